Background: an optimization exercise with open tools, aiming at small area. Do not read the settings as production practice. RTL that was checked went through simulation tests only; none was proved equivalent to the original. Order is by start time. A run may have started before the one above it ended, and the first run may already hold edits. Not every run is shown, and edits may drop behaviour that the tests do not exercise. Function not checked in runs 10, 16, 17, 19, 24 and 25: the RTL went through the layout flow alone.

==> flow/design.v <==
module rgb_to_ycrcb(input clk,
	input [7:0] r,   
	input [7:0] g,   
	input [7:0] b,   
	output reg [7:0] y,   
	output reg [7:0] cr,   
	output reg [7:0] cb);   
	wire [7:0] const_y_r = 8'h4c;   
	wire [7:0] const_y_g = 8'h96;   
	wire [7:0] const_y_b = 8'h24;   
	wire signed [8:0] const_cr_scale = 9'h0b6;   
	wire signed [8:0] const_cb_scale = 8'h090;   
	reg [15:0] y_product_r, y_product_g, y_product_b;
	always @(posedge clk) begin
		y_product_r <= r * const_y_r;
		y_product_g <= g * const_y_g;
		y_product_b <= b * const_y_b;
	end
	wire signed [16:0] y_signed = y_product_r + y_product_g + y_product_b;
	reg signed [16:0] r_sub_y, b_sub_y;
	reg [8:0] y_buffer;
	reg [7:0] r_delay, b_delay;
	always @(posedge clk) begin
		r_delay <= r;
		b_delay <= b;
	end
	always @(posedge clk) begin
		y_buffer <= y_signed[16:8];
		r_sub_y <= {1'b0, r_delay, {8{1'b0}}} - y_signed;
		b_sub_y <= {1'b0, b_delay, {8{1'b0}}} - y_signed;
	end
	wire signed [24:0] cr_product =  r_sub_y * const_cr_scale + (128 << 16);
	wire signed [24:0] cb_product =  b_sub_y * const_cb_scale + (128 << 16);
	always @(posedge clk) begin
		cr <= cr_product[23:16];
		cb <= cb_product[23:16];
		if(y_buffer > 255) begin
			y <= 255;
		end else begin
			y <= y_buffer[7:0];
		end
	end
endmodule
==> flow/run.sh <==
#!/bin/bash
# synth_recipe.tcl (not shown) runs the flow's synth.tcl, then flattens the netlist and writes it again
# the make line also repeats each setting of config.mk as NAME=value (left out here)
make -C /OpenROAD-flow-scripts/flow DESIGN_CONFIG=/design/flow/config.mk WORK_HOME=/design/flow/orfs CLKGATE_MAP_FILE= SYNTH_SCRIPT=/design/flow/synth_recipe.tcl finish
==> flow/config.mk <==
export PLATFORM = sky130hd
export DESIGN_NAME = rgb_to_ycrcb
export DESIGN_NICKNAME = rgb_to_ycrcb
export VERILOG_FILES = /design/flow/design.v
export SDC_FILE = /design/flow/constraint.sdc
export NUM_CORES = 4
export LEC_CHECK = 0
export CAP_MARGIN = 20
export CORE_MARGIN = 2
export CORE_UTILIZATION = 40
export SLEW_MARGIN = 20
==> flow/constraint.sdc <==
create_clock -name core_clock -period 5.0 [get_ports {clk}]
set_input_delay 1.0000 -clock core_clock [delete_from_list [all_inputs] [get_ports {clk}]]
set_output_delay 1.0000 -clock core_clock [all_outputs]
set_load 0.01 [all_outputs]
==> results by group, run 1 <==
Synth
  – Synthesized area: around 8600 µm²
  – Count leader, synth: ha_1
  – Post-synthesis cell type count: 65
  – Post-synth net total: 1115
  – Synthesized instance count: roughly 850
  – Synth Area per Inst: 10.1 µm²
  – Largest cells by area after synthesis: dfxtp_1, ha_1, fa_1
  – Yosys top cell by area: dfxtp_1
  – Register area share after synthesis: 0.255
  – Yosys warns: 1
  – Post-synth EDFFs: 0
  – Synth cell count leaders: ha_1, inv_1, dfxtp_1, fa_1, xnor2_1
  – Number of synthesized register bits: 110
  – Async SR Flop Fraction: 0
  – Prevailing post-synth register cell: dfxtp_1
  – Synth top area share: 0.255

Clock tree
  – CTS max path bufs: 2
  – Clock tree root driver cell: clkbuf_16
  – Post-CTS setup buffers: 0
  – CTS tree: built
  – Hold buffers post-CTS: 0
  – CTS H-tree lvls: 3
  – CTS Buf Count: 9
  – Post-cts sizing count: 0
  – Clock latency on the worst-skew pair: 0.35 ns
  – Sink Count: 110
  – Clock transition at the registers of the reported paths: roughly 0.070 ns

Global routing
  – Global route total overflow: 0
  – Initial antenna violation count: 0
  – Largest net degree at the start of global routing: 17
  – GR Util All Layers: 0.149
  – First-pass GRT wire length: roughly 27000 µm
  – Vias in the first global route: 5879

Routing
  – Vias: 5653
  – DRT iter0 DRCs: 194
  – DR DRC count: 0
  – Routed len/inst: around 13 µm
  – Via-per-instance ratio: around 4.8
  – Drt first pass iters: 4
  – Routed Antenna Nets: 0
  – Post-Route WL: 15600 µm

Timing
  – Crit share post-route: 0.892
  – TNS Setup: 0 ns
  – Hold Fails Final Rpt: 0
  – Clock skew: roughly 0.0067 ns
  – Worst-Margin Slew: just over 0.6 ns
  – Final Slew Violations: 0
  – F_max: roughly 220 MHz
  – Unrepaired setup endpoints after global routing: no
  – Final min period: ~4.5 ns
  – Slew HR: 0.586
  – Final Setup Violations: 0

Floorplan
  – FP Rows: 53
  – Die ar.: roughly 23000 µm²
  – Effective utilization at floorplan: 0.409
  – CORE AREA: between 20000 and 25000 µm²
  – Io pins: 49
  – Die H: roughly 150 µm
  – Die Wd: around 150 µm

Critical path
  – Reg2Reg Depth: 16
  – Reg2Reg Launch Point: b_sub_y[7]
  – R2r setup slk: roughly 0.54 ns
  – CP Capture Type: flip-flop
  – Crit path DAT: 4.70 ns
  – Critical Path Source Type: flip-flop
  – Worst path required time: between 5 and 6 ns
  – R2r endpoint: cr[7]
  – WS Path Type: flip-flop to flip-flop
  – CP Max Fanout: 7

Min path
  – Hold depth: 0
  – HP Start: y_product_g[1]
  – Hold Path Class: flip-flop to flip-flop
  – Hold Path End: b_sub_y[1]

Placed design
  – Port Buffers: 48
  – Dpl hpwl: around 14000 µm
  – GPL Wtd Cong: roughly 0.8

Finish
  – Layout cells sized above 1: 0.0559
  – Area delta synth->final: 12.8%
  – Nets: around 1200
  – Ant diodes: 0

Status
  – Status: complete, no violations

Flow run
  – Maxcap violations: 0
==> metrics by stage <==
step | hold WS (ns) | instance area [µm²] | util | worst slack, ns | cells
3_5_place_dp | 0.393 | 9440 | 0.448 | 0.371 | 1174
2_1_floorplan | 0.351 | 8630 | - | 0.926 | 852
4_1_cts | 0.408 | 9730 | 0.462 | 0.473 | 1188
6_report | 0.403 | 9730 | 0.462 | 0.540 | 1188
3_3_place_gp | 0.392 | 9440 | 0.448 | 0.446 | 1174
5_1_grt | 0.417 | 9730 | 0.462 | 0.128 | 1188
==> layout make-up <==
class	count	area, µm²
Inverter	162	613
Clock inverter	3	43.8
Multi-Input combinational cell	576	5780
Clock buffer	11	253
Timing Repair Buffer	51	503
Sequential cell	110	2200
Tap cell	275	344
Fill cell	2023	11400
==> flip-flops by register name, indices dropped and copies added, names as in the netlist <==
name and flops:
b_sub_y 16, y_product_g 15, y_product_r 12, r_sub_y 9
y_buffer 9, y_product_b 9, b_delay 8, cb 8
cr 8, r_delay 8, y 8
==> cells in the final DEF (no fill, tap or decap), types with 3 or more instances in the layout <==
| cell | n |
|---|---|
| nand4_1 | 3 |
| xor2_1 | 20 |
| nor3_1 | 13 |
| and3_1 | 9 |
| a31oi_1 | 5 |
| clkbuf_16 | 9 |
| a21o_1 | 12 |
| ha_1 | 173 |
| o21ai_0 | 16 |
| nand3_1 | 6 |
| o22ai_1 | 3 |
| and2_1 | 5 |
| fa_1 | 65 |
| buf_4 | 3 |
| clkdlybuf4s50_1 | 48 |
| o21bai_1 | 11 |
| xnor2_1 | 55 |
| a41o_1 | 3 |
| inv_1 | 161 |
| a21oi_1 | 40 |
| o21a_1 | 6 |
| nand2b_1 | 6 |
| nor4_1 | 4 |
| dfxtp_1 | 110 |
| nor2b_1 | 4 |
| a211o_1 | 3 |
| or2_2 | 12 |
| o31ai_1 | 4 |
| nor2_1 | 35 |
| nand2_1 | 17 |
==> worst max-delay path, stage by stage, from the launching register on <==
cell	delay (ns)
dfxtp_1	0.53
ha_1	0.24
fa_1	0.43
fa_1	0.49
inv_1	0.05
fa_1	0.53
inv_1	0.04
ha_1	0.20
nor4_1	0.29
o21ai_0	0.14
a41oi_1	0.17
o21ai_0	0.18
a41oi_1	0.40
o21ai_0	0.22
nor4_1	0.21
nor3_1	0.11
xnor2_1	0.12
==> metal layers <==
metal	track usage	up-vias	part of all wire
met3	0.0322	10	0.029
li1	-	2938	-
met4	0.0327	0	0.012
met1	0.173	2638	0.45
met2	0.280	67	0.51
met5	0	-	0
==> cell families after synthesis <==
family,after synthesis,share of synthesized area
xor gates and xnor gates,76,0.0780
AOI/OAI and AO/OA,129,0.105
adders and majority gates,241,0.405
DFF,110,0.255
and+or+nand+nor,130,0.0805
buffers and inverters,166,0.0754
==> worst max path at each step <==
stage	startpoint	to	depth (start not counted)
after floorplan	b_sub_y[6]	cr[7]	18
after global placement	g[4]	y_product_g[15]	14
after detailed placement	g[4]	y_product_g[15]	14
after CTS	b_sub_y[7]	cr[7]	16
after global routing	b_sub_y[7]	cr[7]	16
final	b_sub_y[7]	cr[7]	16
Power of run 1 is left out: the tool's default activity adds up to more than one toggle a clock period on the data nets, which glitch-free logic cannot reach.
==> run 2: changes to the inputs <==
==> flow/design.v (replaced) <==
module rgb_to_ycrcb(input clk,
	input [7:0] r,
	input [7:0] g,
	input [7:0] b,
	output [7:0] y,
	output [7:0] cr,
	output [7:0] cb);
reg r1_1;
reg r1_2;
reg r1_3;
reg r1_4;
reg r1_5;
reg r1_6;
reg r1_7;
reg r1_8;
reg g1_9;
reg g1_10;
reg g1_11;
reg g1_12;
reg g1_13;
reg g1_14;
reg g1_15;
reg g1_16;
reg b1_17;
reg b1_18;
reg b1_19;
reg b1_20;
reg b1_21;
reg b1_22;
reg b1_23;
reg b1_24;
reg w2_220;
reg w2_221;
reg w2_222;
reg w2_223;
reg w2_224;
reg w2_225;
reg w2_226;
reg w2_227;
reg w2_228;
reg w2_229;
reg w2_230;
reg w2_231;
reg w2_232;
reg w2_233;
reg w2_234;
reg w2_235;
reg r2_236;
reg r2_237;
reg r2_238;
reg r2_239;
reg r2_240;
reg r2_241;
reg r2_242;
reg r2_243;
reg b2_244;
reg b2_245;
reg b2_246;
reg b2_247;
reg b2_248;
reg b2_249;
reg b2_250;
reg b2_251;
reg cr3_686;
reg cr3_687;
reg cr3_688;
reg cr3_689;
reg cr3_690;
reg cr3_691;
reg cr3_692;
reg cr3_693;
reg cb3_694;
reg cb3_695;
reg cb3_696;
reg cb3_697;
reg cb3_698;
reg cb3_699;
reg cb3_700;
reg cb3_701;
reg y3_702;
reg y3_703;
reg y3_704;
reg y3_705;
reg y3_706;
reg y3_707;
reg y3_708;
reg y3_709;
wire s25;
wire c26;
wire s27;
wire c28;
wire s29;
wire c30;
wire s31;
wire c32;
wire s33;
wire c34;
wire s35;
wire c36;
wire s37;
wire c38;
wire s39;
wire c40;
wire s41;
wire c42;
wire s43;
wire c44;
wire s45;
wire c46;
wire s47;
wire c48;
wire s49;
wire c50;
wire s51;
wire c52;
wire s53;
wire c54;
wire s55;
wire c56;
wire s57;
wire c58;
wire s59;
wire c60;
wire s61;
wire c62;
wire s63;
wire c64;
wire s65;
wire c66;
wire s67;
wire c68;
wire s69;
wire c70;
wire s71;
wire c72;
wire s73;
wire c74;
wire s75;
wire c76;
wire s77;
wire c78;
wire s79;
wire c80;
wire s81;
wire c82;
wire s83;
wire c84;
wire s85;
wire c86;
wire s87;
wire c88;
wire s89;
wire c90;
wire s91;
wire c92;
wire s93;
wire c94;
wire s95;
wire c96;
wire s97;
wire c98;
wire s99;
wire c100;
wire s101;
wire c102;
wire s103;
wire c104;
wire s105;
wire c106;
wire s107;
wire c108;
wire s109;
wire c110;
wire s111;
wire c112;
wire s113;
wire c114;
wire s115;
wire c116;
wire s117;
wire c118;
wire s119;
wire c120;
wire s121;
wire c122;
wire s123;
wire c124;
wire s125;
wire c126;
wire s127;
wire c128;
wire s129;
wire c130;
wire s131;
wire c132;
wire s133;
wire c134;
wire s135;
wire c136;
wire p137;
wire p138;
wire p139;
wire p140;
wire p141;
wire p142;
wire p143;
wire p144;
wire p145;
wire p146;
wire p147;
wire p148;
wire p149;
wire p150;
wire p151;
wire p152;
wire p153;
wire p154;
wire p155;
wire p156;
wire p157;
wire p158;
wire p159;
wire p160;
wire p161;
wire p162;
wire q163;
wire g164;
wire q165;
wire g166;
wire q167;
wire g168;
wire q169;
wire g170;
wire q171;
wire g172;
wire q173;
wire g174;
wire q175;
wire g176;
wire q177;
wire g178;
wire q179;
wire g180;
wire q181;
wire g182;
wire q183;
wire g184;
wire q185;
wire g186;
wire q187;
wire g188;
wire q189;
wire g190;
wire q191;
wire g192;
wire q193;
wire g194;
wire q195;
wire g196;
wire q197;
wire g198;
wire q199;
wire g200;
wire q201;
wire g202;
wire q203;
wire g204;
wire q205;
wire o206;
wire o207;
wire o208;
wire o209;
wire o210;
wire o211;
wire o212;
wire o213;
wire o214;
wire o215;
wire o216;
wire o217;
wire o218;
wire o219;
wire i252;
wire i253;
wire i254;
wire i255;
wire i256;
wire i257;
wire i258;
wire i259;
wire i260;
wire p261;
wire p262;
wire p263;
wire p264;
wire p265;
wire p266;
wire p267;
wire p268;
wire p269;
wire p270;
wire p271;
wire p272;
wire p273;
wire p274;
wire p275;
wire p276;
wire g277;
wire q278;
wire g279;
wire q280;
wire g281;
wire q282;
wire g283;
wire q284;
wire g285;
wire q286;
wire g287;
wire q288;
wire g289;
wire q290;
wire g291;
wire q292;
wire g293;
wire q294;
wire g295;
wire q296;
wire g297;
wire q298;
wire o299;
wire o300;
wire o301;
wire o302;
wire o303;
wire o304;
wire o305;
wire o306;
wire p307;
wire p308;
wire p309;
wire p310;
wire p311;
wire p312;
wire p313;
wire p314;
wire p315;
wire p316;
wire p317;
wire p318;
wire p319;
wire p320;
wire p321;
wire p322;
wire g323;
wire q324;
wire g325;
wire q326;
wire g327;
wire q328;
wire g329;
wire q330;
wire g331;
wire q332;
wire g333;
wire q334;
wire g335;
wire q336;
wire g337;
wire q338;
wire g339;
wire q340;
wire g341;
wire q342;
wire g343;
wire q344;
wire o345;
wire o346;
wire o347;
wire o348;
wire o349;
wire o350;
wire o351;
wire o352;
wire y353;
wire y354;
wire y355;
wire y356;
wire y357;
wire y358;
wire y359;
wire y360;
wire i361;
wire i362;
wire i363;
wire i364;
wire i365;
wire i366;
wire i367;
wire i368;
wire i369;
wire i370;
wire i371;
wire i372;
wire i373;
wire i374;
wire i375;
wire i376;
wire s377;
wire c378;
wire s379;
wire c380;
wire s381;
wire c382;
wire s383;
wire c384;
wire s385;
wire c386;
wire s387;
wire c388;
wire s389;
wire c390;
wire s391;
wire c392;
wire s393;
wire c394;
wire s395;
wire c396;
wire s397;
wire c398;
wire s399;
wire c400;
wire s401;
wire c402;
wire s403;
wire c404;
wire s405;
wire c406;
wire s407;
wire c408;
wire s409;
wire c410;
wire s411;
wire c412;
wire s413;
wire c414;
wire s415;
wire c416;
wire s417;
wire c418;
wire s419;
wire c420;
wire s421;
wire c422;
wire s423;
wire c424;
wire s425;
wire c426;
wire s427;
wire c428;
wire s429;
wire c430;
wire s431;
wire c432;
wire s433;
wire c434;
wire s435;
wire c436;
wire s437;
wire c438;
wire s439;
wire c440;
wire s441;
wire c442;
wire s443;
wire c444;
wire s445;
wire c446;
wire p447;
wire p448;
wire p449;
wire p450;
wire p451;
wire p452;
wire p453;
wire p454;
wire p455;
wire p456;
wire p457;
wire p458;
wire p459;
wire p460;
wire p461;
wire p462;
wire p463;
wire p464;
wire p465;
wire p466;
wire p467;
wire p468;
wire p469;
wire p470;
wire p471;
wire p472;
wire p473;
wire p474;
wire p475;
wire p476;
wire p477;
wire p478;
wire p479;
wire p480;
wire p481;
wire p482;
wire p483;
wire p484;
wire p485;
wire p486;
wire q487;
wire g488;
wire q489;
wire g490;
wire q491;
wire g492;
wire q493;
wire g494;
wire q495;
wire g496;
wire q497;
wire g498;
wire q499;
wire g500;
wire q501;
wire g502;
wire q503;
wire g504;
wire q505;
wire q506;
wire g507;
wire q508;
wire g509;
wire q510;
wire g511;
wire q512;
wire g513;
wire q514;
wire g515;
wire q516;
wire g517;
wire q518;
wire g519;
wire q520;
wire g521;
wire q522;
wire g523;
wire q524;
wire g525;
wire q526;
wire g527;
wire q528;
wire g529;
wire q530;
wire g531;
wire q532;
wire q533;
wire g534;
wire q535;
wire g536;
wire q537;
wire g538;
wire q539;
wire g540;
wire q541;
wire g542;
wire q543;
wire g544;
wire q545;
wire g546;
wire q547;
wire g548;
wire q549;
wire g550;
wire q551;
wire o552;
wire o553;
wire o554;
wire o555;
wire o556;
wire o557;
wire o558;
wire o559;
wire i560;
wire s561;
wire c562;
wire s563;
wire c564;
wire s565;
wire c566;
wire s567;
wire c568;
wire s569;
wire c570;
wire s571;
wire c572;
wire s573;
wire c574;
wire s575;
wire c576;
wire s577;
wire c578;
wire s579;
wire c580;
wire s581;
wire c582;
wire s583;
wire c584;
wire i585;
wire i586;
wire p587;
wire p588;
wire p589;
wire p590;
wire p591;
wire p592;
wire p593;
wire p594;
wire p595;
wire p596;
wire p597;
wire p598;
wire p599;
wire p600;
wire p601;
wire p602;
wire p603;
wire p604;
wire p605;
wire p606;
wire p607;
wire p608;
wire p609;
wire p610;
wire p611;
wire p612;
wire p613;
wire p614;
wire p615;
wire p616;
wire p617;
wire p618;
wire p619;
wire p620;
wire g621;
wire q622;
wire q623;
wire g624;
wire q625;
wire g626;
wire q627;
wire g628;
wire q629;
wire g630;
wire q631;
wire g632;
wire q633;
wire g634;
wire q635;
wire g636;
wire q637;
wire g638;
wire q639;
wire g640;
wire q641;
wire g642;
wire q643;
wire g644;
wire q645;
wire g646;
wire q647;
wire g648;
wire q649;
wire g650;
wire q651;
wire g652;
wire q653;
wire g654;
wire q655;
wire g656;
wire q657;
wire g658;
wire q659;
wire g660;
wire q661;
wire g662;
wire q663;
wire g664;
wire q665;
wire g666;
wire q667;
wire g668;
wire q669;
wire g670;
wire q671;
wire g672;
wire q673;
wire g674;
wire q675;
wire g676;
wire q677;
wire o678;
wire o679;
wire o680;
wire o681;
wire o682;
wire o683;
wire o684;
wire o685;
always @(posedge clk) r1_1 <= r[0];
always @(posedge clk) r1_2 <= r[1];
always @(posedge clk) r1_3 <= r[2];
always @(posedge clk) r1_4 <= r[3];
always @(posedge clk) r1_5 <= r[4];
always @(posedge clk) r1_6 <= r[5];
always @(posedge clk) r1_7 <= r[6];
always @(posedge clk) r1_8 <= r[7];
always @(posedge clk) g1_9 <= g[0];
always @(posedge clk) g1_10 <= g[1];
always @(posedge clk) g1_11 <= g[2];
always @(posedge clk) g1_12 <= g[3];
always @(posedge clk) g1_13 <= g[4];
always @(posedge clk) g1_14 <= g[5];
always @(posedge clk) g1_15 <= g[6];
always @(posedge clk) g1_16 <= g[7];
always @(posedge clk) b1_17 <= b[0];
always @(posedge clk) b1_18 <= b[1];
always @(posedge clk) b1_19 <= b[2];
always @(posedge clk) b1_20 <= b[3];
always @(posedge clk) b1_21 <= b[4];
always @(posedge clk) b1_22 <= b[5];
always @(posedge clk) b1_23 <= b[6];
always @(posedge clk) b1_24 <= b[7];
add2 u_s25 (.a(r1_4), .b(r1_3), .s(s25), .co(c26));
add3 u_s27 (.a(r1_5), .b(r1_4), .c(r1_1), .s(s27), .co(c28));
add2 u_s29 (.a(g1_14), .b(g1_13), .s(s29), .co(c30));
add3 u_s31 (.a(r1_6), .b(r1_5), .c(r1_2), .s(s31), .co(c32));
add3 u_s33 (.a(g1_15), .b(g1_14), .c(g1_12), .s(s33), .co(c34));
add2 u_s35 (.a(g1_9), .b(b1_22), .s(s35), .co(c36));
add3 u_s37 (.a(r1_7), .b(r1_6), .c(r1_3), .s(s37), .co(c38));
add3 u_s39 (.a(g1_16), .b(g1_15), .c(g1_13), .s(s39), .co(c40));
add3 u_s41 (.a(g1_10), .b(b1_23), .c(b1_20), .s(s41), .co(c42));
add3 u_s43 (.a(r1_8), .b(r1_7), .c(r1_4), .s(s43), .co(c44));
add3 u_s45 (.a(g1_16), .b(g1_14), .c(g1_11), .s(s45), .co(c46));
add2 u_s47 (.a(b1_24), .b(b1_21), .s(s47), .co(c48));
add3 u_s49 (.a(r1_8), .b(r1_5), .c(g1_15), .s(s49), .co(c50));
add2 u_s51 (.a(r1_2), .b(r1_1), .s(s51), .co(c52));
add3 u_s53 (.a(r1_3), .b(r1_2), .c(g1_12), .s(s53), .co(c54));
add2 u_s55 (.a(g1_11), .b(g1_9), .s(s55), .co(c56));
add3 u_s57 (.a(g1_13), .b(g1_12), .c(g1_10), .s(s57), .co(c58));
add3 u_s59 (.a(b1_20), .b(b1_17), .c(s25), .s(s59), .co(c60));
add3 u_s61 (.a(g1_11), .b(b1_21), .c(b1_18), .s(s61), .co(c62));
add3 u_s63 (.a(c26), .b(s29), .c(s27), .s(s63), .co(c64));
add3 u_s65 (.a(b1_19), .b(c30), .c(s35), .s(s65), .co(c66));
add3 u_s67 (.a(c28), .b(s31), .c(s33), .s(s67), .co(c68));
add3 u_s69 (.a(c36), .b(c32), .c(c34), .s(s69), .co(c70));
add3 u_s71 (.a(s37), .b(s39), .c(s41), .s(s71), .co(c72));
add3 u_s73 (.a(s47), .b(c38), .c(c40), .s(s73), .co(c74));
add3 u_s75 (.a(c42), .b(s43), .c(s45), .s(s75), .co(c76));
add3 u_s77 (.a(g1_12), .b(b1_22), .c(c48), .s(s77), .co(c78));
add3 u_s79 (.a(c44), .b(c46), .c(s49), .s(s79), .co(c80));
add3 u_s81 (.a(r1_6), .b(g1_16), .c(g1_13), .s(s81), .co(c82));
add2 u_s83 (.a(b1_23), .b(c50), .s(s83), .co(c84));
add2 u_s85 (.a(r1_7), .b(g1_14), .s(s85), .co(c86));
add2 u_s87 (.a(r1_1), .b(g1_10), .s(s87), .co(c88));
add3 u_s89 (.a(g1_11), .b(g1_10), .c(b1_18), .s(s89), .co(c90));
add3 u_s91 (.a(b1_19), .b(c52), .c(s55), .s(s91), .co(c92));
add3 u_s93 (.a(c56), .b(c54), .c(s57), .s(s93), .co(c94));
add3 u_s95 (.a(c58), .b(s61), .c(c60), .s(s95), .co(c96));
add3 u_s97 (.a(c62), .b(s65), .c(c64), .s(s97), .co(c98));
add3 u_s99 (.a(c66), .b(s69), .c(c68), .s(s99), .co(c100));
add3 u_s101 (.a(c70), .b(s73), .c(c72), .s(s101), .co(c102));
add3 u_s103 (.a(s77), .b(c74), .c(c76), .s(s103), .co(c104));
add3 u_s105 (.a(s81), .b(c78), .c(s83), .s(s105), .co(c106));
add3 u_s107 (.a(b1_24), .b(s85), .c(c82), .s(s107), .co(c108));
add2 u_s109 (.a(r1_8), .b(g1_15), .s(s109), .co(c110));
add2 u_s111 (.a(g1_9), .b(b1_17), .s(s111), .co(c112));
add3 u_s113 (.a(c88), .b(s51), .c(s89), .s(s113), .co(c114));
add3 u_s115 (.a(c90), .b(s53), .c(s91), .s(s115), .co(c116));
add3 u_s117 (.a(c92), .b(s59), .c(s93), .s(s117), .co(c118));
add3 u_s119 (.a(c94), .b(s63), .c(s95), .s(s119), .co(c120));
add3 u_s121 (.a(s67), .b(c96), .c(s97), .s(s121), .co(c122));
add3 u_s123 (.a(s71), .b(c98), .c(s99), .s(s123), .co(c124));
add3 u_s125 (.a(s75), .b(c100), .c(s101), .s(s125), .co(c126));
add3 u_s127 (.a(s79), .b(c102), .c(s103), .s(s127), .co(c128));
add3 u_s129 (.a(c80), .b(s105), .c(c104), .s(s129), .co(c130));
add3 u_s131 (.a(c84), .b(s107), .c(c106), .s(s131), .co(c132));
add3 u_s133 (.a(c86), .b(s109), .c(c108), .s(s133), .co(c134));
add2 u_s135 (.a(g1_16), .b(c110), .s(s135), .co(c136));
assign p137 = s87 ^ s111;
assign p138 = s87 & s111;
assign p139 = s113 ^ c112;
assign p140 = s113 & c112;
assign p141 = s115 ^ c114;
assign p142 = s115 & c114;
assign p143 = s117 ^ c116;
assign p144 = s117 & c116;
assign p145 = s119 ^ c118;
assign p146 = s119 & c118;
assign p147 = s121 ^ c120;
assign p148 = s121 & c120;
assign p149 = s123 ^ c122;
assign p150 = s123 & c122;
assign p151 = s125 ^ c124;
assign p152 = s125 & c124;
assign p153 = s127 ^ c126;
assign p154 = s127 & c126;
assign p155 = s129 ^ c128;
assign p156 = s129 & c128;
assign p157 = s131 ^ c130;
assign p158 = s131 & c130;
assign p159 = s133 ^ c132;
assign p160 = s133 & c132;
assign p161 = s135 ^ c134;
assign p162 = s135 & c134;
assign q163 = p137 & g1_9;
assign g164 = p142 | (p141 & p140);
assign q165 = p141 & p139;
assign g166 = p146 | (p145 & p144);
assign q167 = p145 & p143;
assign g168 = p150 | (p149 & p148);
assign q169 = p149 & p147;
assign g170 = p154 | (p153 & p152);
assign q171 = p153 & p151;
assign g172 = p158 | (p157 & p156);
assign q173 = p157 & p155;
assign g174 = p162 | (p161 & p160);
assign q175 = p161 & p159;
assign g176 = g164 | (q165 & p138);
assign q177 = q165 & q163;
assign g178 = g168 | (q169 & g166);
assign q179 = q169 & q167;
assign g180 = g172 | (q173 & g170);
assign q181 = q173 & q171;
assign g182 = g178 | (q179 & g176);
assign q183 = q179 & q177;
assign g184 = g180 | (q181 & g182);
assign q185 = q181 & q183;
assign g186 = g166 | (q167 & g176);
assign q187 = q167 & q177;
assign g188 = g170 | (q171 & g182);
assign q189 = q171 & q183;
assign g190 = g174 | (q175 & g184);
assign q191 = q175 & q185;
assign g192 = p140 | (p139 & p138);
assign q193 = p139 & q163;
assign g194 = p144 | (p143 & g176);
assign q195 = p143 & q177;
assign g196 = p148 | (p147 & g186);
assign q197 = p147 & q187;
assign g198 = p152 | (p151 & g182);
assign q199 = p151 & q183;
assign g200 = p156 | (p155 & g188);
assign q201 = p155 & q189;
assign g202 = p160 | (p159 & g184);
assign q203 = p159 & q185;
assign g204 = 1'b0 | (c136 & g190);
assign q205 = c136 & q191;
assign o206 = p139 ^ p138;
assign o207 = p141 ^ g192;
assign o208 = p143 ^ g176;
assign o209 = p145 ^ g194;
assign o210 = p147 ^ g186;
assign o211 = p149 ^ g196;
assign o212 = p151 ^ g182;
assign o213 = p153 ^ g198;
assign o214 = p155 ^ g188;
assign o215 = p157 ^ g200;
assign o216 = p159 ^ g184;
assign o217 = p161 ^ g202;
assign o218 = c136 ^ g190;
assign o219 = 1'b0 ^ g204;
always @(posedge clk) w2_220 <= g1_9;
always @(posedge clk) w2_221 <= p137;
always @(posedge clk) w2_222 <= o206;
always @(posedge clk) w2_223 <= o207;
always @(posedge clk) w2_224 <= o208;
always @(posedge clk) w2_225 <= o209;
always @(posedge clk) w2_226 <= o210;
always @(posedge clk) w2_227 <= o211;
always @(posedge clk) w2_228 <= o212;
always @(posedge clk) w2_229 <= o213;
always @(posedge clk) w2_230 <= o214;
always @(posedge clk) w2_231 <= o215;
always @(posedge clk) w2_232 <= o216;
always @(posedge clk) w2_233 <= o217;
always @(posedge clk) w2_234 <= o218;
always @(posedge clk) w2_235 <= o219;
always @(posedge clk) r2_236 <= r1_1;
always @(posedge clk) r2_237 <= r1_2;
always @(posedge clk) r2_238 <= r1_3;
always @(posedge clk) r2_239 <= r1_4;
always @(posedge clk) r2_240 <= r1_5;
always @(posedge clk) r2_241 <= r1_6;
always @(posedge clk) r2_242 <= r1_7;
always @(posedge clk) r2_243 <= r1_8;
always @(posedge clk) b2_244 <= b1_17;
always @(posedge clk) b2_245 <= b1_18;
always @(posedge clk) b2_246 <= b1_19;
always @(posedge clk) b2_247 <= b1_20;
always @(posedge clk) b2_248 <= b1_21;
always @(posedge clk) b2_249 <= b1_22;
always @(posedge clk) b2_250 <= b1_23;
always @(posedge clk) b2_251 <= b1_24;
assign i252 = ~w2_227;
assign i253 = ~w2_228;
assign i254 = ~w2_229;
assign i255 = ~w2_230;
assign i256 = ~w2_231;
assign i257 = ~w2_232;
assign i258 = ~w2_233;
assign i259 = ~w2_234;
assign i260 = ~w2_235;
assign p261 = r2_236 ^ i252;
assign p262 = r2_236 & i252;
assign p263 = r2_237 ^ i253;
assign p264 = r2_237 & i253;
assign p265 = r2_238 ^ i254;
assign p266 = r2_238 & i254;
assign p267 = r2_239 ^ i255;
assign p268 = r2_239 & i255;
assign p269 = r2_240 ^ i256;
assign p270 = r2_240 & i256;
assign p271 = r2_241 ^ i257;
assign p272 = r2_241 & i257;
assign p273 = r2_242 ^ i258;
assign p274 = r2_242 & i258;
assign p275 = r2_243 ^ i259;
assign p276 = r2_243 & i259;
assign g277 = p264 | (p263 & p262);
assign q278 = p263 & p261;
assign g279 = p268 | (p267 & p266);
assign q280 = p267 & p265;
assign g281 = p272 | (p271 & p270);
assign q282 = p271 & p269;
assign g283 = p276 | (p275 & p274);
assign q284 = p275 & p273;
assign g285 = g279 | (q280 & g277);
assign q286 = q280 & q278;
assign g287 = g283 | (q284 & g281);
assign q288 = q284 & q282;
assign g289 = g287 | (q288 & g285);
assign q290 = q288 & q286;
assign g291 = g281 | (q282 & g285);
assign q292 = q282 & q286;
assign g293 = p266 | (p265 & g277);
assign q294 = p265 & q278;
assign g295 = p270 | (p269 & g285);
assign q296 = p269 & q286;
assign g297 = p274 | (p273 & g291);
assign q298 = p273 & q292;
assign o299 = p263 ^ p262;
assign o300 = p265 ^ g277;
assign o301 = p267 ^ g293;
assign o302 = p269 ^ g285;
assign o303 = p271 ^ g295;
assign o304 = p273 ^ g291;
assign o305 = p275 ^ g297;
assign o306 = i260 ^ g289;
assign p307 = b2_244 ^ i252;
assign p308 = b2_244 & i252;
assign p309 = b2_245 ^ i253;
assign p310 = b2_245 & i253;
assign p311 = b2_246 ^ i254;
assign p312 = b2_246 & i254;
assign p313 = b2_247 ^ i255;
assign p314 = b2_247 & i255;
assign p315 = b2_248 ^ i256;
assign p316 = b2_248 & i256;
assign p317 = b2_249 ^ i257;
assign p318 = b2_249 & i257;
assign p319 = b2_250 ^ i258;
assign p320 = b2_250 & i258;
assign p321 = b2_251 ^ i259;
assign p322 = b2_251 & i259;
assign g323 = p310 | (p309 & p308);
assign q324 = p309 & p307;
assign g325 = p314 | (p313 & p312);
assign q326 = p313 & p311;
assign g327 = p318 | (p317 & p316);
assign q328 = p317 & p315;
assign g329 = p322 | (p321 & p320);
assign q330 = p321 & p319;
assign g331 = g325 | (q326 & g323);
assign q332 = q326 & q324;
assign g333 = g329 | (q330 & g327);
assign q334 = q330 & q328;
assign g335 = g333 | (q334 & g331);
assign q336 = q334 & q332;
assign g337 = g327 | (q328 & g331);
assign q338 = q328 & q332;
assign g339 = p312 | (p311 & g323);
assign q340 = p311 & q324;
assign g341 = p316 | (p315 & g331);
assign q342 = p315 & q332;
assign g343 = p320 | (p319 & g337);
assign q344 = p319 & q338;
assign o345 = p309 ^ p308;
assign o346 = p311 ^ g323;
assign o347 = p313 ^ g339;
assign o348 = p315 ^ g331;
assign o349 = p317 ^ g341;
assign o350 = p319 ^ g337;
assign o351 = p321 ^ g343;
assign o352 = i260 ^ g335;
assign y353 = w2_227 | w2_235;
assign y354 = w2_228 | w2_235;
assign y355 = w2_229 | w2_235;
assign y356 = w2_230 | w2_235;
assign y357 = w2_231 | w2_235;
assign y358 = w2_232 | w2_235;
assign y359 = w2_233 | w2_235;
assign y360 = w2_234 | w2_235;
assign i361 = ~w2_220;
assign i362 = ~w2_221;
assign i363 = ~w2_222;
assign i364 = ~w2_223;
assign i365 = ~w2_224;
assign i366 = ~w2_225;
assign i367 = ~w2_226;
assign i368 = ~o306;
assign i369 = ~p261;
assign i370 = ~o299;
assign i371 = ~o300;
assign i372 = ~o301;
assign i373 = ~o302;
assign i374 = ~o303;
assign i375 = ~o304;
assign i376 = ~o305;
add2 u_s377 (.a(w2_223), .b(w2_226), .s(s377), .co(c378));
add2 u_s379 (.a(w2_224), .b(i363), .s(s379), .co(c380));
add2 u_s381 (.a(w2_225), .b(i364), .s(s381), .co(c382));
add2 u_s383 (.a(w2_226), .b(i365), .s(s383), .co(c384));
add2 u_s385 (.a(i366), .b(i369), .s(s385), .co(c386));
add2 u_s387 (.a(i367), .b(i370), .s(s387), .co(c388));
add2 u_s389 (.a(p261), .b(i371), .s(s389), .co(c390));
assign s391 = ~(o299 ^ i372);
assign c392 = o299 | i372;
add2 u_s393 (.a(w2_225), .b(i361), .s(s393), .co(c394));
add3 u_s395 (.a(w2_222), .b(i362), .c(s377), .s(s395), .co(c396));
add3 u_s397 (.a(c378), .b(s379), .c(i369), .s(s397), .co(c398));
add3 u_s399 (.a(c380), .b(s381), .c(i370), .s(s399), .co(c400));
add3 u_s401 (.a(c382), .b(s383), .c(i371), .s(s401), .co(c402));
add3 u_s403 (.a(c384), .b(s385), .c(i372), .s(s403), .co(c404));
add3 u_s405 (.a(c386), .b(s387), .c(i373), .s(s405), .co(c406));
add3 u_s407 (.a(c388), .b(s389), .c(i374), .s(s407), .co(c408));
add3 u_s409 (.a(c390), .b(o306), .c(i375), .s(s409), .co(c410));
add3 u_s411 (.a(i371), .b(i373), .c(c392), .s(s411), .co(c412));
add3 u_s413 (.a(o300), .b(o301), .c(o306), .s(s413), .co(c414));
add2 u_s415 (.a(w2_220), .b(w2_223), .s(s415), .co(c416));
add3 u_s417 (.a(w2_221), .b(w2_224), .c(w2_226), .s(s417), .co(c418));
add3 u_s419 (.a(i363), .b(s393), .c(i369), .s(s419), .co(c420));
add3 u_s421 (.a(c394), .b(i370), .c(s395), .s(s421), .co(c422));
add3 u_s423 (.a(c396), .b(i371), .c(s397), .s(s423), .co(c424));
add3 u_s425 (.a(c398), .b(i372), .c(s399), .s(s425), .co(c426));
add3 u_s427 (.a(i373), .b(c400), .c(s401), .s(s427), .co(c428));
add3 u_s429 (.a(i374), .b(c402), .c(s403), .s(s429), .co(c430));
add3 u_s431 (.a(i375), .b(c404), .c(s405), .s(s431), .co(c432));
add3 u_s433 (.a(i376), .b(c406), .c(s407), .s(s433), .co(c434));
add3 u_s435 (.a(s391), .b(c408), .c(s409), .s(s435), .co(c436));
add3 u_s437 (.a(i376), .b(c410), .c(s411), .s(s437), .co(c438));
add3 u_s439 (.a(i374), .b(s413), .c(c412), .s(s439), .co(c440));
add3 u_s441 (.a(i373), .b(i375), .c(c414), .s(s441), .co(c442));
add3 u_s443 (.a(o302), .b(i374), .c(i376), .s(s443), .co(c444));
add3 u_s445 (.a(o304), .b(o306), .c(o303), .s(s445), .co(c446));
assign p447 = w2_220 & w2_222;
assign p448 = w2_220 | w2_222;
assign p449 = w2_221 & w2_223;
assign p450 = w2_221 | w2_223;
assign p451 = w2_222 & w2_224;
assign p452 = w2_222 | w2_224;
assign p453 = w2_225 & s415;
assign p454 = w2_225 | s415;
assign p455 = s417 & c416;
assign p456 = s417 | c416;
assign p457 = s419 & c418;
assign p458 = s419 | c418;
assign p459 = s421 & c420;
assign p460 = s421 | c420;
assign p461 = s423 & c422;
assign p462 = s423 | c422;
assign p463 = s425 & c424;
assign p464 = s425 | c424;
assign p465 = s427 & c426;
assign p466 = s427 | c426;
assign p467 = s429 & c428;
assign p468 = s429 | c428;
assign p469 = s431 & c430;
assign p470 = s431 | c430;
assign p471 = s433 ^ c432;
assign p472 = s433 & c432;
assign p473 = s435 ^ c434;
assign p474 = s435 & c434;
assign p475 = s437 ^ c436;
assign p476 = s437 & c436;
assign p477 = s439 ^ c438;
assign p478 = s439 & c438;
assign p479 = s441 ^ c440;
assign p480 = s441 & c440;
assign p481 = s443 ^ c442;
assign p482 = s443 & c442;
assign p483 = s445 ^ c444;
assign p484 = s445 & c444;
assign p485 = o305 ^ c446;
assign p486 = o305 & c446;
assign q487 = w2_221 & w2_220;
assign g488 = p449 | (p450 & p447);
assign q489 = p450 & p448;
assign g490 = p453 | (p454 & p451);
assign q491 = p454 & p452;
assign g492 = p457 | (p458 & p455);
assign q493 = p458 & p456;
assign g494 = p461 | (p462 & p459);
assign q495 = p462 & p460;
assign g496 = p465 | (p466 & p463);
assign q497 = p466 & p464;
assign g498 = p469 | (p470 & p467);
assign q499 = p470 & p468;
assign g500 = p474 | (p473 & p472);
assign q501 = p473 & p471;
assign g502 = p478 | (p477 & p476);
assign q503 = p477 & p475;
assign g504 = p482 | (p481 & p480);
assign q505 = p481 & p479;
assign q506 = q489 & q487;
assign g507 = g492 | (q493 & g490);
assign q508 = q493 & q491;
assign g509 = g496 | (q497 & g494);
assign q510 = q497 & q495;
assign g511 = g500 | (q501 & g498);
assign q512 = q501 & q499;
assign g513 = g504 | (q505 & g502);
assign q514 = q505 & q503;
assign g515 = g507 | (q508 & g488);
assign q516 = q508 & q506;
assign g517 = g511 | (q512 & g509);
assign q518 = q512 & q510;
assign g519 = g517 | (q518 & g515);
assign q520 = q518 & q516;
assign g521 = g509 | (q510 & g515);
assign q522 = q510 & q516;
assign g523 = g513 | (q514 & g519);
assign q524 = q514 & q520;
assign g525 = g490 | (q491 & g488);
assign q526 = q491 & q506;
assign g527 = g494 | (q495 & g515);
assign q528 = q495 & q516;
assign g529 = g498 | (q499 & g521);
assign q530 = q499 & q522;
assign g531 = g502 | (q503 & g519);
assign q532 = q503 & q520;
assign q533 = p448 & q487;
assign g534 = p451 | (p452 & g488);
assign q535 = p452 & q506;
assign g536 = p455 | (p456 & g525);
assign q537 = p456 & q526;
assign g538 = p459 | (p460 & g515);
assign q539 = p460 & q516;
assign g540 = p463 | (p464 & g527);
assign q541 = p464 & q528;
assign g542 = p467 | (p468 & g521);
assign q543 = p468 & q522;
assign g544 = p472 | (p471 & g529);
assign q545 = p471 & q530;
assign g546 = p476 | (p475 & g519);
assign q547 = p475 & q520;
assign g548 = p480 | (p479 & g531);
assign q549 = p479 & q532;
assign g550 = p484 | (p483 & g523);
assign q551 = p483 & q524;
assign o552 = p471 ^ g529;
assign o553 = p473 ^ g544;
assign o554 = p475 ^ g519;
assign o555 = p477 ^ g546;
assign o556 = p479 ^ g531;
assign o557 = p481 ^ g548;
assign o558 = p483 ^ g523;
assign o559 = p485 ^ g550;
assign i560 = ~o352;
add2 u_s561 (.a(i362), .b(i365), .s(s561), .co(c562));
add2 u_s563 (.a(i363), .b(i366), .s(s563), .co(c564));
add2 u_s565 (.a(i364), .b(i367), .s(s565), .co(c566));
add2 u_s567 (.a(i365), .b(p307), .s(s567), .co(c568));
add2 u_s569 (.a(i366), .b(o345), .s(s569), .co(c570));
add2 u_s571 (.a(i367), .b(o346), .s(s571), .co(c572));
add2 u_s573 (.a(p307), .b(o347), .s(s573), .co(c574));
add2 u_s575 (.a(o345), .b(o348), .s(s575), .co(c576));
add2 u_s577 (.a(o346), .b(o349), .s(s577), .co(c578));
add2 u_s579 (.a(o347), .b(o350), .s(s579), .co(c580));
add2 u_s581 (.a(o348), .b(o351), .s(s581), .co(c582));
assign s583 = ~(o349 ^ i560);
assign c584 = o349 | i560;
assign i585 = ~o350;
assign i586 = ~o351;
assign p587 = 1'b1 & i361;
assign p588 = 1'b1 | i361;
assign p589 = i364 & w2_220;
assign p590 = i364 | w2_220;
assign p591 = s561 & i361;
assign p592 = s561 | i361;
assign p593 = s563 & c562;
assign p594 = s563 | c562;
assign p595 = s565 & c564;
assign p596 = s565 | c564;
assign p597 = s567 & c566;
assign p598 = s567 | c566;
assign p599 = s569 & c568;
assign p600 = s569 | c568;
assign p601 = s571 & c570;
assign p602 = s571 | c570;
assign p603 = s573 & c572;
assign p604 = s573 | c572;
assign p605 = s575 ^ c574;
assign p606 = s575 & c574;
assign p607 = s577 ^ c576;
assign p608 = s577 & c576;
assign p609 = s579 ^ c578;
assign p610 = s579 & c578;
assign p611 = s581 ^ c580;
assign p612 = s581 & c580;
assign p613 = s583 ^ c582;
assign p614 = s583 & c582;
assign p615 = i585 ^ c584;
assign p616 = i585 & c584;
assign p617 = i586 ^ o350;
assign p618 = i586 & o350;
assign p619 = o352 ^ o351;
assign p620 = o352 & o351;
assign g621 = 1'b0 | (i362 & p587);
assign q622 = i362 & p588;
assign q623 = p590 & i363;
assign g624 = p593 | (p594 & p591);
assign q625 = p594 & p592;
assign g626 = p597 | (p598 & p595);
assign q627 = p598 & p596;
assign g628 = p601 | (p602 & p599);
assign q629 = p602 & p600;
assign g630 = p606 | (p605 & p603);
assign q631 = p605 & p604;
assign g632 = p610 | (p609 & p608);
assign q633 = p609 & p607;
assign g634 = p614 | (p613 & p612);
assign q635 = p613 & p611;
assign g636 = p618 | (p617 & p616);
assign q637 = p617 & p615;
assign g638 = p589 | (q623 & g621);
assign q639 = q623 & q622;
assign g640 = g626 | (q627 & g624);
assign q641 = q627 & q625;
assign g642 = g630 | (q631 & g628);
assign q643 = q631 & q629;
assign g644 = g634 | (q635 & g632);
assign q645 = q635 & q633;
assign g646 = g640 | (q641 & g638);
assign q647 = q641 & q639;
assign g648 = g644 | (q645 & g642);
assign q649 = q645 & q643;
assign g650 = g648 | (q649 & g646);
assign q651 = q649 & q647;
assign g652 = g642 | (q643 & g646);
assign q653 = q643 & q647;
assign g654 = g624 | (q625 & g638);
assign q655 = q625 & q639;
assign g656 = g628 | (q629 & g646);
assign q657 = q629 & q647;
assign g658 = g632 | (q633 & g652);
assign q659 = q633 & q653;
assign g660 = g636 | (q637 & g650);
assign q661 = q637 & q651;
assign g662 = 1'b0 | (i363 & g621);
assign q663 = i363 & q622;
assign g664 = p591 | (p592 & g638);
assign q665 = p592 & q639;
assign g666 = p595 | (p596 & g654);
assign q667 = p596 & q655;
assign g668 = p599 | (p600 & g646);
assign q669 = p600 & q647;
assign g670 = p603 | (p604 & g656);
assign q671 = p604 & q657;
assign g672 = p608 | (p607 & g652);
assign q673 = p607 & q653;
assign g674 = p612 | (p611 & g658);
assign q675 = p611 & q659;
assign g676 = p616 | (p615 & g650);
assign q677 = p615 & q651;
assign o678 = p605 ^ g670;
assign o679 = p607 ^ g652;
assign o680 = p609 ^ g672;
assign o681 = p611 ^ g658;
assign o682 = p613 ^ g674;
assign o683 = p615 ^ g650;
assign o684 = p617 ^ g676;
assign o685 = p619 ^ g660;
always @(posedge clk) cr3_686 <= o552;
always @(posedge clk) cr3_687 <= o553;
always @(posedge clk) cr3_688 <= o554;
always @(posedge clk) cr3_689 <= o555;
always @(posedge clk) cr3_690 <= o556;
always @(posedge clk) cr3_691 <= o557;
always @(posedge clk) cr3_692 <= o558;
always @(posedge clk) cr3_693 <= o559;
always @(posedge clk) cb3_694 <= o678;
always @(posedge clk) cb3_695 <= o679;
always @(posedge clk) cb3_696 <= o680;
always @(posedge clk) cb3_697 <= o681;
always @(posedge clk) cb3_698 <= o682;
always @(posedge clk) cb3_699 <= o683;
always @(posedge clk) cb3_700 <= o684;
always @(posedge clk) cb3_701 <= o685;
always @(posedge clk) y3_702 <= y353;
always @(posedge clk) y3_703 <= y354;
always @(posedge clk) y3_704 <= y355;
always @(posedge clk) y3_705 <= y356;
always @(posedge clk) y3_706 <= y357;
always @(posedge clk) y3_707 <= y358;
always @(posedge clk) y3_708 <= y359;
always @(posedge clk) y3_709 <= y360;
assign y = {y3_709, y3_708, y3_707, y3_706, y3_705, y3_704, y3_703, y3_702};
assign cr = {cr3_693, cr3_692, cr3_691, cr3_690, cr3_689, cr3_688, cr3_687, cr3_686};
assign cb = {cb3_701, cb3_700, cb3_699, cb3_698, cb3_697, cb3_696, cb3_695, cb3_694};
endmodule
module add3(input a, input b, input c, output s, output co);
assign s = a ^ b ^ c;
assign co = (a & b) | (a & c) | (b & c);
endmodule
module add2(input a, input b, output s, output co);
assign s = a ^ b;
assign co = a & b;
endmodule
--- a/flow/config.mk
+++ b/flow/config.mk
@@ -10,2 +10,4 @@
 export CORE_UTILIZATION = 40
 export SLEW_MARGIN = 20
+export SYNTH_HIERARCHICAL = 1
+export SYNTH_MINIMUM_KEEP_SIZE = 0
==> run 2 against run 1 <==
  * Still clean
  * Register-to-register slack got worse by 0.36 ns
  * Global-route usage increased by 0.33 points
  * Area after synthesis decreased by 35%
==> results by group, run 2 <==
Routing
  – DR DRC count: 0 (unchanged)
  – Routed Antenna Nets: 0 (unchanged)
  – Routed len/inst: 15.1 µm (+15%)
  – Drt first pass iters: 4 (unchanged)
  – Post-Route WL: 10200 µm (-35%)
  – Vias: 3256 (-42%)
  – DRT iter0 DRCs: 105 (-46%)
  – Via-per-instance ratio: 4.80 (+0.92%)

Clock tree
  – Clock latency on the worst-skew pair: 0.34 ns (about the same)
  – CTS Buf Count: 9 (unchanged)
  – CTS max path bufs: 2 (unchanged)
  – Sink Count: 80 (-27%)
  – Clock tree root driver cell: clkbuf_16
  – Clock transition at the registers of the reported paths: 0.06 ns (about the same)
  – CTS H-tree lvls: 3 (unchanged)
  – CTS tree: built
  – Hold buffers post-CTS: 0 (unchanged)

Timing
  – TNS Setup: 0 ns (unchanged)
  – Crit share post-route: 0.963 (+0.0712)
  – Worst-Margin Slew: 0.424 ns (-0.192 ns)
  – Clock skew: 0.00848 ns (+0.00181 ns)
  – Setup ws final: 0.184 ns (-0.356 ns)
  – Final Setup Violations: 0 (unchanged)
  – Hold Fails Final Rpt: 0 (unchanged)
  – Final Slew Violations: 0 (unchanged)
  – Slew HR: 0.717 (+0.131)
  – F_max: 208 MHz (-7.4%)
  – Final min period: 4.82 ns (+0.356 ns)

Placed design
  – Port Buffers: 48 (unchanged)
  – Dpl hpwl: 8520 µm (-38%)
  – Pre-CTS WS: 0.00712 ns (-0.363 ns)
  – Placed insts: 654 (-44%)
  – Cell Area, Placed: 6130 µm² (-35%)
  – GPL Wtd Cong: 0.797 (+2.6%)

Synth
  – Synth top area share: 0.322 (+0.0671)
  – Post-synth net total: 638 (-43%)
  – Adder-Cell Fraction of Synth Area: 0.496 (+0.0903)
  – Post-synthesis xor/xnor area fraction: 0.0392 (-0.0388)
  – Synth Area per Inst: 12.5 µm² (+23%)
  – Prevailing post-synth register cell: dfxtp_1
  – Compound-Gate Fraction of Synth Area: 0.0718 (-0.0336)
  – Post-synthesis simple-gate area fraction: 0.0443 (-0.0362)
  – Post-synthesis mux area share: 0 (unchanged)
  – Largest cells by area after synthesis: fa_1, dfxtp_1, ha_1
  – Yosys warns: 7 (+6)
  – Largest family of logic cells by synthesized area: adder cells
  – Post-synthesis cell type count: 41 (-37%)
  – Yosys top cell by area: fa_1
  – Register area share after synthesis: 0.286 (+0.0313)
  – Number of synthesized register bits: 80 (-27%)
  – Synthesized area: 5590 µm² (-35%)
  – Synthesized instance count: 448 (-47%)
  – Async SR Flop Fraction: 0 (unchanged)
  – Count leader, synth: fa_1
  – Synth cell count leaders: fa_1, dfxtp_1, ha_1, inv_1, buf_4
  – Post-synth EDFFs: 0 (unchanged)

Floorplan
  – FP Rows: 43 (-19%)
  – Die Wd: 122 µm (-19%)
  – Io pins: 49 (unchanged)
  – Die H: 122 µm (-19%)
  – Die ar.: 14900 µm² (-34%)
  – Effective utilization at floorplan: 0.406 (-0.00327)
  – CORE AREA: 13800 µm² (-35%)

Critical path
  – CP Capture Type: flip-flop
  – Crit path DAT: 5.04 ns (+0.34 ns)
  – Worst path depth: 20 (+4)
  – CP Max Fanout: 4 (-3)
  – Crit-path cells: inv_2 > ha_2 > inv_2 > fa_2 > inv_2 > a21o_1 > a21o_1 > a21o_1 > a21oi_2 > fa_1 > fa_1 > fa_1 > ha_4 > nor2b_1 > o211ai_1 > nand3_1 > a31o_2 > fa_2 > xor2_1 > xnor2_1
  – Critical Path Source Type: flip-flop
  – Worst path required time: 5.23 ns (about the same)
  – WS Path Type: flip-flop to flip-flop
  – Slowest CP cell: fa_1
  – Buf+Inv Stages, Crit Path: 3 (+1)
  – Reg2Reg Depth: 20 (+4)
  – CP top delay family: adder cells
  – Delay of the slowest critical-path stage: 0.60 ns (+0.07 ns)

Finish
  – Nets: 683 (-42%)
  – Commonest cells after routing, fill and taps aside: fa_1, dfxtp_1, ha_1
  – Most common cell after layout, fill and taps aside: fa_1
  – Ant diodes: 0 (unchanged)
  – Finished Layout Cells: 678 (-43%)
  – Design area: 6570 µm² (-32%)
  – Fill cells: 1273 (-37%)
  – Layout cells sized above 1: 0.114 (+0.0586)
  – Area delta synth->final: 17.5%

Global routing
  – Vias in the first global route: 3625 (-38%)
  – Largest net degree at the start of global routing: 15 (-2)
  – Global route total overflow: 0 (unchanged)
  – First-pass GRT wire length: 17200 µm (-36%)
  – Initial antenna violation count: 0 (unchanged)
  – GR Util All Layers: 0.152 (+0.00330)

Flow run
  – Maxcap violations: 0 (unchanged)

Status
  – Status: complete, no violations

Min path
  – Hold depth: 0 (unchanged)
  – Hold Path Class: flip-flop to flip-flop
==> run 2: kinds of logic after synthesis <==
group	after synthesis
AOI/OAI and AO/OA	59
DFF	80
xor gates and xnor gates	25
buffers and inverters	69
adders and majority gates	168
and+or+nand+nor	47
==> run 2: final timing paths <==
kind | slack, ns | startpoint | to
setup / recovery | 0.18 | w2_227 | cr3_693
hold / removal | 0.42 | b1_24 | b2_251
setup reg to reg | 0.18 | w2_227 | cr3_693
hold reg to reg | 0.42 | b1_24 | b2_251
==> run 2: repair_timing <==
item / in CTS / in global routing
buffers inserted: 0 / 8
gates resized for setup: 1 / 17
setup endpoints to repair: 1 / 2
pin swaps: 0 / 16
==> run 2: area by class of cell <==
cell class	instances	area (µm²)	share of cell area
clock buffers	11	253	0.0385
clock inverters	5	62.6	0.00952
inverters	44	165	0.0251
multi-input cells	299	3700	0.563
flip-flops and latches	80	1600	0.244
well taps	180	225	0.0343
repair buffers	59	563	0.0857
==> run 2: modules after synthesis, one instance, submodules excluded <==
module,times used,flops+latches,cells inside
add2,32,0,1
add3,69,0,1
rgb_to_ycrcb,1,80,347
==> run 2: stage by stage <==
stage          hold WS, ns  utilization
2_1_floorplan        0.375            -
3_3_place_gp         0.418        0.445
3_5_place_dp         0.421        0.445
4_1_cts              0.430        0.469
5_1_grt              0.444        0.477
6_report             0.418        0.477
==> run 2: routing by layer <==
| metal | up-vias | GRT usage | share of wire |
|---|---|---|---|
| met5 | - | 0 | 0 |
| met4 | 0 | 0.0611 | 0.023 |
| met3 | 22 | 0.0367 | 0.036 |
| met2 | 66 | 0.261 | 0.50 |
| met1 | 1607 | 0.185 | 0.44 |
| li1 | 1561 | - | - |
Power of run 2 is left out for the same reason.
==> run 3: changes to the inputs <==
==> flow/flow/run.sh (new file) <==
#!/bin/bash
bash standard.sh > standard.log 2>&1
==> flow/standard.sh (new file) <==
#!/bin/bash
# synth_recipe.tcl (not shown) runs the flow's synth.tcl, then flattens the netlist and writes it again
# the make line also repeats each setting of config.mk as NAME=value (left out here)
make -C /OpenROAD-flow-scripts/flow DESIGN_CONFIG=/design/flow/config.mk WORK_HOME=/design/flow/orfs CLKGATE_MAP_FILE= SYNTH_SCRIPT=/design/flow/synth_recipe.tcl "${@:-finish}"
removed: flow/run.sh
==> run 3 against run 2 <==
  * Via count stayed put
  * Wire length stayed put
  * Design area stayed put
  * Hold slack stayed put
  * Non-clock buffer count stayed put
  * Sequential share of layout area stayed put
  * First-iteration DRC count stayed put
  * Setup slack stayed put
  * Maximum frequency stayed put
  * Critical path depth stayed put
  * Critical path type unchanged
  * Largest cell class unchanged
==> results by group, run 3 <==
Status
  – Status: complete, no violations

Timing
  – Worst hold margin: 0.418 ns (unchanged)
  – Final Slew Violations: 0 (unchanged)
  – Hold Fails Final Rpt: 0 (unchanged)
  – Final min period: 4.82 ns (unchanged)
  – Clock skew: 0.00848 ns (unchanged)
  – Setup ws final: 0.184 ns (unchanged)
  – Slew HR: 0.717 (unchanged)
  – F_max: 208 MHz (unchanged)
  – Final Setup Violations: 0 (unchanged)
  – Worst-Margin Slew: 0.424 ns (unchanged)
  – Crit share post-route: 0.963 (unchanged)

Routing
  – DR DRC count: 0 (unchanged)
  – DRT iter0 DRCs: 105 (unchanged)
  – Routed Antenna Nets: 0 (unchanged)
  – Via-per-instance ratio: 4.80 (unchanged)
  – Routed len/inst: 15.1 µm (unchanged)
  – Vias: 3256 (unchanged)
  – Drt first pass iters: 4 (unchanged)
  – Post-Route WL: 10200 µm (unchanged)

Critical path
  – Worst path required time: 5.23 ns (about the same)
  – WS Path Type: flip-flop to flip-flop
  – Reg2Reg Launch Point: w2_227
  – CP Launch Point: w2_227
  – CP endpoint: cr3_693
  – CP Max Fanout: 4 (unchanged)
  – R2r endpoint: cr3_693
  – Critical Path Source Type: flip-flop
  – CP Capture Type: flip-flop
  – Reg2Reg Depth: 20 (unchanged)
  – Crit path DAT: 5.04 ns (about the same)
  – R2r setup slk: 0.18 ns (about the same)

Min path
  – Hold depth: 0 (unchanged)
  – Hold Path Class: flip-flop to flip-flop

Synth
  – Prevailing post-synth register cell: dfxtp_1
  – Synth cell count leaders: fa_1, dfxtp_1, ha_1, inv_1, buf_4
  – Count leader, synth: fa_1
  – Number of synthesized register bits: 80 (unchanged)
  – Yosys top cell by area: fa_1
  – Largest cells by area after synthesis: fa_1, dfxtp_1, ha_1
  – Synthesized area: 5590 µm² (unchanged)
  – Post-synth net total: 638 (unchanged)
  – Post-synth EDFFs: 0 (unchanged)
  – Post-synthesis cell type count: 41 (unchanged)
  – Yosys warns: 7 (unchanged)
  – Synthesized instance count: 448 (unchanged)
  – Synth top area share: 0.322 (unchanged)
  – Synth Area per Inst: 12.5 µm² (unchanged)
  – Register area share after synthesis: 0.286 (unchanged)
  – Async SR Flop Fraction: 0 (unchanged)

Floorplan
  – Die ar.: 14900 µm² (unchanged)
  – CORE AREA: 13800 µm² (unchanged)
  – FP Rows: 43 (unchanged)
  – Die H: 122 µm (unchanged)
  – Die Wd: 122 µm (unchanged)
  – Effective utilization at floorplan: 0.406 (unchanged)
  – Io pins: 49 (unchanged)

Finish
  – Most common cell after layout, fill and taps aside: fa_1
  – Nets: 683 (unchanged)
  – Layout cells sized above 1: 0.114 (unchanged)
  – Ant diodes: 0 (unchanged)
  – Commonest cells after routing, fill and taps aside: fa_1, dfxtp_1, ha_1
  – Area delta synth->final: 17.5% (unchanged)
  – Finished Layout Cells: 678 (unchanged)

Flow run
  – Maxcap violations: 0 (unchanged)

Clock tree
  – Clock latency on the worst-skew pair: 0.34 ns (about the same)
  – CTS Buf Count: 9 (unchanged)
  – Clock tree root driver cell: clkbuf_16
  – CTS max path bufs: 2 (unchanged)
  – CTS tree: built
  – Hold buffers post-CTS: 0 (unchanged)
  – Sink Count: 80 (unchanged)
  – CTS H-tree lvls: 3 (unchanged)
  – Clock transition at the registers of the reported paths: 0.06 ns (about the same)

Global routing
  – GR Util All Layers: 0.152 (unchanged)
  – First-pass GRT wire length: 17200 µm (unchanged)
  – Largest net degree at the start of global routing: 15 (unchanged)
  – Global route total overflow: 0 (unchanged)
  – Initial antenna violation count: 0 (unchanged)
  – Vias in the first global route: 3625 (unchanged)

Placed design
  – Port Buffers: 48 (unchanged)
  – Pre-CTS WS: 0.00712 ns (unchanged)
  – Dpl hpwl: 8520 µm (unchanged)
  – Placed insts: 654 (unchanged)
  – GPL Wtd Cong: 0.797 (unchanged)
run 3: cell counts in the layout (fill, tap and decap cells not counted):
Identical to the previous run, type by type.
run 3: final cells by class:
class / instances / area [µm²]
clock inverters: 5 / 62.6
fillers: 1273 / 7200
inverters: 44 / 165
well taps: 180 / 225
repair buffers: 59 / 563
multi-input cells: 299 / 3700
clock buffers: 11 / 253
flip-flops and latches: 80 / 1600
run 3: logic make-up (layout without fill, tap and decap cells):
group                    Yosys count  count (layout)  share of synthesized area
XOR/XNOR                          25              25                     0.0392
adder cells (fa/ha/maj)          168             168                      0.496
flip-flops                        80              80                      0.286
AND/OR/NAND/NOR                   47              47                     0.0443
AO/OA/AOI/OAI                     59              59                     0.0718
buffers and inverters             69             119                     0.0624
run 3: repair_timing:
action	4_1_cts	5_1_grt
resized for setup	1	17
buffers inserted	0	8
setup endpoints to repair	1	2
pin swaps	0	16
run 3: critical path: stages, from the launching register on:
cell      delay (ns)
dfxtp_2         0.33
inv_2           0.04
ha_2            0.16
inv_2           0.05
fa_2            0.19
inv_2           0.04
a21o_1          0.15
a21o_1          0.18
a21o_1          0.17
a21oi_2         0.17
fa_1            0.50
fa_1            0.53
fa_1            0.60
ha_4            0.23
nor2b_1         0.13
o211ai_1        0.21
nand3_1         0.14
a31o_2          0.27
fa_2            0.36
xor2_1          0.15
xnor2_1         0.12
run 3: stage by stage:
| stage | TNS [ns] | cell area, µm² | util |
|---|---|---|---|
| after floorplan | 0 | 5590 | - |
| after global placement | 0 | 6130 | 0.445 |
| after detailed placement | 0 | 6130 | 0.445 |
| after CTS | 0 | 6460 | 0.469 |
| after global routing | -0.0340 | 6570 | 0.477 |
| final | 0 | 6570 | 0.477 |
run 3: worst min path at each step:
stage,start,endpoint,slack (ns)
finish,b1_24,b2_251,0.42
global route,b1_18,b2_245,0.44
CTS,b1_24,b2_251,0.43
detailed placement,b1_24,b2_251,0.42
global placement,b1_18,b2_245,0.42
floorplan,b1_17,b2_244,0.37
run 3: layer usage:
metal,share of wire,global-route usage,up-vias
met2,0.50,0.261,66
met4,0.023,0.0611,0
met3,0.036,0.0367,22
met1,0.44,0.185,1607
met5,0,0,-
li1,-,-,1561
run 3: per-module statistics from Yosys (local to each module, per instance):
module        cells inside  flops+latches
add2                     1              0
rgb_to_ycrcb           347             80
add3                     1              0
Power of run 3 is left out for the same reason.
==> run 4: changes to the inputs <==
==> flow/flow/run.sh (replaced) <==
#!/bin/bash
bash standard.sh "BUFFER_PORTS_ARGS=-buffer_cell sky130_fd_sc_hd__buf_1" finish > standard.log 2>&1
==> run 4 against run 3 <==
  * Core utilization is 2.6 points lower
  * Critical path depth stayed put
  * Cell count is 0.15% lower
  * Synthesized cell count stayed put
  * Register-to-register slack better by 0.03 ns
  * Global-route usage is 0.34 points lower
  * Setup slack better by 0.031 ns
  * Via count is 1.3% lower
  * Design area is 5.4% lower
  * Largest cell class unchanged
==> results by group, run 4 <==
Status
  – Status: complete, no violations

Global routing
  – Largest net degree at the start of global routing: 13 (-2)
  – Vias in the first global route: 3559 (-1.8%)
  – GR Util All Layers: 0.149 (-0.00344)
  – Initial antenna violation count: 0 (unchanged)
  – Global route total overflow: 0 (unchanged)
  – First-pass GRT wire length: 16900 µm (-1.9%)

Synth
  – Largest cells by area after synthesis: fa_1, dfxtp_1, ha_1
  – Synthesized instance count: 448 (unchanged)
  – Synthesized area: 5590 µm² (unchanged)
  – Post-synth EDFFs: 0 (unchanged)
  – Async SR Flop Fraction: 0 (unchanged)
  – Post-synthesis cell type count: 41 (unchanged)
  – Count leader, synth: fa_1
  – Synth Area per Inst: 12.5 µm² (unchanged)
  – Synth top area share: 0.322 (unchanged)
  – Synth cell count leaders: fa_1, dfxtp_1, ha_1, inv_1, buf_4
  – Post-synth net total: 638 (unchanged)
  – Yosys warns: 7 (unchanged)
  – Register area share after synthesis: 0.286 (unchanged)
  – Number of synthesized register bits: 80 (unchanged)
  – Yosys top cell by area: fa_1
  – Prevailing post-synth register cell: dfxtp_1

Routing
  – Vias: 3215 (-1.3%)
  – Via-per-instance ratio: 4.75 (-1.1%)
  – DR DRC count: 0 (unchanged)
  – Post-Route WL: 9830 µm (-3.8%)
  – Drt first pass iters: 5 (+1)
  – DRT iter0 DRCs: 171 (+63%)
  – Routed len/inst: 14.5 µm (-3.6%)
  – Routed Antenna Nets: 0 (unchanged)

Finish
  – Fill cells: 1309 (+2.8%)
  – Commonest cells after routing, fill and taps aside: fa_1, dfxtp_1, ha_1
  – Ant diodes: 0 (unchanged)
  – Design area: 6220 µm² (-5.4%)
  – Layout cells sized above 1: 0.103 (-0.0118)
  – Area delta synth->final: 11.2%
  – Most common cell after layout, fill and taps aside: fa_1
  – Nets: 684 (+0.15%)

Critical path
  – Worst path required time: 5.23 ns (about the same)
  – Worst path depth: 20 (unchanged)
  – CP endpoint: cr3_693
  – Critical Path Source Type: flip-flop
  – Delay of the slowest critical-path stage: 0.60 ns (about the same)
  – R2r endpoint: cr3_693
  – Reg2Reg Launch Point: w2_227
  – CP top delay family: adder cells
  – Most frequent cell on the critical path: fa_1
  – Crit-path cells: inv_1 > ha_1 > inv_1 > fa_1 > inv_1 > a21o_1 > a21o_1 > a21o_1 > a21oi_2 > fa_1 > fa_1 > fa_1 > ha_4 > nor2b_1 > o211ai_1 > nand3_1 > a31o_2 > fa_2 > xor2_1 > xnor2_1
  – R2r setup slk: 0.21 ns (+0.03 ns)
  – Crit path DAT: 5.01 ns (-0.03 ns)
  – CP Capture Type: flip-flop
  – Reg2Reg Depth: 20 (unchanged)
  – CP Launch Point: w2_227
  – WS Path Type: flip-flop to flip-flop
  – Slowest CP cell: fa_1
  – Buf+Inv Stages, Crit Path: 3 (unchanged)
  – CP Max Fanout: 5 (+1)

Timing
  – Unrepaired setup endpoints after global routing: no
  – Crit share post-route: 0.957 (-0.00618)
  – F_max: 209 MHz (+0.65%)
  – Worst-Margin Slew: 0.429 ns (+0.00549 ns)
  – Hold Fails Final Rpt: 0 (unchanged)
  – Final Slew Violations: 0 (unchanged)
  – Slew HR: 0.714 (-0.00328)
  – Clock skew: 0.00688 ns (-0.00160 ns)
  – Final Setup Violations: 0 (unchanged)
  – Final min period: 4.79 ns (-0.0309 ns)

Placed design
  – Port Buffers: 48 (unchanged)
  – Cell Area, Placed: 5840 µm² (-4.8%)
  – GPL Wtd Cong: 0.843 (+5.7%)
  – Dpl hpwl: 8360 µm (-1.9%)

Floorplan
  – CORE AREA: 13800 µm² (unchanged)
  – Die ar.: 14900 µm² (unchanged)
  – Effective utilization at floorplan: 0.406 (unchanged)
  – FP Rows: 43 (unchanged)
  – Die Wd: 122 µm (unchanged)
  – Io pins: 49 (unchanged)
  – Die H: 122 µm (unchanged)

Clock tree
  – Clock transition at the registers of the reported paths: 0.06 ns (about the same)
  – CTS tree: built
  – CTS H-tree lvls: 3 (unchanged)
  – CTS Buf Count: 9 (unchanged)
  – Clock latency on the worst-skew pair: 0.34 ns (about the same)
  – Sink Count: 80 (unchanged)
  – Hold buffers post-CTS: 0 (unchanged)
  – Clock tree root driver cell: clkbuf_16
  – CTS max path bufs: 2 (unchanged)

Min path
  – Hold depth: 0 (unchanged)
  – Hold Path Class: flip-flop to flip-flop

Flow run
  – Maxcap violations: 0 (unchanged)
-- run 4: cell counts after synthesis --
No cell type changed its count.
-- run 4: cells by family (layout without fill, tap and decap cells) --
| logic type | Yosys count | in the layout | synth area share |
|---|---|---|---|
| compound gates | 59 | 59 | 0.0718 |
| flops | 80 | 80 | 0.286 |
| buf+inv | 69 | 118 | 0.0624 |
| simple gates | 47 | 47 | 0.0443 |
| xor+xnor | 25 | 25 | 0.0392 |
| fa+ha+maj | 168 | 168 | 0.496 |
-- run 4: worst min-delay path by stage --
| stage | to | slack, ns | start |
|---|---|---|---|
| after global placement | b2_245 | 0.42 | b1_18 |
| after detailed placement | b2_244 | 0.42 | b1_17 |
| after global routing | b2_245 | 0.45 | b1_18 |
| final | b2_244 | 0.42 | b1_17 |
| after floorplan | b2_244 | 0.37 | b1_17 |
| after CTS | b2_244 | 0.43 | b1_17 |
-- run 4: cell type report --
class                           instances  area [µm²]  area share
Multi-Input combinational cell        299        3690       0.594
Sequential cell                        80        1600       0.258
Timing Repair Buffer                   60         270      0.0435
Clock buffer                           10         239      0.0384
Tap cell                              180         225      0.0362
Inverter                               44         165      0.0266
Clock inverter                          4        22.5     0.00362
-- run 4: metrics by stage --
stage	std cells	TNS [ns]	setup WS [ns]	util	hold slack, ns
6_report	677	0	0.215	0.451	0.420
2_1_floorplan	448	0	0.292	-	0.375
4_1_cts	669	0	0.0631	0.444	0.433
3_3_place_gp	655	0	0.157	0.424	0.418
3_5_place_dp	655	-0.00365	-0.00365	0.424	0.422
5_1_grt	677	0	0.0203	0.451	0.446
-- run 4: routing by layer --
layer / vias to the layer above / GRT usage / wire (µm)
met4: 0 / 0.0603 / 182
met2: 53 / 0.250 / 4860
li1: 1563 / - / -
met5: - / 0 / 0
met1: 1587 / 0.185 / 4470
met3: 12 / 0.0353 / 326
-- run 4: modules after synthesis (local to each module, per instance) --
module	cells inside	cell area, µm²	flops+latches
add2	1	12.5	0
add3	1	20.0	0
rgb_to_ycrcb	347	3810	80
-- run 4: repair_timing --
| action | in CTS | in global routing |
|---|---|---|
| setup buffers | 0 | 8 |
| gates cloned | 0 | 0 |
| endpoints found under the setup margin | 1 | 2 |
| pin swaps | 0 | 9 |
| hold endpoints to repair | 0 | 0 |
| gates resized for setup | 1 | 12 |
-- run 4: worst reg2reg max path, cell delays in order, from the launching register on --
cell and delay [ns]:
dfxtp_2 0.32, inv_1 0.05, ha_1 0.19, inv_1 0.06, fa_1 0.15, inv_1 0.06, a21o_1 0.15, a21o_1 0.18
a21o_1 0.20, a21oi_2 0.17, fa_1 0.48, fa_1 0.53, fa_1 0.60, ha_4 0.23, nor2b_1 0.13, o211ai_1 0.16
nand3_1 0.13, a31o_2 0.26, fa_2 0.33, xor2_1 0.17, xnor2_1 0.12
Power of run 4 is left out for the same reason.
==> run 5: changes to the inputs <==
--- a/flow/config.mk
+++ b/flow/config.mk
@@ -8,5 +8,7 @@
 export CAP_MARGIN = 20
 export CORE_MARGIN = 2
-export CORE_UTILIZATION = 40
+export CORE_UTILIZATION = 60
+export CTS_BUF_LIST = sky130_fd_sc_hd__clkbuf_8
+export CTS_CLUSTER_SIZE = 20
 export SLEW_MARGIN = 20
 export SYNTH_HIERARCHICAL = 1
==> run 5 against run 4 <==
  * Sequential share of layout area is 0.75 points higher
  * Critical endpoint unchanged
  * Cell count is 10% lower
  * Die area down 32%
  * Sequential cell count stayed put
  * Critical path depth shrank 1
  * Non-clock buffer count down 4
  * Global-route usage is 6.4 points higher
  * First-iteration DRC count shrank 75%
==> results by group, run 5 <==
Critical path
  – Worst path required time: 5.26 ns (+0.03 ns)
  – WS Path Type: flip-flop to flip-flop
  – CP Launch Point: w2_227
  – Reg2Reg Launch Point: w2_227
  – CP Max Fanout: 3 (-2)
  – Crit path DAT: 4.99 ns (-0.02 ns)
  – R2r setup slk: 0.26 ns (+0.05 ns)
  – CP endpoint: cr3_693
  – Critical Path Source Type: flip-flop
  – Reg2Reg Depth: 19 (-5.0%)
  – R2r endpoint: cr3_693
  – CP Capture Type: flip-flop

Placed design
  – GPL Wtd Cong: 0.853 (+1.1%)
  – Dpl hpwl: 8100 µm (-3.1%)
  – Port Buffers: 48 (unchanged)

Routing
  – Routed Antenna Nets: 0 (unchanged)
  – Vias: 3179 (-1.1%)
  – Drt first pass iters: 6 (+1)
  – Via-per-instance ratio: 5.25 (+10%)
  – Routed len/inst: 15.4 µm (+6.2%)
  – DR DRC count: 0 (unchanged)
  – Post-Route WL: 9350 µm (-4.9%)
  – DRT iter0 DRCs: 43 (-75%)

Timing
  – Hold Fails Final Rpt: 0 (unchanged)
  – Final Setup Violations: 0 (unchanged)
  – Crit share post-route: 0.948 (-0.00937)
  – Slew HR: 0.739 (+0.0248)
  – F_max: 211 MHz (+0.99%)
  – Unrepaired setup endpoints after global routing: no
  – Worst-Margin Slew: 0.388 ns (-0.0413 ns)
  – Final min period: 4.74 ns (-0.0468 ns)
  – Final Slew Violations: 0 (unchanged)
  – TNS Setup: 0 ns (unchanged)
  – Clock skew: 0.0125 ns (+0.00564 ns)

Finish
  – Area delta synth->final: 7.95%
  – Commonest cells after routing, fill and taps aside: fa_1, dfxtp_1, ha_1
  – Layout cells sized above 1: 0.0889 (-0.0137)
  – Final Util: 0.659 (+0.208)
  – Ant diodes: 0 (unchanged)
  – Most common cell after layout, fill and taps aside: fa_1
  – Nets: 680 (-0.58%)

Floorplan
  – Io pins: 49 (unchanged)
  – Effective utilization at floorplan: 0.611 (+0.205)
  – Die ar.: 10100 µm² (-32%)
  – Die Wd: 101 µm (-18%)
  – Die H: 101 µm (-18%)
  – CORE AREA: 9150 µm² (-34%)
  – FP Rows: 35 (-19%)

Synth
  – Prevailing post-synth register cell: dfxtp_1
  – Synth Area per Inst: 12.5 µm² (unchanged)
  – Number of synthesized register bits: 80 (unchanged)
  – Post-synth net total: 638 (unchanged)
  – Synthesized area: 5590 µm² (unchanged)
  – Yosys top cell by area: fa_1
  – Synth cell count leaders: fa_1, dfxtp_1, ha_1, inv_1, buf_4
  – Synthesized instance count: 448 (unchanged)
  – Register area share after synthesis: 0.286 (unchanged)
  – Async SR Flop Fraction: 0 (unchanged)
  – Largest cells by area after synthesis: fa_1, dfxtp_1, ha_1
  – Synth top area share: 0.322 (unchanged)
  – Yosys warns: 7 (unchanged)
  – Post-synthesis cell type count: 41 (unchanged)
  – Post-synth EDFFs: 0 (unchanged)
  – Count leader, synth: fa_1

Clock tree
  – Clock latency on the worst-skew pair: 0.36 ns (+0.02 ns)
  – CTS max path bufs: 2 (unchanged)
  – CTS Buf Count: 9 (unchanged)
  – Sink Count: 80 (unchanged)
  – Hold buffers post-CTS: 0 (unchanged)
  – Clock tree root driver cell: clkbuf_8
  – Clock transition at the registers of the reported paths: 0.09 ns (+0.03 ns)
  – CTS tree: built
  – CTS H-tree lvls: 3 (unchanged)

Flow run
  – Maxcap violations: 0 (unchanged)

Global routing
  – Largest net degree at the start of global routing: 16 (+3)
  – Vias in the first global route: 3525 (-0.96%)
  – GR Util All Layers: 0.213 (+0.0641)
  – First-pass GRT wire length: 16200 µm (-4.0%)
  – Global route total overflow: 0 (unchanged)
  – Initial antenna violation count: 0 (unchanged)

Status
  – Status: complete, no violations

Min path
  – Hold Path Class: flip-flop to flip-flop
## run 5: how the worst min path moves through the flow
| stage | from | to | cells after the start |
|---|---|---|---|
| after floorplan | b1_17 | b2_244 | 0 |
| after global placement | b1_17 | b2_244 | 0 |
| after detailed placement | b1_17 | b2_244 | 0 |
| after CTS | b1_24 | b2_251 | 0 |
| after global routing | b1_24 | b2_251 | 0 |
| final | b1_24 | b2_251 | 0 |
## run 5: what timing repair did
action / CTS / global route
setup endpoints to repair: 0 / 3
gates resized for setup: 0 / 7
setup buffers: 0 / 2
## run 5: metal layers
metal / up-vias / global-route usage / wire length (µm)
li1: 1564 / - / -
met1: 1531 / 0.262 / 4240
met2: 68 / 0.373 / 4630
met3: 16 / 0.0409 / 300
met4: 0 / 0.0811 / 180
met5: - / 0 / 0
## run 5: critical path, cell delays in order (launching register included)
cell and delay, ns:
dfxtp_1 0.31, inv_1 0.07, ha_1 0.14, inv_1 0.05, fa_1 0.35, inv_1 0.09
fa_1 0.47, inv_1 0.15, ha_1 0.26, fa_1 0.53, fa_1 0.46, ha_1 0.34
a21oi_1 0.15, nor2b_1 0.06, o211ai_1 0.15, nand3_1 0.12, a31o_2 0.27, fa_1 0.37
xor2_1 0.16, xnor2_1 0.13
## run 5: cell type report
type	instances	area [µm²]
tap	111	139
clock inverter	6	73.8
inverter	44	165
multi-input combinational	299	3680
sequential	80	1600
clock buffer	10	138
timing repair buffer	56	240
fill	703	3120
## run 5: cell families (layout without fill, tap and decap cells)
kind of cell	Yosys count	in the layout	share of synthesized area
fa+ha+maj	168	168	0.496
flops	80	80	0.286
buf+inv	69	116	0.0624
compound gates	59	59	0.0718
simple gates	47	47	0.0443
xor+xnor	25	25	0.0392
## run 5: metrics by stage
stage | cells | hold slack (ns) | area (µm²) | worst slack (ns)
6_report | 606 | 0.423 | 6030 | 0.261
5_1_grt | 606 | 0.436 | 6030 | 0.00898
4_1_cts | 604 | 0.429 | 5980 | 0.0127
3_5_place_dp | 588 | 0.414 | 5770 | 0.0342
3_3_place_gp | 588 | 0.418 | 5770 | 0.155
2_1_floorplan | 448 | 0.375 | 5590 | 0.292
## run 5: modules after synthesis (local to each module, per instance)
module | copies in the design | cells inside | cell area [µm²]
add2 | 32 | 1 | 12.5
rgb_to_ycrcb | 1 | 347 | 3810
add3 | 69 | 1 | 20.0
Power of run 5 is left out for the same reason.
--- run 6: outline of the changes from run 5 ---
flow/design.v: 1336 -> 1199 lines; modules unchanged: 2
  rgb_to_ycrcb: edited, 1328 -> 1191 lines, not shown
==> run 6 against run 5 <==
  * Still clean on timing, DRC and antenna
  * Sequential cell count up 9
  * Highest routed layer unchanged
  * Design area is 1.3% lower
  * Global-route usage shrank 0.94 points
  * Critical endpoint is now eh2_326
  * Synthesized cell count down 6.3%
  * Core utilization increased by 1.7 points
  * Critical path type unchanged
  * Die area shrank 1.8%
  * First-iteration DRC count rose by 26%
==> results by group, run 6 <==
Status
  – Status: complete, no violations

Placed design
  – Port Buffers: 48 (unchanged)
  – GPL Wtd Cong: 0.845 (-0.88%)
  – Cell Area, Placed: 5730 µm² (-0.74%)
  – Dpl hpwl: 7800 µm (-3.7%)
  – Placed insts: 566 (-3.7%)

Finish
  – Nets: 644 (-5.3%)
  – Area delta synth->final: 8.57%
  – Fill cells: 669 (-4.8%)
  – Design area: 5960 µm² (-1.3%)
  – Final Util: 0.677 (+0.0173)
  – Most common cell after layout, fill and taps aside: fa_1
  – Layout cells sized above 1: 0.0949 (+0.00605)
  – Ant diodes: 0 (unchanged)
  – Commonest cells after routing, fill and taps aside: fa_1, dfxtp_1, ha_1
  – Finished Layout Cells: 582 (-4.0%)

Clock tree
  – Sink Count: 89 (+11%)
  – CTS max path bufs: 2 (unchanged)
  – Clock tree root driver cell: clkbuf_8
  – Post-CTS setup buffers: 0 (unchanged)
  – Clock transition at the registers of the reported paths: 0.10 ns (about the same)
  – Clock latency on the worst-skew pair: 0.37 ns (about the same)
  – Hold buffers post-CTS: 0 (unchanged)
  – CTS H-tree lvls: 3 (unchanged)
  – CTS Buf Count: 9 (unchanged)
  – CTS tree: built

Synth
  – Synthesized instance count: 420 (-6.3%)
  – Yosys warns: 7 (unchanged)
  – Synth top area share: 0.365 (+0.0425)
  – Count leader, synth: fa_1
  – Number of synthesized register bits: 89 (+11%)
  – Post-synthesis mux area share: 0 (unchanged)
  – Compound-Gate Fraction of Synth Area: 0.0741 (+0.00226)
  – Synth cell count leaders: fa_1, dfxtp_1, ha_1, inv_1, buf_4
  – Prevailing post-synth register cell: dfxtp_1
  – Largest cells by area after synthesis: fa_1, dfxtp_1, ha_1
  – Post-synth net total: 595 (-6.7%)
  – Yosys top cell by area: fa_1
  – Post-synthesis xor/xnor area fraction: 0.0255 (-0.0136)
  – Async SR Flop Fraction: 0 (unchanged)
  – Register area share after synthesis: 0.325 (+0.0382)
  – Post-synthesis cell type count: 40 (-2.4%)
  – Post-synth EDFFs: 0 (unchanged)
  – Post-synthesis simple-gate area fraction: 0.0312 (-0.0131)
  – Synthesized area: 5490 µm² (-1.8%)
  – Adder-Cell Fraction of Synth Area: 0.479 (-0.0170)
  – Synth Area per Inst: 13.1 µm² (+4.7%)
  – Largest family of logic cells by synthesized area: adder cells

Routing
  – Via-per-instance ratio: 5.24 (about the same)
  – Routed Antenna Nets: 0 (unchanged)
  – Vias: 3051 (-4.0%)
  – DRT iter0 DRCs: 54 (+26%)
  – Routed len/inst: 15.4 µm (-0.42%)
  – Post-Route WL: 8940 µm (-4.4%)
  – DR DRC count: 0 (unchanged)
  – Drt first pass iters: 4 (-2)

Floorplan
  – Io pins: 49 (unchanged)
  – Die Wd: 99.6 µm (-0.89%)
  – Die ar.: 9930 µm² (-1.8%)
  – Die H: 99.6 µm (-0.89%)
  – Effective utilization at floorplan: 0.623 (+0.0124)
  – FP Rows: 34 (-2.9%)
  – CORE AREA: 8810 µm² (-3.8%)

Timing
  – Unrepaired setup endpoints after global routing: no
  – F_max: 208 MHz (-1.7%)
  – Final Setup Violations: 0 (unchanged)
  – Clock skew: 0.00977 ns (-0.00274 ns)
  – Worst-Margin Slew: 0.504 ns (+0.116 ns)
  – Slew HR: 0.663 (-0.0762)
  – Crit share post-route: 0.964 (+0.0161)
  – Hold Fails Final Rpt: 0 (unchanged)
  – Final min period: 4.82 ns (+0.0807 ns)
  – Final Slew Violations: 0 (unchanged)

Critical path
  – CP top delay family: adder cells
  – Crit path DAT: 5.08 ns (+0.09 ns)
  – Slowest CP cell: fa_1
  – Worst path required time: 5.26 ns (about the same)
  – Critical Path Source Type: flip-flop
  – Delay of the slowest critical-path stage: 0.40 ns (-0.13 ns)
  – Most frequent cell on the critical path: ha_1
  – CP Max Fanout: 2 (-1)
  – Buf+Inv Stages, Crit Path: 1 (-3)
  – CP Capture Type: flip-flop
  – Crit-path cells: inv_1 > ha_1 > ha_1 > ha_1 > ha_1 > ha_1 > ha_1 > fa_2 > fa_1 > fa_2 > fa_2 > fa_2 > fa_1 > fa_2 > fa_1 > ha_1
  – WS Path Type: flip-flop to flip-flop

Global routing
  – Global route total overflow: 0 (unchanged)
  – Vias in the first global route: 3332 (-5.5%)
  – First-pass GRT wire length: 15600 µm (-3.9%)
  – Initial antenna violation count: 0 (unchanged)
  – GR Util All Layers: 0.204 (-0.00945)
  – Largest net degree at the start of global routing: 20 (+4)

Min path
  – Hold Path Class: flip-flop to flip-flop

Flow run
  – Maxcap violations: 0 (unchanged)
==> run 6: cell count changes after synthesis, sizes merged, moves of 4 or more <==
cell,previous run,this run
a21oi,15,8
dfxtp,80,89
fa,90,100
ha,75,50
nand2,7,17
nor2b,4,0
nor3,6,1
or2,9,2
xor2,18,9
==> run 6: area by class of cell <==
class | count | area, µm² | area share
flip-flops and latches | 89 | 1780 | 0.299
repair buffers | 62 | 285 | 0.0479
clock buffers | 9 | 124 | 0.0208
clock inverters | 7 | 81.3 | 0.0136
well taps | 108 | 135 | 0.0227
multi-input cells | 259 | 3370 | 0.566
inverters | 48 | 180 | 0.0302
==> run 6: final timing paths <==
path / start / to / slack (ns) / cells after the start
setup / recovery: w1_196 / eh2_326 / 0.18 / 16
hold / removal: y2_300 / y3_641 / 0.34 / 0
setup reg to reg: w1_196 / eh2_326 / 0.18 / 16
hold reg to reg: y2_300 / y3_641 / 0.34 / 0
==> run 6: worst register-to-register path: stages, from the launching register on <==
cell	delay, ns
dfxtp_1	0.34
inv_1	0.04
ha_1	0.19
ha_1	0.19
ha_1	0.18
ha_1	0.18
ha_1	0.18
ha_1	0.22
fa_2	0.35
fa_1	0.38
fa_2	0.36
fa_2	0.35
fa_2	0.35
fa_1	0.40
fa_2	0.36
fa_1	0.37
ha_1	0.29
==> run 6: layer usage <==
layer / global-route usage / wire, µm
met1: 0.268 / 4060
met2: 0.347 / 4430
met3: 0.0274 / 299
met4: 0.0780 / 157
met5: 0 / 0
==> run 6: kinds of logic after synthesis <==
family	count (synthesis)
adders and majority gates	150
DFF	89
buffers and inverters	72
AOI/OAI and AO/OA	57
and+or+nand+nor	36
xor gates and xnor gates	16
==> run 6: per-module statistics from Yosys, one instance, submodules excluded <==
module	flops+latches	cells
add2	0	1
add3	0	1
rgb_to_ycrcb	89	316
==> run 6: through the flow <==
| stage | hold WS (ns) | setup WS (ns) | TNS (ns) |
|---|---|---|---|
| after floorplan | 0.310 | 0.192 | 0 |
| after global placement | 0.310 | 0.0460 | 0 |
| after detailed placement | 0.316 | -0.0517 | -0.0581 |
| after CTS | 0.340 | 0.0268 | 0 |
| after global routing | 0.346 | 0.0353 | 0 |
| final | 0.338 | 0.181 | 0 |
==> run 6: repair_timing <==
| action | 4_1_cts | 5_1_grt |
|---|---|---|
| gates cloned | 0 | 0 |
| setup endpoints to repair | 2 | 2 |
| resized for setup | 3 | 7 |
Power of run 6 is left out for the same reason.
==> run 7: changes to the inputs <==
--- a/flow/config.mk
+++ b/flow/config.mk
@@ -8,7 +8,8 @@
 export CAP_MARGIN = 20
 export CORE_MARGIN = 2
-export CORE_UTILIZATION = 60
-export CTS_BUF_LIST = sky130_fd_sc_hd__clkbuf_8
+export CORE_UTILIZATION = 70
+export CTS_BUF_LIST = sky130_fd_sc_hd__clkbuf_4 sky130_fd_sc_hd__clkbuf_8
 export CTS_CLUSTER_SIZE = 20
+export PLACE_DENSITY = 0.8
 export SLEW_MARGIN = 20
 export SYNTH_HIERARCHICAL = 1
==> run 7 against run 6 <==
  * Wire length increased by 5.0%
  * Critical path depth did not move
  * Non-clock buffer count shrank 9
  * Design area fell by 1.7%
  * Register-to-register slack is essentially flat
  * Global-route usage up 4.6 points
  * Via count is 1.3% higher
  * Area after synthesis unchanged
  * Sequential share of layout area is 0.50 points higher
  * Clock-buffer cell count did not move
  * Largest cell class unchanged
==> results by group, run 7 <==
Timing
  – Hold Fails Final Rpt: 0 (unchanged)
  – Clock skew: 0.0132 ns (+0.00345 ns)
  – Final min period: 4.81 ns (-0.00582 ns)
  – Crit share post-route: 0.963 (-0.00116)
  – Slew HR: 0.738 (+0.0758)
  – Worst-Margin Slew: 0.393 ns (-0.111 ns)
  – F_max: 208 MHz (+0.12%)
  – Worst hold margin: 0.332 ns (-0.00563 ns)
  – Setup ws final: 0.187 ns (+0.00582 ns)
  – Final Setup Violations: 0 (unchanged)
  – Unrepaired setup endpoints after global routing: no
  – Final Slew Violations: 0 (unchanged)

Synth
  – Count leader, synth: fa_1
  – Synth top area share: 0.365 (unchanged)
  – Post-synth net total: 595 (unchanged)
  – Yosys warns: 7 (unchanged)
  – Async SR Flop Fraction: 0 (unchanged)
  – Prevailing post-synth register cell: dfxtp_1
  – Synth Area per Inst: 13.1 µm² (unchanged)
  – Post-synthesis cell type count: 40 (unchanged)
  – Yosys top cell by area: fa_1
  – Register area share after synthesis: 0.325 (unchanged)
  – Post-synth EDFFs: 0 (unchanged)
  – Synthesized area: 5490 µm² (unchanged)
  – Number of synthesized register bits: 89 (unchanged)
  – Largest cells by area after synthesis: fa_1, dfxtp_1, ha_1
  – Synthesized instance count: 420 (unchanged)
  – Synth cell count leaders: fa_1, dfxtp_1, ha_1, inv_1, buf_4

Critical path
  – Most frequent cell on the critical path: ha_1
  – CP Capture Type: flip-flop
  – Slowest CP cell: fa_1
  – Worst path required time: 5.25 ns (about the same)
  – Delay of the slowest critical-path stage: 0.38 ns (-0.02 ns)
  – Reg2Reg Launch Point: w1_196
  – WS Path Type: flip-flop to flip-flop
  – R2r endpoint: eh2_326
  – R2r setup slk: 0.19 ns (about the same)
  – Reg2Reg Depth: 16 (unchanged)
  – Crit-path cells: inv_1 > ha_1 > ha_1 > ha_1 > ha_1 > ha_1 > ha_2 > fa_1 > fa_2 > fa_2 > fa_1 > fa_2 > fa_2 > fa_1 > fa_1 > ha_1
  – Crit path DAT: 5.07 ns (about the same)
  – CP Max Fanout: 2 (unchanged)
  – Critical Path Source Type: flip-flop

Clock tree
  – Hold buffers post-CTS: 0 (unchanged)
  – Clock tree root driver cell: clkbuf_8
  – CTS max path bufs: 2 (unchanged)
  – CTS H-tree lvls: 3 (unchanged)
  – CTS tree: built
  – Clock transition at the registers of the reported paths: 0.10 ns (about the same)
  – Clock latency on the worst-skew pair: 0.36 ns (about the same)
  – Post-CTS setup buffers: 0 (unchanged)
  – Post-cts sizing count: 3 (unchanged)
  – Sink Count: 89 (unchanged)
  – CTS Buf Count: 9 (unchanged)

Floorplan
  – Die ar.: 8560 µm² (-14%)
  – Die Wd: 92.5 µm (-7.1%)
  – CORE AREA: 7650 µm² (-13%)
  – Die H: 92.5 µm (-7.1%)
  – Effective utilization at floorplan: 0.718 (+0.0944)
  – FP Rows: 32 (-5.9%)
  – Io pins: 49 (unchanged)

Finish
  – Ant diodes: 0 (unchanged)
  – Area delta synth->final: 6.77%
  – Most common cell after layout, fill and taps aside: fa_1
  – Design area: 5860 µm² (-1.7%)
  – Nets: 635 (-1.4%)
  – Finished Layout Cells: 567 (-2.6%)
  – Commonest cells after routing, fill and taps aside: fa_1, dfxtp_1, ha_1
  – Layout cells sized above 1: 0.0753 (-0.0197)

Routing
  – Post-Route WL: 9380 µm (+5.0%)
  – Via-per-instance ratio: 5.45 (+4.0%)
  – Routed Antenna Nets: 0 (unchanged)
  – DR DRC count: 0 (unchanged)
  – Routed len/inst: 16.6 µm (+7.7%)
  – Vias: 3091 (+1.3%)
  – Drt first pass iters: 4 (unchanged)
  – DRT iter0 DRCs: 93 (+72%)

Min path
  – Hold Path Class: flip-flop to flip-flop
  – HP Start: y2_295
  – Hold depth: 0 (unchanged)
  – Hold Path End: y3_636

Global routing
  – Global route total overflow: 0 (unchanged)
  – First-pass GRT wire length: 16100 µm (+3.1%)
  – Largest net degree at the start of global routing: 18 (-10%)
  – Vias in the first global route: 3420 (+2.6%)
  – GR Util All Layers: 0.250 (+0.0462)
  – Initial antenna violation count: 0 (unchanged)

Flow run
  – Maxcap violations: 0 (unchanged)

Placed design
  – Cell Area, Placed: 5650 µm² (-1.3%)
  – Pre-CTS WS: -0.0642 ns (-0.0125 ns)
  – GPL Wtd Cong: 0.837 (-1.0%)
  – Placed insts: 551 (-2.7%)
  – Port Buffers: 48 (unchanged)
  – Dpl hpwl: 8140 µm (+4.4%)

Status
  – Status: complete, no violations
[run 7: cell counts after synthesis]
No cell type changed its count.
[run 7: logic make-up (layout without fill, tap and decap cells)]
group / count (synthesis) / after routing / synth area share
compound gates: 57 / 57 / 0.0741
xor+xnor: 16 / 16 / 0.0255
fa+ha+maj: 150 / 150 / 0.479
buf+inv: 72 / 117 / 0.0657
flops: 89 / 89 / 0.325
simple gates: 36 / 36 / 0.0312
[run 7: how the worst max path moves through the flow]
stage,from,slack (ns),endpoint,cells after the start
after floorplan,w1_196,0.19,dh2_317,16
after global placement,w1_196,0.11,eh2_326,16
after detailed placement,w1_196,-0.06,eh2_326,16
after CTS,w1_196,0.03,eh2_326,16
after global routing,w1_196,0.04,dh2_317,16
final,w1_196,0.19,eh2_326,16
[run 7: final cells by class]
cell class	instances	area, µm²
Multi-Input combinational cell	259	3370
Timing Repair Buffer	53	218
Tap cell	102	128
Clock inverter	7	60.1
Clock buffer	9	124
Inverter	48	180
Fill cell	485	1790
Sequential cell	89	1780
[run 7: worst max-delay path: cells and delay by family (launching register included)]
family,cells,cell delay (ns)
DFF,1,0.33
adders and majority gates,15,4.33
buffers and inverters,1,0.04
[run 7: metrics by stage]
stage | util | setup TNS [ns]
5_1_grt | 0.766 | 0
3_5_place_dp | 0.739 | -0.107
3_3_place_gp | 0.739 | 0
2_1_floorplan | - | 0
4_1_cts | 0.764 | 0
6_report | 0.766 | 0
[run 7: Yosys stat by module, one instance, submodules excluded]
module,copies in the design,cell area (µm²),cells
rgb_to_ycrcb,1,3530,316
add2,17,12.5,1
add3,87,20.0,1
[run 7: routing by layer]
layer | wire, µm | share of wire | GRT usage | vias up
met5 | 0 | 0 | 0 | -
met4 | 168 | 0.018 | 0.0771 | 0
met3 | 280 | 0.030 | 0.0480 | 17
met2 | 5190 | 0.55 | 0.453 | 67
met1 | 3750 | 0.40 | 0.302 | 1563
li1 | - | - | - | 1444
Power of run 7 is left out for the same reason.
## Run 8: large edit since run 7, in outline
flow/design.v: 1199 -> 1245 lines; modules unchanged: 2
  rgb_to_ycrcb: edited, 1191 -> 1237 lines, not shown
==> flow/flow/run.sh (replaced) <==
#!/bin/bash
bash standard.sh "BUFFER_PORTS_ARGS=-buffer_cell sky130_fd_sc_hd__buf_1" \
  "CTS_ARGS=-sink_clustering_enable -repair_clock_nets -dont_use_dummy_load -buf_list sky130_fd_sc_hd__clkbuf_8 -sink_clustering_size 30" \
  finish > standard.log 2>&1
--- a/flow/config.mk
+++ b/flow/config.mk
@@ -9,6 +9,4 @@
 export CORE_MARGIN = 2
 export CORE_UTILIZATION = 70
-export CTS_BUF_LIST = sky130_fd_sc_hd__clkbuf_4 sky130_fd_sc_hd__clkbuf_8
-export CTS_CLUSTER_SIZE = 20
 export PLACE_DENSITY = 0.8
 export SLEW_MARGIN = 20
==> run 8 against run 7 <==
  * Non-clock buffer count rose by 3
  * Register-to-register slack barely moved
  * Cell count rose by 0.18%
  * Critical path type unchanged
  * Still clean
  * Critical endpoint is now dh2_340
  * Setup slack got worse by 0.0070 ns
  * Highest routed layer unchanged
==> results by group, run 8 <==
Status
  – Status: complete, no violations

Finish
  – Layout cells sized above 1: 0.0579 (-0.0173)
  – Commonest cells after routing, fill and taps aside: fa_1, dfxtp_1, ha_1
  – Area delta synth->final: 5.95%
  – Ant diodes: 0 (unchanged)
  – Most common cell after layout, fill and taps aside: fa_1
  – Nets: 643 (+1.3%)
  – Finished Layout Cells: 568 (+0.18%)
  – Design area: 5840 µm² (-0.36%)

Global routing
  – First-pass GRT wire length: 16700 µm (+4.0%)
  – Initial antenna violation count: 0 (unchanged)
  – Global route total overflow: 0 (unchanged)
  – GR Util All Layers: 0.256 (+0.00611)
  – Largest net degree at the start of global routing: 18 (unchanged)
  – Vias in the first global route: 3671 (+7.3%)

Min path
  – Hold depth: 0 (unchanged)
  – HP Start: y2_323
  – Hold Path Class: flip-flop to flip-flop
  – Hold Path End: y3_664

Timing
  – Hold Fails Final Rpt: 0 (unchanged)
  – Setup ws final: 0.180 ns (-0.00702 ns)
  – Unrepaired setup endpoints after global routing: no
  – Clock skew: 0.0334 ns (+0.0202 ns)
  – F_max: 207 MHz (-0.15%)
  – Final Setup Violations: 0 (unchanged)
  – Slew HR: 0.495 (-0.243)
  – Crit share post-route: 0.964 (+0.00140)
  – Final Slew Violations: 0 (unchanged)
  – Final min period: 4.82 ns (+0.00702 ns)
  – Worst-Margin Slew: 0.749 ns (+0.357 ns)

Placed design
  – Dpl hpwl: 8220 µm (+0.97%)
  – Placed insts: 559 (+1.5%)
  – GPL Wtd Cong: 0.817 (-2.4%)
  – Pre-CTS WS: -0.0117 ns (+0.0525 ns)
  – Port Buffers: 48 (unchanged)
  – Cell Area, Placed: 5690 µm² (+0.73%)

Clock tree
  – CTS H-tree lvls: 3 (unchanged)
  – CTS tree: built
  – Clock tree root driver cell: clkbuf_8
  – CTS Buf Count: 9 (unchanged)
  – Clock transition at the registers of the reported paths: 0.09 ns (about the same)
  – Sink Count: 89 (unchanged)
  – CTS max path bufs: 2 (unchanged)
  – Clock latency on the worst-skew pair: 0.36 ns (about the same)

Synth
  – Count leader, synth: fa_1
  – Register area share after synthesis: 0.323 (-0.00133)
  – Post-synth net total: 601 (+1.0%)
  – Post-synthesis cell type count: 40 (unchanged)
  – Post-synth EDFFs: 0 (unchanged)
  – Yosys top cell by area: fa_1
  – Largest cells by area after synthesis: fa_1, dfxtp_1, ha_1
  – Yosys warns: 7 (unchanged)
  – Prevailing post-synth register cell: dfxtp_1
  – Number of synthesized register bits: 89 (unchanged)
  – Synthesized area: 5510 µm² (+0.41%)
  – Synth top area share: 0.363 (-0.00149)
  – Synthesized instance count: 426 (+1.4%)
  – Synth cell count leaders: fa_1, dfxtp_1, ha_1, inv_1, buf_4
  – Async SR Flop Fraction: 0 (unchanged)
  – Synth Area per Inst: 12.9 µm² (-1.0%)

Critical path
  – Most frequent cell on the critical path: ha_1
  – R2r setup slk: 0.18 ns (about the same)
  – Critical Path Source Type: flip-flop
  – Delay of the slowest critical-path stage: 0.40 ns (+0.02 ns)
  – Crit-path cells: ha_1 > ha_1 > ha_1 > ha_1 > ha_1 > ha_2 > fa_2 > fa_2 > fa_2 > fa_1 > fa_1 > fa_1 > fa_2 > fa_1 > ha_1
  – Reg2Reg Launch Point: w1_212
  – WS Path Type: flip-flop to flip-flop
  – R2r endpoint: dh2_340
  – Worst path required time: 5.23 ns (-0.02 ns)
  – Slowest CP cell: fa_1
  – Crit path DAT: 5.05 ns (-0.02 ns)
  – CP Capture Type: flip-flop
  – CP Max Fanout: 2 (unchanged)
  – Reg2Reg Depth: 15 (-1)

Flow run
  – Maxcap violations: 0 (unchanged)

Routing
  – Via-per-instance ratio: 5.64 (+3.5%)
  – Routed Antenna Nets: 0 (unchanged)
  – DR DRC count: 0 (unchanged)
  – Routed len/inst: 17.2 µm (+3.8%)
  – Post-Route WL: 9750 µm (+3.9%)
  – Vias: 3204 (+3.7%)
  – Drt first pass iters: 4 (unchanged)
  – DRT iter0 DRCs: 78 (-16%)

Floorplan
  – FP Rows: 32 (unchanged)
  – Die ar.: 8600 µm² (+0.40%)
  – Io pins: 49 (unchanged)
  – Die H: 92.7 µm (+0.20%)
  – Die Wd: 92.7 µm (+0.20%)
  – Effective utilization at floorplan: 0.717 (-0.000808)
  – CORE AREA: 7690 µm² (+0.52%)
## run 8: changes by cell type in the layout (fill, tap and decap cells not counted), moves of 3 or more
cell / change
a31oi_1: -4
a21o_1: -4
a21oi_1: +6
inv_6: -3
o21ai_0: +6
clkinvlp_4: -3
buf_4: +3
a211oi_1: +3
o21ai_1: -3
nor2b_1: +3
inv_1: -7
nor2_1: +7
## run 8: layer usage
| layer | vias to the layer above | wire length (µm) | global-route usage |
|---|---|---|---|
| li1 | 1467 | - | - |
| met1 | 1625 | 3930 | 0.303 |
| met2 | 90 | 5240 | 0.470 |
| met3 | 22 | 346 | 0.0350 |
| met4 | 0 | 239 | 0.105 |
| met5 | - | 0 | 0 |
## run 8: worst max path at each step
| stage | startpoint | to | slack (ns) | cells past startpoint |
|---|---|---|---|---|
| after floorplan | w1_212 | dh2_340 | 0.23 | 15 |
| after global placement | w1_212 | eh2_349 | 0.11 | 15 |
| after detailed placement | w1_212 | dh2_340 | -0.01 | 15 |
| after CTS | w1_212 | dh2_340 | 0.04 | 15 |
| after global routing | w1_212 | dh2_340 | 0.02 | 15 |
| final | w1_212 | dh2_340 | 0.18 | 15 |
## run 8: metrics by stage
step / utilization / TNS [ns] / hold WS (ns)
global route: 0.759 / 0 / 0.326
finish: 0.759 / 0 / 0.315
detailed placement: 0.741 / -0.0117 / 0.313
floorplan: - / 0 / 0.310
global placement: 0.741 / 0 / 0.310
CTS: 0.758 / 0 / 0.319
## run 8: repair_timing
action                     CTS  global route
hold buffers                 0             0
gates resized for setup      3             5
pin swaps                    0             0
setup endpoints to repair    2             2
setup buffers                0             0
## run 8: cells by family (layout without fill, tap and decap cells)
family	Yosys count	in the layout	share of synthesized area
fa+ha+maj	150	150	0.477
flops	89	89	0.323
buf+inv	64	104	0.0599
compound gates	63	63	0.0781
simple gates	44	44	0.0363
xor+xnor	16	16	0.0254
## run 8: cell type report
cell class                      instances  area, µm²
Tap cell                              102        128
Multi-Input combinational cell        273       3420
Sequential cell                        89       1780
Timing Repair Buffer                   56        240
Fill cell                             512       1850
Clock buffer                            9        124
Inverter                               39        146
## run 8: per-module statistics from Yosys (local to each module, per instance)
| module | flip-flops and latches | cell area, µm² |
|---|---|---|
| rgb_to_ycrcb | 89 | 3560 |
| add3 | 0 | 20.0 |
| add2 | 0 | 12.5 |
## run 8: critical path: cells and delay by family, from the launching register on
kind,cells,cell delay [ns]
adder cells (fa/ha/maj),15,4.39
flip-flops,1,0.32
Power of run 8 is left out for the same reason.
==> run 9: changes to the inputs <==
==> flow/flow/run.sh (replaced) <==
#!/bin/bash
bash standard.sh "BUFFER_PORTS_ARGS=-buffer_cell sky130_fd_sc_hd__buf_1" \
  "CTS_ARGS=-sink_clustering_enable -repair_clock_nets -dont_use_dummy_load -buf_list {sky130_fd_sc_hd__clkbuf_4 sky130_fd_sc_hd__clkbuf_8} -sink_clustering_size 20" \
  finish > standard.log 2>&1
==> run 9 against run 8 <==
  * Via count did not move
  * Synthesized cell count stayed put
  * Area after synthesis stayed put
  * Register-to-register slack barely moved
  * Critical path type unchanged
==> results by group, run 9 <==
Critical path
  – CP Capture Type: flip-flop
  – R2r endpoint: dh2_340
  – Crit path DAT: 5.05 ns (about the same)
  – R2r setup slk: 0.18 ns (about the same)
  – Reg2Reg Launch Point: w1_212
  – CP Max Fanout: 2 (unchanged)
  – Critical Path Source Type: flip-flop
  – Reg2Reg Depth: 15 (unchanged)
  – Worst path required time: 5.23 ns (about the same)
  – WS Path Type: flip-flop to flip-flop

Synth
  – Post-synth EDFFs: 0 (unchanged)
  – Async SR Flop Fraction: 0 (unchanged)
  – Count leader, synth: fa_1
  – Yosys top cell by area: fa_1
  – Synthesized instance count: 426 (unchanged)
  – Synth top area share: 0.363 (unchanged)
  – Synth cell count leaders: fa_1, dfxtp_1, ha_1, inv_1, buf_4
  – Post-synth net total: 601 (unchanged)
  – Synthesized area: 5510 µm² (unchanged)
  – Largest cells by area after synthesis: fa_1, dfxtp_1, ha_1
  – Register area share after synthesis: 0.323 (unchanged)
  – Synth Area per Inst: 12.9 µm² (unchanged)
  – Number of synthesized register bits: 89 (unchanged)
  – Post-synthesis cell type count: 40 (unchanged)
  – Yosys warns: 7 (unchanged)
  – Prevailing post-synth register cell: dfxtp_1

Global routing
  – Initial antenna violation count: 0 (unchanged)
  – Vias in the first global route: 3671 (unchanged)
  – Largest net degree at the start of global routing: 18 (unchanged)
  – First-pass GRT wire length: 16700 µm (unchanged)
  – GR Util All Layers: 0.256 (unchanged)
  – Global route total overflow: 0 (unchanged)

Placed design
  – Dpl hpwl: 8220 µm (unchanged)
  – Port Buffers: 48 (unchanged)
  – Placed insts: 559 (unchanged)
  – GPL Wtd Cong: 0.817 (unchanged)
  – Pre-CTS WS: -0.0117 ns (unchanged)

Finish
  – Sequential cell area: 1780 µm² (unchanged)
  – Commonest cells after routing, fill and taps aside: fa_1, dfxtp_1, ha_1
  – Nets: 643 (unchanged)
  – Finished Layout Cells: 568 (unchanged)
  – Fill cells: 512 (unchanged)
  – Area delta synth->final: 5.95% (unchanged)
  – Layout cells sized above 1: 0.0579 (unchanged)
  – Most common cell after layout, fill and taps aside: fa_1
  – Ant diodes: 0 (unchanged)
  – Multi-input logic area: 3420 µm² (unchanged)

Routing
  – DR DRC count: 0 (unchanged)
  – Metal3 WL: 346 µm (unchanged)
  – Post-Route WL: 9750 µm (unchanged)
  – DR WL met2: 5240 µm (unchanged)
  – Routed len/inst: 17.2 µm (unchanged)
  – Via-per-instance ratio: 5.64 (unchanged)
  – Routed Antenna Nets: 0 (unchanged)
  – DRT iter0 DRCs: 78 (unchanged)
  – Max Used Layer: met4
  – Vias: 3204 (unchanged)
  – Drt first pass iters: 4 (unchanged)
  – Met1 wire length: 3930 µm (unchanged)

Min path
  – Hold Path End: y3_664
  – Hold Path Class: flip-flop to flip-flop
  – HP Start: y2_323
  – Hold depth: 0 (unchanged)

Timing
  – Crit share post-route: 0.964 (unchanged)
  – Hold Fails Final Rpt: 0 (unchanged)
  – Worst hold margin: 0.315 ns (unchanged)
  – F_max: 207 MHz (unchanged)
  – Setup ws final: 0.180 ns (unchanged)
  – Final min period: 4.82 ns (unchanged)
  – Clock skew: 0.0334 ns (unchanged)
  – Unrepaired setup endpoints after global routing: no
  – Worst-Margin Slew: 0.749 ns (unchanged)
  – Final Setup Violations: 0 (unchanged)
  – Slew HR: 0.495 (unchanged)
  – Final Slew Violations: 0 (unchanged)

Clock tree
  – Sink Count: 89 (unchanged)
  – CTS Buf Count: 9 (unchanged)
  – CTS H-tree lvls: 3 (unchanged)
  – CTS max path bufs: 2 (unchanged)
  – Hold buffers post-CTS: 0 (unchanged)
  – Post-CTS setup buffers: 0 (unchanged)
  – CTS tree: built
  – Clock latency on the worst-skew pair: 0.36 ns (about the same)
  – Post-cts sizing count: 3 (unchanged)
  – Clock transition at the registers of the reported paths: 0.09 ns (about the same)
  – Clock tree root driver cell: clkbuf_8

Floorplan
  – Die Wd: 92.7 µm (unchanged)
  – FP Rows: 32 (unchanged)
  – Io pins: 49 (unchanged)
  – CORE AREA: 7690 µm² (unchanged)
  – Die ar.: 8600 µm² (unchanged)
  – Effective utilization at floorplan: 0.717 (unchanged)
  – Die H: 92.7 µm (unchanged)

Flow run
  – Maxcap violations: 0 (unchanged)

Status
  – Status: complete, no violations
run 9: cells by family (layout without fill, tap and decap cells):
kind of cell | count (synthesis) | in the layout | share of synthesized area
fa+ha+maj | 150 | 150 | 0.477
xor+xnor | 16 | 16 | 0.0254
compound gates | 63 | 63 | 0.0781
simple gates | 44 | 44 | 0.0363
buf+inv | 64 | 104 | 0.0599
flops | 89 | 89 | 0.323
run 9: area by class of cell:
type	count	area share
clock buffer	9	0.0212
multi-input combinational	273	0.586
tap	102	0.0219
inverter	39	0.0251
sequential	89	0.305
timing repair buffer	56	0.0411
run 9: per-stage QoR:
step	instance area, µm²	util	TNS (ns)
3_5_place_dp	5690	0.741	-0.0117
3_3_place_gp	5690	0.741	0
6_report	5840	0.759	0
2_1_floorplan	5510	-	0
5_1_grt	5840	0.759	0
4_1_cts	5830	0.758	0
run 9: worst max path at each step:
stage	endpoint	slack, ns	start	depth (start not counted)
CTS	dh2_340	0.04	w1_212	15
global placement	eh2_349	0.11	w1_212	15
global route	dh2_340	0.02	w1_212	15
floorplan	dh2_340	0.23	w1_212	15
detailed placement	dh2_340	-0.01	w1_212	15
finish	dh2_340	0.18	w1_212	15
run 9: modules after synthesis, one instance, submodules excluded:
module / area, µm² / cells inside / flip-flops and latches
rgb_to_ycrcb: 3560 / 322 / 89
add3: 20.0 / 1 / 0
add2: 12.5 / 1 / 0
run 9: routing by layer:
metal	vias to the layer above	global-route usage
met1	1625	0.303
met5	-	0
met2	90	0.470
met3	22	0.0350
li1	1467	-
met4	0	0.105
run 9: critical path: stages, from the launching register on:
cell and delay (ns):
dfxtp_1 0.32, ha_1 0.19, ha_1 0.18, ha_1 0.20, ha_1 0.20, ha_1 0.19
ha_2 0.20, fa_2 0.35, fa_2 0.36, fa_2 0.34, fa_1 0.38, fa_1 0.38
fa_1 0.40, fa_2 0.35, fa_1 0.38, ha_1 0.29
Power of run 9 is left out for the same reason.
==> run 10: changes to the inputs <==
--- a/flow/design.v
+++ b/flow/design.v
@@ -207,30 +207,30 @@
 wire s111;
 wire c112;
-wire p113;
-wire p114;
-wire p115;
-wire p116;
-wire p117;
-wire p118;
-wire p119;
-wire p120;
-wire p121;
-wire p122;
-wire p123;
-wire p124;
-wire p125;
-wire p126;
-wire p127;
-wire p128;
-wire p129;
-wire p130;
-wire p131;
-wire p132;
-wire p133;
-wire p134;
-wire p135;
-wire p136;
-wire p137;
-wire p138;
+wire s113;
+wire c114;
+wire s115;
+wire c116;
+wire s117;
+wire c118;
+wire s119;
+wire c120;
+wire s121;
+wire c122;
+wire s123;
+wire c124;
+wire s125;
+wire c126;
+wire s127;
+wire c128;
+wire s129;
+wire c130;
+wire s131;
+wire c132;
+wire s133;
+wire c134;
+wire s135;
+wire c136;
+wire s137;
+wire c138;
 wire q139;
 wire g140;
@@ -481,20 +481,20 @@
 wire p450;
 wire p451;
-wire p452;
-wire p453;
-wire p454;
-wire p455;
-wire p456;
-wire p457;
-wire p458;
-wire p459;
-wire p460;
-wire p461;
-wire p462;
-wire p463;
-wire p464;
-wire p465;
-wire p466;
-wire p467;
+wire s452;
+wire c453;
+wire s454;
+wire c455;
+wire s456;
+wire c457;
+wire s458;
+wire c459;
+wire s460;
+wire c461;
+wire s462;
+wire c463;
+wire s464;
+wire c465;
+wire s466;
+wire c467;
 wire g468;
 wire q469;
@@ -593,20 +593,20 @@
 wire p562;
 wire p563;
-wire p564;
-wire p565;
-wire p566;
-wire p567;
-wire p568;
-wire p569;
-wire p570;
-wire p571;
-wire p572;
-wire p573;
-wire p574;
-wire p575;
-wire p576;
-wire p577;
-wire p578;
-wire p579;
+wire s564;
+wire c565;
+wire s566;
+wire c567;
+wire s568;
+wire c569;
+wire s570;
+wire c571;
+wire s572;
+wire c573;
+wire s574;
+wire c575;
+wire s576;
+wire c577;
+wire s578;
+wire c579;
 wire q580;
 wire q581;
@@ -727,44 +727,31 @@
 add3 u_s109 (.a(c62), .b(s85), .c(c84), .s(s109), .co(c110));
 add2 u_s111 (.a(g[7]), .b(c86), .s(s111), .co(c112));
-assign p113 = s63 ^ s87;
-assign p114 = s63 & s87;
-assign p115 = s89 ^ c88;
-assign p116 = s89 & c88;
-assign p117 = s91 ^ c90;
-assign p118 = s91 & c90;
-assign p119 = s93 ^ c92;
-assign p120 = s93 & c92;
-assign p121 = s95 ^ c94;
-assign p122 = s95 & c94;
-assign p123 = s97 ^ c96;
-assign p124 = s97 & c96;
-assign p125 = s99 ^ c98;
-assign p126 = s99 & c98;
-assign p127 = s101 ^ c100;
-assign p128 = s101 & c100;
-assign p129 = s103 ^ c102;
-assign p130 = s103 & c102;
-assign p131 = s105 ^ c104;
-assign p132 = s105 & c104;
-assign p133 = s107 ^ c106;
-assign p134 = s107 & c106;
-assign p135 = s109 ^ c108;
-assign p136 = s109 & c108;
-assign p137 = s111 ^ c110;
-assign p138 = s111 & c110;
-assign q139 = p113 & g[0];
-assign g140 = p118 | (p117 & p116);
-assign q141 = p117 & p115;
-assign g142 = p122 | (p121 & p120);
-assign q143 = p121 & p119;
-assign g144 = p126 | (p125 & p124);
-assign q145 = p125 & p123;
-assign g146 = p130 | (p129 & p128);
-assign q147 = p129 & p127;
-assign g148 = p134 | (p133 & p132);
-assign q149 = p133 & p131;
-assign g150 = p138 | (p137 & p136);
-assign q151 = p137 & p135;
-assign g152 = g140 | (q141 & p114);
+add2 u_s113 (.a(s63), .b(s87), .s(s113), .co(c114));
+add2 u_s115 (.a(s89), .b(c88), .s(s115), .co(c116));
+add2 u_s117 (.a(s91), .b(c90), .s(s117), .co(c118));
+add2 u_s119 (.a(s93), .b(c92), .s(s119), .co(c120));
+add2 u_s121 (.a(s95), .b(c94), .s(s121), .co(c122));
+add2 u_s123 (.a(s97), .b(c96), .s(s123), .co(c124));
+add2 u_s125 (.a(s99), .b(c98), .s(s125), .co(c126));
+add2 u_s127 (.a(s101), .b(c100), .s(s127), .co(c128));
+add2 u_s129 (.a(s103), .b(c102), .s(s129), .co(c130));
+add2 u_s131 (.a(s105), .b(c104), .s(s131), .co(c132));
+add2 u_s133 (.a(s107), .b(c106), .s(s133), .co(c134));
+add2 u_s135 (.a(s109), .b(c108), .s(s135), .co(c136));
+add2 u_s137 (.a(s111), .b(c110), .s(s137), .co(c138));
+assign q139 = s113 & g[0];
+assign g140 = c118 | (s117 & c116);
+assign q141 = s117 & s115;
+assign g142 = c122 | (s121 & c120);
+assign q143 = s121 & s119;
+assign g144 = c126 | (s125 & c124);
+assign q145 = s125 & s123;
+assign g146 = c130 | (s129 & c128);
+assign q147 = s129 & s127;
+assign g148 = c134 | (s133 & c132);
+assign q149 = s133 & s131;
+assign g150 = c138 | (s137 & c136);
+assign q151 = s137 & s135;
+assign g152 = g140 | (q141 & c114);
 assign q153 = q141 & q139;
 assign g154 = g144 | (q145 & g142);
@@ -782,34 +769,34 @@
 assign g166 = g150 | (q151 & g160);
 assign q167 = q151 & q161;
-assign g168 = p116 | (p115 & p114);
-assign q169 = p115 & q139;
-assign g170 = p120 | (p119 & g152);
-assign q171 = p119 & q153;
-assign g172 = p124 | (p123 & g162);
-assign q173 = p123 & q163;
-assign g174 = p128 | (p127 & g158);
-assign q175 = p127 & q159;
-assign g176 = p132 | (p131 & g164);
-assign q177 = p131 & q165;
-assign g178 = p136 | (p135 & g160);
-assign q179 = p135 & q161;
+assign g168 = c116 | (s115 & c114);
+assign q169 = s115 & q139;
+assign g170 = c120 | (s119 & g152);
+assign q171 = s119 & q153;
+assign g172 = c124 | (s123 & g162);
+assign q173 = s123 & q163;
+assign g174 = c128 | (s127 & g158);
+assign q175 = s127 & q159;
+assign g176 = c132 | (s131 & g164);
+assign q177 = s131 & q165;
+assign g178 = c136 | (s135 & g160);
+assign q179 = s135 & q161;
 assign g180 = 1'b0 | (c112 & g166);
 assign q181 = c112 & q167;
-assign o182 = p115 ^ p114;
-assign o183 = p117 ^ g168;
-assign o184 = p119 ^ g152;
-assign o185 = p121 ^ g170;
-assign o186 = p123 ^ g162;
-assign o187 = p125 ^ g172;
-assign o188 = p127 ^ g158;
-assign o189 = p129 ^ g174;
-assign o190 = p131 ^ g164;
-assign o191 = p133 ^ g176;
-assign o192 = p135 ^ g160;
-assign o193 = p137 ^ g178;
+assign o182 = s115 ^ c114;
+assign o183 = s117 ^ g168;
+assign o184 = s119 ^ g152;
+assign o185 = s121 ^ g170;
+assign o186 = s123 ^ g162;
+assign o187 = s125 ^ g172;
+assign o188 = s127 ^ g158;
+assign o189 = s129 ^ g174;
+assign o190 = s131 ^ g164;
+assign o191 = s133 ^ g176;
+assign o192 = s135 ^ g160;
+assign o193 = s137 ^ g178;
 assign o194 = c112 ^ g166;
 assign o195 = 1'b0 ^ g180;
 assign i196 = ~g[0];
-assign i197 = ~p113;
+assign i197 = ~s113;
 assign i198 = ~o182;
 assign i199 = ~o183;
@@ -1018,20 +1005,12 @@
 assign p450 = s410 & c409;
 assign p451 = s410 | c409;
-assign p452 = s412 ^ c411;
-assign p453 = s412 & c411;
-assign p454 = s414 ^ c413;
-assign p455 = s414 & c413;
-assign p456 = s416 ^ c415;
-assign p457 = s416 & c415;
-assign p458 = s418 ^ c417;
-assign p459 = s418 & c417;
-assign p460 = s420 ^ c419;
-assign p461 = s420 & c419;
-assign p462 = s422 ^ c421;
-assign p463 = s422 & c421;
-assign p464 = s424 ^ c423;
-assign p465 = s424 & c423;
-assign p466 = dh2_339 ^ c425;
-assign p467 = dh2_339 & c425;
+add2 u_s452 (.a(s412), .b(c411), .s(s452), .co(c453));
+add2 u_s454 (.a(s414), .b(c413), .s(s454), .co(c455));
+add2 u_s456 (.a(s416), .b(c415), .s(s456), .co(c457));
+add2 u_s458 (.a(s418), .b(c417), .s(s458), .co(c459));
+add2 u_s460 (.a(s420), .b(c419), .s(s460), .co(c461));
+add2 u_s462 (.a(s422), .b(c421), .s(s462), .co(c463));
+add2 u_s464 (.a(s424), .b(c423), .s(s464), .co(c465));
+add2 u_s466 (.a(dh2_339), .b(c425), .s(s466), .co(c467));
 assign g468 = 1'b0 | (i352 & p426);
 assign q469 = i352 & p427;
@@ -1048,10 +1027,10 @@
 assign g480 = p450 | (p451 & p448);
 assign q481 = p451 & p449;
-assign g482 = p455 | (p454 & p453);
-assign q483 = p454 & p452;
-assign g484 = p459 | (p458 & p457);
-assign q485 = p458 & p456;
-assign g486 = p463 | (p462 & p461);
-assign q487 = p462 & p460;
+assign g482 = c455 | (s454 & c453);
+assign q483 = s454 & s452;
+assign g484 = c459 | (s458 & c457);
+assign q485 = s458 & s456;
+assign g486 = c463 | (s462 & c461);
+assign q487 = s462 & s460;
 assign g488 = g470 | (q471 & g468);
 assign q489 = q471 & q469;
@@ -1094,20 +1073,20 @@
 assign g526 = p448 | (p449 & g504);
 assign q527 = p449 & q505;
-assign g528 = p453 | (p452 & g512);
-assign q529 = p452 & q513;
-assign g530 = p457 | (p456 & g502);
-assign q531 = p456 & q503;
-assign g532 = p461 | (p460 & g514);
-assign q533 = p460 & q515;
-assign g534 = p465 | (p464 & g506);
-assign q535 = p464 & q507;
-assign o536 = p452 ^ g512;
-assign o537 = p454 ^ g528;
-assign o538 = p456 ^ g502;
-assign o539 = p458 ^ g530;
-assign o540 = p460 ^ g514;
-assign o541 = p462 ^ g532;
-assign o542 = p464 ^ g506;
-assign o543 = p466 ^ g534;
+assign g528 = c453 | (s452 & g512);
+assign q529 = s452 & q513;
+assign g530 = c457 | (s456 & g502);
+assign q531 = s456 & q503;
+assign g532 = c461 | (s460 & g514);
+assign q533 = s460 & q515;
+assign g534 = c465 | (s464 & g506);
+assign q535 = s464 & q507;
+assign o536 = s452 ^ g512;
+assign o537 = s454 ^ g528;
+assign o538 = s456 ^ g502;
+assign o539 = s458 ^ g530;
+assign o540 = s460 ^ g514;
+assign o541 = s462 ^ g532;
+assign o542 = s464 ^ g506;
+assign o543 = s466 ^ g534;
 assign i544 = ~eh2_349;
 assign i545 = ~eh2_346;
@@ -1130,20 +1109,12 @@
 assign p562 = eh2_341 & eh2_344;
 assign p563 = eh2_341 | eh2_344;
-assign p564 = eh2_342 ^ eh2_345;
-assign p565 = eh2_342 & eh2_345;
-assign p566 = eh2_343 ^ eh2_346;
-assign p567 = eh2_343 & eh2_346;
-assign p568 = eh2_344 ^ eh2_347;
-assign p569 = eh2_344 & eh2_347;
-assign p570 = eh2_345 ^ eh2_348;
-assign p571 = eh2_345 & eh2_348;
-assign p572 = i544 ^ i545;
-assign p573 = i544 & i545;
-assign p574 = i546 ^ eh2_346;
-assign p575 = i546 & eh2_346;
-assign p576 = i547 ^ eh2_347;
-assign p577 = i547 & eh2_347;
-assign p578 = eh2_349 ^ eh2_348;
-assign p579 = eh2_349 & eh2_348;
+add2 u_s564 (.a(eh2_342), .b(eh2_345), .s(s564), .co(c565));
+add2 u_s566 (.a(eh2_343), .b(eh2_346), .s(s566), .co(c567));
+add2 u_s568 (.a(eh2_344), .b(eh2_347), .s(s568), .co(c569));
+add2 u_s570 (.a(eh2_345), .b(eh2_348), .s(s570), .co(c571));
+add2 u_s572 (.a(i544), .b(i545), .s(s572), .co(c573));
+add2 u_s574 (.a(i546), .b(eh2_346), .s(s574), .co(c575));
+add2 u_s576 (.a(i547), .b(eh2_347), .s(s576), .co(c577));
+add2 u_s578 (.a(eh2_349), .b(eh2_348), .s(s578), .co(c579));
 assign q580 = wl2_326 & wl2_325;
 assign q581 = p549 & wl2_327;
@@ -1154,12 +1125,12 @@
 assign g586 = p560 | (p561 & p558);
 assign q587 = p561 & p559;
-assign g588 = p565 | (p564 & p562);
-assign q589 = p564 & p563;
-assign g590 = p569 | (p568 & p567);
-assign q591 = p568 & p566;
-assign g592 = p573 | (p572 & p571);
-assign q593 = p572 & p570;
-assign g594 = p577 | (p576 & p575);
-assign q595 = p576 & p574;
+assign g588 = c565 | (s564 & p562);
+assign q589 = s564 & p563;
+assign g590 = c569 | (s568 & c567);
+assign q591 = s568 & s566;
+assign g592 = c573 | (s572 & c571);
+assign q593 = s572 & s570;
+assign g594 = c577 | (s576 & c575);
+assign q595 = s576 & s574;
 assign q596 = q581 & q580;
 assign g597 = g584 | (q585 & g582);
@@ -1194,18 +1165,18 @@
 assign g626 = p562 | (p563 & g613);
 assign q627 = p563 & q614;
-assign g628 = p567 | (p566 & g609);
-assign q629 = p566 & q610;
-assign g630 = p571 | (p570 & g615);
-assign q631 = p570 & q616;
-assign g632 = p575 | (p574 & g607);
-assign q633 = p574 & q608;
-assign o634 = p564 ^ g626;
-assign o635 = p566 ^ g609;
-assign o636 = p568 ^ g628;
-assign o637 = p570 ^ g615;
-assign o638 = p572 ^ g630;
-assign o639 = p574 ^ g607;
-assign o640 = p576 ^ g632;
-assign o641 = p578 ^ g617;
+assign g628 = c567 | (s566 & g609);
+assign q629 = s566 & q610;
+assign g630 = c571 | (s570 & g615);
+assign q631 = s570 & q616;
+assign g632 = c575 | (s574 & g607);
+assign q633 = s574 & q608;
+assign o634 = s564 ^ g626;
+assign o635 = s566 ^ g609;
+assign o636 = s568 ^ g628;
+assign o637 = s570 ^ g615;
+assign o638 = s572 ^ g630;
+assign o639 = s574 ^ g607;
+assign o640 = s576 ^ g632;
+assign o641 = s578 ^ g617;
 always @(posedge clk) cr3_642 <= o536;
 always @(posedge clk) cr3_643 <= o537;
@@ -1240,4 +1211,8 @@
 assign co = (a & b) | (a & c) | (b & c);
 endmodule
+module add2c(input a, input b, output s, output co);
+assign s = ~(a ^ b);
+assign co = a | b;
+endmodule
 module add2(input a, input b, output s, output co);
 assign s = a ^ b;
==> run 10 against run 9 <==
  * Core utilization is 0.57 points lower
  * Via count shrank 0.84%
  * Wire length hardly changed
  * Setup slack worse by 0.020 ns
  * Highest routed layer unchanged
==> results by group, run 10 <==
Floorplan
  – Die H: 92.2 µm (-0.53%)
  – Effective utilization at floorplan: 0.713 (-0.00426)
  – Die Wd: 92.2 µm (-0.53%)
  – Die ar.: 8510 µm² (-1.1%)
  – FP Rows: 32 (unchanged)
  – CORE AREA: 7650 µm² (-0.52%)
  – Io pins: 49 (unchanged)

Finish
  – Sequential cell area: 1780 µm² (unchanged)
  – Layout cells sized above 1: 0.0629 (+0.00495)
  – Most common cell after layout, fill and taps aside: dfxtp_1
  – Nets: 657 (+2.2%)
  – Final Util: 0.754 (-0.00568)
  – Fill cells: 499 (-2.5%)
  – Commonest cells after routing, fill and taps aside: dfxtp_1, fa_1, ha_1
  – Area delta synth->final: 5.79%
  – Multi-input logic area: 3380 µm² (-1.2%)
  – Ant diodes: 0 (unchanged)

Synth
  – Count leader, synth: dfxtp_1
  – Post-synth EDFFs: 0 (unchanged)
  – Async SR Flop Fraction: 0 (unchanged)
  – Prevailing post-synth register cell: dfxtp_1
  – Register area share after synthesis: 0.327 (+0.00364)
  – Post-synth net total: 616 (+2.5%)
  – Number of synthesized register bits: 89 (unchanged)
  – Synthesized instance count: 438 (+2.8%)
  – Synthesized area: 5450 µm² (-1.1%)
  – Synth top area share: 0.327 (-0.0363)
  – Synth Area per Inst: 12.4 µm² (-3.8%)
  – Yosys warns: 7 (unchanged)
  – Post-synthesis cell type count: 42 (+5.0%)
  – Largest cells by area after synthesis: dfxtp_1, fa_1, ha_1
  – Synth cell count leaders: dfxtp_1, fa_1, ha_1, inv_1, nor2_1
  – Yosys top cell by area: dfxtp_1

Critical path
  – CP endpoint: dh2_340
  – CP Capture Type: flip-flop
  – R2r endpoint: dh2_340
  – Reg2Reg Depth: 15 (unchanged)
  – R2r setup slk: 0.16 ns (-0.02 ns)
  – CP Launch Point: w1_212
  – Critical Path Source Type: flip-flop
  – CP Max Fanout: 2 (unchanged)
  – WS Path Type: flip-flop to flip-flop
  – Crit path DAT: 5.08 ns (+0.03 ns)
  – Reg2Reg Launch Point: w1_212
  – Worst path required time: 5.24 ns (about the same)

Timing
  – Clock skew: 0.0303 ns (-0.00313 ns)
  – Worst hold margin: 0.326 ns (+0.0108 ns)
  – Final min period: 4.84 ns (+0.0201 ns)
  – Worst-Margin Slew: 0.463 ns (-0.286 ns)
  – Unrepaired setup endpoints after global routing: no
  – Final Slew Violations: 0 (unchanged)
  – F_max: 207 MHz (-0.42%)
  – Setup ws final: 0.159 ns (-0.0201 ns)
  – TNS Setup: 0 ns (unchanged)
  – Hold Fails Final Rpt: 0 (unchanged)
  – Crit share post-route: 0.968 (+0.00403)
  – Final Setup Violations: 0 (unchanged)
  – Slew HR: 0.687 (+0.192)

Routing
  – DRT iter0 DRCs: 76 (-2.6%)
  – Routed Antenna Nets: 0 (unchanged)
  – Post-Route WL: 9760 µm (about the same)
  – Vias: 3177 (-0.84%)
  – Drt first pass iters: 4 (unchanged)
  – Routed len/inst: 16.8 µm (-1.9%)
  – Via-per-instance ratio: 5.49 (-2.7%)
  – DR DRC count: 0 (unchanged)

Global routing
  – GR Util All Layers: 0.256 (about the same)
  – Largest net degree at the start of global routing: 15 (-3)
  – Global route total overflow: 0 (unchanged)
  – Initial antenna violation count: 0 (unchanged)
  – First-pass GRT wire length: 16400 µm (-1.7%)
  – Vias in the first global route: 3573 (-2.7%)

Clock tree
  – Clock tree root driver cell: clkbuf_8
  – CTS H-tree lvls: 3 (unchanged)
  – CTS Buf Count: 9 (unchanged)
  – Clock latency on the worst-skew pair: 0.34 ns (-0.02 ns)
  – CTS tree: built
  – CTS max path bufs: 2 (unchanged)
  – Post-CTS setup buffers: 0 (unchanged)
  – Clock transition at the registers of the reported paths: 0.08 ns (about the same)
  – Sink Count: 89 (unchanged)

Min path
  – Hold Path Class: flip-flop to flip-flop

Placed design
  – Port Buffers: 48 (unchanged)
  – Dpl hpwl: 8380 µm (+1.9%)
  – Pre-CTS WS: -0.000286 ns (+0.0114 ns)
  – GPL Wtd Cong: 0.851 (+4.2%)

Status
  – Status: complete, no violations

Flow run
  – Maxcap violations: 0 (unchanged)
[run 10: changes by cell type after synthesis, moves of 3 or more]
cell / before / now
xor2_1: 9 / 6
a21oi_1: 14 / 11
ha_1: 50 / 66
nor2b_1: 3 / 0
nand2_1: 16 / 26
nor2_1: 13 / 28
inv_1: 39 / 31
a211oi_1: 3 / 0
fa_1: 100 / 87
[run 10: what timing repair did]
item | in CTS | in global routing
endpoints found under the setup margin | 0 | 2
resized for setup | 0 | 6
hold buffers | 0 | 0
[run 10: area by class of cell]
type	count	area share
Clock buffer	9	0.0215
Multi-Input combinational cell	292	0.586
Tap cell	102	0.0221
Inverter	32	0.0208
Sequential cell	89	0.309
Timing Repair Buffer	55	0.0404
[run 10: worst min path at each step]
stage,start,to,slack [ns],cells after the start
after floorplan,y2_317,y3_658,0.31,0
after global placement,y2_317,y3_658,0.31,0
after detailed placement,y2_319,y3_660,0.31,0
after CTS,y2_319,y3_660,0.33,0
after global routing,y2_319,y3_660,0.33,0
final,y2_319,y3_660,0.33,0
[run 10: metal layers]
metal / global-route usage / up-vias / routed length [µm]
li1: - / 1505 / -
met1: 0.306 / 1567 / 4080
met2: 0.465 / 87 / 5140
met3: 0.0411 / 18 / 314
met4: 0.0958 / 0 / 216
met5: 0 / - / 0
[run 10: critical path, cell delays in order, from the launching register on]
cell and delay, ns:
dfxtp_1 0.32, ha_1 0.19, ha_1 0.18, ha_1 0.19, ha_1 0.19, ha_1 0.19
ha_2 0.20, fa_1 0.38, fa_1 0.39, fa_2 0.35, fa_1 0.38, fa_2 0.35
fa_1 0.39, fa_1 0.39, fa_1 0.38, ha_1 0.27
[run 10: logic make-up after synthesis]
family,share of synthesized area
adders and majority gates,0.477
DFF,0.327
muxes,0.00207
buffers and inverters,0.0558
AOI/OAI and AO/OA,0.0643
xor gates and xnor gates,0.0209
and+or+nand+nor,0.0528
[run 10: through the flow]
step                      cell area, µm²  cells
after floorplan                     5450    438
after global placement              5630    570
after detailed placement            5630    570
after CTS                           5750    579
after global routing                5760    579
final                               5760    579
[run 10: per-module statistics from Yosys, one instance, submodules excluded]
module	cells	copies in the design
rgb_to_ycrcb	305	1
add3	1	87
add2	1	46
Power of run 10 is left out for the same reason.
## Run 11: large edit since run 10, in outline
flow/design.v: 1220 -> 1197 lines; modules unchanged: 3
  rgb_to_ycrcb: edited, 1208 -> 1185 lines, not shown
==> flow/flow/run.sh (replaced) <==
#!/bin/bash
bash standard.sh "BUFFER_PORTS_ARGS=-buffer_cell sky130_fd_sc_hd__buf_1" \
  "CTS_ARGS=-sink_clustering_enable -repair_clock_nets -dont_use_dummy_load -root_buf sky130_fd_sc_hd__clkbuf_8 -buf_list sky130_fd_sc_hd__clkbuf_4 -sink_clustering_size 20" \
  finish > standard.log 2>&1
==> run 11 against run 10 <==
  * Sequential cell count did not move
  * Global-route usage increased by 1.2 points
  * Register-to-register slack got worse by 0.04 ns
  * Critical path depth did not move
  * Largest cell class unchanged
  * Via count fell by 1.0%
  * Synthesized cell count is 4.6% lower
  * Highest routed layer unchanged
  * Cell count fell by 3.5%
  * Clock skew decreased by 0.0046 ns
  * Design area is 1.1% lower
  * Hold slack got worse by 0.0043 ns
  * Setup slack got worse by 0.037 ns
  * Non-clock buffer count rose by 3
==> results by group, run 11 <==
Clock tree
  – CTS tree: built
  – Sink Count: 89 (unchanged)
  – CTS max path bufs: 2 (unchanged)
  – Clock latency on the worst-skew pair: 0.36 ns (+0.02 ns)
  – CTS H-tree lvls: 3 (unchanged)
  – CTS Buf Count: 9 (unchanged)
  – Clock tree root driver cell: clkbuf_8
  – Clock transition at the registers of the reported paths: 0.09 ns (about the same)

Timing
  – Crit share post-route: 0.976 (+0.00741)
  – Clock skew: 0.0256 ns (-0.00463 ns)
  – F_max: 205 MHz (-0.76%)
  – Slew HR: 0.635 (-0.0522)
  – Unrepaired setup endpoints after global routing: no
  – Worst-Margin Slew: 0.543 ns (+0.0800 ns)
  – Hold Fails Final Rpt: 0 (unchanged)
  – Final min period: 4.88 ns (+0.0370 ns)
  – TNS Setup: 0 ns (unchanged)
  – Setup ws final: 0.122 ns (-0.0370 ns)
  – Final Slew Violations: 0 (unchanged)
  – Final Setup Violations: 0 (unchanged)

Flow run
  – Maxcap violations: 0 (unchanged)

Global routing
  – Global route total overflow: 0 (unchanged)
  – Initial antenna violation count: 0 (unchanged)
  – Largest net degree at the start of global routing: 17 (+2)
  – First-pass GRT wire length: 16800 µm (+2.2%)
  – Vias in the first global route: 3532 (-1.1%)
  – GR Util All Layers: 0.268 (+0.0119)

Critical path
  – Crit-path cells: ha_1 > ha_1 > ha_1 > ha_1 > ha_1 > ha_2 > fa_1 > fa_2 > fa_2 > fa_2 > fa_2 > fa_1 > fa_1 > fa_1 > ha_1
  – Critical Path Source Type: flip-flop
  – Most frequent cell on the critical path: ha_1
  – Slowest CP cell: fa_1
  – Worst path required time: 5.25 ns (about the same)
  – WS Path Type: flip-flop to flip-flop
  – Crit path DAT: 5.13 ns (+0.05 ns)
  – Buf+Inv Stages, Crit Path: 0 (unchanged)
  – CP Max Fanout: 2 (unchanged)
  – R2r endpoint: eh2_334
  – CP Capture Type: flip-flop
  – CP top delay family: adder cells
  – R2r setup slk: 0.12 ns (-0.04 ns)
  – Reg2Reg Launch Point: w1_197
  – Reg2Reg Depth: 15 (unchanged)
  – Delay of the slowest critical-path stage: 0.39 ns (about the same)

Synth
  – Post-synth net total: 589 (-4.4%)
  – Register area share after synthesis: 0.332 (+0.00542)
  – Synth Area per Inst: 12.8 µm² (+3.1%)
  – Prevailing post-synth register cell: dfxtp_1
  – Synthesized area: 5360 µm² (-1.6%)
  – Largest cells by area after synthesis: dfxtp_1, fa_1, ha_1
  – Synthesized instance count: 418 (-4.6%)
  – Count leader, synth: dfxtp_1
  – Number of synthesized register bits: 89 (unchanged)
  – Synth top area share: 0.332 (+0.00542)
  – Synth cell count leaders: dfxtp_1, fa_1, ha_1, inv_1
  – Yosys warns: 7 (unchanged)
  – Yosys top cell by area: dfxtp_1
  – Post-synthesis cell type count: 42 (unchanged)
  – Async SR Flop Fraction: 0 (unchanged)
  – Post-synth EDFFs: 0 (unchanged)

Routing
  – Post-Route WL: 9930 µm (+1.8%)
  – Via-per-instance ratio: 5.62 (+2.5%)
  – DRT iter0 DRCs: 124 (+63%)
  – Routed Antenna Nets: 0 (unchanged)
  – DR DRC count: 0 (unchanged)
  – Routed len/inst: 17.8 µm (+5.4%)
  – Drt first pass iters: 4 (unchanged)
  – Vias: 3144 (-1.0%)

Floorplan
  – Die Wd: 91.5 µm (-0.79%)
  – Io pins: 49 (unchanged)
  – CORE AREA: 7330 µm² (-4.1%)
  – FP Rows: 31 (-3.1%)
  – Die H: 91.5 µm (-0.79%)
  – Die ar.: 8370 µm² (-1.6%)
  – Effective utilization at floorplan: 0.731 (+0.0187)

Status
  – Status: complete, no violations

Placed design
  – GPL Wtd Cong: 0.889 (+4.5%)
  – Cell Area, Placed: 5560 µm² (-1.2%)
  – Dpl hpwl: 8270 µm (-1.2%)
  – Port Buffers: 48 (unchanged)
  – Pre-CTS WS: -0.0610 ns (-0.0607 ns)

Finish
  – Design area: 5700 µm² (-1.1%)
  – Nets: 633 (-3.7%)
  – Commonest cells after routing, fill and taps aside: dfxtp_1, fa_1, ha_1
  – Ant diodes: 0 (unchanged)
  – Area delta synth->final: 6.37%
  – Most common cell after layout, fill and taps aside: dfxtp_1
  – Layout cells sized above 1: 0.0717 (+0.00885)

Min path
  – Hold Path End: y3_645
  – HP Start: y2_304
  – Hold Path Class: flip-flop to flip-flop
  – Hold depth: 0 (unchanged)
[run 11: changes by cell type in the layout (fill, tap and decap cells not counted), moves of 3 or more]
cell | previous run | this run
nand2_1 | 26 | 15
ha_1 | 65 | 57
nor2_1 | 28 | 24
o21ai_0 | 11 | 7
buf_4 | 7 | 10
fa_2 | 5 | 8
[run 11: modules after synthesis (local to each module, per instance)]
module,copies in the design,cell area (µm²)
add2,38,12.5
rgb_to_ycrcb,1,3120
add3,88,20.0
[run 11: worst register-to-register path, stage by stage (launching register included)]
cell and delay [ns]:
dfxtp_1 0.32, ha_1 0.20, ha_1 0.21, ha_1 0.21, ha_1 0.20, ha_1 0.21, ha_2 0.20, fa_1 0.39
fa_2 0.35, fa_2 0.35, fa_2 0.37, fa_2 0.35, fa_1 0.38, fa_1 0.39, fa_1 0.38, ha_1 0.28
[run 11: final cells by class]
class	count	area, µm²
Tap cell	99	124
Sequential cell	89	1780
Fill cell	435	1630
Multi-Input combinational cell	272	3300
Inverter	32	120
Timing Repair Buffer	58	255
Clock buffer	9	124
[run 11: timing repair]
action / 4_1_cts / 5_1_grt
endpoints found under the hold margin: 0 / 0
setup buffers: 0 / 0
hold buffers: 0 / 0
resized for setup: 4 / 5
pin swaps: 0 / 0
setup endpoints to repair: 2 / 2
[run 11: kinds of logic after synthesis]
family,Yosys count,synth area share
flops,89,0.332
xor+xnor,15,0.0245
compound gates,59,0.0796
buf+inv,57,0.0567
fa+ha+maj,147,0.466
simple gates,51,0.0406
[run 11: how the worst max path moves through the flow]
stage,cells past startpoint,startpoint,endpoint
after global placement,14,g[6],w1_211
final,15,w1_197,eh2_334
after CTS,15,w1_197,dh2_325
after global routing,15,w1_197,eh2_334
after detailed placement,14,r[5],w1_211
after floorplan,15,w1_197,dh2_325
[run 11: metal layers]
| layer | part of all wire | up-vias | wire, µm | track usage |
|---|---|---|---|---|
| met1 | 0.40 | 1572 | 3920 | 0.309 |
| met2 | 0.53 | 95 | 5300 | 0.474 |
| met4 | 0.035 | 0 | 345 | 0.146 |
| li1 | - | 1445 | - | - |
| met3 | 0.036 | 32 | 354 | 0.0432 |
| met5 | 0 | - | 0 | 0 |
[run 11: through the flow]
stage	cells	util	hold WS [ns]
floorplan	418	-	0.310
global placement	550	0.758	0.310
detailed placement	550	0.758	0.312
CTS	559	0.776	0.324
global route	559	0.778	0.327
finish	559	0.778	0.322
Power of run 11 is left out for the same reason.
==> run 12: changes to the inputs <==
==> flow/flow/run.sh (replaced) <==
#!/bin/bash
bash standard.sh "BUFFER_PORTS_ARGS=-buffer_cell sky130_fd_sc_hd__buf_1" \
  "CTS_ARGS=-sink_clustering_enable -repair_clock_nets -dont_use_dummy_load -buf_list {sky130_fd_sc_hd__clkbuf_4 sky130_fd_sc_hd__clkbuf_8} -sink_clustering_size 20" \
  finish > standard.log 2>&1
--- a/flow/config.mk
+++ b/flow/config.mk
@@ -8,6 +8,6 @@
 export CAP_MARGIN = 20
 export CORE_MARGIN = 2
-export CORE_UTILIZATION = 70
-export PLACE_DENSITY = 0.8
+export CORE_UTILIZATION = 80
+export PLACE_DENSITY = 0.9
 export SLEW_MARGIN = 20
 export SYNTH_HIERARCHICAL = 1
==> run 12 against run 11 <==
  * First-iteration DRC count up 110%
  * Highest routed layer unchanged
  * Global-route usage is 11 points higher
  * Still clean
  * Die area down 12%
  * Hold slack improved by 0.0075 ns
==> results by group, run 12 <==
Status
  – Status: complete, no violations

Clock tree
  – CTS Buf Count: 9 (unchanged)
  – Sink Count: 89 (unchanged)
  – Clock latency on the worst-skew pair: 0.35 ns (about the same)
  – Post-CTS setup buffers: 0 (unchanged)
  – CTS H-tree lvls: 3 (unchanged)
  – Clock tree root driver cell: clkbuf_8
  – CTS tree: built
  – CTS max path bufs: 2 (unchanged)
  – Clock transition at the registers of the reported paths: 0.08 ns (about the same)
  – Hold buffers post-CTS: 0 (unchanged)

Routing
  – Vias: 3484 (+11%)
  – DRT iter0 DRCs: 264 (+110%)
  – DR DRC count: 0 (unchanged)
  – Post-Route WL: 12900 µm (+30%)
  – Routed Antenna Nets: 0 (unchanged)
  – Drt first pass iters: 21 (+17)
  – Via-per-instance ratio: 6.49 (+15%)
  – Routed len/inst: 24.0 µm (+35%)

Min path
  – Hold Path Class: flip-flop to flip-flop
  – HP Start: y2_302

Placed design
  – Cell Area, Placed: 5530 µm² (-0.50%)
  – Dpl hpwl: 9460 µm (+14%)
  – Placed insts: 528 (-4.0%)
  – GPL Wtd Cong: 0.905 (+1.7%)
  – Port Buffers: 48 (unchanged)

Timing
  – Crit share post-route: 0.985 (+0.00941)
  – Hold Fails Final Rpt: 0 (unchanged)
  – Slew HR: 0.604 (-0.0312)
  – Worst-Margin Slew: 0.589 ns (+0.0465 ns)
  – Final Slew Violations: 0 (unchanged)
  – TNS Setup: 0 ns (unchanged)
  – Final Setup Violations: 0 (unchanged)
  – Unrepaired setup endpoints after global routing: no
  – Clock skew: 0.0179 ns (-0.00770 ns)
  – F_max: 203 MHz (-0.96%)
  – Final min period: 4.92 ns (+0.0470 ns)

Flow run
  – Maxcap violations: 0 (unchanged)

Synth
  – Yosys warns: 7 (unchanged)
  – Number of synthesized register bits: 89 (unchanged)
  – Synthesized instance count: 418 (unchanged)
  – Post-synth net total: 589 (unchanged)
  – Synth top area share: 0.332 (unchanged)
  – Post-synthesis cell type count: 42 (unchanged)
  – Register area share after synthesis: 0.332 (unchanged)
  – Async SR Flop Fraction: 0 (unchanged)
  – Largest cells by area after synthesis: dfxtp_1, fa_1, ha_1
  – Count leader, synth: dfxtp_1
  – Post-synth EDFFs: 0 (unchanged)
  – Synth cell count leaders: dfxtp_1, fa_1, ha_1, inv_1
  – Yosys top cell by area: dfxtp_1
  – Synthesized area: 5360 µm² (unchanged)
  – Prevailing post-synth register cell: dfxtp_1
  – Synth Area per Inst: 12.8 µm² (unchanged)

Global routing
  – Largest net degree at the start of global routing: 15 (-2)
  – First-pass GRT wire length: 20100 µm (+20%)
  – Vias in the first global route: 3965 (+12%)
  – Global route total overflow: 0 (unchanged)
  – Initial antenna violation count: 0 (unchanged)
  – GR Util All Layers: 0.378 (+0.111)

Finish
  – Most common cell after layout, fill and taps aside: dfxtp_1
  – Area delta synth->final: 6.19%
  – Layout cells sized above 1: 0.0913 (+0.0196)
  – Finished Layout Cells: 537 (-3.9%)
  – Final Util: 0.886 (+0.108)
  – Commonest cells after routing, fill and taps aside: dfxtp_1, fa_1, ha_1
  – Ant diodes: 0 (unchanged)
  – Design area: 5690 µm² (-0.18%)
  – Nets: 633 (unchanged)

Critical path
  – Buf+Inv Stages, Crit Path: 0 (unchanged)
  – Reg2Reg Launch Point: w1_197
  – WS Path Type: flip-flop to flip-flop
  – CP Launch Point: w1_197
  – Slowest CP cell: fa_1
  – Crit path DAT: 5.16 ns (+0.03 ns)
  – CP Capture Type: flip-flop
  – Crit-path cells: ha_1 > ha_1 > ha_1 > ha_1 > ha_2 > ha_2 > fa_1 > fa_2 > fa_1 > fa_2 > fa_2 > fa_2 > fa_2 > fa_2 > ha_1
  – Most frequent cell on the critical path: fa_2
  – Critical Path Source Type: flip-flop
  – CP top delay family: adder cells
  – Delay of the slowest critical-path stage: 0.40 ns (about the same)
  – CP Max Fanout: 2 (unchanged)
  – Worst path required time: 5.23 ns (-0.02 ns)

Floorplan
  – FP Rows: 29 (-6.5%)
  – CORE AREA: 6420 µm² (-12%)
  – Die ar.: 7370 µm² (-12%)
  – Effective utilization at floorplan: 0.835 (+0.103)
  – Io pins: 49 (unchanged)
  – Die H: 85.9 µm (-6.2%)
  – Die Wd: 85.9 µm (-6.2%)
## run 12: cell count changes in the layout (fill, tap and decap cells not counted), sizes merged
| cell | previous run | this run |
|---|---|---|
| clkbuf | 9 | 13 |
| buf | 58 | 54 |
## run 12: cell type report
type	count	area, µm²
Clock buffer	9	124
Fill cell	257	731
Inverter	32	120
Multi-Input combinational cell	272	3310
Sequential cell	89	1780
Tap cell	77	96.3
Timing Repair Buffer	58	260
## run 12: per-stage QoR
step / setup slack, ns / hold WS [ns]
2_1_floorplan: 0.232 / 0.310
3_3_place_gp: 0.108 / 0.310
3_5_place_dp: -0.265 / 0.313
4_1_cts: 0.00527 / 0.330
5_1_grt: 0.0233 / 0.340
6_report: 0.0754 / 0.329
## run 12: worst reg2reg max path, stage by stage, from the launching register on
cell,delay (ns)
dfxtp_1,0.33
ha_1,0.22
ha_1,0.19
ha_1,0.20
ha_1,0.22
ha_2,0.20
ha_2,0.20
fa_1,0.39
fa_2,0.36
fa_1,0.40
fa_2,0.37
fa_2,0.37
fa_2,0.36
fa_2,0.35
fa_2,0.35
ha_1,0.29
## run 12: path summary, 6_finish.rpt
check / to / slack, ns / depth (start not counted)
setup reg to reg: dh2_325 / 0.08 / 15
hold reg to reg: y3_643 / 0.33 / 0
hold / removal: y3_643 / 0.33 / 0
setup / recovery: dh2_325 / 0.08 / 15
## run 12: what timing repair did
item,CTS,global route
hold endpoints to repair,0,0
endpoints found under the setup margin,2,4
resized for setup,8,10
## run 12: cell families (layout without fill, tap and decap cells)
kind of cell,after synthesis,count (layout),share of synthesized area
and+or+nand+nor,51,51,0.0406
xor gates and xnor gates,15,15,0.0245
AOI/OAI and AO/OA,59,59,0.0796
buffers and inverters,57,99,0.0567
adders and majority gates,147,147,0.466
DFF,89,89,0.332
## run 12: modules after synthesis, one instance, submodules excluded
| module | cell area (µm²) | flip-flops and latches | copies in the design | cells |
|---|---|---|---|---|
| add2 | 12.5 | 0 | 38 | 1 |
| add3 | 20.0 | 0 | 88 | 1 |
| rgb_to_ycrcb | 3120 | 89 | 1 | 292 |
## run 12: routing by layer
layer	GRT usage	wire length, µm	vias up
li1	-	-	1447
met1	0.429	4600	1751
met2	0.683	6790	221
met3	0.0731	780	65
met4	0.189	732	0
met5	0	0	-
Power of run 12 is left out for the same reason.
==> run 13: changes to the inputs <==
--- a/flow/config.mk
+++ b/flow/config.mk
@@ -8,6 +8,6 @@
 export CAP_MARGIN = 20
 export CORE_MARGIN = 2
-export CORE_UTILIZATION = 80
-export PLACE_DENSITY = 0.9
+export CORE_UTILIZATION = 70
+export PLACE_DENSITY = 0.8
 export SLEW_MARGIN = 20
 export SYNTH_HIERARCHICAL = 1
==> run 13 against run 12 <==
  * Die area increased by 14%
  * Design area increased by 0.18%
  * Clock-buffer cell count unchanged
  * Via count decreased by 9.8%
  * First-iteration DRC count decreased by 53%
  * Core utilization decreased by 11 points
  * Still clean
  * Clock skew increased by 0.0077 ns
  * Setup slack improved by 0.047 ns
  * Non-clock buffer count unchanged
  * Critical path type unchanged
  * Sequential cell count unchanged
  * Cell count increased by 4.1%
  * Critical endpoint is now eh2_334
==> results by group, run 13 <==
Status
  – Status: complete, no violations

Floorplan
  – Io pins: 49 (unchanged)
  – FP Rows: 31 (+6.9%)
  – CORE AREA: 7330 µm² (+14%)
  – Effective utilization at floorplan: 0.731 (-0.103)
  – Die H: 91.5 µm (+6.6%)
  – Die ar.: 8370 µm² (+14%)
  – Die Wd: 91.5 µm (+6.6%)

Routing
  – DR DRC count: 0 (unchanged)
  – Routed len/inst: 17.8 µm (-26%)
  – Vias: 3144 (-9.8%)
  – Via-per-instance ratio: 5.62 (-13%)
  – Post-Route WL: 9930 µm (-23%)
  – Drt first pass iters: 4 (-81%)
  – DRT iter0 DRCs: 124 (-53%)
  – Routed Antenna Nets: 0 (unchanged)

Synth
  – Register area share after synthesis: 0.332 (unchanged)
  – Post-synthesis cell type count: 42 (unchanged)
  – Prevailing post-synth register cell: dfxtp_1
  – Yosys warns: 7 (unchanged)
  – Number of synthesized register bits: 89 (unchanged)
  – Post-synth EDFFs: 0 (unchanged)
  – Synth top area share: 0.332 (unchanged)
  – Largest cells by area after synthesis: dfxtp_1, fa_1, ha_1
  – Synthesized instance count: 418 (unchanged)
  – Post-synth net total: 589 (unchanged)
  – Count leader, synth: dfxtp_1
  – Yosys top cell by area: dfxtp_1
  – Async SR Flop Fraction: 0 (unchanged)
  – Synth cell count leaders: dfxtp_1, fa_1, ha_1, inv_1
  – Synth Area per Inst: 12.8 µm² (unchanged)
  – Synthesized area: 5360 µm² (unchanged)

Min path
  – HP Start: y2_304
  – Hold Path Class: flip-flop to flip-flop

Critical path
  – CP top delay family: adder cells
  – Slowest CP cell: fa_1
  – Crit path DAT: 5.13 ns (-0.03 ns)
  – Reg2Reg Launch Point: w1_197
  – Delay of the slowest critical-path stage: 0.39 ns (about the same)
  – Crit-path cells: ha_1 > ha_1 > ha_1 > ha_1 > ha_1 > ha_2 > fa_1 > fa_2 > fa_2 > fa_2 > fa_2 > fa_1 > fa_1 > fa_1 > ha_1
  – CP Launch Point: w1_197
  – CP Max Fanout: 2 (unchanged)
  – Most frequent cell on the critical path: ha_1
  – Buf+Inv Stages, Crit Path: 0 (unchanged)
  – Critical Path Source Type: flip-flop
  – WS Path Type: flip-flop to flip-flop
  – Worst path required time: 5.25 ns (+0.02 ns)
  – CP Capture Type: flip-flop

Timing
  – Slew HR: 0.635 (+0.0312)
  – Final Setup Violations: 0 (unchanged)
  – Final min period: 4.88 ns (-0.0470 ns)
  – TNS Setup: 0 ns (unchanged)
  – Setup ws final: 0.122 ns (+0.0470 ns)
  – Hold Fails Final Rpt: 0 (unchanged)
  – Unrepaired setup endpoints after global routing: no
  – Crit share post-route: 0.976 (-0.00941)
  – Clock skew: 0.0256 ns (+0.00770 ns)
  – Final Slew Violations: 0 (unchanged)
  – F_max: 205 MHz (+0.96%)
  – Worst-Margin Slew: 0.543 ns (-0.0465 ns)

Finish
  – Most common cell after layout, fill and taps aside: dfxtp_1
  – Finished Layout Cells: 559 (+4.1%)
  – Area delta synth->final: 6.37%
  – Fill cells: 435 (+69%)
  – Design area: 5700 µm² (+0.18%)
  – Nets: 633 (unchanged)
  – Ant diodes: 0 (unchanged)
  – Commonest cells after routing, fill and taps aside: dfxtp_1, fa_1, ha_1
  – Layout cells sized above 1: 0.0717 (-0.0196)
  – Multi-input logic area: 3300 µm² (-0.38%)
  – Sequential cell area: 1780 µm² (unchanged)

Clock tree
  – Sink Count: 89 (unchanged)
  – CTS tree: built
  – Clock tree root driver cell: clkbuf_8
  – Clock transition at the registers of the reported paths: 0.09 ns (about the same)
  – Clock latency on the worst-skew pair: 0.36 ns (about the same)
  – CTS H-tree lvls: 3 (unchanged)
  – CTS Buf Count: 9 (unchanged)
  – CTS max path bufs: 2 (unchanged)
  – Post-CTS setup buffers: 0 (unchanged)

Global routing
  – First-pass GRT wire length: 16800 µm (-16%)
  – GR Util All Layers: 0.268 (-0.111)
  – Global route total overflow: 0 (unchanged)
  – Initial antenna violation count: 0 (unchanged)
  – Vias in the first global route: 3532 (-11%)
  – Largest net degree at the start of global routing: 17 (+2)

Flow run
  – Maxcap violations: 0 (unchanged)

Placed design
  – Pre-CTS WS: -0.0610 ns (+0.204 ns)
  – Cell Area, Placed: 5560 µm² (+0.50%)
  – Placed insts: 550 (+4.2%)
  – Dpl hpwl: 8270 µm (-13%)
  – GPL Wtd Cong: 0.889 (-1.7%)
  – Port Buffers: 48 (unchanged)
[run 13: cell types whose count changed in the layout (fill, tap and decap cells not counted)]
cell      before  now
buf_1         44   48
clkbuf_2       4    0
fa_1          76   80
fa_2          12    8
ha_1          56   57
ha_2           2    1
[run 13: area by class of cell]
cell class / count / share of cell area
clock buffer: 9 / 0.0217
inverter: 32 / 0.0211
multi-input combinational: 272 / 0.578
sequential: 89 / 0.312
tap: 99 / 0.0217
timing repair buffer: 58 / 0.0448
[run 13: worst paths after layout]
path              slack (ns)  depth (start not counted)       to
setup / recovery        0.12                         15  eh2_334
hold / removal          0.32                          0   y3_645
setup reg to reg        0.12                         15  eh2_334
hold reg to reg         0.32                          0   y3_645
[run 13: repair_timing]
item	in CTS	in global routing
hold buffers	0	0
endpoints found under the setup margin	2	2
resized for setup	4	5
[run 13: per-layer routing]
| layer | routed length, µm | global-route usage |
|---|---|---|
| met1 | 3920 | 0.309 |
| met2 | 5300 | 0.474 |
| met3 | 354 | 0.0432 |
| met4 | 345 | 0.146 |
| met5 | 0 | 0 |
[run 13: cell families after synthesis]
| kind of cell | after synthesis | synth area share |
|---|---|---|
| flops | 89 | 0.332 |
| xor+xnor | 15 | 0.0245 |
| buf+inv | 57 | 0.0567 |
| simple gates | 51 | 0.0406 |
| compound gates | 59 | 0.0796 |
| fa+ha+maj | 147 | 0.466 |
[run 13: metrics by stage]
| stage | hold WS (ns) | util |
|---|---|---|
| after floorplan | 0.310 | - |
| after global placement | 0.310 | 0.758 |
| after detailed placement | 0.312 | 0.758 |
| after CTS | 0.324 | 0.776 |
| after global routing | 0.327 | 0.778 |
| final | 0.322 | 0.778 |
[run 13: Yosys stat by module, one instance, submodules excluded]
module	cells inside	area [µm²]	flops+latches
add2	1	12.5	0
add3	1	20.0	0
rgb_to_ycrcb	292	3120	89
Power of run 13 is left out for the same reason.
==> run 14: changes to the inputs <==
--- a/flow/design.v
+++ b/flow/design.v
@@ -71,28 +71,28 @@
 reg eh2_333;
 reg eh2_334;
-reg cr3_627;
-reg cr3_628;
-reg cr3_629;
-reg cr3_630;
-reg cr3_631;
-reg cr3_632;
-reg cr3_633;
-reg cr3_634;
-reg cb3_635;
-reg cb3_636;
-reg cb3_637;
-reg cb3_638;
-reg cb3_639;
-reg cb3_640;
-reg cb3_641;
-reg cb3_642;
-reg y3_643;
-reg y3_644;
-reg y3_645;
-reg y3_646;
-reg y3_647;
-reg y3_648;
-reg y3_649;
-reg y3_650;
+reg cr3_567;
+reg cr3_568;
+reg cr3_569;
+reg cr3_570;
+reg cr3_571;
+reg cr3_572;
+reg cr3_573;
+reg cr3_574;
+reg cb3_575;
+reg cb3_576;
+reg cb3_577;
+reg cb3_578;
+reg cb3_579;
+reg cb3_580;
+reg cb3_581;
+reg cb3_582;
+reg y3_583;
+reg y3_584;
+reg y3_585;
+reg y3_586;
+reg y3_587;
+reg y3_588;
+reg y3_589;
+reg y3_590;
 wire s1;
 wire c2;
@@ -559,101 +559,41 @@
 wire o528;
 wire i529;
-wire i530;
-wire i531;
-wire i532;
-wire p533;
-wire p534;
-wire p535;
-wire p536;
-wire p537;
-wire p538;
-wire p539;
-wire p540;
-wire p541;
-wire p542;
-wire p543;
-wire p544;
-wire p545;
-wire p546;
-wire p547;
-wire p548;
+wire c530;
+wire c531;
+wire c532;
+wire c533;
+wire c534;
+wire c535;
+wire c536;
+wire c537;
+wire s538;
+wire c539;
+wire s540;
+wire c541;
+wire s542;
+wire c543;
+wire s544;
+wire c545;
+wire i546;
+wire s547;
+wire c548;
 wire s549;
 wire c550;
-wire s551;
-wire c552;
-wire s553;
-wire c554;
-wire s555;
-wire c556;
-wire s557;
-wire c558;
-wire s559;
-wire c560;
-wire s561;
-wire c562;
-wire s563;
-wire c564;
-wire q565;
-wire q566;
-wire g567;
-wire q568;
-wire g569;
-wire q570;
-wire g571;
-wire q572;
-wire g573;
-wire q574;
-wire g575;
-wire q576;
-wire g577;
-wire q578;
-wire g579;
-wire q580;
-wire q581;
-wire g582;
-wire q583;
-wire g584;
-wire q585;
-wire g586;
-wire q587;
-wire g588;
-wire q589;
-wire g590;
-wire q591;
-wire g592;
-wire q593;
-wire g594;
-wire q595;
-wire g596;
-wire q597;
-wire g598;
-wire q599;
-wire g600;
-wire q601;
-wire g602;
-wire q603;
-wire q604;
-wire g605;
-wire q606;
-wire g607;
-wire q608;
-wire g609;
-wire q610;
-wire g611;
-wire q612;
-wire g613;
-wire q614;
-wire g615;
-wire q616;
-wire g617;
-wire q618;
-wire o619;
-wire o620;
-wire o621;
-wire o622;
-wire o623;
-wire o624;
-wire o625;
-wire o626;
+wire i551;
+wire s552;
+wire c553;
+wire s554;
+wire c555;
+wire s556;
+wire c557;
+wire s558;
+wire c559;
+wire g560;
+wire q561;
+wire g562;
+wire q563;
+wire o564;
+wire o565;
+wire o566;
 add3 u_s1 (.a(r[0]), .b(g[1]), .c(g[0]), .s(s1), .co(c2));
 add3 u_s3 (.a(r[1]), .b(r[0]), .c(g[2]), .s(s3), .co(c4));
@@ -1067,120 +1007,59 @@
 assign o528 = s451 ^ g519;
 assign i529 = ~eh2_334;
-assign i530 = ~eh2_331;
-assign i531 = ~eh2_332;
-assign i532 = ~eh2_333;
-assign p533 = wl2_310 & wl2_313;
-assign p534 = wl2_310 | wl2_313;
-assign p535 = wl2_311 & wl2_314;
-assign p536 = wl2_311 | wl2_314;
-assign p537 = wl2_312 & wl2_315;
-assign p538 = wl2_312 | wl2_315;
-assign p539 = wl2_313 & wl2_316;
-assign p540 = wl2_313 | wl2_316;
-assign p541 = wl2_314 & eh2_326;
-assign p542 = wl2_314 | eh2_326;
-assign p543 = wl2_315 & eh2_327;
-assign p544 = wl2_315 | eh2_327;
-assign p545 = wl2_316 & eh2_328;
-assign p546 = wl2_316 | eh2_328;
-assign p547 = eh2_326 & eh2_329;
-assign p548 = eh2_326 | eh2_329;
-add2 u_s549 (.a(eh2_327), .b(eh2_330), .s(s549), .co(c550));
-add2 u_s551 (.a(eh2_328), .b(eh2_331), .s(s551), .co(c552));
-add2 u_s553 (.a(eh2_329), .b(eh2_332), .s(s553), .co(c554));
-add2 u_s555 (.a(eh2_330), .b(eh2_333), .s(s555), .co(c556));
-add2 u_s557 (.a(i529), .b(i530), .s(s557), .co(c558));
-add2 u_s559 (.a(i531), .b(eh2_331), .s(s559), .co(c560));
-add2 u_s561 (.a(i532), .b(eh2_332), .s(s561), .co(c562));
-add2 u_s563 (.a(eh2_334), .b(eh2_333), .s(s563), .co(c564));
-assign q565 = wl2_311 & wl2_310;
-assign q566 = p534 & wl2_312;
-assign g567 = p537 | (p538 & p535);
-assign q568 = p538 & p536;
-assign g569 = p541 | (p542 & p539);
-assign q570 = p542 & p540;
-assign g571 = p545 | (p546 & p543);
-assign q572 = p546 & p544;
-assign g573 = c550 | (s549 & p547);
-assign q574 = s549 & p548;
-assign g575 = c554 | (s553 & c552);
-assign q576 = s553 & s551;
-assign g577 = c558 | (s557 & c556);
-assign q578 = s557 & s555;
-assign g579 = c562 | (s561 & c560);
-assign q580 = s561 & s559;
-assign q581 = q566 & q565;
-assign g582 = g569 | (q570 & g567);
-assign q583 = q570 & q568;
-assign g584 = g573 | (q574 & g571);
-assign q585 = q574 & q572;
-assign g586 = g577 | (q578 & g575);
-assign q587 = q578 & q576;
-assign g588 = g582 | (q583 & p533);
-assign q589 = q583 & q581;
-assign g590 = g586 | (q587 & g584);
-assign q591 = q587 & q585;
-assign g592 = g590 | (q591 & g588);
-assign q593 = q591 & q589;
-assign g594 = g584 | (q585 & g588);
-assign q595 = q585 & q589;
-assign g596 = g567 | (q568 & p533);
-assign q597 = q568 & q581;
-assign g598 = g571 | (q572 & g588);
-assign q599 = q572 & q589;
-assign g600 = g575 | (q576 & g594);
-assign q601 = q576 & q595;
-assign g602 = g579 | (q580 & g592);
-assign q603 = q580 & q593;
-assign q604 = wl2_312 & q565;
-assign g605 = p535 | (p536 & p533);
-assign q606 = p536 & q581;
-assign g607 = p539 | (p540 & g596);
-assign q608 = p540 & q597;
-assign g609 = p543 | (p544 & g588);
-assign q610 = p544 & q589;
-assign g611 = p547 | (p548 & g598);
-assign q612 = p548 & q599;
-assign g613 = c552 | (s551 & g594);
-assign q614 = s551 & q595;
-assign g615 = c556 | (s555 & g600);
-assign q616 = s555 & q601;
-assign g617 = c560 | (s559 & g592);
-assign q618 = s559 & q593;
-assign o619 = s549 ^ g611;
-assign o620 = s551 ^ g594;
-assign o621 = s553 ^ g613;
-assign o622 = s555 ^ g600;
-assign o623 = s557 ^ g615;
-assign o624 = s559 ^ g592;
-assign o625 = s561 ^ g617;
-assign o626 = s563 ^ g602;
-always @(posedge clk) cr3_627 <= o521;
-always @(posedge clk) cr3_628 <= o522;
-always @(posedge clk) cr3_629 <= o523;
-always @(posedge clk) cr3_630 <= o524;
-always @(posedge clk) cr3_631 <= o525;
-always @(posedge clk) cr3_632 <= o526;
-always @(posedge clk) cr3_633 <= o527;
-always @(posedge clk) cr3_634 <= o528;
-always @(posedge clk) cb3_635 <= o619;
-always @(posedge clk) cb3_636 <= o620;
-always @(posedge clk) cb3_637 <= o621;
-always @(posedge clk) cb3_638 <= o622;
-always @(posedge clk) cb3_639 <= o623;
-always @(posedge clk) cb3_640 <= o624;
-always @(posedge clk) cb3_641 <= o625;
-always @(posedge clk) cb3_642 <= o626;
-always @(posedge clk) y3_643 <= y2_302;
-always @(posedge clk) y3_644 <= y2_303;
-always @(posedge clk) y3_645 <= y2_304;
-always @(posedge clk) y3_646 <= y2_305;
-always @(posedge clk) y3_647 <= y2_306;
-always @(posedge clk) y3_648 <= y2_307;
-always @(posedge clk) y3_649 <= y2_308;
-always @(posedge clk) y3_650 <= y2_309;
-assign y = {y3_650, y3_649, y3_648, y3_647, y3_646, y3_645, y3_644, y3_643};
-assign cr = {cr3_634, cr3_633, cr3_632, cr3_631, cr3_630, cr3_629, cr3_628, cr3_627};
-assign cb = {cb3_642, cb3_641, cb3_640, cb3_639, cb3_638, cb3_637, cb3_636, cb3_635};
+assign c530 = wl2_310 & wl2_313;
+assign c531 = (wl2_311 & wl2_314) | (wl2_311 & c530) | (wl2_314 & c530);
+assign c532 = (wl2_312 & wl2_315) | (wl2_312 & c531) | (wl2_315 & c531);
+assign c533 = (wl2_313 & wl2_316) | (wl2_313 & c532) | (wl2_316 & c532);
+assign c534 = (wl2_314 & eh2_326) | (wl2_314 & c533) | (eh2_326 & c533);
+assign c535 = (wl2_315 & eh2_327) | (wl2_315 & c534) | (eh2_327 & c534);
+assign c536 = (wl2_316 & eh2_328) | (wl2_316 & c535) | (eh2_328 & c535);
+assign c537 = (eh2_326 & eh2_329) | (eh2_326 & c536) | (eh2_329 & c536);
+add3 u_s538 (.a(eh2_327), .b(eh2_330), .c(c537), .s(s538), .co(c539));
+add3 u_s540 (.a(eh2_328), .b(eh2_331), .c(c539), .s(s540), .co(c541));
+add3 u_s542 (.a(eh2_329), .b(eh2_332), .c(c541), .s(s542), .co(c543));
+add3 u_s544 (.a(eh2_330), .b(eh2_333), .c(c543), .s(s544), .co(c545));
+assign i546 = ~eh2_331;
+add2 u_s547 (.a(i529), .b(i546), .s(s547), .co(c548));
+xnor2m u_s549 (.a(eh2_332), .b(eh2_331), .y(s549));
+or2m u_c550 (.a(eh2_332), .b(eh2_331), .y(c550));
+assign i551 = ~eh2_333;
+add2 u_s552 (.a(c545), .b(s547), .s(s552), .co(c553));
+add2 u_s554 (.a(s549), .b(c548), .s(s554), .co(c555));
+add2 u_s556 (.a(i551), .b(c550), .s(s556), .co(c557));
+add2 u_s558 (.a(eh2_334), .b(eh2_333), .s(s558), .co(c559));
+assign g560 = c555 | (s554 & c553);
+assign q561 = s554 & s552;
+assign g562 = c557 | (s556 & g560);
+assign q563 = s556 & q561;
+assign o564 = s554 ^ c553;
+assign o565 = s556 ^ g560;
+assign o566 = s558 ^ g562;
+always @(posedge clk) cr3_567 <= o521;
+always @(posedge clk) cr3_568 <= o522;
+always @(posedge clk) cr3_569 <= o523;
+always @(posedge clk) cr3_570 <= o524;
+always @(posedge clk) cr3_571 <= o525;
+always @(posedge clk) cr3_572 <= o526;
+always @(posedge clk) cr3_573 <= o527;
+always @(posedge clk) cr3_574 <= o528;
+always @(posedge clk) cb3_575 <= s538;
+always @(posedge clk) cb3_576 <= s540;
+always @(posedge clk) cb3_577 <= s542;
+always @(posedge clk) cb3_578 <= s544;
+always @(posedge clk) cb3_579 <= s552;
+always @(posedge clk) cb3_580 <= o564;
+always @(posedge clk) cb3_581 <= o565;
+always @(posedge clk) cb3_582 <= o566;
+always @(posedge clk) y3_583 <= y2_302;
+always @(posedge clk) y3_584 <= y2_303;
+always @(posedge clk) y3_585 <= y2_304;
+always @(posedge clk) y3_586 <= y2_305;
+always @(posedge clk) y3_587 <= y2_306;
+always @(posedge clk) y3_588 <= y2_307;
+always @(posedge clk) y3_589 <= y2_308;
+always @(posedge clk) y3_590 <= y2_309;
+assign y = {y3_590, y3_589, y3_588, y3_587, y3_586, y3_585, y3_584, y3_583};
+assign cr = {cr3_574, cr3_573, cr3_572, cr3_571, cr3_570, cr3_569, cr3_568, cr3_567};
+assign cb = {cb3_582, cb3_581, cb3_580, cb3_579, cb3_578, cb3_577, cb3_576, cb3_575};
 endmodule
 module add3(input a, input b, input c, output s, output co);
@@ -1188,7 +1067,9 @@
 assign co = (a & b) | (a & c) | (b & c);
 endmodule
-module add2c(input a, input b, output s, output co);
-assign s = ~(a ^ b);
-assign co = a | b;
+module xnor2m(input a, input b, output y);
+assign y = ~(a ^ b);
+endmodule
+module or2m(input a, input b, output y);
+assign y = a | b;
 endmodule
 module add2(input a, input b, output s, output co);
==> run 14 against run 13 <==
  * Still clean on timing, DRC and antenna
  * Cell count down 4.5%
  * Hold slack better by 0.0070 ns
  * Via count down 7.3%
  * Maximum frequency down 0.91%
  * Clock skew up 0.0071 ns
  * Clock-buffer cell count unchanged
  * Register-to-register slack worse by 0.04 ns
  * First-iteration DRC count down 25%
  * Sequential cell count unchanged
  * Sequential share of layout area up 0.66 points
  * Synthesized cell count down 5.7%
  * Area after synthesis down 2.0%
  * Largest cell class unchanged
==> results by group, run 14 <==
Synth
  – Count leader, synth: fa_1
  – Post-synth net total: 565 (-4.1%)
  – Number of synthesized register bits: 89 (unchanged)
  – Prevailing post-synth register cell: dfxtp_1
  – Synth Area per Inst: 13.3 µm² (+4.0%)
  – Synthesized area: 5250 µm² (-2.0%)
  – Register area share after synthesis: 0.339 (+0.00681)
  – Async SR Flop Fraction: 0 (unchanged)
  – Yosys warns: 7 (unchanged)
  – Synthesized instance count: 394 (-5.7%)
  – Largest cells by area after synthesis: fa_1, dfxtp_1, ha_1
  – Synth cell count leaders: fa_1, dfxtp_1, ha_1, inv_1, buf_4
  – Post-synthesis cell type count: 43 (+2.4%)
  – Yosys top cell by area: fa_1
  – Post-synth EDFFs: 0 (unchanged)
  – Synth top area share: 0.351 (+0.0182)

Timing
  – Crit share post-route: 0.984 (+0.00895)
  – Worst-Margin Slew: 0.377 ns (-0.166 ns)
  – Final min period: 4.92 ns (+0.0447 ns)
  – TNS Setup: 0 ns (unchanged)
  – Hold Fails Final Rpt: 0 (unchanged)
  – Final Setup Violations: 0 (unchanged)
  – Final Slew Violations: 0 (unchanged)
  – Slew HR: 0.746 (+0.111)
  – F_max: 203 MHz (-0.91%)
  – Clock skew: 0.0327 ns (+0.00708 ns)

Critical path
  – Crit-path cells: ha_1 > ha_1 > ha_1 > ha_1 > ha_1 > ha_1 > fa_1 > fa_2 > fa_2 > fa_2 > fa_1 > fa_1 > fa_1 > fa_2 > ha_1
  – R2r setup slk: 0.08 ns (-0.04 ns)
  – Crit path DAT: 5.15 ns (+0.02 ns)
  – CP Max Fanout: 2 (unchanged)
  – CP Capture Type: flip-flop
  – Delay of the slowest critical-path stage: 0.43 ns (+0.04 ns)
  – Reg2Reg Launch Point: w1_197
  – Reg2Reg Depth: 15 (unchanged)
  – Slowest CP cell: fa_1
  – Most frequent cell on the critical path: ha_1
  – Worst path required time: 5.23 ns (-0.02 ns)
  – R2r endpoint: dh2_325
  – WS Path Type: flip-flop to flip-flop
  – Critical Path Source Type: flip-flop

Finish
  – Nets: 608 (-3.9%)
  – Layout cells sized above 1: 0.0828 (+0.0110)
  – Commonest cells after routing, fill and taps aside: dfxtp_1, fa_1, ha_1
  – Most common cell after layout, fill and taps aside: dfxtp_1
  – Area delta synth->final: 6.31% (about the same)
  – Design area: 5580 µm² (-2.1%)
  – Ant diodes: 0 (unchanged)

Min path
  – Hold Path Class: flip-flop to flip-flop
  – Hold Path End: y3_583
  – HP Start: y2_302
  – Hold depth: 0 (unchanged)

Routing
  – Via-per-instance ratio: 5.46 (-2.9%)
  – Routed len/inst: 17.4 µm (-2.2%)
  – Routed Antenna Nets: 0 (unchanged)
  – Drt first pass iters: 4 (unchanged)
  – DRT iter0 DRCs: 93 (-25%)
  – DR DRC count: 0 (unchanged)
  – Vias: 2915 (-7.3%)
  – Post-Route WL: 9270 µm (-6.6%)

Global routing
  – Largest net degree at the start of global routing: 16 (-1)
  – Vias in the first global route: 3277 (-7.2%)
  – Global route total overflow: 0 (unchanged)
  – GR Util All Layers: 0.245 (-0.0230)
  – First-pass GRT wire length: 15300 µm (-8.9%)
  – Initial antenna violation count: 0 (unchanged)

Clock tree
  – CTS tree: built
  – CTS H-tree lvls: 3 (unchanged)
  – Hold buffers post-CTS: 0 (unchanged)
  – Clock latency on the worst-skew pair: 0.35 ns (about the same)
  – Post-CTS setup buffers: 0 (unchanged)
  – Clock transition at the registers of the reported paths: 0.08 ns (about the same)
  – CTS max path bufs: 2 (unchanged)
  – Post-cts sizing count: 1 (-3)
  – CTS Buf Count: 9 (unchanged)
  – Sink Count: 89 (unchanged)
  – Clock tree root driver cell: clkbuf_8

Placed design
  – GPL Wtd Cong: 0.923 (+3.8%)
  – Port Buffers: 48 (unchanged)
  – Dpl hpwl: 7860 µm (-5.0%)
  – Cell Area, Placed: 5440 µm² (-2.1%)

Floorplan
  – FP Rows: 31 (unchanged)
  – Die Wd: 90.6 µm (-0.96%)
  – Die H: 90.6 µm (-0.96%)
  – Effective utilization at floorplan: 0.724 (-0.00702)
  – CORE AREA: 7250 µm² (-1.1%)
  – Io pins: 49 (unchanged)
  – Die ar.: 8210 µm² (-1.9%)

Flow run
  – Maxcap violations: 0 (unchanged)

Status
  – Status: complete, no violations
## run 14: cell types whose count changed in the layout (fill, tap and decap cells not counted), sizes merged, moves of 4 or more
cell	delta
nor2	-5
a21oi	-4
fa	+4
ha	-4
o211ai	-4
## run 14: layer usage
layer  up-vias  global-route usage  share of wire
li1       1351                   -              -
met1      1477               0.310           0.42
met2        75               0.438           0.53
met3        12              0.0334          0.028
met4         0              0.0756          0.014
met5         -                   0              0
## run 14: final cells by class
cell class | instances | area (µm²)
clock buffer | 9 | 124
fill | 487 | 1670
inverter | 31 | 116
multi-input combinational | 249 | 3190
sequential | 89 | 1780
tap | 99 | 124
timing repair buffer | 57 | 248
## run 14: critical path: cells and delay by family, from the launching register on
family                     cells  cell delay (ns)
DFF                            1             0.32
adders and majority gates     15             4.51
## run 14: per-module statistics from Yosys, one instance, submodules excluded
module	area (µm²)	flops+latches	cells	times used
add2	12.5	0	1	35
or2m	6.26	0	1	1
xnor2m	8.76	0	1	1
add3	20.0	0	1	92
rgb_to_ycrcb	2960	89	265	1
## run 14: per-stage QoR
step	worst slack, ns	std cells	hold WS [ns]	utilization
global placement	0.136	525	0.310	0.750
CTS	0.00712	534	0.332	0.767
detailed placement	-0.0214	525	0.312	0.750
global route	-0.0706	534	0.339	0.770
finish	0.0777	534	0.329	0.770
floorplan	0.232	394	0.310	-
## run 14: cell families (layout without fill, tap and decap cells)
kind of cell,Yosys count,in the layout,share of synthesized area
simple gates,45,45,0.0372
fa+ha+maj,149,149,0.485
buf+inv,56,97,0.0572
flops,89,89,0.339
xor+xnor,12,12,0.0200
compound gates,43,43,0.0612
## run 14: worst max-delay path by stage
stage / start / slack [ns] / to
floorplan: w1_197 / 0.23 / dh2_325
global placement: w1_197 / 0.14 / eh2_334
detailed placement: w1_197 / -0.02 / eh2_334
CTS: w1_197 / 0.007 / eh2_334
global route: w1_197 / -0.07 / dh2_325
finish: w1_197 / 0.08 / dh2_325
Power of run 14 is left out for the same reason.
==> run 15: changes to the inputs <==
--- a/flow/config.mk
+++ b/flow/config.mk
@@ -9,4 +9,5 @@
 export CORE_MARGIN = 2
 export CORE_UTILIZATION = 70
+export GPL_TIMING_DRIVEN = 0
 export PLACE_DENSITY = 0.8
 export SLEW_MARGIN = 20
==> run 15 against run 14 <==
  * Still clean on timing, DRC and antenna
  * Register-to-register slack better by 0.06 ns
  * Maximum frequency increased by 1.3%
  * Die area did not move
  * Setup slack improved by 0.064 ns
  * Clock-buffer cell count is the same
  * Sequential cell count unchanged
  * First-iteration DRC count decreased by 18%
  * Sequential share of layout area shrank 0.66 points
  * Global-route usage rose by 1.2 points
  * Hold slack worse by 0.0012 ns
  * Core utilization up 1.6 points
  * Critical path depth stayed put
==> results by group, run 15 <==
Timing
  – TNS Setup: 0 ns (unchanged)
  – Final Slew Violations: 0 (unchanged)
  – Final min period: 4.86 ns (-0.0638 ns)
  – Worst-Margin Slew: 0.397 ns (+0.0200 ns)
  – Slew HR: 0.735 (-0.0106)
  – F_max: 206 MHz (+1.3%)
  – Crit share post-route: 0.972 (-0.0128)
  – Setup ws final: 0.142 ns (+0.0638 ns)
  – Final Setup Violations: 0 (unchanged)
  – Clock skew: 0.0280 ns (-0.00477 ns)
  – Hold Fails Final Rpt: 0 (unchanged)

Synth
  – Register area share after synthesis: 0.339 (unchanged)
  – Yosys warns: 7 (unchanged)
  – Synthesized instance count: 394 (unchanged)
  – Count leader, synth: fa_1
  – Synthesized area: 5250 µm² (unchanged)
  – Synth Area per Inst: 13.3 µm² (unchanged)
  – Prevailing post-synth register cell: dfxtp_1
  – Post-synth net total: 565 (unchanged)
  – Post-synth EDFFs: 0 (unchanged)
  – Yosys top cell by area: fa_1
  – Synth cell count leaders: fa_1, dfxtp_1, ha_1, inv_1, buf_4
  – Largest cells by area after synthesis: fa_1, dfxtp_1, ha_1
  – Number of synthesized register bits: 89 (unchanged)
  – Post-synthesis cell type count: 43 (unchanged)
  – Async SR Flop Fraction: 0 (unchanged)
  – Synth top area share: 0.351 (unchanged)

Critical path
  – CP Max Fanout: 2 (unchanged)
  – Buf+Inv Stages, Crit Path: 0 (unchanged)
  – Critical Path Source Type: flip-flop
  – CP Launch Point: w1_197
  – WS Path Type: flip-flop to flip-flop
  – R2r endpoint: eh2_334
  – CP Capture Type: flip-flop
  – Most frequent cell on the critical path: ha_1
  – CP top delay family: adder cells
  – Worst path required time: 5.23 ns (about the same)
  – R2r setup slk: 0.14 ns (+0.06 ns)
  – Crit path DAT: 5.09 ns (-0.06 ns)
  – Slowest CP cell: fa_1
  – Delay of the slowest critical-path stage: 0.40 ns (-0.03 ns)
  – Reg2Reg Depth: 15 (unchanged)
  – Crit-path cells: ha_1 > ha_1 > ha_1 > ha_1 > ha_1 > ha_2 > fa_2 > fa_2 > fa_1 > fa_2 > fa_1 > fa_2 > fa_1 > fa_1 > ha_1
  – Reg2Reg Launch Point: w1_197

Clock tree
  – Hold buffers post-CTS: 0 (unchanged)
  – Clock latency on the worst-skew pair: 0.35 ns (about the same)
  – CTS max path bufs: 2 (unchanged)
  – CTS H-tree lvls: 3 (unchanged)
  – CTS tree: built
  – CTS Buf Count: 9 (unchanged)
  – Clock transition at the registers of the reported paths: 0.09 ns (about the same)
  – Sink Count: 89 (unchanged)
  – Clock tree root driver cell: clkbuf_8

Routing
  – Vias: 2974 (+2.0%)
  – Via-per-instance ratio: 5.41 (-0.94%)
  – DRT iter0 DRCs: 76 (-18%)
  – DR DRC count: 0 (unchanged)
  – Routed len/inst: 17.0 µm (-1.9%)
  – Post-Route WL: 9370 µm (+1.0%)
  – Routed Antenna Nets: 0 (unchanged)
  – Drt first pass iters: 4 (unchanged)

Floorplan
  – Die Wd: 90.6 µm (unchanged)
  – Die ar.: 8210 µm² (unchanged)
  – Io pins: 49 (unchanged)
  – Effective utilization at floorplan: 0.724 (unchanged)
  – FP Rows: 31 (unchanged)
  – CORE AREA: 7250 µm² (unchanged)
  – Die H: 90.6 µm (unchanged)

Placed design
  – Port Buffers: 48 (unchanged)
  – Dpl hpwl: 7920 µm (+0.70%)
  – Pre-CTS WS: -0.0771 ns (-0.0557 ns)
  – GPL Wtd Cong: 0.845 (-8.5%)

Min path
  – Hold depth: 0 (unchanged)
  – HP Start: y2_304
  – Hold Path End: y3_585
  – Hold Path Class: flip-flop to flip-flop

Status
  – Status: complete, no violations

Finish
  – Layout cells sized above 1: 0.115 (+0.0325)
  – Most common cell after layout, fill and taps aside: dfxtp_1
  – Nets: 624 (+2.6%)
  – Ant diodes: 0 (unchanged)
  – Fill cells: 464 (-4.7%)
  – Area delta synth->final: 8.58%
  – Commonest cells after routing, fill and taps aside: dfxtp_1, fa_1, ha_1

Flow run
  – Maxcap violations: 0 (unchanged)

Global routing
  – Initial antenna violation count: 0 (unchanged)
  – Vias in the first global route: 3428 (+4.6%)
  – GR Util All Layers: 0.257 (+0.0118)
  – Global route total overflow: 0 (unchanged)
  – First-pass GRT wire length: 16100 µm (+5.0%)
  – Largest net degree at the start of global routing: 17 (+1)
run 15: timing repair:
item,CTS,global route
setup buffers,0,0
setup endpoints to repair,2,2
gates resized for setup,3,6
run 15: layout make-up:
cell class | instances | area [µm²] | share of cell area
Sequential cell | 89 | 1780 | 0.312
Tap cell | 99 | 124 | 0.0217
Inverter | 31 | 116 | 0.0204
Timing Repair Buffer | 48 | 180 | 0.0316
Buffer | 25 | 184 | 0.0323
Clock buffer | 9 | 124 | 0.0217
Multi-Input combinational cell | 249 | 3190 | 0.560
run 15: worst max-delay path by stage:
stage | slack (ns) | cells after the start | end
3_3_place_gp | -0.04 | 14 | w1_211
6_report | 0.14 | 15 | eh2_334
5_1_grt | -0.008 | 15 | eh2_334
3_5_place_dp | -0.08 | 15 | eh2_334
4_1_cts | 0.01 | 15 | dh2_325
2_1_floorplan | 0.23 | 15 | dh2_325
run 15: cell families after synthesis:
logic type | count (synthesis) | synth area share
flops | 89 | 0.339
buf+inv | 56 | 0.0572
xor+xnor | 12 | 0.0200
fa+ha+maj | 149 | 0.485
compound gates | 43 | 0.0612
simple gates | 45 | 0.0372
run 15: Yosys stat by module (local to each module, per instance):
module / flip-flops and latches / cells / times used / area (µm²)
add3: 0 / 1 / 92 / 20.0
add2: 0 / 1 / 35 / 12.5
xnor2m: 0 / 1 / 1 / 8.76
rgb_to_ycrcb: 89 / 265 / 1 / 2960
or2m: 0 / 1 / 1 / 6.26
run 15: worst register-to-register path: stages (launching register included):
cell and delay [ns]:
dfxtp_1 0.32, ha_1 0.19, ha_1 0.18, ha_1 0.18
ha_1 0.18, ha_1 0.19, ha_2 0.21, fa_2 0.35
fa_2 0.36, fa_1 0.40, fa_2 0.36, fa_1 0.40
fa_2 0.36, fa_1 0.38, fa_1 0.38, ha_1 0.31
run 15: stage by stage:
step	instances	instance area [µm²]	hold slack, ns	util
2_1_floorplan	394	5250	0.310	-
6_report	550	5700	0.328	0.786
3_5_place_dp	541	5560	0.312	0.766
5_1_grt	550	5700	0.338	0.786
3_3_place_gp	541	5560	0.311	0.766
4_1_cts	550	5690	0.327	0.784
run 15: metal layers:
metal  vias up  share of wire  GRT usage
li1       1379              -          -
met4         0          0.026     0.0795
met3        18          0.032     0.0434
met2        77           0.55      0.484
met5         -              0          0
met1      1500           0.39      0.296
Power of run 15 is left out for the same reason.
==> run 16: changes to the inputs <==
--- a/flow/design.v
+++ b/flow/design.v
@@ -319,5 +319,5 @@
 wire l255;
 wire o256;
-wire i257;
+wire z257;
 wire s258;
 wire c259;
@@ -790,6 +790,6 @@
 assign l255 = i219 ^ o254;
 assign o256 = i219 | o254;
-assign i257 = ~o256;
-add3 u_s258 (.a(r1_229), .b(w1_204), .c(i257), .s(s258), .co(c259));
+zero7 u_z257 (.a({i219, i218, i217, i216, i215, i214, i213}), .z(z257));
+add3 u_s258 (.a(r1_229), .b(w1_204), .c(z257), .s(s258), .co(c259));
 add3 u_s260 (.a(r1_230), .b(w1_205), .c(c259), .s(s260), .co(c261));
 add3 u_s262 (.a(r1_231), .b(w1_206), .c(c261), .s(s262), .co(c263));
@@ -800,5 +800,5 @@
 add3 u_s272 (.a(r1_236), .b(w1_211), .c(c271), .s(s272), .co(c273));
 add2 u_s274 (.a(w1_212), .b(c273), .s(s274), .co(c275));
-add3 u_s276 (.a(b1_237), .b(w1_204), .c(i257), .s(s276), .co(c277));
+add3 u_s276 (.a(b1_237), .b(w1_204), .c(z257), .s(s276), .co(c277));
 add3 u_s278 (.a(b1_238), .b(w1_205), .c(c277), .s(s278), .co(c279));
 add3 u_s280 (.a(b1_239), .b(w1_206), .c(c279), .s(s280), .co(c281));
@@ -1067,4 +1067,7 @@
 assign co = (a & b) | (a & c) | (b & c);
 endmodule
+module zero7(input [6:0] a, output z);
+assign z = ~(|a);
+endmodule
 module xnor2m(input a, input b, output y);
 assign y = ~(a ^ b);
--- a/flow/config.mk
+++ b/flow/config.mk
@@ -9,5 +9,4 @@
 export CORE_MARGIN = 2
 export CORE_UTILIZATION = 70
-export GPL_TIMING_DRIVEN = 0
 export PLACE_DENSITY = 0.8
 export SLEW_MARGIN = 20
==> run 16 against run 15 <==
  * Still clean
  * Via count up 0.67%
  * Clock skew up 0.0034 ns
  * First-iteration DRC count up 9.2%
  * Sequential cell count unchanged
  * Die area up 1.0%
  * Sequential share of layout area up 0.42 points
  * Clock-buffer cell count unchanged
  * Cell count up 0.18%
  * Global-route usage down 0.25 points
  * Maximum frequency up 6.0%
  * Critical endpoint is now w1_210
  * Largest cell class unchanged
==> results by group, run 16 <==
Synth
  – Yosys top cell by area: fa_1
  – Post-synth EDFFs: 0 (unchanged)
  – Synth cell count leaders: fa_1, dfxtp_1, ha_1, inv_1, buf_4
  – Post-synthesis cell type count: 39 (-9.3%)
  – Post-synth net total: 580 (+2.7%)
  – Synth Area per Inst: 12.9 µm² (-2.9%)
  – Count leader, synth: fa_1
  – Yosys warns: 7 (unchanged)
  – Async SR Flop Fraction: 0 (unchanged)
  – Synth top area share: 0.347 (-0.00372)
  – Synthesized instance count: 410 (+4.1%)
  – Prevailing post-synth register cell: dfxtp_1
  – Register area share after synthesis: 0.336 (-0.00360)
  – Synthesized area: 5310 µm² (+1.1%)
  – Number of synthesized register bits: 89 (unchanged)
  – Largest cells by area after synthesis: fa_1, dfxtp_1, ha_1

Critical path
  – Slowest CP cell: fa_1
  – R2r endpoint: eh2_334
  – R2r setup slk: 0.87 ns (+0.73 ns)
  – CP Max Fanout: 4 (+2)
  – Buf+Inv Stages, Crit Path: 1 (+1)
  – Crit-path cells: buf_1 > fa_1 > fa_1 > fa_1 > fa_1 > fa_1 > ha_1 > o211ai_1 > nor2_1 > and3_1 > o31ai_1 > nand2_1 > ha_1 > nor2_1 > xor2_1
  – Worst path required time: 5.27 ns (+0.04 ns)
  – Reg2Reg Launch Point: w1_201
  – Delay of the slowest critical-path stage: 0.50 ns (+0.10 ns)
  – Most frequent cell on the critical path: fa_1
  – CP endpoint: w1_210
  – Worst path depth: 15 (unchanged)
  – Critical Path Source Type: input pin
  – CP Launch Point: g[4]
  – Reg2Reg Depth: 12 (-3)
  – CP top delay family: adder cells
  – WS Path Type: input pin to flip-flop
  – CP Capture Type: flip-flop
  – Crit path DAT: 4.85 ns (-0.24 ns)

Clock tree
  – CTS max path bufs: 2 (unchanged)
  – CTS Buf Count: 9 (unchanged)
  – Sink Count: 89 (unchanged)
  – Hold buffers post-CTS: 0 (unchanged)
  – Clock tree root driver cell: clkbuf_8
  – Clock transition at the registers of the reported paths: 0.09 ns (about the same)
  – CTS H-tree lvls: 3 (unchanged)
  – CTS tree: built
  – Clock latency on the worst-skew pair: 0.36 ns (about the same)
  – Post-CTS setup buffers: 0 (unchanged)
  – Post-cts sizing count: 0 (-3)

Placed design
  – Port Buffers: 48 (unchanged)
  – Dpl hpwl: 7850 µm (-0.88%)
  – GPL Wtd Cong: 0.893 (+5.8%)

Timing
  – Hold Fails Final Rpt: 0 (unchanged)
  – F_max: 218 MHz (+6.0%)
  – Unrepaired setup endpoints after global routing: no
  – Worst-Margin Slew: 0.395 ns (-0.00214 ns)
  – Worst hold margin: 0.333 ns (+0.00549 ns)
  – Final min period: 4.58 ns (-0.276 ns)
  – Final Setup Violations: 0 (unchanged)
  – Clock skew: 0.0314 ns (+0.00342 ns)
  – Slew HR: 0.735 (-0.000763)
  – Crit share post-route: 0.916 (-0.0553)
  – TNS Setup: 0 ns (unchanged)
  – Final Slew Violations: 0 (unchanged)

Floorplan
  – FP Rows: 31 (unchanged)
  – Die ar.: 8300 µm² (+1.0%)
  – CORE AREA: 7290 µm² (+0.53%)
  – Io pins: 49 (unchanged)
  – Effective utilization at floorplan: 0.728 (+0.00387)
  – Die Wd: 91.1 µm (+0.51%)
  – Die H: 91.1 µm (+0.51%)

Finish
  – Layout cells sized above 1: 0.0509 (-0.0644)
  – Commonest cells after routing, fill and taps aside: fa_1, dfxtp_1, ha_1
  – Most common cell after layout, fill and taps aside: fa_1
  – Nets: 624 (unchanged)
  – Area delta synth->final: 6.01%
  – Fill cells: 485 (+4.5%)
  – Ant diodes: 0 (unchanged)
  – Final Util: 0.772 (-0.0145)

Routing
  – Routed Antenna Nets: 0 (unchanged)
  – Post-Route WL: 9360 µm (-0.13%)
  – DR DRC count: 0 (unchanged)
  – Drt first pass iters: 4 (unchanged)
  – Vias: 2994 (+0.67%)
  – DRT iter0 DRCs: 83 (+9.2%)
  – Routed len/inst: 17.0 µm (-0.31%)
  – Via-per-instance ratio: 5.43 (+0.49%)

Global routing
  – Largest net degree at the start of global routing: 17 (unchanged)
  – GR Util All Layers: 0.254 (-0.00252)
  – Global route total overflow: 0 (unchanged)
  – First-pass GRT wire length: 16000 µm (-0.65%)
  – Vias in the first global route: 3422 (-0.18%)
  – Initial antenna violation count: 0 (unchanged)

Flow run
  – Maxcap violations: 0 (unchanged)

Status
  – Status: complete, no violations

Min path
  – Hold Path Class: flip-flop to flip-flop
run 16: worst min-delay path by stage:
stage / start / slack [ns] / end / cells past startpoint
global placement: y2_309 / 0.31 / y3_590 / 0
detailed placement: y2_309 / 0.31 / y3_590 / 0
CTS: y2_309 / 0.33 / y3_590 / 0
finish: y2_309 / 0.33 / y3_590 / 0
global route: y2_306 / 0.35 / y3_587 / 0
floorplan: y2_302 / 0.31 / y3_583 / 0
run 16: layout make-up:
| class | instances | area [µm²] | share of cell area |
|---|---|---|---|
| multi-input combinational | 261 | 3210 | 0.571 |
| clock buffer | 9 | 124 | 0.0220 |
| timing repair buffer | 58 | 255 | 0.0454 |
| tap | 99 | 124 | 0.0220 |
| sequential | 89 | 1780 | 0.317 |
| inverter | 35 | 131 | 0.0233 |
run 16: layer usage:
layer	wire length, µm	vias to the layer above	global-route usage	part of all wire
met3	280	18	0.0456	0.030
met5	0	-	0	0
li1	-	1407	-	-
met2	5000	67	0.464	0.53
met4	176	0	0.0884	0.019
met1	3900	1502	0.301	0.42
run 16: kinds of logic (layout without fill, tap and decap cells):
| group | Yosys count | after routing | share of synthesized area |
|---|---|---|---|
| buffers and inverters | 60 | 102 | 0.0594 |
| AO/OA/AOI/OAI | 51 | 51 | 0.0665 |
| adder cells (fa/ha/maj) | 145 | 145 | 0.472 |
| flip-flops | 89 | 89 | 0.336 |
| XOR/XNOR | 13 | 13 | 0.0214 |
| AND/OR/NAND/NOR | 52 | 52 | 0.0453 |
run 16: per-module statistics from Yosys (local to each module, per instance):
module	cells	cell area [µm²]	flops+latches	copies in the design
add2	1	12.5	0	35
xnor2m	1	8.76	0	1
zero7	2	20.0	0	1
or2m	1	6.26	0	1
rgb_to_ycrcb	279	2990	89	1
add3	1	20.0	0	92
run 16: metrics by stage:
| step | cell area (µm²) | setup WS, ns | cells |
|---|---|---|---|
| floorplan | 5310 | 0.520 | 410 |
| global placement | 5500 | 0.153 | 542 |
| detailed placement | 5500 | 0.0549 | 542 |
| CTS | 5630 | 0.399 | 551 |
| global route | 5630 | 0.208 | 551 |
| finish | 5630 | 0.418 | 551 |
Power of run 16 is left out for the same reason.
## Run 17: large edit since run 16, in outline
flow/design.v: 1081 -> 1033 lines; modules unchanged: 5
  rgb_to_ycrcb: edited, 1064 -> 1016 lines, not shown
==> run 17 against run 16 <==
  * Still clean
  * Register-to-register slack worse by 0.34 ns
  * Die area fell by 3.2%
  * Sequential share of layout area up 0.19 points
  * Clock skew shrank 0.0035 ns
  * Wire length down 13%
==> results by group, run 17 <==
Status
  – Status: complete, no violations

Placed design
  – Port Buffers: 48 (unchanged)
  – Dpl hpwl: 7180 µm (-8.5%)
  – GPL Wtd Cong: 0.864 (-3.2%)

Timing
  – Hold Fails Final Rpt: 0 (unchanged)
  – Worst-Margin Slew: 0.379 ns (-0.0156 ns)
  – Unrepaired setup endpoints after global routing: no
  – Clock skew: 0.0279 ns (-0.00348 ns)
  – F_max: 220 MHz (+0.61%)
  – Final Setup Violations: 0 (unchanged)
  – TNS Setup: 0 ns (unchanged)
  – Slew HR: 0.747 (+0.0126)
  – Crit share post-route: 0.911 (-0.00557)
  – Final min period: 4.55 ns (-0.0278 ns)
  – Final Slew Violations: 0 (unchanged)

Routing
  – DR DRC count: 0 (unchanged)
  – Vias: 2722 (-9.1%)
  – Routed Antenna Nets: 0 (unchanged)
  – Post-Route WL: 8100 µm (-13%)
  – Drt first pass iters: 4 (unchanged)
  – DRT iter0 DRCs: 72 (-13%)
  – Via-per-instance ratio: 5.25 (-3.3%)
  – Routed len/inst: 15.6 µm (-7.9%)

Critical path
  – WS Path Type: input pin to flip-flop
  – CP Capture Type: flip-flop
  – Crit path DAT: 4.83 ns (-0.02 ns)
  – Critical Path Source Type: input pin
  – CP Max Fanout: 4 (unchanged)
  – Worst path required time: 5.27 ns (about the same)

Synth
  – Synth top area share: 0.386 (+0.0392)
  – Number of synthesized register bits: 86 (-3.4%)
  – Yosys top cell by area: fa_1
  – Prevailing post-synth register cell: dfxtp_1
  – Synthesized instance count: 383 (-6.6%)
  – Count leader, synth: fa_1
  – Synth cell count leaders: fa_1, dfxtp_1, inv_1, ha_1, buf_4
  – Register area share after synthesis: 0.335 (about the same)
  – Async SR Flop Fraction: 0 (unchanged)
  – Synthesized area: 5130 µm² (-3.3%)
  – Post-synthesis cell type count: 44 (+13%)
  – Post-synth net total: 547 (-5.7%)
  – Synth Area per Inst: 13.4 µm² (+3.5%)
  – Largest cells by area after synthesis: fa_1, dfxtp_1, ha_1
  – Post-synth EDFFs: 0 (unchanged)
  – Yosys warns: 7 (unchanged)

Clock tree
  – Post-cts sizing count: 0 (unchanged)
  – Clock transition at the registers of the reported paths: 0.08 ns (about the same)
  – CTS H-tree lvls: 3 (unchanged)
  – Clock tree root driver cell: clkbuf_8
  – CTS max path bufs: 2 (unchanged)
  – CTS tree: built
  – Clock latency on the worst-skew pair: 0.34 ns (-0.02 ns)
  – Post-CTS setup buffers: 0 (unchanged)
  – CTS Buf Count: 9 (unchanged)
  – Hold buffers post-CTS: 0 (unchanged)
  – Sink Count: 86 (-3.4%)

Floorplan
  – CORE AREA: 7180 µm² (-1.6%)
  – Die Wd: 89.6 µm (-1.6%)
  – Die ar.: 8030 µm² (-3.2%)
  – FP Rows: 31 (unchanged)
  – Io pins: 49 (unchanged)
  – Effective utilization at floorplan: 0.715 (-0.0128)
  – Die H: 89.6 µm (-1.6%)

Finish
  – Most common cell after layout, fill and taps aside: fa_1
  – Commonest cells after routing, fill and taps aside: fa_1, dfxtp_1, buf_1
  – Ant diodes: 0 (unchanged)
  – Fill cells: 455 (-6.2%)
  – Area delta synth->final: 5.34%
  – Sequential cell area: 1720 µm² (-3.4%)
  – Layout cells sized above 1: 0.0549 (+0.00401)
  – Multi-input logic area: 3050 µm² (-4.9%)
  – Nets: 585 (-6.3%)

Global routing
  – First-pass GRT wire length: 13800 µm (-13%)
  – Largest net degree at the start of global routing: 16 (-1)
  – M3 GR Usage: 0.0430 (-0.00268)
  – Vias in the first global route: 3060 (-11%)
  – GRT busiest layer: met2
  – Met1 usage: 0.286 (-0.0150)
  – Global route total overflow: 0 (unchanged)
  – Met2 usage: 0.432 (-0.0317)
  – Initial antenna violation count: 0 (unchanged)
  – GR Util All Layers: 0.237 (-0.0170)

Min path
  – Hold Path Class: flip-flop to flip-flop

Flow run
  – Maxcap violations: 0 (unchanged)
-- run 17: changes by cell type after synthesis, moves of 3 or more --
cell      before  now
maj3_1         0    3
o21ai_1        5    1
a22oi_1        4    1
inv_1         35   45
ha_1          53   40
a21o_1         6    2
o31ai_1        3    0
fa_1          92   99
nor2_1        20    9
dfxtp_1       89   86
o211ai_1       3    0
a21oi_1        6   10
-- run 17: kinds of logic after synthesis --
| group | Yosys count | synth area share |
|---|---|---|
| fa+ha+maj | 142 | 0.490 |
| flops | 86 | 0.335 |
| buf+inv | 71 | 0.0695 |
| compound gates | 37 | 0.0505 |
| simple gates | 35 | 0.0332 |
| xor+xnor | 12 | 0.0219 |
-- run 17: layout make-up --
cell class	count	share of cell area
well taps	99	0.0229
multi-input cells	226	0.565
inverters	46	0.0319
clock buffers	9	0.0229
repair buffers	52	0.0389
flip-flops and latches	86	0.318
-- run 17: worst max-delay path: stages --
cell and delay (ns):
buf_1 0.26, fa_1 0.51, fa_1 0.56, fa_1 0.41, ha_1 0.29, ha_1 0.34, a41o_1 0.25, a21oi_1 0.11
o21ai_1 0.11, a31o_2 0.28, a21boi_1 0.19, inv_1 0.08, ha_1 0.18, nor2_1 0.12, xor2_1 0.15
-- run 17: modules after synthesis, one instance, submodules excluded --
| module | cells inside | area (µm²) |
|---|---|---|
| add2 | 1 | 12.5 |
| add3 | 1 | 20.0 |
| or2m | 1 | 6.26 |
| rgb_to_ycrcb | 252 | 2780 |
| xnor2m | 1 | 8.76 |
| zero7 | 2 | 20.0 |
-- run 17: path summary, 6_finish.rpt --
kind | slack (ns) | startpoint | endpoint | cells after the start
max | 0.45 | r[5] | w1_210 | 15
max reg2reg | 0.53 | w1_200 | d2_c452 | 16
min | 0.33 | y2_302 | y3_558 | 0
min reg2reg | 0.33 | y2_302 | y3_558 | 0
-- run 17: layer usage --
| layer | vias up | wire (µm) |
|---|---|---|
| met3 | 10 | 246 |
| met2 | 49 | 4420 |
| met5 | - | 0 |
| met1 | 1403 | 3310 |
| li1 | 1260 | - |
| met4 | 0 | 130 |
-- run 17: per-stage QoR --
step	utilization	cells	setup WS (ns)	instance area [µm²]	hold slack (ns)
after detailed placement	0.736	509	0.0686	5280	0.312
after global placement	0.736	509	0.221	5280	0.310
after global routing	0.753	518	0.212	5410	0.332
after CTS	0.753	518	0.428	5410	0.329
after floorplan	-	383	0.594	5130	0.310
final	0.753	518	0.446	5410	0.328
Power of run 17 is left out for the same reason.
==> run 18: changes to the inputs <==
--- a/flow/design.v
+++ b/flow/design.v
@@ -59,37 +59,37 @@
 reg d2_c451;
 reg d2_c452;
-reg e2_512;
-reg e2_513;
-reg e2_514;
-reg e2_515;
-reg e2_516;
-reg e2_517;
-reg e2_518;
-reg e2_519;
-reg e2_c521;
-reg cr3_542;
-reg cr3_543;
-reg cr3_544;
-reg cr3_545;
-reg cr3_546;
-reg cr3_547;
-reg cr3_548;
-reg cr3_549;
-reg cb3_550;
-reg cb3_551;
-reg cb3_552;
-reg cb3_553;
-reg cb3_554;
-reg cb3_555;
-reg cb3_556;
-reg cb3_557;
-reg y3_558;
-reg y3_559;
-reg y3_560;
-reg y3_561;
-reg y3_562;
-reg y3_563;
-reg y3_564;
-reg y3_565;
+reg e2_520;
+reg e2_521;
+reg e2_522;
+reg e2_523;
+reg e2_524;
+reg e2_525;
+reg e2_526;
+reg e2_527;
+reg e2_c529;
+reg cr3_550;
+reg cr3_551;
+reg cr3_552;
+reg cr3_553;
+reg cr3_554;
+reg cr3_555;
+reg cr3_556;
+reg cr3_557;
+reg cb3_558;
+reg cb3_559;
+reg cb3_560;
+reg cb3_561;
+reg cb3_562;
+reg cb3_563;
+reg cb3_564;
+reg cb3_565;
+reg y3_566;
+reg y3_567;
+reg y3_568;
+reg y3_569;
+reg y3_570;
+reg y3_571;
+reg y3_572;
+reg y3_573;
 wire s1;
 wire c2;
@@ -511,12 +511,12 @@
 wire s471;
 wire c472;
-wire i473;
-wire s474;
-wire c475;
-wire s476;
-wire c477;
-wire s478;
-wire c479;
-wire i480;
+wire s473;
+wire c474;
+wire s475;
+wire c476;
+wire s477;
+wire c478;
+wire s479;
+wire c480;
 wire s481;
 wire c482;
@@ -539,36 +539,44 @@
 wire s499;
 wire c500;
-wire s501;
-wire c502;
-wire q503;
+wire g501;
+wire q502;
+wire g503;
 wire q504;
-wire g505;
-wire q506;
-wire g507;
-wire q508;
-wire o509;
-wire o510;
-wire o511;
-wire i520;
-wire s522;
-wire c523;
-wire s524;
-wire c525;
-wire s526;
-wire c527;
-wire s528;
-wire c529;
+wire q505;
+wire g506;
+wire q507;
+wire g508;
+wire q509;
+wire g510;
+wire q511;
+wire g512;
+wire q513;
+wire o514;
+wire o515;
+wire o516;
+wire o517;
+wire o518;
+wire o519;
+wire i528;
 wire s530;
 wire c531;
-wire i532;
-wire s533;
-wire c534;
-wire i535;
+wire s532;
+wire c533;
+wire s534;
+wire c535;
 wire s536;
 wire c537;
-wire i538;
-wire s539;
-wire c540;
-wire i541;
+wire s538;
+wire c539;
+wire i540;
+wire s541;
+wire c542;
+wire i543;
+wire s544;
+wire c545;
+wire i546;
+wire s547;
+wire c548;
+wire i549;
 add3 u_s1 (.a(r[0]), .b(g[1]), .c(g[0]), .s(s1), .co(c2));
 add3 u_s3 (.a(r[1]), .b(r[0]), .c(g[2]), .s(s3), .co(c4));
@@ -935,83 +943,93 @@
 add3 u_s463 (.a(i450), .b(c457), .c(s461), .s(s463), .co(c464));
 add3 u_s465 (.a(c459), .b(s463), .c(c460), .s(s465), .co(c466));
-add3 u_s467 (.a(d2_431), .b(d2_438), .c(i446), .s(s467), .co(c468));
-add3 u_s469 (.a(i449), .b(c462), .c(s467), .s(s469), .co(c470));
-add3 u_s471 (.a(c464), .b(s469), .c(c466), .s(s471), .co(c472));
-assign i473 = ~s471;
-add3 u_s474 (.a(d2_432), .b(i447), .c(i450), .s(s474), .co(c475));
-add3 u_s476 (.a(c468), .b(s474), .c(c470), .s(s476), .co(c477));
-add3 u_s478 (.a(s476), .b(c472), .c(s471), .s(s478), .co(c479));
-assign i480 = ~s478;
-add3 u_s481 (.a(d2_433), .b(d2_438), .c(i448), .s(s481), .co(c482));
-add3 u_s483 (.a(c475), .b(s481), .c(c477), .s(s483), .co(c484));
-add3 u_s485 (.a(s483), .b(c479), .c(s478), .s(s485), .co(c486));
-xnor2m u_s487 (.a(d2_434), .b(i449), .y(s487));
-or2m u_c488 (.a(d2_434), .b(i449), .y(c488));
-add3 u_s489 (.a(s487), .b(c482), .c(c484), .s(s489), .co(c490));
-xnor2m u_s491 (.a(d2_435), .b(i450), .y(s491));
-or2m u_c492 (.a(d2_435), .b(i450), .y(c492));
-add3 u_s493 (.a(c488), .b(s491), .c(c490), .s(s493), .co(c494));
-add3 u_s495 (.a(d2_436), .b(d2_438), .c(c492), .s(s495), .co(c496));
-add2 u_s497 (.a(c486), .b(s489), .s(s497), .co(c498));
-add2 u_s499 (.a(c494), .b(s495), .s(s499), .co(c500));
-add2 u_s501 (.a(d2_437), .b(c496), .s(s501), .co(c502));
-assign q503 = s497 & s485;
-assign q504 = s499 & s493;
-assign g505 = c500 | (q504 & c498);
-assign q506 = q504 & q503;
-assign g507 = 1'b0 | (s493 & c498);
-assign q508 = s493 & q503;
-assign o509 = s493 ^ c498;
-assign o510 = s499 ^ g507;
-assign o511 = s501 ^ g505;
-always @(posedge clk) e2_512 <= s278;
-always @(posedge clk) e2_513 <= s280;
-always @(posedge clk) e2_514 <= s282;
-always @(posedge clk) e2_515 <= s284;
-always @(posedge clk) e2_516 <= s286;
-always @(posedge clk) e2_517 <= s288;
-always @(posedge clk) e2_518 <= s290;
-always @(posedge clk) e2_519 <= s292;
-assign i520 = ~e2_519;
-always @(posedge clk) e2_c521 <= c427;
-add3 u_s522 (.a(e2_512), .b(e2_515), .c(e2_c521), .s(s522), .co(c523));
-add3 u_s524 (.a(e2_513), .b(e2_516), .c(c523), .s(s524), .co(c525));
-add3 u_s526 (.a(e2_514), .b(e2_517), .c(c525), .s(s526), .co(c527));
-add3 u_s528 (.a(e2_515), .b(e2_518), .c(c527), .s(s528), .co(c529));
-add3 u_s530 (.a(e2_516), .b(i520), .c(c529), .s(s530), .co(c531));
-assign i532 = ~s530;
-add3 u_s533 (.a(e2_517), .b(c531), .c(s530), .s(s533), .co(c534));
-assign i535 = ~s533;
-add3 u_s536 (.a(e2_518), .b(c534), .c(s533), .s(s536), .co(c537));
-assign i538 = ~s536;
-add3 u_s539 (.a(i520), .b(c537), .c(s536), .s(s539), .co(c540));
-assign i541 = ~s539;
-always @(posedge clk) cr3_542 <= s465;
-always @(posedge clk) cr3_543 <= i473;
-always @(posedge clk) cr3_544 <= i480;
-always @(posedge clk) cr3_545 <= s485;
-always @(posedge clk) cr3_546 <= s497;
-always @(posedge clk) cr3_547 <= o509;
-always @(posedge clk) cr3_548 <= o510;
-always @(posedge clk) cr3_549 <= o511;
-always @(posedge clk) cb3_550 <= s522;
-always @(posedge clk) cb3_551 <= s524;
-always @(posedge clk) cb3_552 <= s526;
-always @(posedge clk) cb3_553 <= s528;
-always @(posedge clk) cb3_554 <= i532;
-always @(posedge clk) cb3_555 <= i535;
-always @(posedge clk) cb3_556 <= i538;
-always @(posedge clk) cb3_557 <= i541;
-always @(posedge clk) y3_558 <= y2_302;
-always @(posedge clk) y3_559 <= y2_303;
-always @(posedge clk) y3_560 <= y2_304;
-always @(posedge clk) y3_561 <= y2_305;
-always @(posedge clk) y3_562 <= y2_306;
-always @(posedge clk) y3_563 <= y2_307;
-always @(posedge clk) y3_564 <= y2_308;
-always @(posedge clk) y3_565 <= y2_309;
-assign y = {y3_565, y3_564, y3_563, y3_562, y3_561, y3_560, y3_559, y3_558};
-assign cr = {cr3_549, cr3_548, cr3_547, cr3_546, cr3_545, cr3_544, cr3_543, cr3_542};
-assign cb = {cb3_557, cb3_556, cb3_555, cb3_554, cb3_553, cb3_552, cb3_551, cb3_550};
+xnor2m u_s467 (.a(d2_431), .b(d2_438), .y(s467));
+or2m u_c468 (.a(d2_431), .b(d2_438), .y(c468));
+add3 u_s469 (.a(i446), .b(i449), .c(s467), .s(s469), .co(c470));
+add3 u_s471 (.a(c462), .b(s469), .c(c464), .s(s471), .co(c472));
+xnor2m u_s473 (.a(d2_432), .b(i447), .y(s473));
+or2m u_c474 (.a(d2_432), .b(i447), .y(c474));
+add3 u_s475 (.a(i450), .b(c468), .c(s473), .s(s475), .co(c476));
+add3 u_s477 (.a(c470), .b(s475), .c(c472), .s(s477), .co(c478));
+add3 u_s479 (.a(d2_433), .b(d2_438), .c(i448), .s(s479), .co(c480));
+add3 u_s481 (.a(c474), .b(s479), .c(c476), .s(s481), .co(c482));
+xnor2m u_s483 (.a(d2_434), .b(i449), .y(s483));
+or2m u_c484 (.a(d2_434), .b(i449), .y(c484));
+add3 u_s485 (.a(s483), .b(c480), .c(c482), .s(s485), .co(c486));
+xnor2m u_s487 (.a(d2_435), .b(i450), .y(s487));
+or2m u_c488 (.a(d2_435), .b(i450), .y(c488));
+add3 u_s489 (.a(c484), .b(s487), .c(c486), .s(s489), .co(c490));
+add3 u_s491 (.a(d2_436), .b(d2_438), .c(c488), .s(s491), .co(c492));
+add2 u_s493 (.a(c466), .b(s471), .s(s493), .co(c494));
+add2 u_s495 (.a(c478), .b(s481), .s(s495), .co(c496));
+add2 u_s497 (.a(c490), .b(s491), .s(s497), .co(c498));
+add2 u_s499 (.a(d2_437), .b(c492), .s(s499), .co(c500));
+assign g501 = 1'b0 | (s477 & c494);
+assign q502 = s477 & s493;
+assign g503 = 1'b0 | (s485 & c496);
+assign q504 = s485 & s495;
+assign q505 = s497 & s489;
+assign g506 = g503 | (q504 & g501);
+assign q507 = q504 & q502;
+assign g508 = c498 | (q505 & g506);
+assign q509 = q505 & q507;
+assign g510 = c496 | (s495 & g501);
+assign q511 = s495 & q502;
+assign g512 = 1'b0 | (s489 & g506);
+assign q513 = s489 & q507;
+assign o514 = s477 ^ c494;
+assign o515 = s495 ^ g501;
+assign o516 = s485 ^ g510;
+assign o517 = s489 ^ g506;
+assign o518 = s497 ^ g512;
+assign o519 = s499 ^ g508;
+always @(posedge clk) e2_520 <= s278;
+always @(posedge clk) e2_521 <= s280;
+always @(posedge clk) e2_522 <= s282;
+always @(posedge clk) e2_523 <= s284;
+always @(posedge clk) e2_524 <= s286;
+always @(posedge clk) e2_525 <= s288;
+always @(posedge clk) e2_526 <= s290;
+always @(posedge clk) e2_527 <= s292;
+assign i528 = ~e2_527;
+always @(posedge clk) e2_c529 <= c427;
+add3 u_s530 (.a(e2_520), .b(e2_523), .c(e2_c529), .s(s530), .co(c531));
+add3 u_s532 (.a(e2_521), .b(e2_524), .c(c531), .s(s532), .co(c533));
+add3 u_s534 (.a(e2_522), .b(e2_525), .c(c533), .s(s534), .co(c535));
+add3 u_s536 (.a(e2_523), .b(e2_526), .c(c535), .s(s536), .co(c537));
+add3 u_s538 (.a(e2_524), .b(i528), .c(c537), .s(s538), .co(c539));
+assign i540 = ~s538;
+add3 u_s541 (.a(e2_525), .b(c539), .c(s538), .s(s541), .co(c542));
+assign i543 = ~s541;
+add3 u_s544 (.a(e2_526), .b(c542), .c(s541), .s(s544), .co(c545));
+assign i546 = ~s544;
+add3 u_s547 (.a(i528), .b(c545), .c(s544), .s(s547), .co(c548));
+assign i549 = ~s547;
+always @(posedge clk) cr3_550 <= s465;
+always @(posedge clk) cr3_551 <= s493;
+always @(posedge clk) cr3_552 <= o514;
+always @(posedge clk) cr3_553 <= o515;
+always @(posedge clk) cr3_554 <= o516;
+always @(posedge clk) cr3_555 <= o517;
+always @(posedge clk) cr3_556 <= o518;
+always @(posedge clk) cr3_557 <= o519;
+always @(posedge clk) cb3_558 <= s530;
+always @(posedge clk) cb3_559 <= s532;
+always @(posedge clk) cb3_560 <= s534;
+always @(posedge clk) cb3_561 <= s536;
+always @(posedge clk) cb3_562 <= i540;
+always @(posedge clk) cb3_563 <= i543;
+always @(posedge clk) cb3_564 <= i546;
+always @(posedge clk) cb3_565 <= i549;
+always @(posedge clk) y3_566 <= y2_302;
+always @(posedge clk) y3_567 <= y2_303;
+always @(posedge clk) y3_568 <= y2_304;
+always @(posedge clk) y3_569 <= y2_305;
+always @(posedge clk) y3_570 <= y2_306;
+always @(posedge clk) y3_571 <= y2_307;
+always @(posedge clk) y3_572 <= y2_308;
+always @(posedge clk) y3_573 <= y2_309;
+assign y = {y3_573, y3_572, y3_571, y3_570, y3_569, y3_568, y3_567, y3_566};
+assign cr = {cr3_557, cr3_556, cr3_555, cr3_554, cr3_553, cr3_552, cr3_551, cr3_550};
+assign cb = {cb3_565, cb3_564, cb3_563, cb3_562, cb3_561, cb3_560, cb3_559, cb3_558};
 endmodule
 module add3(input a, input b, input c, output s, output co);
==> run 18 against run 17 <==
  * Still clean on timing, DRC and antenna
  * Register-to-register slack hardly changed
  * Synthesized cell count is 1.3% higher
  * Design area is 0.49% higher
  * First-iteration DRC count is 6.9% higher
  * Clock skew is 0.0054 ns higher
  * Via count is 3.3% higher
  * Critical path depth stayed put
  * Non-clock buffer count is 3 higher
  * Global-route usage is 1.6 points higher
  * Highest routed layer unchanged
==> results by group, run 18 <==
Synth
  – Post-synth EDFFs: 0 (unchanged)
  – Async SR Flop Fraction: 0 (unchanged)
  – Synthesized instance count: 388 (+1.3%)
  – Number of synthesized register bits: 86 (unchanged)
  – Post-synthesis simple-gate area fraction: 0.0356 (+0.00241)
  – Synthesized area: 5140 µm² (about the same)
  – Post-synth net total: 552 (+0.91%)
  – Synth top area share: 0.374 (-0.0120)
  – Post-synthesis mux area share: 0 (unchanged)
  – Yosys warns: 7 (unchanged)
  – Adder-Cell Fraction of Synth Area: 0.487 (-0.00279)
  – Yosys top cell by area: fa_1
  – Largest family of logic cells by synthesized area: adder cells
  – Compound-Gate Fraction of Synth Area: 0.0468 (-0.00369)
  – Count leader, synth: fa_1
  – Prevailing post-synth register cell: dfxtp_1
  – Post-synthesis cell type count: 39 (-11%)
  – Synth Area per Inst: 13.2 µm² (-1.2%)
  – Post-synthesis xor/xnor area fraction: 0.0270 (+0.00510)
  – Register area share after synthesis: 0.335 (about the same)
  – Largest cells by area after synthesis: fa_1, dfxtp_1, ha_1
  – Synth cell count leaders: fa_1, dfxtp_1, inv_1, ha_1, buf_4

Floorplan
  – CORE AREA: 7180 µm² (unchanged)
  – Die ar.: 8040 µm² (about the same)
  – FP Rows: 31 (unchanged)
  – Io pins: 49 (unchanged)
  – Die Wd: 89.7 µm (about the same)
  – Die H: 89.7 µm (about the same)
  – Effective utilization at floorplan: 0.716 (about the same)

Placed design
  – Pre-CTS WS: -0.111 ns (-0.179 ns)
  – GPL Wtd Cong: 0.868 (+0.44%)
  – Port Buffers: 48 (unchanged)
  – Dpl hpwl: 7650 µm (+6.6%)

Min path
  – HP Start: y2_304
  – Hold Path Class: flip-flop to flip-flop
  – Hold depth: 0 (unchanged)
  – Hold Path End: y3_568

Finish
  – Commonest cells after routing, fill and taps aside: fa_1, dfxtp_1, buf_1
  – Most common cell after layout, fill and taps aside: fa_1
  – Ant diodes: 0 (unchanged)
  – Nets: 593 (+1.4%)
  – Sequential cell area: 1720 µm² (unchanged)
  – Area delta synth->final: 5.77%
  – Fill cells: 457 (+0.44%)
  – Layout cells sized above 1: 0.0539 (-0.00103)
  – Multi-input logic area: 3060 µm² (+0.25%)

Timing
  – Worst-Margin Slew: 0.418 ns (+0.0383 ns)
  – F_max: 211 MHz (-3.9%)
  – Crit share post-route: 0.948 (+0.0374)
  – Final Setup Violations: 0 (unchanged)
  – Slew HR: 0.722 (-0.0255)
  – Final min period: 4.74 ns (+0.187 ns)
  – Hold Fails Final Rpt: 0 (unchanged)
  – Clock skew: 0.0333 ns (+0.00540 ns)
  – Final Slew Violations: 0 (unchanged)
  – Unrepaired setup endpoints after global routing: no
  – Setup ws final: 0.259 ns (-0.187 ns)

Routing
  – DR DRC count: 0 (unchanged)
  – Via-per-instance ratio: 5.35 (+1.8%)
  – Routed len/inst: 16.7 µm (+6.5%)
  – DRT iter0 DRCs: 77 (+6.9%)
  – Drt first pass iters: 4 (unchanged)
  – Vias: 2813 (+3.3%)
  – Routed Antenna Nets: 0 (unchanged)
  – Post-Route WL: 8760 µm (+8.1%)

Clock tree
  – CTS tree: built
  – Clock latency on the worst-skew pair: 0.35 ns (about the same)
  – CTS H-tree lvls: 3 (unchanged)
  – Post-cts sizing count: 0 (unchanged)
  – Sink Count: 86 (unchanged)
  – Clock transition at the registers of the reported paths: 0.07 ns (about the same)
  – Clock tree root driver cell: clkbuf_8
  – Hold buffers post-CTS: 0 (unchanged)
  – Post-CTS setup buffers: 0 (unchanged)
  – CTS max path bufs: 2 (unchanged)
  – CTS Buf Count: 9 (unchanged)

Critical path
  – CP Capture Type: flip-flop
  – Worst path required time: 5.26 ns (about the same)
  – WS Path Type: input pin to flip-flop
  – Reg2Reg Launch Point: w1_200
  – CP Max Fanout: 4 (unchanged)
  – Critical Path Source Type: input pin
  – R2r setup slk: 0.53 ns (about the same)
  – Crit path DAT: 5.01 ns (+0.18 ns)
  – Reg2Reg Depth: 16 (unchanged)
  – R2r endpoint: d2_c452

Global routing
  – Initial antenna violation count: 0 (unchanged)
  – GR Util All Layers: 0.253 (+0.0163)
  – Vias in the first global route: 3183 (+4.0%)
  – First-pass GRT wire length: 14700 µm (+6.1%)
  – Global route total overflow: 0 (unchanged)
  – Largest net degree at the start of global routing: 16 (unchanged)

Flow run
  – Maxcap violations: 0 (unchanged)

Status
  – Status: complete, no violations
run 18: changes by cell type in the layout (fill, tap and decap cells not counted), sizes merged, moves of 3 or more:
cell / delta
buf: +3
ha: +3
fa: -3
xnor2: +3
run 18: cells by family (layout without fill, tap and decap cells):
family,after synthesis,after routing
adders and majority gates,143,143
xor gates and xnor gates,15,15
DFF,86,86
buffers and inverters,70,109
and+or+nand+nor,37,37
AOI/OAI and AO/OA,37,37
run 18: per-module statistics from Yosys (local to each module, per instance):
module	copies in the design	area [µm²]
zero7	1	20.0
rgb_to_ycrcb	1	2800
add2	27	12.5
or2m	4	6.26
add3	96	20.0
xnor2m	4	8.76
run 18: metrics by stage:
step	setup TNS, ns	utilization	instance area, µm²	hold slack [ns]	std cells
finish	0	0.757	5430	0.311	526
global route	0	0.757	5430	0.330	526
CTS	0	0.757	5430	0.314	526
detailed placement	-0.212	0.740	5310	0.314	517
global placement	0	0.740	5310	0.311	517
floorplan	0	-	5140	0.310	388
run 18: how the worst max path moves through the flow:
stage / start / endpoint / slack [ns] / depth (start not counted)
3_5_place_dp: r[5] / w1_210 / -0.11 / 15
2_1_floorplan: r[6] / w1_210 / 0.53 / 14
6_report: r[5] / w1_210 / 0.26 / 15
5_1_grt: r[5] / w1_210 / 0.01 / 15
3_3_place_gp: r[5] / w1_210 / 0.12 / 15
4_1_cts: r[5] / w1_210 / 0.24 / 15
run 18: worst max-delay path: stages:
cell and delay [ns]:
buf_1 0.26, fa_1 0.52, fa_1 0.58, fa_1 0.42, ha_1 0.29, ha_1 0.35
a41o_1 0.26, a21oi_1 0.10, o21ai_0 0.13, a31o_2 0.29, a21boi_0 0.27, inv_1 0.08
ha_1 0.19, nor2_1 0.13, xor2_1 0.14
run 18: metal layers:
metal / part of all wire / up-vias / GRT usage
met2: 0.54 / 76 / 0.463
met1: 0.39 / 1426 / 0.296
met3: 0.036 / 26 / 0.0430
li1: - / 1285 / -
met4: 0.028 / 0 / 0.103
met5: 0 / - / 0
run 18: area by class of cell:
class | count | share of cell area
sequential | 86 | 0.317
inverter | 45 | 0.0311
multi-input combinational | 232 | 0.564
timing repair buffer | 55 | 0.0428
tap | 99 | 0.0228
clock buffer | 9 | 0.0228
Power of run 18 is left out for the same reason.
==> run 19: changes to the inputs <==
--- a/flow/design.v
+++ b/flow/design.v
@@ -46,50 +46,49 @@
 reg y2_308;
 reg y2_309;
-reg d2_428;
-reg d2_429;
-reg d2_430;
-reg d2_431;
-reg d2_432;
-reg d2_433;
-reg d2_434;
-reg d2_435;
-reg d2_436;
-reg d2_437;
 reg d2_438;
-reg d2_c451;
-reg d2_c452;
+reg d2_439;
+reg d2_440;
+reg d2_441;
+reg d2_442;
+reg d2_443;
+reg d2_444;
+reg d2_445;
+reg d2_446;
+reg d2_447;
+reg d2_c459;
+reg d2_c460;
+reg e2_515;
+reg e2_516;
+reg e2_517;
+reg e2_518;
+reg e2_519;
 reg e2_520;
 reg e2_521;
 reg e2_522;
-reg e2_523;
-reg e2_524;
-reg e2_525;
-reg e2_526;
-reg e2_527;
-reg e2_c529;
+reg e2_c524;
+reg cr3_545;
+reg cr3_546;
+reg cr3_547;
+reg cr3_548;
+reg cr3_549;
 reg cr3_550;
 reg cr3_551;
 reg cr3_552;
-reg cr3_553;
-reg cr3_554;
-reg cr3_555;
-reg cr3_556;
-reg cr3_557;
+reg cb3_553;
+reg cb3_554;
+reg cb3_555;
+reg cb3_556;
+reg cb3_557;
 reg cb3_558;
 reg cb3_559;
 reg cb3_560;
-reg cb3_561;
-reg cb3_562;
-reg cb3_563;
-reg cb3_564;
-reg cb3_565;
+reg y3_561;
+reg y3_562;
+reg y3_563;
+reg y3_564;
+reg y3_565;
 reg y3_566;
 reg y3_567;
 reg y3_568;
-reg y3_569;
-reg y3_570;
-reg y3_571;
-reg y3_572;
-reg y3_573;
 wire s1;
 wire c2;
@@ -407,8 +406,8 @@
 wire s354;
 wire c355;
-wire p356;
-wire p357;
-wire p358;
-wire p359;
+wire s356;
+wire c357;
+wire s358;
+wire c359;
 wire p360;
 wire p361;
@@ -429,12 +428,12 @@
 wire p376;
 wire p377;
-wire s378;
-wire c379;
-wire g380;
-wire q381;
-wire g382;
-wire q383;
-wire g384;
-wire q385;
+wire p378;
+wire p379;
+wire p380;
+wire p381;
+wire p382;
+wire p383;
+wire s384;
+wire c385;
 wire g386;
 wire q387;
@@ -469,50 +468,51 @@
 wire g416;
 wire q417;
-wire o418;
-wire o419;
-wire c420;
-wire c421;
-wire c422;
-wire c423;
-wire c424;
-wire c425;
-wire c426;
-wire c427;
-wire i439;
-wire i440;
-wire i441;
-wire i442;
-wire i443;
-wire i444;
-wire i445;
-wire i446;
-wire i447;
+wire g418;
+wire q419;
+wire g420;
+wire q421;
+wire g422;
+wire q423;
+wire g424;
+wire q425;
+wire g426;
+wire q427;
+wire o428;
+wire o429;
+wire c430;
+wire c431;
+wire c432;
+wire c433;
+wire c434;
+wire c435;
+wire c436;
+wire c437;
 wire i448;
 wire i449;
 wire i450;
-wire s453;
-wire c454;
-wire c455;
-wire s456;
-wire c457;
-wire s458;
-wire c459;
-wire c460;
+wire i451;
+wire i452;
+wire i453;
+wire i454;
+wire i455;
+wire i456;
+wire i457;
+wire i458;
 wire s461;
 wire c462;
-wire s463;
-wire c464;
-wire s465;
-wire c466;
-wire s467;
-wire c468;
-wire s469;
-wire c470;
-wire s471;
-wire c472;
-wire s473;
-wire c474;
-wire s475;
-wire c476;
+wire c463;
+wire s464;
+wire c465;
+wire s466;
+wire c467;
+wire s468;
+wire c469;
+wire s470;
+wire c471;
+wire s472;
+wire c473;
+wire s474;
+wire c475;
+wire i476;
 wire s477;
 wire c478;
@@ -521,28 +521,28 @@
 wire s481;
 wire c482;
-wire s483;
-wire c484;
-wire s485;
-wire c486;
-wire s487;
-wire c488;
-wire s489;
-wire c490;
-wire s491;
-wire c492;
-wire s493;
-wire c494;
-wire s495;
-wire c496;
-wire s497;
-wire c498;
-wire s499;
-wire c500;
-wire g501;
-wire q502;
-wire g503;
-wire q504;
-wire q505;
-wire g506;
+wire i483;
+wire s484;
+wire c485;
+wire s486;
+wire c487;
+wire s488;
+wire c489;
+wire s490;
+wire c491;
+wire s492;
+wire c493;
+wire s494;
+wire c495;
+wire s496;
+wire c497;
+wire s498;
+wire c499;
+wire s500;
+wire c501;
+wire s502;
+wire c503;
+wire s504;
+wire c505;
+wire q506;
 wire q507;
 wire g508;
@@ -550,33 +550,28 @@
 wire g510;
 wire q511;
-wire g512;
-wire q513;
+wire o512;
+wire o513;
 wire o514;
-wire o515;
-wire o516;
-wire o517;
-wire o518;
-wire o519;
-wire i528;
-wire s530;
-wire c531;
-wire s532;
-wire c533;
-wire s534;
-wire c535;
+wire i523;
+wire s525;
+wire c526;
+wire s527;
+wire c528;
+wire s529;
+wire c530;
+wire s531;
+wire c532;
+wire s533;
+wire c534;
+wire i535;
 wire s536;
 wire c537;
-wire s538;
-wire c539;
-wire i540;
-wire s541;
-wire c542;
-wire i543;
-wire s544;
-wire c545;
-wire i546;
-wire s547;
-wire c548;
-wire i549;
+wire i538;
+wire s539;
+wire c540;
+wire i541;
+wire s542;
+wire c543;
+wire i544;
 add3 u_s1 (.a(r[0]), .b(g[1]), .c(g[0]), .s(s1), .co(c2));
 add3 u_s3 (.a(r[1]), .b(r[0]), .c(g[2]), .s(s3), .co(c4));
@@ -830,206 +825,199 @@
 add3 u_s334 (.a(l249), .b(i315), .c(i318), .s(s334), .co(c335));
 add3 u_s336 (.a(l251), .b(i316), .c(i319), .s(s336), .co(c337));
-add2 u_s338 (.a(i311), .b(i313), .s(s338), .co(c339));
-add2 u_s340 (.a(i312), .b(i314), .s(s340), .co(c341));
-add3 u_s342 (.a(i213), .b(i313), .c(i315), .s(s342), .co(c343));
-add3 u_s344 (.a(w1_197), .b(s326), .c(i316), .s(s344), .co(c345));
-add3 u_s346 (.a(i317), .b(c327), .c(s328), .s(s346), .co(c347));
-add3 u_s348 (.a(i318), .b(c329), .c(s330), .s(s348), .co(c349));
-add3 u_s350 (.a(s332), .b(c331), .c(i319), .s(s350), .co(c351));
-add3 u_s352 (.a(c333), .b(s334), .c(i320), .s(s352), .co(c353));
-add3 u_s354 (.a(c335), .b(s336), .c(i321), .s(s354), .co(c355));
-assign p356 = 1'b1 & w1_197;
-assign p357 = 1'b1 | w1_197;
-assign p358 = i312 & i213;
-assign p359 = i312 | i213;
-assign p360 = s338 & w1_197;
-assign p361 = s338 | w1_197;
-assign p362 = s340 & c339;
-assign p363 = s340 | c339;
-assign p364 = s342 & c341;
-assign p365 = s342 | c341;
-assign p366 = s344 & c343;
-assign p367 = s344 | c343;
-assign p368 = s346 & c345;
-assign p369 = s346 | c345;
-assign p370 = s348 & c347;
-assign p371 = s348 | c347;
-assign p372 = s350 & c349;
-assign p373 = s350 | c349;
-assign p374 = s352 & c351;
-assign p375 = s352 | c351;
-assign p376 = s354 & c353;
-assign p377 = s354 | c353;
-add2 u_s378 (.a(c337), .b(c355), .s(s378), .co(c379));
-assign g380 = 1'b0 | (i311 & p356);
-assign q381 = i311 & p357;
-assign g382 = p360 | (p361 & p358);
-assign q383 = p361 & p359;
-assign g384 = p364 | (p365 & p362);
-assign q385 = p365 & p363;
-assign g386 = p368 | (p369 & p366);
-assign q387 = p369 & p367;
-assign g388 = p372 | (p373 & p370);
-assign q389 = p373 & p371;
-assign g390 = p376 | (p377 & p374);
-assign q391 = p377 & p375;
-assign g392 = g382 | (q383 & g380);
-assign q393 = q383 & q381;
-assign g394 = g386 | (q387 & g384);
-assign q395 = q387 & q385;
-assign g396 = g390 | (q391 & g388);
-assign q397 = q391 & q389;
-assign g398 = g394 | (q395 & g392);
-assign q399 = q395 & q393;
-assign g400 = g396 | (q397 & g398);
-assign q401 = q397 & q399;
-assign g402 = g384 | (q385 & g392);
-assign q403 = q385 & q393;
-assign g404 = g388 | (q389 & g398);
-assign q405 = q389 & q399;
-assign g406 = p358 | (p359 & g380);
-assign q407 = p359 & q381;
-assign g408 = p362 | (p363 & g392);
-assign q409 = p363 & q393;
-assign g410 = p366 | (p367 & g402);
-assign q411 = p367 & q403;
-assign g412 = p370 | (p371 & g398);
-assign q413 = p371 & q399;
-assign g414 = p374 | (p375 & g404);
-assign q415 = p375 & q405;
-assign g416 = c379 | (s378 & g400);
-assign q417 = s378 & q401;
-assign o418 = s378 ^ g400;
-assign o419 = 1'b0 ^ g416;
-assign c420 = i213 & l249;
-assign c421 = (l245 & c420) | (l245 & l251) | (c420 & l251);
-assign c422 = (l247 & l253) | (l247 & c421) | (l253 & c421);
-assign c423 = (l249 & l255) | (l249 & c422) | (l255 & c422);
-assign c424 = (l251 & s276) | (l251 & c423) | (s276 & c423);
-assign c425 = (l253 & s278) | (l253 & c424) | (s278 & c424);
-assign c426 = (l255 & s280) | (l255 & c425) | (s280 & c425);
-assign c427 = (s276 & s282) | (s276 & c426) | (s282 & c426);
-always @(posedge clk) d2_428 <= l253;
-always @(posedge clk) d2_429 <= l255;
-always @(posedge clk) d2_430 <= s258;
-always @(posedge clk) d2_431 <= s260;
-always @(posedge clk) d2_432 <= s262;
-always @(posedge clk) d2_433 <= s264;
-always @(posedge clk) d2_434 <= s266;
-always @(posedge clk) d2_435 <= s268;
-always @(posedge clk) d2_436 <= s270;
-always @(posedge clk) d2_437 <= s272;
-always @(posedge clk) d2_438 <= s274;
-assign i439 = ~d2_438;
-assign i440 = ~1'b0;
-assign i441 = ~d2_428;
-assign i442 = ~d2_429;
-assign i443 = ~d2_430;
-assign i444 = ~d2_431;
-assign i445 = ~d2_432;
-assign i446 = ~d2_433;
-assign i447 = ~d2_434;
-assign i448 = ~d2_435;
-assign i449 = ~d2_436;
-assign i450 = ~d2_437;
-always @(posedge clk) d2_c451 <= o418;
-always @(posedge clk) d2_c452 <= o419;
-add3 u_s453 (.a(d2_428), .b(d2_c451), .c(i443), .s(s453), .co(c454));
-assign c455 = (i446 & i448) | (i446 & s453) | (i448 & s453);
-add3 u_s456 (.a(d2_429), .b(d2_c452), .c(i444), .s(s456), .co(c457));
-add3 u_s458 (.a(i447), .b(i449), .c(c454), .s(s458), .co(c459));
-assign c460 = (s456 & c455) | (s456 & s458) | (c455 & s458);
-add3 u_s461 (.a(d2_430), .b(i445), .c(i448), .s(s461), .co(c462));
-add3 u_s463 (.a(i450), .b(c457), .c(s461), .s(s463), .co(c464));
-add3 u_s465 (.a(c459), .b(s463), .c(c460), .s(s465), .co(c466));
-xnor2m u_s467 (.a(d2_431), .b(d2_438), .y(s467));
-or2m u_c468 (.a(d2_431), .b(d2_438), .y(c468));
-add3 u_s469 (.a(i446), .b(i449), .c(s467), .s(s469), .co(c470));
-add3 u_s471 (.a(c462), .b(s469), .c(c464), .s(s471), .co(c472));
-xnor2m u_s473 (.a(d2_432), .b(i447), .y(s473));
-or2m u_c474 (.a(d2_432), .b(i447), .y(c474));
-add3 u_s475 (.a(i450), .b(c468), .c(s473), .s(s475), .co(c476));
-add3 u_s477 (.a(c470), .b(s475), .c(c472), .s(s477), .co(c478));
-add3 u_s479 (.a(d2_433), .b(d2_438), .c(i448), .s(s479), .co(c480));
-add3 u_s481 (.a(c474), .b(s479), .c(c476), .s(s481), .co(c482));
-xnor2m u_s483 (.a(d2_434), .b(i449), .y(s483));
-or2m u_c484 (.a(d2_434), .b(i449), .y(c484));
-add3 u_s485 (.a(s483), .b(c480), .c(c482), .s(s485), .co(c486));
-xnor2m u_s487 (.a(d2_435), .b(i450), .y(s487));
-or2m u_c488 (.a(d2_435), .b(i450), .y(c488));
-add3 u_s489 (.a(c484), .b(s487), .c(c486), .s(s489), .co(c490));
-add3 u_s491 (.a(d2_436), .b(d2_438), .c(c488), .s(s491), .co(c492));
-add2 u_s493 (.a(c466), .b(s471), .s(s493), .co(c494));
-add2 u_s495 (.a(c478), .b(s481), .s(s495), .co(c496));
-add2 u_s497 (.a(c490), .b(s491), .s(s497), .co(c498));
-add2 u_s499 (.a(d2_437), .b(c492), .s(s499), .co(c500));
-assign g501 = 1'b0 | (s477 & c494);
-assign q502 = s477 & s493;
-assign g503 = 1'b0 | (s485 & c496);
-assign q504 = s485 & s495;
-assign q505 = s497 & s489;
-assign g506 = g503 | (q504 & g501);
-assign q507 = q504 & q502;
-assign g508 = c498 | (q505 & g506);
-assign q509 = q505 & q507;
-assign g510 = c496 | (s495 & g501);
-assign q511 = s495 & q502;
-assign g512 = 1'b0 | (s489 & g506);
-assign q513 = s489 & q507;
-assign o514 = s477 ^ c494;
-assign o515 = s495 ^ g501;
-assign o516 = s485 ^ g510;
-assign o517 = s489 ^ g506;
-assign o518 = s497 ^ g512;
-assign o519 = s499 ^ g508;
-always @(posedge clk) e2_520 <= s278;
-always @(posedge clk) e2_521 <= s280;
-always @(posedge clk) e2_522 <= s282;
-always @(posedge clk) e2_523 <= s284;
-always @(posedge clk) e2_524 <= s286;
-always @(posedge clk) e2_525 <= s288;
-always @(posedge clk) e2_526 <= s290;
-always @(posedge clk) e2_527 <= s292;
-assign i528 = ~e2_527;
-always @(posedge clk) e2_c529 <= c427;
-add3 u_s530 (.a(e2_520), .b(e2_523), .c(e2_c529), .s(s530), .co(c531));
-add3 u_s532 (.a(e2_521), .b(e2_524), .c(c531), .s(s532), .co(c533));
-add3 u_s534 (.a(e2_522), .b(e2_525), .c(c533), .s(s534), .co(c535));
-add3 u_s536 (.a(e2_523), .b(e2_526), .c(c535), .s(s536), .co(c537));
-add3 u_s538 (.a(e2_524), .b(i528), .c(c537), .s(s538), .co(c539));
-assign i540 = ~s538;
-add3 u_s541 (.a(e2_525), .b(c539), .c(s538), .s(s541), .co(c542));
-assign i543 = ~s541;
-add3 u_s544 (.a(e2_526), .b(c542), .c(s541), .s(s544), .co(c545));
-assign i546 = ~s544;
-add3 u_s547 (.a(i528), .b(c545), .c(s544), .s(s547), .co(c548));
-assign i549 = ~s547;
-always @(posedge clk) cr3_550 <= s465;
-always @(posedge clk) cr3_551 <= s493;
+add3 u_s338 (.a(l253), .b(i317), .c(i320), .s(s338), .co(c339));
+add2 u_s340 (.a(i311), .b(i313), .s(s340), .co(c341));
+add2 u_s342 (.a(i312), .b(i314), .s(s342), .co(c343));
+add3 u_s344 (.a(i213), .b(i313), .c(i315), .s(s344), .co(c345));
+add3 u_s346 (.a(w1_197), .b(s326), .c(i316), .s(s346), .co(c347));
+add3 u_s348 (.a(i317), .b(c327), .c(s328), .s(s348), .co(c349));
+add3 u_s350 (.a(i318), .b(c329), .c(s330), .s(s350), .co(c351));
+add3 u_s352 (.a(s332), .b(c331), .c(i319), .s(s352), .co(c353));
+add3 u_s354 (.a(c333), .b(s334), .c(i320), .s(s354), .co(c355));
+add3 u_s356 (.a(c335), .b(s336), .c(i321), .s(s356), .co(c357));
+add3 u_s358 (.a(c337), .b(s338), .c(i322), .s(s358), .co(c359));
+assign p360 = 1'b1 & w1_197;
+assign p361 = 1'b1 | w1_197;
+assign p362 = i312 & i213;
+assign p363 = i312 | i213;
+assign p364 = s340 & w1_197;
+assign p365 = s340 | w1_197;
+assign p366 = s342 & c341;
+assign p367 = s342 | c341;
+assign p368 = s344 & c343;
+assign p369 = s344 | c343;
+assign p370 = s346 & c345;
+assign p371 = s346 | c345;
+assign p372 = s348 & c347;
+assign p373 = s348 | c347;
+assign p374 = s350 & c349;
+assign p375 = s350 | c349;
+assign p376 = s352 & c351;
+assign p377 = s352 | c351;
+assign p378 = s354 & c353;
+assign p379 = s354 | c353;
+assign p380 = s356 & c355;
+assign p381 = s356 | c355;
+assign p382 = s358 & c357;
+assign p383 = s358 | c357;
+add2 u_s384 (.a(c339), .b(c359), .s(s384), .co(c385));
+assign g386 = 1'b0 | (i311 & p360);
+assign q387 = i311 & p361;
+assign g388 = p364 | (p365 & p362);
+assign q389 = p365 & p363;
+assign g390 = p368 | (p369 & p366);
+assign q391 = p369 & p367;
+assign g392 = p372 | (p373 & p370);
+assign q393 = p373 & p371;
+assign g394 = p376 | (p377 & p374);
+assign q395 = p377 & p375;
+assign g396 = p380 | (p381 & p378);
+assign q397 = p381 & p379;
+assign g398 = c385 | (s384 & p382);
+assign q399 = s384 & p383;
+assign g400 = g388 | (q389 & g386);
+assign q401 = q389 & q387;
+assign g402 = g392 | (q393 & g390);
+assign q403 = q393 & q391;
+assign g404 = g396 | (q397 & g394);
+assign q405 = q397 & q395;
+assign g406 = g402 | (q403 & g400);
+assign q407 = q403 & q401;
+assign g408 = g404 | (q405 & g406);
+assign q409 = q405 & q407;
+assign g410 = g390 | (q391 & g400);
+assign q411 = q391 & q401;
+assign g412 = g394 | (q395 & g406);
+assign q413 = q395 & q407;
+assign g414 = g398 | (q399 & g408);
+assign q415 = q399 & q409;
+assign g416 = p362 | (p363 & g386);
+assign q417 = p363 & q387;
+assign g418 = p366 | (p367 & g400);
+assign q419 = p367 & q401;
+assign g420 = p370 | (p371 & g410);
+assign q421 = p371 & q411;
+assign g422 = p374 | (p375 & g406);
+assign q423 = p375 & q407;
+assign g424 = p378 | (p379 & g412);
+assign q425 = p379 & q413;
+assign g426 = p382 | (p383 & g408);
+assign q427 = p383 & q409;
+assign o428 = s384 ^ g426;
+assign o429 = 1'b0 ^ g414;
+assign c430 = i213 & l249;
+assign c431 = (l245 & c430) | (l245 & l251) | (c430 & l251);
+assign c432 = (l247 & l253) | (l247 & c431) | (l253 & c431);
+assign c433 = (l249 & l255) | (l249 & c432) | (l255 & c432);
+assign c434 = (l251 & s276) | (l251 & c433) | (s276 & c433);
+assign c435 = (l253 & s278) | (l253 & c434) | (s278 & c434);
+assign c436 = (l255 & s280) | (l255 & c435) | (s280 & c435);
+assign c437 = (s276 & s282) | (s276 & c436) | (s282 & c436);
+always @(posedge clk) d2_438 <= l255;
+always @(posedge clk) d2_439 <= s258;
+always @(posedge clk) d2_440 <= s260;
+always @(posedge clk) d2_441 <= s262;
+always @(posedge clk) d2_442 <= s264;
+always @(posedge clk) d2_443 <= s266;
+always @(posedge clk) d2_444 <= s268;
+always @(posedge clk) d2_445 <= s270;
+always @(posedge clk) d2_446 <= s272;
+always @(posedge clk) d2_447 <= s274;
+assign i448 = ~d2_447;
+assign i449 = ~1'b0;
+assign i450 = ~d2_438;
+assign i451 = ~d2_439;
+assign i452 = ~d2_440;
+assign i453 = ~d2_441;
+assign i454 = ~d2_442;
+assign i455 = ~d2_443;
+assign i456 = ~d2_444;
+assign i457 = ~d2_445;
+assign i458 = ~d2_446;
+always @(posedge clk) d2_c459 <= o428;
+always @(posedge clk) d2_c460 <= o429;
+add3 u_s461 (.a(d2_438), .b(d2_c459), .c(i452), .s(s461), .co(c462));
+assign c463 = (i455 & i457) | (i455 & s461) | (i457 & s461);
+add3 u_s464 (.a(d2_439), .b(d2_c460), .c(i453), .s(s464), .co(c465));
+add3 u_s466 (.a(i456), .b(i458), .c(c462), .s(s466), .co(c467));
+add3 u_s468 (.a(s464), .b(c463), .c(s466), .s(s468), .co(c469));
+add3 u_s470 (.a(d2_440), .b(d2_447), .c(i454), .s(s470), .co(c471));
+add3 u_s472 (.a(i457), .b(c465), .c(s470), .s(s472), .co(c473));
+add3 u_s474 (.a(c467), .b(s472), .c(c469), .s(s474), .co(c475));
+assign i476 = ~s474;
+add3 u_s477 (.a(d2_441), .b(i455), .c(i458), .s(s477), .co(c478));
+add3 u_s479 (.a(c471), .b(s477), .c(c473), .s(s479), .co(c480));
+add3 u_s481 (.a(s479), .b(c475), .c(s474), .s(s481), .co(c482));
+assign i483 = ~s481;
+add3 u_s484 (.a(d2_442), .b(d2_447), .c(i456), .s(s484), .co(c485));
+add3 u_s486 (.a(c478), .b(s484), .c(c480), .s(s486), .co(c487));
+add3 u_s488 (.a(s486), .b(c482), .c(s481), .s(s488), .co(c489));
+xnor2m u_s490 (.a(d2_443), .b(i457), .y(s490));
+or2m u_c491 (.a(d2_443), .b(i457), .y(c491));
+add3 u_s492 (.a(s490), .b(c485), .c(c487), .s(s492), .co(c493));
+xnor2m u_s494 (.a(d2_444), .b(i458), .y(s494));
+or2m u_c495 (.a(d2_444), .b(i458), .y(c495));
+add3 u_s496 (.a(c491), .b(s494), .c(c493), .s(s496), .co(c497));
+add3 u_s498 (.a(d2_445), .b(d2_447), .c(c495), .s(s498), .co(c499));
+add2 u_s500 (.a(c489), .b(s492), .s(s500), .co(c501));
+add2 u_s502 (.a(c497), .b(s498), .s(s502), .co(c503));
+add2 u_s504 (.a(d2_446), .b(c499), .s(s504), .co(c505));
+assign q506 = s500 & s488;
+assign q507 = s502 & s496;
+assign g508 = c503 | (q507 & c501);
+assign q509 = q507 & q506;
+assign g510 = 1'b0 | (s496 & c501);
+assign q511 = s496 & q506;
+assign o512 = s496 ^ c501;
+assign o513 = s502 ^ g510;
+assign o514 = s504 ^ g508;
+always @(posedge clk) e2_515 <= s278;
+always @(posedge clk) e2_516 <= s280;
+always @(posedge clk) e2_517 <= s282;
+always @(posedge clk) e2_518 <= s284;
+always @(posedge clk) e2_519 <= s286;
+always @(posedge clk) e2_520 <= s288;
+always @(posedge clk) e2_521 <= s290;
+always @(posedge clk) e2_522 <= s292;
+assign i523 = ~e2_522;
+always @(posedge clk) e2_c524 <= c437;
+add3 u_s525 (.a(e2_515), .b(e2_518), .c(e2_c524), .s(s525), .co(c526));
+add3 u_s527 (.a(e2_516), .b(e2_519), .c(c526), .s(s527), .co(c528));
+add3 u_s529 (.a(e2_517), .b(e2_520), .c(c528), .s(s529), .co(c530));
+add3 u_s531 (.a(e2_518), .b(e2_521), .c(c530), .s(s531), .co(c532));
+add3 u_s533 (.a(e2_519), .b(i523), .c(c532), .s(s533), .co(c534));
+assign i535 = ~s533;
+add3 u_s536 (.a(e2_520), .b(c534), .c(s533), .s(s536), .co(c537));
+assign i538 = ~s536;
+add3 u_s539 (.a(e2_521), .b(c537), .c(s536), .s(s539), .co(c540));
+assign i541 = ~s539;
+add3 u_s542 (.a(i523), .b(c540), .c(s539), .s(s542), .co(c543));
+assign i544 = ~s542;
+always @(posedge clk) cr3_545 <= s468;
+always @(posedge clk) cr3_546 <= i476;
+always @(posedge clk) cr3_547 <= i483;
+always @(posedge clk) cr3_548 <= s488;
+always @(posedge clk) cr3_549 <= s500;
+always @(posedge clk) cr3_550 <= o512;
+always @(posedge clk) cr3_551 <= o513;
 always @(posedge clk) cr3_552 <= o514;
-always @(posedge clk) cr3_553 <= o515;
-always @(posedge clk) cr3_554 <= o516;
-always @(posedge clk) cr3_555 <= o517;
-always @(posedge clk) cr3_556 <= o518;
-always @(posedge clk) cr3_557 <= o519;
-always @(posedge clk) cb3_558 <= s530;
-always @(posedge clk) cb3_559 <= s532;
-always @(posedge clk) cb3_560 <= s534;
-always @(posedge clk) cb3_561 <= s536;
-always @(posedge clk) cb3_562 <= i540;
-always @(posedge clk) cb3_563 <= i543;
-always @(posedge clk) cb3_564 <= i546;
-always @(posedge clk) cb3_565 <= i549;
-always @(posedge clk) y3_566 <= y2_302;
-always @(posedge clk) y3_567 <= y2_303;
-always @(posedge clk) y3_568 <= y2_304;
-always @(posedge clk) y3_569 <= y2_305;
-always @(posedge clk) y3_570 <= y2_306;
-always @(posedge clk) y3_571 <= y2_307;
-always @(posedge clk) y3_572 <= y2_308;
-always @(posedge clk) y3_573 <= y2_309;
-assign y = {y3_573, y3_572, y3_571, y3_570, y3_569, y3_568, y3_567, y3_566};
-assign cr = {cr3_557, cr3_556, cr3_555, cr3_554, cr3_553, cr3_552, cr3_551, cr3_550};
-assign cb = {cb3_565, cb3_564, cb3_563, cb3_562, cb3_561, cb3_560, cb3_559, cb3_558};
+always @(posedge clk) cb3_553 <= s525;
+always @(posedge clk) cb3_554 <= s527;
+always @(posedge clk) cb3_555 <= s529;
+always @(posedge clk) cb3_556 <= s531;
+always @(posedge clk) cb3_557 <= i535;
+always @(posedge clk) cb3_558 <= i538;
+always @(posedge clk) cb3_559 <= i541;
+always @(posedge clk) cb3_560 <= i544;
+always @(posedge clk) y3_561 <= y2_302;
+always @(posedge clk) y3_562 <= y2_303;
+always @(posedge clk) y3_563 <= y2_304;
+always @(posedge clk) y3_564 <= y2_305;
+always @(posedge clk) y3_565 <= y2_306;
+always @(posedge clk) y3_566 <= y2_307;
+always @(posedge clk) y3_567 <= y2_308;
+always @(posedge clk) y3_568 <= y2_309;
+assign y = {y3_568, y3_567, y3_566, y3_565, y3_564, y3_563, y3_562, y3_561};
+assign cr = {cr3_552, cr3_551, cr3_550, cr3_549, cr3_548, cr3_547, cr3_546, cr3_545};
+assign cb = {cb3_560, cb3_559, cb3_558, cb3_557, cb3_556, cb3_555, cb3_554, cb3_553};
 endmodule
 module add3(input a, input b, input c, output s, output co);
==> run 19 against run 18 <==
  * Die area about the same
  * Design area increased by 1.5%
  * Core utilization increased by 1.1 points
  * Critical path depth decreased by 2
  * Clock skew decreased by 0.0013 ns
  * Wire length increased by 1.6%
  * Area after synthesis about the same
  * Setup slack got worse by 0.064 ns
  * Global-route usage increased by 0.46 points
  * Maximum frequency decreased by 1.3%
  * Via count about the same
==> results by group, run 19 <==
Status
  – Status: complete, no violations

Synth
  – Yosys top cell by area: fa_1
  – Synth cell count leaders: fa_1, dfxtp_1, inv_1, ha_1, buf_4
  – Number of synthesized register bits: 85 (-1.2%)
  – Register area share after synthesis: 0.331 (-0.00382)
  – Post-synth net total: 550 (-0.36%)
  – Post-synthesis cell type count: 39 (unchanged)
  – Synth top area share: 0.386 (+0.0118)
  – Synthesized area: 5130 µm² (about the same)
  – Async SR Flop Fraction: 0 (unchanged)
  – Largest cells by area after synthesis: fa_1, dfxtp_1, ha_1
  – Synth Area per Inst: 13.3 µm² (+0.23%)
  – Yosys warns: 7 (unchanged)
  – Synthesized instance count: 387 (-0.26%)
  – Post-synth EDFFs: 0 (unchanged)
  – Count leader, synth: fa_1
  – Prevailing post-synth register cell: dfxtp_1

Global routing
  – Global route total overflow: 0 (unchanged)
  – Largest net degree at the start of global routing: 17 (+1)
  – GR Util All Layers: 0.258 (+0.00457)
  – Vias in the first global route: 3204 (+0.66%)
  – First-pass GRT wire length: 14900 µm (+1.5%)
  – Initial antenna violation count: 0 (unchanged)

Routing
  – Max Used Layer: met4
  – DR DRC count: 0 (unchanged)
  – Routed Antenna Nets: 0 (unchanged)
  – Routed len/inst: 16.6 µm (-0.32%)
  – Post-Route WL: 8900 µm (+1.6%)
  – DR WL met2: 4830 µm (+1.1%)
  – Met1 wire length: 3430 µm (+0.12%)
  – DRT iter0 DRCs: 95 (+23%)
  – Drt first pass iters: 7 (+3)
  – Vias: 2815 (+0.071%)
  – Metal3 WL: 426 µm (+34%)
  – Via-per-instance ratio: 5.25 (-1.8%)

Timing
  – Slew HR: 0.692 (-0.0294)
  – Hold Fails Final Rpt: 0 (unchanged)
  – Final min period: 4.81 ns (+0.0639 ns)
  – Worst-Margin Slew: 0.459 ns (+0.0418 ns)
  – Crit share post-route: 0.961 (+0.0128)
  – Final Slew Violations: 0 (unchanged)
  – F_max: 208 MHz (-1.3%)
  – Worst hold margin: 0.325 ns (+0.0145 ns)
  – Clock skew: 0.0320 ns (-0.00132 ns)
  – Final Setup Violations: 0 (unchanged)
  – Unrepaired setup endpoints after global routing: no
  – Setup ws final: 0.195 ns (-0.0639 ns)

Finish
  – Layout cells sized above 1: 0.0732 (+0.0194)
  – Final Util: 0.768 (+0.0113)
  – Finished Layout Cells: 536 (+1.9%)
  – Ant diodes: 0 (unchanged)
  – Fill cells: 450 (-1.5%)
  – Multi-input logic area: 3070 µm² (+0.37%)
  – Sequential cell area: 1700 µm² (-1.2%)
  – Area delta synth->final: 7.38%
  – Nets: 602 (+1.5%)
  – Most common cell after layout, fill and taps aside: fa_1
  – Commonest cells after routing, fill and taps aside: fa_1, dfxtp_1, buf_1

Floorplan
  – Die H: 89.7 µm (about the same)
  – Die ar.: 8040 µm² (about the same)
  – Die Wd: 89.7 µm (about the same)
  – Io pins: 49 (unchanged)
  – CORE AREA: 7180 µm² (unchanged)
  – FP Rows: 31 (unchanged)
  – Effective utilization at floorplan: 0.716 (about the same)

Min path
  – Hold Path End: y3_562
  – Hold depth: 0 (unchanged)
  – HP Start: y2_303
  – Hold Path Class: flip-flop to flip-flop

Clock tree
  – Clock tree root driver cell: clkbuf_8
  – Post-CTS setup buffers: 0 (unchanged)
  – CTS tree: built
  – Clock latency on the worst-skew pair: 0.35 ns (about the same)
  – Hold buffers post-CTS: 0 (unchanged)
  – CTS H-tree lvls: 3 (unchanged)
  – CTS max path bufs: 2 (unchanged)
  – CTS Buf Count: 9 (unchanged)
  – Post-cts sizing count: 0 (unchanged)
  – Clock transition at the registers of the reported paths: 0.07 ns (about the same)
  – Sink Count: 85 (-1.2%)

Critical path
  – Crit path DAT: 5.07 ns (+0.06 ns)
  – CP Launch Point: r[5]
  – Slowest CP cell: fa_1
  – CP top delay family: adder cells
  – CP Capture Type: flip-flop
  – Reg2Reg Launch Point: w1_197
  – Reg2Reg Depth: 15 (-1)
  – Worst path required time: 5.27 ns (about the same)
  – R2r setup slk: 0.23 ns (-0.30 ns)
  – Crit-path cells: buf_1 > fa_1 > fa_1 > fa_1 > fa_1 > fa_1 > ha_1 > or4_1 > o22ai_1 > inv_1 > ha_1 > nor2_1 > xor2_1
  – Buf+Inv Stages, Crit Path: 2 (unchanged)
  – CP Max Fanout: 3 (-1)
  – Critical Path Source Type: input pin
  – Most frequent cell on the critical path: fa_1
  – Delay of the slowest critical-path stage: 0.52 ns (-0.06 ns)
  – R2r endpoint: d2_c460
  – WS Path Type: input pin to flip-flop

Flow run
  – Maxcap violations: 0 (unchanged)

Placed design
  – Dpl hpwl: 7490 µm (-2.1%)
  – GPL Wtd Cong: 0.880 (+1.3%)
  – Pre-CTS WS: -0.0936 ns (+0.0170 ns)
  – Port Buffers: 48 (unchanged)
  – Placed insts: 527 (+1.9%)
[run 19: stage by stage]
step,cell area (µm²),TNS (ns)
CTS,5510,0
detailed placement,5390,-0.161
global placement,5390,0
floorplan,5130,0
finish,5510,0
global route,5510,0
[run 19: final cells by class]
| class | instances | share of cell area |
|---|---|---|
| Multi-Input combinational cell | 230 | 0.557 |
| Sequential cell | 85 | 0.309 |
| Timing Repair Buffer | 66 | 0.0572 |
| Inverter | 47 | 0.0320 |
| Clock buffer | 9 | 0.0225 |
| Tap cell | 99 | 0.0225 |
[run 19: Yosys stat by module (local to each module, per instance)]
module	cell area, µm²	copies in the design
rgb_to_ycrcb	2780	1
add2	12.5	26
zero7	20.0	1
xnor2m	8.76	2
or2m	6.26	2
add3	20.0	99
[run 19: how the worst max path moves through the flow]
stage	end	slack [ns]	cells after the start
floorplan	w1_210	0.40	12
global placement	w1_210	0.07	13
detailed placement	w1_210	-0.09	13
CTS	w1_208	0.21	13
global route	d2_c460	0.01	15
finish	w1_208	0.19	13
[run 19: cell families (layout without fill, tap and decap cells)]
kind of cell | after synthesis | after routing | synth area share
fa+ha+maj | 140 | 140 | 0.485
flops | 85 | 85 | 0.331
buf+inv | 72 | 122 | 0.0702
compound gates | 44 | 44 | 0.0582
simple gates | 33 | 33 | 0.0302
xor+xnor | 13 | 13 | 0.0251
[run 19: worst reg2reg max path: cells and delay by family, from the launching register on]
family,cells,cell delay (ns)
buffers and inverters,2,0.28
adder cells (fa/ha/maj),7,3.01
AO/OA/AOI/OAI,4,0.67
flip-flops,1,0.37
AND/OR/NAND/NOR,2,0.35
[run 19: metal layers]
metal  vias to the layer above  track usage
li1                       1309            -
met1                      1391        0.303
met2                        93        0.468
met3                        22       0.0585
met4                         0       0.0868
met5                         -            0
Power of run 19 is left out for the same reason.
## Run 20: large edit since run 19, in outline
flow/design.v: 1039 -> 953 lines; modules unchanged: 5
  rgb_to_ycrcb: edited, 1022 -> 936 lines, not shown
==> run 20 against run 19 <==
  * Still clean
  * Clock-buffer cell count stayed put
  * Die area is 2.3% lower
  * Register-to-register slack improved by 0.27 ns
  * Synthesized cell count shrank 8.0%
  * Cell count fell by 8.6%
  * Clock skew rose by 0.0044 ns
  * Non-clock buffer count is 13 lower
  * Global-route usage shrank 0.90 points
  * Critical path depth decreased by 1
  * Critical path type unchanged
  * Critical endpoint is now wc1_145
==> results by group, run 20 <==
Finish
  – Multi-input logic area: 2910 µm² (-5.3%)
  – Sequential cell area: 1740 µm² (+2.4%)
  – Most common cell after layout, fill and taps aside: fa_1
  – Commonest cells after routing, fill and taps aside: fa_1, dfxtp_1, buf_1
  – Fill cells: 417 (-7.3%)
  – Nets: 555 (-7.8%)
  – Layout cells sized above 1: 0.0558 (-0.0174)
  – Ant diodes: 0 (unchanged)
  – Area delta synth->final: 5.62%

Timing
  – Clock skew: 0.0364 ns (+0.00444 ns)
  – F_max: 218 MHz (+4.5%)
  – Final Slew Violations: 0 (unchanged)
  – Slew HR: 0.657 (-0.0350)
  – Final min period: 4.60 ns (-0.208 ns)
  – Setup ws final: 0.403 ns (+0.208 ns)
  – Crit share post-route: 0.919 (-0.0416)
  – Unrepaired setup endpoints after global routing: no
  – Hold Fails Final Rpt: 0 (unchanged)
  – TNS Setup: 0 ns (unchanged)
  – Worst-Margin Slew: 0.501 ns (+0.0418 ns)
  – Final Setup Violations: 0 (unchanged)

Global routing
  – Vias in the first global route: 2964 (-7.5%)
  – First-pass GRT wire length: 14000 µm (-6.0%)
  – Initial antenna violation count: 0 (unchanged)
  – GR Util All Layers: 0.249 (-0.00900)
  – Largest net degree at the start of global routing: 17 (unchanged)
  – Global route total overflow: 0 (unchanged)

Synth
  – Number of synthesized register bits: 87 (+2.4%)
  – Synthesized instance count: 356 (-8.0%)
  – Post-synthesis cell type count: 34 (-13%)
  – Synth top area share: 0.431 (+0.0454)
  – Async SR Flop Fraction: 0 (unchanged)
  – Yosys top cell by area: fa_1
  – Register area share after synthesis: 0.347 (+0.0161)
  – Post-synth EDFFs: 0 (unchanged)
  – Yosys warns: 7 (unchanged)
  – Synth cell count leaders: fa_1, dfxtp_1, inv_1, ha_1, buf_4
  – Prevailing post-synth register cell: dfxtp_1
  – Count leader, synth: fa_1
  – Synth Area per Inst: 14.1 µm² (+6.1%)
  – Largest cells by area after synthesis: fa_1, dfxtp_1, ha_1
  – Synthesized area: 5010 µm² (-2.4%)
  – Post-synth net total: 515 (-6.4%)

Clock tree
  – Clock tree root driver cell: clkbuf_8
  – Sink Count: 87 (+2.4%)
  – Post-cts sizing count: 0 (unchanged)
  – Post-CTS setup buffers: 0 (unchanged)
  – Clock latency on the worst-skew pair: 0.35 ns (about the same)
  – Hold buffers post-CTS: 0 (unchanged)
  – Clock transition at the registers of the reported paths: 0.06 ns (about the same)
  – CTS tree: built
  – CTS H-tree lvls: 3 (unchanged)
  – CTS max path bufs: 2 (unchanged)
  – CTS Buf Count: 9 (unchanged)

Critical path
  – Reg2Reg Launch Point: w1_134
  – Slowest CP cell: fa_1
  – Delay of the slowest critical-path stage: 0.45 ns (-0.07 ns)
  – CP Max Fanout: 2 (-1)
  – R2r setup slk: 0.50 ns (+0.27 ns)
  – Worst path required time: 5.20 ns (-0.07 ns)
  – Crit path DAT: 4.80 ns (-0.27 ns)
  – Critical Path Source Type: input pin
  – Reg2Reg Depth: 15 (unchanged)
  – Most frequent cell on the critical path: fa_1
  – Crit-path cells: buf_1 > fa_1 > fa_1 > fa_1 > fa_1 > fa_1 > fa_1 > fa_1 > ha_1 > a31o_2 > ha_1 > xor2_1
  – R2r endpoint: d2_c412
  – CP Capture Type: flip-flop
  – WS Path Type: input pin to flip-flop

Routing
  – Drt first pass iters: 4 (-3)
  – DRT iter0 DRCs: 90 (-5.3%)
  – Routed Antenna Nets: 0 (unchanged)
  – Post-Route WL: 8240 µm (-7.4%)
  – Vias: 2498 (-11%)
  – Via-per-instance ratio: 5.10 (-2.9%)
  – DR DRC count: 0 (unchanged)
  – Routed len/inst: 16.8 µm (+1.3%)

Floorplan
  – Die ar.: 7850 µm² (-2.3%)
  – FP Rows: 30 (-3.2%)
  – CORE AREA: 6870 µm² (-4.3%)
  – Effective utilization at floorplan: 0.730 (+0.0141)
  – Io pins: 49 (unchanged)
  – Die Wd: 88.6 µm (-1.1%)
  – Die H: 88.6 µm (-1.1%)

Placed design
  – Dpl hpwl: 7320 µm (-2.3%)
  – Port Buffers: 48 (unchanged)
  – Pre-CTS WS: 0.0781 ns (+0.172 ns)
  – GPL Wtd Cong: 0.918 (+4.4%)

Min path
  – HP Start: y2_263
  – Hold Path End: y3_519
  – Hold depth: 0 (unchanged)
  – Hold Path Class: flip-flop to flip-flop

Flow run
  – Maxcap violations: 0 (unchanged)

Status
  – Status: complete, no violations
run 20: modules after synthesis, one instance, submodules excluded:
module	cells	area (µm²)	copies in the design
rgb_to_ycrcb	225	2590	1
or2m	1	6.26	2
add2	1	12.5	17
xnor2m	1	8.76	2
zero7	2	20.0	1
add3	1	20.0	108
run 20: cells by family after synthesis:
group / count (synthesis) / synth area share
XOR/XNOR: 8 / 0.0170
flip-flops: 87 / 0.347
AO/OA/AOI/OAI: 26 / 0.0367
adder cells (fa/ha/maj): 136 / 0.500
buffers and inverters: 72 / 0.0719
AND/OR/NAND/NOR: 27 / 0.0267
run 20: through the flow:
step,hold slack [ns],util,instance area (µm²),std cells
final,0.328,0.771,5290,490
after global routing,0.338,0.771,5290,490
after CTS,0.328,0.771,5290,490
after detailed placement,0.313,0.753,5170,481
after global placement,0.311,0.753,5170,481
after floorplan,0.310,-,5010,356
run 20: worst max-delay path by stage:
stage / end / from / cells after the start
after global routing: wc1_145 / r[0] / 12
after global placement: wc1_145 / r[0] / 12
after detailed placement: wc1_145 / r[0] / 12
final: wc1_145 / r[0] / 12
after floorplan: wc1_145 / r[0] / 11
after CTS: wc1_145 / r[0] / 12
run 20: worst max-delay path, delay by kind of cell:
kind                     cells  cell delay [ns]
adder cells (fa/ha/maj)      9             3.27
AO/OA/AOI/OAI                1             0.26
buffers and inverters        1             0.12
XOR/XNOR                     1             0.14
run 20: final cells by class:
| type | instances | area share |
|---|---|---|
| clock buffer | 9 | 0.0234 |
| inverter | 48 | 0.0340 |
| multi-input combinational | 197 | 0.550 |
| sequential | 87 | 0.329 |
| tap | 96 | 0.0227 |
| timing repair buffer | 53 | 0.0411 |
run 20: routing by layer:
layer,track usage,part of all wire
met4,0.0771,0.017
met2,0.441,0.53
met3,0.0513,0.034
met5,0,0
met1,0.310,0.41
Power of run 20 is left out for the same reason.
==> run 21: changes to the inputs <==
==> flow/flow/run.sh (replaced) <==
#!/bin/bash
bash standard.sh "BUFFER_PORTS_ARGS=-buffer_cell sky130_fd_sc_hd__buf_1" \
  "CTS_ARGS=-sink_clustering_enable -repair_clock_nets -dont_use_dummy_load -buf_list {sky130_fd_sc_hd__clkbuf_8 sky130_fd_sc_hd__clkbuf_16} -sink_clustering_size 45 -sink_clustering_max_diameter 200" \
  finish > standard.log 2>&1
==> run 21 against run 20 <==
  * Setup slack unchanged
  * Area after synthesis unchanged
  * Sequential cell count unchanged
==> results by group, run 21 <==
Status
  – Status: complete, no violations

Min path
  – Hold depth: 0 (unchanged)
  – Hold Path Class: flip-flop to flip-flop
  – HP Start: y2_263
  – Hold Path End: y3_519

Placed design
  – GPL Wtd Cong: 0.918 (unchanged)
  – Port Buffers: 48 (unchanged)
  – Dpl hpwl: 7320 µm (unchanged)

Synth
  – Async SR Flop Fraction: 0 (unchanged)
  – Yosys top cell by area: fa_1
  – Post-synthesis cell type count: 34 (unchanged)
  – Synth Area per Inst: 14.1 µm² (unchanged)
  – Post-synth EDFFs: 0 (unchanged)
  – Synthesized area: 5010 µm² (unchanged)
  – Prevailing post-synth register cell: dfxtp_1
  – Yosys warns: 7 (unchanged)
  – Synthesized instance count: 356 (unchanged)
  – Register area share after synthesis: 0.347 (unchanged)
  – Count leader, synth: fa_1
  – Number of synthesized register bits: 87 (unchanged)
  – Largest cells by area after synthesis: fa_1, dfxtp_1, ha_1
  – Synth top area share: 0.431 (unchanged)
  – Synth cell count leaders: fa_1, dfxtp_1, inv_1, ha_1, buf_4
  – Post-synth net total: 515 (unchanged)

Global routing
  – M3 GR Usage: 0.0513 (unchanged)
  – Met1 usage: 0.310 (unchanged)
  – Global route total overflow: 0 (unchanged)
  – GR Util All Layers: 0.249 (unchanged)
  – Vias in the first global route: 2964 (unchanged)
  – Initial antenna violation count: 0 (unchanged)
  – Met2 usage: 0.441 (unchanged)
  – First-pass GRT wire length: 14000 µm (unchanged)
  – Largest net degree at the start of global routing: 17 (unchanged)
  – GRT busiest layer: met2

Finish
  – Multi-input logic area: 2910 µm² (unchanged)
  – Fill cells: 417 (unchanged)
  – Nets: 555 (unchanged)
  – Area delta synth->final: 5.62% (unchanged)
  – Ant diodes: 0 (unchanged)
  – Commonest cells after routing, fill and taps aside: fa_1, dfxtp_1, buf_1
  – Most common cell after layout, fill and taps aside: fa_1
  – Layout cells sized above 1: 0.0558 (unchanged)
  – Sequential cell area: 1740 µm² (unchanged)

Floorplan
  – Die Wd: 88.6 µm (unchanged)
  – CORE AREA: 6870 µm² (unchanged)
  – Die ar.: 7850 µm² (unchanged)
  – Effective utilization at floorplan: 0.730 (unchanged)
  – FP Rows: 30 (unchanged)
  – Io pins: 49 (unchanged)
  – Die H: 88.6 µm (unchanged)

Timing
  – Crit share post-route: 0.919 (unchanged)
  – Worst-Margin Slew: 0.501 ns (unchanged)
  – TNS Setup: 0 ns (unchanged)
  – Slew HR: 0.657 (unchanged)
  – Final min period: 4.60 ns (unchanged)
  – Final Slew Violations: 0 (unchanged)
  – Clock skew: 0.0364 ns (unchanged)
  – Final Setup Violations: 0 (unchanged)
  – Unrepaired setup endpoints after global routing: no
  – F_max: 218 MHz (unchanged)
  – Hold Fails Final Rpt: 0 (unchanged)

Routing
  – Via-per-instance ratio: 5.10 (unchanged)
  – DR DRC count: 0 (unchanged)
  – DRT iter0 DRCs: 90 (unchanged)
  – Post-Route WL: 8240 µm (unchanged)
  – Routed Antenna Nets: 0 (unchanged)
  – Drt first pass iters: 4 (unchanged)
  – Vias: 2498 (unchanged)
  – Routed len/inst: 16.8 µm (unchanged)

Clock tree
  – CTS max path bufs: 2 (unchanged)
  – Clock latency on the worst-skew pair: 0.35 ns (about the same)
  – Clock transition at the registers of the reported paths: 0.06 ns (about the same)
  – CTS tree: built
  – CTS H-tree lvls: 3 (unchanged)
  – Post-CTS setup buffers: 0 (unchanged)
  – Post-cts sizing count: 0 (unchanged)
  – Clock tree root driver cell: clkbuf_8
  – Sink Count: 87 (unchanged)
  – Hold buffers post-CTS: 0 (unchanged)
  – CTS Buf Count: 9 (unchanged)

Critical path
  – Worst path required time: 5.20 ns (about the same)
  – CP Capture Type: flip-flop
  – CP Max Fanout: 2 (unchanged)
  – WS Path Type: input pin to flip-flop
  – R2r endpoint: d2_c412
  – R2r setup slk: 0.50 ns (about the same)
  – Critical Path Source Type: input pin
  – Reg2Reg Depth: 15 (unchanged)
  – Crit path DAT: 4.80 ns (about the same)
  – Reg2Reg Launch Point: w1_134

Flow run
  – Maxcap violations: 0 (unchanged)
## run 21: cell counts in the layout (fill, tap and decap cells not counted)
No cell type changed its count.
## run 21: layout make-up
class | instances | area share
sequential | 87 | 0.329
clock buffer | 9 | 0.0234
inverter | 48 | 0.0340
timing repair buffer | 53 | 0.0411
multi-input combinational | 197 | 0.550
tap | 96 | 0.0227
## run 21: worst max path at each step
stage          startpoint       to  slack (ns)  cells after the start
3_5_place_dp         r[0]  wc1_145        0.08                     12
4_1_cts              r[0]  wc1_145        0.40                     12
3_3_place_gp         r[0]  wc1_145        0.16                     12
6_report             r[0]  wc1_145        0.40                     12
2_1_floorplan        r[0]  wc1_145        0.36                     11
5_1_grt              r[0]  wc1_145        0.28                     12
## run 21: modules after synthesis (local to each module, per instance)
module | cells inside | cell area, µm² | flip-flops and latches | copies in the design
or2m | 1 | 6.26 | 0 | 2
zero7 | 2 | 20.0 | 0 | 1
xnor2m | 1 | 8.76 | 0 | 2
add2 | 1 | 12.5 | 0 | 17
add3 | 1 | 20.0 | 0 | 108
rgb_to_ycrcb | 225 | 2590 | 87 | 1
## run 21: logic make-up after synthesis
logic type / synth area share
and+or+nand+nor: 0.0267
xor gates and xnor gates: 0.0170
AOI/OAI and AO/OA: 0.0367
adders and majority gates: 0.500
buffers and inverters: 0.0719
DFF: 0.347
## run 21: critical path: stages
cell and delay [ns]:
buf_1 0.12, fa_1 0.44, fa_1 0.45, fa_1 0.39
fa_1 0.41, fa_1 0.39, fa_1 0.40, fa_1 0.38
ha_1 0.22, a31o_2 0.26, ha_1 0.19, xor2_1 0.14
## run 21: per-layer routing
metal / up-vias / wire length, µm
met5: - / 0
met4: 0 / 139
met3: 16 / 277
met2: 61 / 4410
met1: 1267 / 3410
li1: 1154 / -
## run 21: metrics by stage
| step | utilization | std cells | hold slack, ns | instance area (µm²) | setup WS [ns] |
|---|---|---|---|---|---|
| final | 0.771 | 490 | 0.328 | 5290 | 0.403 |
| after global routing | 0.771 | 490 | 0.338 | 5290 | 0.280 |
| after CTS | 0.771 | 490 | 0.328 | 5290 | 0.401 |
| after detailed placement | 0.753 | 481 | 0.313 | 5170 | 0.0781 |
| after global placement | 0.753 | 481 | 0.311 | 5170 | 0.155 |
| after floorplan | - | 356 | 0.310 | 5010 | 0.360 |
Power of run 21 is left out for the same reason.
==> run 22: changes to the inputs <==
==> flow/flow/run.sh (replaced) <==
#!/bin/bash
bash standard.sh "BUFFER_PORTS_ARGS=-buffer_cell sky130_fd_sc_hd__buf_1" \
  "CTS_ARGS=-sink_clustering_enable -repair_clock_nets -dont_use_dummy_load -root_buf sky130_fd_sc_hd__clkbuf_16 -buf_list sky130_fd_sc_hd__clkbuf_4 -sink_clustering_size 10 -sink_buffer_max_cap_derate 1.0" \
  finish > standard.log 2>&1
==> run 22 against run 21 <==
  * Sequential share of layout area down 0.62 points
  * Maximum frequency shrank 3.0%
  * Design area is 1.9% higher
  * Clock-buffer cell count is the same
  * Hold slack worse by 0.0052 ns
  * Die area is the same
  * Setup slack worse by 0.14 ns
  * Non-clock buffer count unchanged
  * Sequential cell count unchanged
  * Area after synthesis did not move
  * Cell count did not move
==> results by group, run 22 <==
Finish
  – Commonest cells after routing, fill and taps aside: fa_1, dfxtp_1, buf_1
  – Sequential cell area: 1740 µm² (unchanged)
  – Fill cells: 380 (-8.9%)
  – Ant diodes: 0 (unchanged)
  – Most common cell after layout, fill and taps aside: fa_1
  – Layout cells sized above 1: 0.0558 (unchanged)
  – Multi-input logic area: 2910 µm² (unchanged)
  – Nets: 555 (unchanged)
  – Area delta synth->final: 7.64%

Critical path
  – Buf+Inv Stages, Crit Path: 1 (unchanged)
  – Most frequent cell on the critical path: fa_1
  – Reg2Reg Launch Point: w1_134
  – Critical Path Source Type: input pin
  – Crit-path cells: buf_1 > fa_1 > fa_1 > fa_1 > fa_1 > fa_1 > fa_1 > fa_1 > ha_1 > a31o_2 > ha_1 > xor2_1
  – Delay of the slowest critical-path stage: 0.46 ns (about the same)
  – CP Launch Point: r[0]
  – Crit path DAT: 4.94 ns (+0.14 ns)
  – Slowest CP cell: fa_1
  – WS Path Type: input pin to flip-flop
  – Worst path required time: 5.20 ns (about the same)
  – CP Max Fanout: 2 (unchanged)
  – CP Capture Type: flip-flop
  – CP top delay family: adder cells

Routing
  – DRT iter0 DRCs: 111 (+23%)
  – Post-Route WL: 9700 µm (+18%)
  – DR DRC count: 0 (unchanged)
  – Vias: 2648 (+6.0%)
  – Via-per-instance ratio: 5.40 (+6.0%)
  – Routed Antenna Nets: 0 (unchanged)
  – Routed len/inst: 19.8 µm (+18%)
  – Drt first pass iters: 4 (unchanged)

Floorplan
  – Effective utilization at floorplan: 0.730 (unchanged)
  – CORE AREA: 6870 µm² (unchanged)
  – Die H: 88.6 µm (unchanged)
  – Die Wd: 88.6 µm (unchanged)
  – Die ar.: 7850 µm² (unchanged)
  – FP Rows: 30 (unchanged)
  – Io pins: 49 (unchanged)

Global routing
  – GR Util All Layers: 0.286 (+0.0375)
  – Largest net degree at the start of global routing: 17 (unchanged)
  – Global route total overflow: 0 (unchanged)
  – Vias in the first global route: 3122 (+5.3%)
  – First-pass GRT wire length: 15800 µm (+12%)
  – Initial antenna violation count: 0 (unchanged)

Min path
  – HP Start: y2_263
  – Hold Path Class: flip-flop to flip-flop

Timing
  – Unrepaired setup endpoints after global routing: no
  – Final Setup Violations: 0 (unchanged)
  – Worst-Margin Slew: 0.487 ns (-0.0137 ns)
  – Hold Fails Final Rpt: 0 (unchanged)
  – Slew HR: 0.667 (+0.00937)
  – Crit share post-route: 0.948 (+0.0285)
  – Clock skew: 0.0162 ns (-0.0202 ns)
  – Final min period: 4.74 ns (+0.143 ns)
  – TNS Setup: 0 ns (unchanged)
  – F_max: 211 MHz (-3.0%)
  – Final Slew Violations: 0 (unchanged)

Synth
  – Synth top area share: 0.431 (unchanged)
  – Number of synthesized register bits: 87 (unchanged)
  – Synth cell count leaders: fa_1, dfxtp_1, inv_1, ha_1, buf_4
  – Yosys top cell by area: fa_1
  – Post-synthesis cell type count: 34 (unchanged)
  – Largest cells by area after synthesis: fa_1, dfxtp_1, ha_1
  – Async SR Flop Fraction: 0 (unchanged)
  – Yosys warns: 7 (unchanged)
  – Synthesized area: 5010 µm² (unchanged)
  – Post-synth EDFFs: 0 (unchanged)
  – Count leader, synth: fa_1
  – Synth Area per Inst: 14.1 µm² (unchanged)
  – Prevailing post-synth register cell: dfxtp_1
  – Register area share after synthesis: 0.347 (unchanged)
  – Post-synth net total: 515 (unchanged)
  – Synthesized instance count: 356 (unchanged)

Clock tree
  – Clock latency on the worst-skew pair: 0.33 ns (-0.02 ns)
  – CTS Buf Count: 9 (unchanged)
  – CTS max path bufs: 2 (unchanged)
  – Clock tree root driver cell: clkbuf_16
  – CTS tree: built
  – Post-cts sizing count: 0 (unchanged)
  – Sink Count: 87 (unchanged)
  – Hold buffers post-CTS: 0 (unchanged)
  – Clock transition at the registers of the reported paths: 0.05 ns (about the same)
  – Post-CTS setup buffers: 0 (unchanged)
  – CTS H-tree lvls: 3 (unchanged)

Status
  – Status: complete, no violations

Placed design
  – Port Buffers: 48 (unchanged)
  – Dpl hpwl: 7320 µm (unchanged)
  – GPL Wtd Cong: 0.918 (unchanged)

Flow run
  – Maxcap violations: 0 (unchanged)
run 22: cell counts after synthesis:
Identical to the previous run, type by type.
run 22: per-module statistics from Yosys (local to each module, per instance):
module / cell area (µm²) / flops+latches
zero7: 20.0 / 0
xnor2m: 8.76 / 0
rgb_to_ycrcb: 2590 / 87
add3: 20.0 / 0
or2m: 6.26 / 0
add2: 12.5 / 0
run 22: per-layer routing:
| layer | GRT usage | up-vias | part of all wire |
|---|---|---|---|
| met5 | 0 | - | 0 |
| met3 | 0.0644 | 21 | 0.042 |
| met1 | 0.339 | 1371 | 0.38 |
| met4 | 0.0882 | 0 | 0.019 |
| met2 | 0.522 | 99 | 0.56 |
| li1 | - | 1157 | - |
run 22: kinds of logic (layout without fill, tap and decap cells):
group | after synthesis | after routing | share of synthesized area
adders and majority gates | 136 | 136 | 0.500
buffers and inverters | 72 | 110 | 0.0719
and+or+nand+nor | 27 | 27 | 0.0267
xor gates and xnor gates | 8 | 8 | 0.0170
DFF | 87 | 87 | 0.347
AOI/OAI and AO/OA | 26 | 26 | 0.0367
run 22: final cells by class:
type	instances	share of cell area
multi-input cells	197	0.539
flip-flops and latches	87	0.323
clock buffers	9	0.0417
repair buffers	53	0.0404
inverters	48	0.0334
well taps	96	0.0223
run 22: final timing paths:
path	to	slack, ns	cells after the start
worst max register to register	d2_c412	0.49	15
worst min register to register	y3_519	0.32	0
worst max-delay path	wc1_145	0.26	12
worst min-delay path	y3_519	0.32	0
run 22: stage by stage:
| stage | util | cell area, µm² | instances | setup slack, ns | hold slack, ns |
|---|---|---|---|---|---|
| after floorplan | - | 5010 | 356 | 0.360 | 0.310 |
| after global placement | 0.753 | 5170 | 481 | 0.155 | 0.311 |
| after detailed placement | 0.753 | 5170 | 481 | 0.0781 | 0.313 |
| after CTS | 0.785 | 5400 | 490 | 0.304 | 0.325 |
| after global routing | 0.785 | 5400 | 490 | 0.191 | 0.334 |
| final | 0.785 | 5400 | 490 | 0.260 | 0.323 |
Power of run 22 is left out for the same reason.
==> run 23: changes to the inputs <==
==> flow/flow/run.sh (replaced) <==
#!/bin/bash
bash standard.sh "BUFFER_PORTS_ARGS=-buffer_cell sky130_fd_sc_hd__buf_1" \
  "CTS_ARGS=-sink_clustering_enable -repair_clock_nets -dont_use_dummy_load -root_buf sky130_fd_sc_hd__clkbuf_8 -buf_list {sky130_fd_sc_hd__clkbuf_4 sky130_fd_sc_hd__clkbuf_8} -sink_clustering_size 20 -sink_buffer_max_cap_derate 0.5" \
  finish > standard.log 2>&1
==> run 23 against run 22 <==
  * Maximum frequency grew 3.1%
  * Synthesized cell count is the same
  * Hold slack gained 0.0052 ns
  * Clock-buffer cell count is the same
  * Setup slack gained 0.14 ns
  * Via count shrank 5.7%
  * Wire length shrank 15%
  * Highest routed layer unchanged
  * Still clean on timing, DRC and antenna
  * Non-clock buffer count is the same
  * Clock skew grew 0.020 ns
  * Core utilization shrank 1.5 points
  * Register-to-register slack is essentially flat
  * Design area shrank 1.9%
==> results by group, run 23 <==
Timing
  – Hold Fails Final Rpt: 0 (unchanged)
  – Final min period: 4.60 ns (-0.143 ns)
  – TNS Setup: 0 ns (unchanged)
  – Slew HR: 0.657 (-0.00937)
  – Clock skew: 0.0364 ns (+0.0202 ns)
  – Crit share post-route: 0.919 (-0.0285)
  – Unrepaired setup endpoints after global routing: no
  – Final Slew Violations: 0 (unchanged)
  – Final Setup Violations: 0 (unchanged)
  – F_max: 218 MHz (+3.1%)
  – Worst-Margin Slew: 0.501 ns (+0.0137 ns)

Floorplan
  – Die Wd: 88.6 µm (unchanged)
  – Die ar.: 7850 µm² (unchanged)
  – Effective utilization at floorplan: 0.730 (unchanged)
  – FP Rows: 30 (unchanged)
  – Die H: 88.6 µm (unchanged)
  – Io pins: 49 (unchanged)
  – CORE AREA: 6870 µm² (unchanged)

Routing
  – Drt first pass iters: 4 (unchanged)
  – Routed Antenna Nets: 0 (unchanged)
  – Post-Route WL: 8240 µm (-15%)
  – DR DRC count: 0 (unchanged)
  – Routed len/inst: 16.8 µm (-15%)
  – Via-per-instance ratio: 5.10 (-5.7%)
  – Vias: 2498 (-5.7%)
  – DRT iter0 DRCs: 90 (-19%)

Synth
  – Synth top area share: 0.431 (unchanged)
  – Yosys warns: 7 (unchanged)
  – Synthesized area: 5010 µm² (unchanged)
  – Prevailing post-synth register cell: dfxtp_1
  – Number of synthesized register bits: 87 (unchanged)
  – Largest cells by area after synthesis: fa_1, dfxtp_1, ha_1
  – Post-synthesis mux area share: 0 (unchanged)
  – Adder-Cell Fraction of Synth Area: 0.500 (unchanged)
  – Register area share after synthesis: 0.347 (unchanged)
  – Yosys top cell by area: fa_1
  – Synth cell count leaders: fa_1, dfxtp_1, inv_1, ha_1, buf_4
  – Post-synthesis cell type count: 34 (unchanged)
  – Post-synthesis xor/xnor area fraction: 0.0170 (unchanged)
  – Post-synth EDFFs: 0 (unchanged)
  – Post-synthesis simple-gate area fraction: 0.0267 (unchanged)
  – Largest family of logic cells by synthesized area: adder cells
  – Async SR Flop Fraction: 0 (unchanged)
  – Count leader, synth: fa_1
  – Synthesized instance count: 356 (unchanged)
  – Compound-Gate Fraction of Synth Area: 0.0367 (unchanged)
  – Post-synth net total: 515 (unchanged)
  – Synth Area per Inst: 14.1 µm² (unchanged)

Clock tree
  – Clock latency on the worst-skew pair: 0.35 ns (+0.02 ns)
  – Post-cts sizing count: 0 (unchanged)
  – Post-CTS setup buffers: 0 (unchanged)
  – CTS tree: built
  – Hold buffers post-CTS: 0 (unchanged)
  – CTS Buf Count: 9 (unchanged)
  – CTS H-tree lvls: 3 (unchanged)
  – CTS max path bufs: 2 (unchanged)
  – Clock transition at the registers of the reported paths: 0.06 ns (about the same)
  – Clock tree root driver cell: clkbuf_8
  – Sink Count: 87 (unchanged)

Critical path
  – Most frequent cell on the critical path: fa_1
  – CP top delay family: adder cells
  – Crit-path cells: buf_1 > fa_1 > fa_1 > fa_1 > fa_1 > fa_1 > fa_1 > fa_1 > ha_1 > a31o_2 > ha_1 > xor2_1
  – Slowest CP cell: fa_1
  – Delay of the slowest critical-path stage: 0.45 ns (about the same)
  – Worst path required time: 5.20 ns (about the same)
  – CP Capture Type: flip-flop
  – WS Path Type: input pin to flip-flop
  – Crit path DAT: 4.80 ns (-0.14 ns)
  – CP Max Fanout: 2 (unchanged)
  – Critical Path Source Type: input pin
  – Buf+Inv Stages, Crit Path: 1 (unchanged)

Min path
  – Hold Path Class: flip-flop to flip-flop

Global routing
  – First-pass GRT wire length: 14000 µm (-11%)
  – Largest net degree at the start of global routing: 17 (unchanged)
  – GR Util All Layers: 0.249 (-0.0375)
  – Initial antenna violation count: 0 (unchanged)
  – Vias in the first global route: 2964 (-5.1%)
  – Global route total overflow: 0 (unchanged)

Finish
  – Sequential cell area: 1740 µm² (unchanged)
  – Multi-input logic area: 2910 µm² (unchanged)
  – Fill cells: 417 (+9.7%)
  – Area delta synth->final: 5.62%
  – Most common cell after layout, fill and taps aside: fa_1
  – Commonest cells after routing, fill and taps aside: fa_1, dfxtp_1, buf_1
  – Nets: 555 (unchanged)
  – Ant diodes: 0 (unchanged)
  – Layout cells sized above 1: 0.0558 (unchanged)

Placed design
  – Dpl hpwl: 7320 µm (unchanged)
  – GPL Wtd Cong: 0.918 (unchanged)
  – Port Buffers: 48 (unchanged)

Flow run
  – Maxcap violations: 0 (unchanged)

Status
  – Status: complete, no violations
## run 23: through the flow
step	hold slack, ns	std cells	utilization	area [µm²]	setup WS, ns
6_report	0.328	490	0.771	5290	0.403
2_1_floorplan	0.310	356	-	5010	0.360
3_3_place_gp	0.311	481	0.753	5170	0.155
3_5_place_dp	0.313	481	0.753	5170	0.0781
5_1_grt	0.338	490	0.771	5290	0.280
4_1_cts	0.328	490	0.771	5290	0.401
## run 23: metal layers
layer / GRT usage / share of wire
met5: 0 / 0
met4: 0.0771 / 0.017
met3: 0.0513 / 0.034
met2: 0.441 / 0.53
met1: 0.310 / 0.41
## run 23: per-module statistics from Yosys, one instance, submodules excluded
| module | cell area, µm² | cells | times used |
|---|---|---|---|
| xnor2m | 8.76 | 1 | 2 |
| add3 | 20.0 | 1 | 108 |
| rgb_to_ycrcb | 2590 | 225 | 1 |
| add2 | 12.5 | 1 | 17 |
| or2m | 6.26 | 1 | 2 |
| zero7 | 20.0 | 2 | 1 |
## run 23: cell families after synthesis
logic type,count (synthesis)
adders and majority gates,136
DFF,87
buffers and inverters,72
and+or+nand+nor,27
AOI/OAI and AO/OA,26
xor gates and xnor gates,8
## run 23: final timing paths
kind	startpoint	cells past startpoint	to	slack [ns]
min reg2reg	y2_263	0	y3_519	0.33
min	y2_263	0	y3_519	0.33
max reg2reg	w1_134	15	d2_c412	0.50
max	r[0]	12	wc1_145	0.40
## run 23: final cells by class
type                    count  share of cell area
clock buffers               9              0.0234
inverters                  48              0.0340
multi-input cells         197               0.550
flip-flops and latches     87               0.329
well taps                  96              0.0227
repair buffers             53              0.0411
## run 23: worst reg2reg max path, stage by stage, from the launching register on
cell and delay [ns]:
dfxtp_1 0.39, inv_1 0.19, nor4_2 0.09, fa_1 0.39
fa_1 0.42, fa_1 0.40, fa_1 0.39, fa_1 0.53
inv_1 0.07, fa_1 0.44, and2_0 0.18, or3_1 0.31
o21ai_0 0.08, nor2_1 0.06, ha_1 0.18, or2_2 0.28
Power of run 23 is left out for the same reason.
==> run 24: changes to the inputs <==
--- a/flow/design.v
+++ b/flow/design.v
@@ -47,50 +47,48 @@
 reg y2_268;
 reg y2_269;
-reg d2_388;
-reg d2_389;
-reg d2_390;
-reg d2_391;
-reg d2_392;
-reg d2_393;
-reg d2_394;
-reg d2_395;
-reg d2_396;
-reg d2_397;
-reg d2_398;
-reg d2_c411;
-reg d2_c412;
-reg e2_472;
-reg e2_473;
-reg e2_474;
-reg e2_475;
+reg d2_406;
+reg d2_407;
+reg d2_408;
+reg d2_409;
+reg d2_410;
+reg d2_411;
+reg d2_412;
+reg d2_413;
+reg d2_414;
+reg d2_c425;
+reg d2_c426;
 reg e2_476;
 reg e2_477;
 reg e2_478;
 reg e2_479;
-reg e2_c481;
-reg cr3_502;
-reg cr3_503;
-reg cr3_504;
-reg cr3_505;
+reg e2_480;
+reg e2_481;
+reg e2_482;
+reg e2_483;
+reg e2_c485;
 reg cr3_506;
 reg cr3_507;
 reg cr3_508;
 reg cr3_509;
-reg cb3_510;
-reg cb3_511;
-reg cb3_512;
-reg cb3_513;
+reg cr3_510;
+reg cr3_511;
+reg cr3_512;
+reg cr3_513;
 reg cb3_514;
 reg cb3_515;
 reg cb3_516;
 reg cb3_517;
-reg y3_518;
-reg y3_519;
-reg y3_520;
-reg y3_521;
+reg cb3_518;
+reg cb3_519;
+reg cb3_520;
+reg cb3_521;
 reg y3_522;
 reg y3_523;
 reg y3_524;
 reg y3_525;
+reg y3_526;
+reg y3_527;
+reg y3_528;
+reg y3_529;
 wire s1;
 wire c2;
@@ -367,12 +365,12 @@
 wire s314;
 wire c315;
-wire p316;
-wire p317;
-wire p318;
-wire p319;
-wire p320;
-wire p321;
-wire p322;
-wire p323;
+wire s316;
+wire c317;
+wire s318;
+wire c319;
+wire s320;
+wire c321;
+wire s322;
+wire c323;
 wire p324;
 wire p325;
@@ -389,18 +387,18 @@
 wire p336;
 wire p337;
-wire s338;
-wire c339;
-wire g340;
-wire q341;
-wire g342;
-wire q343;
-wire g344;
-wire q345;
-wire g346;
-wire q347;
-wire g348;
-wire q349;
-wire g350;
-wire q351;
+wire p338;
+wire p339;
+wire p340;
+wire p341;
+wire p342;
+wire p343;
+wire p344;
+wire p345;
+wire p346;
+wire p347;
+wire p348;
+wire p349;
+wire s350;
+wire c351;
 wire g352;
 wire q353;
@@ -429,40 +427,42 @@
 wire g376;
 wire q377;
-wire o378;
-wire o379;
-wire c380;
-wire c381;
-wire c382;
-wire c383;
-wire c384;
-wire c385;
-wire c386;
-wire c387;
-wire i399;
-wire i400;
-wire i401;
-wire i402;
-wire i403;
-wire i404;
-wire i405;
-wire i406;
-wire i407;
-wire i408;
-wire i409;
-wire i410;
-wire s413;
-wire c414;
-wire c415;
-wire s416;
-wire c417;
-wire s418;
-wire c419;
-wire c420;
-wire s421;
-wire c422;
-wire s423;
-wire c424;
-wire s425;
-wire c426;
+wire g378;
+wire q379;
+wire g380;
+wire q381;
+wire g382;
+wire q383;
+wire g384;
+wire q385;
+wire g386;
+wire q387;
+wire g388;
+wire q389;
+wire g390;
+wire q391;
+wire g392;
+wire q393;
+wire g394;
+wire q395;
+wire o396;
+wire o397;
+wire c398;
+wire c399;
+wire c400;
+wire c401;
+wire c402;
+wire c403;
+wire c404;
+wire c405;
+wire i415;
+wire i416;
+wire i417;
+wire i418;
+wire i419;
+wire i420;
+wire i421;
+wire i422;
+wire i423;
+wire i424;
 wire s427;
 wire c428;
@@ -471,16 +471,16 @@
 wire s431;
 wire c432;
-wire i433;
-wire s434;
-wire c435;
-wire s436;
-wire c437;
+wire s433;
+wire c434;
+wire s435;
+wire c436;
+wire i437;
 wire s438;
 wire c439;
-wire i440;
-wire s441;
-wire c442;
-wire s443;
-wire c444;
+wire s440;
+wire c441;
+wire s442;
+wire c443;
+wire i444;
 wire s445;
 wire c446;
@@ -501,18 +501,18 @@
 wire s461;
 wire c462;
-wire q463;
-wire q464;
-wire g465;
-wire q466;
-wire g467;
+wire s463;
+wire c464;
+wire s465;
+wire c466;
+wire q467;
 wire q468;
-wire o469;
-wire o470;
-wire o471;
-wire i480;
-wire s482;
-wire c483;
-wire s484;
-wire c485;
+wire g469;
+wire q470;
+wire g471;
+wire q472;
+wire o473;
+wire o474;
+wire o475;
+wire i484;
 wire s486;
 wire c487;
@@ -521,14 +521,18 @@
 wire s490;
 wire c491;
-wire i492;
-wire s493;
-wire c494;
-wire i495;
-wire s496;
-wire c497;
-wire i498;
-wire s499;
-wire c500;
-wire i501;
+wire s492;
+wire c493;
+wire s494;
+wire c495;
+wire i496;
+wire s497;
+wire c498;
+wire i499;
+wire s500;
+wire c501;
+wire i502;
+wire s503;
+wire c504;
+wire i505;
 add3 u_s1 (.a(r[0]), .b(g[1]), .c(g[0]), .s(s1), .co(c2));
 add2 u_s3 (.a(b[0]), .b(s1), .s(s3), .co(c4));
@@ -742,196 +746,200 @@
 add3 u_s294 (.a(l209), .b(i275), .c(i278), .s(s294), .co(c295));
 add3 u_s296 (.a(l211), .b(i276), .c(i279), .s(s296), .co(c297));
-add2 u_s298 (.a(i271), .b(i273), .s(s298), .co(c299));
-add2 u_s300 (.a(i272), .b(i274), .s(s300), .co(c301));
-add3 u_s302 (.a(i189), .b(i273), .c(i275), .s(s302), .co(c303));
-add3 u_s304 (.a(w1_134), .b(s286), .c(i276), .s(s304), .co(c305));
-add3 u_s306 (.a(i277), .b(c287), .c(s288), .s(s306), .co(c307));
-add3 u_s308 (.a(i278), .b(c289), .c(s290), .s(s308), .co(c309));
-add3 u_s310 (.a(s292), .b(c291), .c(i279), .s(s310), .co(c311));
-add3 u_s312 (.a(c293), .b(s294), .c(i280), .s(s312), .co(c313));
-add3 u_s314 (.a(c295), .b(s296), .c(i281), .s(s314), .co(c315));
-assign p316 = 1'b1 & w1_134;
-assign p317 = 1'b1 | w1_134;
-assign p318 = i272 & i189;
-assign p319 = i272 | i189;
-assign p320 = s298 & w1_134;
-assign p321 = s298 | w1_134;
-assign p322 = s300 & c299;
-assign p323 = s300 | c299;
-assign p324 = s302 & c301;
-assign p325 = s302 | c301;
-assign p326 = s304 & c303;
-assign p327 = s304 | c303;
-assign p328 = s306 & c305;
-assign p329 = s306 | c305;
-assign p330 = s308 & c307;
-assign p331 = s308 | c307;
-assign p332 = s310 & c309;
-assign p333 = s310 | c309;
-assign p334 = s312 & c311;
-assign p335 = s312 | c311;
-assign p336 = s314 & c313;
-assign p337 = s314 | c313;
-add2 u_s338 (.a(c297), .b(c315), .s(s338), .co(c339));
-assign g340 = 1'b0 | (i271 & p316);
-assign q341 = i271 & p317;
-assign g342 = p320 | (p321 & p318);
-assign q343 = p321 & p319;
-assign g344 = p324 | (p325 & p322);
-assign q345 = p325 & p323;
-assign g346 = p328 | (p329 & p326);
-assign q347 = p329 & p327;
-assign g348 = p332 | (p333 & p330);
-assign q349 = p333 & p331;
-assign g350 = p336 | (p337 & p334);
-assign q351 = p337 & p335;
-assign g352 = g342 | (q343 & g340);
-assign q353 = q343 & q341;
-assign g354 = g346 | (q347 & g344);
-assign q355 = q347 & q345;
-assign g356 = g350 | (q351 & g348);
-assign q357 = q351 & q349;
-assign g358 = g354 | (q355 & g352);
-assign q359 = q355 & q353;
-assign g360 = g356 | (q357 & g358);
-assign q361 = q357 & q359;
-assign g362 = g344 | (q345 & g352);
-assign q363 = q345 & q353;
-assign g364 = g348 | (q349 & g358);
-assign q365 = q349 & q359;
-assign g366 = p318 | (p319 & g340);
-assign q367 = p319 & q341;
-assign g368 = p322 | (p323 & g352);
-assign q369 = p323 & q353;
-assign g370 = p326 | (p327 & g362);
-assign q371 = p327 & q363;
-assign g372 = p330 | (p331 & g358);
-assign q373 = p331 & q359;
-assign g374 = p334 | (p335 & g364);
-assign q375 = p335 & q365;
-assign g376 = c339 | (s338 & g360);
-assign q377 = s338 & q361;
-assign o378 = s338 ^ g360;
-assign o379 = 1'b0 ^ g376;
-assign c380 = i189 & l209;
-assign c381 = (l205 & c380) | (l205 & l211) | (c380 & l211);
-assign c382 = (l207 & l213) | (l207 & c381) | (l213 & c381);
-assign c383 = (l209 & l215) | (l209 & c382) | (l215 & c382);
-assign c384 = (l211 & s236) | (l211 & c383) | (s236 & c383);
-assign c385 = (l213 & s238) | (l213 & c384) | (s238 & c384);
-assign c386 = (l215 & s240) | (l215 & c385) | (s240 & c385);
-assign c387 = (s236 & s242) | (s236 & c386) | (s242 & c386);
-always @(posedge clk) d2_388 <= l213;
-always @(posedge clk) d2_389 <= l215;
-always @(posedge clk) d2_390 <= s218;
-always @(posedge clk) d2_391 <= s220;
-always @(posedge clk) d2_392 <= s222;
-always @(posedge clk) d2_393 <= s224;
-always @(posedge clk) d2_394 <= s226;
-always @(posedge clk) d2_395 <= s228;
-always @(posedge clk) d2_396 <= s230;
-always @(posedge clk) d2_397 <= s232;
-always @(posedge clk) d2_398 <= s234;
-assign i399 = ~d2_398;
-assign i400 = ~1'b0;
-assign i401 = ~d2_388;
-assign i402 = ~d2_389;
-assign i403 = ~d2_390;
-assign i404 = ~d2_391;
-assign i405 = ~d2_392;
-assign i406 = ~d2_393;
-assign i407 = ~d2_394;
-assign i408 = ~d2_395;
-assign i409 = ~d2_396;
-assign i410 = ~d2_397;
-always @(posedge clk) d2_c411 <= o378;
-always @(posedge clk) d2_c412 <= o379;
-add3 u_s413 (.a(d2_388), .b(d2_c411), .c(i403), .s(s413), .co(c414));
-assign c415 = (i406 & i408) | (i406 & s413) | (i408 & s413);
-add3 u_s416 (.a(d2_389), .b(d2_c412), .c(i404), .s(s416), .co(c417));
-add3 u_s418 (.a(i407), .b(i409), .c(c414), .s(s418), .co(c419));
-assign c420 = (s416 & c415) | (s416 & s418) | (c415 & s418);
-add3 u_s421 (.a(d2_390), .b(i405), .c(i408), .s(s421), .co(c422));
-add3 u_s423 (.a(i410), .b(c417), .c(s421), .s(s423), .co(c424));
-add3 u_s425 (.a(c419), .b(s423), .c(c420), .s(s425), .co(c426));
-add3 u_s427 (.a(d2_391), .b(d2_398), .c(i406), .s(s427), .co(c428));
-add3 u_s429 (.a(i409), .b(c422), .c(s427), .s(s429), .co(c430));
-add3 u_s431 (.a(c424), .b(s429), .c(c426), .s(s431), .co(c432));
-assign i433 = ~s431;
-add3 u_s434 (.a(d2_392), .b(i407), .c(i410), .s(s434), .co(c435));
-add3 u_s436 (.a(c428), .b(s434), .c(c430), .s(s436), .co(c437));
-add3 u_s438 (.a(s436), .b(c432), .c(s431), .s(s438), .co(c439));
-assign i440 = ~s438;
-add3 u_s441 (.a(d2_393), .b(d2_398), .c(i408), .s(s441), .co(c442));
-add3 u_s443 (.a(c435), .b(s441), .c(c437), .s(s443), .co(c444));
-add3 u_s445 (.a(s443), .b(c439), .c(s438), .s(s445), .co(c446));
-xnor2m u_s447 (.a(d2_394), .b(i409), .y(s447));
-or2m u_c448 (.a(d2_394), .b(i409), .y(c448));
-add3 u_s449 (.a(s447), .b(c442), .c(c444), .s(s449), .co(c450));
-xnor2m u_s451 (.a(d2_395), .b(i410), .y(s451));
-or2m u_c452 (.a(d2_395), .b(i410), .y(c452));
-add3 u_s453 (.a(c448), .b(s451), .c(c450), .s(s453), .co(c454));
-add3 u_s455 (.a(d2_396), .b(d2_398), .c(c452), .s(s455), .co(c456));
-add2 u_s457 (.a(c446), .b(s449), .s(s457), .co(c458));
-add2 u_s459 (.a(c454), .b(s455), .s(s459), .co(c460));
-add2 u_s461 (.a(d2_397), .b(c456), .s(s461), .co(c462));
-assign q463 = s457 & s445;
-assign q464 = s459 & s453;
-assign g465 = c460 | (q464 & c458);
-assign q466 = q464 & q463;
-assign g467 = 1'b0 | (s453 & c458);
-assign q468 = s453 & q463;
-assign o469 = s453 ^ c458;
-assign o470 = s459 ^ g467;
-assign o471 = s461 ^ g465;
-always @(posedge clk) e2_472 <= s238;
-always @(posedge clk) e2_473 <= s240;
-always @(posedge clk) e2_474 <= s242;
-always @(posedge clk) e2_475 <= s244;
-always @(posedge clk) e2_476 <= s246;
-always @(posedge clk) e2_477 <= s248;
-always @(posedge clk) e2_478 <= s250;
-always @(posedge clk) e2_479 <= s252;
-assign i480 = ~e2_479;
-always @(posedge clk) e2_c481 <= c387;
-add3 u_s482 (.a(e2_472), .b(e2_475), .c(e2_c481), .s(s482), .co(c483));
-add3 u_s484 (.a(e2_473), .b(e2_476), .c(c483), .s(s484), .co(c485));
-add3 u_s486 (.a(e2_474), .b(e2_477), .c(c485), .s(s486), .co(c487));
-add3 u_s488 (.a(e2_475), .b(e2_478), .c(c487), .s(s488), .co(c489));
-add3 u_s490 (.a(e2_476), .b(i480), .c(c489), .s(s490), .co(c491));
-assign i492 = ~s490;
-add3 u_s493 (.a(e2_477), .b(c491), .c(s490), .s(s493), .co(c494));
-assign i495 = ~s493;
-add3 u_s496 (.a(e2_478), .b(c494), .c(s493), .s(s496), .co(c497));
-assign i498 = ~s496;
-add3 u_s499 (.a(i480), .b(c497), .c(s496), .s(s499), .co(c500));
-assign i501 = ~s499;
-always @(posedge clk) cr3_502 <= s425;
-always @(posedge clk) cr3_503 <= i433;
-always @(posedge clk) cr3_504 <= i440;
-always @(posedge clk) cr3_505 <= s445;
-always @(posedge clk) cr3_506 <= s457;
-always @(posedge clk) cr3_507 <= o469;
-always @(posedge clk) cr3_508 <= o470;
-always @(posedge clk) cr3_509 <= o471;
-always @(posedge clk) cb3_510 <= s482;
-always @(posedge clk) cb3_511 <= s484;
-always @(posedge clk) cb3_512 <= s486;
-always @(posedge clk) cb3_513 <= s488;
-always @(posedge clk) cb3_514 <= i492;
-always @(posedge clk) cb3_515 <= i495;
-always @(posedge clk) cb3_516 <= i498;
-always @(posedge clk) cb3_517 <= i501;
-always @(posedge clk) y3_518 <= y2_262;
-always @(posedge clk) y3_519 <= y2_263;
-always @(posedge clk) y3_520 <= y2_264;
-always @(posedge clk) y3_521 <= y2_265;
-always @(posedge clk) y3_522 <= y2_266;
-always @(posedge clk) y3_523 <= y2_267;
-always @(posedge clk) y3_524 <= y2_268;
-always @(posedge clk) y3_525 <= y2_269;
-assign y = {y3_525, y3_524, y3_523, y3_522, y3_521, y3_520, y3_519, y3_518};
-assign cr = {cr3_509, cr3_508, cr3_507, cr3_506, cr3_505, cr3_504, cr3_503, cr3_502};
-assign cb = {cb3_517, cb3_516, cb3_515, cb3_514, cb3_513, cb3_512, cb3_511, cb3_510};
+add3 u_s298 (.a(l213), .b(i277), .c(i280), .s(s298), .co(c299));
+add3 u_s300 (.a(l215), .b(i278), .c(i281), .s(s300), .co(c301));
+add2 u_s302 (.a(i271), .b(i273), .s(s302), .co(c303));
+add2 u_s304 (.a(i272), .b(i274), .s(s304), .co(c305));
+add3 u_s306 (.a(i189), .b(i273), .c(i275), .s(s306), .co(c307));
+add3 u_s308 (.a(w1_134), .b(s286), .c(i276), .s(s308), .co(c309));
+add3 u_s310 (.a(i277), .b(c287), .c(s288), .s(s310), .co(c311));
+add3 u_s312 (.a(i278), .b(c289), .c(s290), .s(s312), .co(c313));
+add3 u_s314 (.a(s292), .b(c291), .c(i279), .s(s314), .co(c315));
+add3 u_s316 (.a(c293), .b(s294), .c(i280), .s(s316), .co(c317));
+add3 u_s318 (.a(c295), .b(s296), .c(i281), .s(s318), .co(c319));
+add3 u_s320 (.a(c297), .b(s298), .c(i282), .s(s320), .co(c321));
+add3 u_s322 (.a(c299), .b(s300), .c(i283), .s(s322), .co(c323));
+assign p324 = 1'b1 & w1_134;
+assign p325 = 1'b1 | w1_134;
+assign p326 = i272 & i189;
+assign p327 = i272 | i189;
+assign p328 = s302 & w1_134;
+assign p329 = s302 | w1_134;
+assign p330 = s304 & c303;
+assign p331 = s304 | c303;
+assign p332 = s306 & c305;
+assign p333 = s306 | c305;
+assign p334 = s308 & c307;
+assign p335 = s308 | c307;
+assign p336 = s310 & c309;
+assign p337 = s310 | c309;
+assign p338 = s312 & c311;
+assign p339 = s312 | c311;
+assign p340 = s314 & c313;
+assign p341 = s314 | c313;
+assign p342 = s316 & c315;
+assign p343 = s316 | c315;
+assign p344 = s318 & c317;
+assign p345 = s318 | c317;
+assign p346 = s320 & c319;
+assign p347 = s320 | c319;
+assign p348 = s322 & c321;
+assign p349 = s322 | c321;
+add2 u_s350 (.a(c301), .b(c323), .s(s350), .co(c351));
+assign g352 = 1'b0 | (i271 & p324);
+assign q353 = i271 & p325;
+assign g354 = p328 | (p329 & p326);
+assign q355 = p329 & p327;
+assign g356 = p332 | (p333 & p330);
+assign q357 = p333 & p331;
+assign g358 = p336 | (p337 & p334);
+assign q359 = p337 & p335;
+assign g360 = p340 | (p341 & p338);
+assign q361 = p341 & p339;
+assign g362 = p344 | (p345 & p342);
+assign q363 = p345 & p343;
+assign g364 = p348 | (p349 & p346);
+assign q365 = p349 & p347;
+assign g366 = g354 | (q355 & g352);
+assign q367 = q355 & q353;
+assign g368 = g358 | (q359 & g356);
+assign q369 = q359 & q357;
+assign g370 = g362 | (q363 & g360);
+assign q371 = q363 & q361;
+assign g372 = g368 | (q369 & g366);
+assign q373 = q369 & q367;
+assign g374 = g370 | (q371 & g372);
+assign q375 = q371 & q373;
+assign g376 = g356 | (q357 & g366);
+assign q377 = q357 & q367;
+assign g378 = g360 | (q361 & g372);
+assign q379 = q361 & q373;
+assign g380 = g364 | (q365 & g374);
+assign q381 = q365 & q375;
+assign g382 = p326 | (p327 & g352);
+assign q383 = p327 & q353;
+assign g384 = p330 | (p331 & g366);
+assign q385 = p331 & q367;
+assign g386 = p334 | (p335 & g376);
+assign q387 = p335 & q377;
+assign g388 = p338 | (p339 & g372);
+assign q389 = p339 & q373;
+assign g390 = p342 | (p343 & g378);
+assign q391 = p343 & q379;
+assign g392 = p346 | (p347 & g374);
+assign q393 = p347 & q375;
+assign g394 = c351 | (s350 & g380);
+assign q395 = s350 & q381;
+assign o396 = s350 ^ g380;
+assign o397 = 1'b0 ^ g394;
+assign c398 = i189 & l209;
+assign c399 = (l205 & c398) | (l205 & l211) | (c398 & l211);
+assign c400 = (l207 & l213) | (l207 & c399) | (l213 & c399);
+assign c401 = (l209 & l215) | (l209 & c400) | (l215 & c400);
+assign c402 = (l211 & s236) | (l211 & c401) | (s236 & c401);
+assign c403 = (l213 & s238) | (l213 & c402) | (s238 & c402);
+assign c404 = (l215 & s240) | (l215 & c403) | (s240 & c403);
+assign c405 = (s236 & s242) | (s236 & c404) | (s242 & c404);
+always @(posedge clk) d2_406 <= s218;
+always @(posedge clk) d2_407 <= s220;
+always @(posedge clk) d2_408 <= s222;
+always @(posedge clk) d2_409 <= s224;
+always @(posedge clk) d2_410 <= s226;
+always @(posedge clk) d2_411 <= s228;
+always @(posedge clk) d2_412 <= s230;
+always @(posedge clk) d2_413 <= s232;
+always @(posedge clk) d2_414 <= s234;
+assign i415 = ~d2_414;
+assign i416 = ~1'b0;
+assign i417 = ~d2_406;
+assign i418 = ~d2_407;
+assign i419 = ~d2_408;
+assign i420 = ~d2_409;
+assign i421 = ~d2_410;
+assign i422 = ~d2_411;
+assign i423 = ~d2_412;
+assign i424 = ~d2_413;
+always @(posedge clk) d2_c425 <= o396;
+always @(posedge clk) d2_c426 <= o397;
+add3 u_s427 (.a(d2_406), .b(d2_c425), .c(i419), .s(s427), .co(c428));
+add3 u_s429 (.a(i422), .b(i424), .c(s427), .s(s429), .co(c430));
+add3 u_s431 (.a(d2_407), .b(d2_414), .c(d2_c426), .s(s431), .co(c432));
+add3 u_s433 (.a(i420), .b(i423), .c(c428), .s(s433), .co(c434));
+add3 u_s435 (.a(s431), .b(c430), .c(s433), .s(s435), .co(c436));
+assign i437 = ~s435;
+add3 u_s438 (.a(d2_408), .b(i421), .c(i424), .s(s438), .co(c439));
+add3 u_s440 (.a(c432), .b(s438), .c(c434), .s(s440), .co(c441));
+add3 u_s442 (.a(s440), .b(c436), .c(s435), .s(s442), .co(c443));
+assign i444 = ~s442;
+add3 u_s445 (.a(d2_409), .b(d2_414), .c(i422), .s(s445), .co(c446));
+add3 u_s447 (.a(c439), .b(s445), .c(c441), .s(s447), .co(c448));
+add3 u_s449 (.a(s447), .b(c443), .c(s442), .s(s449), .co(c450));
+xnor2m u_s451 (.a(d2_410), .b(i423), .y(s451));
+or2m u_c452 (.a(d2_410), .b(i423), .y(c452));
+add3 u_s453 (.a(s451), .b(c446), .c(c448), .s(s453), .co(c454));
+xnor2m u_s455 (.a(d2_411), .b(i424), .y(s455));
+or2m u_c456 (.a(d2_411), .b(i424), .y(c456));
+add3 u_s457 (.a(c452), .b(s455), .c(c454), .s(s457), .co(c458));
+add3 u_s459 (.a(d2_412), .b(d2_414), .c(c456), .s(s459), .co(c460));
+add2 u_s461 (.a(c450), .b(s453), .s(s461), .co(c462));
+add2 u_s463 (.a(c458), .b(s459), .s(s463), .co(c464));
+add2 u_s465 (.a(d2_413), .b(c460), .s(s465), .co(c466));
+assign q467 = s461 & s449;
+assign q468 = s463 & s457;
+assign g469 = c464 | (q468 & c462);
+assign q470 = q468 & q467;
+assign g471 = 1'b0 | (s457 & c462);
+assign q472 = s457 & q467;
+assign o473 = s457 ^ c462;
+assign o474 = s463 ^ g471;
+assign o475 = s465 ^ g469;
+always @(posedge clk) e2_476 <= s238;
+always @(posedge clk) e2_477 <= s240;
+always @(posedge clk) e2_478 <= s242;
+always @(posedge clk) e2_479 <= s244;
+always @(posedge clk) e2_480 <= s246;
+always @(posedge clk) e2_481 <= s248;
+always @(posedge clk) e2_482 <= s250;
+always @(posedge clk) e2_483 <= s252;
+assign i484 = ~e2_483;
+always @(posedge clk) e2_c485 <= c405;
+add3 u_s486 (.a(e2_476), .b(e2_479), .c(e2_c485), .s(s486), .co(c487));
+add3 u_s488 (.a(e2_477), .b(e2_480), .c(c487), .s(s488), .co(c489));
+add3 u_s490 (.a(e2_478), .b(e2_481), .c(c489), .s(s490), .co(c491));
+add3 u_s492 (.a(e2_479), .b(e2_482), .c(c491), .s(s492), .co(c493));
+add3 u_s494 (.a(e2_480), .b(i484), .c(c493), .s(s494), .co(c495));
+assign i496 = ~s494;
+add3 u_s497 (.a(e2_481), .b(c495), .c(s494), .s(s497), .co(c498));
+assign i499 = ~s497;
+add3 u_s500 (.a(e2_482), .b(c498), .c(s497), .s(s500), .co(c501));
+assign i502 = ~s500;
+add3 u_s503 (.a(i484), .b(c501), .c(s500), .s(s503), .co(c504));
+assign i505 = ~s503;
+always @(posedge clk) cr3_506 <= s429;
+always @(posedge clk) cr3_507 <= i437;
+always @(posedge clk) cr3_508 <= i444;
+always @(posedge clk) cr3_509 <= s449;
+always @(posedge clk) cr3_510 <= s461;
+always @(posedge clk) cr3_511 <= o473;
+always @(posedge clk) cr3_512 <= o474;
+always @(posedge clk) cr3_513 <= o475;
+always @(posedge clk) cb3_514 <= s486;
+always @(posedge clk) cb3_515 <= s488;
+always @(posedge clk) cb3_516 <= s490;
+always @(posedge clk) cb3_517 <= s492;
+always @(posedge clk) cb3_518 <= i496;
+always @(posedge clk) cb3_519 <= i499;
+always @(posedge clk) cb3_520 <= i502;
+always @(posedge clk) cb3_521 <= i505;
+always @(posedge clk) y3_522 <= y2_262;
+always @(posedge clk) y3_523 <= y2_263;
+always @(posedge clk) y3_524 <= y2_264;
+always @(posedge clk) y3_525 <= y2_265;
+always @(posedge clk) y3_526 <= y2_266;
+always @(posedge clk) y3_527 <= y2_267;
+always @(posedge clk) y3_528 <= y2_268;
+always @(posedge clk) y3_529 <= y2_269;
+assign y = {y3_529, y3_528, y3_527, y3_526, y3_525, y3_524, y3_523, y3_522};
+assign cr = {cr3_513, cr3_512, cr3_511, cr3_510, cr3_509, cr3_508, cr3_507, cr3_506};
+assign cb = {cb3_521, cb3_520, cb3_519, cb3_518, cb3_517, cb3_516, cb3_515, cb3_514};
 endmodule
 module add3(input a, input b, input c, output s, output co);
==> flow/flow/run.sh (replaced) <==
#!/bin/bash
bash standard.sh "BUFFER_PORTS_ARGS=-buffer_cell sky130_fd_sc_hd__buf_1" \
  "CTS_ARGS=-sink_clustering_enable -repair_clock_nets -dont_use_dummy_load -buf_list {sky130_fd_sc_hd__clkbuf_4 sky130_fd_sc_hd__clkbuf_8} -sink_clustering_size 20" \
  finish > standard.log 2>&1
==> run 24 against run 23 <==
  * Non-clock buffer count is 3 higher
  * Area after synthesis down 0.22%
  * Clock skew is 0.0056 ns lower
  * Register-to-register slack lost 0.31 ns
  * Setup slack got worse by 0.21 ns
  * Largest cell class unchanged
==> results by group, run 24 <==
Critical path
  – Worst path required time: 5.22 ns (+0.02 ns)
  – Buf+Inv Stages, Crit Path: 2 (+1)
  – Crit-path cells: inv_1 > or4_1 > nor4_2 > fa_1 > fa_1 > fa_1 > fa_2 > fa_2 > fa_1 > fa_1 > inv_1 > fa_2 > o22ai_2 > nor3_1 > a21o_1 > ha_1 > or2_2
  – Slowest CP cell: fa_1
  – Critical Path Source Type: flip-flop
  – CP top delay family: adder cells
  – Most frequent cell on the critical path: fa_1
  – Delay of the slowest critical-path stage: 0.52 ns (+0.07 ns)
  – CP Max Fanout: 3 (+1)
  – WS Path Type: flip-flop to flip-flop
  – CP Capture Type: flip-flop
  – Crit path DAT: 5.03 ns (+0.23 ns)

Finish
  – Commonest cells after routing, fill and taps aside: fa_1, dfxtp_1, buf_1
  – Layout cells sized above 1: 0.0861 (+0.0302)
  – Area delta synth->final: 6.35%
  – Fill cells: 415 (-0.48%)
  – Ant diodes: 0 (unchanged)
  – Most common cell after layout, fill and taps aside: fa_1
  – Nets: 556 (+0.18%)

Synth
  – Yosys top cell by area: fa_1
  – Largest cells by area after synthesis: fa_1, dfxtp_1, ha_1
  – Number of synthesized register bits: 85 (-2.3%)
  – Synth Area per Inst: 14.1 µm² (+0.34%)
  – Synthesized instance count: 354 (-0.56%)
  – Post-synthesis cell type count: 38 (+12%)
  – Async SR Flop Fraction: 0 (unchanged)
  – Register area share after synthesis: 0.340 (-0.00722)
  – Post-synth net total: 513 (-0.39%)
  – Prevailing post-synth register cell: dfxtp_1
  – Yosys warns: 7 (unchanged)
  – Synth top area share: 0.432 (+0.000971)
  – Synth cell count leaders: fa_1, dfxtp_1, inv_1, ha_1, buf_4
  – Post-synth EDFFs: 0 (unchanged)
  – Synthesized area: 5000 µm² (-0.22%)
  – Count leader, synth: fa_1

Timing
  – Final min period: 4.81 ns (+0.210 ns)
  – Slew HR: 0.682 (+0.0251)
  – Final Slew Violations: 0 (unchanged)
  – Unrepaired setup endpoints after global routing: no
  – Clock skew: 0.0308 ns (-0.00558 ns)
  – Hold Fails Final Rpt: 0 (unchanged)
  – Final Setup Violations: 0 (unchanged)
  – TNS Setup: 0 ns (unchanged)
  – Worst-Margin Slew: 0.464 ns (-0.0368 ns)
  – Worst hold margin: 0.323 ns (-0.00476 ns)
  – F_max: 208 MHz (-4.4%)
  – Crit share post-route: 0.961 (+0.0420)

Floorplan
  – Io pins: 49 (unchanged)
  – Die ar.: 7840 µm² (-0.21%)
  – Die H: 88.5 µm (-0.11%)
  – Effective utilization at floorplan: 0.728 (-0.00164)
  – Die Wd: 88.5 µm (-0.11%)
  – FP Rows: 30 (unchanged)
  – CORE AREA: 6870 µm² (unchanged)

Clock tree
  – CTS tree: built
  – Clock transition at the registers of the reported paths: 0.07 ns (about the same)
  – CTS max path bufs: 2 (unchanged)
  – CTS Buf Count: 9 (unchanged)
  – Clock tree root driver cell: clkbuf_8
  – Clock latency on the worst-skew pair: 0.35 ns (about the same)
  – CTS H-tree lvls: 3 (unchanged)
  – Sink Count: 85 (-2.3%)

Global routing
  – Largest net degree at the start of global routing: 16 (-1)
  – Vias in the first global route: 3016 (+1.8%)
  – Initial antenna violation count: 0 (unchanged)
  – GR Util All Layers: 0.251 (+0.00173)
  – First-pass GRT wire length: 14000 µm (about the same)
  – Global route total overflow: 0 (unchanged)

Status
  – Status: complete, no violations

Min path
  – Hold Path Class: flip-flop to flip-flop

Routing
  – DR DRC count: 0 (unchanged)
  – Routed Antenna Nets: 0 (unchanged)
  – Routed len/inst: 16.6 µm (-1.3%)
  – Drt first pass iters: 4 (unchanged)
  – DRT iter0 DRCs: 56 (-38%)
  – Post-Route WL: 8150 µm (-1.1%)
  – Via-per-instance ratio: 5.22 (+2.4%)
  – Vias: 2562 (+2.6%)

Flow run
  – Maxcap violations: 0 (unchanged)

Placed design
  – GPL Wtd Cong: 0.850 (-7.4%)
  – Port Buffers: 48 (unchanged)
  – Dpl hpwl: 7030 µm (-4.0%)
[run 24: cell count changes after synthesis, sizes merged, moves of 2 or more]
cell,previous run,this run
a211oi,1,3
dfxtp,87,85
maj3,2,0
nand2,11,9
nor2,6,8
nor3,0,2
o22ai,5,3
[run 24: path summary, 6_finish.rpt]
| path | from | endpoint | slack (ns) | cells past startpoint |
|---|---|---|---|---|
| max reg2reg | w1_140 | d2_c426 | 0.19 | 17 |
| max | w1_140 | d2_c426 | 0.19 | 17 |
| min reg2reg | y2_263 | y3_523 | 0.32 | 0 |
| min | y2_263 | y3_523 | 0.32 | 0 |
[run 24: final cells by class]
cell class,count,area [µm²],share of cell area
Multi-Input combinational cell,197,2950,0.555
Sequential cell,85,1700,0.320
Tap cell,96,120,0.0226
Timing Repair Buffer,56,240,0.0452
Inverter,48,180,0.0339
Clock buffer,9,124,0.0233
[run 24: what timing repair did]
item	4_1_cts	5_1_grt
setup endpoints to repair	0	2
hold buffers	0	0
buffers inserted	0	0
gates resized for setup	0	4
[run 24: per-layer routing]
layer,track usage,routed length [µm]
met5,0,0
met4,0.0716,136
met3,0.0504,312
met2,0.454,4530
met1,0.308,3160
[run 24: cell families (layout without fill, tap and decap cells)]
family                   after synthesis  after routing  synth area share
AND/OR/NAND/NOR                       26             26            0.0263
flip-flops                            85             85             0.340
adder cells (fa/ha/maj)              134            134             0.497
AO/OA/AOI/OAI                         29             29            0.0448
buffers and inverters                 72            113            0.0721
XOR/XNOR                               8              8            0.0193
[run 24: stage by stage]
stage	util	worst slack [ns]	instance area [µm²]	instances
2_1_floorplan	-	0.194	5000	354
3_5_place_dp	0.754	0.0722	5180	482
5_1_grt	0.774	0.0120	5320	491
4_1_cts	0.772	0.0324	5310	491
3_3_place_gp	0.754	0.162	5180	482
6_report	0.774	0.193	5320	491
[run 24: per-module statistics from Yosys (local to each module, per instance)]
module,cell area (µm²),flops+latches,times used,cells
rgb_to_ycrcb,2580,85,1,223
add3,20.0,0,108,1
xnor2m,8.76,0,2,1
zero7,20.0,0,1,2
or2m,6.26,0,2,1
add2,12.5,0,17,1
Power of run 24 is left out for the same reason.
==> run 25: changes to the inputs <==
--- a/flow/design.v
+++ b/flow/design.v
@@ -47,15 +47,19 @@
 reg y2_268;
 reg y2_269;
+reg d2_398;
+reg d2_399;
+reg d2_400;
+reg d2_401;
+reg d2_402;
+reg d2_403;
+reg d2_404;
+reg d2_405;
 reg d2_406;
 reg d2_407;
-reg d2_408;
-reg d2_409;
-reg d2_410;
-reg d2_411;
-reg d2_412;
-reg d2_413;
-reg d2_414;
-reg d2_c425;
-reg d2_c426;
+reg d2_c419;
+reg d2_c420;
+reg e2_473;
+reg e2_474;
+reg e2_475;
 reg e2_476;
 reg e2_477;
@@ -63,8 +67,8 @@
 reg e2_479;
 reg e2_480;
-reg e2_481;
-reg e2_482;
-reg e2_483;
-reg e2_c485;
+reg e2_c482;
+reg cr3_503;
+reg cr3_504;
+reg cr3_505;
 reg cr3_506;
 reg cr3_507;
@@ -72,7 +76,7 @@
 reg cr3_509;
 reg cr3_510;
-reg cr3_511;
-reg cr3_512;
-reg cr3_513;
+reg cb3_511;
+reg cb3_512;
+reg cb3_513;
 reg cb3_514;
 reg cb3_515;
@@ -80,7 +84,7 @@
 reg cb3_517;
 reg cb3_518;
-reg cb3_519;
-reg cb3_520;
-reg cb3_521;
+reg y3_519;
+reg y3_520;
+reg y3_521;
 reg y3_522;
 reg y3_523;
@@ -88,7 +92,4 @@
 reg y3_525;
 reg y3_526;
-reg y3_527;
-reg y3_528;
-reg y3_529;
 wire s1;
 wire c2;
@@ -369,8 +370,8 @@
 wire s318;
 wire c319;
-wire s320;
-wire c321;
-wire s322;
-wire c323;
+wire p320;
+wire p321;
+wire p322;
+wire p323;
 wire p324;
 wire p325;
@@ -393,12 +394,12 @@
 wire p342;
 wire p343;
-wire p344;
-wire p345;
-wire p346;
-wire p347;
-wire p348;
-wire p349;
-wire s350;
-wire c351;
+wire s344;
+wire c345;
+wire g346;
+wire q347;
+wire g348;
+wire q349;
+wire g350;
+wire q351;
 wire g352;
 wire q353;
@@ -437,90 +438,89 @@
 wire g386;
 wire q387;
-wire g388;
-wire q389;
-wire g390;
-wire q391;
-wire g392;
-wire q393;
-wire g394;
-wire q395;
-wire o396;
-wire o397;
-wire c398;
-wire c399;
-wire c400;
-wire c401;
-wire c402;
-wire c403;
-wire c404;
-wire c405;
+wire o388;
+wire o389;
+wire c390;
+wire c391;
+wire c392;
+wire c393;
+wire c394;
+wire c395;
+wire c396;
+wire c397;
+wire i408;
+wire i409;
+wire i410;
+wire i411;
+wire i412;
+wire i413;
+wire i414;
 wire i415;
 wire i416;
 wire i417;
 wire i418;
-wire i419;
-wire i420;
-wire i421;
-wire i422;
-wire i423;
-wire i424;
-wire s427;
-wire c428;
-wire s429;
-wire c430;
-wire s431;
-wire c432;
-wire s433;
-wire c434;
-wire s435;
-wire c436;
-wire i437;
-wire s438;
-wire c439;
-wire s440;
-wire c441;
-wire s442;
-wire c443;
-wire i444;
-wire s445;
-wire c446;
-wire s447;
-wire c448;
-wire s449;
-wire c450;
-wire s451;
-wire c452;
-wire s453;
-wire c454;
-wire s455;
-wire c456;
-wire s457;
-wire c458;
-wire s459;
-wire c460;
-wire s461;
-wire c462;
-wire s463;
-wire c464;
-wire s465;
-wire c466;
+wire s421;
+wire c422;
+wire c423;
+wire s424;
+wire c425;
+wire s426;
+wire c427;
+wire s428;
+wire c429;
+wire s430;
+wire c431;
+wire s432;
+wire c433;
+wire s434;
+wire c435;
+wire i436;
+wire s437;
+wire c438;
+wire s439;
+wire c440;
+wire s441;
+wire c442;
+wire i443;
+wire s444;
+wire c445;
+wire s446;
+wire c447;
+wire s448;
+wire c449;
+wire s450;
+wire c451;
+wire s452;
+wire c453;
+wire s454;
+wire c455;
+wire s456;
+wire c457;
+wire s458;
+wire c459;
+wire s460;
+wire c461;
+wire s462;
+wire c463;
+wire s464;
+wire c465;
+wire g466;
 wire q467;
-wire q468;
-wire g469;
-wire q470;
-wire g471;
-wire q472;
-wire o473;
-wire o474;
-wire o475;
-wire i484;
-wire s486;
-wire c487;
-wire s488;
-wire c489;
-wire s490;
-wire c491;
-wire s492;
-wire c493;
+wire g468;
+wire q469;
+wire o470;
+wire o471;
+wire o472;
+wire i481;
+wire s483;
+wire c484;
+wire s485;
+wire c486;
+wire s487;
+wire c488;
+wire s489;
+wire c490;
+wire s491;
+wire c492;
+wire i493;
 wire s494;
 wire c495;
@@ -532,7 +532,4 @@
 wire c501;
 wire i502;
-wire s503;
-wire c504;
-wire i505;
 add3 u_s1 (.a(r[0]), .b(g[1]), .c(g[0]), .s(s1), .co(c2));
 add2 u_s3 (.a(b[0]), .b(s1), .s(s3), .co(c4));
@@ -747,199 +744,196 @@
 add3 u_s296 (.a(l211), .b(i276), .c(i279), .s(s296), .co(c297));
 add3 u_s298 (.a(l213), .b(i277), .c(i280), .s(s298), .co(c299));
-add3 u_s300 (.a(l215), .b(i278), .c(i281), .s(s300), .co(c301));
-add2 u_s302 (.a(i271), .b(i273), .s(s302), .co(c303));
-add2 u_s304 (.a(i272), .b(i274), .s(s304), .co(c305));
-add3 u_s306 (.a(i189), .b(i273), .c(i275), .s(s306), .co(c307));
-add3 u_s308 (.a(w1_134), .b(s286), .c(i276), .s(s308), .co(c309));
-add3 u_s310 (.a(i277), .b(c287), .c(s288), .s(s310), .co(c311));
-add3 u_s312 (.a(i278), .b(c289), .c(s290), .s(s312), .co(c313));
-add3 u_s314 (.a(s292), .b(c291), .c(i279), .s(s314), .co(c315));
-add3 u_s316 (.a(c293), .b(s294), .c(i280), .s(s316), .co(c317));
-add3 u_s318 (.a(c295), .b(s296), .c(i281), .s(s318), .co(c319));
-add3 u_s320 (.a(c297), .b(s298), .c(i282), .s(s320), .co(c321));
-add3 u_s322 (.a(c299), .b(s300), .c(i283), .s(s322), .co(c323));
-assign p324 = 1'b1 & w1_134;
-assign p325 = 1'b1 | w1_134;
-assign p326 = i272 & i189;
-assign p327 = i272 | i189;
-assign p328 = s302 & w1_134;
-assign p329 = s302 | w1_134;
-assign p330 = s304 & c303;
-assign p331 = s304 | c303;
-assign p332 = s306 & c305;
-assign p333 = s306 | c305;
-assign p334 = s308 & c307;
-assign p335 = s308 | c307;
-assign p336 = s310 & c309;
-assign p337 = s310 | c309;
-assign p338 = s312 & c311;
-assign p339 = s312 | c311;
-assign p340 = s314 & c313;
-assign p341 = s314 | c313;
-assign p342 = s316 & c315;
-assign p343 = s316 | c315;
-assign p344 = s318 & c317;
-assign p345 = s318 | c317;
-assign p346 = s320 & c319;
-assign p347 = s320 | c319;
-assign p348 = s322 & c321;
-assign p349 = s322 | c321;
-add2 u_s350 (.a(c301), .b(c323), .s(s350), .co(c351));
-assign g352 = 1'b0 | (i271 & p324);
-assign q353 = i271 & p325;
-assign g354 = p328 | (p329 & p326);
-assign q355 = p329 & p327;
-assign g356 = p332 | (p333 & p330);
-assign q357 = p333 & p331;
-assign g358 = p336 | (p337 & p334);
-assign q359 = p337 & p335;
-assign g360 = p340 | (p341 & p338);
-assign q361 = p341 & p339;
-assign g362 = p344 | (p345 & p342);
-assign q363 = p345 & p343;
-assign g364 = p348 | (p349 & p346);
-assign q365 = p349 & p347;
-assign g366 = g354 | (q355 & g352);
-assign q367 = q355 & q353;
-assign g368 = g358 | (q359 & g356);
-assign q369 = q359 & q357;
-assign g370 = g362 | (q363 & g360);
-assign q371 = q363 & q361;
-assign g372 = g368 | (q369 & g366);
-assign q373 = q369 & q367;
-assign g374 = g370 | (q371 & g372);
-assign q375 = q371 & q373;
-assign g376 = g356 | (q357 & g366);
-assign q377 = q357 & q367;
-assign g378 = g360 | (q361 & g372);
-assign q379 = q361 & q373;
-assign g380 = g364 | (q365 & g374);
-assign q381 = q365 & q375;
-assign g382 = p326 | (p327 & g352);
-assign q383 = p327 & q353;
-assign g384 = p330 | (p331 & g366);
-assign q385 = p331 & q367;
-assign g386 = p334 | (p335 & g376);
-assign q387 = p335 & q377;
-assign g388 = p338 | (p339 & g372);
-assign q389 = p339 & q373;
-assign g390 = p342 | (p343 & g378);
-assign q391 = p343 & q379;
-assign g392 = p346 | (p347 & g374);
-assign q393 = p347 & q375;
-assign g394 = c351 | (s350 & g380);
-assign q395 = s350 & q381;
-assign o396 = s350 ^ g380;
-assign o397 = 1'b0 ^ g394;
-assign c398 = i189 & l209;
-assign c399 = (l205 & c398) | (l205 & l211) | (c398 & l211);
-assign c400 = (l207 & l213) | (l207 & c399) | (l213 & c399);
-assign c401 = (l209 & l215) | (l209 & c400) | (l215 & c400);
-assign c402 = (l211 & s236) | (l211 & c401) | (s236 & c401);
-assign c403 = (l213 & s238) | (l213 & c402) | (s238 & c402);
-assign c404 = (l215 & s240) | (l215 & c403) | (s240 & c403);
-assign c405 = (s236 & s242) | (s236 & c404) | (s242 & c404);
-always @(posedge clk) d2_406 <= s218;
-always @(posedge clk) d2_407 <= s220;
-always @(posedge clk) d2_408 <= s222;
-always @(posedge clk) d2_409 <= s224;
-always @(posedge clk) d2_410 <= s226;
-always @(posedge clk) d2_411 <= s228;
-always @(posedge clk) d2_412 <= s230;
-always @(posedge clk) d2_413 <= s232;
-always @(posedge clk) d2_414 <= s234;
-assign i415 = ~d2_414;
-assign i416 = ~1'b0;
-assign i417 = ~d2_406;
-assign i418 = ~d2_407;
-assign i419 = ~d2_408;
-assign i420 = ~d2_409;
-assign i421 = ~d2_410;
-assign i422 = ~d2_411;
-assign i423 = ~d2_412;
-assign i424 = ~d2_413;
-always @(posedge clk) d2_c425 <= o396;
-always @(posedge clk) d2_c426 <= o397;
-add3 u_s427 (.a(d2_406), .b(d2_c425), .c(i419), .s(s427), .co(c428));
-add3 u_s429 (.a(i422), .b(i424), .c(s427), .s(s429), .co(c430));
-add3 u_s431 (.a(d2_407), .b(d2_414), .c(d2_c426), .s(s431), .co(c432));
-add3 u_s433 (.a(i420), .b(i423), .c(c428), .s(s433), .co(c434));
-add3 u_s435 (.a(s431), .b(c430), .c(s433), .s(s435), .co(c436));
-assign i437 = ~s435;
-add3 u_s438 (.a(d2_408), .b(i421), .c(i424), .s(s438), .co(c439));
-add3 u_s440 (.a(c432), .b(s438), .c(c434), .s(s440), .co(c441));
-add3 u_s442 (.a(s440), .b(c436), .c(s435), .s(s442), .co(c443));
-assign i444 = ~s442;
-add3 u_s445 (.a(d2_409), .b(d2_414), .c(i422), .s(s445), .co(c446));
-add3 u_s447 (.a(c439), .b(s445), .c(c441), .s(s447), .co(c448));
-add3 u_s449 (.a(s447), .b(c443), .c(s442), .s(s449), .co(c450));
-xnor2m u_s451 (.a(d2_410), .b(i423), .y(s451));
-or2m u_c452 (.a(d2_410), .b(i423), .y(c452));
-add3 u_s453 (.a(s451), .b(c446), .c(c448), .s(s453), .co(c454));
-xnor2m u_s455 (.a(d2_411), .b(i424), .y(s455));
-or2m u_c456 (.a(d2_411), .b(i424), .y(c456));
-add3 u_s457 (.a(c452), .b(s455), .c(c454), .s(s457), .co(c458));
-add3 u_s459 (.a(d2_412), .b(d2_414), .c(c456), .s(s459), .co(c460));
-add2 u_s461 (.a(c450), .b(s453), .s(s461), .co(c462));
-add2 u_s463 (.a(c458), .b(s459), .s(s463), .co(c464));
-add2 u_s465 (.a(d2_413), .b(c460), .s(s465), .co(c466));
-assign q467 = s461 & s449;
-assign q468 = s463 & s457;
-assign g469 = c464 | (q468 & c462);
-assign q470 = q468 & q467;
-assign g471 = 1'b0 | (s457 & c462);
-assign q472 = s457 & q467;
-assign o473 = s457 ^ c462;
-assign o474 = s463 ^ g471;
-assign o475 = s465 ^ g469;
-always @(posedge clk) e2_476 <= s238;
-always @(posedge clk) e2_477 <= s240;
-always @(posedge clk) e2_478 <= s242;
-always @(posedge clk) e2_479 <= s244;
-always @(posedge clk) e2_480 <= s246;
-always @(posedge clk) e2_481 <= s248;
-always @(posedge clk) e2_482 <= s250;
-always @(posedge clk) e2_483 <= s252;
-assign i484 = ~e2_483;
-always @(posedge clk) e2_c485 <= c405;
-add3 u_s486 (.a(e2_476), .b(e2_479), .c(e2_c485), .s(s486), .co(c487));
-add3 u_s488 (.a(e2_477), .b(e2_480), .c(c487), .s(s488), .co(c489));
-add3 u_s490 (.a(e2_478), .b(e2_481), .c(c489), .s(s490), .co(c491));
-add3 u_s492 (.a(e2_479), .b(e2_482), .c(c491), .s(s492), .co(c493));
-add3 u_s494 (.a(e2_480), .b(i484), .c(c493), .s(s494), .co(c495));
+add2 u_s300 (.a(i271), .b(i273), .s(s300), .co(c301));
+add2 u_s302 (.a(i272), .b(i274), .s(s302), .co(c303));
+add3 u_s304 (.a(i189), .b(i273), .c(i275), .s(s304), .co(c305));
+add3 u_s306 (.a(w1_134), .b(s286), .c(i276), .s(s306), .co(c307));
+add3 u_s308 (.a(i277), .b(c287), .c(s288), .s(s308), .co(c309));
+add3 u_s310 (.a(i278), .b(c289), .c(s290), .s(s310), .co(c311));
+add3 u_s312 (.a(s292), .b(c291), .c(i279), .s(s312), .co(c313));
+add3 u_s314 (.a(c293), .b(s294), .c(i280), .s(s314), .co(c315));
+add3 u_s316 (.a(c295), .b(s296), .c(i281), .s(s316), .co(c317));
+add3 u_s318 (.a(c297), .b(s298), .c(i282), .s(s318), .co(c319));
+assign p320 = 1'b1 & w1_134;
+assign p321 = 1'b1 | w1_134;
+assign p322 = i272 & i189;
+assign p323 = i272 | i189;
+assign p324 = s300 & w1_134;
+assign p325 = s300 | w1_134;
+assign p326 = s302 & c301;
+assign p327 = s302 | c301;
+assign p328 = s304 & c303;
+assign p329 = s304 | c303;
+assign p330 = s306 & c305;
+assign p331 = s306 | c305;
+assign p332 = s308 & c307;
+assign p333 = s308 | c307;
+assign p334 = s310 & c309;
+assign p335 = s310 | c309;
+assign p336 = s312 & c311;
+assign p337 = s312 | c311;
+assign p338 = s314 & c313;
+assign p339 = s314 | c313;
+assign p340 = s316 & c315;
+assign p341 = s316 | c315;
+assign p342 = s318 & c317;
+assign p343 = s318 | c317;
+add2 u_s344 (.a(c299), .b(c319), .s(s344), .co(c345));
+assign g346 = 1'b0 | (i271 & p320);
+assign q347 = i271 & p321;
+assign g348 = p324 | (p325 & p322);
+assign q349 = p325 & p323;
+assign g350 = p328 | (p329 & p326);
+assign q351 = p329 & p327;
+assign g352 = p332 | (p333 & p330);
+assign q353 = p333 & p331;
+assign g354 = p336 | (p337 & p334);
+assign q355 = p337 & p335;
+assign g356 = p340 | (p341 & p338);
+assign q357 = p341 & p339;
+assign g358 = c345 | (s344 & p342);
+assign q359 = s344 & p343;
+assign g360 = g348 | (q349 & g346);
+assign q361 = q349 & q347;
+assign g362 = g352 | (q353 & g350);
+assign q363 = q353 & q351;
+assign g364 = g356 | (q357 & g354);
+assign q365 = q357 & q355;
+assign g366 = g362 | (q363 & g360);
+assign q367 = q363 & q361;
+assign g368 = g364 | (q365 & g366);
+assign q369 = q365 & q367;
+assign g370 = g350 | (q351 & g360);
+assign q371 = q351 & q361;
+assign g372 = g354 | (q355 & g366);
+assign q373 = q355 & q367;
+assign g374 = g358 | (q359 & g368);
+assign q375 = q359 & q369;
+assign g376 = p322 | (p323 & g346);
+assign q377 = p323 & q347;
+assign g378 = p326 | (p327 & g360);
+assign q379 = p327 & q361;
+assign g380 = p330 | (p331 & g370);
+assign q381 = p331 & q371;
+assign g382 = p334 | (p335 & g366);
+assign q383 = p335 & q367;
+assign g384 = p338 | (p339 & g372);
+assign q385 = p339 & q373;
+assign g386 = p342 | (p343 & g368);
+assign q387 = p343 & q369;
+assign o388 = s344 ^ g386;
+assign o389 = 1'b0 ^ g374;
+assign c390 = i189 & l209;
+assign c391 = (l205 & c390) | (l205 & l211) | (c390 & l211);
+assign c392 = (l207 & l213) | (l207 & c391) | (l213 & c391);
+assign c393 = (l209 & l215) | (l209 & c392) | (l215 & c392);
+assign c394 = (l211 & s236) | (l211 & c393) | (s236 & c393);
+assign c395 = (l213 & s238) | (l213 & c394) | (s238 & c394);
+assign c396 = (l215 & s240) | (l215 & c395) | (s240 & c395);
+assign c397 = (s236 & s242) | (s236 & c396) | (s242 & c396);
+always @(posedge clk) d2_398 <= l215;
+always @(posedge clk) d2_399 <= s218;
+always @(posedge clk) d2_400 <= s220;
+always @(posedge clk) d2_401 <= s222;
+always @(posedge clk) d2_402 <= s224;
+always @(posedge clk) d2_403 <= s226;
+always @(posedge clk) d2_404 <= s228;
+always @(posedge clk) d2_405 <= s230;
+always @(posedge clk) d2_406 <= s232;
+always @(posedge clk) d2_407 <= s234;
+assign i408 = ~d2_407;
+assign i409 = ~1'b0;
+assign i410 = ~d2_398;
+assign i411 = ~d2_399;
+assign i412 = ~d2_400;
+assign i413 = ~d2_401;
+assign i414 = ~d2_402;
+assign i415 = ~d2_403;
+assign i416 = ~d2_404;
+assign i417 = ~d2_405;
+assign i418 = ~d2_406;
+always @(posedge clk) d2_c419 <= o388;
+always @(posedge clk) d2_c420 <= o389;
+add3 u_s421 (.a(d2_398), .b(d2_c419), .c(i412), .s(s421), .co(c422));
+assign c423 = (i415 & i417) | (i415 & s421) | (i417 & s421);
+add3 u_s424 (.a(d2_399), .b(d2_c420), .c(i413), .s(s424), .co(c425));
+add3 u_s426 (.a(i416), .b(i418), .c(c422), .s(s426), .co(c427));
+add3 u_s428 (.a(s424), .b(c423), .c(s426), .s(s428), .co(c429));
+add3 u_s430 (.a(d2_400), .b(d2_407), .c(i414), .s(s430), .co(c431));
+add3 u_s432 (.a(i417), .b(c425), .c(s430), .s(s432), .co(c433));
+add3 u_s434 (.a(c427), .b(s432), .c(c429), .s(s434), .co(c435));
+assign i436 = ~s434;
+add3 u_s437 (.a(d2_401), .b(i415), .c(i418), .s(s437), .co(c438));
+add3 u_s439 (.a(c431), .b(s437), .c(c433), .s(s439), .co(c440));
+add3 u_s441 (.a(s439), .b(c435), .c(s434), .s(s441), .co(c442));
+assign i443 = ~s441;
+add3 u_s444 (.a(d2_402), .b(d2_407), .c(i416), .s(s444), .co(c445));
+add3 u_s446 (.a(c438), .b(s444), .c(c440), .s(s446), .co(c447));
+add3 u_s448 (.a(s446), .b(c442), .c(s441), .s(s448), .co(c449));
+xnor2m u_s450 (.a(d2_403), .b(i417), .y(s450));
+or2m u_c451 (.a(d2_403), .b(i417), .y(c451));
+add3 u_s452 (.a(s450), .b(c445), .c(c447), .s(s452), .co(c453));
+xnor2m u_s454 (.a(d2_404), .b(i418), .y(s454));
+or2m u_c455 (.a(d2_404), .b(i418), .y(c455));
+add3 u_s456 (.a(c451), .b(s454), .c(c453), .s(s456), .co(c457));
+add3 u_s458 (.a(d2_405), .b(d2_407), .c(c455), .s(s458), .co(c459));
+add2 u_s460 (.a(c449), .b(s452), .s(s460), .co(c461));
+add2 u_s462 (.a(c457), .b(s458), .s(s462), .co(c463));
+add2 u_s464 (.a(d2_406), .b(c459), .s(s464), .co(c465));
+assign g466 = 1'b0 | (s456 & c461);
+assign q467 = s456 & s460;
+assign g468 = c463 | (s462 & g466);
+assign q469 = s462 & q467;
+assign o470 = s456 ^ c461;
+assign o471 = s462 ^ g466;
+assign o472 = s464 ^ g468;
+always @(posedge clk) e2_473 <= s238;
+always @(posedge clk) e2_474 <= s240;
+always @(posedge clk) e2_475 <= s242;
+always @(posedge clk) e2_476 <= s244;
+always @(posedge clk) e2_477 <= s246;
+always @(posedge clk) e2_478 <= s248;
+always @(posedge clk) e2_479 <= s250;
+always @(posedge clk) e2_480 <= s252;
+assign i481 = ~e2_480;
+always @(posedge clk) e2_c482 <= c397;
+add3 u_s483 (.a(e2_473), .b(e2_476), .c(e2_c482), .s(s483), .co(c484));
+add3 u_s485 (.a(e2_474), .b(e2_477), .c(c484), .s(s485), .co(c486));
+add3 u_s487 (.a(e2_475), .b(e2_478), .c(c486), .s(s487), .co(c488));
+add3 u_s489 (.a(e2_476), .b(e2_479), .c(c488), .s(s489), .co(c490));
+add3 u_s491 (.a(e2_477), .b(i481), .c(c490), .s(s491), .co(c492));
+assign i493 = ~s491;
+add3 u_s494 (.a(e2_478), .b(c492), .c(s491), .s(s494), .co(c495));
 assign i496 = ~s494;
-add3 u_s497 (.a(e2_481), .b(c495), .c(s494), .s(s497), .co(c498));
+add3 u_s497 (.a(e2_479), .b(c495), .c(s494), .s(s497), .co(c498));
 assign i499 = ~s497;
-add3 u_s500 (.a(e2_482), .b(c498), .c(s497), .s(s500), .co(c501));
+add3 u_s500 (.a(i481), .b(c498), .c(s497), .s(s500), .co(c501));
 assign i502 = ~s500;
-add3 u_s503 (.a(i484), .b(c501), .c(s500), .s(s503), .co(c504));
-assign i505 = ~s503;
-always @(posedge clk) cr3_506 <= s429;
-always @(posedge clk) cr3_507 <= i437;
-always @(posedge clk) cr3_508 <= i444;
-always @(posedge clk) cr3_509 <= s449;
-always @(posedge clk) cr3_510 <= s461;
-always @(posedge clk) cr3_511 <= o473;
-always @(posedge clk) cr3_512 <= o474;
-always @(posedge clk) cr3_513 <= o475;
-always @(posedge clk) cb3_514 <= s486;
-always @(posedge clk) cb3_515 <= s488;
-always @(posedge clk) cb3_516 <= s490;
-always @(posedge clk) cb3_517 <= s492;
-always @(posedge clk) cb3_518 <= i496;
-always @(posedge clk) cb3_519 <= i499;
-always @(posedge clk) cb3_520 <= i502;
-always @(posedge clk) cb3_521 <= i505;
-always @(posedge clk) y3_522 <= y2_262;
-always @(posedge clk) y3_523 <= y2_263;
-always @(posedge clk) y3_524 <= y2_264;
-always @(posedge clk) y3_525 <= y2_265;
-always @(posedge clk) y3_526 <= y2_266;
-always @(posedge clk) y3_527 <= y2_267;
-always @(posedge clk) y3_528 <= y2_268;
-always @(posedge clk) y3_529 <= y2_269;
-assign y = {y3_529, y3_528, y3_527, y3_526, y3_525, y3_524, y3_523, y3_522};
-assign cr = {cr3_513, cr3_512, cr3_511, cr3_510, cr3_509, cr3_508, cr3_507, cr3_506};
-assign cb = {cb3_521, cb3_520, cb3_519, cb3_518, cb3_517, cb3_516, cb3_515, cb3_514};
+always @(posedge clk) cr3_503 <= s428;
+always @(posedge clk) cr3_504 <= i436;
+always @(posedge clk) cr3_505 <= i443;
+always @(posedge clk) cr3_506 <= s448;
+always @(posedge clk) cr3_507 <= s460;
+always @(posedge clk) cr3_508 <= o470;
+always @(posedge clk) cr3_509 <= o471;
+always @(posedge clk) cr3_510 <= o472;
+always @(posedge clk) cb3_511 <= s483;
+always @(posedge clk) cb3_512 <= s485;
+always @(posedge clk) cb3_513 <= s487;
+always @(posedge clk) cb3_514 <= s489;
+always @(posedge clk) cb3_515 <= i493;
+always @(posedge clk) cb3_516 <= i496;
+always @(posedge clk) cb3_517 <= i499;
+always @(posedge clk) cb3_518 <= i502;
+always @(posedge clk) y3_519 <= y2_262;
+always @(posedge clk) y3_520 <= y2_263;
+always @(posedge clk) y3_521 <= y2_264;
+always @(posedge clk) y3_522 <= y2_265;
+always @(posedge clk) y3_523 <= y2_266;
+always @(posedge clk) y3_524 <= y2_267;
+always @(posedge clk) y3_525 <= y2_268;
+always @(posedge clk) y3_526 <= y2_269;
+assign y = {y3_526, y3_525, y3_524, y3_523, y3_522, y3_521, y3_520, y3_519};
+assign cr = {cr3_510, cr3_509, cr3_508, cr3_507, cr3_506, cr3_505, cr3_504, cr3_503};
+assign cb = {cb3_518, cb3_517, cb3_516, cb3_515, cb3_514, cb3_513, cb3_512, cb3_511};
 endmodule
 module add3(input a, input b, input c, output s, output co);
==> run 25 against run 24 <==
  * Still clean on timing, DRC and antenna
  * Sequential cell count grew 1
  * Design area did not move
  * Register-to-register slack improved by 0.14 ns
  * Setup slack better by 0.14 ns
  * Wire length rose by 2.9%
  * Synthesized cell count rose by 2.8%
  * Area after synthesis up 0.73%
  * Clock-buffer cell count did not move
  * Largest cell class unchanged
==> results by group, run 25 <==
Placed design
  – Dpl hpwl: 7220 µm (+2.8%)
  – GPL Wtd Cong: 0.891 (+4.8%)
  – Pre-CTS WS: 0.0571 ns (-0.0152 ns)
  – Port Buffers: 48 (unchanged)
  – Placed insts: 489 (+1.5%)

Critical path
  – Critical Path Source Type: flip-flop
  – Reg2Reg Depth: 15 (-2)
  – CP Launch Point: w1_134
  – CP endpoint: d2_c419
  – CP Max Fanout: 6 (+3)
  – CP Capture Type: flip-flop
  – Worst path required time: 5.20 ns (-0.02 ns)
  – R2r setup slk: 0.34 ns (+0.14 ns)
  – Reg2Reg Launch Point: w1_134
  – R2r endpoint: d2_c419
  – Crit path DAT: 4.87 ns (-0.16 ns)
  – WS Path Type: flip-flop to flip-flop

Routing
  – Routed len/inst: 16.8 µm (+1.4%)
  – DR DRC count: 0 (unchanged)
  – Post-Route WL: 8380 µm (+2.9%)
  – Via-per-instance ratio: 5.28 (+1.1%)
  – Routed Antenna Nets: 0 (unchanged)
  – Drt first pass iters: 4 (unchanged)
  – DRT iter0 DRCs: 150 (+170%)
  – Vias: 2627 (+2.5%)

Finish
  – Fill cells: 393 (-5.3%)
  – Area delta synth->final: 5.59%
  – Commonest cells after routing, fill and taps aside: fa_1, dfxtp_1, buf_1
  – Finished Layout Cells: 498 (+1.4%)
  – Nets: 563 (+1.3%)
  – Most common cell after layout, fill and taps aside: fa_1
  – Ant diodes: 0 (unchanged)
  – Layout cells sized above 1: 0.0473 (-0.0388)

Timing
  – Final Slew Violations: 0 (unchanged)
  – Hold Fails Final Rpt: 0 (unchanged)
  – Clock skew: 0.0364 ns (+0.00556 ns)
  – Unrepaired setup endpoints after global routing: no
  – Crit share post-route: 0.933 (-0.0286)
  – Final Setup Violations: 0 (unchanged)
  – TNS Setup: 0 ns (unchanged)
  – Slew HR: 0.590 (-0.0927)
  – Final min period: 4.66 ns (-0.143 ns)
  – Setup ws final: 0.336 ns (+0.143 ns)
  – Worst-Margin Slew: 0.611 ns (+0.147 ns)
  – F_max: 214 MHz (+3.1%)

Global routing
  – Global route total overflow: 0 (unchanged)
  – First-pass GRT wire length: 14300 µm (+1.8%)
  – Initial antenna violation count: 0 (unchanged)
  – GR Util All Layers: 0.253 (+0.00252)
  – Vias in the first global route: 3044 (+0.93%)
  – Largest net degree at the start of global routing: 17 (+1)

Min path
  – Hold Path Class: flip-flop to flip-flop

Clock tree
  – CTS H-tree lvls: 3 (unchanged)
  – Clock transition at the registers of the reported paths: 0.07 ns (about the same)
  – CTS Buf Count: 9 (unchanged)
  – Sink Count: 86 (+1.2%)
  – Post-cts sizing count: 0 (unchanged)
  – CTS max path bufs: 2 (unchanged)
  – Hold buffers post-CTS: 0 (unchanged)
  – Post-CTS setup buffers: 0 (unchanged)
  – Clock tree root driver cell: clkbuf_8
  – CTS tree: built
  – Clock latency on the worst-skew pair: 0.35 ns (about the same)

Status
  – Status: complete, no violations

Synth
  – Post-synthesis cell type count: 34 (-11%)
  – Yosys top cell by area: fa_1
  – Yosys warns: 7 (unchanged)
  – Synth top area share: 0.429 (-0.00311)
  – Count leader, synth: fa_1
  – Synth Area per Inst: 13.8 µm² (-2.0%)
  – Number of synthesized register bits: 86 (+1.2%)
  – Synth cell count leaders: fa_1, dfxtp_1, inv_1, ha_1, buf_4
  – Prevailing post-synth register cell: dfxtp_1
  – Register area share after synthesis: 0.342 (+0.00152)
  – Post-synth EDFFs: 0 (unchanged)
  – Post-synth net total: 523 (+1.9%)
  – Synthesized instance count: 364 (+2.8%)
  – Synthesized area: 5040 µm² (+0.73%)
  – Async SR Flop Fraction: 0 (unchanged)
  – Largest cells by area after synthesis: fa_1, dfxtp_1, ha_1

Floorplan
  – Die H: 88.8 µm (+0.34%)
  – Io pins: 49 (unchanged)
  – Die ar.: 7890 µm² (+0.69%)
  – FP Rows: 30 (unchanged)
  – Die Wd: 88.8 µm (+0.34%)
  – Effective utilization at floorplan: 0.733 (+0.00528)
  – CORE AREA: 6870 µm² (unchanged)

Flow run
  – Maxcap violations: 0 (unchanged)
==> run 25: logic make-up after synthesis <==
group	count (synthesis)	synth area share
fa+ha+maj	137	0.500
flops	86	0.342
buf+inv	72	0.0715
compound gates	38	0.0497
simple gates	23	0.0219
xor+xnor	8	0.0154
==> run 25: worst min path at each step <==
| stage | start | endpoint | cells after the start |
|---|---|---|---|
| 6_report | y2_263 | y3_520 | 0 |
| 5_1_grt | y2_263 | y3_520 | 0 |
| 4_1_cts | y2_263 | y3_520 | 0 |
| 3_5_place_dp | y2_266 | y3_523 | 0 |
| 3_3_place_gp | y2_263 | y3_520 | 0 |
| 2_1_floorplan | y2_262 | y3_519 | 0 |
==> run 25: Yosys stat by module, one instance, submodules excluded <==
module / times used / flops+latches / area [µm²]
zero7: 1 / 0 / 20.0
add2: 17 / 0 / 12.5
add3: 108 / 0 / 20.0
xnor2m: 2 / 0 / 8.76
or2m: 2 / 0 / 6.26
rgb_to_ycrcb: 1 / 86 / 2610
==> run 25: metal layers <==
| metal | up-vias | track usage | routed length [µm] |
|---|---|---|---|
| li1 | 1195 | - | - |
| met1 | 1367 | 0.306 | 3410 |
| met2 | 53 | 0.464 | 4600 |
| met3 | 12 | 0.0532 | 250 |
| met4 | 0 | 0.0634 | 114 |
| met5 | - | 0 | 0 |
==> run 25: area by class of cell <==
type | count | area (µm²) | area share
repair buffers | 53 | 218 | 0.0409
flip-flops and latches | 86 | 1720 | 0.324
inverters | 48 | 180 | 0.0339
clock buffers | 9 | 124 | 0.0233
multi-input cells | 206 | 2960 | 0.556
well taps | 96 | 120 | 0.0226
==> run 25: through the flow <==
step	util	hold WS, ns	instance area [µm²]
global route	0.774	0.340	5320
detailed placement	0.756	0.313	5190
finish	0.774	0.324	5320
global placement	0.756	0.311	5190
floorplan	-	0.310	5040
CTS	0.774	0.326	5320
==> run 25: worst max-delay path: stages (launching register included) <==
cell and delay [ns]:
dfxtp_1 0.38, inv_1 0.21, nor4_2 0.10, fa_1 0.39, fa_1 0.39, fa_1 0.40, fa_1 0.39, fa_1 0.40
fa_1 0.55, inv_1 0.08, fa_1 0.45, nand2_1 0.10, o21ai_0 0.10, a211oi_1 0.30, a211oi_1 0.12, xor2_1 0.17
Power of run 25 is left out for the same reason.
==> run 26: changes to the inputs <==
==> flow/design.v (replaced) <==
module rgb_to_ycrcb(input clk,
	input [7:0] r,
	input [7:0] g,
	input [7:0] b,
	output [7:0] y,
	output [7:0] cr,
	output [7:0] cb);
reg w1_124;
reg w1_125;
reg w1_126;
reg w1_127;
reg w1_128;
reg w1_129;
reg w1_130;
reg w1_131;
reg w1_132;
reg w1_133;
reg wc1_144;
reg wc1_145;
reg wc1_146;
reg r1_147;
reg r1_148;
reg r1_149;
reg r1_150;
reg r1_151;
reg r1_152;
reg r1_153;
reg r1_154;
reg b1_155;
reg b1_156;
reg b1_157;
reg b1_158;
reg b1_159;
reg b1_160;
reg b1_161;
reg b1_162;
reg g1_163;
reg g1_164;
reg g1_165;
reg g1_166;
reg y2_252;
reg y2_253;
reg y2_254;
reg y2_255;
reg y2_256;
reg y2_257;
reg y2_258;
reg y2_259;
reg d2_378;
reg d2_379;
reg d2_380;
reg d2_381;
reg d2_382;
reg d2_383;
reg d2_384;
reg d2_385;
reg d2_386;
reg d2_387;
reg d2_388;
reg d2_c401;
reg d2_c402;
reg e2_462;
reg e2_463;
reg e2_464;
reg e2_465;
reg e2_466;
reg e2_467;
reg e2_468;
reg e2_469;
reg e2_c471;
reg cr3_492;
reg cr3_493;
reg cr3_494;
reg cr3_495;
reg cr3_496;
reg cr3_497;
reg cr3_498;
reg cr3_499;
reg cb3_500;
reg cb3_501;
reg cb3_502;
reg cb3_503;
reg cb3_504;
reg cb3_505;
reg cb3_506;
reg cb3_507;
reg y3_508;
reg y3_509;
reg y3_510;
reg y3_511;
reg y3_512;
reg y3_513;
reg y3_514;
reg y3_515;
wire s1;
wire c2;
wire s3;
wire c4;
wire s5;
wire c6;
wire s7;
wire c8;
wire s9;
wire c10;
wire s11;
wire c12;
wire s13;
wire c14;
wire s15;
wire c16;
wire s17;
wire c18;
wire s19;
wire c20;
wire s21;
wire c22;
wire s23;
wire c24;
wire s25;
wire c26;
wire s27;
wire c28;
wire s29;
wire c30;
wire s31;
wire c32;
wire s33;
wire c34;
wire s35;
wire c36;
wire s37;
wire c38;
wire s39;
wire c40;
wire s41;
wire c42;
wire s43;
wire c44;
wire s45;
wire c46;
wire s47;
wire c48;
wire s49;
wire c50;
wire s51;
wire c52;
wire s53;
wire c54;
wire s55;
wire c56;
wire s57;
wire c58;
wire s59;
wire c60;
wire s61;
wire c62;
wire s63;
wire c64;
wire s65;
wire c66;
wire s67;
wire c68;
wire s69;
wire c70;
wire s71;
wire c72;
wire s73;
wire c74;
wire s75;
wire c76;
wire s77;
wire c78;
wire s79;
wire c80;
wire s81;
wire c82;
wire s83;
wire c84;
wire s85;
wire c86;
wire s87;
wire c88;
wire s89;
wire c90;
wire s91;
wire c92;
wire s93;
wire c94;
wire s95;
wire c96;
wire s97;
wire c98;
wire s99;
wire c100;
wire s101;
wire c102;
wire q103;
wire q104;
wire q105;
wire q106;
wire q107;
wire g108;
wire q109;
wire g110;
wire q111;
wire g112;
wire q113;
wire q114;
wire g115;
wire q116;
wire g117;
wire q118;
wire o119;
wire o120;
wire o121;
wire o122;
wire o123;
wire i134;
wire i135;
wire i136;
wire i137;
wire i138;
wire i139;
wire i140;
wire i141;
wire i142;
wire i143;
wire s167;
wire c168;
wire s169;
wire c170;
wire s171;
wire c172;
wire s173;
wire c174;
wire s175;
wire c176;
wire s177;
wire c178;
wire s179;
wire c180;
wire s181;
wire c182;
wire s183;
wire c184;
wire s185;
wire c186;
wire s187;
wire c188;
wire i189;
wire i190;
wire i191;
wire i192;
wire i193;
wire i194;
wire l195;
wire o196;
wire l197;
wire o198;
wire l199;
wire o200;
wire l201;
wire o202;
wire l203;
wire o204;
wire l205;
wire o206;
wire z207;
wire s208;
wire c209;
wire s210;
wire c211;
wire s212;
wire c213;
wire s214;
wire c215;
wire s216;
wire c217;
wire s218;
wire c219;
wire s220;
wire c221;
wire s222;
wire c223;
wire s224;
wire c225;
wire s226;
wire c227;
wire s228;
wire c229;
wire s230;
wire c231;
wire s232;
wire c233;
wire s234;
wire c235;
wire s236;
wire c237;
wire s238;
wire c239;
wire s240;
wire c241;
wire s242;
wire c243;
wire y244;
wire y245;
wire y246;
wire y247;
wire y248;
wire y249;
wire y250;
wire y251;
wire i260;
wire i261;
wire i262;
wire i263;
wire i264;
wire i265;
wire i266;
wire i267;
wire i268;
wire i269;
wire i270;
wire i271;
wire i272;
wire i273;
wire i274;
wire i275;
wire s276;
wire c277;
wire s278;
wire c279;
wire s280;
wire c281;
wire s282;
wire c283;
wire s284;
wire c285;
wire s286;
wire c287;
wire s288;
wire c289;
wire s290;
wire c291;
wire s292;
wire c293;
wire s294;
wire c295;
wire s296;
wire c297;
wire s298;
wire c299;
wire s300;
wire c301;
wire s302;
wire c303;
wire s304;
wire c305;
wire p306;
wire p307;
wire p308;
wire p309;
wire p310;
wire p311;
wire p312;
wire p313;
wire p314;
wire p315;
wire p316;
wire p317;
wire p318;
wire p319;
wire p320;
wire p321;
wire p322;
wire p323;
wire p324;
wire p325;
wire p326;
wire p327;
wire s328;
wire c329;
wire g330;
wire q331;
wire g332;
wire q333;
wire g334;
wire q335;
wire g336;
wire q337;
wire g338;
wire q339;
wire g340;
wire q341;
wire g342;
wire q343;
wire g344;
wire q345;
wire g346;
wire q347;
wire g348;
wire q349;
wire g350;
wire q351;
wire g352;
wire q353;
wire g354;
wire q355;
wire g356;
wire q357;
wire g358;
wire q359;
wire g360;
wire q361;
wire g362;
wire q363;
wire g364;
wire q365;
wire g366;
wire q367;
wire o368;
wire o369;
wire c370;
wire c371;
wire c372;
wire c373;
wire c374;
wire c375;
wire c376;
wire c377;
wire i389;
wire i390;
wire i391;
wire i392;
wire i393;
wire i394;
wire i395;
wire i396;
wire i397;
wire i398;
wire i399;
wire i400;
wire s403;
wire c404;
wire c405;
wire s406;
wire c407;
wire s408;
wire c409;
wire c410;
wire s411;
wire c412;
wire s413;
wire c414;
wire s415;
wire c416;
wire s417;
wire c418;
wire s419;
wire c420;
wire s421;
wire c422;
wire i423;
wire s424;
wire c425;
wire s426;
wire c427;
wire s428;
wire c429;
wire i430;
wire s431;
wire c432;
wire s433;
wire c434;
wire s435;
wire c436;
wire s437;
wire c438;
wire s439;
wire c440;
wire s441;
wire c442;
wire s443;
wire c444;
wire s445;
wire c446;
wire s447;
wire c448;
wire s449;
wire c450;
wire s451;
wire c452;
wire q453;
wire q454;
wire g455;
wire q456;
wire g457;
wire q458;
wire o459;
wire o460;
wire o461;
wire i470;
wire s472;
wire c473;
wire s474;
wire c475;
wire s476;
wire c477;
wire s478;
wire c479;
wire s480;
wire c481;
wire i482;
wire s483;
wire c484;
wire i485;
wire s486;
wire c487;
wire i488;
wire s489;
wire c490;
wire i491;
add3 u_s1 (.a(r[0]), .b(g[1]), .c(g[0]), .s(s1), .co(c2));
add2 u_s3 (.a(b[0]), .b(s1), .s(s3), .co(c4));
add3 u_s5 (.a(r[1]), .b(r[0]), .c(g[2]), .s(s5), .co(c6));
add3 u_s7 (.a(g[1]), .b(b[1]), .c(c2), .s(s7), .co(c8));
add3 u_s9 (.a(s5), .b(c4), .c(s7), .s(s9), .co(c10));
add3 u_s11 (.a(r[2]), .b(r[1]), .c(g[3]), .s(s11), .co(c12));
add3 u_s13 (.a(g[2]), .b(g[0]), .c(b[2]), .s(s13), .co(c14));
add3 u_s15 (.a(c6), .b(s11), .c(s13), .s(s15), .co(c16));
add3 u_s17 (.a(c8), .b(s15), .c(c10), .s(s17), .co(c18));
add3 u_s19 (.a(r[3]), .b(r[2]), .c(g[4]), .s(s19), .co(c20));
add3 u_s21 (.a(g[3]), .b(g[1]), .c(b[3]), .s(s21), .co(c22));
add3 u_s23 (.a(b[0]), .b(c12), .c(c14), .s(s23), .co(c24));
add3 u_s25 (.a(s19), .b(s21), .c(c16), .s(s25), .co(c26));
add3 u_s27 (.a(s23), .b(s25), .c(c18), .s(s27), .co(c28));
add3 u_s29 (.a(r[4]), .b(r[3]), .c(r[0]), .s(s29), .co(c30));
add3 u_s31 (.a(g[5]), .b(g[4]), .c(g[2]), .s(s31), .co(c32));
add3 u_s33 (.a(b[4]), .b(b[1]), .c(c20), .s(s33), .co(c34));
add3 u_s35 (.a(c22), .b(s29), .c(s31), .s(s35), .co(c36));
add3 u_s37 (.a(c24), .b(s33), .c(s35), .s(s37), .co(c38));
add3 u_s39 (.a(c26), .b(s37), .c(c28), .s(s39), .co(c40));
add3 u_s41 (.a(r[5]), .b(r[4]), .c(r[1]), .s(s41), .co(c42));
add3 u_s43 (.a(g[6]), .b(g[5]), .c(g[3]), .s(s43), .co(c44));
add3 u_s45 (.a(g[0]), .b(b[5]), .c(b[2]), .s(s45), .co(c46));
add3 u_s47 (.a(c30), .b(c32), .c(s41), .s(s47), .co(c48));
add3 u_s49 (.a(s43), .b(s45), .c(c34), .s(s49), .co(c50));
add3 u_s51 (.a(c36), .b(s47), .c(s49), .s(s51), .co(c52));
add3 u_s53 (.a(c38), .b(s51), .c(c40), .s(s53), .co(c54));
add3 u_s55 (.a(r[6]), .b(r[5]), .c(r[2]), .s(s55), .co(c56));
add3 u_s57 (.a(g[7]), .b(g[6]), .c(g[4]), .s(s57), .co(c58));
add3 u_s59 (.a(g[1]), .b(b[6]), .c(b[3]), .s(s59), .co(c60));
add3 u_s61 (.a(c42), .b(c44), .c(c46), .s(s61), .co(c62));
add3 u_s63 (.a(s55), .b(s57), .c(s59), .s(s63), .co(c64));
add3 u_s65 (.a(c48), .b(s61), .c(s63), .s(s65), .co(c66));
add3 u_s67 (.a(c50), .b(s65), .c(c52), .s(s67), .co(c68));
add3 u_s69 (.a(r[7]), .b(r[6]), .c(r[3]), .s(s69), .co(c70));
add3 u_s71 (.a(g[7]), .b(g[5]), .c(g[2]), .s(s71), .co(c72));
add3 u_s73 (.a(b[7]), .b(b[4]), .c(c56), .s(s73), .co(c74));
add3 u_s75 (.a(c58), .b(c60), .c(s69), .s(s75), .co(c76));
add3 u_s77 (.a(s71), .b(c62), .c(c64), .s(s77), .co(c78));
add3 u_s79 (.a(s73), .b(s75), .c(c66), .s(s79), .co(c80));
add3 u_s81 (.a(s77), .b(s79), .c(c68), .s(s81), .co(c82));
add3 u_s83 (.a(r[7]), .b(r[4]), .c(g[6]), .s(s83), .co(c84));
add3 u_s85 (.a(g[3]), .b(b[5]), .c(c70), .s(s85), .co(c86));
add3 u_s87 (.a(c72), .b(s83), .c(c74), .s(s87), .co(c88));
add3 u_s89 (.a(c76), .b(s85), .c(c78), .s(s89), .co(c90));
add3 u_s91 (.a(s87), .b(c80), .c(s89), .s(s91), .co(c92));
add3 u_s93 (.a(c84), .b(c86), .c(c88), .s(s93), .co(c94));
add3 u_s95 (.a(c90), .b(s93), .c(c92), .s(s95), .co(c96));
add2 u_s97 (.a(c54), .b(s67), .s(s97), .co(c98));
add2 u_s99 (.a(c82), .b(s91), .s(s99), .co(c100));
add2 u_s101 (.a(c94), .b(c96), .s(s101), .co(c102));
assign q103 = s39 & s27;
assign q104 = s97 & s53;
assign q105 = s99 & s81;
assign q106 = s101 & s95;
assign q107 = q104 & q103;
assign g108 = c102 | (q106 & c100);
assign q109 = q106 & q105;
assign g110 = g108 | (q109 & c98);
assign q111 = q109 & q107;
assign g112 = c100 | (q105 & c98);
assign q113 = q105 & q107;
assign q114 = s53 & q103;
assign g115 = 1'b0 | (s81 & c98);
assign q116 = s81 & q107;
assign g117 = 1'b0 | (s95 & g112);
assign q118 = s95 & q113;
assign o119 = s81 ^ c98;
assign o120 = s99 ^ g115;
assign o121 = s95 ^ g112;
assign o122 = s101 ^ g117;
assign o123 = 1'b0 ^ g110;
always @(posedge clk) w1_124 <= g[0];
always @(posedge clk) w1_125 <= s3;
always @(posedge clk) w1_126 <= s9;
always @(posedge clk) w1_127 <= s17;
always @(posedge clk) w1_128 <= s27;
always @(posedge clk) w1_129 <= s39;
always @(posedge clk) w1_130 <= s53;
always @(posedge clk) w1_131 <= s97;
always @(posedge clk) w1_132 <= o119;
always @(posedge clk) w1_133 <= o120;
assign i134 = ~w1_124;
assign i135 = ~w1_125;
assign i136 = ~w1_126;
assign i137 = ~w1_127;
assign i138 = ~w1_128;
assign i139 = ~w1_129;
assign i140 = ~w1_130;
assign i141 = ~w1_131;
assign i142 = ~w1_132;
assign i143 = ~w1_133;
always @(posedge clk) wc1_144 <= o121;
always @(posedge clk) wc1_145 <= o122;
always @(posedge clk) wc1_146 <= o123;
always @(posedge clk) r1_147 <= r[0];
always @(posedge clk) r1_148 <= r[1];
always @(posedge clk) r1_149 <= r[2];
always @(posedge clk) r1_150 <= r[3];
always @(posedge clk) r1_151 <= r[4];
always @(posedge clk) r1_152 <= r[5];
always @(posedge clk) r1_153 <= r[6];
always @(posedge clk) r1_154 <= r[7];
always @(posedge clk) b1_155 <= b[0];
always @(posedge clk) b1_156 <= b[1];
always @(posedge clk) b1_157 <= b[2];
always @(posedge clk) b1_158 <= b[3];
always @(posedge clk) b1_159 <= b[4];
always @(posedge clk) b1_160 <= b[5];
always @(posedge clk) b1_161 <= b[6];
always @(posedge clk) b1_162 <= b[7];
always @(posedge clk) g1_163 <= g[7];
always @(posedge clk) g1_164 <= g[4];
always @(posedge clk) g1_165 <= g[5];
always @(posedge clk) g1_166 <= g[6];
add3 u_s167 (.a(r1_152), .b(g1_163), .c(g1_164), .s(s167), .co(c168));
add3 u_s169 (.a(b1_161), .b(wc1_144), .c(s167), .s(s169), .co(c170));
add3 u_s171 (.a(r1_153), .b(g1_165), .c(b1_162), .s(s171), .co(c172));
add3 u_s173 (.a(wc1_145), .b(c168), .c(s171), .s(s173), .co(c174));
add2 u_s175 (.a(c170), .b(s173), .s(s175), .co(c176));
add3 u_s177 (.a(r1_154), .b(g1_166), .c(wc1_146), .s(s177), .co(c178));
add3 u_s179 (.a(c172), .b(s177), .c(c174), .s(s179), .co(c180));
add2 u_s181 (.a(c176), .b(s179), .s(s181), .co(c182));
add3 u_s183 (.a(g1_163), .b(c178), .c(c180), .s(s183), .co(c184));
add2 u_s185 (.a(c182), .b(s183), .s(s185), .co(c186));
add2 u_s187 (.a(c184), .b(c186), .s(s187), .co(c188));
assign i189 = ~s169;
assign i190 = ~s175;
assign i191 = ~s181;
assign i192 = ~s185;
assign i193 = ~s187;
assign i194 = ~c188;
assign l195 = w1_125 ^ w1_124;
assign o196 = w1_125 | w1_124;
assign l197 = w1_126 ^ o196;
assign o198 = w1_126 | o196;
assign l199 = w1_127 ^ o198;
assign o200 = w1_127 | o198;
assign l201 = w1_128 ^ o200;
assign o202 = w1_128 | o200;
assign l203 = w1_129 ^ o202;
assign o204 = w1_129 | o202;
assign l205 = w1_130 ^ o204;
assign o206 = w1_130 | o204;
zero7 u_z207 (.a({w1_130, w1_129, w1_128, w1_127, w1_126, w1_125, w1_124}), .z(z207));
add3 u_s208 (.a(r1_147), .b(i141), .c(z207), .s(s208), .co(c209));
add3 u_s210 (.a(r1_148), .b(i142), .c(c209), .s(s210), .co(c211));
add3 u_s212 (.a(r1_149), .b(i143), .c(c211), .s(s212), .co(c213));
add3 u_s214 (.a(r1_150), .b(i189), .c(c213), .s(s214), .co(c215));
add3 u_s216 (.a(r1_151), .b(i190), .c(c215), .s(s216), .co(c217));
add3 u_s218 (.a(r1_152), .b(i191), .c(c217), .s(s218), .co(c219));
add3 u_s220 (.a(r1_153), .b(i192), .c(c219), .s(s220), .co(c221));
add3 u_s222 (.a(r1_154), .b(i193), .c(c221), .s(s222), .co(c223));
add2 u_s224 (.a(i194), .b(c223), .s(s224), .co(c225));
add3 u_s226 (.a(b1_155), .b(i141), .c(z207), .s(s226), .co(c227));
add3 u_s228 (.a(b1_156), .b(i142), .c(c227), .s(s228), .co(c229));
add3 u_s230 (.a(b1_157), .b(i143), .c(c229), .s(s230), .co(c231));
add3 u_s232 (.a(b1_158), .b(i189), .c(c231), .s(s232), .co(c233));
add3 u_s234 (.a(b1_159), .b(i190), .c(c233), .s(s234), .co(c235));
add3 u_s236 (.a(b1_160), .b(i191), .c(c235), .s(s236), .co(c237));
add3 u_s238 (.a(b1_161), .b(i192), .c(c237), .s(s238), .co(c239));
add3 u_s240 (.a(b1_162), .b(i193), .c(c239), .s(s240), .co(c241));
add2 u_s242 (.a(i194), .b(c241), .s(s242), .co(c243));
assign y244 = w1_131 | c188;
assign y245 = w1_132 | c188;
assign y246 = w1_133 | c188;
assign y247 = s169 | c188;
assign y248 = s175 | c188;
assign y249 = s181 | c188;
assign y250 = s185 | c188;
assign y251 = s187 | c188;
always @(posedge clk) y2_252 <= y244;
always @(posedge clk) y2_253 <= y245;
always @(posedge clk) y2_254 <= y246;
always @(posedge clk) y2_255 <= y247;
always @(posedge clk) y2_256 <= y248;
always @(posedge clk) y2_257 <= y249;
always @(posedge clk) y2_258 <= y250;
always @(posedge clk) y2_259 <= y251;
assign i260 = ~s224;
assign i261 = ~l195;
assign i262 = ~l197;
assign i263 = ~l199;
assign i264 = ~l201;
assign i265 = ~l203;
assign i266 = ~l205;
assign i267 = ~s208;
assign i268 = ~s210;
assign i269 = ~s212;
assign i270 = ~s214;
assign i271 = ~s216;
assign i272 = ~s218;
assign i273 = ~s220;
assign i274 = ~s222;
assign i275 = ~s242;
add2 u_s276 (.a(i261), .b(i264), .s(s276), .co(c277));
add3 u_s278 (.a(w1_124), .b(i262), .c(i265), .s(s278), .co(c279));
add3 u_s280 (.a(l195), .b(i263), .c(i266), .s(s280), .co(c281));
add3 u_s282 (.a(l197), .b(i264), .c(i267), .s(s282), .co(c283));
add3 u_s284 (.a(l199), .b(i265), .c(i268), .s(s284), .co(c285));
add3 u_s286 (.a(l201), .b(i266), .c(i269), .s(s286), .co(c287));
add2 u_s288 (.a(i261), .b(i263), .s(s288), .co(c289));
add2 u_s290 (.a(i262), .b(i264), .s(s290), .co(c291));
add3 u_s292 (.a(w1_124), .b(i263), .c(i265), .s(s292), .co(c293));
add3 u_s294 (.a(i134), .b(s276), .c(i266), .s(s294), .co(c295));
add3 u_s296 (.a(i267), .b(c277), .c(s278), .s(s296), .co(c297));
add3 u_s298 (.a(i268), .b(c279), .c(s280), .s(s298), .co(c299));
add3 u_s300 (.a(s282), .b(c281), .c(i269), .s(s300), .co(c301));
add3 u_s302 (.a(c283), .b(s284), .c(i270), .s(s302), .co(c303));
add3 u_s304 (.a(c285), .b(s286), .c(i271), .s(s304), .co(c305));
assign p306 = 1'b1 & i134;
assign p307 = 1'b1 | i134;
assign p308 = i262 & w1_124;
assign p309 = i262 | w1_124;
assign p310 = s288 & i134;
assign p311 = s288 | i134;
assign p312 = s290 & c289;
assign p313 = s290 | c289;
assign p314 = s292 & c291;
assign p315 = s292 | c291;
assign p316 = s294 & c293;
assign p317 = s294 | c293;
assign p318 = s296 & c295;
assign p319 = s296 | c295;
assign p320 = s298 & c297;
assign p321 = s298 | c297;
assign p322 = s300 & c299;
assign p323 = s300 | c299;
assign p324 = s302 & c301;
assign p325 = s302 | c301;
assign p326 = s304 & c303;
assign p327 = s304 | c303;
add2 u_s328 (.a(c287), .b(c305), .s(s328), .co(c329));
assign g330 = 1'b0 | (i261 & p306);
assign q331 = i261 & p307;
assign g332 = p310 | (p311 & p308);
assign q333 = p311 & p309;
assign g334 = p314 | (p315 & p312);
assign q335 = p315 & p313;
assign g336 = p318 | (p319 & p316);
assign q337 = p319 & p317;
assign g338 = p322 | (p323 & p320);
assign q339 = p323 & p321;
assign g340 = p326 | (p327 & p324);
assign q341 = p327 & p325;
assign g342 = g332 | (q333 & g330);
assign q343 = q333 & q331;
assign g344 = g336 | (q337 & g334);
assign q345 = q337 & q335;
assign g346 = g340 | (q341 & g338);
assign q347 = q341 & q339;
assign g348 = g344 | (q345 & g342);
assign q349 = q345 & q343;
assign g350 = g346 | (q347 & g348);
assign q351 = q347 & q349;
assign g352 = g334 | (q335 & g342);
assign q353 = q335 & q343;
assign g354 = g338 | (q339 & g348);
assign q355 = q339 & q349;
assign g356 = p308 | (p309 & g330);
assign q357 = p309 & q331;
assign g358 = p312 | (p313 & g342);
assign q359 = p313 & q343;
assign g360 = p316 | (p317 & g352);
assign q361 = p317 & q353;
assign g362 = p320 | (p321 & g348);
assign q363 = p321 & q349;
assign g364 = p324 | (p325 & g354);
assign q365 = p325 & q355;
assign g366 = c329 | (s328 & g350);
assign q367 = s328 & q351;
assign o368 = s328 ^ g350;
assign o369 = 1'b0 ^ g366;
assign c370 = w1_124 & l199;
assign c371 = (l195 & l201) | (l195 & c370) | (l201 & c370);
assign c372 = (l197 & l203) | (l197 & c371) | (l203 & c371);
assign c373 = (l199 & l205) | (l199 & c372) | (l205 & c372);
assign c374 = (l201 & s226) | (l201 & c373) | (s226 & c373);
assign c375 = (l203 & s228) | (l203 & c374) | (s228 & c374);
assign c376 = (l205 & s230) | (l205 & c375) | (s230 & c375);
assign c377 = (s226 & s232) | (s226 & c376) | (s232 & c376);
always @(posedge clk) d2_378 <= l203;
always @(posedge clk) d2_379 <= l205;
always @(posedge clk) d2_380 <= s208;
always @(posedge clk) d2_381 <= s210;
always @(posedge clk) d2_382 <= s212;
always @(posedge clk) d2_383 <= s214;
always @(posedge clk) d2_384 <= s216;
always @(posedge clk) d2_385 <= s218;
always @(posedge clk) d2_386 <= s220;
always @(posedge clk) d2_387 <= s222;
always @(posedge clk) d2_388 <= s224;
assign i389 = ~d2_388;
assign i390 = ~1'b0;
assign i391 = ~d2_378;
assign i392 = ~d2_379;
assign i393 = ~d2_380;
assign i394 = ~d2_381;
assign i395 = ~d2_382;
assign i396 = ~d2_383;
assign i397 = ~d2_384;
assign i398 = ~d2_385;
assign i399 = ~d2_386;
assign i400 = ~d2_387;
always @(posedge clk) d2_c401 <= o368;
always @(posedge clk) d2_c402 <= o369;
add3 u_s403 (.a(d2_378), .b(d2_c401), .c(i393), .s(s403), .co(c404));
assign c405 = (i396 & i398) | (i396 & s403) | (i398 & s403);
add3 u_s406 (.a(d2_379), .b(d2_c402), .c(i394), .s(s406), .co(c407));
add3 u_s408 (.a(i397), .b(i399), .c(c404), .s(s408), .co(c409));
assign c410 = (s406 & c405) | (s406 & s408) | (c405 & s408);
add3 u_s411 (.a(d2_380), .b(i395), .c(i398), .s(s411), .co(c412));
add3 u_s413 (.a(i400), .b(c407), .c(s411), .s(s413), .co(c414));
add3 u_s415 (.a(c409), .b(s413), .c(c410), .s(s415), .co(c416));
add3 u_s417 (.a(d2_381), .b(d2_388), .c(i396), .s(s417), .co(c418));
add3 u_s419 (.a(i399), .b(c412), .c(s417), .s(s419), .co(c420));
add3 u_s421 (.a(c414), .b(s419), .c(c416), .s(s421), .co(c422));
assign i423 = ~s421;
add3 u_s424 (.a(d2_382), .b(i397), .c(i400), .s(s424), .co(c425));
add3 u_s426 (.a(c418), .b(s424), .c(c420), .s(s426), .co(c427));
add3 u_s428 (.a(s426), .b(c422), .c(s421), .s(s428), .co(c429));
assign i430 = ~s428;
add3 u_s431 (.a(d2_383), .b(d2_388), .c(i398), .s(s431), .co(c432));
add3 u_s433 (.a(c425), .b(s431), .c(c427), .s(s433), .co(c434));
add3 u_s435 (.a(s433), .b(c429), .c(s428), .s(s435), .co(c436));
xnor2m u_s437 (.a(d2_384), .b(i399), .y(s437));
or2m u_c438 (.a(d2_384), .b(i399), .y(c438));
add3 u_s439 (.a(s437), .b(c432), .c(c434), .s(s439), .co(c440));
xnor2m u_s441 (.a(d2_385), .b(i400), .y(s441));
or2m u_c442 (.a(d2_385), .b(i400), .y(c442));
add3 u_s443 (.a(c438), .b(s441), .c(c440), .s(s443), .co(c444));
add3 u_s445 (.a(d2_386), .b(d2_388), .c(c442), .s(s445), .co(c446));
add2 u_s447 (.a(c436), .b(s439), .s(s447), .co(c448));
add2 u_s449 (.a(c444), .b(s445), .s(s449), .co(c450));
add2 u_s451 (.a(d2_387), .b(c446), .s(s451), .co(c452));
assign q453 = s447 & s435;
assign q454 = s449 & s443;
assign g455 = c450 | (q454 & c448);
assign q456 = q454 & q453;
assign g457 = 1'b0 | (s443 & c448);
assign q458 = s443 & q453;
assign o459 = s443 ^ c448;
assign o460 = s449 ^ g457;
assign o461 = s451 ^ g455;
always @(posedge clk) e2_462 <= s228;
always @(posedge clk) e2_463 <= s230;
always @(posedge clk) e2_464 <= s232;
always @(posedge clk) e2_465 <= s234;
always @(posedge clk) e2_466 <= s236;
always @(posedge clk) e2_467 <= s238;
always @(posedge clk) e2_468 <= s240;
always @(posedge clk) e2_469 <= s242;
assign i470 = ~e2_469;
always @(posedge clk) e2_c471 <= c377;
add3 u_s472 (.a(e2_462), .b(e2_465), .c(e2_c471), .s(s472), .co(c473));
add3 u_s474 (.a(e2_463), .b(e2_466), .c(c473), .s(s474), .co(c475));
add3 u_s476 (.a(e2_464), .b(e2_467), .c(c475), .s(s476), .co(c477));
add3 u_s478 (.a(e2_465), .b(e2_468), .c(c477), .s(s478), .co(c479));
add3 u_s480 (.a(e2_466), .b(i470), .c(c479), .s(s480), .co(c481));
assign i482 = ~s480;
add3 u_s483 (.a(e2_467), .b(c481), .c(s480), .s(s483), .co(c484));
assign i485 = ~s483;
add3 u_s486 (.a(e2_468), .b(c484), .c(s483), .s(s486), .co(c487));
assign i488 = ~s486;
add3 u_s489 (.a(i470), .b(c487), .c(s486), .s(s489), .co(c490));
assign i491 = ~s489;
always @(posedge clk) cr3_492 <= s415;
always @(posedge clk) cr3_493 <= i423;
always @(posedge clk) cr3_494 <= i430;
always @(posedge clk) cr3_495 <= s435;
always @(posedge clk) cr3_496 <= s447;
always @(posedge clk) cr3_497 <= o459;
always @(posedge clk) cr3_498 <= o460;
always @(posedge clk) cr3_499 <= o461;
always @(posedge clk) cb3_500 <= s472;
always @(posedge clk) cb3_501 <= s474;
always @(posedge clk) cb3_502 <= s476;
always @(posedge clk) cb3_503 <= s478;
always @(posedge clk) cb3_504 <= i482;
always @(posedge clk) cb3_505 <= i485;
always @(posedge clk) cb3_506 <= i488;
always @(posedge clk) cb3_507 <= i491;
always @(posedge clk) y3_508 <= y2_252;
always @(posedge clk) y3_509 <= y2_253;
always @(posedge clk) y3_510 <= y2_254;
always @(posedge clk) y3_511 <= y2_255;
always @(posedge clk) y3_512 <= y2_256;
always @(posedge clk) y3_513 <= y2_257;
always @(posedge clk) y3_514 <= y2_258;
always @(posedge clk) y3_515 <= y2_259;
assign y = {y3_515, y3_514, y3_513, y3_512, y3_511, y3_510, y3_509, y3_508};
assign cr = {cr3_499, cr3_498, cr3_497, cr3_496, cr3_495, cr3_494, cr3_493, cr3_492};
assign cb = {cb3_507, cb3_506, cb3_505, cb3_504, cb3_503, cb3_502, cb3_501, cb3_500};
endmodule
module add3(input a, input b, input c, output s, output co);
assign s = a ^ b ^ c;
assign co = (a & b) | (a & c) | (b & c);
endmodule
module zero7(input [6:0] a, output z);
assign z = ~(|a);
endmodule
module xnor2m(input a, input b, output y);
assign y = ~(a ^ b);
endmodule
module or2m(input a, input b, output y);
assign y = a | b;
endmodule
module add2(input a, input b, output s, output co);
assign s = a ^ b;
assign co = a & b;
endmodule
==> run 26 against run 25 <==
  * Still clean on timing, DRC and antenna
  * Clock skew decreased by 0.0025 ns
  * Synthesized cell count down 7.1%
  * Wire length down 3.6%
  * Clock-buffer cell count stayed put
  * Cell count is 5.0% lower
  * Area after synthesis down 1.8%
  * Critical path depth shrank 3
==> results by group, run 26 <==
Status
  – Status: complete, no violations

Synth
  – Synthesized area: 4950 µm² (-1.8%)
  – Post-synthesis mux area share: 0 (unchanged)
  – Prevailing post-synth register cell: dfxtp_1
  – Register area share after synthesis: 0.352 (+0.0103)
  – Synth Area per Inst: 14.6 µm² (+5.8%)
  – Largest cells by area after synthesis: fa_1, dfxtp_1, ha_1
  – Post-synthesis xor/xnor area fraction: 0.0139 (-0.00149)
  – Compound-Gate Fraction of Synth Area: 0.0341 (-0.0155)
  – Post-synthesis cell type count: 32 (-5.9%)
  – Largest family of logic cells by synthesized area: adder cells
  – Post-synth EDFFs: 0 (unchanged)
  – Synthesized instance count: 338 (-7.1%)
  – Yosys warns: 7 (unchanged)
  – Post-synth net total: 497 (-5.0%)
  – Number of synthesized register bits: 87 (+1.2%)
  – Synth top area share: 0.437 (+0.00782)
  – Post-synthesis simple-gate area fraction: 0.0190 (-0.00289)
  – Synth cell count leaders: fa_1, dfxtp_1, inv_1, ha_1, buf_4
  – Adder-Cell Fraction of Synth Area: 0.513 (+0.0137)
  – Count leader, synth: fa_1
  – Yosys top cell by area: fa_1
  – Async SR Flop Fraction: 0 (unchanged)

Critical path
  – CP Max Fanout: 2 (-4)
  – R2r setup slk: 0.51 ns (+0.17 ns)
  – Worst path required time: 5.23 ns (+0.03 ns)
  – CP endpoint: wc1_145
  – R2r endpoint: d2_c402
  – CP Capture Type: flip-flop
  – CP Launch Point: r[0]
  – Crit path DAT: 4.95 ns (+0.08 ns)
  – WS Path Type: input pin to flip-flop
  – Reg2Reg Depth: 16 (+1)
  – Reg2Reg Launch Point: w1_124
  – Critical Path Source Type: input pin

Global routing
  – M3 GR Usage: 0.0500 (-0.00322)
  – GR Util All Layers: 0.250 (-0.00329)
  – Vias in the first global route: 2876 (-5.5%)
  – Met1 usage: 0.302 (-0.00377)
  – Met2 usage: 0.446 (-0.0185)
  – Largest net degree at the start of global routing: 16 (-1)
  – First-pass GRT wire length: 13800 µm (-3.5%)
  – GRT busiest layer: met2
  – Initial antenna violation count: 0 (unchanged)
  – Global route total overflow: 0 (unchanged)

Placed design
  – Dpl hpwl: 7070 µm (-2.2%)
  – Pre-CTS WS: -0.0726 ns (-0.130 ns)
  – Port Buffers: 48 (unchanged)
  – Cell Area, Placed: 5110 µm² (-1.6%)
  – GPL Wtd Cong: 0.892 (+0.10%)

Floorplan
  – Die H: 88.1 µm (-0.86%)
  – Effective utilization at floorplan: 0.724 (-0.00916)
  – Die Wd: 88.1 µm (-0.86%)
  – CORE AREA: 6830 µm² (-0.55%)
  – FP Rows: 30 (unchanged)
  – Die ar.: 7760 µm² (-1.7%)
  – Io pins: 49 (unchanged)

Clock tree
  – Hold buffers post-CTS: 0 (unchanged)
  – Clock transition at the registers of the reported paths: 0.06 ns (about the same)
  – CTS max path bufs: 2 (unchanged)
  – CTS tree: built
  – Clock tree root driver cell: clkbuf_8
  – CTS Buf Count: 9 (unchanged)
  – Post-CTS setup buffers: 0 (unchanged)
  – Clock latency on the worst-skew pair: 0.36 ns (about the same)
  – Post-cts sizing count: 0 (unchanged)
  – Sink Count: 87 (+1.2%)
  – CTS H-tree lvls: 3 (unchanged)

Timing
  – Final Setup Violations: 0 (unchanged)
  – Slew HR: 0.738 (+0.148)
  – Unrepaired setup endpoints after global routing: no
  – Final min period: 4.73 ns (+0.0623 ns)
  – Clock skew: 0.0339 ns (-0.00247 ns)
  – Final Slew Violations: 0 (unchanged)
  – Worst-Margin Slew: 0.390 ns (-0.221 ns)
  – F_max: 212 MHz (-1.3%)
  – Setup ws final: 0.274 ns (-0.0623 ns)
  – Crit share post-route: 0.945 (+0.0125)
  – Hold Fails Final Rpt: 0 (unchanged)
  – TNS Setup: 0 ns (unchanged)

Routing
  – Routed len/inst: 17.1 µm (+1.5%)
  – Vias: 2443 (-7.0%)
  – DR DRC count: 0 (unchanged)
  – Drt first pass iters: 4 (unchanged)
  – Via-per-instance ratio: 5.16 (-2.1%)
  – Routed Antenna Nets: 0 (unchanged)
  – Post-Route WL: 8080 µm (-3.6%)
  – DRT iter0 DRCs: 92 (-39%)

Finish
  – Most common cell after layout, fill and taps aside: fa_1
  – Area delta synth->final: 5.84%
  – Design area: 5240 µm² (-1.6%)
  – Nets: 538 (-4.4%)
  – Ant diodes: 0 (unchanged)
  – Commonest cells after routing, fill and taps aside: fa_1, dfxtp_1, buf_1
  – Fill cells: 434 (+10%)
  – Layout cells sized above 1: 0.0610 (+0.0137)

Min path
  – Hold Path Class: flip-flop to flip-flop

Flow run
  – Maxcap violations: 0 (unchanged)
[run 26: cell types whose count changed after synthesis, sizes merged, moves of 3 or more]
cell   change
o21ai      -5
o31ai      -4
o22ai      +3
inv        -7
a21oi      -6
nand2      -4
[run 26: per-layer routing]
metal  vias up  wire [µm]
met5         -          0
met1      1264       3270
met4         0        199
met3        14        251
met2        59       4350
li1       1106          -
[run 26: kinds of logic after synthesis]
| family | count (synthesis) |
|---|---|
| buffers and inverters | 65 |
| AOI/OAI and AO/OA | 22 |
| DFF | 87 |
| xor gates and xnor gates | 7 |
| adders and majority gates | 139 |
| and+or+nand+nor | 18 |
[run 26: worst min-delay path by stage]
stage | depth (start not counted) | start | slack, ns | endpoint
floorplan | 0 | y2_252 | 0.31 | y3_508
finish | 0 | y2_253 | 0.33 | y3_509
CTS | 0 | y2_253 | 0.33 | y3_509
detailed placement | 0 | y2_258 | 0.31 | y3_514
global placement | 0 | y2_253 | 0.31 | y3_509
global route | 0 | y2_253 | 0.33 | y3_509
[run 26: critical path, stage by stage]
cell and delay (ns):
buf_1 0.13, fa_1 0.49, fa_1 0.47, fa_1 0.40, fa_1 0.41, fa_1 0.42, fa_1 0.40, fa_1 0.39
ha_1 0.24, a31o_2 0.28, ha_1 0.19, xor2_1 0.13
[run 26: final cells by class]
class | count | area (µm²) | share of cell area
clock buffers | 9 | 124 | 0.0237
multi-input cells | 186 | 2870 | 0.548
well taps | 96 | 120 | 0.0229
inverters | 41 | 154 | 0.0294
repair buffers | 54 | 225 | 0.0430
flip-flops and latches | 87 | 1740 | 0.333
[run 26: through the flow]
step           instances   util  hold WS (ns)
5_1_grt              473  0.766         0.333
2_1_floorplan        338      -         0.310
6_report             473  0.766         0.325
4_1_cts              473  0.766         0.330
3_5_place_dp         464  0.748         0.315
3_3_place_gp         464  0.748         0.310
[run 26: per-module statistics from Yosys (local to each module, per instance)]
module        flops+latches  copies in the design  cell area, µm²
or2m                      0                     2            6.26
xnor2m                    0                     2            8.76
rgb_to_ycrcb             87                     1            2520
add3                      0                   108            20.0
add2                      0                    17            12.5
zero7                     0                     1            20.0
Power of run 26 is left out for the same reason.
==> run 27: changes to the inputs <==
--- a/flow/design.v
+++ b/flow/design.v
@@ -47,50 +47,48 @@
 reg y2_258;
 reg y2_259;
-reg d2_378;
-reg d2_379;
-reg d2_380;
-reg d2_381;
-reg d2_382;
-reg d2_383;
-reg d2_384;
-reg d2_385;
-reg d2_386;
-reg d2_387;
-reg d2_388;
-reg d2_c401;
-reg d2_c402;
-reg e2_462;
-reg e2_463;
-reg e2_464;
-reg e2_465;
+reg d2_396;
+reg d2_397;
+reg d2_398;
+reg d2_399;
+reg d2_400;
+reg d2_401;
+reg d2_402;
+reg d2_403;
+reg d2_404;
+reg d2_c415;
+reg d2_c416;
 reg e2_466;
 reg e2_467;
 reg e2_468;
 reg e2_469;
-reg e2_c471;
-reg cr3_492;
-reg cr3_493;
-reg cr3_494;
-reg cr3_495;
+reg e2_470;
+reg e2_471;
+reg e2_472;
+reg e2_473;
+reg e2_c475;
 reg cr3_496;
 reg cr3_497;
 reg cr3_498;
 reg cr3_499;
-reg cb3_500;
-reg cb3_501;
-reg cb3_502;
-reg cb3_503;
+reg cr3_500;
+reg cr3_501;
+reg cr3_502;
+reg cr3_503;
 reg cb3_504;
 reg cb3_505;
 reg cb3_506;
 reg cb3_507;
-reg y3_508;
-reg y3_509;
-reg y3_510;
-reg y3_511;
+reg cb3_508;
+reg cb3_509;
+reg cb3_510;
+reg cb3_511;
 reg y3_512;
 reg y3_513;
 reg y3_514;
 reg y3_515;
+reg y3_516;
+reg y3_517;
+reg y3_518;
+reg y3_519;
 wire s1;
 wire c2;
@@ -357,12 +355,12 @@
 wire s304;
 wire c305;
-wire p306;
-wire p307;
-wire p308;
-wire p309;
-wire p310;
-wire p311;
-wire p312;
-wire p313;
+wire s306;
+wire c307;
+wire s308;
+wire c309;
+wire s310;
+wire c311;
+wire s312;
+wire c313;
 wire p314;
 wire p315;
@@ -379,18 +377,18 @@
 wire p326;
 wire p327;
-wire s328;
-wire c329;
-wire g330;
-wire q331;
-wire g332;
-wire q333;
-wire g334;
-wire q335;
-wire g336;
-wire q337;
-wire g338;
-wire q339;
-wire g340;
-wire q341;
+wire p328;
+wire p329;
+wire p330;
+wire p331;
+wire p332;
+wire p333;
+wire p334;
+wire p335;
+wire p336;
+wire p337;
+wire p338;
+wire p339;
+wire s340;
+wire c341;
 wire g342;
 wire q343;
@@ -419,40 +417,42 @@
 wire g366;
 wire q367;
-wire o368;
-wire o369;
-wire c370;
-wire c371;
-wire c372;
-wire c373;
-wire c374;
-wire c375;
-wire c376;
-wire c377;
-wire i389;
-wire i390;
-wire i391;
-wire i392;
-wire i393;
-wire i394;
-wire i395;
-wire i396;
-wire i397;
-wire i398;
-wire i399;
-wire i400;
-wire s403;
-wire c404;
-wire c405;
-wire s406;
-wire c407;
-wire s408;
-wire c409;
-wire c410;
-wire s411;
-wire c412;
-wire s413;
-wire c414;
-wire s415;
-wire c416;
+wire g368;
+wire q369;
+wire g370;
+wire q371;
+wire g372;
+wire q373;
+wire g374;
+wire q375;
+wire g376;
+wire q377;
+wire g378;
+wire q379;
+wire g380;
+wire q381;
+wire g382;
+wire q383;
+wire g384;
+wire q385;
+wire o386;
+wire o387;
+wire c388;
+wire c389;
+wire c390;
+wire c391;
+wire c392;
+wire c393;
+wire c394;
+wire c395;
+wire i405;
+wire i406;
+wire i407;
+wire i408;
+wire i409;
+wire i410;
+wire i411;
+wire i412;
+wire i413;
+wire i414;
 wire s417;
 wire c418;
@@ -461,16 +461,16 @@
 wire s421;
 wire c422;
-wire i423;
-wire s424;
-wire c425;
-wire s426;
-wire c427;
+wire s423;
+wire c424;
+wire s425;
+wire c426;
+wire i427;
 wire s428;
 wire c429;
-wire i430;
-wire s431;
-wire c432;
-wire s433;
-wire c434;
+wire s430;
+wire c431;
+wire s432;
+wire c433;
+wire i434;
 wire s435;
 wire c436;
@@ -491,18 +491,18 @@
 wire s451;
 wire c452;
-wire q453;
-wire q454;
-wire g455;
-wire q456;
-wire g457;
+wire s453;
+wire c454;
+wire s455;
+wire c456;
+wire q457;
 wire q458;
-wire o459;
-wire o460;
-wire o461;
-wire i470;
-wire s472;
-wire c473;
-wire s474;
-wire c475;
+wire g459;
+wire q460;
+wire g461;
+wire q462;
+wire o463;
+wire o464;
+wire o465;
+wire i474;
 wire s476;
 wire c477;
@@ -511,14 +511,18 @@
 wire s480;
 wire c481;
-wire i482;
-wire s483;
-wire c484;
-wire i485;
-wire s486;
-wire c487;
-wire i488;
-wire s489;
-wire c490;
-wire i491;
+wire s482;
+wire c483;
+wire s484;
+wire c485;
+wire i486;
+wire s487;
+wire c488;
+wire i489;
+wire s490;
+wire c491;
+wire i492;
+wire s493;
+wire c494;
+wire i495;
 add3 u_s1 (.a(r[0]), .b(g[1]), .c(g[0]), .s(s1), .co(c2));
 add2 u_s3 (.a(b[0]), .b(s1), .s(s3), .co(c4));
@@ -722,196 +726,200 @@
 add3 u_s284 (.a(l199), .b(i265), .c(i268), .s(s284), .co(c285));
 add3 u_s286 (.a(l201), .b(i266), .c(i269), .s(s286), .co(c287));
-add2 u_s288 (.a(i261), .b(i263), .s(s288), .co(c289));
-add2 u_s290 (.a(i262), .b(i264), .s(s290), .co(c291));
-add3 u_s292 (.a(w1_124), .b(i263), .c(i265), .s(s292), .co(c293));
-add3 u_s294 (.a(i134), .b(s276), .c(i266), .s(s294), .co(c295));
-add3 u_s296 (.a(i267), .b(c277), .c(s278), .s(s296), .co(c297));
-add3 u_s298 (.a(i268), .b(c279), .c(s280), .s(s298), .co(c299));
-add3 u_s300 (.a(s282), .b(c281), .c(i269), .s(s300), .co(c301));
-add3 u_s302 (.a(c283), .b(s284), .c(i270), .s(s302), .co(c303));
-add3 u_s304 (.a(c285), .b(s286), .c(i271), .s(s304), .co(c305));
-assign p306 = 1'b1 & i134;
-assign p307 = 1'b1 | i134;
-assign p308 = i262 & w1_124;
-assign p309 = i262 | w1_124;
-assign p310 = s288 & i134;
-assign p311 = s288 | i134;
-assign p312 = s290 & c289;
-assign p313 = s290 | c289;
-assign p314 = s292 & c291;
-assign p315 = s292 | c291;
-assign p316 = s294 & c293;
-assign p317 = s294 | c293;
-assign p318 = s296 & c295;
-assign p319 = s296 | c295;
-assign p320 = s298 & c297;
-assign p321 = s298 | c297;
-assign p322 = s300 & c299;
-assign p323 = s300 | c299;
-assign p324 = s302 & c301;
-assign p325 = s302 | c301;
-assign p326 = s304 & c303;
-assign p327 = s304 | c303;
-add2 u_s328 (.a(c287), .b(c305), .s(s328), .co(c329));
-assign g330 = 1'b0 | (i261 & p306);
-assign q331 = i261 & p307;
-assign g332 = p310 | (p311 & p308);
-assign q333 = p311 & p309;
-assign g334 = p314 | (p315 & p312);
-assign q335 = p315 & p313;
-assign g336 = p318 | (p319 & p316);
-assign q337 = p319 & p317;
-assign g338 = p322 | (p323 & p320);
-assign q339 = p323 & p321;
-assign g340 = p326 | (p327 & p324);
-assign q341 = p327 & p325;
-assign g342 = g332 | (q333 & g330);
-assign q343 = q333 & q331;
-assign g344 = g336 | (q337 & g334);
-assign q345 = q337 & q335;
-assign g346 = g340 | (q341 & g338);
-assign q347 = q341 & q339;
-assign g348 = g344 | (q345 & g342);
-assign q349 = q345 & q343;
-assign g350 = g346 | (q347 & g348);
-assign q351 = q347 & q349;
-assign g352 = g334 | (q335 & g342);
-assign q353 = q335 & q343;
-assign g354 = g338 | (q339 & g348);
-assign q355 = q339 & q349;
-assign g356 = p308 | (p309 & g330);
-assign q357 = p309 & q331;
-assign g358 = p312 | (p313 & g342);
-assign q359 = p313 & q343;
-assign g360 = p316 | (p317 & g352);
-assign q361 = p317 & q353;
-assign g362 = p320 | (p321 & g348);
-assign q363 = p321 & q349;
-assign g364 = p324 | (p325 & g354);
-assign q365 = p325 & q355;
-assign g366 = c329 | (s328 & g350);
-assign q367 = s328 & q351;
-assign o368 = s328 ^ g350;
-assign o369 = 1'b0 ^ g366;
-assign c370 = w1_124 & l199;
-assign c371 = (l195 & l201) | (l195 & c370) | (l201 & c370);
-assign c372 = (l197 & l203) | (l197 & c371) | (l203 & c371);
-assign c373 = (l199 & l205) | (l199 & c372) | (l205 & c372);
-assign c374 = (l201 & s226) | (l201 & c373) | (s226 & c373);
-assign c375 = (l203 & s228) | (l203 & c374) | (s228 & c374);
-assign c376 = (l205 & s230) | (l205 & c375) | (s230 & c375);
-assign c377 = (s226 & s232) | (s226 & c376) | (s232 & c376);
-always @(posedge clk) d2_378 <= l203;
-always @(posedge clk) d2_379 <= l205;
-always @(posedge clk) d2_380 <= s208;
-always @(posedge clk) d2_381 <= s210;
-always @(posedge clk) d2_382 <= s212;
-always @(posedge clk) d2_383 <= s214;
-always @(posedge clk) d2_384 <= s216;
-always @(posedge clk) d2_385 <= s218;
-always @(posedge clk) d2_386 <= s220;
-always @(posedge clk) d2_387 <= s222;
-always @(posedge clk) d2_388 <= s224;
-assign i389 = ~d2_388;
-assign i390 = ~1'b0;
-assign i391 = ~d2_378;
-assign i392 = ~d2_379;
-assign i393 = ~d2_380;
-assign i394 = ~d2_381;
-assign i395 = ~d2_382;
-assign i396 = ~d2_383;
-assign i397 = ~d2_384;
-assign i398 = ~d2_385;
-assign i399 = ~d2_386;
-assign i400 = ~d2_387;
-always @(posedge clk) d2_c401 <= o368;
-always @(posedge clk) d2_c402 <= o369;
-add3 u_s403 (.a(d2_378), .b(d2_c401), .c(i393), .s(s403), .co(c404));
-assign c405 = (i396 & i398) | (i396 & s403) | (i398 & s403);
-add3 u_s406 (.a(d2_379), .b(d2_c402), .c(i394), .s(s406), .co(c407));
-add3 u_s408 (.a(i397), .b(i399), .c(c404), .s(s408), .co(c409));
-assign c410 = (s406 & c405) | (s406 & s408) | (c405 & s408);
-add3 u_s411 (.a(d2_380), .b(i395), .c(i398), .s(s411), .co(c412));
-add3 u_s413 (.a(i400), .b(c407), .c(s411), .s(s413), .co(c414));
-add3 u_s415 (.a(c409), .b(s413), .c(c410), .s(s415), .co(c416));
-add3 u_s417 (.a(d2_381), .b(d2_388), .c(i396), .s(s417), .co(c418));
-add3 u_s419 (.a(i399), .b(c412), .c(s417), .s(s419), .co(c420));
-add3 u_s421 (.a(c414), .b(s419), .c(c416), .s(s421), .co(c422));
-assign i423 = ~s421;
-add3 u_s424 (.a(d2_382), .b(i397), .c(i400), .s(s424), .co(c425));
-add3 u_s426 (.a(c418), .b(s424), .c(c420), .s(s426), .co(c427));
-add3 u_s428 (.a(s426), .b(c422), .c(s421), .s(s428), .co(c429));
-assign i430 = ~s428;
-add3 u_s431 (.a(d2_383), .b(d2_388), .c(i398), .s(s431), .co(c432));
-add3 u_s433 (.a(c425), .b(s431), .c(c427), .s(s433), .co(c434));
-add3 u_s435 (.a(s433), .b(c429), .c(s428), .s(s435), .co(c436));
-xnor2m u_s437 (.a(d2_384), .b(i399), .y(s437));
-or2m u_c438 (.a(d2_384), .b(i399), .y(c438));
-add3 u_s439 (.a(s437), .b(c432), .c(c434), .s(s439), .co(c440));
-xnor2m u_s441 (.a(d2_385), .b(i400), .y(s441));
-or2m u_c442 (.a(d2_385), .b(i400), .y(c442));
-add3 u_s443 (.a(c438), .b(s441), .c(c440), .s(s443), .co(c444));
-add3 u_s445 (.a(d2_386), .b(d2_388), .c(c442), .s(s445), .co(c446));
-add2 u_s447 (.a(c436), .b(s439), .s(s447), .co(c448));
-add2 u_s449 (.a(c444), .b(s445), .s(s449), .co(c450));
-add2 u_s451 (.a(d2_387), .b(c446), .s(s451), .co(c452));
-assign q453 = s447 & s435;
-assign q454 = s449 & s443;
-assign g455 = c450 | (q454 & c448);
-assign q456 = q454 & q453;
-assign g457 = 1'b0 | (s443 & c448);
-assign q458 = s443 & q453;
-assign o459 = s443 ^ c448;
-assign o460 = s449 ^ g457;
-assign o461 = s451 ^ g455;
-always @(posedge clk) e2_462 <= s228;
-always @(posedge clk) e2_463 <= s230;
-always @(posedge clk) e2_464 <= s232;
-always @(posedge clk) e2_465 <= s234;
-always @(posedge clk) e2_466 <= s236;
-always @(posedge clk) e2_467 <= s238;
-always @(posedge clk) e2_468 <= s240;
-always @(posedge clk) e2_469 <= s242;
-assign i470 = ~e2_469;
-always @(posedge clk) e2_c471 <= c377;
-add3 u_s472 (.a(e2_462), .b(e2_465), .c(e2_c471), .s(s472), .co(c473));
-add3 u_s474 (.a(e2_463), .b(e2_466), .c(c473), .s(s474), .co(c475));
-add3 u_s476 (.a(e2_464), .b(e2_467), .c(c475), .s(s476), .co(c477));
-add3 u_s478 (.a(e2_465), .b(e2_468), .c(c477), .s(s478), .co(c479));
-add3 u_s480 (.a(e2_466), .b(i470), .c(c479), .s(s480), .co(c481));
-assign i482 = ~s480;
-add3 u_s483 (.a(e2_467), .b(c481), .c(s480), .s(s483), .co(c484));
-assign i485 = ~s483;
-add3 u_s486 (.a(e2_468), .b(c484), .c(s483), .s(s486), .co(c487));
-assign i488 = ~s486;
-add3 u_s489 (.a(i470), .b(c487), .c(s486), .s(s489), .co(c490));
-assign i491 = ~s489;
-always @(posedge clk) cr3_492 <= s415;
-always @(posedge clk) cr3_493 <= i423;
-always @(posedge clk) cr3_494 <= i430;
-always @(posedge clk) cr3_495 <= s435;
-always @(posedge clk) cr3_496 <= s447;
-always @(posedge clk) cr3_497 <= o459;
-always @(posedge clk) cr3_498 <= o460;
-always @(posedge clk) cr3_499 <= o461;
-always @(posedge clk) cb3_500 <= s472;
-always @(posedge clk) cb3_501 <= s474;
-always @(posedge clk) cb3_502 <= s476;
-always @(posedge clk) cb3_503 <= s478;
-always @(posedge clk) cb3_504 <= i482;
-always @(posedge clk) cb3_505 <= i485;
-always @(posedge clk) cb3_506 <= i488;
-always @(posedge clk) cb3_507 <= i491;
-always @(posedge clk) y3_508 <= y2_252;
-always @(posedge clk) y3_509 <= y2_253;
-always @(posedge clk) y3_510 <= y2_254;
-always @(posedge clk) y3_511 <= y2_255;
-always @(posedge clk) y3_512 <= y2_256;
-always @(posedge clk) y3_513 <= y2_257;
-always @(posedge clk) y3_514 <= y2_258;
-always @(posedge clk) y3_515 <= y2_259;
-assign y = {y3_515, y3_514, y3_513, y3_512, y3_511, y3_510, y3_509, y3_508};
-assign cr = {cr3_499, cr3_498, cr3_497, cr3_496, cr3_495, cr3_494, cr3_493, cr3_492};
-assign cb = {cb3_507, cb3_506, cb3_505, cb3_504, cb3_503, cb3_502, cb3_501, cb3_500};
+add3 u_s288 (.a(l203), .b(i267), .c(i270), .s(s288), .co(c289));
+add3 u_s290 (.a(l205), .b(i268), .c(i271), .s(s290), .co(c291));
+add2 u_s292 (.a(i261), .b(i263), .s(s292), .co(c293));
+add2 u_s294 (.a(i262), .b(i264), .s(s294), .co(c295));
+add3 u_s296 (.a(w1_124), .b(i263), .c(i265), .s(s296), .co(c297));
+add3 u_s298 (.a(i134), .b(s276), .c(i266), .s(s298), .co(c299));
+add3 u_s300 (.a(i267), .b(c277), .c(s278), .s(s300), .co(c301));
+add3 u_s302 (.a(i268), .b(c279), .c(s280), .s(s302), .co(c303));
+add3 u_s304 (.a(s282), .b(c281), .c(i269), .s(s304), .co(c305));
+add3 u_s306 (.a(c283), .b(s284), .c(i270), .s(s306), .co(c307));
+add3 u_s308 (.a(c285), .b(s286), .c(i271), .s(s308), .co(c309));
+add3 u_s310 (.a(c287), .b(s288), .c(i272), .s(s310), .co(c311));
+add3 u_s312 (.a(c289), .b(s290), .c(i273), .s(s312), .co(c313));
+assign p314 = 1'b1 & i134;
+assign p315 = 1'b1 | i134;
+assign p316 = i262 & w1_124;
+assign p317 = i262 | w1_124;
+assign p318 = s292 & i134;
+assign p319 = s292 | i134;
+assign p320 = s294 & c293;
+assign p321 = s294 | c293;
+assign p322 = s296 & c295;
+assign p323 = s296 | c295;
+assign p324 = s298 & c297;
+assign p325 = s298 | c297;
+assign p326 = s300 & c299;
+assign p327 = s300 | c299;
+assign p328 = s302 & c301;
+assign p329 = s302 | c301;
+assign p330 = s304 & c303;
+assign p331 = s304 | c303;
+assign p332 = s306 & c305;
+assign p333 = s306 | c305;
+assign p334 = s308 & c307;
+assign p335 = s308 | c307;
+assign p336 = s310 & c309;
+assign p337 = s310 | c309;
+assign p338 = s312 & c311;
+assign p339 = s312 | c311;
+add2 u_s340 (.a(c291), .b(c313), .s(s340), .co(c341));
+assign g342 = 1'b0 | (i261 & p314);
+assign q343 = i261 & p315;
+assign g344 = p318 | (p319 & p316);
+assign q345 = p319 & p317;
+assign g346 = p322 | (p323 & p320);
+assign q347 = p323 & p321;
+assign g348 = p326 | (p327 & p324);
+assign q349 = p327 & p325;
+assign g350 = p330 | (p331 & p328);
+assign q351 = p331 & p329;
+assign g352 = p334 | (p335 & p332);
+assign q353 = p335 & p333;
+assign g354 = p338 | (p339 & p336);
+assign q355 = p339 & p337;
+assign g356 = g344 | (q345 & g342);
+assign q357 = q345 & q343;
+assign g358 = g348 | (q349 & g346);
+assign q359 = q349 & q347;
+assign g360 = g352 | (q353 & g350);
+assign q361 = q353 & q351;
+assign g362 = g358 | (q359 & g356);
+assign q363 = q359 & q357;
+assign g364 = g360 | (q361 & g362);
+assign q365 = q361 & q363;
+assign g366 = g346 | (q347 & g356);
+assign q367 = q347 & q357;
+assign g368 = g350 | (q351 & g362);
+assign q369 = q351 & q363;
+assign g370 = g354 | (q355 & g364);
+assign q371 = q355 & q365;
+assign g372 = p316 | (p317 & g342);
+assign q373 = p317 & q343;
+assign g374 = p320 | (p321 & g356);
+assign q375 = p321 & q357;
+assign g376 = p324 | (p325 & g366);
+assign q377 = p325 & q367;
+assign g378 = p328 | (p329 & g362);
+assign q379 = p329 & q363;
+assign g380 = p332 | (p333 & g368);
+assign q381 = p333 & q369;
+assign g382 = p336 | (p337 & g364);
+assign q383 = p337 & q365;
+assign g384 = c341 | (s340 & g370);
+assign q385 = s340 & q371;
+assign o386 = s340 ^ g370;
+assign o387 = 1'b0 ^ g384;
+assign c388 = w1_124 & l199;
+assign c389 = (l195 & l201) | (l195 & c388) | (l201 & c388);
+assign c390 = (l197 & l203) | (l197 & c389) | (l203 & c389);
+assign c391 = (l199 & l205) | (l199 & c390) | (l205 & c390);
+assign c392 = (l201 & s226) | (l201 & c391) | (s226 & c391);
+assign c393 = (l203 & s228) | (l203 & c392) | (s228 & c392);
+assign c394 = (l205 & s230) | (l205 & c393) | (s230 & c393);
+assign c395 = (s226 & s232) | (s226 & c394) | (s232 & c394);
+always @(posedge clk) d2_396 <= s208;
+always @(posedge clk) d2_397 <= s210;
+always @(posedge clk) d2_398 <= s212;
+always @(posedge clk) d2_399 <= s214;
+always @(posedge clk) d2_400 <= s216;
+always @(posedge clk) d2_401 <= s218;
+always @(posedge clk) d2_402 <= s220;
+always @(posedge clk) d2_403 <= s222;
+always @(posedge clk) d2_404 <= s224;
+assign i405 = ~d2_404;
+assign i406 = ~1'b0;
+assign i407 = ~d2_396;
+assign i408 = ~d2_397;
+assign i409 = ~d2_398;
+assign i410 = ~d2_399;
+assign i411 = ~d2_400;
+assign i412 = ~d2_401;
+assign i413 = ~d2_402;
+assign i414 = ~d2_403;
+always @(posedge clk) d2_c415 <= o386;
+always @(posedge clk) d2_c416 <= o387;
+add3 u_s417 (.a(d2_396), .b(d2_c415), .c(i409), .s(s417), .co(c418));
+add3 u_s419 (.a(i412), .b(i414), .c(s417), .s(s419), .co(c420));
+add3 u_s421 (.a(d2_397), .b(d2_404), .c(d2_c416), .s(s421), .co(c422));
+add3 u_s423 (.a(i410), .b(i413), .c(c418), .s(s423), .co(c424));
+add3 u_s425 (.a(s421), .b(c420), .c(s423), .s(s425), .co(c426));
+assign i427 = ~s425;
+add3 u_s428 (.a(d2_398), .b(i411), .c(i414), .s(s428), .co(c429));
+add3 u_s430 (.a(c422), .b(s428), .c(c424), .s(s430), .co(c431));
+add3 u_s432 (.a(s430), .b(c426), .c(s425), .s(s432), .co(c433));
+assign i434 = ~s432;
+add3 u_s435 (.a(d2_399), .b(d2_404), .c(i412), .s(s435), .co(c436));
+add3 u_s437 (.a(c429), .b(s435), .c(c431), .s(s437), .co(c438));
+add3 u_s439 (.a(s437), .b(c433), .c(s432), .s(s439), .co(c440));
+xnor2m u_s441 (.a(d2_400), .b(i413), .y(s441));
+or2m u_c442 (.a(d2_400), .b(i413), .y(c442));
+add3 u_s443 (.a(s441), .b(c436), .c(c438), .s(s443), .co(c444));
+xnor2m u_s445 (.a(d2_401), .b(i414), .y(s445));
+or2m u_c446 (.a(d2_401), .b(i414), .y(c446));
+add3 u_s447 (.a(c442), .b(s445), .c(c444), .s(s447), .co(c448));
+add3 u_s449 (.a(d2_402), .b(d2_404), .c(c446), .s(s449), .co(c450));
+add2 u_s451 (.a(c440), .b(s443), .s(s451), .co(c452));
+add2 u_s453 (.a(c448), .b(s449), .s(s453), .co(c454));
+add2 u_s455 (.a(d2_403), .b(c450), .s(s455), .co(c456));
+assign q457 = s451 & s439;
+assign q458 = s453 & s447;
+assign g459 = c454 | (q458 & c452);
+assign q460 = q458 & q457;
+assign g461 = 1'b0 | (s447 & c452);
+assign q462 = s447 & q457;
+assign o463 = s447 ^ c452;
+assign o464 = s453 ^ g461;
+assign o465 = s455 ^ g459;
+always @(posedge clk) e2_466 <= s228;
+always @(posedge clk) e2_467 <= s230;
+always @(posedge clk) e2_468 <= s232;
+always @(posedge clk) e2_469 <= s234;
+always @(posedge clk) e2_470 <= s236;
+always @(posedge clk) e2_471 <= s238;
+always @(posedge clk) e2_472 <= s240;
+always @(posedge clk) e2_473 <= s242;
+assign i474 = ~e2_473;
+always @(posedge clk) e2_c475 <= c395;
+add3 u_s476 (.a(e2_466), .b(e2_469), .c(e2_c475), .s(s476), .co(c477));
+add3 u_s478 (.a(e2_467), .b(e2_470), .c(c477), .s(s478), .co(c479));
+add3 u_s480 (.a(e2_468), .b(e2_471), .c(c479), .s(s480), .co(c481));
+add3 u_s482 (.a(e2_469), .b(e2_472), .c(c481), .s(s482), .co(c483));
+add3 u_s484 (.a(e2_470), .b(i474), .c(c483), .s(s484), .co(c485));
+assign i486 = ~s484;
+add3 u_s487 (.a(e2_471), .b(c485), .c(s484), .s(s487), .co(c488));
+assign i489 = ~s487;
+add3 u_s490 (.a(e2_472), .b(c488), .c(s487), .s(s490), .co(c491));
+assign i492 = ~s490;
+add3 u_s493 (.a(i474), .b(c491), .c(s490), .s(s493), .co(c494));
+assign i495 = ~s493;
+always @(posedge clk) cr3_496 <= s419;
+always @(posedge clk) cr3_497 <= i427;
+always @(posedge clk) cr3_498 <= i434;
+always @(posedge clk) cr3_499 <= s439;
+always @(posedge clk) cr3_500 <= s451;
+always @(posedge clk) cr3_501 <= o463;
+always @(posedge clk) cr3_502 <= o464;
+always @(posedge clk) cr3_503 <= o465;
+always @(posedge clk) cb3_504 <= s476;
+always @(posedge clk) cb3_505 <= s478;
+always @(posedge clk) cb3_506 <= s480;
+always @(posedge clk) cb3_507 <= s482;
+always @(posedge clk) cb3_508 <= i486;
+always @(posedge clk) cb3_509 <= i489;
+always @(posedge clk) cb3_510 <= i492;
+always @(posedge clk) cb3_511 <= i495;
+always @(posedge clk) y3_512 <= y2_252;
+always @(posedge clk) y3_513 <= y2_253;
+always @(posedge clk) y3_514 <= y2_254;
+always @(posedge clk) y3_515 <= y2_255;
+always @(posedge clk) y3_516 <= y2_256;
+always @(posedge clk) y3_517 <= y2_257;
+always @(posedge clk) y3_518 <= y2_258;
+always @(posedge clk) y3_519 <= y2_259;
+assign y = {y3_519, y3_518, y3_517, y3_516, y3_515, y3_514, y3_513, y3_512};
+assign cr = {cr3_503, cr3_502, cr3_501, cr3_500, cr3_499, cr3_498, cr3_497, cr3_496};
+assign cb = {cb3_511, cb3_510, cb3_509, cb3_508, cb3_507, cb3_506, cb3_505, cb3_504};
 endmodule
 module add3(input a, input b, input c, output s, output co);
==> run 27 against run 26 <==
  * Setup slack worse by 0.049 ns
  * Critical path depth is 5 higher
  * Core utilization grew 0.18 points
==> results by group, run 27 <==
Finish
  – Most common cell after layout, fill and taps aside: fa_1
  – Design area: 5220 µm² (-0.31%)
  – Ant diodes: 0 (unchanged)
  – Layout cells sized above 1: 0.0733 (+0.0123)
  – Nets: 543 (+0.93%)
  – Commonest cells after routing, fill and taps aside: fa_1, dfxtp_1, buf_1
  – Area delta synth->final: 6.21%

Critical path
  – R2r setup slk: 0.23 ns (-0.28 ns)
  – Crit path DAT: 4.99 ns (+0.04 ns)
  – CP Max Fanout: 3 (+1)
  – CP Capture Type: flip-flop
  – Most frequent cell on the critical path: fa_1
  – Critical Path Source Type: flip-flop
  – Worst path required time: 5.21 ns (-0.02 ns)
  – Crit-path cells: or4_1 > nor4_2 > fa_1 > fa_1 > fa_2 > fa_1 > fa_2 > fa_2 > fa_1 > inv_1 > fa_1 > nor2_1 > nor2_1 > o31ai_1 > o21ai_1 > ha_1 > or2_2
  – WS Path Type: flip-flop to flip-flop
  – Reg2Reg Depth: 17 (+1)
  – R2r endpoint: d2_c416
  – Delay of the slowest critical-path stage: 0.57 ns (+0.08 ns)
  – Reg2Reg Launch Point: w1_130
  – Slowest CP cell: fa_1

Clock tree
  – CTS tree: built
  – Clock transition at the registers of the reported paths: 0.06 ns (about the same)
  – Clock latency on the worst-skew pair: 0.36 ns (about the same)
  – CTS H-tree lvls: 3 (unchanged)
  – CTS Buf Count: 9 (unchanged)
  – Sink Count: 85 (-2.3%)
  – Clock tree root driver cell: clkbuf_8
  – CTS max path bufs: 2 (unchanged)

Synth
  – Yosys top cell by area: fa_1
  – Number of synthesized register bits: 85 (-2.3%)
  – Largest cells by area after synthesis: fa_1, dfxtp_1, ha_1
  – Synthesized instance count: 342 (+1.2%)
  – Post-synthesis cell type count: 34 (+6.3%)
  – Prevailing post-synth register cell: dfxtp_1
  – Post-synth net total: 501 (+0.80%)
  – Post-synth EDFFs: 0 (unchanged)
  – Yosys warns: 7 (unchanged)
  – Count leader, synth: fa_1
  – Async SR Flop Fraction: 0 (unchanged)
  – Synth cell count leaders: fa_1, dfxtp_1, inv_1, ha_1, buf_4
  – Synth Area per Inst: 14.4 µm² (-1.8%)
  – Synth top area share: 0.440 (+0.00289)
  – Synthesized area: 4910 µm² (-0.66%)
  – Register area share after synthesis: 0.346 (-0.00582)

Timing
  – Hold Fails Final Rpt: 0 (unchanged)
  – Final Slew Violations: 0 (unchanged)
  – Final Setup Violations: 0 (unchanged)
  – Crit share post-route: 0.955 (+0.00971)
  – Slew HR: 0.722 (-0.0156)
  – Unrepaired setup endpoints after global routing: no
  – Final min period: 4.77 ns (+0.0485 ns)
  – Clock skew: 0.0429 ns (+0.00903 ns)
  – Worst-Margin Slew: 0.413 ns (+0.0232 ns)
  – F_max: 209 MHz (-1.0%)
  – TNS Setup: 0 ns (unchanged)

Flow run
  – Maxcap violations: 0 (unchanged)

Min path
  – Hold Path Class: flip-flop to flip-flop
  – HP Start: y2_254
  – Hold depth: 0 (unchanged)
  – Hold Path End: y3_514

Floorplan
  – Io pins: 49 (unchanged)
  – Die H: 87.8 µm (-0.32%)
  – Die Wd: 87.8 µm (-0.32%)
  – Die ar.: 7710 µm² (-0.63%)
  – CORE AREA: 6790 µm² (-0.55%)
  – FP Rows: 30 (unchanged)
  – Effective utilization at floorplan: 0.723 (-0.000787)

Global routing
  – Initial antenna violation count: 0 (unchanged)
  – Largest net degree at the start of global routing: 19 (+3)
  – Global route total overflow: 0 (unchanged)
  – GR Util All Layers: 0.252 (+0.00262)
  – Vias in the first global route: 2997 (+4.2%)
  – First-pass GRT wire length: 14000 µm (+1.7%)

Placed design
  – Port Buffers: 48 (unchanged)
  – GPL Wtd Cong: 0.877 (-1.7%)
  – Cell Area, Placed: 5090 µm² (-0.49%)
  – Dpl hpwl: 7170 µm (+1.5%)

Routing
  – DRT iter0 DRCs: 55 (-40%)
  – Vias: 2471 (+1.1%)
  – Drt first pass iters: 6 (+2)
  – Via-per-instance ratio: 5.17 (about the same)
  – Routed len/inst: 17.0 µm (-0.62%)
  – Post-Route WL: 8110 µm (+0.43%)
  – DR DRC count: 0 (unchanged)
  – Routed Antenna Nets: 0 (unchanged)

Status
  – Status: complete, no violations
## run 27: changes by cell type in the layout (fill, tap and decap cells not counted), sizes merged, moves of 2 or more
cell	delta
o21ai	+2
a21oi	+2
maj3	-4
a31oi	+2
dfxtp	-2
## run 27: area by class of cell
type                            instances  area [µm²]
Clock buffer                            9         124
Inverter                               41         154
Multi-Input combinational cell        192        2890
Tap cell                               96         120
Sequential cell                        85        1700
Timing Repair Buffer                   55         233
Fill cell                             415        1570
## run 27: kinds of logic (layout without fill, tap and decap cells)
| kind of cell | count (synthesis) | after routing | share of synthesized area |
|---|---|---|---|
| xor+xnor | 7 | 7 | 0.0140 |
| compound gates | 29 | 29 | 0.0410 |
| fa+ha+maj | 135 | 135 | 0.508 |
| buf+inv | 65 | 105 | 0.0680 |
| flops | 85 | 85 | 0.346 |
| simple gates | 21 | 21 | 0.0224 |
## run 27: Yosys stat by module (local to each module, per instance)
module	copies in the design	cell area [µm²]
xnor2m	2	8.76
or2m	2	6.26
rgb_to_ycrcb	1	2490
add2	17	12.5
add3	108	20.0
zero7	1	20.0
## run 27: worst max path at each step
stage / start / end / slack (ns) / cells after the start
detailed placement: w1_130 / d2_c416 / 0.05 / 17
global route: w1_130 / d2_c416 / 0.03 / 17
floorplan: w1_124 / d2_c416 / 0.27 / 15
finish: w1_130 / d2_c416 / 0.23 / 17
global placement: r[0] / wc1_145 / 0.17 / 12
CTS: w1_130 / d2_c416 / 0.04 / 17
## run 27: layer usage
layer,share of wire,up-vias,track usage
li1,-,1129,-
met4,0.010,0,0.0699
met2,0.58,50,0.481
met3,0.030,9,0.0490
met5,0,-,0
met1,0.38,1283,0.289
## run 27: repair_timing
| action | 4_1_cts | 5_1_grt |
|---|---|---|
| setup endpoints to repair | 0 | 2 |
| gates resized for setup | 0 | 5 |
| setup buffers | 0 | 0 |
| hold buffers | 0 | 0 |
## run 27: worst max-delay path: cells and delay by family (launching register included)
kind,cells,cell delay (ns)
and+or+nand+nor,5,0.65
DFF,1,0.35
adders and majority gates,9,3.45
buffers and inverters,1,0.07
AOI/OAI and AO/OA,2,0.15
## run 27: metrics by stage
stage,hold WS [ns],setup WS (ns),utilization,instances
6_report,0.326,0.225,0.768,478
3_5_place_dp,0.315,0.0507,0.749,469
2_1_floorplan,0.310,0.268,-,342
5_1_grt,0.339,0.0253,0.768,478
3_3_place_gp,0.310,0.166,0.749,469
4_1_cts,0.329,0.0364,0.767,478
Power of run 27 is left out for the same reason.
==> run 28: changes to the inputs <==
==> flow/flow/run.sh (replaced) <==
#!/bin/bash
bash standard.sh "BUFFER_PORTS_ARGS=-buffer_cell sky130_fd_sc_hd__buf_1" \
  "CTS_ARGS=-sink_clustering_enable -repair_clock_nets -dont_use_dummy_load -buf_list {sky130_fd_sc_hd__clkbuf_4 sky130_fd_sc_hd__clkbuf_8} -sink_clustering_size 20" \
  GPL_KEEP_OVERFLOW=0 finish > standard.log 2>&1
==> run 28 against run 27 <==
  * Clock-buffer cell count stayed put
  * Synthesized cell count stayed put
  * Sequential cell count stayed put
  * Core utilization is 0.59 points lower
  * Clock skew is 0.0081 ns lower
  * Hold slack better by 0.0017 ns
  * First-iteration DRC count is 27% higher
  * Wire length is 2.0% higher
  * Sequential share of layout area is 0.32 points higher
  * Largest cell class unchanged
==> results by group, run 28 <==
Critical path
  – WS Path Type: flip-flop to flip-flop
  – Reg2Reg Depth: 17 (unchanged)
  – Most frequent cell on the critical path: fa_2
  – Critical Path Source Type: flip-flop
  – Delay of the slowest critical-path stage: 0.60 ns (+0.03 ns)
  – R2r setup slk: 0.22 ns (about the same)
  – Crit path DAT: 5.00 ns (about the same)
  – CP top delay family: adder cells
  – Worst path depth: 17 (unchanged)
  – Worst path required time: 5.22 ns (about the same)
  – CP Capture Type: flip-flop
  – Crit-path cells: or4_4 > nor4_2 > fa_2 > fa_2 > fa_1 > fa_2 > fa_2 > fa_2 > fa_1 > inv_1 > fa_1 > nor2_1 > nor2_1 > o31ai_1 > o21ai_1 > ha_1 > or2_2
  – CP Max Fanout: 3 (unchanged)
  – Buf+Inv Stages, Crit Path: 1 (unchanged)
  – Slowest CP cell: fa_1

Synth
  – Register area share after synthesis: 0.346 (unchanged)
  – Yosys warns: 7 (unchanged)
  – Synth Area per Inst: 14.4 µm² (unchanged)
  – Synth top area share: 0.440 (unchanged)
  – Number of synthesized register bits: 85 (unchanged)
  – Synthesized area: 4910 µm² (unchanged)
  – Post-synth net total: 501 (unchanged)
  – Prevailing post-synth register cell: dfxtp_1
  – Largest cells by area after synthesis: fa_1, dfxtp_1, ha_1
  – Synthesized instance count: 342 (unchanged)
  – Count leader, synth: fa_1
  – Post-synthesis cell type count: 34 (unchanged)
  – Yosys top cell by area: fa_1
  – Async SR Flop Fraction: 0 (unchanged)
  – Post-synth EDFFs: 0 (unchanged)
  – Synth cell count leaders: fa_1, dfxtp_1, inv_1, ha_1, buf_4

Timing
  – Final Slew Violations: 0 (unchanged)
  – Clock skew: 0.0349 ns (-0.00805 ns)
  – TNS Setup: 0 ns (unchanged)
  – Hold Fails Final Rpt: 0 (unchanged)
  – Unrepaired setup endpoints after global routing: no
  – Final Setup Violations: 0 (unchanged)
  – Worst-Margin Slew: 0.376 ns (-0.0378 ns)
  – Final min period: 4.78 ns (+0.00412 ns)
  – Setup ws final: 0.221 ns (-0.00413 ns)
  – F_max: 209 MHz (about the same)
  – Slew HR: 0.743 (+0.0210)
  – Crit share post-route: 0.956 (about the same)

Floorplan
  – Effective utilization at floorplan: 0.723 (unchanged)
  – Die H: 87.8 µm (unchanged)
  – Die ar.: 7710 µm² (unchanged)
  – Die Wd: 87.8 µm (unchanged)
  – Io pins: 49 (unchanged)
  – FP Rows: 30 (unchanged)
  – CORE AREA: 6790 µm² (unchanged)

Status
  – Status: complete, no violations

Global routing
  – Global route total overflow: 0 (unchanged)
  – First-pass GRT wire length: 14000 µm (-0.35%)
  – GR Util All Layers: 0.253 (+0.000710)
  – Largest net degree at the start of global routing: 19 (unchanged)
  – Initial antenna violation count: 0 (unchanged)
  – Vias in the first global route: 2935 (-2.1%)

Finish
  – Sequential cell area: 1710 µm² (+0.22%)
  – Most common cell after layout, fill and taps aside: fa_1
  – Fill cells: 402 (-3.1%)
  – Commonest cells after routing, fill and taps aside: fa_1, dfxtp_1, buf_1
  – Multi-input logic area: 2900 µm² (+0.30%)
  – Ant diodes: 0 (unchanged)
  – Layout cells sized above 1: 0.0667 (-0.00663)
  – Area delta synth->final: 5.40%
  – Nets: 536 (-1.3%)

Clock tree
  – Clock latency on the worst-skew pair: 0.36 ns (about the same)
  – Sink Count: 85 (unchanged)
  – Clock transition at the registers of the reported paths: 0.07 ns (about the same)
  – CTS tree: built
  – Clock tree root driver cell: clkbuf_8
  – Hold buffers post-CTS: 0 (unchanged)
  – Post-CTS setup buffers: 0 (unchanged)
  – CTS H-tree lvls: 3 (unchanged)
  – CTS Buf Count: 9 (unchanged)
  – CTS max path bufs: 2 (unchanged)

Min path
  – Hold Path Class: flip-flop to flip-flop
  – Hold depth: 0 (unchanged)

Routing
  – Via-per-instance ratio: 5.30 (+2.6%)
  – Routed len/inst: 17.6 µm (+3.5%)
  – Post-Route WL: 8270 µm (+2.0%)
  – Vias: 2498 (+1.1%)
  – DR DRC count: 0 (unchanged)
  – DRT iter0 DRCs: 70 (+27%)
  – Drt first pass iters: 4 (-2)
  – Routed Antenna Nets: 0 (unchanged)

Flow run
  – Maxcap violations: 0 (unchanged)

Placed design
  – Pre-CTS WS: -0.111 ns (-0.162 ns)
  – Dpl hpwl: 7020 µm (-2.1%)
  – Port Buffers: 48 (unchanged)
  – GPL Wtd Cong: 0.873 (-0.35%)
run 28: changes by cell type in the layout (fill, tap and decap cells not counted):
cell | before | now
buf_4 | 7 | 0
dfxtp_1 | 84 | 83
dfxtp_4 | 0 | 1
fa_1 | 105 | 103
fa_2 | 3 | 5
or4_1 | 1 | 0
or4_4 | 0 | 1
run 28: modules after synthesis, one instance, submodules excluded:
module,times used,cells,flops+latches
add2,17,1,0
or2m,2,1,0
rgb_to_ycrcb,1,211,85
zero7,1,2,0
add3,108,1,0
xnor2m,2,1,0
run 28: metal layers:
layer	vias up	track usage	share of wire
li1	1117	-	-
met2	64	0.460	0.56
met1	1304	0.299	0.40
met3	13	0.0452	0.028
met5	-	0	0
met4	0	0.101	0.017
run 28: path summary, 6_finish.rpt:
path / startpoint / end
hold reg to reg: y2_254 / y3_514
hold / removal: y2_254 / y3_514
setup reg to reg: w1_130 / d2_c416
setup / recovery: w1_130 / d2_c416
run 28: final cells by class:
| type | count | area share |
|---|---|---|
| well taps | 96 | 0.0232 |
| multi-input cells | 192 | 0.559 |
| inverters | 41 | 0.0297 |
| flip-flops and latches | 85 | 0.329 |
| repair buffers | 48 | 0.0348 |
| clock buffers | 9 | 0.0239 |
run 28: cells by family after synthesis:
| group | after synthesis | synth area share |
|---|---|---|
| XOR/XNOR | 7 | 0.0140 |
| buffers and inverters | 65 | 0.0680 |
| flip-flops | 85 | 0.346 |
| AND/OR/NAND/NOR | 21 | 0.0224 |
| AO/OA/AOI/OAI | 29 | 0.0410 |
| adder cells (fa/ha/maj) | 135 | 0.508 |
run 28: timing repair:
| item | CTS | global route |
|---|---|---|
| hold endpoints to repair | 0 | 0 |
| setup endpoints to repair | 2 | 2 |
| gates resized for setup | 1 | 9 |
| pin swaps | 0 | 4 |
run 28: stage by stage:
stage / cells / hold WS, ns / utilization / cell area (µm²)
after global placement: 462 / 0.311 / 0.741 / 5030
after CTS: 471 / 0.331 / 0.759 / 5160
after floorplan: 342 / 0.310 / - / 4910
after global routing: 471 / 0.339 / 0.762 / 5180
final: 471 / 0.328 / 0.762 / 5180
after detailed placement: 462 / 0.314 / 0.741 / 5030
run 28: worst reg2reg max path: stages, from the launching register on:
cell     delay (ns)
dfxtp_2        0.35
or4_4          0.13
nor4_2         0.05
fa_2           0.35
fa_2           0.34
fa_1           0.38
fa_2           0.35
fa_2           0.35
fa_2           0.35
fa_1           0.60
inv_1          0.09
fa_1           0.49
nor2_1         0.14
nor2_1         0.06
o31ai_1        0.06
o21ai_1        0.11
ha_1           0.18
or2_2          0.28
Power of run 28 is left out for the same reason.
==> run 29: changes to the inputs <==
--- a/flow/config.mk
+++ b/flow/config.mk
@@ -8,6 +8,6 @@
 export CAP_MARGIN = 20
 export CORE_MARGIN = 2
-export CORE_UTILIZATION = 70
-export PLACE_DENSITY = 0.8
+export CORE_UTILIZATION = 60
+export PLACE_DENSITY = 0.7
 export SLEW_MARGIN = 20
 export SYNTH_HIERARCHICAL = 1
==> run 29 against run 28 <==
  * Still clean on timing, DRC and antenna
  * Clock skew up 0.00050 ns
  * Cell count rose by 1.9%
  * Sequential cell count did not move
  * Maximum frequency about the same
  * Core utilization is 12 points lower
  * Synthesized cell count stayed put
  * Register-to-register slack about the same
  * Wire length is 5.1% lower
  * Area after synthesis unchanged
  * Setup slack better by 0.0033 ns
  * Clock-buffer cell count stayed put
==> results by group, run 29 <==
Synth
  – Register area share after synthesis: 0.346 (unchanged)
  – Number of synthesized register bits: 85 (unchanged)
  – Synth cell count leaders: fa_1, dfxtp_1, inv_1, ha_1, buf_4
  – Yosys top cell by area: fa_1
  – Count leader, synth: fa_1
  – Synth Area per Inst: 14.4 µm² (unchanged)
  – Post-synth EDFFs: 0 (unchanged)
  – Synth top area share: 0.440 (unchanged)
  – Largest cells by area after synthesis: fa_1, dfxtp_1, ha_1
  – Synthesized area: 4910 µm² (unchanged)
  – Async SR Flop Fraction: 0 (unchanged)
  – Yosys warns: 7 (unchanged)
  – Synthesized instance count: 342 (unchanged)
  – Post-synth net total: 501 (unchanged)
  – Post-synthesis cell type count: 34 (unchanged)
  – Prevailing post-synth register cell: dfxtp_1

Timing
  – Worst hold margin: 0.323 ns (-0.00533 ns)
  – F_max: 209 MHz (about the same)
  – Final Slew Violations: 0 (unchanged)
  – Slew HR: 0.740 (-0.00323)
  – Clock skew: 0.0354 ns (+0.000501 ns)
  – Setup ws final: 0.224 ns (+0.00327 ns)
  – Worst-Margin Slew: 0.380 ns (+0.00473 ns)
  – Final min period: 4.78 ns (-0.00326 ns)
  – Final Setup Violations: 0 (unchanged)
  – Hold Fails Final Rpt: 0 (unchanged)
  – Unrepaired setup endpoints after global routing: no
  – Crit share post-route: 0.955 (about the same)

Critical path
  – Worst path required time: 5.20 ns (-0.02 ns)
  – Reg2Reg Launch Point: w1_130
  – CP Max Fanout: 3 (unchanged)
  – WS Path Type: flip-flop to flip-flop
  – CP Capture Type: flip-flop
  – Crit path DAT: 4.98 ns (-0.02 ns)
  – CP Launch Point: w1_130
  – Critical Path Source Type: flip-flop

Floorplan
  – Die ar.: 8930 µm² (+16%)
  – Die Wd: 94.5 µm (+7.6%)
  – Die H: 94.5 µm (+7.6%)
  – Io pins: 49 (unchanged)
  – FP Rows: 33 (+10%)
  – CORE AREA: 8090 µm² (+19%)
  – Effective utilization at floorplan: 0.607 (-0.116)

Finish
  – Final Util: 0.640 (-0.122)
  – Ant diodes: 0 (unchanged)
  – Commonest cells after routing, fill and taps aside: fa_1, dfxtp_1, buf_1
  – Nets: 536 (unchanged)
  – Most common cell after layout, fill and taps aside: fa_1
  – Layout cells sized above 1: 0.0587 (-0.00800)
  – Area delta synth->final: 5.45% (about the same)

Clock tree
  – CTS H-tree lvls: 3 (unchanged)
  – CTS Buf Count: 9 (unchanged)
  – Hold buffers post-CTS: 0 (unchanged)
  – CTS max path bufs: 2 (unchanged)
  – Clock latency on the worst-skew pair: 0.35 ns (about the same)
  – Sink Count: 85 (unchanged)
  – CTS tree: built
  – Clock tree root driver cell: clkbuf_8
  – Clock transition at the registers of the reported paths: 0.06 ns (about the same)

Global routing
  – GR Util All Layers: 0.206 (-0.0471)
  – Global route total overflow: 0 (unchanged)
  – Largest net degree at the start of global routing: 18 (-1)
  – Initial antenna violation count: 0 (unchanged)
  – Vias in the first global route: 2841 (-3.2%)
  – First-pass GRT wire length: 13400 µm (-4.0%)

Routing
  – Drt first pass iters: 4 (unchanged)
  – DRT iter0 DRCs: 52 (-26%)
  – Routed Antenna Nets: 0 (unchanged)
  – Via-per-instance ratio: 5.06 (-4.7%)
  – DR DRC count: 0 (unchanged)
  – Vias: 2427 (-2.8%)
  – Routed len/inst: 16.4 µm (-6.8%)
  – Post-Route WL: 7850 µm (-5.1%)

Min path
  – Hold Path Class: flip-flop to flip-flop
  – HP Start: y2_254

Placed design
  – GPL Wtd Cong: 0.855 (-2.1%)
  – Dpl hpwl: 6940 µm (-1.1%)
  – Pre-CTS WS: -0.0854 ns (+0.0256 ns)
  – Port Buffers: 48 (unchanged)

Status
  – Status: complete, no violations

Flow run
  – Maxcap violations: 0 (unchanged)
[run 29: cell count changes in the layout (fill, tap and decap cells not counted)]
cell | previous run | this run
or4_4 | 1 | 0
fa_2 | 5 | 3
fa_1 | 103 | 105
or4_1 | 0 | 1
[run 29: timing repair]
item,CTS,global route
gates resized for setup,1,6
pin swaps,0,1
setup endpoints to repair,2,2
buffers inserted,0,0
[run 29: critical path, stage by stage, from the launching register on]
cell	delay, ns
dfxtp_2	0.35
or4_1	0.13
nor4_2	0.05
fa_1	0.38
fa_1	0.39
fa_2	0.36
fa_1	0.40
fa_2	0.35
fa_2	0.35
fa_1	0.55
inv_1	0.06
fa_1	0.48
nor2_1	0.11
nor2_1	0.06
o31ai_1	0.07
o21ai_1	0.09
ha_1	0.18
or2_2	0.28
[run 29: final cells by class]
cell class	instances	area [µm²]
fill	651	2910
multi-input combinational	192	2890
sequential	85	1710
timing repair buffer	48	180
inverter	41	154
tap	105	131
clock buffer	9	124
[run 29: Yosys stat by module (local to each module, per instance)]
module / cell area [µm²] / flops+latches / times used / cells inside
add3: 20.0 / 0 / 108 / 1
zero7: 20.0 / 0 / 1 / 2
add2: 12.5 / 0 / 17 / 1
rgb_to_ycrcb: 2490 / 85 / 1 / 211
or2m: 6.26 / 0 / 2 / 1
xnor2m: 8.76 / 0 / 2 / 1
[run 29: stage by stage]
stage,std cells,instance area (µm²),setup TNS [ns]
after global placement,471,5050,0
after floorplan,342,4910,0
after global routing,480,5180,0
final,480,5180,0
after CTS,480,5170,0
after detailed placement,471,5050,-0.0854
[run 29: cells by family after synthesis]
| logic type | Yosys count | share of synthesized area |
|---|---|---|
| AND/OR/NAND/NOR | 21 | 0.0224 |
| AO/OA/AOI/OAI | 29 | 0.0410 |
| adder cells (fa/ha/maj) | 135 | 0.508 |
| flip-flops | 85 | 0.346 |
| XOR/XNOR | 7 | 0.0140 |
| buffers and inverters | 65 | 0.0680 |
[run 29: final timing paths]
path | end | slack [ns] | cells past startpoint
worst min register to register | y3_514 | 0.32 | 0
worst min-delay path | y3_514 | 0.32 | 0
worst max-delay path | d2_c416 | 0.22 | 17
worst max register to register | d2_c416 | 0.22 | 17
[run 29: per-layer routing]
layer | routed length [µm] | GRT usage | vias to the layer above
met1 | 3060 | 0.233 | 1245
met5 | 0 | 0 | -
li1 | - | - | 1113
met2 | 4340 | 0.379 | 53
met4 | 206 | 0.0725 | 0
met3 | 245 | 0.0511 | 16
Power of run 29 is left out for the same reason.
==> run 30: changes to the inputs <==
--- a/flow/design.v
+++ b/flow/design.v
@@ -58,37 +58,37 @@
 reg d2_c415;
 reg d2_c416;
-reg e2_466;
-reg e2_467;
-reg e2_468;
-reg e2_469;
-reg e2_470;
-reg e2_471;
-reg e2_472;
-reg e2_473;
-reg e2_c475;
-reg cr3_496;
-reg cr3_497;
-reg cr3_498;
-reg cr3_499;
-reg cr3_500;
-reg cr3_501;
-reg cr3_502;
-reg cr3_503;
-reg cb3_504;
-reg cb3_505;
-reg cb3_506;
-reg cb3_507;
-reg cb3_508;
-reg cb3_509;
-reg cb3_510;
-reg cb3_511;
-reg y3_512;
-reg y3_513;
-reg y3_514;
-reg y3_515;
-reg y3_516;
-reg y3_517;
-reg y3_518;
-reg y3_519;
+reg e2_457;
+reg e2_458;
+reg e2_459;
+reg e2_460;
+reg e2_461;
+reg e2_462;
+reg e2_463;
+reg e2_464;
+reg e2_c466;
+reg cr3_487;
+reg cr3_488;
+reg cr3_489;
+reg cr3_490;
+reg cr3_491;
+reg cr3_492;
+reg cr3_493;
+reg cr3_494;
+reg cb3_495;
+reg cb3_496;
+reg cb3_497;
+reg cb3_498;
+reg cb3_499;
+reg cb3_500;
+reg cb3_501;
+reg cb3_502;
+reg y3_503;
+reg y3_504;
+reg y3_505;
+reg y3_506;
+reg y3_507;
+reg y3_508;
+reg y3_509;
+reg y3_510;
 wire s1;
 wire c2;
@@ -483,10 +483,10 @@
 wire s443;
 wire c444;
-wire s445;
-wire c446;
-wire s447;
-wire c448;
-wire s449;
-wire c450;
+wire i445;
+wire s446;
+wire c447;
+wire s448;
+wire c449;
+wire i450;
 wire s451;
 wire c452;
@@ -495,34 +495,25 @@
 wire s455;
 wire c456;
-wire q457;
-wire q458;
-wire g459;
-wire q460;
-wire g461;
-wire q462;
-wire o463;
-wire o464;
-wire o465;
-wire i474;
-wire s476;
-wire c477;
+wire i465;
+wire s467;
+wire c468;
+wire s469;
+wire c470;
+wire s471;
+wire c472;
+wire s473;
+wire c474;
+wire s475;
+wire c476;
+wire i477;
 wire s478;
 wire c479;
-wire s480;
-wire c481;
-wire s482;
-wire c483;
+wire i480;
+wire s481;
+wire c482;
+wire i483;
 wire s484;
 wire c485;
 wire i486;
-wire s487;
-wire c488;
-wire i489;
-wire s490;
-wire c491;
-wire i492;
-wire s493;
-wire c494;
-wire i495;
 add3 u_s1 (.a(r[0]), .b(g[1]), .c(g[0]), .s(s1), .co(c2));
 add2 u_s3 (.a(b[0]), .b(s1), .s(s3), .co(c4));
@@ -854,72 +845,62 @@
 add3 u_s437 (.a(c429), .b(s435), .c(c431), .s(s437), .co(c438));
 add3 u_s439 (.a(s437), .b(c433), .c(s432), .s(s439), .co(c440));
-xnor2m u_s441 (.a(d2_400), .b(i413), .y(s441));
-or2m u_c442 (.a(d2_400), .b(i413), .y(c442));
-add3 u_s443 (.a(s441), .b(c436), .c(c438), .s(s443), .co(c444));
-xnor2m u_s445 (.a(d2_401), .b(i414), .y(s445));
-or2m u_c446 (.a(d2_401), .b(i414), .y(c446));
-add3 u_s447 (.a(c442), .b(s445), .c(c444), .s(s447), .co(c448));
-add3 u_s449 (.a(d2_402), .b(d2_404), .c(c446), .s(s449), .co(c450));
-add2 u_s451 (.a(c440), .b(s443), .s(s451), .co(c452));
-add2 u_s453 (.a(c448), .b(s449), .s(s453), .co(c454));
-add2 u_s455 (.a(d2_403), .b(c450), .s(s455), .co(c456));
-assign q457 = s451 & s439;
-assign q458 = s453 & s447;
-assign g459 = c454 | (q458 & c452);
-assign q460 = q458 & q457;
-assign g461 = 1'b0 | (s447 & c452);
-assign q462 = s447 & q457;
-assign o463 = s447 ^ c452;
-assign o464 = s453 ^ g461;
-assign o465 = s455 ^ g459;
-always @(posedge clk) e2_466 <= s228;
-always @(posedge clk) e2_467 <= s230;
-always @(posedge clk) e2_468 <= s232;
-always @(posedge clk) e2_469 <= s234;
-always @(posedge clk) e2_470 <= s236;
-always @(posedge clk) e2_471 <= s238;
-always @(posedge clk) e2_472 <= s240;
-always @(posedge clk) e2_473 <= s242;
-assign i474 = ~e2_473;
-always @(posedge clk) e2_c475 <= c395;
-add3 u_s476 (.a(e2_466), .b(e2_469), .c(e2_c475), .s(s476), .co(c477));
-add3 u_s478 (.a(e2_467), .b(e2_470), .c(c477), .s(s478), .co(c479));
-add3 u_s480 (.a(e2_468), .b(e2_471), .c(c479), .s(s480), .co(c481));
-add3 u_s482 (.a(e2_469), .b(e2_472), .c(c481), .s(s482), .co(c483));
-add3 u_s484 (.a(e2_470), .b(i474), .c(c483), .s(s484), .co(c485));
+add3 u_s441 (.a(d2_400), .b(i413), .c(c436), .s(s441), .co(c442));
+add3 u_s443 (.a(s441), .b(c438), .c(c440), .s(s443), .co(c444));
+assign i445 = ~s443;
+add3 u_s446 (.a(d2_401), .b(i414), .c(c442), .s(s446), .co(c447));
+add3 u_s448 (.a(s446), .b(c444), .c(s443), .s(s448), .co(c449));
+assign i450 = ~s448;
+add3 u_s451 (.a(d2_402), .b(d2_404), .c(c447), .s(s451), .co(c452));
+add3 u_s453 (.a(s451), .b(c449), .c(s448), .s(s453), .co(c454));
+add3 u_s455 (.a(d2_403), .b(c452), .c(c454), .s(s455), .co(c456));
+always @(posedge clk) e2_457 <= s228;
+always @(posedge clk) e2_458 <= s230;
+always @(posedge clk) e2_459 <= s232;
+always @(posedge clk) e2_460 <= s234;
+always @(posedge clk) e2_461 <= s236;
+always @(posedge clk) e2_462 <= s238;
+always @(posedge clk) e2_463 <= s240;
+always @(posedge clk) e2_464 <= s242;
+assign i465 = ~e2_464;
+always @(posedge clk) e2_c466 <= c395;
+add3 u_s467 (.a(e2_457), .b(e2_460), .c(e2_c466), .s(s467), .co(c468));
+add3 u_s469 (.a(e2_458), .b(e2_461), .c(c468), .s(s469), .co(c470));
+add3 u_s471 (.a(e2_459), .b(e2_462), .c(c470), .s(s471), .co(c472));
+add3 u_s473 (.a(e2_460), .b(e2_463), .c(c472), .s(s473), .co(c474));
+add3 u_s475 (.a(e2_461), .b(i465), .c(c474), .s(s475), .co(c476));
+assign i477 = ~s475;
+add3 u_s478 (.a(e2_462), .b(c476), .c(s475), .s(s478), .co(c479));
+assign i480 = ~s478;
+add3 u_s481 (.a(e2_463), .b(c479), .c(s478), .s(s481), .co(c482));
+assign i483 = ~s481;
+add3 u_s484 (.a(i465), .b(c482), .c(s481), .s(s484), .co(c485));
 assign i486 = ~s484;
-add3 u_s487 (.a(e2_471), .b(c485), .c(s484), .s(s487), .co(c488));
-assign i489 = ~s487;
-add3 u_s490 (.a(e2_472), .b(c488), .c(s487), .s(s490), .co(c491));
-assign i492 = ~s490;
-add3 u_s493 (.a(i474), .b(c491), .c(s490), .s(s493), .co(c494));
-assign i495 = ~s493;
-always @(posedge clk) cr3_496 <= s419;
-always @(posedge clk) cr3_497 <= i427;
-always @(posedge clk) cr3_498 <= i434;
-always @(posedge clk) cr3_499 <= s439;
-always @(posedge clk) cr3_500 <= s451;
-always @(posedge clk) cr3_501 <= o463;
-always @(posedge clk) cr3_502 <= o464;
-always @(posedge clk) cr3_503 <= o465;
-always @(posedge clk) cb3_504 <= s476;
-always @(posedge clk) cb3_505 <= s478;
-always @(posedge clk) cb3_506 <= s480;
-always @(posedge clk) cb3_507 <= s482;
-always @(posedge clk) cb3_508 <= i486;
-always @(posedge clk) cb3_509 <= i489;
-always @(posedge clk) cb3_510 <= i492;
-always @(posedge clk) cb3_511 <= i495;
-always @(posedge clk) y3_512 <= y2_252;
-always @(posedge clk) y3_513 <= y2_253;
-always @(posedge clk) y3_514 <= y2_254;
-always @(posedge clk) y3_515 <= y2_255;
-always @(posedge clk) y3_516 <= y2_256;
-always @(posedge clk) y3_517 <= y2_257;
-always @(posedge clk) y3_518 <= y2_258;
-always @(posedge clk) y3_519 <= y2_259;
-assign y = {y3_519, y3_518, y3_517, y3_516, y3_515, y3_514, y3_513, y3_512};
-assign cr = {cr3_503, cr3_502, cr3_501, cr3_500, cr3_499, cr3_498, cr3_497, cr3_496};
-assign cb = {cb3_511, cb3_510, cb3_509, cb3_508, cb3_507, cb3_506, cb3_505, cb3_504};
+always @(posedge clk) cr3_487 <= s419;
+always @(posedge clk) cr3_488 <= i427;
+always @(posedge clk) cr3_489 <= i434;
+always @(posedge clk) cr3_490 <= s439;
+always @(posedge clk) cr3_491 <= i445;
+always @(posedge clk) cr3_492 <= i450;
+always @(posedge clk) cr3_493 <= s453;
+always @(posedge clk) cr3_494 <= s455;
+always @(posedge clk) cb3_495 <= s467;
+always @(posedge clk) cb3_496 <= s469;
+always @(posedge clk) cb3_497 <= s471;
+always @(posedge clk) cb3_498 <= s473;
+always @(posedge clk) cb3_499 <= i477;
+always @(posedge clk) cb3_500 <= i480;
+always @(posedge clk) cb3_501 <= i483;
+always @(posedge clk) cb3_502 <= i486;
+always @(posedge clk) y3_503 <= y2_252;
+always @(posedge clk) y3_504 <= y2_253;
+always @(posedge clk) y3_505 <= y2_254;
+always @(posedge clk) y3_506 <= y2_255;
+always @(posedge clk) y3_507 <= y2_256;
+always @(posedge clk) y3_508 <= y2_257;
+always @(posedge clk) y3_509 <= y2_258;
+always @(posedge clk) y3_510 <= y2_259;
+assign y = {y3_510, y3_509, y3_508, y3_507, y3_506, y3_505, y3_504, y3_503};
+assign cr = {cr3_494, cr3_493, cr3_492, cr3_491, cr3_490, cr3_489, cr3_488, cr3_487};
+assign cb = {cb3_502, cb3_501, cb3_500, cb3_499, cb3_498, cb3_497, cb3_496, cb3_495};
 endmodule
 module add3(input a, input b, input c, output s, output co);
==> run 30 against run 29 <==
  * Largest cell class unchanged
  * Hold slack better by 0.0019 ns
  * Register-to-register slack better by 0.02 ns
  * Sequential share of layout area up 0.11 points
  * Clock-buffer cell count unchanged
  * Still clean
  * Via count down 0.82%
  * Critical path type unchanged
  * Wire length down 4.1%
  * Design area down 0.34%
  * Global-route usage down 0.46 points
==> results by group, run 30 <==
Routing
  – Vias: 2407 (-0.82%)
  – Routed Antenna Nets: 0 (unchanged)
  – Drt first pass iters: 4 (unchanged)
  – DRT iter0 DRCs: 41 (-21%)
  – Via-per-instance ratio: 5.10 (+0.86%)
  – Routed len/inst: 15.9 µm (-2.5%)
  – Post-Route WL: 7530 µm (-4.1%)
  – DR DRC count: 0 (unchanged)

Clock tree
  – CTS H-tree lvls: 3 (unchanged)
  – Clock transition at the registers of the reported paths: 0.07 ns (about the same)
  – CTS max path bufs: 2 (unchanged)
  – CTS Buf Count: 9 (unchanged)
  – Hold buffers post-CTS: 0 (unchanged)
  – Clock tree root driver cell: clkbuf_8
  – Sink Count: 85 (unchanged)
  – CTS tree: built
  – Clock latency on the worst-skew pair: 0.36 ns (about the same)

Critical path
  – Reg2Reg Depth: 17 (unchanged)
  – CP Max Fanout: 3 (unchanged)
  – Crit path DAT: 4.97 ns (about the same)
  – Crit-path cells: or4_1 > nor4_2 > fa_1 > fa_2 > fa_2 > fa_2 > fa_1 > fa_2 > fa_1 > inv_1 > fa_1 > nor2_1 > nor2_1 > o31ai_1 > o21ai_0 > ha_1 > or2_2
  – Worst path required time: 5.21 ns (about the same)
  – Slowest CP cell: fa_1
  – Critical Path Source Type: flip-flop
  – Delay of the slowest critical-path stage: 0.52 ns (-0.03 ns)
  – CP Capture Type: flip-flop
  – WS Path Type: flip-flop to flip-flop

Synth
  – Yosys warns: 7 (unchanged)
  – Synth Area per Inst: 14.5 µm² (+1.1%)
  – Number of synthesized register bits: 85 (unchanged)
  – Largest cells by area after synthesis: fa_1, dfxtp_1, ha_1
  – Async SR Flop Fraction: 0 (unchanged)
  – Largest family of logic cells by synthesized area: adder cells
  – Post-synth EDFFs: 0 (unchanged)
  – Post-synthesis xor/xnor area fraction: 0.00690 (-0.00711)
  – Count leader, synth: fa_1
  – Register area share after synthesis: 0.347 (+0.00115)
  – Post-synthesis mux area share: 0 (unchanged)
  – Synth top area share: 0.458 (+0.0178)
  – Synthesized area: 4900 µm² (-0.33%)
  – Synthesized instance count: 337 (-1.5%)
  – Post-synthesis cell type count: 32 (-5.9%)
  – Synth cell count leaders: fa_1, dfxtp_1, inv_1, buf_4, ha_1
  – Compound-Gate Fraction of Synth Area: 0.0398 (-0.00114)
  – Post-synth net total: 496 (-1.0%)
  – Yosys top cell by area: fa_1
  – Post-synthesis simple-gate area fraction: 0.0199 (-0.00248)
  – Prevailing post-synth register cell: dfxtp_1
  – Adder-Cell Fraction of Synth Area: 0.516 (+0.00782)

Finish
  – Area delta synth->final: 5.44% (about the same)
  – Most common cell after layout, fill and taps aside: fa_1
  – Commonest cells after routing, fill and taps aside: fa_1, dfxtp_1, buf_1
  – Nets: 531 (-0.93%)
  – Layout cells sized above 1: 0.0622 (+0.00350)
  – Ant diodes: 0 (unchanged)

Floorplan
  – CORE AREA: 7810 µm² (-3.5%)
  – Die Wd: 94.4 µm (-0.16%)
  – Io pins: 49 (unchanged)
  – FP Rows: 32 (-3.0%)
  – Effective utilization at floorplan: 0.627 (+0.0201)
  – Die ar.: 8900 µm² (-0.32%)
  – Die H: 94.4 µm (-0.16%)

Timing
  – Hold Fails Final Rpt: 0 (unchanged)
  – Final min period: 4.76 ns (-0.0173 ns)
  – Worst-Margin Slew: 0.417 ns (+0.0364 ns)
  – Final Slew Violations: 0 (unchanged)
  – TNS Setup: 0 ns (unchanged)
  – Unrepaired setup endpoints after global routing: no
  – Crit share post-route: 0.952 (-0.00345)
  – F_max: 210 MHz (+0.36%)
  – Clock skew: 0.0356 ns (+0.000212 ns)
  – Slew HR: 0.715 (-0.0249)
  – Final Setup Violations: 0 (unchanged)

Min path
  – Hold depth: 0 (unchanged)
  – Hold Path Class: flip-flop to flip-flop

Placed design
  – Dpl hpwl: 6630 µm (-4.6%)
  – GPL Wtd Cong: 0.853 (-0.21%)
  – Port Buffers: 48 (unchanged)

Global routing
  – Vias in the first global route: 2852 (+0.39%)
  – First-pass GRT wire length: 13000 µm (-2.8%)
  – Initial antenna violation count: 0 (unchanged)
  – GR Util All Layers: 0.201 (-0.00463)
  – Largest net degree at the start of global routing: 16 (-2)
  – Global route total overflow: 0 (unchanged)

Status
  – Status: complete, no violations

Flow run
  – Maxcap violations: 0 (unchanged)
[run 30: cell families (layout without fill, tap and decap cells)]
logic type / Yosys count / after routing
AOI/OAI and AO/OA: 28 / 28
xor gates and xnor gates: 3 / 3
adders and majority gates: 135 / 135
buffers and inverters: 67 / 100
DFF: 85 / 85
and+or+nand+nor: 19 / 19
[run 30: final timing paths]
| kind | slack [ns] | start | to |
|---|---|---|---|
| worst max-delay path | 0.24 | w1_130 | d2_c416 |
| worst min-delay path | 0.32 | y2_255 | y3_506 |
| worst max register to register | 0.24 | w1_130 | d2_c416 |
| worst min register to register | 0.32 | y2_255 | y3_506 |
[run 30: per-module statistics from Yosys, one instance, submodules excluded]
module	cells inside	cell area, µm²
rgb_to_ycrcb	209	2460
zero7	2	20.0
add2	1	12.5
add3	1	20.0
[run 30: timing repair]
item	in CTS	in global routing
pin swaps	0	2
gates resized for setup	1	6
setup buffers	0	0
endpoints found under the setup margin	1	2
[run 30: per-stage QoR]
stage	worst slack, ns	cells	area [µm²]	hold WS, ns	util
after floorplan	0.289	337	4900	0.310	-
after global placement	0.0752	463	5030	0.310	0.644
after detailed placement	0.0275	463	5030	0.312	0.644
after CTS	0.0522	472	5150	0.322	0.660
after global routing	0.0584	472	5160	0.331	0.662
final	0.242	472	5160	0.325	0.662
[run 30: worst max-delay path: cells and delay by family (launching register included)]
kind	cells	cell delay (ns)
buf+inv	1	0.07
simple gates	5	0.66
compound gates	2	0.18
flops	1	0.35
fa+ha+maj	9	3.37
[run 30: layout make-up]
| type | count | area [µm²] |
|---|---|---|
| clock buffers | 9 | 124 |
| fillers | 578 | 2640 |
| inverters | 43 | 161 |
| multi-input cells | 185 | 2870 |
| flip-flops and latches | 85 | 1710 |
| well taps | 102 | 128 |
| repair buffers | 48 | 180 |
[run 30: routing by layer]
metal / part of all wire / GRT usage / vias to the layer above
met2: 0.54 / 0.367 / 52
met3: 0.036 / 0.0359 / 18
met1: 0.41 / 0.235 / 1246
li1: - / - / 1091
met4: 0.020 / 0.0845 / 0
met5: 0 / 0 / -
Power of run 30 is left out for the same reason.
==> run 31: changes to the inputs <==
==> flow/flow/run.sh (replaced) <==
#!/bin/bash
bash standard.sh "BUFFER_PORTS_ARGS=-buffer_cell sky130_fd_sc_hd__buf_1" \
  "CTS_ARGS=-sink_clustering_enable -repair_clock_nets -dont_use_dummy_load -root_buf sky130_fd_sc_hd__clkbuf_8 -buf_list sky130_fd_sc_hd__clkbuf_4 -sink_clustering_size 20 -sink_buffer_max_cap_derate 1.0" \
  GPL_KEEP_OVERFLOW=0 finish > standard.log 2>&1
==> run 31 against run 30 <==
  * Design area did not move
  * First-iteration DRC count did not move
  * Area after synthesis did not move
  * Highest routed layer unchanged
  * Core utilization did not move
==> results by group, run 31 <==
Timing
  – Unrepaired setup endpoints after global routing: no
  – Final Setup Violations: 0 (unchanged)
  – Crit share post-route: 0.952 (unchanged)
  – Hold Fails Final Rpt: 0 (unchanged)
  – Worst-Margin Slew: 0.417 ns (unchanged)
  – Final min period: 4.76 ns (unchanged)
  – F_max: 210 MHz (unchanged)
  – Clock skew: 0.0356 ns (unchanged)
  – TNS Setup: 0 ns (unchanged)
  – Setup ws final: 0.242 ns (unchanged)
  – Final Slew Violations: 0 (unchanged)
  – Slew HR: 0.715 (unchanged)

Floorplan
  – Effective utilization at floorplan: 0.627 (unchanged)
  – Die ar.: 8900 µm² (unchanged)
  – FP Rows: 32 (unchanged)
  – CORE AREA: 7810 µm² (unchanged)
  – Die Wd: 94.4 µm (unchanged)
  – Die H: 94.4 µm (unchanged)
  – Io pins: 49 (unchanged)

Placed design
  – Pre-CTS WS: 0.0275 ns (unchanged)
  – Dpl hpwl: 6630 µm (unchanged)
  – GPL Wtd Cong: 0.853 (unchanged)
  – Port Buffers: 48 (unchanged)
  – Cell Area, Placed: 5030 µm² (unchanged)

Global routing
  – GR Util All Layers: 0.201 (unchanged)
  – First-pass GRT wire length: 13000 µm (unchanged)
  – Largest net degree at the start of global routing: 16 (unchanged)
  – Global route total overflow: 0 (unchanged)
  – Initial antenna violation count: 0 (unchanged)
  – Vias in the first global route: 2852 (unchanged)

Synth
  – Count leader, synth: fa_1
  – Post-synth net total: 496 (unchanged)
  – Synth Area per Inst: 14.5 µm² (unchanged)
  – Largest cells by area after synthesis: fa_1, dfxtp_1, ha_1
  – Synthesized instance count: 337 (unchanged)
  – Post-synth EDFFs: 0 (unchanged)
  – Post-synthesis cell type count: 32 (unchanged)
  – Synthesized area: 4900 µm² (unchanged)
  – Register area share after synthesis: 0.347 (unchanged)
  – Yosys top cell by area: fa_1
  – Synth top area share: 0.458 (unchanged)
  – Number of synthesized register bits: 85 (unchanged)
  – Yosys warns: 7 (unchanged)
  – Async SR Flop Fraction: 0 (unchanged)
  – Synth cell count leaders: fa_1, dfxtp_1, inv_1, buf_4, ha_1
  – Prevailing post-synth register cell: dfxtp_1

Routing
  – DRT iter0 DRCs: 41 (unchanged)
  – Via-per-instance ratio: 5.10 (unchanged)
  – DR DRC count: 0 (unchanged)
  – Vias: 2407 (unchanged)
  – Post-Route WL: 7530 µm (unchanged)
  – Drt first pass iters: 4 (unchanged)
  – Routed Antenna Nets: 0 (unchanged)
  – Routed len/inst: 15.9 µm (unchanged)

Clock tree
  – Hold buffers post-CTS: 0 (unchanged)
  – Clock transition at the registers of the reported paths: 0.07 ns (about the same)
  – Sink Count: 85 (unchanged)
  – Clock latency on the worst-skew pair: 0.36 ns (about the same)
  – CTS Buf Count: 9 (unchanged)
  – CTS max path bufs: 2 (unchanged)
  – Post-CTS setup buffers: 0 (unchanged)
  – Clock tree root driver cell: clkbuf_8
  – CTS H-tree lvls: 3 (unchanged)
  – CTS tree: built

Min path
  – Hold Path Class: flip-flop to flip-flop

Finish
  – Area delta synth->final: 5.44% (unchanged)
  – Nets: 531 (unchanged)
  – Layout cells sized above 1: 0.0622 (unchanged)
  – Ant diodes: 0 (unchanged)
  – Fill cells: 578 (unchanged)
  – Commonest cells after routing, fill and taps aside: fa_1, dfxtp_1, buf_1
  – Most common cell after layout, fill and taps aside: fa_1
  – Design area: 5160 µm² (unchanged)

Critical path
  – CP Capture Type: flip-flop
  – Crit path DAT: 4.97 ns (about the same)
  – Slowest CP cell: fa_1
  – Crit-path cells: or4_1 > nor4_2 > fa_1 > fa_2 > fa_2 > fa_2 > fa_1 > fa_2 > fa_1 > inv_1 > fa_1 > nor2_1 > nor2_1 > o31ai_1 > o21ai_0 > ha_1 > or2_2
  – CP Max Fanout: 3 (unchanged)
  – Worst path required time: 5.21 ns (about the same)
  – CP top delay family: adder cells
  – Critical Path Source Type: flip-flop
  – Buf+Inv Stages, Crit Path: 1 (unchanged)
  – Delay of the slowest critical-path stage: 0.52 ns (about the same)
  – WS Path Type: flip-flop to flip-flop

Status
  – Status: complete, no violations

Flow run
  – Maxcap violations: 0 (unchanged)
## run 31: cell counts after synthesis
No cell type changed its count.
## run 31: through the flow
stage	hold WS [ns]	cells	util
2_1_floorplan	0.310	337	-
3_3_place_gp	0.310	463	0.644
3_5_place_dp	0.312	463	0.644
4_1_cts	0.322	472	0.660
5_1_grt	0.331	472	0.662
6_report	0.325	472	0.662
## run 31: worst paths after layout
kind / start / end / slack (ns) / cells past startpoint
worst max-delay path: w1_130 / d2_c416 / 0.24 / 17
worst min-delay path: y2_255 / y3_506 / 0.32 / 0
worst max register to register: w1_130 / d2_c416 / 0.24 / 17
worst min register to register: y2_255 / y3_506 / 0.32 / 0
## run 31: final cells by class
class	instances	area, µm²	share of cell area
Clock buffer	9	124	0.0240
Multi-Input combinational cell	185	2870	0.555
Inverter	43	161	0.0313
Sequential cell	85	1710	0.330
Tap cell	102	128	0.0247
Timing Repair Buffer	48	180	0.0349
## run 31: modules after synthesis, one instance, submodules excluded
module        cells  area (µm²)
add3              1        20.0
rgb_to_ycrcb    209        2460
add2              1        12.5
zero7             2        20.0
## run 31: cell families after synthesis
family                   after synthesis  share of synthesized area
adder cells (fa/ha/maj)              135                      0.516
flip-flops                            85                      0.347
buffers and inverters                 67                     0.0697
AO/OA/AOI/OAI                         28                     0.0398
AND/OR/NAND/NOR                       19                     0.0199
XOR/XNOR                               3                    0.00690
## run 31: per-layer routing
metal  GRT usage  share of wire  up-vias
met4      0.0845          0.020        0
met3      0.0359          0.036       18
met1       0.235           0.41     1246
met2       0.367           0.54       52
li1            -              -     1091
met5           0              0        -
## run 31: timing repair
action,CTS,global route
pin swaps,0,2
setup endpoints to repair,1,2
gates cloned,0,0
gates resized for setup,1,6
Power of run 31 is left out for the same reason.
==> run 32: changes to the inputs <==
==> flow/flow/run.sh (replaced) <==
#!/bin/bash
bash standard.sh "BUFFER_PORTS_ARGS=-buffer_cell sky130_fd_sc_hd__buf_1" \
  "CTS_ARGS=-sink_clustering_enable -dont_use_dummy_load -root_buf sky130_fd_sc_hd__clkbuf_8 -buf_list sky130_fd_sc_hd__clkbuf_4 -sink_clustering_size 20 -sink_buffer_max_cap_derate 1.0" \
  GPL_KEEP_OVERFLOW=0 finish > standard.log 2>&1
==> run 32 against run 31 <==
  * Still clean on timing, DRC and antenna
  * Area after synthesis did not move
  * Global-route usage did not move
  * Sequential cell count did not move
  * Maximum frequency did not move
  * Wire length did not move
  * Largest cell class unchanged
==> results by group, run 32 <==
Synth
  – Post-synth EDFFs: 0 (unchanged)
  – Synthesized area: 4900 µm² (unchanged)
  – Synthesized instance count: 337 (unchanged)
  – Synth Area per Inst: 14.5 µm² (unchanged)
  – Largest cells by area after synthesis: fa_1, dfxtp_1, ha_1
  – Yosys warns: 7 (unchanged)
  – Post-synthesis cell type count: 32 (unchanged)
  – Async SR Flop Fraction: 0 (unchanged)
  – Prevailing post-synth register cell: dfxtp_1
  – Synth cell count leaders: fa_1, dfxtp_1, inv_1, buf_4, ha_1
  – Post-synth net total: 496 (unchanged)
  – Number of synthesized register bits: 85 (unchanged)
  – Synth top area share: 0.458 (unchanged)
  – Count leader, synth: fa_1
  – Yosys top cell by area: fa_1
  – Register area share after synthesis: 0.347 (unchanged)

Floorplan
  – FP Rows: 32 (unchanged)
  – Io pins: 49 (unchanged)
  – Effective utilization at floorplan: 0.627 (unchanged)
  – Die Wd: 94.4 µm (unchanged)
  – Die H: 94.4 µm (unchanged)
  – CORE AREA: 7810 µm² (unchanged)
  – Die ar.: 8900 µm² (unchanged)

Timing
  – TNS Setup: 0 ns (unchanged)
  – Hold Fails Final Rpt: 0 (unchanged)
  – Clock skew: 0.0356 ns (unchanged)
  – Final Setup Violations: 0 (unchanged)
  – Slew HR: 0.715 (unchanged)
  – Unrepaired setup endpoints after global routing: no
  – Crit share post-route: 0.952 (unchanged)
  – Final Slew Violations: 0 (unchanged)
  – Worst hold margin: 0.325 ns (unchanged)
  – Worst-Margin Slew: 0.417 ns (unchanged)
  – Final min period: 4.76 ns (unchanged)
  – F_max: 210 MHz (unchanged)

Critical path
  – Buf+Inv Stages, Crit Path: 1 (unchanged)
  – WS Path Type: flip-flop to flip-flop
  – CP Max Fanout: 3 (unchanged)
  – Crit path DAT: 4.97 ns (about the same)
  – Worst path required time: 5.21 ns (about the same)
  – CP top delay family: adder cells
  – Crit-path cells: or4_1 > nor4_2 > fa_1 > fa_2 > fa_2 > fa_2 > fa_1 > fa_2 > fa_1 > inv_1 > fa_1 > nor2_1 > nor2_1 > o31ai_1 > o21ai_0 > ha_1 > or2_2
  – Critical Path Source Type: flip-flop
  – Slowest CP cell: fa_1
  – CP Capture Type: flip-flop
  – Delay of the slowest critical-path stage: 0.52 ns (about the same)

Clock tree
  – CTS Buf Count: 9 (unchanged)
  – Clock tree root driver cell: clkbuf_8
  – Hold buffers post-CTS: 0 (unchanged)
  – Clock latency on the worst-skew pair: 0.36 ns (about the same)
  – Sink Count: 85 (unchanged)
  – CTS max path bufs: 2 (unchanged)
  – CTS H-tree lvls: 3 (unchanged)
  – CTS tree: built
  – Clock transition at the registers of the reported paths: 0.07 ns (about the same)

Global routing
  – First-pass GRT wire length: 13000 µm (unchanged)
  – GRT busiest layer: met2
  – Met2 usage: 0.367 (unchanged)
  – Largest net degree at the start of global routing: 16 (unchanged)
  – Initial antenna violation count: 0 (unchanged)
  – GR Util All Layers: 0.201 (unchanged)
  – Met1 usage: 0.235 (unchanged)
  – Global route total overflow: 0 (unchanged)
  – M3 GR Usage: 0.0359 (unchanged)
  – Vias in the first global route: 2852 (unchanged)

Routing
  – Routed Antenna Nets: 0 (unchanged)
  – DRT iter0 DRCs: 41 (unchanged)
  – Drt first pass iters: 4 (unchanged)
  – DR DRC count: 0 (unchanged)
  – Post-Route WL: 7530 µm (unchanged)
  – Via-per-instance ratio: 5.10 (unchanged)
  – Vias: 2407 (unchanged)
  – Routed len/inst: 15.9 µm (unchanged)

Finish
  – Ant diodes: 0 (unchanged)
  – Fill cells: 578 (unchanged)
  – Sequential cell area: 1710 µm² (unchanged)
  – Design area: 5160 µm² (unchanged)
  – Nets: 531 (unchanged)
  – Commonest cells after routing, fill and taps aside: fa_1, dfxtp_1, buf_1
  – Most common cell after layout, fill and taps aside: fa_1
  – Area delta synth->final: 5.44% (unchanged)
  – Multi-input logic area: 2870 µm² (unchanged)
  – Layout cells sized above 1: 0.0622 (unchanged)
  – Final Util: 0.662 (unchanged)

Placed design
  – Dpl hpwl: 6630 µm (unchanged)
  – Cell Area, Placed: 5030 µm² (unchanged)
  – GPL Wtd Cong: 0.853 (unchanged)
  – Port Buffers: 48 (unchanged)

Min path
  – Hold Path Class: flip-flop to flip-flop

Flow run
  – Maxcap violations: 0 (unchanged)

Status
  – Status: complete, no violations
## run 32: cell counts in the layout (fill, tap and decap cells not counted)
No cell type changed its count.
## run 32: worst reg2reg max path, delay by kind of cell (launching register included)
kind	cells	cell delay (ns)
buffers and inverters	1	0.07
AO/OA/AOI/OAI	2	0.18
AND/OR/NAND/NOR	5	0.66
adder cells (fa/ha/maj)	9	3.37
flip-flops	1	0.35
## run 32: final cells by class
class	instances	share of cell area
Multi-Input combinational cell	185	0.555
Sequential cell	85	0.330
Timing Repair Buffer	48	0.0349
Inverter	43	0.0313
Tap cell	102	0.0247
Clock buffer	9	0.0240
## run 32: cell families (layout without fill, tap and decap cells)
family                   count (synthesis)  after routing  synth area share
XOR/XNOR                                 3              3           0.00690
adder cells (fa/ha/maj)                135            135             0.516
AND/OR/NAND/NOR                         19             19            0.0199
AO/OA/AOI/OAI                           28             28            0.0398
buffers and inverters                   67            100            0.0697
flip-flops                              85             85             0.347
## run 32: repair_timing
action / in CTS / in global routing
pin swaps: 0 / 2
setup endpoints to repair: 1 / 2
resized for setup: 1 / 6
buffers inserted: 0 / 0
## run 32: final timing paths
path,start,end,slack [ns],cells past startpoint
max,w1_130,d2_c416,0.24,17
min,y2_255,y3_506,0.32,0
max reg2reg,w1_130,d2_c416,0.24,17
min reg2reg,y2_255,y3_506,0.32,0
## run 32: modules after synthesis, one instance, submodules excluded
module | flip-flops and latches | area [µm²]
rgb_to_ycrcb | 85 | 2460
add3 | 0 | 20.0
zero7 | 0 | 20.0
add2 | 0 | 12.5
## run 32: per-stage QoR
step	setup slack [ns]	std cells
CTS	0.0522	472
finish	0.242	472
detailed placement	0.0275	463
global route	0.0584	472
global placement	0.0752	463
floorplan	0.289	337
## run 32: metal layers
metal  routed length (µm)  vias to the layer above
li1                     -                     1091
met1                 3080                     1246
met2                 4030                       52
met3                  272                       18
met4                  151                        0
met5                    0                        -
Power of run 32 is left out for the same reason.

## port drivers added, routing unchanged
No port has a modelled driver above. Below, the same layouts with a new extraction and two added sets of constraints.
Step 1, drivers: a clkbuf_16 drives clk and a buf_2 each remaining input, both assumed.
Step 2, shift: input delay + t, output delay - t, t = (earliest + latest rising clock arrival at the registers) / 2. This alone moves slack from input paths to output paths.
a / b / c = no drivers / after step 1 / after step 2; a / b = the first two.
| run | t, ns | setup slack, ns | hold slack, ns | worst setup path at the end | clock arrival spread, ns |
|---|---|---|---|---|---|
| run 1 | 0.393 | 0.540 / 0.540 / 0.394 | 0.403 / 0.403 / 0.403 | input to register | 0.008 / 0.008 |
| run 2 | 0.374 | 0.184 / 0.184 / 0.184 | 0.418 / 0.418 / 0.418 | register to register | 0.011 / 0.011 |
| run 3 | 0.374 | 0.184 / 0.184 / 0.184 | 0.418 / 0.418 / 0.418 | register to register | 0.011 / 0.011 |
| run 4 | 0.377 | 0.215 / 0.215 / 0.215 | 0.420 / 0.420 / 0.420 | register to register | 0.008 / 0.008 |
| run 5 | 0.392 | 0.261 / 0.261 / 0.261 | 0.423 / 0.423 / 0.423 | register to register | 0.013 / 0.013 |
| run 6 | 0.393 | 0.181 / 0.181 / 0.168 | 0.338 / 0.338 / 0.338 | input to register | 0.010 / 0.011 |
| run 7 | 0.382 | 0.187 / 0.187 / 0.079 | 0.332 / 0.332 / 0.332 | input to register | 0.014 / 0.014 |
| run 8 | 0.371 | 0.180 / 0.180 / -0.048 | 0.315 / 0.315 / 0.315 | input to register | 0.033 / 0.034 |
| run 9 | 0.371 | 0.180 / 0.180 / -0.048 | 0.315 / 0.315 / 0.315 | input to register | 0.033 / 0.034 |
| run 10 | 0.358 | 0.159 / 0.159 / 0.039 | 0.326 / 0.326 / 0.326 | input to register | 0.030 / 0.031 |
| run 11 | 0.374 | 0.122 / 0.122 / -0.054 | 0.322 / 0.322 / 0.322 | input to register | 0.027 / 0.027 |
| run 12 | 0.373 | 0.075 / 0.075 / -0.192 | 0.329 / 0.329 / 0.329 | input to register | 0.018 / 0.019 |
| run 13 | 0.374 | 0.122 / 0.122 / -0.054 | 0.322 / 0.322 / 0.322 | input to register | 0.027 / 0.027 |
| run 14 | 0.362 | 0.078 / 0.078 / 0.018 | 0.329 / 0.329 / 0.329 | input to register | 0.033 / 0.033 |
| run 15 | 0.363 | 0.142 / 0.142 / -0.065 | 0.328 / 0.328 / 0.328 | input to register | 0.028 / 0.028 |
| run 16 | 0.370 | 0.418 / 0.426 / 0.056 | 0.333 / 0.333 / 0.333 | input to register | 0.031 / 0.032 |
| run 17 | 0.359 | 0.446 / 0.455 / 0.095 | 0.328 / 0.328 / 0.328 | input to register | 0.030 / 0.029 |
| run 18 | 0.364 | 0.259 / 0.270 / -0.095 | 0.311 / 0.311 / 0.311 | input to register | 0.034 / 0.033 |
| run 19 | 0.365 | 0.195 / 0.205 / -0.161 | 0.325 / 0.325 / 0.325 | input to register | 0.032 / 0.033 |
| run 20 | 0.363 | 0.403 / 0.404 / 0.040 | 0.328 / 0.328 / 0.328 | input to register | 0.037 / 0.037 |
| run 21 | 0.363 | 0.403 / 0.404 / 0.040 | 0.328 / 0.328 / 0.328 | input to register | 0.037 / 0.037 |
| run 22 | 0.355 | 0.260 / 0.266 / -0.090 | 0.323 / 0.323 / 0.323 | input to register | 0.017 / 0.017 |
| run 23 | 0.363 | 0.403 / 0.404 / 0.040 | 0.328 / 0.328 / 0.328 | input to register | 0.037 / 0.037 |
| run 24 | 0.364 | 0.193 / 0.193 / 0.107 | 0.323 / 0.323 / 0.323 | input to register | 0.036 / 0.036 |
| run 25 | 0.365 | 0.336 / 0.336 / 0.008 | 0.324 / 0.324 / 0.324 | input to register | 0.036 / 0.037 |
| run 26 | 0.367 | 0.274 / 0.283 / -0.084 | 0.325 / 0.325 / 0.325 | input to register | 0.034 / 0.034 |
| run 27 | 0.365 | 0.225 / 0.225 / 0.087 | 0.326 / 0.326 / 0.326 | input to register | 0.043 / 0.043 |
| run 28 | 0.366 | 0.221 / 0.221 / -0.012 | 0.328 / 0.328 / 0.328 | input to register | 0.035 / 0.034 |
| run 29 | 0.359 | 0.224 / 0.224 / 0.044 | 0.323 / 0.323 / 0.323 | input to register | 0.035 / 0.036 |
| run 30 | 0.369 | 0.242 / 0.242 / 0.060 | 0.325 / 0.325 / 0.325 | input to register | 0.035 / 0.036 |
| run 31 | 0.369 | 0.242 / 0.242 / 0.060 | 0.325 / 0.325 / 0.325 | input to register | 0.035 / 0.036 |
| run 32 | 0.369 | 0.242 / 0.242 / 0.060 | 0.325 / 0.325 / 0.325 | input to register | 0.035 / 0.036 |
Met with ideal ports but missed after step 2: setup timing in 11 of these runs.
